From an optimization exercise on the open Yosys and OpenROAD flow, aimed at small area and a short achievable clock period; shortcuts taken in it are not production practice.
At most, simulation tests tie the RTL to the original design; equivalence was not proved.
Order is by start time. A run may have started before the one above it ended, and the first run may already hold edits.
Some runs may be left out. An edit can pass the tests and still lose a function that they never use.
For runs 3, 20 to 22, 25, 27, 28, 33 to 35, 48 and 49, only the layout was checked, not whether the RTL still works.
Power is estimated from default activity; no workload was simulated.

<file path="flow/design.v">
`default_nettype none
`timescale 1ns/1ns
module pe #(
    parameter int A_W = 8,  
    parameter int B_W = 8,
    parameter int ACC_W = 18
) (
    input logic clk, 
    input logic rst,  
    input logic clr,  
    input logic signed [A_W-1:0] a_in,
    input logic signed [B_W-1:0] b_in,
    output logic signed [A_W-1:0] a_out,
    output logic signed [B_W-1:0] b_out,
    output logic signed [ACC_W-1:0] acc_out
);
    localparam int PROD_W = A_W + B_W;
    logic signed [PROD_W-1:0] prod;
    assign prod = a_in * b_in;
    always_ff @(posedge clk) begin
        if (rst) begin
            acc_out <= '0;
            a_out <= '0;
            b_out <= '0;
        end else if (clr) begin
            acc_out <= '0;
            a_out <= a_in;
            b_out <= b_in;
        end else begin
            a_out <= a_in;
            b_out <= b_in;
            acc_out <= acc_out + $signed(prod);
        end
    end
endmodule
`default_nettype none
`timescale 1ns/1ns
module sysarray #(
    parameter int A_W = 8,  
    parameter int B_W = 8,  
    parameter int ACC_W = 18
) (
    input logic clk,
    input logic rst,
    input logic clr,
    input logic [2:0][A_W-1:0] left,
    input logic [2:0][B_W-1:0] top,
    output logic [8:0][ACC_W-1:0] out
);
    logic [2:0][3:0][A_W-1:0] a_bus;  
    logic [3:0][2:0][B_W-1:0] b_bus;
    assign a_bus[0][0] = left[0];  
    assign a_bus[1][0] = left[1];
    assign a_bus[2][0] = left[2];
    assign b_bus[0][0] = top[0];
    assign b_bus[0][1] = top[1];
    assign b_bus[0][2] = top[2];
    pe #(.A_W(A_W),.B_W(B_W),.ACC_W(ACC_W)) pe1 (
        .clk(clk), 
        .rst(rst), 
        .clr(clr),
        .a_in(a_bus[0][0]), 
        .b_in(b_bus[0][0]),
        .a_out(a_bus[0][1]),
        .b_out(b_bus[1][0]),
        .acc_out(out[0])
    );
    pe #(.A_W(A_W),.B_W(B_W),.ACC_W(ACC_W)) pe2 (
        .clk(clk), 
        .rst(rst), 
        .clr(clr),
        .a_in(a_bus[0][1]), 
        .b_in(b_bus[0][1]),
        .a_out(a_bus[0][2]),
        .b_out(b_bus[1][1]),
        .acc_out(out[1])
    );
    pe #(.A_W(A_W),.B_W(B_W),.ACC_W(ACC_W)) pe3 (
        .clk(clk), 
        .rst(rst), 
        .clr(clr),
        .a_in(a_bus[0][2]), 
        .b_in(b_bus[0][2]),
        .a_out(a_bus[0][3]),
        .b_out(b_bus[1][2]),
        .acc_out(out[2])
    );
    pe #(.A_W(A_W),.B_W(B_W),.ACC_W(ACC_W)) pe4 (
        .clk(clk), 
        .rst(rst), 
        .clr(clr),
        .a_in(a_bus[1][0]), 
        .b_in(b_bus[1][0]),
        .a_out(a_bus[1][1]),
        .b_out(b_bus[2][0]),
        .acc_out(out[3])
    );
    pe #(.A_W(A_W),.B_W(B_W),.ACC_W(ACC_W)) pe5 (
        .clk(clk), 
        .rst(rst), 
        .clr(clr),
        .a_in(a_bus[1][1]), 
        .b_in(b_bus[1][1]),
        .a_out(a_bus[1][2]),
        .b_out(b_bus[2][1]),
        .acc_out(out[4])
    );
    pe #(.A_W(A_W),.B_W(B_W),.ACC_W(ACC_W)) pe6 (
        .clk(clk), 
        .rst(rst), 
        .clr(clr),
        .a_in(a_bus[1][2]), 
        .b_in(b_bus[1][2]),
        .a_out(a_bus[1][3]),
        .b_out(b_bus[2][2]),
        .acc_out(out[5])
    );
    pe #(.A_W(A_W),.B_W(B_W),.ACC_W(ACC_W)) pe7 (
        .clk(clk), 
        .rst(rst), 
        .clr(clr),
        .a_in(a_bus[2][0]), 
        .b_in(b_bus[2][0]),
        .a_out(a_bus[2][1]),
        .b_out(b_bus[3][0]),
        .acc_out(out[6])
    );
    pe #(.A_W(A_W),.B_W(B_W),.ACC_W(ACC_W)) pe8 (
        .clk(clk), 
        .rst(rst), 
        .clr(clr),
        .a_in(a_bus[2][1]), 
        .b_in(b_bus[2][1]),
        .a_out(a_bus[2][2]),
        .b_out(b_bus[3][1]),
        .acc_out(out[7])
    );
    pe #(.A_W(A_W),.B_W(B_W),.ACC_W(ACC_W)) pe9 (
        .clk(clk), 
        .rst(rst), 
        .clr(clr),
        .a_in(a_bus[2][2]), 
        .b_in(b_bus[2][2]),
        .a_out(a_bus[2][3]),
        .b_out(b_bus[3][2]),
        .acc_out(out[8])
    );
endmodule
`default_nettype none
`timescale 1ns/1ns
module sysarray_flat (
    input  wire         clk,
    input  wire         rst,
    input  wire         clr,
    input  wire [23:0]  a_left,
    input  wire [23:0]  b_top,
    output wire [161:0] acc_out
);
    sysarray #(.A_W(8), .B_W(8), .ACC_W(18)) u_arr (
        .clk(clk),
        .rst(rst),
        .clr(clr),
        .left(a_left),
        .top(b_top),
        .out(acc_out)
    );
endmodule
</file>
<file path="flow/run.sh">
#!/bin/bash
# synth_recipe.tcl (not shown) runs the flow's synth.tcl, then flattens the netlist and writes it again
# the make line also repeats each setting of config.mk as NAME=value (left out here)
make -C /OpenROAD-flow-scripts/flow DESIGN_CONFIG=/design/flow/config.mk WORK_HOME=/design/flow/orfs CLKGATE_MAP_FILE= SYNTH_SCRIPT=/design/flow/synth_recipe.tcl finish
</file>
<file path="flow/config.mk">
export PLATFORM = sky130hd
export DESIGN_NAME = sysarray_flat
export DESIGN_NICKNAME = sysarray_flat
export VERILOG_FILES = /design/flow/design.v
export SDC_FILE = /design/flow/constraint.sdc
export NUM_CORES = 4
export LEC_CHECK = 0
export CAP_MARGIN = 20
export CORE_MARGIN = 2
export CORE_UTILIZATION = 40
export SLEW_MARGIN = 20
</file>
<file path="flow/constraint.sdc">
create_clock -name core_clock -period 5.0 [get_ports {clk}]
set_input_delay 1.0000 -clock core_clock [delete_from_list [all_inputs] [get_ports {clk}]]
set_output_delay 1.0000 -clock core_clock [all_outputs]
set_load 0.01 [all_outputs]
</file>
==> summary.txt, run 1 <==
largest net degree at the start of global routing=68; Tightest Hold Check Type=reg -> reg; TritonCTS Buffers=39; ys flop type=dfxtp_1; most numerous cell in the Yosys netlist=inv_1; outcome=no timing/DRC/antenna violations; cell area after synthesis=35,900 sq um; Worst-Margin Slew=0.819 ns; # clock sinks=258; Final Hold Fails=0; Crit path arrival time=5.41 ns; Setup WS pre-CTS=-1.06 ns; Setup CP Type=in -> reg; CTS H-tree depth=2; CTS max path bufs=3; max_cap viols=0; Final Max Slew Viols=0; router iterations before antenna repair=5; post-synth top area share=40.1%; Clk pin slew, worst setup/hold paths=0.05 ns; Critical Path RT=5.51 ns; CTS tree=done; first-pass GRT wire length=146,000 um; cell taking the most area after synthesis=fa_1; gpl congestion=0.853; area grow syn2layout=22.2%; Max IR drop VDD=0.000726 V; Starting DRT DRC Count=805; die width=304 um; layout cell share with drive strength beyond 1=15.2%; global route overflow=0; drc violations=0; DIE AREA=92,200 sq um; worst skew pair latency=0.59 ns; most used cell, CP=fa_1; Finish-stage setup viols=0; crit-path cells=buf_2 > clkinv_2 > buf_4 > nor2_4 > fa_2 > fa_1 > fa_1 > fa_1 > ha_1 > ha_2 > or3_4 > o22a_4 > o311a_4 > buf_6 > o21a_1 > nor3_2; Rel. slew slack=45.4%; routed vias/inst=4.68; Period Utilization, post-route=98.0%; CP delay by family, top=adder cells; placed cell areas=42,200 sq um; GRT Total Usage=19.6%; cell row count=109; DRT antenna net count=0; WL/cell=15.9 um; startpoint types=input port; vias in the first global route=27,861; initial antenna violation count=2; DPL Wire Length=72,100 um; CP endpoint kind=flip-flop; Power Dens Cells=383 nW/um^2; Synth Area per Inst=9.97 sq um; Setup WS post-layout=0.0984 ns; final WL=85,000 um; fmax=204 MHz; Core Box Area=88,600 sq um; clock skew=0.0316 ns; cell area after layout=43,900 sq um; delay of the slowest critical-path stage=0.58 ns; asr flop ratio synth=0%; commonest cells in the netlist=inv_1, fa_1, ha_1; slowest library cell on the worst path=fa_1; Post-Syn Nets=4,751; Initial Util=40.5%; critical path peak fanout=8; Seq/Total Area, Yosys=14.4%; Crit path buffers/inverters=4; die height=304 um; clock root cell=clkbuf_16; minimum clock period=4.90 ns; Seq cells post-synth=258; Synth area leaders=fa_1, dfxtp_1, ha_1; Post-layout nets=5,306; Pleak=0.0227 uW; EDFF count, synth=0; post-synth cell types=59; via count=25,029; Antenna Cells=0; Yosys warnings=1; Post-Synthesis Cells=3,602; Buffers on Ports=212; # IOs=213
[cell type report]
class	count	area, sq um
clock buffers	47	1040
clock inverters	22	295
fillers	8263	44800
inverters	789	2970
multi-input cells	2504	28200
flip-flops and latches	258	5190
well taps	1165	1460
repair buffers	565	4730
[per-stage QoR]
| step | instances | hold slack (ns) | TNS [ns] | total power [uW] | utilization [%] |
|---|---|---|---|---|---|
| after global placement | 5270 | 0.567 | -34.10 | 13500 | 47.6 |
| after detailed placement | 5270 | 0.569 | -35.53 | 13600 | 47.6 |
| after CTS | 5347 | 0.589 | 0 | 17000 | 49.3 |
| after global routing | 5350 | 0.565 | -0.00725 | 18600 | 49.5 |
| final | 5350 | 0.540 | 0 | 16800 | 49.5 |
| after floorplan | 3602 | 0.500 | -2.08 | 9840 | - |
[final timing paths]
check	start	depth (start not counted)	endpoint	slack, ns
hold reg to reg	u_arr.pe3.b_out[2]	1	u_arr.pe6.b_out[2]	0.54
hold / removal	u_arr.pe3.b_out[2]	1	u_arr.pe6.b_out[2]	0.54
setup reg to reg	u_arr.pe2.b_out[2]	17	u_arr.pe5.acc_out[17]	0.21
setup / recovery	b_top[7]	16	u_arr.pe1.acc_out[14]	0.1
[repair_timing]
item / CTS / global route
buffers inserted: 8 / 4
gates resized for setup: 118 / 174
pin swaps: 49 / 83
hold buffers: 0 / 0
setup endpoints to repair: 36 / 47
[routing by layer]
layer | vias up | wire length [um] | track usage [%]
li1 | 12031 | - | -
met1 | 12591 | 37100 | 25.3
met2 | 307 | 42700 | 34.5
met3 | 96 | 3530 | 2.98
met4 | 4 | 1630 | 4.45
met5 | - | 24 | 0
[registers in the layout, indices dropped and copies added, names as in the netlist]
| register | count |
|---|---|
| u_arr.pe1.acc_out | 18 |
| u_arr.pe2.acc_out | 18 |
| u_arr.pe3.acc_out | 18 |
| u_arr.pe4.acc_out | 18 |
| u_arr.pe5.acc_out | 18 |
| u_arr.pe6.acc_out | 18 |
| u_arr.pe7.acc_out | 18 |
| u_arr.pe8.acc_out | 18 |
| u_arr.pe9.acc_out | 18 |
| u_arr.pe1.a_out | 8 |
| u_arr.pe1.b_out | 8 |
| u_arr.pe2.a_out | 8 |
| u_arr.pe2.b_out | 8 |
| u_arr.pe3.b_out | 8 |
| u_arr.pe4.a_out | 8 |
| u_arr.pe4.b_out | 8 |
| u_arr.pe5.a_out | 8 |
| u_arr.pe5.b_out | 8 |
| u_arr.pe6.b_out | 8 |
| u_arr.pe7.a_out | 8 |
| u_arr.pe8.a_out | 8 |
[power by group]
part	internal, uW	total (uW)	switching (uW)
combinational	5710	11200	5500
clock	1800	2950	1150
sequential	2340	2670	325
[logic make-up (layout without fill, tap and decap cells)]
| family | count (synthesis) | count (layout) | synth area share (%) |
|---|---|---|---|
| mux | 8 | 8 | 0.244 |
| fa+ha+maj | 1098 | 1098 | 53.3 |
| simple gates | 977 | 977 | 14.2 |
| flops | 258 | 258 | 14.4 |
| buf+inv | 840 | 1423 | 8.78 |
| compound gates | 272 | 272 | 5.43 |
| xor+xnor | 149 | 149 | 3.63 |
[cell usage in the layout (no fill, tap or decap), types with 13 or more instances in the layout]
master	n
nor3_1	22
nor2_1	144
clkdlybuf4s50_1	163
ha_1	354
a21oi_1	38
fa_2	18
ha_4	16
o21a_1	21
a21o_1	32
xnor2_1	96
inv_1	776
and2_1	335
o21ai_0	41
a211oi_1	32
dfxtp_1	236
clkbuf_2	26
xor2_1	53
nand2_1	244
nand2b_1	18
clkbuf_16	39
o211ai_1	13
and2_4	19
buf_4	334
fa_1	702
nor2b_1	128
buf_6	20
dfxtp_2	22
## Run 2: large edit since run 1, in outline
flow/design.v: 167 -> 410 lines; modules unchanged: 0
  pe: edited, 33 -> 326 lines, shown in part
  fa: new, 10 lines
  ha: new, 9 lines
  sysarray: edited, 111 -> 42 lines, not shown
  sysarray_flat: edited, 17 -> 17 lines
==> module pe, changes in run 2, first 20 of 356 lines <==
@@ -1,33 +1,326 @@
-module pe #(
-    parameter int A_W = 8,  
-    parameter int B_W = 8,
-    parameter int ACC_W = 18
-) (
-    input logic clk, 
-    input logic rst,  
-    input logic clr,  
-    input logic signed [A_W-1:0] a_in,
-    input logic signed [B_W-1:0] b_in,
-    output logic signed [A_W-1:0] a_out,
-    output logic signed [B_W-1:0] b_out,
-    output logic signed [ACC_W-1:0] acc_out
+module pe (
+    input  logic        clk,
+    input  logic        rst,
+    input  logic        clr,
+    input  logic [7:0]  a_in,
+    input  logic [7:0]  b_in,
==> module fa as of run 2 <==
module fa (
    input  logic x,
    input  logic y,
    input  logic z,
    output logic s,
    output logic c
);
    assign s = x ^ y ^ z;
    assign c = (x & y) | (x & z) | (y & z);
endmodule
==> module ha as of run 2 <==
module ha (
    input  logic x,
    input  logic y,
    output logic s,
    output logic c
);
    assign s = x ^ y;
    assign c = x & y;
endmodule
==> module sysarray_flat, changes in run 2 <==
@@ -6,7 +6,7 @@
     input  wire [23:0]  b_top,
     output wire [161:0] acc_out
 );
-    sysarray #(.A_W(8), .B_W(8), .ACC_W(18)) u_arr (
+    sysarray u_arr (
         .clk(clk),
         .rst(rst),
         .clr(clr),
--- a/flow/config.mk
+++ b/flow/config.mk
@@ -9,3 +9,5 @@
 export CORE_MARGIN = 2
 export CORE_UTILIZATION = 40
 export SLEW_MARGIN = 20
+export SYNTH_HIERARCHICAL = 1
+export SYNTH_MINIMUM_KEEP_SIZE = 0
==> run 2 against run 1 <==
Global-route usage is 1.9 points higher. Cell area is 23% lower. Utilization is 1.5 points lower. Wire length is 8.9% lower. Synthesized area is 21% lower. Largest power group unchanged. Critical path depth is 4 lower. Combinational power is 12% higher. Sequential cell count stayed put.
==> summary.txt, run 2 <==
DPL Wire Length=62,900 um (was 72,100 um); leading cell type in the layout, fill and taps excluded=and2_1 (was inv_1); Biggest register=u_arr.g_row.g_col.u_pe.acc_out; layout cell share with drive strength beyond 1=10.1% (was 15.2%); Synth area leaders=fa_1, dfxtp_1, and2_1 (was fa_1, dfxtp_1, ha_1); clock skew=0.0145 ns (was 0.0316 ns); Seq cells post-synth=258 (unchanged); DIE AREA=73,300 sq um (was 92,200 sq um); Initial Util=40.5% (about the same); global route overflow=0 (unchanged); via count=21,349 (was 25,029); RSZ-0062 raised after global routing=false; Worst Hold Depth=2 (was 1); CTS H-tree depth=2 (unchanged); drc violations=0 (unchanged); routed vias/inst=5.22 (was 4.68); hold_ws=0.574 ns (was 0.540 ns); clock root cell=clkbuf_16 (unchanged); Seq/Total Area, Yosys=18.2% (was 14.4%); Period Utilization, post-route=94.9% (was 98.0%); register-to-register setup slack=0.61 ns (was 0.21 ns); vias in the first global route=23,569 (was 27,861); sequential cell fraction of total power=15.5% (was 15.9%); sw frac=44.4% (was 41.4%); Post-Syn Nets=3,511 (was 4,751); area grow syn2layout=18.5% (was 22.2%); largest registers=u_arr.g_row.g_col.u_pe.acc_out x162, u_arr.g_row.g_col.g_hop.a_q x48, u_arr.g_row.g_col.g_hop.b_q x48; placed cell areas=32,500 sq um (was 42,200 sq um); cell taking the most area after synthesis=fa_1 (unchanged); # clock sinks=258 (unchanged); # IOs=213 (unchanged); die height=271 um (was 304 um); Yosys warnings=8 (was 1); post-synth top area share=31.0% (was 40.1%); Crit path arrival time=5.17 ns (was 5.41 ns); router iterations before antenna repair=7 (was 5); Final Hold Fails=0 (unchanged); Finish-stage setup viols=0 (unchanged); DRT antenna net count=0 (unchanged); cell row count=97 (was 109); Pleak=0.0147 uW (was 0.0227 uW); initial antenna violation count=2 (unchanged); Power, Total=18,100 uW (was 16,800 uW); WL/cell=18.9 um (was 15.9 um); GRT Total Usage=21.5% (was 19.6%); worst skew pair latency=0.55 ns (was 0.59 ns); gpl congestion=0.908 (was 0.853); Synth Area per Inst=10.2 sq um (was 9.97 sq um); EDFF count, synth=0 (unchanged); CTS tree=done (unchanged); clock power share=15.0% (was 17.5%); Post-CTS Hold Fix Bufs=0 (unchanged); Worst-Margin Slew=1.00 ns (was 0.819 ns); Post-layout nets=3,834 (was 5,306); Power Dens Cells=535 nW/um^2 (was 383 nW/um^2); post-synth cell types=49 (was 59); commonest cells in the netlist=and2_1, fa_1, dfxtp_1 (was inv_1, fa_1, ha_1); Rel. slew slack=33.2% (was 45.4%); max reg flops=162; CP endpoint kind=flip-flop (unchanged); Comb pwr share=69.5% (was 66.6%); Post-Synthesis Cells=2,794 (was 3,602); fmax=211 MHz (was 204 MHz); Starting DRT DRC Count=891 (was 805); Max IR drop VDD=0.000460 V (was 0.000726 V); TritonCTS Buffers=37 (was 39); Buffers on Ports=212 (unchanged); first-pass GRT wire length=127,000 um (was 146,000 um); ys flop type=dfxtp_1 (unchanged); Setup CP Type=in -> reg (unchanged); Int Pwr=10,000 uW (was 9850 uW); Final Max Slew Viols=0 (unchanged); Post-CTS Resized=0 (was 118); die width=271 um (was 304 um); largest net degree at the start of global routing=58 (was 68); critical path peak fanout=7 (was 8); Core Box Area=70,300 sq um (was 88,600 sq um); cell area after synthesis=28,500 sq um (was 35,900 sq um); cell area after layout=33,700 sq um (was 43,900 sq um); most numerous cell in the Yosys netlist=and2_1 (was inv_1); Reg2Reg Depth=11 (was 17); Tightest Hold Check Type=reg -> reg (unchanged); asr flop ratio synth=0% (unchanged); Switch Pwr=8020 uW (was 6970 uW); minimum clock period=4.74 ns (was 4.90 ns); postcts setup bufs=0 (was 8); CTS max path bufs=3 (unchanged); final WL=77,400 um (was 85,000 um); startpoint types=input port (unchanged); Clk pin slew, worst setup/hold paths=0.06 ns (was 0.05 ns); Critical Path RT=5.43 ns (was 5.51 ns); max_cap viols=0 (unchanged); commonest non-fill, non-tap cells in the layout=and2_1, fa_1, dfxtp_1 (was inv_1, fa_1, ha_1); outcome=no timing/DRC/antenna violations (unchanged)
==> run 2: final timing paths <==
check / from / end
hold / removal: u_arr.g_row[1].g_col[2].u_pe.acc_out[0] / u_arr.g_row[1].g_col[2].u_pe.acc_out[0]
setup / recovery: b_top[21] / u_arr.g_row[0].g_col[2].u_pe.acc_out[12]
hold reg to reg: u_arr.g_row[1].g_col[2].u_pe.acc_out[0] / u_arr.g_row[1].g_col[2].u_pe.acc_out[0]
setup reg to reg: u_arr.g_row[1].g_col[0].g_hop.a_q[4] / u_arr.g_row[1].g_col[1].u_pe.acc_out[16]
==> run 2: per-stage QoR <==
stage	setup slack (ns)	util [%]	std cells	TNS, ns
2_1_floorplan	0.402	-	2794	0
3_3_place_gp	-0.221	46.2	4018	-3.72
3_5_place_dp	-0.321	46.2	4018	-5.35
4_1_cts	0.283	48.0	4086	0
5_1_grt	0.0483	48.0	4087	0
6_report	0.255	48.0	4087	0
==> run 2: cells by family after synthesis <==
kind of cell	share of synthesized area [%]
AOI/OAI and AO/OA	12.2
DFF	18.2
and+or+nand+nor	22.1
adders and majority gates	40.9
buffers and inverters	3.12
xor gates and xnor gates	2.49
muxes	0.950
==> run 2: layout make-up <==
| class | count | area [sq um] |
|---|---|---|
| Sequential cell | 258 | 5160 |
| Antenna cell | 1 | 2.50 |
| Clock inverter | 12 | 97.6 |
| Tap cell | 940 | 1180 |
| Multi-Input combinational cell | 2346 | 22400 |
| Clock buffer | 56 | 1150 |
| Timing Repair Buffer | 375 | 3350 |
| Inverter | 99 | 372 |
| Fill cell | 6540 | 36600 |
==> run 2: power groups by stage <==
stage          sequential (uW)  clock, uW  combinational [uW]
3_5_place_dp              2840          0               12400
3_3_place_gp              2840          0               12400
2_1_floorplan             2750          0                8670
5_1_grt                   2840       2890               14000
6_report                  2800       2720               12500
4_1_cts                   2810       2820               12500
==> run 2: per-module statistics from Yosys, one instance, submodules excluded, a selection <==
module | flip-flops and latches | copies in the design | area (sq um) | cells inside
fa | 0 | 432 | 20.0 | 1
ha | 0 | 63 | 12.5 | 1
pe | 18 | 9 | 1820 | 233
sysarray | 96 | 1 | 2600 | 202
==> run 2: metal layers <==
layer / track usage (%) / routed length [um]
met3: 3.78 / 3170
met4: 6.51 / 2150
met1: 27.4 / 33600
met2: 37.1 / 38500
met5: 0 / 0
==> run 2: critical path: stages <==
cell and delay, ns:
clkdlybuf4s50_1 0.54, and2_1 0.23, fa_1 0.51, fa_1 0.47, fa_1 0.46, fa_1 0.50
ha_1 0.41, and2_1 0.24, o2111ai_1 0.13, a31oi_1 0.24, nor3_1 0.07, nor3_1 0.36
==> inputs of run 3 (changes only) <==
--- a/flow/design.v
+++ b/flow/design.v
@@ -191,6 +191,24 @@
     logic inv_c1;
     logic inv_s2;
     logic inv_c2;
+    logic cpc0;
+    logic cpc1;
+    logic cpc2;
+    logic cpc3;
+    logic cpc4;
+    logic cpc5;
+    logic cpc6;
+    logic cpc7;
+    logic cpc8;
+    logic cpc9;
+    logic cpc10;
+    logic cpc11;
+    logic cpc12;
+    logic cpc13;
+    logic cpc14;
+    logic cpc15;
+    logic cpc16;
+    logic cpc17;
     assign pp0_0 = a_in[0] & b_in[0];
     assign pp0_1 = a_in[0] & b_in[1];
     assign pp0_2 = a_in[0] & b_in[2];
@@ -320,7 +338,24 @@
     assign inv_c2 = acc_out[17];
     assign rx = {inv_c1, inv_c0, inv_s0, fa_s47, fa_s46, fa_c44, fa_c43, fa_c42, fa_c41, fa_c40, fa_c39, fa_c38, fa_c37, fa_c36, fa_c35, ha_c6, pp1_0, acc_out[0]};
     assign ry = {inv_s2, inv_s1, fa_c47, fa_c46, fa_c45, fa_s45, fa_s44, fa_s43, fa_s42, fa_s41, fa_s40, fa_s39, fa_s38, fa_s37, fa_s36, fa_s35, ha_s6, pp0_0};
-    assign sum = rx + ry;
+    ha u_cpa0 (.x(acc_out[0]), .y(pp0_0), .s(sum[0]), .c(cpc0));
+    fa u_cpa1 (.x(pp1_0), .y(ha_s6), .z(cpc0), .s(sum[1]), .c(cpc1));
+    fa u_cpa2 (.x(ha_c6), .y(fa_s35), .z(cpc1), .s(sum[2]), .c(cpc2));
+    fa u_cpa3 (.x(fa_c35), .y(fa_s36), .z(cpc2), .s(sum[3]), .c(cpc3));
+    fa u_cpa4 (.x(fa_c36), .y(fa_s37), .z(cpc3), .s(sum[4]), .c(cpc4));
+    fa u_cpa5 (.x(fa_c37), .y(fa_s38), .z(cpc4), .s(sum[5]), .c(cpc5));
+    fa u_cpa6 (.x(fa_c38), .y(fa_s39), .z(cpc5), .s(sum[6]), .c(cpc6));
+    fa u_cpa7 (.x(fa_c39), .y(fa_s40), .z(cpc6), .s(sum[7]), .c(cpc7));
+    fa u_cpa8 (.x(fa_c40), .y(fa_s41), .z(cpc7), .s(sum[8]), .c(cpc8));
+    fa u_cpa9 (.x(fa_c41), .y(fa_s42), .z(cpc8), .s(sum[9]), .c(cpc9));
+    fa u_cpa10 (.x(fa_c42), .y(fa_s43), .z(cpc9), .s(sum[10]), .c(cpc10));
+    fa u_cpa11 (.x(fa_c43), .y(fa_s44), .z(cpc10), .s(sum[11]), .c(cpc11));
+    fa u_cpa12 (.x(fa_c44), .y(fa_s45), .z(cpc11), .s(sum[12]), .c(cpc12));
+    fa u_cpa13 (.x(fa_s46), .y(fa_c45), .z(cpc12), .s(sum[13]), .c(cpc13));
+    fa u_cpa14 (.x(fa_s47), .y(fa_c46), .z(cpc13), .s(sum[14]), .c(cpc14));
+    fa u_cpa15 (.x(inv_s0), .y(fa_c47), .z(cpc14), .s(sum[15]), .c(cpc15));
+    fa u_cpa16 (.x(inv_c0), .y(inv_s1), .z(cpc15), .s(sum[16]), .c(cpc16));
+    fa u_cpa17 (.x(inv_c1), .y(inv_s2), .z(cpc16), .s(sum[17]), .c(cpc17));
     always_ff @(posedge clk) begin
         if (rst || clr) acc_out <= '0;
         else            acc_out <= sum;
==> run 3 against run 2 <==
Critical endpoint is now u_arr.g_row[0].g_col[0].u_pe.acc_out[17]. Wire length shrank 24%. Clock skew rose by 0.0045 ns. Now fails the layout checks on negative setup slack. Via count fell by 29%. Highest routed layer unchanged. First-iteration DRC count shrank 50%. Cell area is 7.7% lower.
==> summary.txt, run 3 <==
largest net degree at the start of global routing=104 (was 58); Int Pwr=7920 uW (was 10,000 uW); Comb pwr share=54.9% (was 69.5%); Clk pin slew, worst setup/hold paths=0.06 ns (about the same); placed cell areas=29,500 sq um (was 32,500 sq um); Final Hold Fails=0 (unchanged); Switch Pwr=4190 uW (was 8020 uW); routed vias/inst=4.77 (was 5.22); SO Faults=negative setup slack; initial antenna violation count=0 (was 2); RSZ-0062 raised after global routing=true (was false); Worst Hold Depth=2 (unchanged); Antenna Cells=0 (was 1); clock skew=0.0191 ns (was 0.0145 ns); cell area after layout=31,100 sq um (was 33,700 sq um); WL/cell=18.5 um (was 18.9 um); Post-layout nets=3,079 (was 3,834); vias in the first global route=18,312 (was 23,569); Post-Synthesis Cells=1,885 (was 2,794); post-synth top area share=47.9% (was 31.0%); die height=251 um (was 271 um); gpl congestion=0.939 (was 0.908); outcome=finished with violations (was no timing/DRC/antenna violations); commonest non-fill, non-tap cells in the layout=fa_1, and2_1, buf_4 (was and2_1, fa_1, dfxtp_1); Buffers on Ports=212 (unchanged); max_cap viols=0 (unchanged); Post-CTS Hold Fix Bufs=0 (unchanged); M1 GR Usage=25.1% (was 27.4%); post-synth cell types=13 (was 49); first-pass GRT wire length=97,900 um (was 127,000 um); startpoint types=input port (unchanged); most numerous cell in the Yosys netlist=fa_1 (was and2_1); Max IR drop VDD=0.000321 V (was 0.000460 V); worst skew pair latency=0.56 ns (was 0.55 ns); GRT Total Usage=19.7% (was 21.5%); grt met2 use=33.9% (was 37.1%); Yosys warnings=8 (unchanged); CTS H-tree depth=2 (unchanged); Period Utilization, post-route=151% (was 94.9%); Final Max Slew Viols=0 (unchanged); Post-Syn Nets=2,602 (was 3,511); Multi-input gate area=19,000 sq um (was 22,400 sq um); Tightest Hold Check Type=reg -> reg (unchanged); Seq cells post-synth=258 (unchanged); Seq/Total Area, Yosys=21.1% (was 18.2%); cell area after synthesis=24,400 sq um (was 28,500 sq um); Reg2Reg Depth=20 (was 11); DIE AREA=63,100 sq um (was 73,300 sq um); non-filler cells, final=3,173 (was 4,087); area grow syn2layout=27.4% (was 18.5%); sequential cell fraction of total power=21.9% (was 15.5%); met3 Use GR=3.40% (was 3.78%); final core utilization=51.6% (was 48.0%); CTS tree=done (unchanged); CP endpoint kind=flip-flop (unchanged); cell taking the most area after synthesis=fa_1 (unchanged); CTS max path bufs=3 (unchanged); Filler Cell Count=5,278 (was 6,540); global route overflow=0 (unchanged); Starting DRT DRC Count=449 (was 891); Synth area leaders=fa_1, dfxtp_1, and2_1 (unchanged); critical path peak fanout=5 (was 7); # clock sinks=258 (unchanged); ys flop type=dfxtp_1 (unchanged); EDFF count, synth=0 (unchanged); TritonCTS Buffers=37 (unchanged); Reg area=5200 sq um (was 5160 sq um); DPL Wire Length=48,300 um (was 62,900 um); Worst-Margin Slew=0.919 ns (was 1.00 ns); via count=15,149 (was 21,349); Rel. slew slack=38.8% (was 33.2%); leading cell type in the layout, fill and taps excluded=fa_1 (was and2_1); die width=251 um (was 271 um); asr flop ratio synth=0% (unchanged); Setup WS post-layout=-2.55 ns (was 0.255 ns); minimum clock period=7.55 ns (was 4.74 ns); Critical Path RT=5.40 ns (was 5.43 ns); largest registers=u_arr.g_row.g_col.u_pe.acc_out x162, u_arr.g_row.g_col.g_hop.a_q x48, u_arr.g_row.g_col.g_hop.b_q x48 (unchanged); Pleak=0.0132 uW (was 0.0147 uW); layout cell share with drive strength beyond 1=30.1% (was 10.1%); cell row count=90 (was 97); Biggest register=u_arr.g_row.g_col.u_pe.acc_out (unchanged); Core Box Area=60,400 sq um (was 70,300 sq um); Crit path arrival time=7.95 ns (was 5.17 ns); DRT antenna net count=0 (unchanged); commonest cells in the netlist=fa_1, and2_1, dfxtp_1 (was and2_1, fa_1, dfxtp_1); drc violations=0 (unchanged); GRT Max-Usage Layer=met2 (unchanged); clock power share=23.2% (was 15.0%); # IOs=213 (unchanged); max reg flops=162 (unchanged); fmax=132 MHz (was 211 MHz); Power Dens Cells=389 nW/um^2 (was 535 nW/um^2); Initial Util=40.5% (about the same); Placed Cells=3,098 (was 4,018); Finish-stage setup viols=64 (was 0); sw frac=34.6% (was 44.4%); router iterations before antenna repair=4 (was 7); clock root cell=clkbuf_16 (unchanged); Setup CP Type=in -> reg (unchanged); final WL=58,800 um (was 77,400 um); Synth Area per Inst=13.0 sq um (was 10.2 sq um)
run 3: cell types whose count changed after synthesis, moves of 63 or more:
cell,change
nand2_1,-81
ha_1,-144
a21oi_1,-117
nor3b_2,+90
nor3b_1,+63
nor2_1,-108
nor3_1,-81
fa_1,+144
run 3: critical path: stages:
cell	delay (ns)
buf_8	0.10
and2_4	0.16
ha_4	0.25
fa_1	0.43
fa_2	0.37
fa_2	0.40
fa_2	0.35
fa_2	0.35
fa_2	0.35
fa_2	0.36
fa_2	0.35
fa_2	0.34
fa_2	0.38
fa_2	0.35
fa_2	0.34
fa_2	0.35
fa_2	0.34
fa_2	0.35
fa_2	0.40
fa_1	0.46
nor3b_2	0.16
run 3: kinds of logic after synthesis:
logic type	after synthesis	synth area share [%]
DFF	258	21.1
adders and majority gates	666	52.1
buffers and inverters	127	3.96
and+or+nand+nor	834	22.8
run 3: worst paths after layout:
| check | from | end | slack [ns] |
|---|---|---|---|
| worst min-delay path | u_arr.g_row[0].g_col[0].g_hop.a_q[4] | u_arr.g_row[0].g_col[1].g_hop.a_q[4] | 0.60 |
| worst max-delay path | b_top[2] | u_arr.g_row[0].g_col[0].u_pe.acc_out[17] | -2.55 |
| worst min register to register | u_arr.g_row[0].g_col[0].g_hop.a_q[4] | u_arr.g_row[0].g_col[1].g_hop.a_q[4] | 0.60 |
| worst max register to register | u_arr.g_row[0].g_col[0].g_hop.b_q[2] | u_arr.g_row[1].g_col[0].u_pe.acc_out[17] | -2.35 |
run 3: final cells by class:
cell class,count,area share [%]
Clock buffer,50,3.49
Clock inverter,18,0.708
Inverter,54,0.651
Multi-Input combinational cell,1500,61.2
Sequential cell,258,16.7
Tap cell,782,3.14
Timing Repair Buffer,511,14.1
run 3: repair_timing:
action,in CTS,in global routing
resized for setup,171,45
buffers inserted,6,1
endpoints found under the setup margin,72,67
pin swaps,50,31
run 3: stage by stage:
stage	hold slack (ns)	total power (uW)	TNS [ns]	setup slack, ns
6_report	0.605	12100	-79.67	-2.55
3_3_place_gp	0.589	9180	-124.54	-3.51
4_1_cts	0.618	12400	-80.83	-2.61
3_5_place_dp	0.606	9400	-129.13	-3.61
5_1_grt	0.649	13300	-88.02	-2.70
2_1_floorplan	0.481	7240	-85.98	-2.71
run 3: power groups by stage:
stage          combinational (uW)  clock, uW  sequential [uW]
5_1_grt                      7620       2980             2690
6_report                     6660       2810             2650
4_1_cts                      6810       2920             2660
3_3_place_gp                 6490          0             2690
2_1_floorplan                4530          0             2710
3_5_place_dp                 6710          0             2700
run 3: routing by layer:
metal	wire length (um)	part of all wire, %
met1	24500	42
met2	30000	51
met3	2470	4.2
met4	1830	3.1
met5	0	0
==> inputs of run 4 (changes only) <==
--- a/flow/design.v
+++ b/flow/design.v
@@ -191,24 +191,6 @@
     logic inv_c1;
     logic inv_s2;
     logic inv_c2;
-    logic cpc0;
-    logic cpc1;
-    logic cpc2;
-    logic cpc3;
-    logic cpc4;
-    logic cpc5;
-    logic cpc6;
-    logic cpc7;
-    logic cpc8;
-    logic cpc9;
-    logic cpc10;
-    logic cpc11;
-    logic cpc12;
-    logic cpc13;
-    logic cpc14;
-    logic cpc15;
-    logic cpc16;
-    logic cpc17;
     assign pp0_0 = a_in[0] & b_in[0];
     assign pp0_1 = a_in[0] & b_in[1];
     assign pp0_2 = a_in[0] & b_in[2];
@@ -338,24 +320,7 @@
     assign inv_c2 = acc_out[17];
     assign rx = {inv_c1, inv_c0, inv_s0, fa_s47, fa_s46, fa_c44, fa_c43, fa_c42, fa_c41, fa_c40, fa_c39, fa_c38, fa_c37, fa_c36, fa_c35, ha_c6, pp1_0, acc_out[0]};
     assign ry = {inv_s2, inv_s1, fa_c47, fa_c46, fa_c45, fa_s45, fa_s44, fa_s43, fa_s42, fa_s41, fa_s40, fa_s39, fa_s38, fa_s37, fa_s36, fa_s35, ha_s6, pp0_0};
-    ha u_cpa0 (.x(acc_out[0]), .y(pp0_0), .s(sum[0]), .c(cpc0));
-    fa u_cpa1 (.x(pp1_0), .y(ha_s6), .z(cpc0), .s(sum[1]), .c(cpc1));
-    fa u_cpa2 (.x(ha_c6), .y(fa_s35), .z(cpc1), .s(sum[2]), .c(cpc2));
-    fa u_cpa3 (.x(fa_c35), .y(fa_s36), .z(cpc2), .s(sum[3]), .c(cpc3));
-    fa u_cpa4 (.x(fa_c36), .y(fa_s37), .z(cpc3), .s(sum[4]), .c(cpc4));
-    fa u_cpa5 (.x(fa_c37), .y(fa_s38), .z(cpc4), .s(sum[5]), .c(cpc5));
-    fa u_cpa6 (.x(fa_c38), .y(fa_s39), .z(cpc5), .s(sum[6]), .c(cpc6));
-    fa u_cpa7 (.x(fa_c39), .y(fa_s40), .z(cpc6), .s(sum[7]), .c(cpc7));
-    fa u_cpa8 (.x(fa_c40), .y(fa_s41), .z(cpc7), .s(sum[8]), .c(cpc8));
-    fa u_cpa9 (.x(fa_c41), .y(fa_s42), .z(cpc8), .s(sum[9]), .c(cpc9));
-    fa u_cpa10 (.x(fa_c42), .y(fa_s43), .z(cpc9), .s(sum[10]), .c(cpc10));
-    fa u_cpa11 (.x(fa_c43), .y(fa_s44), .z(cpc10), .s(sum[11]), .c(cpc11));
-    fa u_cpa12 (.x(fa_c44), .y(fa_s45), .z(cpc11), .s(sum[12]), .c(cpc12));
-    fa u_cpa13 (.x(fa_s46), .y(fa_c45), .z(cpc12), .s(sum[13]), .c(cpc13));
-    fa u_cpa14 (.x(fa_s47), .y(fa_c46), .z(cpc13), .s(sum[14]), .c(cpc14));
-    fa u_cpa15 (.x(inv_s0), .y(fa_c47), .z(cpc14), .s(sum[15]), .c(cpc15));
-    fa u_cpa16 (.x(inv_c0), .y(inv_s1), .z(cpc15), .s(sum[16]), .c(cpc16));
-    fa u_cpa17 (.x(inv_c1), .y(inv_s2), .z(cpc16), .s(sum[17]), .c(cpc17));
+    assign sum = rx + ry;
     always_ff @(posedge clk) begin
         if (rst || clr) acc_out <= '0;
         else            acc_out <= sum;
--- a/flow/config.mk
+++ b/flow/config.mk
@@ -8,6 +8,7 @@
 export CAP_MARGIN = 20
 export CORE_MARGIN = 2
 export CORE_UTILIZATION = 40
+export SETUP_SLACK_MARGIN = 1.0
 export SLEW_MARGIN = 20
 export SYNTH_HIERARCHICAL = 1
 export SYNTH_MINIMUM_KEEP_SIZE = 0
==> run 4 against run 3 <==
Now clean on timing, DRC and antenna. Synthesized area up 16%. Clock-buffer cell count up 3. Synthesized cell count up 48%. Clock power down 12%. Global-route usage up 1.7 points. Sequential power up 6%. Worst hold slack worse by 0.071 ns. Via count up 41%. Die area up 16%. Largest power group unchanged.
==> summary.txt, run 4 <==
Biggest register=u_arr.g_row.g_col.u_pe.acc_out (unchanged); placed cell areas=32,700 sq um (was 29,500 sq um); Final Hold Fails=0 (unchanged); die width=271 um (was 251 um); asr flop ratio synth=0% (unchanged); Buffers on Ports=212 (unchanged); Period Utilization, post-route=81.6% (was 151%); post-synth cell types=49 (was 13); Post-Synthesis Cells=2,794 (was 1,885); CTS max path bufs=3 (unchanged); worst r2r src=u_arr.g_row[0].g_col[0].g_hop.b_q[1] (was u_arr.g_row[0].g_col[0].g_hop.b_q[2]); area grow syn2layout=23.4% (was 27.4%); EDFF count, synth=0 (unchanged); DPL Wire Length=61,800 um (was 48,300 um); post-synth top area share=31.0% (was 47.9%); Max IR drop VDD=0.000334 V (was 0.000321 V); worst skew pair latency=0.55 ns (was 0.56 ns); cell area after synthesis=28,500 sq um (was 24,400 sq um); largest net degree at the start of global routing=56 (was 104); clock root cell=clkbuf_16 (unchanged); GRT Total Usage=21.5% (was 19.7%); routed vias/inst=5.29 (was 4.77); Post-CTS Hold Fix Bufs=0 (unchanged); router iterations before antenna repair=5 (was 4); CTS H-tree depth=2 (unchanged); Synth Area per Inst=10.2 sq um (was 13.0 sq um); Core Box Area=70,300 sq um (was 60,400 sq um); # IOs=213 (unchanged); drc violations=0 (unchanged); RSZ-0062 raised after global routing=true (unchanged); most numerous cell in the Yosys netlist=and2_1 (was fa_1); outcome=no timing/DRC/antenna violations (was finished with violations); Starting DRT DRC Count=1,042 (was 449); Crit path arrival time=4.50 ns (was 7.95 ns); DIE AREA=73,300 sq um (was 63,100 sq um); layout cell share with drive strength beyond 1=23.1% (was 30.1%); Synth area leaders=fa_1, dfxtp_1, and2_1 (unchanged); Final Max Slew Viols=0 (unchanged); Yosys warnings=8 (unchanged); WL/cell=19.5 um (was 18.5 um); max_cap viols=0 (unchanged); Finish-stage setup viols=0 (was 64); startpoint types=input port (unchanged); Tightest Hold Check Type=reg -> reg (unchanged); cell area after layout=35,100 sq um (was 31,100 sq um); fmax=245 MHz (was 132 MHz); DRT antenna net count=0 (unchanged); Rel. slew slack=26.0% (was 38.8%); Pleak=0.0146 uW (was 0.0132 uW); Antenna Cells=0 (unchanged); slowest library cell on the worst path=fa_2 (was fa_1); CP endpoint kind=flip-flop (unchanged); final WL=78,700 um (was 58,800 um); leading cell type in the layout, fill and taps excluded=and2_1 (was fa_1); minimum clock period=4.08 ns (was 7.55 ns); Post-layout nets=3,799 (was 3,079); Placed Cells=3,943 (was 3,098); cell row count=97 (was 90); Initial Util=40.5% (about the same); largest registers=u_arr.g_row.g_col.u_pe.acc_out x162, u_arr.g_row.g_col.g_hop.a_q x48, u_arr.g_row.g_col.g_hop.b_q x48 (unchanged); Worst-Margin Slew=1.11 ns (was 0.919 ns); Reg-to-Reg End=u_arr.g_row[1].g_col[0].u_pe.acc_out[13] (was u_arr.g_row[1].g_col[0].u_pe.acc_out[17]); worst hold start=u_arr.g_row[2].g_col[0].g_hop.a_q[3] (was u_arr.g_row[0].g_col[0].g_hop.a_q[4]); hold_ws=0.534 ns (was 0.605 ns); final core utilization=50.0% (was 51.6%); vias in the first global route=23,025 (was 18,312); Post-Syn Nets=3,511 (was 2,602); non-filler cells, final=4,044 (was 3,173); Filler Cell Count=6,370 (was 5,278); # clock sinks=258 (unchanged); crit-path cells=buf_2 > and2_4 > fa_1 > fa_2 > fa_2 > fa_2 > ha_4 > buf_6 > nand4_1 > nor2_2 > a211o_1 > xnor2_1 > nor2_1 (was buf_8 > and2_4 > ha_4 > fa_1 > fa_2 > fa_2 > fa_2 > fa_2 > fa_2 > fa_2 > fa_2 > fa_2 > fa_2 > fa_2 > fa_2 > fa_2 > fa_2 > fa_2 > fa_2 > fa_1 > nor3b_2); Hold Path Sink=u_arr.g_row[2].g_col[1].g_hop.a_q[3] (was u_arr.g_row[0].g_col[1].g_hop.a_q[4]); cell taking the most area after synthesis=fa_1 (unchanged); register-to-register setup slack=0.98 ns (was -2.35 ns); TritonCTS Buffers=36 (was 37); commonest non-fill, non-tap cells in the layout=and2_1, fa_1, nand2_1 (was fa_1, and2_1, buf_4); max reg flops=162 (unchanged); initial antenna violation count=7 (was 0); commonest cells in the netlist=and2_1, fa_1, dfxtp_1 (was fa_1, and2_1, dfxtp_1); via count=21,374 (was 15,149); sum of negative setup slack=0 ns (was -79.67 ns); CTS tree=done (unchanged); Seq/Total Area, Yosys=18.2% (was 21.1%); Worst Hold Depth=1 (was 2); Clk pin slew, worst setup/hold paths=0.05 ns (was 0.06 ns); Seq cells post-synth=258 (unchanged); critical path peak fanout=5 (unchanged); most used cell, CP=fa_2 (unchanged); first-pass GRT wire length=126,000 um (was 97,900 um); delay of the slowest critical-path stage=0.59 ns (was 0.46 ns); die height=271 um (was 251 um); Critical Path RT=5.41 ns (was 5.40 ns); clock skew=0.0181 ns (was 0.0191 ns); global route overflow=0 (unchanged); gpl congestion=0.876 (was 0.939); Reg2Reg Depth=12 (was 20); Power Dens Cells=564 nW/um^2 (was 389 nW/um^2); ys flop type=dfxtp_1 (unchanged); Setup CP Type=in -> reg (unchanged)
-- run 4: area by class of cell --
cell class                 count  area, sq um  share of cell area [%]
tap                          940         1180                    3.35
timing repair buffer         341         2980                    8.49
clock buffer                  53         1060                    3.01
sequential                   258         5330                    15.2
multi-input combinational   2346        24100                    68.7
inverter                      99          372                    1.06
clock inverter                 7         60.1                   0.171
-- run 4: how the worst max path moves through the flow --
stage | startpoint | to | slack [ns]
after global placement | a_left[6] | u_arr.g_row[0].g_col[0].u_pe.acc_out[12] | -0.02
final | a_left[14] | u_arr.g_row[1].g_col[0].u_pe.acc_out[13] | 0.92
after detailed placement | b_top[13] | u_arr.g_row[0].g_col[1].u_pe.acc_out[16] | -0.04
after CTS | u_arr.g_row[1].g_col[0].g_hop.b_q[6] | u_arr.g_row[1].g_col[1].u_pe.acc_out[14] | 1.00
after global routing | a_left[14] | u_arr.g_row[1].g_col[0].u_pe.acc_out[13] | 0.88
after floorplan | b_top[5] | u_arr.g_row[0].g_col[0].u_pe.acc_out[16] | 0.79
-- run 4: stage by stage --
stage	total power, uW	worst slack, ns
finish	19800	0.918
global route	21400	0.878
CTS	18900	1.00
detailed placement	15700	-0.0386
global placement	15600	-0.0241
floorplan	12800	0.785
-- run 4: kinds of logic (layout without fill, tap and decap cells) --
kind of cell	after synthesis	after routing	share of synthesized area [%]
AND/OR/NAND/NOR	1131	1131	22.1
multiplexers	27	27	0.950
buffers and inverters	190	500	3.12
flip-flops	258	258	18.2
XOR/XNOR	81	81	2.49
AO/OA/AOI/OAI	441	441	12.2
adder cells (fa/ha/maj)	666	666	40.9
-- run 4: critical path, delay by kind of cell --
family / cells / cell delay [ns]
buffers and inverters: 2 / 0.25
adder cells (fa/ha/maj): 5 / 2.28
AO/OA/AOI/OAI: 1 / 0.17
XOR/XNOR: 1 / 0.12
AND/OR/NAND/NOR: 4 / 0.67
-- run 4: modules after synthesis (local to each module, per instance), a selection --
module | cells | flip-flops and latches
sysarray | 202 | 96
pe | 233 | 18
fa | 1 | 0
ha | 1 | 0
-- run 4: repair_timing --
item,in CTS,in global routing
setup buffers,21,19
gates cloned,1,0
resized for setup,294,275
setup endpoints to repair,88,77
pin swaps,97,178
-- run 4: metal layers --
layer	vias to the layer above	share of wire, %	global-route usage, %
li1	10001	-	-
met1	10798	44	28.5
met2	461	49	36.5
met3	104	4.7	3.67
met4	10	2.2	4.97
met5	-	0.065	0
-- run 4: power breakdown --
group / internal [uW] / switching [uW] / leakage [uW]
logic: 7130 / 7380 / 0.0119
clock network: 1500 / 983 / 0.000555
registers: 2400 / 401 / 0.00215
==> inputs of run 5 (changes only) <==
--- a/flow/config.mk
+++ b/flow/config.mk
@@ -8,7 +8,7 @@
 export CAP_MARGIN = 20
 export CORE_MARGIN = 2
 export CORE_UTILIZATION = 40
-export SETUP_SLACK_MARGIN = 1.0
+export SETUP_SLACK_MARGIN = 0.5
 export SLEW_MARGIN = 20
 export SYNTH_HIERARCHICAL = 1
 export SYNTH_MINIMUM_KEEP_SIZE = 0
==> run 5 against run 4 <==
Still clean. Final cell count increased by 1.4%. First-iteration DRC count decreased by 16%. Total power decreased by 5.6%. Utilization decreased by 1.3 points. Clock-buffer cell count decreased by 2. Clock power increased by 8.9%. Synthesized area unchanged. Fmax decreased by 7.3%. Critical endpoint is now u_arr.g_row[1].g_col[0].u_pe.acc_out[16].
==> summary.txt, run 5 <==
largest registers=u_arr.g_row.g_col.u_pe.acc_out x162, u_arr.g_row.g_col.g_hop.a_q x48, u_arr.g_row.g_col.g_hop.b_q x48 (unchanged); Final Hold Fails=0 (unchanged); Synth area leaders=fa_1, dfxtp_1, and2_1 (unchanged); worst skew pair latency=0.56 ns (was 0.55 ns); commonest non-fill, non-tap cells in the layout=and2_1, fa_1, dfxtp_1 (was and2_1, fa_1, nand2_1); Power Dens Cells=547 nW/um^2 (was 564 nW/um^2); leading cell type in the layout, fill and taps excluded=and2_1 (unchanged); Yosys warnings=8 (unchanged); commonest cells in the netlist=and2_1, fa_1, dfxtp_1 (unchanged); most numerous cell in the Yosys netlist=and2_1 (unchanged); Power, Total=18,700 uW (was 19,800 uW); sum of negative setup slack=0 ns (unchanged); Post-Synthesis Cells=2,794 (unchanged); # clock sinks=258 (unchanged); asr flop ratio synth=0% (unchanged); Placed Cells=4,033 (was 3,943); cell row count=97 (unchanged); Setup crit start=a_left[8] (was a_left[14]); startpoint types=input port (unchanged); EDFF count, synth=0 (unchanged); vias in the first global route=23,724 (was 23,025); post-synth cell types=49 (unchanged); global route overflow=0 (unchanged); clock skew=0.0292 ns (was 0.0181 ns); DRT antenna net count=0 (unchanged); Starting DRT DRC Count=877 (was 1,042); largest net degree at the start of global routing=48 (was 56); cell area after synthesis=28,500 sq um (unchanged); CTS H-tree depth=2 (unchanged); slowest library cell on the worst path=fa_1 (was fa_2); Biggest register=u_arr.g_row.g_col.u_pe.acc_out (unchanged); Tightest Hold Check Type=reg -> reg (unchanged); via count=21,544 (was 21,374); crit-path cells=clkdlybuf4s50_1 > nand2_1 > fa_1 > fa_1 > fa_1 > fa_1 > ha_1 > buf_4 > o211ai_2 > a31oi_4 > a2111oi_4 > mux2i_1 (was buf_2 > and2_4 > fa_1 > fa_2 > fa_2 > fa_2 > ha_4 > buf_6 > nand4_1 > nor2_2 > a211o_1 > xnor2_1 > nor2_1); final core utilization=48.6% (was 50.0%); CTS max path bufs=3 (unchanged); most used cell, CP=fa_1 (was fa_2); Rel. slew slack=53.0% (was 26.0%); ys flop type=dfxtp_1 (unchanged); Seq cells post-synth=258 (unchanged); met1 wire length=33,800 um (was 34,500 um); Pleak=0.0150 uW (was 0.0146 uW); Crit path arrival time=4.88 ns (was 4.50 ns); Buffers on Ports=212 (unchanged); Period Utilization, post-route=88.1% (was 81.6%); RSZ-0062 raised after global routing=true (unchanged); Reg2Reg Depth=11 (was 12); Post-layout nets=3,853 (was 3,799); DIE AREA=73,300 sq um (unchanged); Finish-stage setup viols=0 (unchanged); Post-Syn Nets=3,511 (unchanged); Reg-to-Reg End=u_arr.g_row[1].g_col[1].u_pe.acc_out[16] (was u_arr.g_row[1].g_col[0].u_pe.acc_out[13]); critical path peak fanout=4 (was 5); minimum clock period=4.40 ns (was 4.08 ns); max_cap viols=0 (unchanged); drc violations=0 (unchanged); delay of the slowest critical-path stage=0.57 ns (was 0.59 ns); worst hold start=u_arr.g_row[2].g_col[0].g_hop.a_q[5] (was u_arr.g_row[2].g_col[0].g_hop.a_q[3]); non-filler cells, final=4,101 (was 4,044); die height=271 um (unchanged); cell taking the most area after synthesis=fa_1 (unchanged); routed vias/inst=5.25 (was 5.29); worst r2r src=u_arr.g_row[1].g_col[0].g_hop.b_q[3] (was u_arr.g_row[0].g_col[0].g_hop.b_q[1]); die width=271 um (unchanged); Worst-Margin Slew=0.705 ns (was 1.11 ns); first-pass GRT wire length=126,000 um (about the same); router iterations before antenna repair=5 (unchanged); Crit path buffers/inverters=2 (unchanged); area grow syn2layout=20.1% (was 23.4%); met3 wire length=3470 um (was 3730 um); final WL=77,600 um (was 78,700 um); DPL Wire Length=62,800 um (was 61,800 um); crit path capture=u_arr.g_row[1].g_col[0].u_pe.acc_out[16] (was u_arr.g_row[1].g_col[0].u_pe.acc_out[13]); WL/cell=18.9 um (was 19.5 um); max reg flops=162 (unchanged); clock root cell=clkbuf_16 (unchanged); register-to-register setup slack=0.73 ns (was 0.98 ns); # IOs=213 (unchanged); Max IR drop VDD=0.000488 V (was 0.000334 V); outcome=no timing/DRC/antenna violations (unchanged); post-synth top area share=31.0% (unchanged); cell area after layout=34,200 sq um (was 35,100 sq um); TritonCTS Buffers=38 (was 36); Top Layer Used=met4 (was met5); GRT Total Usage=21.3% (was 21.5%); placed cell areas=32,600 sq um (was 32,700 sq um); Initial Util=40.5% (unchanged); Setup WS post-layout=0.597 ns (was 0.918 ns); Critical Path RT=5.48 ns (was 5.41 ns); CP delay by family, top=adder cells (unchanged); Final Max Slew Viols=0 (unchanged); gpl congestion=0.895 (was 0.876); CP endpoint kind=flip-flop (unchanged); layout cell share with drive strength beyond 1=12.8% (was 23.1%); Setup WS pre-CTS=-0.288 ns (was -0.0386 ns); hold_ws=0.554 ns (was 0.534 ns); Seq/Total Area, Yosys=18.2% (unchanged); WP depth=12 (was 13); fmax=227 MHz (was 245 MHz); initial antenna violation count=1 (was 7); Setup CP Type=in -> reg (unchanged); Routed met2 length=37,800 um (was 38,800 um); Clk pin slew, worst setup/hold paths=0.06 ns (was 0.05 ns); Synth Area per Inst=10.2 sq um (unchanged); Filler Cell Count=6,483 (was 6,370); CTS tree=done (unchanged); Core Box Area=70,300 sq um (unchanged)
==> run 5: logic make-up after synthesis <==
| kind of cell | after synthesis | synth area share (%) |
|---|---|---|
| mux | 27 | 0.950 |
| flops | 258 | 18.2 |
| xor+xnor | 81 | 2.49 |
| buf+inv | 190 | 3.12 |
| compound gates | 441 | 12.2 |
| fa+ha+maj | 666 | 40.9 |
| simple gates | 1131 | 22.1 |
==> run 5: modules after synthesis (local to each module, per instance), excerpt <==
module | copies in the design | cells | area, sq um | flip-flops and latches
ha | 63 | 1 | 12.5 | 0
sysarray | 1 | 202 | 2600 | 96
fa | 432 | 1 | 20.0 | 0
pe | 9 | 233 | 1820 | 18
==> run 5: repair_timing <==
action                     4_1_cts  5_1_grt
pin swaps                       10       32
hold buffers                     0        0
gates resized for setup         34       82
setup endpoints to repair       34       47
setup buffers                    1        2
==> run 5: per-layer routing <==
layer  vias up  track usage (%)
li1      10108                -
met5         -                0
met1     10799             27.6
met4         0             6.79
met2       509             36.4
met3       128             3.49
==> run 5: worst reg2reg max path, stage by stage, from the launching register on <==
cell       delay [ns]
dfxtp_1          0.54
and2_1           0.21
fa_1             0.45
fa_1             0.44
fa_1             0.58
fa_1             0.43
ha_1             0.43
a21oi_2          0.29
o21ai_0          0.20
and3_1           0.24
a2111oi_4        0.20
mux2i_1          0.22
==> run 5: area by class of cell <==
cell class	instances	area, sq um	area share [%]
timing repair buffer	393	3490	10.2
clock inverter	13	134	0.392
sequential	258	5180	15.2
inverter	99	372	1.09
tap	940	1180	3.44
antenna	1	2.50	0.00732
multi-input combinational	2346	22700	66.5
clock buffer	51	1090	3.19
==> run 5: report_power, final <==
part / total, uW / leakage [uW] / internal (uW) / switching, uW
registers: 2800 / 0.00212 / 2410 / 388
clock network: 2700 / 0.000598 / 1630 / 1070
logic: 13200 / 0.0122 / 6380 / 6810
==> run 5: how the worst min path moves through the flow <==
| stage | end | slack [ns] | depth (start not counted) |
|---|---|---|---|
| floorplan | u_arr.g_row[0].g_col[1].g_hop.a_q[7] | 0.44 | 1 |
| global placement | u_arr.g_row[2].g_col[1].g_hop.b_q[5] | 0.54 | 1 |
| detailed placement | u_arr.g_row[2].g_col[1].g_hop.b_q[5] | 0.54 | 1 |
| CTS | u_arr.g_row[2].g_col[1].g_hop.b_q[5] | 0.56 | 1 |
| global route | u_arr.g_row[2].g_col[1].g_hop.a_q[5] | 0.56 | 1 |
| finish | u_arr.g_row[2].g_col[1].g_hop.a_q[5] | 0.55 | 1 |
==> inputs of run 6 (changes only) <==
--- a/flow/config.mk
+++ b/flow/config.mk
@@ -8,7 +8,7 @@
 export CAP_MARGIN = 20
 export CORE_MARGIN = 2
 export CORE_UTILIZATION = 40
-export SETUP_SLACK_MARGIN = 0.5
+export SETUP_SLACK_MARGIN = 2.0
 export SLEW_MARGIN = 20
 export SYNTH_HIERARCHICAL = 1
 export SYNTH_MINIMUM_KEEP_SIZE = 0
==> run 6 against run 5 <==
Via count up 2.8%. Clock-buffer cell count up 1. Critical path type unchanged. Fmax up 11%. Critical path depth unchanged. Total power up 24%. Highest routed layer unchanged. Global-route usage up 1.0 points.
==> summary.txt, run 6 <==
outcome=no timing/DRC/antenna violations (unchanged); critical path peak fanout=5 (was 4); DIE AREA=73,300 sq um (unchanged); Clk pin slew, worst setup/hold paths=0.06 ns (about the same); TritonCTS Buffers=37 (was 38); area grow syn2layout=37.9% (was 20.1%); layout cell share with drive strength beyond 1=39.2% (was 12.8%); Post-CTS Hold Fix Bufs=0 (unchanged); Yosys warnings=8 (unchanged); commonest non-fill, non-tap cells in the layout=and2_1, fa_1, buf_4 (was and2_1, fa_1, dfxtp_1); Pleak=0.0156 uW (was 0.0150 uW); minimum clock period=3.96 ns (was 4.40 ns); gpl congestion=0.885 (was 0.895); max_cap viols=0 (unchanged); Initial Util=40.5% (unchanged); Finish-stage setup viols=0 (unchanged); Power Dens Cells=589 nW/um^2 (was 547 nW/um^2); GRT Total Usage=22.3% (was 21.3%); Period Utilization, post-route=79.2% (was 88.1%); Setup WS pre-CTS=-0.0292 ns (was -0.288 ns); post-synth top area share=31.0% (unchanged); cell row count=97 (unchanged); Seq cells post-synth=258 (unchanged); largest registers=u_arr.g_row.g_col.u_pe.acc_out x162, u_arr.g_row.g_col.g_hop.a_q x48, u_arr.g_row.g_col.g_hop.b_q x48 (unchanged); mux contribution to synthesized area=0.950% (unchanged); CTS H-tree depth=2 (unchanged); Filler Cell Count=5,931 (was 6,483); Post-Synthesis Cells=2,794 (unchanged); Synth Area per Inst=10.2 sq um (unchanged); Biggest register=u_arr.g_row.g_col.u_pe.acc_out (unchanged); ys flop type=dfxtp_1 (unchanged); drc violations=0 (unchanged); cell area after synthesis=28,500 sq um (unchanged); Setup WS post-layout=1.04 ns (was 0.597 ns); Seq/Total Area, Yosys=18.2% (unchanged); combinational family with the most area after synthesis=adder cells (unchanged); die height=271 um (unchanged); cell taking the most area after synthesis=fa_1 (unchanged); clock root cell=clkbuf_16 (unchanged); Buffers on Ports=212 (unchanged); Final Hold Fails=0 (unchanged); CP endpoint kind=flip-flop (unchanged); Post-layout nets=3,925 (was 3,853); vias in the first global route=24,580 (was 23,724); clock skew=0.0218 ns (was 0.0292 ns); Core Box Area=70,300 sq um (unchanged); leading cell type in the layout, fill and taps excluded=and2_1 (unchanged); Worst-Margin Slew=1.10 ns (was 0.705 ns); # clock sinks=258 (unchanged); post-synth cell types=49 (unchanged); sum of negative setup slack=0 ns (unchanged); Post-Syn Nets=3,511 (unchanged); routed vias/inst=5.30 (was 5.25); initial antenna violation count=2 (was 1); die width=271 um (unchanged); Crit path arrival time=4.43 ns (was 4.88 ns); fmax=253 MHz (was 227 MHz); # IOs=213 (unchanged); most numerous cell in the Yosys netlist=and2_1 (unchanged); asr flop ratio synth=0% (unchanged); largest net degree at the start of global routing=84 (was 48); Synth area leaders=fa_1, dfxtp_1, and2_1 (unchanged); DRT antenna net count=0 (unchanged); Critical Path RT=5.47 ns (was 5.48 ns); slowest library cell on the worst path=fa_2 (was fa_1); Synth Area in Compound Gates=12.2% (unchanged); max reg flops=162 (unchanged); Starting DRT DRC Count=888 (was 877); adder-cell area share of the yosys netlist=40.9% (unchanged); CTS max path bufs=3 (unchanged); commonest cells in the netlist=and2_1, fa_1, dfxtp_1 (unchanged); WL/cell=19.9 um (was 18.9 um); worst skew pair latency=0.56 ns (about the same); Setup CP Type=in -> reg (unchanged); hold_ws=0.525 ns (was 0.554 ns); global route overflow=0 (unchanged); CP delay by family, top=adder cells (unchanged); crit-path cells=buf_8 > and2_4 > fa_1 > fa_2 > fa_2 > fa_1 > ha_4 > o21a_1 > o211ai_2 > a31oi_4 > a2111oi_4 > mux2i_1 (was clkdlybuf4s50_1 > nand2_1 > fa_1 > fa_1 > fa_1 > fa_1 > ha_1 > buf_4 > o211ai_2 > a31oi_4 > a2111oi_4 > mux2i_1); startpoint types=input port (unchanged); DPL Wire Length=63,100 um (was 62,800 um); Final Max Slew Viols=0 (unchanged); Tightest Hold Check Type=reg -> reg (unchanged); RSZ-0062 raised after global routing=true (unchanged); final WL=83,000 um (was 77,600 um); first-pass GRT wire length=132,000 um (was 126,000 um); Crit path buffers/inverters=1 (was 2); Rel. slew slack=26.7% (was 53.0%); via count=22,158 (was 21,544); Post-Synth XOR/XNOR Area=2.49% (unchanged); delay of the slowest critical-path stage=0.53 ns (was 0.57 ns); Max IR drop VDD=0.000479 V (was 0.000488 V); CTS tree=done (unchanged); EDFF count, synth=0 (unchanged); simple-gate share of the synthesized area=22.1% (unchanged); router iterations before antenna repair=5 (unchanged); Power, Total=23,100 uW (was 18,700 uW)
## run 6: cell counts after synthesis
No cell type changed its count.
## run 6: cells by family (layout without fill, tap and decap cells)
logic type | Yosys count | count (layout)
buffers and inverters | 190 | 633
adders and majority gates | 666 | 666
DFF | 258 | 258
other | 0 | 4
muxes | 27 | 27
xor gates and xnor gates | 81 | 81
and+or+nand+nor | 1131 | 1131
AOI/OAI and AO/OA | 441 | 441
## run 6: area by class of cell
cell class | instances | area (sq um) | area share [%]
Timing Repair Buffer | 466 | 4390 | 11.2
Tap cell | 940 | 1180 | 3.00
Clock buffer | 52 | 1090 | 2.79
Inverter | 99 | 372 | 0.947
Antenna cell | 4 | 10.0 | 0.0255
Clock inverter | 16 | 219 | 0.558
Sequential cell | 258 | 5410 | 13.8
Multi-Input combinational cell | 2346 | 26600 | 67.7
## run 6: worst paths after layout
check,from,endpoint,slack [ns],depth (start not counted)
setup / recovery,a_left[9],u_arr.g_row[1].g_col[0].u_pe.acc_out[16],1.04,12
hold / removal,u_arr.g_row[2].g_col[0].g_hop.a_q[3],u_arr.g_row[2].g_col[1].g_hop.a_q[3],0.53,1
setup reg to reg,u_arr.g_row[0].g_col[1].g_hop.a_q[3],u_arr.g_row[0].g_col[2].u_pe.acc_out[14],1.15,10
hold reg to reg,u_arr.g_row[2].g_col[0].g_hop.a_q[3],u_arr.g_row[2].g_col[1].g_hop.a_q[3],0.53,1
## run 6: what timing repair did
action | in CTS | in global routing
resized for setup | 652 | 283
hold endpoints to repair | 0 | 0
pin swaps | 350 | 280
gates cloned | 1 | 0
setup buffers | 123 | 58
endpoints found under the setup margin | 127 | 118
## run 6: power by group
group	switching [uW]	leakage [uW]	internal, uW	total, uW
clock network	1060	0.000637	1790	2850
logic	8660	0.0128	8800	17500
registers	406	0.00217	2400	2800
## run 6: metrics by stage
step | util [%] | cells | instance area (sq um)
floorplan | - | 2794 | 30500
global placement | 47.9 | 3927 | 33700
detailed placement | 47.9 | 3927 | 33700
CTS | 53.4 | 4119 | 37500
global route | 55.8 | 4177 | 39200
finish | 55.8 | 4181 | 39200
## run 6: layer usage
layer  GRT usage (%)  share of wire, %  vias up
li1                -                 -    10280
met5               0                 0        -
met1            28.6                43    11308
met2            39.0                51      442
met3            3.46               4.2      128
met4            6.32               2.5        0
## run 6: modules after synthesis (local to each module, per instance), a selection
module | flops+latches | copies in the design
sysarray | 96 | 1
pe | 18 | 9
fa | 0 | 432
ha | 0 | 63
==> inputs of run 7 (changes only) <==
--- a/flow/config.mk
+++ b/flow/config.mk
@@ -8,7 +8,7 @@
 export CAP_MARGIN = 20
 export CORE_MARGIN = 2
 export CORE_UTILIZATION = 40
-export SETUP_SLACK_MARGIN = 2.0
+export SETUP_SLACK_MARGIN = 1.5
 export SLEW_MARGIN = 20
 export SYNTH_HIERARCHICAL = 1
 export SYNTH_MINIMUM_KEEP_SIZE = 0
==> run 7 against run 6 <==
Clock skew shrank 0.0024 ns. Fmax grew 0.28%. Via count grew 0.38%. Global-route usage grew 0.13 points. Utilization shrank 1.1 points. Combinational power is essentially flat. Register-to-register slack is essentially flat. Sequential cell count is the same. Sequential power is essentially flat. Die area is the same. Clock power shrank 6%. Critical path depth grew 3. Largest cell class unchanged.
==> summary.txt, run 7 <==
clock skew=0.0194 ns (was 0.0218 ns); Yosys warnings=8 (unchanged); Initial Util=40.5% (unchanged); max reg flops=162 (unchanged); Power, Total=23,100 uW (about the same); ys flop type=dfxtp_1 (unchanged); Rel. slew slack=28.3% (was 26.7%); layout cell share with drive strength beyond 1=36.4% (was 39.2%); gpl congestion=0.925 (was 0.885); worst skew pair latency=0.56 ns (about the same); Worst Hold Depth=1 (unchanged); Post-Synthesis Cells=2,794 (unchanged); CTS H-tree depth=2 (unchanged); die height=271 um (unchanged); startpoint types=input port (unchanged); WL/cell=20.0 um (was 19.9 um); GRT Total Usage=22.5% (was 22.3%); sum of negative setup slack=0 ns (unchanged); Seq cells post-synth=258 (unchanged); CTS max path bufs=3 (unchanged); Seq/Total Area, Yosys=18.2% (unchanged); Reg-to-Reg End=u_arr.g_row[0].g_col[2].u_pe.acc_out[16] (was u_arr.g_row[0].g_col[2].u_pe.acc_out[14]); leading cell type in the layout, fill and taps excluded=and2_1 (unchanged); Hold Path Sink=u_arr.g_row[2].g_col[1].g_hop.a_q[0] (was u_arr.g_row[2].g_col[1].g_hop.a_q[3]); worst r2r src=u_arr.g_row[0].g_col[1].g_hop.a_q[5] (was u_arr.g_row[0].g_col[1].g_hop.a_q[3]); Starting DRT DRC Count=894 (was 888); global route overflow=0 (unchanged); Tightest Hold Check Type=reg -> reg (unchanged); RSZ-0062 raised after global routing=true (unchanged); clock root cell=clkbuf_16 (unchanged); initial antenna violation count=1 (was 2); final WL=83,500 um (was 83,000 um); Clk pin slew, worst setup/hold paths=0.06 ns (about the same); Buffers on Ports=212 (unchanged); asr flop ratio synth=0% (unchanged); largest registers=u_arr.g_row.g_col.u_pe.acc_out x162, u_arr.g_row.g_col.g_hop.a_q x48, u_arr.g_row.g_col.g_hop.b_q x48 (unchanged); Worst-Margin Slew=1.07 ns (was 1.10 ns); Pleak=0.0154 uW (was 0.0156 uW); most numerous cell in the Yosys netlist=and2_1 (unchanged); Critical Path RT=5.43 ns (was 5.47 ns); Antenna Cells=0 (was 4); Finish-stage setup viols=0 (unchanged); Post-layout nets=3,921 (was 3,925); Post-CTS Hold Fix Bufs=0 (unchanged); Biggest register=u_arr.g_row.g_col.u_pe.acc_out (unchanged); Core Box Area=70,300 sq um (unchanged); fmax=253 MHz (about the same); drc violations=0 (unchanged); Period Utilization, post-route=79.0% (was 79.2%); CP endpoint kind=flip-flop (unchanged); DIE AREA=73,300 sq um (unchanged); Reg2Reg Depth=10 (unchanged); cell row count=97 (unchanged); critical path peak fanout=4 (was 5); max_cap viols=0 (unchanged); CTS tree=done (unchanged); first-pass GRT wire length=133,000 um (was 132,000 um); vias in the first global route=24,535 (was 24,580); Synth Area per Inst=10.2 sq um (unchanged); commonest non-fill, non-tap cells in the layout=and2_1, fa_1, buf_4 (unchanged); TritonCTS Buffers=37 (unchanged); register-to-register setup slack=1.14 ns (was 1.15 ns); Post-Syn Nets=3,511 (unchanged); Final Hold Fails=0 (unchanged); commonest cells in the netlist=and2_1, fa_1, dfxtp_1 (unchanged); router iterations before antenna repair=7 (was 5); Power Dens Cells=599 nW/um^2 (was 589 nW/um^2); Final Max Slew Viols=0 (unchanged); Max IR drop VDD=0.000479 V (about the same); Setup CP Type=in -> reg (unchanged); worst hold start=u_arr.g_row[2].g_col[0].g_hop.a_q[0] (was u_arr.g_row[2].g_col[0].g_hop.a_q[3]); cell taking the most area after synthesis=fa_1 (unchanged); post-synth top area share=31.0% (unchanged); outcome=no timing/DRC/antenna violations (unchanged); cell area after synthesis=28,500 sq um (unchanged); DPL Wire Length=63,200 um (was 63,100 um); # IOs=213 (unchanged); Crit path arrival time=4.37 ns (was 4.43 ns); largest net degree at the start of global routing=53 (was 84); area grow syn2layout=35.3% (was 37.9%); # clock sinks=258 (unchanged); DRT antenna net count=0 (unchanged); post-synth cell types=49 (unchanged); Synth area leaders=fa_1, dfxtp_1, and2_1 (unchanged); routed vias/inst=5.33 (was 5.30); minimum clock period=3.95 ns (was 3.96 ns); EDFF count, synth=0 (unchanged); die width=271 um (unchanged); via count=22,243 (was 22,158)
-- run 7: worst max path at each step --
stage / from / endpoint / slack, ns / cells past startpoint
global placement: a_left[14] / u_arr.g_row[1].g_col[0].u_pe.acc_out[16] / -0.01 / 11
finish: a_left[9] / u_arr.g_row[1].g_col[0].u_pe.acc_out[15] / 1.05 / 15
detailed placement: a_left[14] / u_arr.g_row[1].g_col[0].u_pe.acc_out[12] / -0.07 / 12
CTS: a_left[0] / u_arr.g_row[0].g_col[0].u_pe.acc_out[16] / 1.07 / 12
floorplan: b_top[5] / u_arr.g_row[0].g_col[0].u_pe.acc_out[16] / 0.79 / 11
global route: a_left[9] / u_arr.g_row[1].g_col[0].u_pe.acc_out[15] / 0.99 / 15
-- run 7: area by class of cell --
class	count	area [sq um]
tap	940	1180
timing repair buffer	462	4260
clock buffer	49	1040
multi-input combinational	2346	26100
fill	6008	31800
inverter	99	372
sequential	258	5420
clock inverter	16	156
-- run 7: power by group --
part           total [uW]  switching, uW  internal, uW  leakage [uW]
sequential           2800            401          2400       0.00217
clock                2670           1100          1570      0.000587
combinational       17600           8780          8820        0.0127
-- run 7: critical path, cell delays in order --
cell and delay, ns:
buf_8 0.11, and2_4 0.13, fa_1 0.50, fa_2 0.36, fa_1 0.50, fa_1 0.46
ha_4 0.29, buf_6 0.12, o211ai_1 0.08, buf_4 0.18, nor2_4 0.06, buf_4 0.16
a31oi_4 0.14, nand3_1 0.10, nor3b_2 0.16
-- run 7: kinds of logic (layout without fill, tap and decap cells) --
family	after synthesis	in the layout	synth area share, %
compound gates	441	441	12.2
simple gates	1131	1131	22.1
flops	258	258	18.2
xor+xnor	81	81	2.49
mux	27	27	0.950
fa+ha+maj	666	666	40.9
buf+inv	190	626	3.12
-- run 7: repair_timing --
action / in CTS / in global routing
buffers inserted: 106 / 73
resized for setup: 599 / 280
pin swaps: 325 / 303
setup endpoints to repair: 103 / 96
-- run 7: per-layer routing --
layer  share of wire (%)  GRT usage, %  up-vias
li1                    -             -    10256
met1                  43          28.6    11325
met2                  51          39.6      502
met3                 3.4          2.62      160
met4                 3.1          7.21        0
met5                   0             0        -
-- run 7: through the flow --
step	cell area (sq um)	utilization, %	setup WS [ns]	hold WS (ns)	instances
finish	38500	54.8	1.05	0.527	4170
global route	38500	54.8	0.993	0.541	4170
CTS	36700	52.2	1.07	0.525	4097
detailed placement	33400	47.5	-0.0738	0.540	3926
global placement	33400	47.5	-0.0149	0.538	3926
floorplan	30200	-	0.786	0.436	2794
-- run 7: Yosys stat by module, one instance, submodules excluded, a selection --
module    cells  cell area, sq um  copies in the design  flops+latches
fa            1              20.0                   432              0
ha            1              12.5                    63              0
pe          233              1820                     9             18
sysarray    202              2600                     1             96
==> inputs of run 8 (changes only) <==
--- a/flow/design.v
+++ b/flow/design.v
@@ -191,6 +191,11 @@
     logic inv_c1;
     logic inv_s2;
     logic inv_c2;
+    logic cpc0;
+    logic cpc1;
+    logic cpc2;
+    logic cpc3;
+    logic [14:0] hi_sum;
     assign pp0_0 = a_in[0] & b_in[0];
     assign pp0_1 = a_in[0] & b_in[1];
     assign pp0_2 = a_in[0] & b_in[2];
@@ -320,7 +325,12 @@
     assign inv_c2 = acc_out[17];
     assign rx = {inv_c1, inv_c0, inv_s0, fa_s47, fa_s46, fa_c44, fa_c43, fa_c42, fa_c41, fa_c40, fa_c39, fa_c38, fa_c37, fa_c36, fa_c35, ha_c6, pp1_0, acc_out[0]};
     assign ry = {inv_s2, inv_s1, fa_c47, fa_c46, fa_c45, fa_s45, fa_s44, fa_s43, fa_s42, fa_s41, fa_s40, fa_s39, fa_s38, fa_s37, fa_s36, fa_s35, ha_s6, pp0_0};
-    assign sum = rx + ry;
+    ha u_cpa0 (.x(acc_out[0]), .y(pp0_0), .s(sum[0]), .c(cpc0));
+    fa u_cpa1 (.x(pp1_0), .y(ha_s6), .z(cpc0), .s(sum[1]), .c(cpc1));
+    fa u_cpa2 (.x(ha_c6), .y(fa_s35), .z(cpc1), .s(sum[2]), .c(cpc2));
+    fa u_cpa3 (.x(fa_c35), .y(fa_s36), .z(cpc2), .s(sum[3]), .c(cpc3));
+    assign hi_sum = {rx[17:4], cpc3} + {ry[17:4], cpc3};
+    assign sum[17:4] = hi_sum[14:1];
     always_ff @(posedge clk) begin
         if (rst || clr) acc_out <= '0;
         else            acc_out <= sum;
@@ -336,6 +346,26 @@
     assign s = x ^ y ^ z;
     assign c = (x & y) | (x & z) | (y & z);
 endmodule
+module bsel (
+    input  logic one,
+    input  logic two,
+    input  logic neg,
+    input  logic x,
+    input  logic y,
+    output logic p
+);
+    assign p = ((one & x) | (two & y)) ^ neg;
+endmodule
+module bseln (
+    input  logic one,
+    input  logic two,
+    input  logic neg,
+    input  logic x,
+    input  logic y,
+    output logic p
+);
+    assign p = ~(((one & x) | (two & y)) ^ neg);
+endmodule
 module ha (
     input  logic x,
     input  logic y,
--- a/flow/config.mk
+++ b/flow/config.mk
@@ -8,7 +8,7 @@
 export CAP_MARGIN = 20
 export CORE_MARGIN = 2
 export CORE_UTILIZATION = 40
-export SETUP_SLACK_MARGIN = 1.5
+export SETUP_SLACK_MARGIN = 1.0
 export SLEW_MARGIN = 20
 export SYNTH_HIERARCHICAL = 1
 export SYNTH_MINIMUM_KEEP_SIZE = 0
==> run 8 against run 7 <==
Final cell count is 8.1% lower. Wire length decreased by 13%. Via count is 11% lower. Non-clock buffer count decreased by 5. Highest routed layer unchanged.
==> summary.txt, run 8 <==
outcome=no timing/DRC/antenna violations (unchanged); Power Dens Cells=574 nW/um^2 (was 599 nW/um^2); non-filler cells, final=3,834 (was 4,170); CTS H-tree depth=2 (unchanged); ys flop type=dfxtp_1 (unchanged); Reg2Reg Depth=11 (was 10); Post-Syn Nets=3,241 (was 3,511); Initial Util=40.3% (was 40.5%); router iterations before antenna repair=5 (was 7); Buffers on Ports=212 (unchanged); NonClk Buf Share=11.8% (was 11.1%); Synth area leaders=fa_1, dfxtp_1, and2_1 (unchanged); inverters=63 (was 99); most numerous cell in the Yosys netlist=and2_1 (unchanged); Period Utilization, post-route=83.8% (was 79.0%); Crit path arrival time=4.61 ns (was 4.37 ns); Critical Path RT=5.42 ns (was 5.43 ns); # Taps=864 (was 940); largest class=multi-input combinational cells (unchanged); final WL=72,300 um (was 83,500 um); largest net degree at the start of global routing=74 (was 53); final core utilization=52.4% (was 54.8%); Max IR drop VDD=0.000652 V (was 0.000479 V); CP endpoint kind=flip-flop (unchanged); largest registers=u_arr.g_row.g_col.u_pe.acc_out x162, u_arr.g_row.g_col.g_hop.a_q x48, u_arr.g_row.g_col.g_hop.b_q x48 (unchanged); Setup CP Type=in -> reg (unchanged); Post-Synthesis Cells=2,524 (was 2,794); Final Max Slew Viols=0 (unchanged); layout cell share with drive strength beyond 1=27.4% (was 36.4%); DPL Wire Length=56,400 um (was 63,200 um); leading cell type in the layout, fill and taps excluded=and2_1 (unchanged); clock root cell=clkbuf_16 (unchanged); post-synth top area share=35.3% (was 31.0%); buffers outside the clock class=457 (was 462); Starting DRT DRC Count=764 (was 894); Rel. slew slack=58.1% (was 28.3%); clk_buf instances=49 (unchanged); worst r2r src=u_arr.g_row[0].g_col[0].g_hop.a_q[3] (was u_arr.g_row[0].g_col[1].g_hop.a_q[5]); CTS tree=done (unchanged); Hold Path Sink=u_arr.g_row[2].g_col[1].g_hop.a_q[3] (was u_arr.g_row[2].g_col[1].g_hop.a_q[0]); first-pass GRT wire length=116,000 um (was 133,000 um); GRT Total Usage=21.6% (was 22.5%); max reg flops=162 (unchanged); drc violations=0 (unchanged); WL/cell=18.9 um (was 20.0 um); delay of the slowest critical-path stage=0.60 ns (was 0.50 ns); comb_multi_in=2,130 (was 2,346); # clock sinks=258 (unchanged); Seq cells=258 (unchanged); register-to-register setup slack=0.93 ns (was 1.14 ns); max_cap viols=0 (unchanged); Worst Hold Depth=1 (unchanged); EDFF count, synth=0 (unchanged); Clk pin slew, worst setup/hold paths=0.05 ns (was 0.06 ns); cell taking the most area after synthesis=fa_1 (unchanged); asr flop ratio synth=0% (unchanged); cell area after synthesis=26,500 sq um (was 28,500 sq um); gpl congestion=0.868 (was 0.925); startpoint types=input port (unchanged); commonest non-fill, non-tap cells in the layout=and2_1, fa_1, buf_4 (unchanged); clock skew=0.0222 ns (was 0.0194 ns); die height=261 um (was 271 um); minimum clock period=4.19 ns (was 3.95 ns); TritonCTS Buffers=36 (was 37); Final Hold Fails=0 (unchanged); clock-cell share of area=3.32% (was 3.11%); commonest cells in the netlist=and2_1, fa_1, dfxtp_1 (unchanged); Seq cells post-synth=258 (unchanged); multi-input combinational area share=65.5% (was 67.7%); Filler Cell Count=5,841 (was 6,008); crit-path cells=buf_6 > buf_6 > buf_6 > buf_6 > and2_4 > fa_2 > fa_2 > fa_2 > fa_1 > ha_4 > buf_6 > nand4_1 > or3_4 > a21oi_2 > nor3b_2 (was buf_8 > and2_4 > fa_1 > fa_2 > fa_1 > fa_1 > ha_4 > buf_6 > o211ai_1 > buf_4 > nor2_4 > buf_4 > a31oi_4 > nand3_1 > nor3b_2); Reg-to-Reg End=u_arr.g_row[0].g_col[1].u_pe.acc_out[13] (was u_arr.g_row[0].g_col[2].u_pe.acc_out[16]); vias in the first global route=21,769 (was 24,535); Core Box Area=65,700 sq um (was 70,300 sq um); RSZ-0062 raised after global routing=true (unchanged); Worst-Margin Slew=0.628 ns (was 1.07 ns); worst skew pair latency=0.55 ns (was 0.56 ns); via count=19,854 (was 22,243); CTS max path bufs=3 (unchanged); Seq/Total Area, Yosys=19.5% (was 18.2%); # IOs=213 (unchanged); DIE AREA=68,400 sq um (was 73,300 sq um); area grow syn2layout=29.9% (was 35.3%); Tightest Hold Check Type=reg -> reg (unchanged); slowest library cell on the worst path=fa_2 (was fa_1); cell row count=94 (was 97); Antenna Cells=1 (was 0); die width=261 um (was 271 um); global route overflow=0 (unchanged); fmax=239 MHz (was 253 MHz); worst hold start=u_arr.g_row[2].g_col[0].g_hop.a_q[3] (was u_arr.g_row[2].g_col[0].g_hop.a_q[0]); Seq area share=15.5% (was 14.1%); post-synth cell types=37 (was 49); Post-layout nets=3,663 (was 3,921); Reg area=5350 sq um (was 5420 sq um); Multi-input gate area=22,600 sq um (was 26,100 sq um); Placed Cells=3,691 (was 3,926); initial antenna violation count=1 (unchanged); most used cell, CP=buf_6 (was fa_1); Synth Area per Inst=10.5 sq um (was 10.2 sq um); Yosys warnings=8 (unchanged); routed vias/inst=5.18 (was 5.33); Finish-stage setup viols=0 (unchanged); Pleak=0.0148 uW (was 0.0154 uW); critical path peak fanout=6 (was 4); DRT antenna net count=0 (unchanged); Biggest register=u_arr.g_row.g_col.u_pe.acc_out (unchanged)
==> run 8: per-stage QoR <==
stage	hold slack [ns]	setup WS, ns	power (uW)	area (sq um)	TNS, ns
final	0.533	0.808	19800	34400	0
after global routing	0.543	0.704	21400	34400	0
after CTS	0.540	0.678	18700	33200	0
after detailed placement	0.565	-0.179	15000	31100	-2.43
after global placement	0.553	-0.156	14900	31100	-1.49
after floorplan	0.436	0.697	11500	27100	0
==> run 8: worst max path at each step <==
stage,start,to,slack [ns],cells after the start
3_3_place_gp,b_top[18],u_arr.g_row[0].g_col[2].u_pe.acc_out[13],-0.16,12
4_1_cts,b_top[14],u_arr.g_row[0].g_col[1].u_pe.acc_out[17],0.68,14
5_1_grt,b_top[14],u_arr.g_row[0].g_col[1].u_pe.acc_out[14],0.70,15
3_5_place_dp,a_left[8],u_arr.g_row[1].g_col[0].u_pe.acc_out[13],-0.18,12
2_1_floorplan,a_left[1],u_arr.g_row[0].g_col[0].u_pe.acc_out[13],0.70,11
6_report,b_top[14],u_arr.g_row[0].g_col[1].u_pe.acc_out[14],0.81,15
==> run 8: metal layers <==
layer | wire length (um) | up-vias | track usage (%)
met5 | 0 | - | 0
met4 | 1850 | 0 | 6.16
met3 | 3120 | 95 | 2.94
met2 | 36400 | 438 | 37.6
met1 | 30900 | 10183 | 27.9
li1 | - | 9138 | -
==> run 8: cells by family (layout without fill, tap and decap cells) <==
| kind of cell | after synthesis | count (layout) | synth area share, % |
|---|---|---|---|
| adders and majority gates | 666 | 666 | 44.7 |
| and+or+nand+nor | 1095 | 1095 | 22.8 |
| buffers and inverters | 136 | 581 | 2.54 |
| DFF | 258 | 258 | 19.5 |
| xor gates and xnor gates | 99 | 99 | 3.27 |
| other | 0 | 1 | 0 |
| AOI/OAI and AO/OA | 270 | 270 | 7.22 |
==> run 8: power breakdown <==
group / switching [uW] / internal (uW)
Combinational: 7050 / 7400
Clock: 992 / 1540
Sequential: 363 / 2410
Total: 8410 / 11300
==> run 8: what timing repair did <==
item / 4_1_cts / 5_1_grt
hold buffers: 0 / 0
resized for setup: 388 / 270
endpoints found under the setup margin: 90 / 81
buffers inserted: 35 / 45
pin swaps: 154 / 223
gates cloned: 1 / 0
==> run 8: modules after synthesis, one instance, submodules excluded, excerpt <==
| module | flip-flops and latches | area (sq um) | cells inside |
|---|---|---|---|
| sysarray | 96 | 2600 | 202 |
| pe | 18 | 1540 | 199 |
| fa | 0 | 20.0 | 1 |
| ha | 0 | 12.5 | 1 |
==> run 8: worst max-delay path, delay by kind of cell <==
| family | cells | cell delay (ns) |
|---|---|---|
| fa+ha+maj | 5 | 2.21 |
| simple gates | 4 | 0.72 |
| buf+inv | 5 | 0.53 |
| compound gates | 1 | 0.14 |
==> inputs of run 9 (changes only) <==
==> flow/flow/run.sh (new file) <==
#!/bin/bash
# The standard layout, with every port buffered by the smallest buffer
# (sky130_fd_sc_hd__buf_1) rather than the cell buffer_ports picks by itself;
# repair_design and repair_timing resize them afterwards where needed.
set -euo pipefail
export BUFFER_PORTS_ARGS="-buffer_cell sky130_fd_sc_hd__buf_1"
bash standard.sh > standard.log 2>&1
==> flow/standard.sh (new file) <==
#!/bin/bash
# synth_recipe.tcl (not shown) runs the flow's synth.tcl, then flattens the netlist and writes it again
# the make line also repeats each setting of config.mk as NAME=value (left out here)
make -C /OpenROAD-flow-scripts/flow DESIGN_CONFIG=/design/flow/config.mk WORK_HOME=/design/flow/orfs CLKGATE_MAP_FILE= SYNTH_SCRIPT=/design/flow/synth_recipe.tcl "${@:-finish}"
removed: flow/run.sh
==> run 9 against run 8 <==
Utilization decreased by 3.0 points. Clock-buffer cell count is 1 lower. First-iteration DRC count increased by 10%. Sequential share of layout area is 0.98 points higher. Total power down 6.3%. Synthesized area is the same. Global-route usage decreased by 0.55 points. Critical endpoint is now u_arr.g_row[0].g_col[0].u_pe.acc_out[10].
==> summary.txt, run 9 <==
Power Dens Cells=571 nW/um^2 (was 574 nW/um^2); first-pass GRT wire length=113,000 um (was 116,000 um); Seq/Total Area, Yosys=19.5% (unchanged); Final Max Slew Viols=0 (unchanged); Power, Total=18,500 uW (was 19,800 uW); delay of the slowest critical-path stage=0.51 ns (was 0.60 ns); WL/cell=19.0 um (was 18.9 um); post-synth top area share=35.3% (unchanged); cell taking the most area after synthesis=fa_1 (unchanged); max_cap viols=0 (unchanged); Seq cells post-synth=258 (unchanged); Reg-to-Reg End=u_arr.g_row[1].g_col[0].u_pe.acc_out[13] (was u_arr.g_row[0].g_col[1].u_pe.acc_out[13]); area grow syn2layout=22.3% (was 29.9%); Antenna Cells=0 (was 1); minimum clock period=4.10 ns (was 4.19 ns); DRT antenna net count=0 (unchanged); Finish-stage setup viols=0 (unchanged); CTS tree=done (unchanged); Reg2Reg Depth=11 (unchanged); Biggest register=u_arr.g_row.g_col.u_pe.acc_out (unchanged); Rel. slew slack=35.7% (was 58.1%); slowest library cell on the worst path=fa_1 (was fa_2); post-synth cell types=37 (unchanged); # clock sinks=258 (unchanged); Final Hold Fails=0 (unchanged); ys flop type=dfxtp_1 (unchanged); largest net degree at the start of global routing=51 (was 74); cell area after layout=32,400 sq um (was 34,400 sq um); die width=261 um (unchanged); Starting DRT DRC Count=843 (was 764); commonest non-fill, non-tap cells in the layout=and2_1, fa_1, nand2_1 (was and2_1, fa_1, buf_4); Synth Area per Inst=10.5 sq um (unchanged); TritonCTS Buffers=36 (unchanged); worst skew pair latency=0.57 ns (was 0.55 ns); Post-CTS Hold Fix Bufs=0 (unchanged); placed cell areas=28,800 sq um (was 31,100 sq um); Core Box Area=65,700 sq um (unchanged); worst r2r src=u_arr.g_row[0].g_col[0].g_hop.b_q[2] (was u_arr.g_row[0].g_col[0].g_hop.a_q[3]); commonest cells in the netlist=and2_1, fa_1, dfxtp_1 (unchanged); EDFF count, synth=0 (unchanged); Clk pin slew, worst setup/hold paths=0.06 ns (was 0.05 ns); Crit path buffers/inverters=3 (was 5); CP endpoint kind=flip-flop (unchanged); Post-layout nets=3,539 (was 3,663); initial antenna violation count=3 (was 1); most numerous cell in the Yosys netlist=and2_1 (unchanged); Worst Hold Depth=1 (unchanged); via count=19,240 (was 19,854); Setup CP Type=in -> reg (unchanged); register-to-register setup slack=0.97 ns (was 0.93 ns); CP delay by family, top=adder cells (unchanged); crit-path cells=buf_2 > and2_4 > fa_2 > fa_2 > fa_1 > fa_1 > ha_4 > a21o_1 > buf_6 > a211oi_4 > buf_4 > o21ai_4 > xnor2_1 > nor2_1 (was buf_6 > buf_6 > buf_6 > buf_6 > and2_4 > fa_2 > fa_2 > fa_2 > fa_1 > ha_4 > buf_6 > nand4_1 > or3_4 > a21oi_2 > nor3b_2); fmax=244 MHz (was 239 MHz); final core utilization=49.3% (was 52.4%); gpl congestion=0.887 (was 0.868); clock root cell=clkbuf_16 (unchanged); drc violations=0 (unchanged); Worst-Margin Slew=0.965 ns (was 0.628 ns); global route overflow=0 (unchanged); routed vias/inst=5.18 (about the same); router iterations before antenna repair=5 (unchanged); hold_ws=0.523 ns (was 0.533 ns); CTS H-tree depth=2 (unchanged); clock skew=0.0309 ns (was 0.0222 ns); largest registers=u_arr.g_row.g_col.u_pe.acc_out x162, u_arr.g_row.g_col.g_hop.a_q x48, u_arr.g_row.g_col.g_hop.b_q x48 (unchanged); critical path peak fanout=6 (unchanged); startpoint types=input port (unchanged); cell row count=94 (unchanged); vias in the first global route=21,177 (was 21,769); asr flop ratio synth=0% (unchanged); worst hold start=u_arr.g_row[2].g_col[0].g_hop.b_q[5] (was u_arr.g_row[2].g_col[0].g_hop.a_q[3]); DPL Wire Length=54,500 um (was 56,400 um); RSZ-0062 raised after global routing=true (unchanged); DIE AREA=68,400 sq um (unchanged); layout cell share with drive strength beyond 1=23.6% (was 27.4%); # IOs=213 (unchanged); Yosys warnings=8 (unchanged); Buffers on Ports=212 (unchanged); Top Layer Used=met5 (was met4); Hold Path Sink=u_arr.g_row[2].g_col[1].g_hop.b_q[5] (was u_arr.g_row[2].g_col[1].g_hop.a_q[3]); Pleak=0.0138 uW (was 0.0148 uW); sum of negative setup slack=0 ns (unchanged); Initial Util=40.3% (unchanged); leading cell type in the layout, fill and taps excluded=and2_1 (unchanged); final WL=70,600 um (was 72,300 um); cell area after synthesis=26,500 sq um (unchanged); Crit path arrival time=4.54 ns (was 4.61 ns); Period Utilization, post-route=82.0% (was 83.8%); Post-Synthesis Cells=2,524 (unchanged); Routed met2 length=35,700 um (was 36,400 um); max reg flops=162 (unchanged); outcome=no timing/DRC/antenna violations (unchanged); Critical Path RT=5.44 ns (was 5.42 ns); Synth area leaders=fa_1, dfxtp_1, and2_1 (unchanged); Post-Syn Nets=3,241 (unchanged); GRT Total Usage=21.0% (was 21.6%); Max IR drop VDD=0.000465 V (was 0.000652 V); met1 wire length=29,500 um (was 30,900 um); die height=261 um (unchanged); Tightest Hold Check Type=reg -> reg (unchanged); met3 wire length=3230 um (was 3120 um); CTS max path bufs=3 (unchanged)
## run 9: through the flow
step / setup slack [ns] / instances
after detailed placement: 0.0559 / 3559
after global placement: 0.0509 / 3559
final: 0.899 / 3712
after global routing: 0.810 / 3712
after floorplan: 0.697 / 2524
after CTS: 0.939 / 3649
## run 9: modules after synthesis, one instance, submodules excluded, excerpt
module,cells inside,flops+latches,copies in the design,cell area [sq um]
sysarray,202,96,1,2600
pe,199,18,9,1540
ha,1,0,72,12.5
fa,1,0,459,20.0
## run 9: area by class of cell
cell class / count / area (sq um)
repair buffers: 333 / 2010
clock inverters: 16 / 248
fillers: 5939 / 33300
well taps: 864 / 1080
inverters: 63 / 236
clock buffers: 48 / 1040
multi-input cells: 2130 / 22500
flip-flops and latches: 258 / 5350
## run 9: timing repair
action,CTS,global route
setup buffers,26,62
cloned,0,1
setup endpoints to repair,74,69
resized for setup,220,250
pin swaps,54,171
## run 9: logic make-up after synthesis
| group | synth area share, % |
|---|---|
| and+or+nand+nor | 22.8 |
| adders and majority gates | 44.7 |
| AOI/OAI and AO/OA | 7.22 |
| DFF | 19.5 |
| buffers and inverters | 2.54 |
| xor gates and xnor gates | 3.27 |
## run 9: worst max-delay path by stage
stage | from | end | depth (start not counted)
2_1_floorplan | a_left[1] | u_arr.g_row[0].g_col[0].u_pe.acc_out[13] | 11
3_3_place_gp | a_left[12] | u_arr.g_row[1].g_col[0].u_pe.acc_out[13] | 12
3_5_place_dp | a_left[12] | u_arr.g_row[1].g_col[0].u_pe.acc_out[17] | 11
4_1_cts | u_arr.g_row[1].g_col[0].g_hop.b_q[7] | u_arr.g_row[1].g_col[1].u_pe.acc_out[17] | 11
5_1_grt | b_top[6] | u_arr.g_row[0].g_col[0].u_pe.acc_out[13] | 13
6_report | b_top[5] | u_arr.g_row[0].g_col[0].u_pe.acc_out[10] | 14
## run 9: layer usage
layer  track usage [%]  up-vias
met1              26.7     9810
met4              6.55        6
met5                 0        -
met3              3.46      108
met2              36.6      415
li1                  -     8901
## run 9: worst reg2reg max path: cells and delay by family, from the launching register on
| family | cells | cell delay (ns) |
|---|---|---|
| fa+ha+maj | 5 | 2.03 |
| compound gates | 3 | 0.93 |
| flops | 1 | 0.49 |
| simple gates | 2 | 0.27 |
| xor+xnor | 1 | 0.19 |
## run 9: report_power, final
group,total [uW],switching (uW),internal (uW)
logic,12900,6720,6210
clock network,2820,1050,1770
registers,2760,352,2410
total,18500,8120,10400
==> inputs of run 10 (changes only) <==
--- a/flow/config.mk
+++ b/flow/config.mk
@@ -8,7 +8,7 @@
 export CAP_MARGIN = 20
 export CORE_MARGIN = 2
 export CORE_UTILIZATION = 40
-export SETUP_SLACK_MARGIN = 1.0
+export SETUP_SLACK_MARGIN = 1.25
 export SLEW_MARGIN = 20
 export SYNTH_HIERARCHICAL = 1
 export SYNTH_MINIMUM_KEEP_SIZE = 0
==> run 10 against run 9 <==
Clock power shrank 4%. First-iteration DRC count grew 0.71%. Still clean on timing, DRC and antenna. Combinational power grew 16%. Critical endpoint is now u_arr.g_row[0].g_col[2].u_pe.acc_out[15]. Die area is the same.
==> summary.txt, run 10 <==
Rel. slew slack=35.8% (was 35.7%); max reg flops=162 (unchanged); Reg2Reg Depth=11 (unchanged); worst r2r src=u_arr.g_row[0].g_col[1].g_hop.a_q[1] (was u_arr.g_row[0].g_col[0].g_hop.b_q[2]); register-to-register setup slack=0.96 ns (was 0.97 ns); Setup CP Type=in -> reg (unchanged); TritonCTS Buffers=36 (unchanged); first-pass GRT wire length=117,000 um (was 113,000 um); RSZ-0062 raised after global routing=true (unchanged); Pleak=0.0145 uW (was 0.0138 uW); sum of negative setup slack=0 ns (unchanged); CTS H-tree depth=2 (unchanged); Starting DRT DRC Count=849 (was 843); initial antenna violation count=1 (was 3); layout cell share with drive strength beyond 1=31.3% (was 23.6%); final WL=73,400 um (was 70,600 um); EDFF count, synth=0 (unchanged); CP delay by family, top=adder cells (unchanged); Yosys warnings=8 (unchanged); vias in the first global route=22,004 (was 21,177); Core Box Area=65,700 sq um (unchanged); WP depth=13 (was 14); fmax=244 MHz (about the same); Crit path arrival time=4.53 ns (was 4.54 ns); Post-Syn Nets=3,241 (unchanged); Tightest Hold Check Type=reg -> reg (unchanged); routed vias/inst=5.21 (was 5.18); Biggest register=u_arr.g_row.g_col.u_pe.acc_out (unchanged); Max IR drop VDD=0.000796 V (was 0.000465 V); via count=19,871 (was 19,240); Initial Util=40.3% (unchanged); Worst-Margin Slew=0.963 ns (was 0.965 ns); Final Hold Fails=0 (unchanged); worst hold start=u_arr.g_row[2].g_col[0].g_hop.a_q[4] (was u_arr.g_row[2].g_col[0].g_hop.b_q[5]); largest registers=u_arr.g_row.g_col.u_pe.acc_out x162, u_arr.g_row.g_col.g_hop.a_q x48, u_arr.g_row.g_col.g_hop.b_q x48 (unchanged); Period Utilization, post-route=82.1% (was 82.0%); DIE AREA=68,400 sq um (unchanged); Power Dens Cells=594 nW/um^2 (was 571 nW/um^2); sequential cell fraction of total power=13.6% (was 14.9%); non-filler cells, final=3,813 (was 3,712); CTS max path bufs=3 (unchanged); WL/cell=19.3 um (was 19.0 um); Synth Area per Inst=10.5 sq um (unchanged); clock skew=0.0164 ns (was 0.0309 ns); most numerous cell in the Yosys netlist=and2_1 (unchanged); # IOs=213 (unchanged); global route overflow=0 (unchanged); leading cell type in the layout, fill and taps excluded=and2_1 (unchanged); Seq/Total Area, Yosys=19.5% (unchanged); Post-layout nets=3,640 (was 3,539); Crit path buffers/inverters=2 (was 3); Switch Pwr=8960 uW (was 8120 uW); Worst Hold Depth=1 (unchanged); clock root cell=clkbuf_16 (unchanged); Int Pwr=11,400 uW (was 10,400 uW); Seq cells post-synth=258 (unchanged); router iterations before antenna repair=5 (unchanged); DPL Wire Length=54,300 um (was 54,500 um); Placed Cells=3,553 (was 3,559); Post-CTS Hold Fix Bufs=0 (unchanged); cell taking the most area after synthesis=fa_1 (unchanged); die width=261 um (unchanged); Critical Path RT=5.43 ns (was 5.44 ns); asr flop ratio synth=0% (unchanged); Synth area leaders=fa_1, dfxtp_1, and2_1 (unchanged); gpl congestion=0.877 (was 0.887); commonest cells in the netlist=and2_1, fa_1, dfxtp_1 (unchanged); sw frac=44.1% (was 43.9%); # clock sinks=258 (unchanged); commonest non-fill, non-tap cells in the layout=and2_1, fa_1, nand2_1 (unchanged); slowest library cell on the worst path=fa_1 (unchanged); critical path peak fanout=5 (was 6); largest net degree at the start of global routing=61 (was 51); max_cap viols=0 (unchanged); DRT antenna net count=0 (unchanged); crit-path cells=buf_1 > buf_6 > and2_4 > fa_2 > fa_2 > fa_1 > fa_1 > ha_4 > a21o_4 > a221o_1 > a211oi_2 > xor2_1 > nor2_1 (was buf_2 > and2_4 > fa_2 > fa_2 > fa_1 > fa_1 > ha_4 > a21o_1 > buf_6 > a211oi_4 > buf_4 > o21ai_4 > xnor2_1 > nor2_1); drc violations=0 (unchanged); Comb pwr share=73.1% (was 69.9%); CTS tree=done (unchanged); cell row count=94 (unchanged); Post-Synthesis Cells=2,524 (unchanged); Finish-stage setup viols=0 (unchanged); area grow syn2layout=29.0% (was 22.3%); post-synth cell types=37 (unchanged); minimum clock period=4.11 ns (was 4.10 ns); Buffers on Ports=212 (unchanged); post-synth top area share=35.3% (unchanged); GRT Total Usage=21.6% (was 21.0%); clock power share=13.3% (was 15.2%); Antenna Cells=0 (unchanged); delay of the slowest critical-path stage=0.50 ns (was 0.51 ns); worst skew pair latency=0.56 ns (was 0.57 ns); ys flop type=dfxtp_1 (unchanged); die height=261 um (unchanged); outcome=no timing/DRC/antenna violations (unchanged); startpoint types=input port (unchanged); Clk pin slew, worst setup/hold paths=0.06 ns (about the same); cell area after synthesis=26,500 sq um (unchanged); Hold Path Sink=u_arr.g_row[2].g_col[1].g_hop.a_q[4] (was u_arr.g_row[2].g_col[1].g_hop.b_q[5]); CP endpoint kind=flip-flop (unchanged); Final Max Slew Viols=0 (unchanged); Reg-to-Reg End=u_arr.g_row[0].g_col[2].u_pe.acc_out[15] (was u_arr.g_row[1].g_col[0].u_pe.acc_out[13])
## run 10: cell counts after synthesis
No cell type changed its count.
## run 10: modules after synthesis, one instance, submodules excluded, excerpt
module	area [sq um]	flip-flops and latches	cells inside
sysarray	2600	96	202
ha	12.5	0	1
fa	20.0	0	1
pe	1540	18	199
## run 10: final cells by class
cell class | count | area, sq um
Timing Repair Buffer | 434 | 3030
Multi-Input combinational cell | 2130 | 23200
Sequential cell | 258 | 5390
Fill cell | 5821 | 31500
Tap cell | 864 | 1080
Inverter | 63 | 236
Clock buffer | 50 | 1070
Clock inverter | 14 | 159
## run 10: how the worst max path moves through the flow
stage                from                                       end  slack, ns
6_report        b_top[21]  u_arr.g_row[0].g_col[2].u_pe.acc_out[15]       0.89
5_1_grt         b_top[10]  u_arr.g_row[0].g_col[1].u_pe.acc_out[13]       0.83
4_1_cts        a_left[16]  u_arr.g_row[2].g_col[0].u_pe.acc_out[13]       0.89
3_5_place_dp    b_top[22]  u_arr.g_row[0].g_col[2].u_pe.acc_out[13]       0.13
3_3_place_gp    b_top[22]  u_arr.g_row[0].g_col[2].u_pe.acc_out[13]       0.17
2_1_floorplan   a_left[1]  u_arr.g_row[0].g_col[0].u_pe.acc_out[13]       0.70
## run 10: power groups by stage
stage               clock network [uW]  registers [uW]  logic (uW)
floorplan                            0            2760        8960
global placement                     0            2820       10800
detailed placement                   0            2830       10900
CTS                               2800            2770       13200
global route                      2870            2800       16300
finish                            2700            2760       14900
## run 10: per-layer routing
layer / GRT usage [%] / part of all wire, % / up-vias / wire length [um]
li1: - / - / 9112 / -
met1: 27.3 / 42 / 10235 / 30800
met2: 38.6 / 51 / 411 / 37700
met3: 3.36 / 4.2 / 113 / 3110
met4: 5.45 / 2.5 / 0 / 1830
met5: 0 / 0 / - / 0
## run 10: cells by family after synthesis
family	share of synthesized area (%)
compound gates	7.22
xor+xnor	3.27
fa+ha+maj	44.7
buf+inv	2.54
flops	19.5
simple gates	22.8
## run 10: per-stage QoR
stage	utilization [%]	instance area [sq um]	hold slack [ns]	power [uW]	worst slack, ns
finish	52.0	34200	0.511	20300	0.895
global route	52.0	34200	0.529	22000	0.825
CTS	49.9	32800	0.528	18800	0.890
detailed placement	44.1	29000	0.551	13700	0.126
global placement	44.1	29000	0.549	13600	0.169
floorplan	-	27400	0.436	11700	0.697
## run 10: what timing repair did
| item | 4_1_cts | 5_1_grt |
|---|---|---|
| setup endpoints to repair | 90 | 87 |
| pin swaps | 263 | 277 |
| gates resized for setup | 467 | 201 |
| cloned | 2 | 0 |
| setup buffers | 123 | 71 |
==> inputs of run 11 (changes only) <==
--- a/flow/config.mk
+++ b/flow/config.mk
@@ -8,7 +8,8 @@
 export CAP_MARGIN = 20
 export CORE_MARGIN = 2
 export CORE_UTILIZATION = 40
-export SETUP_SLACK_MARGIN = 1.25
+export CTS_BUF_LIST = sky130_fd_sc_hd__clkbuf_4 sky130_fd_sc_hd__clkbuf_8
+export SETUP_SLACK_MARGIN = 1.0
 export SLEW_MARGIN = 20
 export SYNTH_HIERARCHICAL = 1
 export SYNTH_MINIMUM_KEEP_SIZE = 0
==> run 11 against run 10 <==
Synthesized area unchanged. Die area unchanged. First-iteration DRC count up 1.5%. Final cell count down 2.5%. Sequential share of layout area up 1.1 points. Utilization down 3.6 points. Total power down 13%. Worst hold slack better by 0.021 ns. Critical path type unchanged.
==> summary.txt, run 11 <==
adder-cell area share of the yosys netlist=44.7% (unchanged); max reg flops=162 (unchanged); most used cell, CP=fa_1; combinational family with the most area after synthesis=adder cells (unchanged); router iterations before antenna repair=5 (unchanged); Initial Util=40.3% (unchanged); DIE AREA=68,400 sq um (unchanged); Worst Hold Depth=1 (unchanged); Synth Area in Compound Gates=7.22% (unchanged); Biggest register=u_arr.g_row.g_col.u_pe.acc_out (unchanged); slowest library cell on the worst path=fa_1 (unchanged); Yosys warnings=8 (unchanged); Int Pwr=9840 uW (was 11,400 uW); Post-Synth XOR/XNOR Area=3.27% (unchanged); Period Utilization, post-route=80.4% (was 82.1%); RSZ-0062 raised after global routing=true (unchanged); Finish-stage setup viols=0 (unchanged); Synth area leaders=fa_1, dfxtp_1, and2_1 (unchanged); Final Max Slew Viols=0 (unchanged); GRT Total Usage=20.9% (was 21.6%); sw frac=44.4% (was 44.1%); outcome=no timing/DRC/antenna violations (unchanged); die width=261 um (unchanged); Max IR drop VDD=0.000556 V (was 0.000796 V); fmax=249 MHz (was 244 MHz); ys flop type=dfxtp_1 (unchanged); Pleak=0.0136 uW (was 0.0145 uW); minimum clock period=4.02 ns (was 4.11 ns); initial antenna violation count=3 (was 1); vias in the first global route=21,240 (was 22,004); max_cap viols=0 (unchanged); mux contribution to synthesized area=0% (unchanged); post-synth cell types=37 (unchanged); via count=19,165 (was 19,871); Worst-Margin Slew=0.968 ns (was 0.963 ns); Reg2Reg Depth=11 (unchanged); drc violations=0 (unchanged); sequential cell fraction of total power=15.6% (was 13.6%); Tightest Hold Check Type=reg -> reg (unchanged); Synth Area per Inst=10.5 sq um (unchanged); first-pass GRT wire length=113,000 um (was 117,000 um); EDFF count, synth=0 (unchanged); Clock net power=2690 uW (was 2700 uW); Post-layout nets=3,526 (was 3,640); Top Consumer=combinational logic (unchanged); largest net degree at the start of global routing=51 (was 61); sequential group power=2760 uW (about the same); gpl congestion=0.887 (was 0.877); CP endpoint kind=flip-flop (unchanged); CTS H-tree depth=2 (unchanged); worst skew pair latency=0.68 ns (was 0.56 ns); cell taking the most area after synthesis=fa_1 (unchanged); Seq cells post-synth=258 (unchanged); Setup CP Type=in -> reg (unchanged); Switch Pwr=7850 uW (was 8960 uW); die height=261 um (unchanged); Seq/Total Area, Yosys=19.5% (unchanged); Final Hold Fails=0 (unchanged); routed vias/inst=5.15 (was 5.21); register-to-register setup slack=1.03 ns (was 0.96 ns); cell area after synthesis=26,500 sq um (unchanged); Post-Synthesis Cells=2,524 (unchanged); startpoint types=input port (unchanged); Comb pwr share=69.2% (was 73.1%); combinational power=12,200 uW (was 14,900 uW); Crit path arrival time=4.56 ns (was 4.53 ns); clock root cell=clkbuf_8 (was clkbuf_16); area grow syn2layout=20.1% (was 29.0%); sum of negative setup slack=0 ns (unchanged); Critical Path RT=5.54 ns (was 5.43 ns); largest registers=u_arr.g_row.g_col.u_pe.acc_out x162, u_arr.g_row.g_col.g_hop.a_q x48, u_arr.g_row.g_col.g_hop.b_q x48 (unchanged); WL/cell=18.8 um (was 19.3 um); simple-gate share of the synthesized area=22.8% (unchanged); most numerous cell in the Yosys netlist=and2_1 (unchanged); crit-path cells=buf_12 > and2_4 > fa_1 > fa_2 > fa_1 > fa_1 > ha_4 > a21o_4 > a221o_1 > a211oi_2 > xor2_1 > nor2_1 (was buf_1 > buf_6 > and2_4 > fa_2 > fa_2 > fa_1 > fa_1 > ha_4 > a21o_4 > a221o_1 > a211oi_2 > xor2_1 > nor2_1); Reg-to-Reg End=u_arr.g_row[2].g_col[0].u_pe.acc_out[15] (was u_arr.g_row[0].g_col[2].u_pe.acc_out[15]); Buffers on Ports=212 (unchanged); worst hold start=u_arr.g_row[2].g_col[0].g_hop.b_q[1] (was u_arr.g_row[2].g_col[0].g_hop.a_q[4]); Power Dens Cells=556 nW/um^2 (was 594 nW/um^2); final WL=70,100 um (was 73,400 um); DPL Wire Length=54,500 um (was 54,300 um); placed cell areas=28,800 sq um (was 29,000 sq um); worst r2r src=u_arr.g_row[0].g_col[1].g_hop.b_q[6] (was u_arr.g_row[0].g_col[1].g_hop.a_q[1]); Setup crit start=a_left[16] (was b_top[21]); Starting DRT DRC Count=862 (was 849); CTS tree=done (unchanged); Crit path buffers/inverters=1 (was 2); commonest non-fill, non-tap cells in the layout=and2_1, fa_1, nand2_1 (unchanged); asr flop ratio synth=0% (unchanged); Core Box Area=65,700 sq um (unchanged); commonest cells in the netlist=and2_1, fa_1, dfxtp_1 (unchanged); DRT antenna net count=0 (unchanged); post-synth top area share=35.3% (unchanged); CP delay by family, top=adder cells (unchanged); delay of the slowest critical-path stage=0.56 ns (was 0.50 ns); Rel. slew slack=35.4% (was 35.8%); clock power share=15.2% (was 13.3%); CTS max path bufs=3 (unchanged); # clock sinks=258 (unchanged); Clk pin slew, worst setup/hold paths=0.06 ns (about the same); layout cell share with drive strength beyond 1=22.8% (was 31.3%); clock skew=0.0496 ns (was 0.0164 ns)
## run 11: cell count changes in the layout (fill, tap and decap cells not counted), moves of 12 or more
cell | before | now
buf_4 | 171 | 96
buf_6 | 69 | 9
clkbuf_8 | 10 | 70
fa_1 | 334 | 375
fa_2 | 134 | 93
and2_1 | 425 | 465
and2_4 | 79 | 39
clkbuf_16 | 37 | 0
o21ai_2 | 20 | 0
dfxtp_2 | 29 | 47
ha_1 | 123 | 138
clkbuf_4 | 2 | 15
o21ai_0 | 8 | 20
## run 11: final cells by class
type                       count  area (sq um)
timing repair buffer         303          1650
clock buffer                  80          1040
sequential                   258          5370
inverter                      63           236
fill                        6050         33900
clock inverter                19           250
tap                          864          1080
multi-input combinational   2130         22200
antenna                        1          2.50
## run 11: per-layer routing
layer  global-route usage (%)  up-vias  routed length, um
met5                        0        -                 13
met4                     6.83        2               2150
met3                     3.35      130               3230
met2                     36.3      400              35200
met1                     26.6     9744              29500
li1                         -     8889                  -
## run 11: metrics by stage
step / instances / setup slack [ns] / hold slack [ns] / util [%]
final: 3718 / 0.978 / 0.532 / 48.4
after global routing: 3718 / 0.846 / 0.544 / 48.4
after CTS: 3667 / 0.955 / 0.533 / 46.4
after detailed placement: 3559 / 0.0559 / 0.563 / 43.7
after global placement: 3559 / 0.0509 / 0.556 / 43.7
after floorplan: 2524 / 0.697 / 0.436 / -
## run 11: Yosys stat by module (local to each module, per instance), a selection
module    flip-flops and latches  copies in the design  cells inside
sysarray                      96                     1           202
pe                            18                     9           199
fa                             0                   459             1
ha                             0                    72             1
## run 11: worst max-delay path by stage
stage / cells after the start / end
after floorplan: 11 / u_arr.g_row[0].g_col[0].u_pe.acc_out[13]
after global placement: 12 / u_arr.g_row[1].g_col[0].u_pe.acc_out[13]
after detailed placement: 11 / u_arr.g_row[1].g_col[0].u_pe.acc_out[17]
after CTS: 11 / u_arr.g_row[1].g_col[1].u_pe.acc_out[17]
after global routing: 12 / u_arr.g_row[2].g_col[0].u_pe.acc_out[15]
final: 12 / u_arr.g_row[2].g_col[0].u_pe.acc_out[15]
## run 11: repair_timing
action | 4_1_cts | 5_1_grt
pin swaps | 23 | 151
resized for setup | 148 | 266
buffers inserted | 9 | 49
hold buffers | 0 | 0
endpoints found under the hold margin | 0 | 0
gates cloned | 0 | 1
setup endpoints to repair | 61 | 64
## run 11: cell families (layout without fill, tap and decap cells)
kind of cell             Yosys count  after routing
XOR/XNOR                          99             99
AO/OA/AOI/OAI                    270            270
other                              0              1
AND/OR/NAND/NOR                 1095           1095
adder cells (fa/ha/maj)          666            666
flip-flops                       258            258
buffers and inverters            136            465
==> inputs of run 12 (changes only) <==
==> flow/config.mk (replaced) <==
export PLATFORM = sky130hd
export DESIGN_NAME = sysarray_flat
export DESIGN_NICKNAME = sysarray_flat
export VERILOG_FILES = /design/flow/design.v
export SDC_FILE = /design/flow/constraint.sdc
export NUM_CORES = 4
export LEC_CHECK = 0
export CAP_MARGIN = 0
export CORE_MARGIN = 2
export CORE_UTILIZATION = 40
export SETUP_SLACK_MARGIN = 1.0
export SLEW_MARGIN = 0
export SYNTH_HIERARCHICAL = 1
export SYNTH_MINIMUM_KEEP_SIZE = 0
==> run 12 against run 11 <==
Still clean. Global-route usage increased by 0.082 points. Synthesized cell count unchanged. Synthesized area unchanged. Combinational power increased by 6%. Register-to-register slack got worse by 0.06 ns. Final cell count decreased by 0.16%. Total power increased by 4.6%. Largest cell class unchanged. Largest power group unchanged.
==> summary.txt, run 12 <==
critical path peak fanout=6 (was 8); gpl congestion=0.887 (unchanged); Pleak=0.0138 uW (was 0.0136 uW); ys flop type=dfxtp_1 (unchanged); initial antenna violation count=3 (unchanged); startpoint types=input port (unchanged); Antenna Cells=0 (was 1); via count=19,240 (was 19,165); met3 Use GR=3.46% (was 3.35%); router iterations before antenna repair=5 (unchanged); layout cell share with drive strength beyond 1=23.6% (was 22.8%); sum of negative setup slack=0 ns (unchanged); Setup WS post-layout=0.899 ns (was 0.978 ns); Setup CP Type=in -> reg (unchanged); Seq cells post-synth=258 (unchanged); Crit path buffers/inverters=3 (was 1); Reg-to-Reg End=u_arr.g_row[1].g_col[0].u_pe.acc_out[13] (was u_arr.g_row[2].g_col[0].u_pe.acc_out[15]); CP endpoint kind=flip-flop (unchanged); Synth area leaders=fa_1, dfxtp_1, and2_1 (unchanged); slowest library cell on the worst path=fa_1 (unchanged); CTS H-tree depth=2 (unchanged); Clk pin slew, worst setup/hold paths=0.06 ns (about the same); largest net degree at the start of global routing=51 (unchanged); Post-Synthesis Cells=2,524 (unchanged); Final Max Slew Viols=0 (unchanged); largest registers=u_arr.g_row.g_col.u_pe.acc_out x162, u_arr.g_row.g_col.g_hop.a_q x48, u_arr.g_row.g_col.g_hop.b_q x48 (unchanged); Worst Hold Depth=1 (unchanged); leading cell type in the layout, fill and taps excluded=and2_1 (unchanged); Synth Area per Inst=10.5 sq um (unchanged); Crit path arrival time=4.54 ns (was 4.56 ns); minimum clock period=4.10 ns (was 4.02 ns); RSZ-0062 raised after global routing=true (unchanged); CTS max path bufs=3 (unchanged); Power Dens Cells=571 nW/um^2 (was 556 nW/um^2); Post-Syn Nets=3,241 (unchanged); final WL=70,600 um (was 70,100 um); EDFF count, synth=0 (unchanged); CTS tree=done (unchanged); WL/cell=19.0 um (was 18.8 um); die width=261 um (unchanged); register-to-register setup slack=0.97 ns (was 1.03 ns); Power, Total=18,500 uW (was 17,700 uW); clock root cell=clkbuf_16 (was clkbuf_8); Critical Path RT=5.44 ns (was 5.54 ns); grt met2 use=36.6% (was 36.3%); Max IR drop VDD=0.000465 V (was 0.000556 V); DRT antenna net count=0 (unchanged); global route overflow=0 (unchanged); fmax=244 MHz (was 249 MHz); Biggest register=u_arr.g_row.g_col.u_pe.acc_out (unchanged); # clock sinks=258 (unchanged); cell row count=94 (unchanged); commonest non-fill, non-tap cells in the layout=and2_1, fa_1, nand2_1 (unchanged); max reg flops=162 (unchanged); Setup WS pre-CTS=0.0559 ns (unchanged); Rel. slew slack=35.7% (was 35.4%); Hold Path Sink=u_arr.g_row[2].g_col[1].g_hop.b_q[5] (was u_arr.g_row[2].g_col[1].g_hop.b_q[1]); post-synth cell types=37 (unchanged); Yosys warnings=8 (unchanged); area grow syn2layout=22.3% (was 20.1%); Reg2Reg Depth=11 (unchanged); crit-path cells=buf_2 > and2_4 > fa_2 > fa_2 > fa_1 > fa_1 > ha_4 > a21o_1 > buf_6 > a211oi_4 > buf_4 > o21ai_4 > xnor2_1 > nor2_1 (was buf_12 > and2_4 > fa_1 > fa_2 > fa_1 > fa_1 > ha_4 > a21o_4 > a221o_1 > a211oi_2 > xor2_1 > nor2_1); cell taking the most area after synthesis=fa_1 (unchanged); clock skew=0.0309 ns (was 0.0496 ns); Finish-stage setup viols=0 (unchanged); # IOs=213 (unchanged); worst skew pair latency=0.57 ns (was 0.68 ns); routed vias/inst=5.18 (was 5.15); die height=261 um (unchanged); DIE AREA=68,400 sq um (unchanged); first-pass GRT wire length=113,000 um (about the same); TritonCTS Buffers=36 (was 53); Worst-Margin Slew=0.965 ns (was 0.968 ns); DPL Wire Length=54,500 um (unchanged); outcome=no timing/DRC/antenna violations (unchanged); GRT Max-Usage Layer=met2 (unchanged); Post-CTS Hold Fix Bufs=0 (unchanged); post-synth top area share=35.3% (unchanged); worst r2r src=u_arr.g_row[0].g_col[0].g_hop.b_q[2] (was u_arr.g_row[0].g_col[1].g_hop.b_q[6]); Buffers on Ports=212 (unchanged); most numerous cell in the Yosys netlist=and2_1 (unchanged); Tightest Hold Check Type=reg -> reg (unchanged); Initial Util=40.3% (unchanged); Final Hold Fails=0 (unchanged); asr flop ratio synth=0% (unchanged); delay of the slowest critical-path stage=0.51 ns (was 0.56 ns); cell area after synthesis=26,500 sq um (unchanged); Period Utilization, post-route=82.0% (was 80.4%); GRT Total Usage=21.0% (was 20.9%); drc violations=0 (unchanged); Seq/Total Area, Yosys=19.5% (unchanged); CP delay by family, top=adder cells (unchanged); commonest cells in the netlist=and2_1, fa_1, dfxtp_1 (unchanged); worst hold start=u_arr.g_row[2].g_col[0].g_hop.b_q[5] (was u_arr.g_row[2].g_col[0].g_hop.b_q[1]); Starting DRT DRC Count=843 (was 862); Core Box Area=65,700 sq um (unchanged); Post-layout nets=3,539 (was 3,526); max_cap viols=0 (unchanged); vias in the first global route=21,177 (was 21,240); M1 GR Usage=26.7% (was 26.6%)
[run 12: cell count changes in the layout (fill, tap and decap cells not counted), moves of 14 or more]
cell / change
fa_1: -14
clkbuf_8: -63
fa_2: +14
clkbuf_4: -14
dfxtp_1: +15
buf_4: +22
clkbuf_16: +38
dfxtp_2: -15
[run 12: logic make-up after synthesis]
| logic type | share of synthesized area, % |
|---|---|
| AO/OA/AOI/OAI | 7.22 |
| XOR/XNOR | 3.27 |
| flip-flops | 19.5 |
| adder cells (fa/ha/maj) | 44.7 |
| AND/OR/NAND/NOR | 22.8 |
| buffers and inverters | 2.54 |
[run 12: routing by layer]
layer / wire length (um) / vias up
met5: 41 / -
met4: 2070 / 6
met3: 3230 / 108
met2: 35700 / 415
met1: 29500 / 9810
li1: - / 8901
[run 12: report_power, final]
group	total, uW	internal, uW	switching, uW	leakage (uW)
clock	2820	1770	1050	0.000634
sequential	2760	2410	352	0.00216
combinational	12900	6210	6720	0.0110
[run 12: area by class of cell]
| type | instances | area, sq um |
|---|---|---|
| fill | 5939 | 33300 |
| multi-input combinational | 2130 | 22500 |
| sequential | 258 | 5350 |
| timing repair buffer | 333 | 2010 |
| tap | 864 | 1080 |
| clock buffer | 48 | 1040 |
| clock inverter | 16 | 248 |
| inverter | 63 | 236 |
[run 12: per-module statistics from Yosys (local to each module, per instance), a selection]
module | flip-flops and latches | cell area [sq um]
sysarray | 96 | 2600
pe | 18 | 1540
fa | 0 | 20.0
ha | 0 | 12.5
[run 12: worst max-delay path by stage]
stage	start	to	slack, ns	cells past startpoint
floorplan	a_left[1]	u_arr.g_row[0].g_col[0].u_pe.acc_out[13]	0.70	11
global placement	a_left[12]	u_arr.g_row[1].g_col[0].u_pe.acc_out[13]	0.05	12
detailed placement	a_left[12]	u_arr.g_row[1].g_col[0].u_pe.acc_out[17]	0.06	11
CTS	u_arr.g_row[1].g_col[0].g_hop.b_q[7]	u_arr.g_row[1].g_col[1].u_pe.acc_out[17]	0.94	11
global route	b_top[6]	u_arr.g_row[0].g_col[0].u_pe.acc_out[13]	0.81	13
finish	b_top[5]	u_arr.g_row[0].g_col[0].u_pe.acc_out[10]	0.90	14
[run 12: timing repair]
action | in CTS | in global routing
cloned | 0 | 1
pin swaps | 54 | 171
resized for setup | 220 | 250
setup buffers | 26 | 62
endpoints found under the setup margin | 74 | 69
[run 12: metrics by stage]
step	hold WS, ns	std cells	area (sq um)	utilization (%)
finish	0.523	3712	32400	49.3
global route	0.538	3712	32400	49.3
detailed placement	0.563	3559	28800	43.7
global placement	0.556	3559	28800	43.7
CTS	0.539	3649	30900	47.0
floorplan	0.436	2524	27100	-
==> inputs of run 13 (changes only) <==
==> flow/config.mk (replaced) <==
export PLATFORM = sky130hd
export DESIGN_NAME = sysarray_flat
export DESIGN_NICKNAME = sysarray_flat
export VERILOG_FILES = /design/flow/design.v
export SDC_FILE = /design/flow/constraint.sdc
export NUM_CORES = 4
export LEC_CHECK = 0
export CAP_MARGIN = 20
export CORE_MARGIN = 2
export CORE_UTILIZATION = 60
export CTS_BUF_LIST = sky130_fd_sc_hd__clkbuf_4 sky130_fd_sc_hd__clkbuf_8
export SETUP_SLACK_MARGIN = 1.0
export SLEW_MARGIN = 20
export SYNTH_HIERARCHICAL = 1
export SYNTH_MINIMUM_KEEP_SIZE = 0
==> run 13 against run 12 <==
Sequential power hardly changed. Cell area is 2.4% lower. Clock-buffer cell count is 27 higher. Non-clock buffer count is 6 higher.
==> summary.txt, run 13 <==
Synth Area per Inst=10.5 sq um (unchanged); worst r2r src=u_arr.g_row[1].g_col[0].g_hop.b_q[6] (was u_arr.g_row[0].g_col[0].g_hop.b_q[2]); leading cell type in the layout, fill and taps excluded=and2_1 (unchanged); post-synth cell types=37 (unchanged); Period Utilization, post-route=81.7% (was 82.0%); initial antenna violation count=3 (unchanged); commonest non-fill, non-tap cells in the layout=and2_1, fa_1, nand2_1 (unchanged); Seq cells post-synth=258 (unchanged); # clock sinks=258 (unchanged); Critical Path RT=5.59 ns (was 5.44 ns); Synth area leaders=fa_1, dfxtp_1, and2_1 (unchanged); delay of the slowest critical-path stage=0.58 ns (was 0.51 ns); worst skew pair latency=0.66 ns (was 0.57 ns); RSZ-0062 raised after global routing=true (unchanged); layout cell share with drive strength beyond 1=23.4% (was 23.6%); DIE AREA=45,900 sq um (was 68,400 sq um); Power Dens Cells=564 nW/um^2 (was 571 nW/um^2); post-synth top area share=35.3% (unchanged); clock skew=0.0370 ns (was 0.0309 ns); Core Box Area=43,900 sq um (was 65,700 sq um); die height=214 um (was 261 um); Crit path arrival time=4.67 ns (was 4.54 ns); Post-Synthesis Cells=2,524 (unchanged); commonest cells in the netlist=and2_1, fa_1, dfxtp_1 (unchanged); Initial Util=60.4% (was 40.3%); outcome=no timing/DRC/antenna violations (unchanged); minimum clock period=4.08 ns (was 4.10 ns); DPL Wire Length=52,700 um (was 54,500 um); simple-gate share of the synthesized area=22.8% (unchanged); fmax=245 MHz (was 244 MHz); Buffers on Ports=212 (unchanged); WL/cell=19.7 um (was 19.0 um); sum of negative setup slack=0 ns (unchanged); crit-path cells=buf_1 > buf_6 > and2_4 > fa_1 > fa_2 > fa_1 > fa_1 > ha_4 > buf_6 > and3_4 > a211oi_4 > or3_4 > a21oi_1 > nor3b_2 (was buf_2 > and2_4 > fa_2 > fa_2 > fa_1 > fa_1 > ha_4 > a21o_1 > buf_6 > a211oi_4 > buf_4 > o21ai_4 > xnor2_1 > nor2_1); most numerous cell in the Yosys netlist=and2_1 (unchanged); Post-Syn Nets=3,241 (unchanged); Worst Hold Depth=1 (unchanged); max reg flops=162 (unchanged); Rel. slew slack=44.9% (was 35.7%); Worst-Margin Slew=0.826 ns (was 0.965 ns); critical path peak fanout=8 (was 6); register-to-register setup slack=1.00 ns (was 0.97 ns); Clk pin slew, worst setup/hold paths=0.06 ns (about the same); drc violations=0 (unchanged); vias in the first global route=20,855 (was 21,177); Yosys warnings=8 (unchanged); routed vias/inst=5.62 (was 5.18); Post-CTS Resized=148 (was 220); router iterations before antenna repair=5 (unchanged); first-pass GRT wire length=110,000 um (was 113,000 um); max_cap viols=0 (unchanged); postcts setup bufs=17 (was 26); worst hold start=u_arr.g_row[2].g_col[0].g_hop.b_q[1] (was u_arr.g_row[2].g_col[0].g_hop.b_q[5]); clock root cell=clkbuf_8 (was clkbuf_16); non-filler cells, final=3,472 (was 3,712); cell row count=77 (was 94); # IOs=213 (unchanged); startpoint types=input port (unchanged); EDFF count, synth=0 (unchanged); die width=214 um (was 261 um); largest registers=u_arr.g_row.g_col.u_pe.acc_out x162, u_arr.g_row.g_col.g_hop.a_q x48, u_arr.g_row.g_col.g_hop.b_q x48 (unchanged); Seq/Total Area, Yosys=19.5% (unchanged); CP endpoint kind=flip-flop (unchanged); Hold Path Sink=u_arr.g_row[2].g_col[1].g_hop.b_q[1] (was u_arr.g_row[2].g_col[1].g_hop.b_q[5]); Finish-stage setup viols=0 (unchanged); Final Max Slew Viols=0 (unchanged); Post-layout nets=3,559 (was 3,539); TritonCTS Buffers=50 (was 36); Post-Synth XOR/XNOR Area=3.27% (unchanged); global route overflow=0 (unchanged); CTS max path bufs=3 (unchanged); Tightest Hold Check Type=reg -> reg (unchanged); most used cell, CP=fa_1; gpl congestion=0.882 (was 0.887); via count=19,504 (was 19,240); final WL=68,500 um (was 70,600 um); asr flop ratio synth=0% (unchanged); slowest library cell on the worst path=fa_1 (unchanged); ys flop type=dfxtp_1 (unchanged); Filler Cell Count=3,372 (was 5,939); placed cell areas=28,500 sq um (was 28,800 sq um); Biggest register=u_arr.g_row.g_col.u_pe.acc_out (unchanged); DRT antenna net count=0 (unchanged); adder-cell area share of the yosys netlist=44.7% (unchanged); Final Hold Fails=0 (unchanged); cell taking the most area after synthesis=fa_1 (unchanged); Setup CP Type=in -> reg (unchanged); Max IR drop VDD=0.000526 V (was 0.000465 V); combinational family with the most area after synthesis=adder cells (unchanged); Reg2Reg Depth=11 (unchanged); Synth Area in Compound Gates=7.22% (unchanged); CTS H-tree depth=2 (unchanged); Starting DRT DRC Count=1,149 (was 843); Reg-to-Reg End=u_arr.g_row[1].g_col[1].u_pe.acc_out[13] (was u_arr.g_row[1].g_col[0].u_pe.acc_out[13]); Pleak=0.0137 uW (was 0.0138 uW); area grow syn2layout=19.4% (was 22.3%); mux contribution to synthesized area=0% (unchanged); Post-CTS Hold Fix Bufs=0 (unchanged); GRT Total Usage=30.2% (was 21.0%); Placed Cells=3,300 (was 3,559); cell area after layout=31,700 sq um (was 32,400 sq um); cell area after synthesis=26,500 sq um (unchanged); largest net degree at the start of global routing=64 (was 51); CTS tree=done (unchanged)
-- run 13: cell counts after synthesis --
No cell type changed its count.
-- run 13: critical path, delay by kind of cell --
kind            cells  cell delay, ns
buf+inv             3            0.33
simple gates        4            0.72
compound gates      2            0.47
fa+ha+maj           5            2.14
-- run 13: worst max-delay path by stage --
| stage | from | to | slack, ns | depth (start not counted) |
|---|---|---|---|---|
| floorplan | a_left[1] | u_arr.g_row[0].g_col[0].u_pe.acc_out[13] | 0.70 | 11 |
| global placement | b_top[23] | u_arr.g_row[0].g_col[2].u_pe.acc_out[17] | 0.06 | 12 |
| detailed placement | b_top[23] | u_arr.g_row[0].g_col[2].u_pe.acc_out[17] | 0.03 | 12 |
| CTS | u_arr.g_row[1].g_col[0].g_hop.a_q[4] | u_arr.g_row[1].g_col[1].u_pe.acc_out[17] | 0.95 | 11 |
| global route | b_top[13] | u_arr.g_row[0].g_col[1].u_pe.acc_out[8] | 0.84 | 14 |
| finish | b_top[13] | u_arr.g_row[0].g_col[1].u_pe.acc_out[14] | 0.92 | 14 |
-- run 13: Yosys stat by module, one instance, submodules excluded, a selection --
module | flops+latches | times used | cell area, sq um | cells
sysarray | 96 | 1 | 2600 | 202
pe | 18 | 9 | 1540 | 199
ha | 0 | 72 | 12.5 | 1
fa | 0 | 459 | 20.0 | 1
-- run 13: through the flow --
stage                     total power (uW)  hold WS [ns]  util (%)  worst slack (ns)
final                                17800         0.521      72.1             0.916
after global routing                 19300         0.542      72.1             0.836
after CTS                            16400         0.529      68.6             0.945
after detailed placement             13500         0.560      64.9            0.0292
after global placement               13300         0.552      64.9            0.0604
after floorplan                      11500         0.436         -             0.697
-- run 13: cell families after synthesis --
family	Yosys count
flops	258
compound gates	270
fa+ha+maj	666
simple gates	1095
xor+xnor	99
buf+inv	136
-- run 13: per-layer routing --
metal | global-route usage, % | up-vias | wire, um
li1 | - | 8947 | -
met1 | 40.8 | 9851 | 29000
met2 | 49.8 | 550 | 33400
met3 | 5.01 | 152 | 3700
met4 | 9.86 | 4 | 2390
met5 | 0 | - | 31
-- run 13: layout make-up --
| class | instances | area [sq um] | area share (%) |
|---|---|---|---|
| multi-input combinational | 2130 | 22200 | 70.3 |
| sequential | 258 | 5350 | 16.9 |
| timing repair buffer | 339 | 1990 | 6.28 |
| clock buffer | 75 | 945 | 2.98 |
| tap | 592 | 741 | 2.34 |
| inverter | 63 | 236 | 0.747 |
| clock inverter | 14 | 150 | 0.474 |
| antenna | 1 | 2.50 | 0.00790 |
-- run 13: where the power goes --
part / switching [uW] / internal [uW] / leakage, uW
sequential: 370 / 2410 / 0.00216
combinational: 6650 / 6060 / 0.0110
clock: 1000 / 1360 / 0.000581
total: 8020 / 9830 / 0.0137
==> inputs of run 14 (changes only) <==
--- a/flow/config.mk
+++ b/flow/config.mk
@@ -7,8 +7,8 @@
 export LEC_CHECK = 0
 export CAP_MARGIN = 20
 export CORE_MARGIN = 2
-export CORE_UTILIZATION = 60
-export CTS_BUF_LIST = sky130_fd_sc_hd__clkbuf_4 sky130_fd_sc_hd__clkbuf_8
+export CORE_UTILIZATION = 40
+export CTS_BUF_LIST = sky130_fd_sc_hd__clkbuf_2 sky130_fd_sc_hd__clkbuf_4 sky130_fd_sc_hd__clkbuf_8
 export SETUP_SLACK_MARGIN = 1.0
 export SLEW_MARGIN = 20
 export SYNTH_HIERARCHICAL = 1
==> run 14 against run 13 <==
Still clean. Clock-buffer cell count increased by 5. Total power decreased by 0.85%. Clock power increased by 14%. Combinational power decreased by 4%. Clock skew increased by 0.013 ns. First-iteration DRC count decreased by 25%. Largest cell class unchanged.
==> summary.txt, run 14 <==
commonest cells in the netlist=and2_1, fa_1, dfxtp_1 (unchanged); Final Hold Fails=0 (unchanged); Clk pin slew, worst setup/hold paths=0.06 ns (about the same); outcome=no timing/DRC/antenna violations (unchanged); die width=261 um (was 214 um); leading cell type in the layout, fill and taps excluded=and2_1 (unchanged); fmax=249 MHz (was 245 MHz); Tightest Hold Check Type=reg -> reg (unchanged); Yosys warnings=8 (unchanged); clock root cell=clkbuf_8 (unchanged); non-filler cells, final=3,718 (was 3,472); Setup WS post-layout=0.978 ns (was 0.916 ns); Final Max Slew Viols=0 (unchanged); register-to-register setup slack=1.03 ns (was 1.00 ns); router iterations before antenna repair=5 (unchanged); DPL Wire Length=54,500 um (was 52,700 um); commonest non-fill, non-tap cells in the layout=and2_1, fa_1, nand2_1 (unchanged); asr flop ratio synth=0% (unchanged); Period Utilization, post-route=80.4% (was 81.7%); max reg flops=162 (unchanged); cell area after synthesis=26,500 sq um (unchanged); Setup CP Type=in -> reg (unchanged); area grow syn2layout=20.1% (was 19.4%); drc violations=0 (unchanged); final WL=70,100 um (was 68,500 um); CTS H-tree depth=2 (unchanged); largest registers=u_arr.g_row.g_col.u_pe.acc_out x162, u_arr.g_row.g_col.g_hop.a_q x48, u_arr.g_row.g_col.g_hop.b_q x48 (unchanged); DRT antenna net count=0 (unchanged); startpoint types=input port (unchanged); post-synth top area share=35.3% (unchanged); Rel. slew slack=35.4% (was 44.9%); via count=19,165 (was 19,504); clock skew=0.0496 ns (was 0.0370 ns); Biggest register=u_arr.g_row.g_col.u_pe.acc_out (unchanged); WL/cell=18.8 um (was 19.7 um); minimum clock period=4.02 ns (was 4.08 ns); Starting DRT DRC Count=862 (was 1,149); # IOs=213 (unchanged); vias in the first global route=21,240 (was 20,855); initial antenna violation count=3 (unchanged); global route overflow=0 (unchanged); Buffers on Ports=212 (unchanged); ys flop type=dfxtp_1 (unchanged); Power Dens Cells=556 nW/um^2 (was 564 nW/um^2); GRT Total Usage=20.9% (was 30.2%); critical path peak fanout=8 (unchanged); sum of negative setup slack=0 ns (unchanged); Power, Total=17,700 uW (was 17,800 uW); Finish-stage setup viols=0 (unchanged); Setup WS pre-CTS=0.0559 ns (was 0.0292 ns); Synth area leaders=fa_1, dfxtp_1, and2_1 (unchanged); # clock sinks=258 (unchanged); Pleak=0.0136 uW (was 0.0137 uW); CTS max path bufs=3 (unchanged); max_cap viols=0 (unchanged); die height=261 um (was 214 um); cell row count=94 (was 77); post-synth cell types=37 (unchanged); Placed Cells=3,559 (was 3,300); Critical Path RT=5.54 ns (was 5.59 ns); most numerous cell in the Yosys netlist=and2_1 (unchanged); Seq/Total Area, Yosys=19.5% (unchanged); final core utilization=48.4% (was 72.1%); RSZ-0062 raised after global routing=true (unchanged); Initial Util=40.3% (was 60.4%); Core Box Area=65,700 sq um (was 43,900 sq um); Worst-Margin Slew=0.968 ns (was 0.826 ns); EDFF count, synth=0 (unchanged); largest net degree at the start of global routing=51 (was 64); Post-Syn Nets=3,241 (unchanged); worst skew pair latency=0.68 ns (was 0.66 ns); Crit path arrival time=4.56 ns (was 4.67 ns); Max IR drop VDD=0.000556 V (was 0.000526 V); layout cell share with drive strength beyond 1=22.8% (was 23.4%); Synth Area per Inst=10.5 sq um (unchanged); CP endpoint kind=flip-flop (unchanged); Seq cells post-synth=258 (unchanged); CTS tree=done (unchanged); routed vias/inst=5.15 (was 5.62); DIE AREA=68,400 sq um (was 45,900 sq um); Post-Synthesis Cells=2,524 (unchanged); Post-layout nets=3,526 (was 3,559); TritonCTS Buffers=53 (was 50); cell area after layout=31,800 sq um (was 31,700 sq um); cell taking the most area after synthesis=fa_1 (unchanged); hold_ws=0.532 ns (was 0.521 ns); first-pass GRT wire length=113,000 um (was 110,000 um); placed cell areas=28,800 sq um (was 28,500 sq um); gpl congestion=0.887 (was 0.882)
## run 14: cell types whose count changed in the layout (fill, tap and decap cells not counted), moves of 4 or more
| cell | before | now |
|---|---|---|
| buf_6 | 16 | 9 |
| buf_1 | 170 | 166 |
| and2_1 | 460 | 465 |
| and3_1 | 14 | 10 |
| dfxtp_2 | 42 | 47 |
| buf_4 | 119 | 96 |
| and3_4 | 13 | 17 |
| dfxtp_4 | 35 | 39 |
| and2_4 | 44 | 39 |
| dfxtp_1 | 181 | 172 |
| clkbuf_8 | 61 | 70 |
## run 14: final timing paths
path	from	end	cells past startpoint
worst min register to register	u_arr.g_row[2].g_col[0].g_hop.b_q[1]	u_arr.g_row[2].g_col[1].g_hop.b_q[1]	1
worst max-delay path	a_left[16]	u_arr.g_row[2].g_col[0].u_pe.acc_out[15]	12
worst min-delay path	u_arr.g_row[2].g_col[0].g_hop.b_q[1]	u_arr.g_row[2].g_col[1].g_hop.b_q[1]	1
worst max register to register	u_arr.g_row[0].g_col[1].g_hop.b_q[6]	u_arr.g_row[2].g_col[0].u_pe.acc_out[15]	11
## run 14: repair_timing
item | CTS | global route
hold buffers | 0 | 0
endpoints found under the setup margin | 61 | 64
resized for setup | 148 | 266
gates cloned | 0 | 1
setup buffers | 9 | 49
pin swaps | 23 | 151
## run 14: worst max-delay path: stages
cell      delay [ns]
buf_12          0.11
and2_4          0.14
fa_1            0.50
fa_2            0.41
fa_1            0.51
fa_1            0.56
ha_4            0.23
a21o_4          0.23
a221o_1         0.39
a211oi_2        0.25
xor2_1          0.18
nor2_1          0.05
## run 14: layer usage
metal | global-route usage (%) | wire length (um) | vias up
met5 | 0 | 13 | -
met4 | 6.83 | 2150 | 2
met3 | 3.35 | 3230 | 130
met2 | 36.3 | 35200 | 400
met1 | 26.6 | 29500 | 9744
li1 | - | - | 8889
## run 14: area by class of cell
class                   instances  area (sq um)
clock inverters                19           250
repair buffers                303          1650
multi-input cells            2130         22200
inverters                      63           236
fillers                      6050         33900
diodes                          1          2.50
flip-flops and latches        258          5370
well taps                     864          1080
clock buffers                  80          1040
## run 14: power breakdown
part | switching [uW] | internal, uW | total (uW)
clock | 1050 | 1640 | 2690
combinational | 6450 | 5800 | 12200
sequential | 349 | 2410 | 2760
total | 7850 | 9840 | 17700
## run 14: cells by family after synthesis
kind of cell	share of synthesized area (%)
flip-flops	19.5
XOR/XNOR	3.27
AND/OR/NAND/NOR	22.8
AO/OA/AOI/OAI	7.22
adder cells (fa/ha/maj)	44.7
buffers and inverters	2.54
==> inputs of run 15 (changes only) <==
--- a/flow/config.mk
+++ b/flow/config.mk
@@ -5,10 +5,11 @@
 export SDC_FILE = /design/flow/constraint.sdc
 export NUM_CORES = 4
 export LEC_CHECK = 0
+export ABC_AREA = 1
 export CAP_MARGIN = 20
 export CORE_MARGIN = 2
 export CORE_UTILIZATION = 40
-export CTS_BUF_LIST = sky130_fd_sc_hd__clkbuf_2 sky130_fd_sc_hd__clkbuf_4 sky130_fd_sc_hd__clkbuf_8
+export CTS_BUF_LIST = sky130_fd_sc_hd__clkbuf_4 sky130_fd_sc_hd__clkbuf_8
 export SETUP_SLACK_MARGIN = 1.0
 export SLEW_MARGIN = 20
 export SYNTH_HIERARCHICAL = 1
==> run 15 against run 14 <==
Synthesized area is 11% higher. Critical endpoint is now u_arr.g_row[0].g_col[2].u_pe.acc_out[15]. Clock-buffer cell count increased by 2. Sequential share of layout area decreased by 0.77 points. Worst setup slack gained 0.19 ns. Register-to-register slack improved by 0.22 ns. Total power shrank 4.5%. Largest power group unchanged. Utilization is 3.8 points lower. Sequential power grew 3%.
==> summary.txt, run 15 <==
TritonCTS Buffers=55 (was 53); max reg flops=162 (unchanged); clock skew=0.0264 ns (was 0.0496 ns); Seq cells post-synth=258 (unchanged); Tightest Hold Check Type=reg -> reg (unchanged); Final Max Slew Viols=0 (unchanged); Switch Pwr=8380 uW (was 7850 uW); startpoint types=input port (unchanged); Setup crit start=b_top[19] (was a_left[16]); Yosys warnings=8 (unchanged); leading cell type in the layout, fill and taps excluded=nand2_1 (was and2_1); final core utilization=44.6% (was 48.4%); largest registers=u_arr.g_row.g_col.u_pe.acc_out x162, u_arr.g_row.g_col.g_hop.a_q x48, u_arr.g_row.g_col.g_hop.b_q x48 (unchanged); commonest cells in the netlist=nand2_1, inv_1, fa_1 (was and2_1, fa_1, dfxtp_1); worst r2r src=u_arr.g_row[1].g_col[1].g_hop.b_q[1] (was u_arr.g_row[0].g_col[1].g_hop.b_q[6]); CTS max path bufs=3 (unchanged); Post-CTS Hold Fix Bufs=0 (unchanged); clock root cell=clkbuf_8 (unchanged); initial antenna violation count=4 (was 3); CP endpoint kind=flip-flop (unchanged); Synth Area per Inst=7.43 sq um (was 10.5 sq um); CTS tree=done (unchanged); Crit path arrival time=4.43 ns (was 4.56 ns); Seq/Total Area, Yosys=17.6% (was 19.5%); Filler Cell Count=7,512 (was 6,050); clock power share=15.7% (was 15.2%); Int Pwr=8530 uW (was 9840 uW); Setup CP Type=in -> reg (unchanged); Biggest register=u_arr.g_row.g_col.u_pe.acc_out (unchanged); Finish-stage setup viols=0 (unchanged); asr flop ratio synth=0% (unchanged); delay of the slowest critical-path stage=0.58 ns (was 0.56 ns); critical path peak fanout=9 (was 8); Post-Synthesis Cells=3,953 (was 2,524); Setup WS post-layout=1.17 ns (was 0.978 ns); Clk pin slew, worst setup/hold paths=0.06 ns (about the same); # clock sinks=258 (unchanged); Starting DRT DRC Count=904 (was 862); Rel. slew slack=29.2% (was 35.4%); final WL=72,800 um (was 70,100 um); first-pass GRT wire length=120,000 um (was 113,000 um); Synth area leaders=fa_1, dfxtp_1, nand2_1 (was fa_1, dfxtp_1, and2_1); EDFF count, synth=0 (unchanged); Placed Cells=4,962 (was 3,559); drc violations=0 (unchanged); # IOs=213 (unchanged); die width=275 um (was 261 um); Max IR drop VDD=0.000329 V (was 0.000556 V); Worst-Margin Slew=1.06 ns (was 0.968 ns); via count=22,653 (was 19,165); GRT Total Usage=19.9% (was 20.9%); Setup WS pre-CTS=0.406 ns (was 0.0559 ns); most numerous cell in the Yosys netlist=nand2_1 (was and2_1); layout cell share with drive strength beyond 1=8.78% (was 22.8%); most used cell, CP=nand2_1 (was fa_1); die height=275 um (was 261 um); worst skew pair latency=0.66 ns (was 0.68 ns); Initial Util=40.3% (about the same); sum of negative setup slack=0 ns (unchanged); sw frac=49.5% (was 44.4%); Post-Syn Nets=4,670 (was 3,241); DPL Wire Length=59,800 um (was 54,500 um); routed vias/inst=4.47 (was 5.15); cell row count=99 (was 94); Period Utilization, post-route=76.6% (was 80.4%); vias in the first global route=23,247 (was 21,240); sequential cell fraction of total power=16.7% (was 15.6%); ys flop type=dfxtp_1 (unchanged); post-synth cell types=21 (was 37); Pleak=0.0191 uW (was 0.0136 uW); CP delay by family, top=adder cells (unchanged); DIE AREA=75,600 sq um (was 68,400 sq um); non-filler cells, final=5,064 (was 3,718); WL/cell=14.4 um (was 18.8 um); CTS H-tree depth=2 (unchanged); crit-path cells=buf_1 > nand2_1 > inv_1 > fa_1 > fa_2 > fa_2 > fa_1 > ha_4 > nand2_1 > nand2_1 > nand2_1 > nand2_1 > nand2_1 > nand3_1 > nand2_1 > nand2_1 > nor2_1 (was buf_12 > and2_4 > fa_1 > fa_2 > fa_1 > fa_1 > ha_4 > a21o_4 > a221o_1 > a211oi_2 > xor2_1 > nor2_1); Crit path buffers/inverters=2 (was 1); slowest library cell on the worst path=fa_2 (was fa_1); post-synth top area share=31.9% (was 35.3%); Comb pwr share=67.6% (was 69.2%); commonest non-fill, non-tap cells in the layout=nand2_1, inv_1, fa_1 (was and2_1, fa_1, nand2_1); Critical Path RT=5.60 ns (was 5.54 ns); DRT antenna net count=0 (unchanged); Final Hold Fails=0 (unchanged); router iterations before antenna repair=5 (unchanged); RSZ-0062 raised after global routing=false (was true); Power Dens Cells=520 nW/um^2 (was 556 nW/um^2); fmax=261 MHz (was 249 MHz); global route overflow=0 (unchanged); largest net degree at the start of global routing=43 (was 51); Post-layout nets=4,778 (was 3,526); minimum clock period=3.83 ns (was 4.02 ns); Core Box Area=72,800 sq um (was 65,700 sq um); max_cap viols=0 (unchanged); cell taking the most area after synthesis=fa_1 (unchanged); gpl congestion=0.866 (was 0.887); outcome=no timing/DRC/antenna violations (unchanged); area grow syn2layout=10.6% (was 20.1%); cell area after synthesis=29,400 sq um (was 26,500 sq um); Buffers on Ports=212 (unchanged); worst hold start=u_arr.g_row[2].g_col[0].g_hop.a_q[1] (was u_arr.g_row[2].g_col[0].g_hop.b_q[1])
## run 15: changes by cell type after synthesis, sizes merged, moves of 96 or more
cell and delta:
inv +879, nand2 +1008, nor2 +231, clkbuf +108, and2 -477, nor2b -96
## run 15: timing repair
item / CTS / global route
endpoints found under the setup margin: 0 / 32
buffers inserted: 0 / 0
resized for setup: 0 / 56
## run 15: layout make-up
| class | count | area, sq um | area share [%] |
|---|---|---|---|
| clock inverters | 16 | 211 | 0.651 |
| multi-input cells | 2562 | 20300 | 62.3 |
| well taps | 959 | 1200 | 3.69 |
| clock buffers | 82 | 1030 | 3.16 |
| flip-flops and latches | 258 | 5230 | 16.1 |
| repair buffers | 242 | 1030 | 3.16 |
| inverters | 942 | 3540 | 10.9 |
| diodes | 3 | 7.51 | 0.0231 |
## run 15: per-stage QoR
step	total power [uW]	hold slack [ns]	instance area [sq um]
floorplan	12000	0.400	30000
global placement	14300	0.569	31200
detailed placement	14400	0.580	31200
CTS	17200	0.592	32400
global route	18900	0.539	32500
finish	16900	0.518	32500
## run 15: logic make-up after synthesis
family,Yosys count,synth area share [%]
AOI/OAI and AO/OA,162,2.76
DFF,258,17.6
adders and majority gates,666,40.3
buffers and inverters,1133,15.3
and+or+nand+nor,1725,23.8
xor gates and xnor gates,9,0.268
## run 15: modules after synthesis (local to each module, per instance), excerpt
module | cell area (sq um) | cells inside | flops+latches
ha | 12.5 | 1 | 0
fa | 20.0 | 1 | 0
pe | 1830 | 347 | 18
sysarray | 2810 | 299 | 96
## run 15: metal layers
layer  routed length (um)  global-route usage (%)
met4                 2150                    5.95
met5                   13                       0
met3                 3490                    3.76
met2                35300                    34.3
met1                31900                    25.4
## run 15: worst min-delay path, delay by kind of cell, from the launching register on
| kind | cells | cell delay (ns) |
|---|---|---|
| simple gates | 1 | 0.03 |
| buf+inv | 1 | 0.07 |
| flops | 1 | 0.38 |
## run 15: path summary, 6_finish.rpt
kind	depth (start not counted)	slack, ns	endpoint
hold reg to reg	2	0.52	u_arr.g_row[2].g_col[1].g_hop.a_q[1]
hold / removal	2	0.52	u_arr.g_row[2].g_col[1].g_hop.a_q[1]
setup / recovery	17	1.17	u_arr.g_row[0].g_col[2].u_pe.acc_out[15]
setup reg to reg	12	1.25	u_arr.g_row[2].g_col[1].u_pe.acc_out[16]
## run 15: power by group through the flow
stage               clock network [uW]  logic [uW]  registers, uW
detailed placement                   0       11500           2870
finish                            2650       11400           2830
global placement                     0       11400           2870
floorplan                            0        9270           2750
CTS                               2770       11600           2830
global route                      2850       13200           2870
==> inputs of run 16 (changes only) <==
--- a/flow/design.v
+++ b/flow/design.v
@@ -195,7 +195,83 @@
     logic cpc1;
     logic cpc2;
     logic cpc3;
-    logic [14:0] hi_sum;
+    logic pp_p4;
+    logic pp_g4;
+    logic pp_p5;
+    logic pp_g5;
+    logic pp_p6;
+    logic pp_g6;
+    logic pp_p7;
+    logic pp_g7;
+    logic pp_p8;
+    logic pp_g8;
+    logic pp_p9;
+    logic pp_g9;
+    logic pp_p10;
+    logic pp_g10;
+    logic pp_p11;
+    logic pp_g11;
+    logic pp_p12;
+    logic pp_g12;
+    logic pp_p13;
+    logic pp_g13;
+    logic pp_p14;
+    logic pp_g14;
+    logic pp_p15;
+    logic pp_g15;
+    logic pp_p16;
+    logic pp_g16;
+    logic pp_p17;
+    logic pp_g17;
+    logic pg1;
+    logic pg2;
+    logic pq3;
+    logic pg4;
+    logic pq5;
+    logic pg6;
+    logic pq7;
+    logic pg8;
+    logic pq9;
+    logic pg10;
+    logic pq11;
+    logic pg12;
+    logic pq13;
+    logic pn14;
+    logic pg15;
+    logic pg16;
+    logic pn17;
+    logic pg18;
+    logic pn19;
+    logic pq20;
+    logic pg21;
+    logic pq22;
+    logic pn23;
+    logic pg24;
+    logic pn25;
+    logic pq26;
+    logic pg27;
+    logic pq28;
+    logic pg29;
+    logic pn30;
+    logic pg31;
+    logic pn32;
+    logic pg33;
+    logic pg34;
+    logic pg35;
+    logic pq36;
+    logic pn37;
+    logic pg38;
+    logic pn39;
+    logic pq40;
+    logic pn41;
+    logic pg42;
+    logic pg43;
+    logic pg44;
+    logic pn45;
+    logic pg46;
+    logic pg47;
+    logic pn48;
+    logic pg49;
     assign pp0_0 = a_in[0] & b_in[0];
     assign pp0_1 = a_in[0] & b_in[1];
     assign pp0_2 = a_in[0] & b_in[2];
@@ -329,8 +405,83 @@
     fa u_cpa1 (.x(pp1_0), .y(ha_s6), .z(cpc0), .s(sum[1]), .c(cpc1));
     fa u_cpa2 (.x(ha_c6), .y(fa_s35), .z(cpc1), .s(sum[2]), .c(cpc2));
     fa u_cpa3 (.x(fa_c35), .y(fa_s36), .z(cpc2), .s(sum[3]), .c(cpc3));
-    assign hi_sum = {rx[17:4], cpc3} + {ry[17:4], cpc3};
-    assign sum[17:4] = hi_sum[14:1];
+    ha u_hpg4 (.x(fa_c36), .y(fa_s37), .s(pp_p4), .c(pp_g4));
+    ha u_hpg5 (.x(fa_c37), .y(fa_s38), .s(pp_p5), .c(pp_g5));
+    ha u_hpg6 (.x(fa_c38), .y(fa_s39), .s(pp_p6), .c(pp_g6));
+    ha u_hpg7 (.x(fa_c39), .y(fa_s40), .s(pp_p7), .c(pp_g7));
+    ha u_hpg8 (.x(fa_c40), .y(fa_s41), .s(pp_p8), .c(pp_g8));
+    ha u_hpg9 (.x(fa_c41), .y(fa_s42), .s(pp_p9), .c(pp_g9));
+    ha u_hpg10 (.x(fa_c42), .y(fa_s43), .s(pp_p10), .c(pp_g10));
+    ha u_hpg11 (.x(fa_c43), .y(fa_s44), .s(pp_p11), .c(pp_g11));
+    ha u_hpg12 (.x(fa_c44), .y(fa_s45), .s(pp_p12), .c(pp_g12));
+    ha u_hpg13 (.x(fa_s46), .y(fa_c45), .s(pp_p13), .c(pp_g13));
+    ha u_hpg14 (.x(fa_s47), .y(fa_c46), .s(pp_p14), .c(pp_g14));
+    ha u_hpg15 (.x(inv_s0), .y(fa_c47), .s(pp_p15), .c(pp_g15));
+    ha u_hpg16 (.x(inv_c0), .y(inv_s1), .s(pp_p16), .c(pp_g16));
+    ha u_hpg17 (.x(inv_c1), .y(inv_s2), .s(pp_p17), .c(pp_g17));
+    paoi u_pg1 (.g1(pp_g4), .p1(pp_p4), .g0(cpc3), .y(pg1));
+    paoi u_pg2 (.g1(pp_g6), .p1(pp_p6), .g0(pp_g5), .y(pg2));
+    pnand u_pq3 (.a(pp_p6), .b(pp_p5), .y(pq3));
+    paoi u_pg4 (.g1(pp_g8), .p1(pp_p8), .g0(pp_g7), .y(pg4));
+    pnand u_pq5 (.a(pp_p8), .b(pp_p7), .y(pq5));
+    paoi u_pg6 (.g1(pp_g10), .p1(pp_p10), .g0(pp_g9), .y(pg6));
+    pnand u_pq7 (.a(pp_p10), .b(pp_p9), .y(pq7));
+    paoi u_pg8 (.g1(pp_g12), .p1(pp_p12), .g0(pp_g11), .y(pg8));
+    pnand u_pq9 (.a(pp_p12), .b(pp_p11), .y(pq9));
+    paoi u_pg10 (.g1(pp_g14), .p1(pp_p14), .g0(pp_g13), .y(pg10));
+    pnand u_pq11 (.a(pp_p14), .b(pp_p13), .y(pq11));
+    paoi u_pg12 (.g1(pp_g16), .p1(pp_p16), .g0(pp_g15), .y(pg12));
+    pnand u_pq13 (.a(pp_p16), .b(pp_p15), .y(pq13));
+    pinv u_pn14 (.a(pg1), .y(pn14));
+    paoi u_pg15 (.g1(pp_g5), .p1(pp_p5), .g0(pn14), .y(pg15));
+    poai u_pg16 (.g1(pg2), .p1(pq3), .g0(pg1), .y(pg16));
+    pinv u_pn17 (.a(pg4), .y(pn17));
+    paoi u_pg18 (.g1(pp_g9), .p1(pp_p9), .g0(pn17), .y(pg18));
+    pinv u_pn19 (.a(pq5), .y(pn19));
+    pnand u_pq20 (.a(pp_p9), .b(pn19), .y(pq20));
+    poai u_pg21 (.g1(pg6), .p1(pq7), .g0(pg4), .y(pg21));
+    pnor u_pq22 (.a(pq7), .b(pq5), .y(pq22));
+    pinv u_pn23 (.a(pg8), .y(pn23));
+    paoi u_pg24 (.g1(pp_g13), .p1(pp_p13), .g0(pn23), .y(pg24));
+    pinv u_pn25 (.a(pq9), .y(pn25));
+    pnand u_pq26 (.a(pp_p13), .b(pn25), .y(pq26));
+    poai u_pg27 (.g1(pg10), .p1(pq11), .g0(pg8), .y(pg27));
+    pnor u_pq28 (.a(pq11), .b(pq9), .y(pq28));
+    paoi u_pg29 (.g1(pp_g7), .p1(pp_p7), .g0(pg16), .y(pg29));
+    pinv u_pn30 (.a(pg16), .y(pn30));
+    poai u_pg31 (.g1(pg4), .p1(pq5), .g0(pn30), .y(pg31));
+    pinv u_pn32 (.a(pg16), .y(pn32));
+    poai u_pg33 (.g1(pg18), .p1(pq20), .g0(pn32), .y(pg33));
+    paoi u_pg34 (.g1(pg21), .p1(pq22), .g0(pg16), .y(pg34));
+    paoi u_pg35 (.g1(pp_g15), .p1(pp_p15), .g0(pg27), .y(pg35));
+    pnand u_pq36 (.a(pp_p15), .b(pq28), .y(pq36));
+    pinv u_pn37 (.a(pg27), .y(pn37));
+    poai u_pg38 (.g1(pg12), .p1(pq13), .g0(pn37), .y(pg38));
+    pinv u_pn39 (.a(pq28), .y(pn39));
+    pnor u_pq40 (.a(pq13), .b(pn39), .y(pq40));
+    pinv u_pn41 (.a(pg34), .y(pn41));
+    paoi u_pg42 (.g1(pp_g11), .p1(pp_p11), .g0(pn41), .y(pg42));
+    poai u_pg43 (.g1(pg8), .p1(pq9), .g0(pg34), .y(pg43));
+    poai u_pg44 (.g1(pg24), .p1(pq26), .g0(pg34), .y(pg44));
+    pinv u_pn45 (.a(pg34), .y(pn45));
+    paoi u_pg46 (.g1(pg27), .p1(pq28), .g0(pn45), .y(pg46));
+    poai u_pg47 (.g1(pg35), .p1(pq36), .g0(pg34), .y(pg47));
+    pinv u_pn48 (.a(pg34), .y(pn48));
+    paoi u_pg49 (.g1(pg38), .p1(pq40), .g0(pn48), .y(pg49));
+    assign sum[4] = pp_p4 ^ cpc3;
+    assign sum[5] = ~(pp_p5 ^ pg1);
+    assign sum[6] = ~(pp_p6 ^ pg15);
+    assign sum[7] = pp_p7 ^ pg16;
+    assign sum[8] = ~(pp_p8 ^ pg29);
+    assign sum[9] = pp_p9 ^ pg31;
+    assign sum[10] = pp_p10 ^ pg33;
+    assign sum[11] = ~(pp_p11 ^ pg34);
+    assign sum[12] = ~(pp_p12 ^ pg42);
+    assign sum[13] = pp_p13 ^ pg43;
+    assign sum[14] = pp_p14 ^ pg44;
+    assign sum[15] = ~(pp_p15 ^ pg46);
+    assign sum[16] = pp_p16 ^ pg47;
+    assign sum[17] = ~(pp_p17 ^ pg49);
     always_ff @(posedge clk) begin
         if (rst || clr) acc_out <= '0;
         else            acc_out <= sum;
@@ -366,6 +517,21 @@
 );
     assign p = ~(((one & x) | (two & y)) ^ neg);
 endmodule
+module paoi (input logic g1, input logic p1, input logic g0, output logic y);
+    assign y = ~(g1 | (p1 & g0));
+endmodule
+module poai (input logic g1, input logic p1, input logic g0, output logic y);
+    assign y = ~(g1 & (p1 | g0));
+endmodule
+module pnand (input logic a, input logic b, output logic y);
+    assign y = ~(a & b);
+endmodule
+module pnor (input logic a, input logic b, output logic y);
+    assign y = ~(a | b);
+endmodule
+module pinv (input logic a, output logic y);
+    assign y = ~a;
+endmodule
 module ha (
     input  logic x,
     input  logic y,
==> run 16 against run 15 <==
Register-to-register slack worse by 0.08 ns. Highest routed layer unchanged. Synthesized area down 3.4%. Sequential cell count unchanged. Utilization up 1.4 points.
==> summary.txt, run 16 <==
outcome=no timing/DRC/antenna violations (unchanged); # IOs=213 (unchanged); max reg flops=162 (unchanged); vias in the first global route=21,732 (was 23,247); Core Box Area=70,100 sq um (was 72,800 sq um); DIE AREA=73,100 sq um (was 75,600 sq um); Max IR drop VDD=0.000605 V (was 0.000329 V); Hold Path Sink=u_arr.g_row[1].g_col[1].g_hop.a_q[7] (was u_arr.g_row[2].g_col[1].g_hop.a_q[1]); most used cell, CP=nand2_1 (unchanged); EDFF count, synth=0 (unchanged); CTS max path bufs=3 (unchanged); clock skew=0.0366 ns (was 0.0264 ns); delay of the slowest critical-path stage=0.56 ns (was 0.58 ns); CTS tree=done (unchanged); startpoint types=input port (unchanged); mux contribution to synthesized area=0% (unchanged); Synth Area per Inst=8.08 sq um (was 7.43 sq um); router iterations before antenna repair=5 (unchanged); Setup WS post-layout=1.13 ns (was 1.17 ns); Seq cells post-synth=258 (unchanged); hold_ws=0.470 ns (was 0.518 ns); WP depth=16 (was 17); commonest non-fill, non-tap cells in the layout=inv_1, nand2_1, fa_1 (was nand2_1, inv_1, fa_1); asr flop ratio synth=0% (unchanged); post-synth cell types=18 (was 21); gpl congestion=0.850 (was 0.866); Reg-to-Reg End=u_arr.g_row[2].g_col[2].u_pe.acc_out[13] (was u_arr.g_row[2].g_col[1].u_pe.acc_out[16]); final WL=68,700 um (was 72,800 um); max_cap viols=0 (unchanged); sum of negative setup slack=0 ns (unchanged); Period Utilization, post-route=77.4% (was 76.6%); register-to-register setup slack=1.17 ns (was 1.25 ns); Power, Total=17,000 uW (was 16,900 uW); worst r2r src=u_arr.g_row[2].g_col[1].g_hop.b_q[5] (was u_arr.g_row[1].g_col[1].g_hop.b_q[1]); Post-Syn Nets=4,229 (was 4,670); Multi-input gate area=19,900 sq um (was 20,300 sq um); routed vias/inst=4.43 (was 4.47); Synth Area in Compound Gates=5.87% (was 2.76%); initial antenna violation count=4 (unchanged); largest net degree at the start of global routing=41 (was 43); first-pass GRT wire length=114,000 um (was 120,000 um); Initial Util=40.5% (was 40.3%); Int Pwr=8980 uW (was 8530 uW); minimum clock period=3.87 ns (was 3.83 ns); CP delay by family, top=adder cells (unchanged); post-synth top area share=32.4% (was 31.9%); clock root cell=clkbuf_8 (unchanged); worst skew pair latency=0.68 ns (was 0.66 ns); CP endpoint kind=flip-flop (unchanged); fmax=258 MHz (was 261 MHz); Tightest Hold Check Type=reg -> reg (unchanged); Critical Path RT=5.55 ns (was 5.60 ns); Comb pwr share=66.7% (was 67.6%); die width=270 um (was 275 um); Synth area leaders=fa_1, dfxtp_1, inv_1 (was fa_1, dfxtp_1, nand2_1); Crit path arrival time=4.42 ns (was 4.43 ns); slowest library cell on the worst path=fa_2 (unchanged); Setup WS pre-CTS=0.232 ns (was 0.406 ns); Power Dens Cells=527 nW/um^2 (was 520 nW/um^2); Final Max Slew Viols=0 (unchanged); area grow syn2layout=13.7% (was 10.6%); RSZ-0062 raised after global routing=false (unchanged); Crit path buffers/inverters=3 (was 2); TritonCTS Buffers=57 (was 55); sequential cell fraction of total power=16.5% (was 16.7%); WL/cell=14.8 um (was 14.4 um); Yosys warnings=8 (unchanged); simple-gate share of the synthesized area=19.7% (was 23.8%); leading cell type in the layout, fill and taps excluded=inv_1 (was nand2_1); via count=20,566 (was 22,653); Reg area=5390 sq um (was 5230 sq um)
[run 16: cell count changes after synthesis, sizes merged]
cell and change:
a21oi +27, and2 -27, fa -9, ha +9, inv -99, nand2 -288
nand3 -117, nor2 +36, o21ai +36, xor2 -9
[run 16: logic make-up (layout without fill, tap and decap cells)]
family / count (synthesis) / after routing
AOI/OAI and AO/OA: 225 / 225
DFF: 258 / 258
other: 0 / 3
and+or+nand+nor: 1329 / 1329
buffers and inverters: 1034 / 1217
adders and majority gates: 666 / 666
[run 16: repair_timing]
item	CTS	global route
resized for setup	48	151
pin swaps	0	8
endpoints found under the setup margin	31	62
setup buffers	6	14
[run 16: per-stage QoR]
step                      instances  util, %  cell area [sq um]
final                          4638     46.0              32300
after global routing           4638     46.0              32300
after CTS                      4621     45.2              31700
after detailed placement       4509     43.1              30200
after global placement         4509     43.1              30200
after floorplan                3512        -              29200
[run 16: Yosys stat by module (local to each module, per instance), excerpt]
module / copies in the design / cells / flops+latches
fa: 459 / 1 / 0
pinv: 108 / 1 / 0
poai: 81 / 1 / 0
sysarray: 1 / 299 / 96
pnand: 81 / 1 / 0
pe: 9 / 235 / 18
pnor: 27 / 1 / 0
[run 16: routing by layer]
metal | vias to the layer above | GRT usage (%) | part of all wire [%]
met5 | - | 0 | 0.017
met3 | 98 | 3.88 | 5.1
met1 | 9805 | 25.1 | 44
li1 | 10321 | - | -
met4 | 2 | 5.52 | 2.3
met2 | 340 | 33.5 | 49
[run 16: worst max-delay path by stage]
stage | endpoint | startpoint
floorplan | u_arr.g_row[2].g_col[0].u_pe.acc_out[12] | a_left[21]
global placement | u_arr.g_row[0].g_col[0].u_pe.acc_out[12] | b_top[3]
detailed placement | u_arr.g_row[1].g_col[0].u_pe.acc_out[12] | a_left[11]
CTS | u_arr.g_row[1].g_col[1].u_pe.acc_out[12] | u_arr.g_row[1].g_col[0].g_hop.b_q[7]
global route | u_arr.g_row[2].g_col[2].u_pe.acc_out[15] | u_arr.g_row[2].g_col[1].g_hop.b_q[6]
finish | u_arr.g_row[1].g_col[0].u_pe.acc_out[13] | a_left[9]
[run 16: final cells by class]
| type | instances | share of cell area [%] |
|---|---|---|
| diodes | 3 | 0.0233 |
| inverters | 843 | 9.80 |
| clock inverters | 22 | 0.915 |
| well taps | 940 | 3.64 |
| multi-input cells | 2220 | 61.6 |
| flip-flops and latches | 258 | 16.7 |
| clock buffers | 84 | 3.35 |
| repair buffers | 268 | 3.98 |
[run 16: power groups by stage]
stage | Sequential [uW] | Combinational, uW | Clock, uW
global route | 2860 | 13000 | 3060
global placement | 2880 | 10800 | 0
CTS | 2830 | 11100 | 2970
finish | 2810 | 11400 | 2860
detailed placement | 2870 | 10900 | 0
floorplan | 2750 | 9220 | 0
==> inputs of run 17 (changes only) <==
--- a/flow/config.mk
+++ b/flow/config.mk
@@ -5,7 +5,6 @@
 export SDC_FILE = /design/flow/constraint.sdc
 export NUM_CORES = 4
 export LEC_CHECK = 0
-export ABC_AREA = 1
 export CAP_MARGIN = 20
 export CORE_MARGIN = 2
 export CORE_UTILIZATION = 40
==> run 17 against run 16 <==
Largest cell class unchanged. Clock skew grew 0.017 ns. Highest routed layer unchanged. Global-route usage up 0.32 points. Sequential power decreased by 2%. Combinational power down 8%. Utilization grew 0.72 points. Register-to-register slack got worse by 0.04 ns. Largest power group unchanged. Non-clock buffer count decreased by 11. Critical path depth decreased by 2. Sequential share of layout area up 1.0 points. Still clean. Sequential cell count unchanged. Synthesized cell count shrank 30%.
==> summary.txt, run 17 <==
mux contribution to synthesized area=0% (unchanged); asr flop ratio synth=0% (unchanged); global route overflow=0 (unchanged); # IOs=213 (unchanged); Setup WS pre-CTS=0.150 ns (was 0.232 ns); Post-CTS Hold Fix Bufs=0 (unchanged); startpoint types=input port (unchanged); fmax=256 MHz (was 258 MHz); delay of the slowest critical-path stage=0.57 ns (was 0.56 ns); Post-Synthesis Cells=2,461 (was 3,512); RSZ-0062 raised after global routing=true (was false); Rel. slew slack=50.1% (was 34.7%); Worst-Margin Slew=0.749 ns (was 0.979 ns); Synth area leaders=fa_1, dfxtp_1, and2_1 (was fa_1, dfxtp_1, inv_1); Yosys warnings=8 (unchanged); CP delay by family, top=adder cells (unchanged); sw frac=44.6% (was 47.3%); first-pass GRT wire length=105,000 um (was 114,000 um); clock root cell=clkbuf_8 (unchanged); Int Pwr=8720 uW (was 8980 uW); slowest library cell on the worst path=fa_1 (was fa_2); area grow syn2layout=15.8% (was 13.7%); Switch Pwr=7010 uW (was 8050 uW); CTS max path bufs=3 (unchanged); adder-cell area share of the yosys netlist=45.4% (was 41.5%); Max IR drop VDD=0.000580 V (was 0.000605 V); Initial Util=40.4% (was 40.5%); Comb pwr share=67.0% (was 66.7%); Post-layout nets=3,426 (was 4,365); Crit path arrival time=4.41 ns (was 4.42 ns); routed vias/inst=4.85 (was 4.43); Setup CP Type=in -> reg (unchanged); critical path peak fanout=7 (was 6); outcome=no timing/DRC/antenna violations (unchanged); DPL Wire Length=51,000 um (was 56,000 um); largest net degree at the start of global routing=56 (was 41); Tightest Hold Check Type=reg -> reg (unchanged); most used cell, CP=fa_1 (was nand2_1); Final Hold Fails=0 (unchanged); minimum clock period=3.91 ns (was 3.87 ns); Top Layer Used=met5 (unchanged); Routed met2 length=32,600 um (was 33,500 um); DRT antenna net count=0 (unchanged); cell taking the most area after synthesis=fa_1 (unchanged); crit-path cells=clkbuf_2 > and2_4 > fa_1 > fa_2 > fa_1 > fa_1 > ha_4 > a21oi_4 > o21ai_2 > a21oi_4 > inv_2 > a21oi_2 > xor2_1 > nor2_1 (was buf_1 > nand2_1 > inv_1 > fa_1 > fa_2 > fa_2 > fa_1 > ha_4 > nand2_1 > nor2_1 > a21oi_4 > buf_4 > o21ai_1 > nand2_1 > nand2_2 > nor2_2); CTS tree=done (unchanged); Setup WS post-layout=1.09 ns (was 1.13 ns); final WL=64,700 um (was 68,700 um); drc violations=0 (unchanged); largest registers=u_arr.g_row.g_col.u_pe.acc_out x162, u_arr.g_row.g_col.g_hop.a_q x48, u_arr.g_row.g_col.g_hop.b_q x48 (unchanged); cell area after synthesis=26,000 sq um (was 28,400 sq um); combinational family with the most area after synthesis=adder cells (unchanged); worst skew pair latency=0.67 ns (was 0.68 ns); commonest cells in the netlist=and2_1, fa_1, dfxtp_1 (was inv_1, nand2_1, fa_1); post-synth cell types=18 (unchanged); leading cell type in the layout, fill and taps excluded=and2_1 (was inv_1); Period Utilization, post-route=78.1% (was 77.4%); Seq/Total Area, Yosys=19.9% (was 18.2%); Crit path buffers/inverters=2 (was 3); CTS H-tree depth=2 (unchanged); # clock sinks=258 (unchanged); Biggest register=u_arr.g_row.g_col.u_pe.acc_out (unchanged); via count=17,504 (was 20,566); ys flop type=dfxtp_1 (unchanged); simple-gate share of the synthesized area=19.7% (about the same); DIE AREA=67,000 sq um (was 73,100 sq um); max_cap viols=0 (unchanged); TritonCTS Buffers=53 (was 57); sum of negative setup slack=0 ns (unchanged); Critical Path RT=5.50 ns (was 5.55 ns); die width=259 um (was 270 um); clock power share=15.6% (was 16.8%); commonest non-fill, non-tap cells in the layout=and2_1, fa_1, nand2_1 (was inv_1, nand2_1, fa_1); Pleak=0.0130 uW (was 0.0181 uW); Starting DRT DRC Count=570 (was 829); Power Dens Cells=523 nW/um^2 (was 527 nW/um^2); Post-Synth XOR/XNOR Area=4.25% (was 0%); met1 wire length=26,500 um (was 30,100 um); die height=259 um (was 270 um); vias in the first global route=19,923 (was 21,732); post-synth top area share=35.4% (was 32.4%); Synth Area per Inst=10.6 sq um (was 8.08 sq um); Finish-stage setup viols=0 (unchanged); EDFF count, synth=0 (unchanged); met3 wire length=3290 um (was 3480 um); GRT Total Usage=19.9% (was 19.6%); layout cell share with drive strength beyond 1=20.7% (was 20.5%); Post-Syn Nets=3,178 (was 4,229); CP endpoint kind=flip-flop (unchanged); WL/cell=17.9 um (was 14.8 um); Clk pin slew, worst setup/hold paths=0.06 ns (about the same); initial antenna violation count=7 (was 4); gpl congestion=0.861 (was 0.850); Core Box Area=64,300 sq um (was 70,100 sq um); cell row count=93 (was 97); sequential cell fraction of total power=17.4% (was 16.5%); Seq cells post-synth=258 (unchanged); most numerous cell in the Yosys netlist=and2_1 (was inv_1); Synth Area in Compound Gates=6.42% (was 5.87%); Final Max Slew Viols=0 (unchanged); router iterations before antenna repair=5 (unchanged); Buffers on Ports=212 (unchanged); max reg flops=162 (unchanged); clock skew=0.0535 ns (was 0.0366 ns)
run 17: per-module statistics from Yosys (local to each module, per instance), excerpt:
module    times used  cells  flip-flops and latches  area [sq um]
sysarray           1    202                      96          2600
pe                 9    129                      18          1020
fa               459      1                       0          20.0
ha               198      1                       0          12.5
paoi             144      1                       0          8.76
poai              81      1                       0          5.00
pinv             108      1                       0          3.75
pnand             81      1                       0          3.75
pnor              27      1                       0          3.75
run 17: repair_timing:
item	CTS	global route
buffers inserted	7	16
gates cloned	0	0
pin swaps	3	54
endpoints found under the setup margin	52	58
gates resized for setup	81	158
run 17: per-layer routing:
metal | vias up | GRT usage (%)
li1 | 8172 | -
met1 | 8840 | 24.1
met2 | 354 | 34.6
met3 | 132 | 4.28
met4 | 6 | 7.55
met5 | - | 0
run 17: metrics by stage:
step	area [sq um]	util, %	hold slack, ns	instances	power [uW]
after detailed placement	28000	43.6	0.566	3486	12600
after floorplan	26600	-	0.436	2461	10900
after global routing	30100	46.7	0.553	3607	17200
final	30100	46.7	0.527	3607	15700
after CTS	29400	45.7	0.541	3587	15300
after global placement	28000	43.6	0.554	3486	12200
run 17: worst paths after layout:
check | startpoint | slack, ns | cells past startpoint | endpoint
max | a_left[18] | 1.09 | 14 | u_arr.g_row[2].g_col[0].u_pe.acc_out[15]
min | u_arr.g_row[2].g_col[0].g_hop.a_q[2] | 0.53 | 1 | u_arr.g_row[2].g_col[1].g_hop.a_q[2]
max reg2reg | u_arr.g_row[1].g_col[0].g_hop.b_q[5] | 1.13 | 13 | u_arr.g_row[1].g_col[1].u_pe.acc_out[15]
min reg2reg | u_arr.g_row[2].g_col[0].g_hop.a_q[2] | 0.53 | 1 | u_arr.g_row[2].g_col[1].g_hop.a_q[2]
run 17: kinds of logic (layout without fill, tap and decap cells):
kind of cell	count (synthesis)	in the layout
buffers and inverters	226	513
and+or+nand+nor	960	960
AOI/OAI and AO/OA	225	225
xor gates and xnor gates	126	126
other	0	4
DFF	258	258
adders and majority gates	666	666
run 17: power by group through the flow:
| stage | Combinational, uW | Clock (uW) | Sequential (uW) |
|---|---|---|---|
| floorplan | 8130 | 0 | 2720 |
| global placement | 9450 | 0 | 2790 |
| detailed placement | 9780 | 0 | 2790 |
| CTS | 9990 | 2550 | 2750 |
| global route | 11800 | 2630 | 2780 |
| finish | 10500 | 2450 | 2740 |
run 17: layout make-up:
cell class	instances	area, sq um
Clock buffer	83	1070
Clock inverter	11	95.1
Tap cell	855	1070
Sequential cell	258	5330
Fill cell	5901	34300
Inverter	162	608
Timing Repair Buffer	257	1200
Antenna cell	4	10.0
Multi-Input combinational cell	1977	20700
==> inputs of run 18 (changes only) <==
--- a/flow/config.mk
+++ b/flow/config.mk
@@ -9,7 +9,7 @@
 export CORE_MARGIN = 2
 export CORE_UTILIZATION = 40
 export CTS_BUF_LIST = sky130_fd_sc_hd__clkbuf_4 sky130_fd_sc_hd__clkbuf_8
-export SETUP_SLACK_MARGIN = 1.0
+export SETUP_SLACK_MARGIN = 1.3
 export SLEW_MARGIN = 20
 export SYNTH_HIERARCHICAL = 1
 export SYNTH_MINIMUM_KEEP_SIZE = 0
==> run 18 against run 17 <==
Largest cell class unchanged. Critical path depth grew 2. Final cell count grew 2.5%. Highest routed layer unchanged. Largest power group unchanged. Worst setup slack lost 0.020 ns. Sequential cell count is the same. First-iteration DRC count grew 10%. Combinational power grew 26%.
==> summary.txt, run 18 <==
# IOs=213 (unchanged); cell row count=93 (unchanged); # clock sinks=258 (unchanged); largest net degree at the start of global routing=60 (was 56); gpl congestion=0.850 (was 0.861); sw frac=44.0% (was 44.6%); DRT antenna net count=0 (unchanged); Max IR drop VDD=0.000802 V (was 0.000580 V); final WL=66,100 um (was 64,700 um); met1 wire length=27,500 um (was 26,500 um); global route overflow=0 (unchanged); via count=17,873 (was 17,504); Post-Synthesis Cells=2,461 (unchanged); Setup CP Type=in -> reg (unchanged); Power Dens Cells=571 nW/um^2 (was 523 nW/um^2); CTS H-tree depth=2 (unchanged); Buffers on Ports=212 (unchanged); Synth area leaders=fa_1, dfxtp_1, and2_1 (unchanged); Filler Cell Count=5,770 (was 5,901); Post-CTS Hold Fix Bufs=0 (unchanged); commonest cells in the netlist=and2_1, fa_1, dfxtp_1 (unchanged); final core utilization=50.3% (was 46.7%); CP delay by family, top=adder cells (unchanged); initial antenna violation count=2 (was 7); crit-path cells=buf_1 > buf_6 > and2_4 > fa_1 > fa_2 > fa_1 > fa_1 > ha_4 > nand2_4 > o21ai_4 > a21oi_4 > buf_12 > buf_4 > o21ai_4 > xnor2_1 > nor2_1 (was clkbuf_2 > and2_4 > fa_1 > fa_2 > fa_1 > fa_1 > ha_4 > a21oi_4 > o21ai_2 > a21oi_4 > inv_2 > a21oi_2 > xor2_1 > nor2_1); sequential cell fraction of total power=14.7% (was 17.4%); die height=259 um (unchanged); ys flop type=dfxtp_1 (unchanged); CP endpoint kind=flip-flop (unchanged); minimum clock period=3.93 ns (was 3.91 ns); Crit path arrival time=4.43 ns (was 4.41 ns); cell area after synthesis=26,000 sq um (unchanged); first-pass GRT wire length=107,000 um (was 105,000 um); leading cell type in the layout, fill and taps excluded=and2_1 (unchanged); mux contribution to synthesized area=0% (unchanged); WL/cell=17.9 um (about the same); post-synth top area share=35.4% (unchanged); die width=259 um (unchanged); Placed Cells=3,487 (was 3,486); Final Max Slew Viols=0 (unchanged); Post-Syn Nets=3,178 (unchanged); clock skew=0.0226 ns (was 0.0535 ns); DIE AREA=67,000 sq um (unchanged); slowest library cell on the worst path=fa_1 (unchanged); router iterations before antenna repair=4 (was 5); Period Utilization, post-route=78.5% (was 78.1%); Biggest register=u_arr.g_row.g_col.u_pe.acc_out (unchanged); drc violations=0 (unchanged); Antenna Cells=0 (was 4); Starting DRT DRC Count=627 (was 570); CTS tree=done (unchanged); Routed met2 length=33,500 um (was 32,600 um); Int Pwr=10,400 uW (was 8720 uW); area grow syn2layout=24.8% (was 15.8%); TritonCTS Buffers=54 (was 53); DPL Wire Length=50,700 um (was 51,000 um); RSZ-0062 raised after global routing=true (unchanged); Setup WS post-layout=1.07 ns (was 1.09 ns); non-filler cells, final=3,697 (was 3,607); Rel. slew slack=40.0% (was 50.1%); Initial Util=40.4% (unchanged); outcome=no timing/DRC/antenna violations (unchanged); GRT Total Usage=20.1% (was 19.9%); cell area after layout=32,400 sq um (was 30,100 sq um); adder-cell area share of the yosys netlist=45.4% (unchanged); routed vias/inst=4.83 (was 4.85); CTS max path bufs=3 (unchanged); startpoint types=input port (unchanged); fmax=255 MHz (was 256 MHz); delay of the slowest critical-path stage=0.51 ns (was 0.57 ns); Pleak=0.0138 uW (was 0.0130 uW); Post-Synth XOR/XNOR Area=4.25% (unchanged); Finish-stage setup viols=0 (unchanged); Worst-Margin Slew=0.900 ns (was 0.749 ns); most numerous cell in the Yosys netlist=and2_1 (unchanged); EDFF count, synth=0 (unchanged); Final Hold Fails=0 (unchanged); Switch Pwr=8150 uW (was 7010 uW); max reg flops=162 (unchanged); Post-layout nets=3,521 (was 3,426); combinational family with the most area after synthesis=adder cells (unchanged); Seq/Total Area, Yosys=19.9% (unchanged); Setup WS pre-CTS=0.0902 ns (was 0.150 ns); vias in the first global route=20,334 (was 19,923); Yosys warnings=8 (unchanged); Top Layer Used=met5 (unchanged); Power, Total=18,500 uW (was 15,700 uW); met3 wire length=3340 um (was 3290 um); placed cell areas=28,300 sq um (was 28,000 sq um); critical path peak fanout=7 (unchanged); Comb pwr share=71.5% (was 67.0%); layout cell share with drive strength beyond 1=31.8% (was 20.7%); clock power share=13.8% (was 15.6%); hold_ws=0.517 ns (was 0.527 ns); Seq cells post-synth=258 (unchanged); worst skew pair latency=0.65 ns (was 0.67 ns); Critical Path RT=5.51 ns (was 5.50 ns); commonest non-fill, non-tap cells in the layout=and2_1, fa_1, nand2_1 (unchanged); sum of negative setup slack=0 ns (unchanged); Synth Area in Compound Gates=6.42% (unchanged); Crit path buffers/inverters=4 (was 2); Synth Area per Inst=10.6 sq um (unchanged); most used cell, CP=fa_1 (unchanged); post-synth cell types=18 (unchanged); cell taking the most area after synthesis=fa_1 (unchanged); Tightest Hold Check Type=reg -> reg (unchanged); Clk pin slew, worst setup/hold paths=0.06 ns (about the same); clock root cell=clkbuf_8 (unchanged); max_cap viols=0 (unchanged); largest registers=u_arr.g_row.g_col.u_pe.acc_out x162, u_arr.g_row.g_col.g_hop.a_q x48, u_arr.g_row.g_col.g_hop.b_q x48 (unchanged); simple-gate share of the synthesized area=19.7% (unchanged); Core Box Area=64,300 sq um (unchanged); asr flop ratio synth=0% (unchanged)
==> run 18: changes by cell type in the layout (fill, tap and decap cells not counted), sizes merged <==
cell      previous run  this run
clkinv               7         8
clkinvlp             1         2
inv                164       162
clkbuf             105        87
diode                4         0
bufinv               1         5
buf                235       343
==> run 18: cell families after synthesis <==
family / after synthesis
adder cells (fa/ha/maj): 666
AO/OA/AOI/OAI: 225
AND/OR/NAND/NOR: 960
flip-flops: 258
buffers and inverters: 226
XOR/XNOR: 126
==> run 18: power by group through the flow <==
stage / combinational (uW) / clock (uW) / sequential [uW]
3_3_place_gp: 9690 / 0 / 2790
6_report: 13200 / 2560 / 2720
3_5_place_dp: 9980 / 0 / 2790
4_1_cts: 11400 / 2680 / 2740
2_1_floorplan: 8310 / 0 / 2730
5_1_grt: 14600 / 2770 / 2760
==> run 18: timing repair <==
| action | in CTS | in global routing |
|---|---|---|
| pin swaps | 154 | 211 |
| buffers inserted | 61 | 55 |
| hold endpoints to repair | 0 | 0 |
| endpoints found under the setup margin | 74 | 68 |
| resized for setup | 360 | 252 |
==> run 18: area by class of cell <==
class / count / area [sq um] / area share, %
clock buffers: 79 / 1010 / 3.10
clock inverters: 15 / 205 / 0.633
inverters: 162 / 613 / 1.89
multi-input cells: 1977 / 21800 / 67.4
flip-flops and latches: 258 / 5440 / 16.8
well taps: 855 / 1070 / 3.30
repair buffers: 351 / 2240 / 6.91
==> run 18: layer usage <==
metal	up-vias	track usage, %
li1	8360	-
met1	9097	25.1
met2	302	35.0
met3	112	4.58
met4	2	5.35
met5	-	0
==> run 18: worst paths after layout <==
| path | start | slack, ns | endpoint | cells after the start |
|---|---|---|---|---|
| worst max-delay path | b_top[6] | 1.07 | u_arr.g_row[0].g_col[0].u_pe.acc_out[16] | 16 |
| worst min-delay path | u_arr.g_row[2].g_col[0].g_hop.a_q[0] | 0.52 | u_arr.g_row[2].g_col[1].g_hop.a_q[0] | 1 |
| worst max register to register | u_arr.g_row[0].g_col[0].g_hop.b_q[2] | 1.19 | u_arr.g_row[1].g_col[0].u_pe.acc_out[14] | 13 |
| worst min register to register | u_arr.g_row[2].g_col[0].g_hop.a_q[0] | 0.52 | u_arr.g_row[2].g_col[1].g_hop.a_q[0] | 1 |
==> run 18: per-module statistics from Yosys (local to each module, per instance), a selection <==
| module | area (sq um) | times used | cells inside |
|---|---|---|---|
| ha | 12.5 | 198 | 1 |
| pnor | 3.75 | 27 | 1 |
| poai | 5.00 | 81 | 1 |
| pinv | 3.75 | 108 | 1 |
| sysarray | 2600 | 1 | 202 |
| paoi | 8.76 | 144 | 1 |
==> inputs of run 19 (changes only) <==
--- a/flow/config.mk
+++ b/flow/config.mk
@@ -9,7 +9,7 @@
 export CORE_MARGIN = 2
 export CORE_UTILIZATION = 40
 export CTS_BUF_LIST = sky130_fd_sc_hd__clkbuf_4 sky130_fd_sc_hd__clkbuf_8
-export SETUP_SLACK_MARGIN = 1.3
+export SETUP_SLACK_MARGIN = 0.7
 export SLEW_MARGIN = 20
 export SYNTH_HIERARCHICAL = 1
 export SYNTH_MINIMUM_KEEP_SIZE = 0
==> run 19 against run 18 <==
Global-route usage fell by 0.68 points. Still clean. Clock-buffer cell count rose by 2. Largest power group unchanged. Wire length fell by 4.7%. Utilization fell by 5.0 points. Clock skew rose by 0.011 ns. Synthesized area did not move. Fmax fell by 6.2%. Worst hold slack improved by 0.021 ns. Cell area fell by 10%. Sequential power barely moved. Worst setup slack got worse by 0.26 ns.
==> summary.txt, run 19 <==
outcome=no timing/DRC/antenna violations (unchanged); Synth area leaders=fa_1, dfxtp_1, and2_1 (unchanged); cell taking the most area after synthesis=fa_1 (unchanged); Tightest Hold Check Type=reg -> reg (unchanged); die width=259 um (unchanged); Yosys warnings=8 (unchanged); DIE AREA=67,000 sq um (unchanged); fmax=239 MHz (was 255 MHz); largest registers=u_arr.g_row.g_col.u_pe.acc_out x162, u_arr.g_row.g_col.g_hop.a_q x48, u_arr.g_row.g_col.g_hop.b_q x48 (unchanged); Finish-stage setup viols=0 (unchanged); Rel. slew slack=53.1% (was 40.0%); Multi-input gate area=19,900 sq um (was 21,800 sq um); CP endpoint kind=flip-flop (unchanged); Initial Util=40.4% (unchanged); Buffers on Ports=212 (unchanged); Starting DRT DRC Count=628 (was 627); Clk pin slew, worst setup/hold paths=0.06 ns (about the same); Seq/Total Area, Yosys=19.9% (unchanged); DRT antenna net count=0 (unchanged); commonest cells in the netlist=and2_1, fa_1, dfxtp_1 (unchanged); placed cell areas=27,800 sq um (was 28,300 sq um); via count=17,566 (was 17,873); sum of negative setup slack=0 ns (unchanged); largest net degree at the start of global routing=33 (was 60); gpl congestion=0.853 (was 0.850); CTS max path bufs=3 (unchanged); Synth Area per Inst=10.6 sq um (unchanged); most numerous cell in the Yosys netlist=and2_1 (unchanged); leading cell type in the layout, fill and taps excluded=and2_1 (unchanged); Period Utilization, post-route=83.7% (was 78.5%); Post-Synthesis Cells=2,461 (unchanged); routed vias/inst=4.87 (was 4.83); Placed Cells=3,511 (was 3,487); delay of the slowest critical-path stage=0.55 ns (was 0.51 ns); post-synth cell types=18 (unchanged); worst r2r src=u_arr.g_row[2].g_col[1].g_hop.a_q[3] (was u_arr.g_row[0].g_col[0].g_hop.b_q[2]); final core utilization=45.3% (was 50.3%); Crit path arrival time=4.69 ns (was 4.43 ns); minimum clock period=4.18 ns (was 3.93 ns); RSZ-0062 raised after global routing=true (unchanged); CTS H-tree depth=2 (unchanged); Reg area=5230 sq um (was 5440 sq um); final WL=63,000 um (was 66,100 um); Post-CTS Hold Fix Bufs=0 (unchanged); Seq cells post-synth=258 (unchanged); Core Box Area=64,300 sq um (unchanged); Max IR drop VDD=0.000392 V (was 0.000802 V); EDFF count, synth=0 (unchanged); Biggest register=u_arr.g_row.g_col.u_pe.acc_out (unchanged); die height=259 um (unchanged); area grow syn2layout=12.3% (was 24.8%); cell area after synthesis=26,000 sq um (unchanged); worst skew pair latency=0.65 ns (about the same); Post-layout nets=3,429 (was 3,521); postcts setup bufs=0 (was 61); layout cell share with drive strength beyond 1=13.2% (was 31.8%); WL/cell=17.5 um (was 17.9 um); CTS tree=done (unchanged); TritonCTS Buffers=54 (unchanged); ys flop type=dfxtp_1 (unchanged); clock skew=0.0332 ns (was 0.0226 ns); critical path peak fanout=5 (was 7); post-synth top area share=35.4% (unchanged); Filler Cell Count=6,076 (was 5,770); cell area after layout=29,200 sq um (was 32,400 sq um); Post-Syn Nets=3,178 (unchanged); crit-path cells=buf_1 > buf_4 > nand2_1 > fa_1 > fa_1 > fa_1 > fa_1 > ha_1 > nand2_1 > nor2_1 > inv_1 > nor2_1 > a21oi_2 > xor2_1 > nor2_1 (was buf_1 > buf_6 > and2_4 > fa_1 > fa_2 > fa_1 > fa_1 > ha_4 > nand2_4 > o21ai_4 > a21oi_4 > buf_12 > buf_4 > o21ai_4 > xnor2_1 > nor2_1); Power Dens Cells=507 nW/um^2 (was 571 nW/um^2); Pleak=0.0130 uW (was 0.0138 uW); Setup CP Type=in -> reg (unchanged); max reg flops=162 (unchanged); Final Max Slew Viols=0 (unchanged); cell row count=93 (unchanged); DPL Wire Length=50,400 um (was 50,700 um); drc violations=0 (unchanged); most used cell, CP=fa_1 (unchanged); asr flop ratio synth=0% (unchanged); Worst-Margin Slew=0.704 ns (was 0.900 ns); global route overflow=0 (unchanged); router iterations before antenna repair=5 (was 4); vias in the first global route=19,918 (was 20,334); Critical Path RT=5.50 ns (was 5.51 ns); worst hold start=u_arr.g_row[2].g_col[0].g_hop.a_q[2] (was u_arr.g_row[2].g_col[0].g_hop.a_q[0]); commonest non-fill, non-tap cells in the layout=and2_1, fa_1, dfxtp_1 (was and2_1, fa_1, nand2_1); Setup crit start=b_top[7] (was b_top[6]); slowest library cell on the worst path=fa_1 (unchanged); GRT Total Usage=19.5% (was 20.1%); first-pass GRT wire length=104,000 um (was 107,000 um); initial antenna violation count=3 (was 2); # IOs=213 (unchanged); clock root cell=clkbuf_8 (unchanged); non-filler cells, final=3,608 (was 3,697); max_cap viols=0 (unchanged); startpoint types=input port (unchanged); # clock sinks=258 (unchanged); Final Hold Fails=0 (unchanged)
## run 19: final timing paths
path	slack (ns)	end	depth (start not counted)
worst max-delay path	0.82	u_arr.g_row[0].g_col[0].u_pe.acc_out[17]	15
worst max register to register	0.90	u_arr.g_row[2].g_col[2].u_pe.acc_out[15]	13
worst min register to register	0.54	u_arr.g_row[2].g_col[1].g_hop.a_q[2]	1
worst min-delay path	0.54	u_arr.g_row[2].g_col[1].g_hop.a_q[2]	1
## run 19: metal layers
| layer | wire length, um | GRT usage (%) | vias to the layer above |
|---|---|---|---|
| li1 | - | - | 8172 |
| met1 | 26600 | 24.2 | 8963 |
| met2 | 31200 | 33.6 | 313 |
| met3 | 3500 | 4.62 | 114 |
| met4 | 1690 | 5.56 | 4 |
| met5 | 26 | 0 | - |
## run 19: kinds of logic after synthesis
logic type	synth area share (%)
xor gates and xnor gates	4.25
DFF	19.9
AOI/OAI and AO/OA	6.42
adders and majority gates	45.4
buffers and inverters	4.33
and+or+nand+nor	19.7
## run 19: what timing repair did
item                                    4_1_cts  5_1_grt
gates resized for setup                       6       62
endpoints found under the setup margin        6       52
pin swaps                                     0        1
hold endpoints to repair                      0        0
## run 19: final cells by class
class / count / share of cell area [%]
tap: 855 / 3.67
sequential: 258 / 17.9
inverter: 162 / 2.09
clock inverter: 15 / 0.446
timing repair buffer: 259 / 4.06
clock buffer: 81 / 3.52
antenna: 1 / 0.00858
multi-input combinational: 1977 / 68.3
## run 19: stage by stage
step,setup WS (ns),hold slack [ns],total power [uW]
2_1_floorplan,0.702,0.436,10500
3_3_place_gp,0.121,0.551,12000
3_5_place_dp,-0.0297,0.578,12300
4_1_cts,0.713,0.591,14900
5_1_grt,0.685,0.556,16300
6_report,0.816,0.538,14800
## run 19: critical path, delay by kind of cell
| kind | cells | cell delay [ns] |
|---|---|---|
| adders and majority gates | 5 | 2.32 |
| and+or+nand+nor | 5 | 0.66 |
| buffers and inverters | 3 | 0.47 |
| xor gates and xnor gates | 1 | 0.15 |
| AOI/OAI and AO/OA | 1 | 0.08 |
## run 19: power breakdown
group	total (uW)	internal [uW]	switching, uW
Clock	2450	1410	1050
Combinational	9610	4240	5370
Sequential	2720	2400	319
Total	14800	8050	6740
## run 19: modules after synthesis, one instance, submodules excluded, a selection
module    times used  flip-flops and latches
sysarray           1                      96
paoi             144                       0
pinv             108                       0
pnand             81                       0
ha               198                       0
pe                 9                      18
poai              81                       0
fa               459                       0
pnor              27                       0
==> run 20: too many edits to list; what changed since run 19 <==
flow/design.v: 606 -> 656 lines; modules unchanged: 11
  pe: edited, 487 -> 537 lines, shown in part
==> module pe, changes in run 20, first 62 of 369 lines <==
@@ -234,42 +234,67 @@
     logic pq11;
     logic pg12;
     logic pq13;
-    logic pn14;
-    logic pg15;
+    logic pg14;
+    logic pq15;
     logic pg16;
-    logic pn17;
+    logic pq17;
     logic pg18;
-    logic pn19;
-    logic pq20;
-    logic pg21;
-    logic pq22;
-    logic pn23;
+    logic pq19;
+    logic pg20;
+    logic pq21;
+    logic pg22;
+    logic pq23;
     logic pg24;
-    logic pn25;
-    logic pq26;
+    logic pq25;
+    logic pn26;
     logic pg27;
-    logic pq28;
+    logic pg28;
     logic pg29;
-    logic pn30;
+    logic pq30;
     logic pg31;
-    logic pn32;
+    logic pq32;
     logic pg33;
-    logic pg34;
+    logic pq34;
     logic pg35;
     logic pq36;
-    logic pn37;
-    logic pg38;
-    logic pn39;
+    logic pg37;
+    logic pq38;
+    logic pg39;
     logic pq40;
-    logic pn41;
-    logic pg42;
+    logic pg41;
+    logic pq42;
     logic pg43;
-    logic pg44;
-    logic pn45;
-    logic pg46;
+    logic pq44;
+    logic pg45;
+    logic pq46;
     logic pg47;
-    logic pn48;
+    logic pq48;
--- a/flow/config.mk
+++ b/flow/config.mk
@@ -9,7 +9,7 @@
 export CORE_MARGIN = 2
 export CORE_UTILIZATION = 40
 export CTS_BUF_LIST = sky130_fd_sc_hd__clkbuf_4 sky130_fd_sc_hd__clkbuf_8
-export SETUP_SLACK_MARGIN = 0.7
+export SETUP_SLACK_MARGIN = 1.0
 export SLEW_MARGIN = 20
 export SYNTH_HIERARCHICAL = 1
 export SYNTH_MINIMUM_KEEP_SIZE = 0
==> run 20 against run 19 <==
Critical path depth fell by 2. Final cell count grew 6.0%. Worst hold slack worse by 0.026 ns. Non-clock buffer count down 29. Clock skew rose by 0.0012 ns. Worst setup slack gained 0.30 ns. Combinational power rose by 33%. Total power grew 23%. Highest routed layer unchanged.
==> summary.txt, run 20 <==
gpl congestion=0.905 (was 0.853); Final Max Slew Viols=0 (unchanged); leading cell type in the layout, fill and taps excluded=and2_1 (unchanged); EDFF count, synth=0 (unchanged); WL/cell=18.6 um (was 17.5 um); # IOs=213 (unchanged); critical path peak fanout=9 (was 5); max_cap viols=0 (unchanged); area grow syn2layout=13.5% (was 12.3%); Period Utilization, post-route=77.7% (was 83.7%); Clk pin slew, worst setup/hold paths=0.07 ns (was 0.06 ns); ys flop type=dfxtp_1 (unchanged); GRT Total Usage=21.2% (was 19.5%); cell row count=95 (was 93); die width=265 um (was 259 um); most numerous cell in the Yosys netlist=and2_1 (unchanged); vias in the first global route=21,871 (was 19,918); final WL=71,300 um (was 63,000 um); CTS H-tree depth=2 (unchanged); Critical Path RT=5.52 ns (was 5.50 ns); Post-CTS Hold Fix Bufs=0 (unchanged); Post-layout nets=3,624 (was 3,429); RSZ-0062 raised after global routing=true (unchanged); Initial Util=40.5% (was 40.4%); drc violations=0 (unchanged); Max IR drop VDD=0.000472 V (was 0.000392 V); routed vias/inst=5.00 (was 4.87); post-synth top area share=33.7% (was 35.4%); CTS max path bufs=3 (unchanged); Tightest Hold Check Type=reg -> reg (unchanged); commonest cells in the netlist=and2_1, fa_1, nand2_1 (was and2_1, fa_1, dfxtp_1); cell area after layout=30,900 sq um (was 29,200 sq um); worst hold start=u_arr.g_row[1].g_col[0].g_hop.a_q[1] (was u_arr.g_row[2].g_col[0].g_hop.a_q[2]); commonest non-fill, non-tap cells in the layout=and2_1, fa_1, nand2_1 (was and2_1, fa_1, dfxtp_1); Crit path arrival time=4.41 ns (was 4.69 ns); post-synth cell types=18 (unchanged); clock root cell=clkbuf_8 (unchanged); Seq cells post-synth=258 (unchanged); postcts setup bufs=0 (unchanged); Synth Area per Inst=10.1 sq um (was 10.6 sq um); Buffers on Ports=212 (unchanged); Core Box Area=67,300 sq um (was 64,300 sq um); Hold Path Sink=u_arr.g_row[1].g_col[1].g_hop.a_q[1] (was u_arr.g_row[2].g_col[1].g_hop.a_q[2]); CP endpoint kind=flip-flop (unchanged); Yosys warnings=8 (unchanged); worst r2r src=u_arr.g_row[2].g_col[0].g_hop.b_q[5] (was u_arr.g_row[2].g_col[1].g_hop.a_q[3]); startpoint types=input port (unchanged); Worst-Margin Slew=0.925 ns (was 0.704 ns); Setup WS pre-CTS=0.317 ns (was -0.0297 ns); minimum clock period=3.88 ns (was 4.18 ns); cell area after synthesis=27,200 sq um (was 26,000 sq um); Starting DRT DRC Count=858 (was 628); Worst Hold Depth=1 (unchanged); hold_ws=0.512 ns (was 0.538 ns); Power Dens Cells=586 nW/um^2 (was 507 nW/um^2); layout cell share with drive strength beyond 1=19.1% (was 13.2%); TritonCTS Buffers=53 (was 54); DRT antenna net count=0 (unchanged); die height=265 um (was 259 um); Setup WS post-layout=1.12 ns (was 0.816 ns); Final Hold Fails=0 (unchanged); initial antenna violation count=4 (was 3); via count=19,127 (was 17,566); Reg-to-Reg End=u_arr.g_row[1].g_col[2].u_pe.acc_out[13] (was u_arr.g_row[2].g_col[2].u_pe.acc_out[15]); Setup CP Type=in -> reg (unchanged); sum of negative setup slack=0 ns (unchanged); outcome=no timing/DRC/antenna violations (unchanged); Setup crit start=b_top[11] (was b_top[7]); Seq/Total Area, Yosys=19.0% (was 19.9%); first-pass GRT wire length=118,000 um (was 104,000 um); DPL Wire Length=58,300 um (was 50,400 um); Rel. slew slack=38.4% (was 53.1%); Finish-stage setup viols=0 (unchanged); global route overflow=0 (unchanged); fmax=258 MHz (was 239 MHz); Pleak=0.0128 uW (was 0.0130 uW); Post-Synthesis Cells=2,686 (was 2,461); Power, Total=18,100 uW (was 14,800 uW); CTS tree=done (unchanged); largest registers=u_arr.g_row.g_col.u_pe.acc_out x162, u_arr.g_row.g_col.g_hop.a_q x48, u_arr.g_row.g_col.g_hop.b_q x48 (unchanged); Synth area leaders=fa_1, dfxtp_1, and2_1 (unchanged); Post-Syn Nets=3,403 (was 3,178); # clock sinks=258 (unchanged); max reg flops=162 (unchanged); router iterations before antenna repair=5 (unchanged); DIE AREA=70,200 sq um (was 67,000 sq um); placed cell areas=29,600 sq um (was 27,800 sq um); worst skew pair latency=0.67 ns (was 0.65 ns); Reg2Reg Depth=12 (was 13); largest net degree at the start of global routing=47 (was 33); asr flop ratio synth=0% (unchanged); register-to-register setup slack=1.16 ns (was 0.90 ns); Filler Cell Count=6,450 (was 6,076); Biggest register=u_arr.g_row.g_col.u_pe.acc_out (unchanged); cell taking the most area after synthesis=fa_1 (unchanged); clock skew=0.0343 ns (was 0.0332 ns)
==> run 20: layout make-up <==
| cell class | instances | area [sq um] | area share (%) |
|---|---|---|---|
| Sequential cell | 258 | 5250 | 17.0 |
| Clock buffer | 83 | 1030 | 3.33 |
| Timing Repair Buffer | 230 | 971 | 3.14 |
| Multi-Input combinational cell | 2265 | 22000 | 71.3 |
| Inverter | 99 | 372 | 1.20 |
| Tap cell | 873 | 1090 | 3.53 |
| Antenna cell | 1 | 2.50 | 0.00810 |
| Clock inverter | 14 | 161 | 0.522 |
==> run 20: critical path, stage by stage <==
cell and delay [ns]:
buf_1 0.33, and2_1 0.21, fa_1 0.43, fa_1 0.39, fa_1 0.51, fa_1 0.45
ha_4 0.29, a21oi_2 0.22, o21ai_2 0.11, a21oi_2 0.10, o21ai_1 0.10, xnor2_1 0.19
nor2_1 0.06
==> run 20: cells by family after synthesis <==
group / count (synthesis) / share of synthesized area, %
adder cells (fa/ha/maj): 666 / 43.3
XOR/XNOR: 126 / 4.05
flip-flops: 258 / 19.0
buffers and inverters: 163 / 3.26
AO/OA/AOI/OAI: 369 / 9.64
AND/OR/NAND/NOR: 1104 / 20.8
==> run 20: worst max path at each step <==
stage | slack [ns] | to | cells past startpoint
global route | 1.0 | u_arr.g_row[1].g_col[2].u_pe.acc_out[12] | 12
finish | 1.12 | u_arr.g_row[0].g_col[1].u_pe.acc_out[13] | 13
detailed placement | 0.32 | u_arr.g_row[0].g_col[2].u_pe.acc_out[13] | 13
CTS | 1.0 | u_arr.g_row[2].g_col[1].u_pe.acc_out[12] | 12
global placement | 0.32 | u_arr.g_row[0].g_col[2].u_pe.acc_out[13] | 13
floorplan | 0.98 | u_arr.g_row[1].g_col[0].u_pe.acc_out[14] | 12
==> run 20: repair_timing <==
item                                    4_1_cts  5_1_grt
pin swaps                                     0        0
endpoints found under the setup margin        4       66
hold endpoints to repair                      0        0
resized for setup                             4       92
==> run 20: where the power goes <==
part           internal, uW  switching (uW)
clock network          1460            1060
registers              2410             360
logic                  5410            7420
total                  9280            8840
==> run 20: through the flow <==
stage               utilization [%]  std cells
finish                         45.9       3823
global route                   45.9       3823
CTS                            45.7       3822
detailed placement             44.0       3725
global placement               44.0       3725
floorplan                         -       2686
==> run 20: routing by layer <==
layer | global-route usage [%] | vias to the layer above | share of wire [%]
li1 | - | 9015 | -
met1 | 27.3 | 9635 | 43
met2 | 36.6 | 374 | 50
met3 | 3.74 | 97 | 4.5
met4 | 5.62 | 6 | 2.3
met5 | 0 | - | 0.052
==> inputs of run 21 (changes only) <==
--- a/flow/design.v
+++ b/flow/design.v
@@ -236,67 +236,42 @@
     logic pq11;
     logic pg12;
     logic pq13;
-    logic pg14;
-    logic pq15;
+    logic pn14;
+    logic pg15;
     logic pg16;
-    logic pq17;
+    logic pn17;
     logic pg18;
-    logic pq19;
-    logic pg20;
-    logic pq21;
-    logic pg22;
-    logic pq23;
+    logic pn19;
+    logic pq20;
+    logic pg21;
+    logic pq22;
+    logic pn23;
     logic pg24;
-    logic pq25;
-    logic pn26;
+    logic pn25;
+    logic pq26;
     logic pg27;
-    logic pg28;
+    logic pq28;
     logic pg29;
-    logic pq30;
+    logic pn30;
     logic pg31;
-    logic pq32;
+    logic pn32;
     logic pg33;
-    logic pq34;
+    logic pg34;
     logic pg35;
     logic pq36;
-    logic pg37;
-    logic pq38;
-    logic pg39;
+    logic pn37;
+    logic pg38;
+    logic pn39;
     logic pq40;
-    logic pg41;
-    logic pq42;
+    logic pn41;
+    logic pg42;
     logic pg43;
-    logic pq44;
-    logic pg45;
-    logic pq46;
+    logic pg44;
+    logic pn45;
+    logic pg46;
     logic pg47;
-    logic pq48;
+    logic pn48;
     logic pg49;
-    logic pn50;
-    logic pg51;
-    logic pg52;
-    logic pg53;
-    logic pg54;
-    logic pq55;
-    logic pg56;
-    logic pq57;
-    logic pg58;
-    logic pq59;
-    logic pg60;
-    logic pq61;
-    logic pg62;
-    logic pq63;
-    logic pg64;
-    logic pq65;
-    logic pn66;
-    logic pg67;
-    logic pg68;
-    logic pn69;
-    logic pg70;
-    logic pn71;
-    logic pg72;
-    logic pg73;
-    logic pg74;
     assign pp0_0 = a_in[0] & b_in[0];
     assign pp0_1 = a_in[0] & b_in[1];
     assign pp0_2 = a_in[0] & b_in[2];
@@ -445,93 +420,68 @@
     ha u_hpg16 (.x(inv_c0), .y(inv_s1), .s(pp_p16), .c(pp_g16));
     ha u_hpg17 (.x(inv_c1), .y(inv_s2), .s(pp_p17), .c(pp_g17));
     paoi u_pg1 (.g1(pp_g4), .p1(pp_p4), .g0(cpc3), .y(pg1));
-    paoi u_pg2 (.g1(pp_g5), .p1(pp_p5), .g0(pp_g4), .y(pg2));
-    pnand u_pq3 (.a(pp_p5), .b(pp_p4), .y(pq3));
-    paoi u_pg4 (.g1(pp_g6), .p1(pp_p6), .g0(pp_g5), .y(pg4));
-    pnand u_pq5 (.a(pp_p6), .b(pp_p5), .y(pq5));
-    paoi u_pg6 (.g1(pp_g7), .p1(pp_p7), .g0(pp_g6), .y(pg6));
-    pnand u_pq7 (.a(pp_p7), .b(pp_p6), .y(pq7));
-    paoi u_pg8 (.g1(pp_g8), .p1(pp_p8), .g0(pp_g7), .y(pg8));
-    pnand u_pq9 (.a(pp_p8), .b(pp_p7), .y(pq9));
-    paoi u_pg10 (.g1(pp_g9), .p1(pp_p9), .g0(pp_g8), .y(pg10));
-    pnand u_pq11 (.a(pp_p9), .b(pp_p8), .y(pq11));
-    paoi u_pg12 (.g1(pp_g10), .p1(pp_p10), .g0(pp_g9), .y(pg12));
-    pnand u_pq13 (.a(pp_p10), .b(pp_p9), .y(pq13));
-    paoi u_pg14 (.g1(pp_g11), .p1(pp_p11), .g0(pp_g10), .y(pg14));
-    pnand u_pq15 (.a(pp_p11), .b(pp_p10), .y(pq15));
-    paoi u_pg16 (.g1(pp_g12), .p1(pp_p12), .g0(pp_g11), .y(pg16));
-    pnand u_pq17 (.a(pp_p12), .b(pp_p11), .y(pq17));
-    paoi u_pg18 (.g1(pp_g13), .p1(pp_p13), .g0(pp_g12), .y(pg18));
-    pnand u_pq19 (.a(pp_p13), .b(pp_p12), .y(pq19));
-    paoi u_pg20 (.g1(pp_g14), .p1(pp_p14), .g0(pp_g13), .y(pg20));
-    pnand u_pq21 (.a(pp_p14), .b(pp_p13), .y(pq21));
-    paoi u_pg22 (.g1(pp_g15), .p1(pp_p15), .g0(pp_g14), .y(pg22));
-    pnand u_pq23 (.a(pp_p15), .b(pp_p14), .y(pq23));
-    paoi u_pg24 (.g1(pp_g16), .p1(pp_p16), .g0(pp_g15), .y(pg24));
-    pnand u_pq25 (.a(pp_p16), .b(pp_p15), .y(pq25));
-    pinv u_pn26 (.a(cpc3), .y(pn26));
-    poai u_pg27 (.g1(pg2), .p1(pq3), .g0(pn26), .y(pg27));
-    poai u_pg28 (.g1(pg4), .p1(pq5), .g0(pg1), .y(pg28));
-    poai u_pg29 (.g1(pg6), .p1(pq7), .g0(pg2), .y(pg29));
-    pnor u_pq30 (.a(pq7), .b(pq3), .y(pq30));
-    poai u_pg31 (.g1(pg8), .p1(pq9), .g0(pg4), .y(pg31));
-    pnor u_pq32 (.a(pq9), .b(pq5), .y(pq32));
-    poai u_pg33 (.g1(pg10), .p1(pq11), .g0(pg6), .y(pg33));
-    pnor u_pq34 (.a(pq11), .b(pq7), .y(pq34));
-    poai u_pg35 (.g1(pg12), .p1(pq13), .g0(pg8), .y(pg35));
-    pnor u_pq36 (.a(pq13), .b(pq9), .y(pq36));
-    poai u_pg37 (.g1(pg14), .p1(pq15), .g0(pg10), .y(pg37));
-    pnor u_pq38 (.a(pq15), .b(pq11), .y(pq38));
-    poai u_pg39 (.g1(pg16), .p1(pq17), .g0(pg12), .y(pg39));
-    pnor u_pq40 (.a(pq17), .b(pq13), .y(pq40));
-    poai u_pg41 (.g1(pg18), .p1(pq19), .g0(pg14), .y(pg41));
-    pnor u_pq42 (.a(pq19), .b(pq15), .y(pq42));
-    poai u_pg43 (.g1(pg20), .p1(pq21), .g0(pg16), .y(pg43));
-    pnor u_pq44 (.a(pq21), .b(pq17), .y(pq44));
-    poai u_pg45 (.g1(pg22), .p1(pq23), .g0(pg18), .y(pg45));
-    pnor u_pq46 (.a(pq23), .b(pq19), .y(pq46));
-    poai u_pg47 (.g1(pg24), .p1(pq25), .g0(pg20), .y(pg47));
-    pnor u_pq48 (.a(pq25), .b(pq21), .y(pq48));
-    paoi u_pg49 (.g1(pg29), .p1(pq30), .g0(cpc3), .y(pg49));
-    pinv u_pn50 (.a(pg1), .y(pn50));
-    paoi u_pg51 (.g1(pg31), .p1(pq32), .g0(pn50), .y(pg51));
-    paoi u_pg52 (.g1(pg33), .p1(pq34), .g0(pg27), .y(pg52));
-    paoi u_pg53 (.g1(pg35), .p1(pq36), .g0(pg28), .y(pg53));
-    paoi u_pg54 (.g1(pg37), .p1(pq38), .g0(pg29), .y(pg54));
-    pnand u_pq55 (.a(pq38), .b(pq30), .y(pq55));
-    paoi u_pg56 (.g1(pg39), .p1(pq40), .g0(pg31), .y(pg56));
-    pnand u_pq57 (.a(pq40), .b(pq32), .y(pq57));
-    paoi u_pg58 (.g1(pg41), .p1(pq42), .g0(pg33), .y(pg58));
-    pnand u_pq59 (.a(pq42), .b(pq34), .y(pq59));
-    paoi u_pg60 (.g1(pg43), .p1(pq44), .g0(pg35), .y(pg60));
-    pnand u_pq61 (.a(pq44), .b(pq36), .y(pq61));
-    paoi u_pg62 (.g1(pg45), .p1(pq46), .g0(pg37), .y(pg62));
-    pnand u_pq63 (.a(pq46), .b(pq38), .y(pq63));
-    paoi u_pg64 (.g1(pg47), .p1(pq48), .g0(pg39), .y(pg64));
-    pnand u_pq65 (.a(pq48), .b(pq40), .y(pq65));
-    pinv u_pn66 (.a(cpc3), .y(pn66));
-    poai u_pg67 (.g1(pg54), .p1(pq55), .g0(pn66), .y(pg67));
-    poai u_pg68 (.g1(pg56), .p1(pq57), .g0(pg1), .y(pg68));
-    pinv u_pn69 (.a(pg27), .y(pn69));
-    poai u_pg70 (.g1(pg58), .p1(pq59), .g0(pn69), .y(pg70));
-    pinv u_pn71 (.a(pg28), .y(pn71));
-    poai u_pg72 (.g1(pg60), .p1(pq61), .g0(pn71), .y(pg72));
-    poai u_pg73 (.g1(pg62), .p1(pq63), .g0(pg49), .y(pg73));
-    poai u_pg74 (.g1(pg64), .p1(pq65), .g0(pg51), .y(pg74));
+    paoi u_pg2 (.g1(pp_g6), .p1(pp_p6), .g0(pp_g5), .y(pg2));
+    pnand u_pq3 (.a(pp_p6), .b(pp_p5), .y(pq3));
+    paoi u_pg4 (.g1(pp_g8), .p1(pp_p8), .g0(pp_g7), .y(pg4));
+    pnand u_pq5 (.a(pp_p8), .b(pp_p7), .y(pq5));
+    paoi u_pg6 (.g1(pp_g10), .p1(pp_p10), .g0(pp_g9), .y(pg6));
+    pnand u_pq7 (.a(pp_p10), .b(pp_p9), .y(pq7));
+    paoi u_pg8 (.g1(pp_g12), .p1(pp_p12), .g0(pp_g11), .y(pg8));
+    pnand u_pq9 (.a(pp_p12), .b(pp_p11), .y(pq9));
+    paoi u_pg10 (.g1(pp_g14), .p1(pp_p14), .g0(pp_g13), .y(pg10));
+    pnand u_pq11 (.a(pp_p14), .b(pp_p13), .y(pq11));
+    paoi u_pg12 (.g1(pp_g16), .p1(pp_p16), .g0(pp_g15), .y(pg12));
+    pnand u_pq13 (.a(pp_p16), .b(pp_p15), .y(pq13));
+    pinv u_pn14 (.a(pg1), .y(pn14));
+    paoi u_pg15 (.g1(pp_g5), .p1(pp_p5), .g0(pn14), .y(pg15));
+    poai u_pg16 (.g1(pg2), .p1(pq3), .g0(pg1), .y(pg16));
+    pinv u_pn17 (.a(pg4), .y(pn17));
+    paoi u_pg18 (.g1(pp_g9), .p1(pp_p9), .g0(pn17), .y(pg18));
+    pinv u_pn19 (.a(pq5), .y(pn19));
+    pnand u_pq20 (.a(pp_p9), .b(pn19), .y(pq20));
+    poai u_pg21 (.g1(pg6), .p1(pq7), .g0(pg4), .y(pg21));
+    pnor u_pq22 (.a(pq7), .b(pq5), .y(pq22));
+    pinv u_pn23 (.a(pg8), .y(pn23));
+    paoi u_pg24 (.g1(pp_g13), .p1(pp_p13), .g0(pn23), .y(pg24));
+    pinv u_pn25 (.a(pq9), .y(pn25));
+    pnand u_pq26 (.a(pp_p13), .b(pn25), .y(pq26));
+    poai u_pg27 (.g1(pg10), .p1(pq11), .g0(pg8), .y(pg27));
+    pnor u_pq28 (.a(pq11), .b(pq9), .y(pq28));
+    paoi u_pg29 (.g1(pp_g7), .p1(pp_p7), .g0(pg16), .y(pg29));
+    pinv u_pn30 (.a(pg16), .y(pn30));
+    poai u_pg31 (.g1(pg4), .p1(pq5), .g0(pn30), .y(pg31));
+    pinv u_pn32 (.a(pg16), .y(pn32));
+    poai u_pg33 (.g1(pg18), .p1(pq20), .g0(pn32), .y(pg33));
+    paoi u_pg34 (.g1(pg21), .p1(pq22), .g0(pg16), .y(pg34));
+    paoi u_pg35 (.g1(pp_g15), .p1(pp_p15), .g0(pg27), .y(pg35));
+    pnand u_pq36 (.a(pp_p15), .b(pq28), .y(pq36));
+    pinv u_pn37 (.a(pg27), .y(pn37));
+    poai u_pg38 (.g1(pg12), .p1(pq13), .g0(pn37), .y(pg38));
+    pinv u_pn39 (.a(pq28), .y(pn39));
+    pnor u_pq40 (.a(pq13), .b(pn39), .y(pq40));
+    pinv u_pn41 (.a(pg34), .y(pn41));
+    paoi u_pg42 (.g1(pp_g11), .p1(pp_p11), .g0(pn41), .y(pg42));
+    poai u_pg43 (.g1(pg8), .p1(pq9), .g0(pg34), .y(pg43));
+    poai u_pg44 (.g1(pg24), .p1(pq26), .g0(pg34), .y(pg44));
+    pinv u_pn45 (.a(pg34), .y(pn45));
+    paoi u_pg46 (.g1(pg27), .p1(pq28), .g0(pn45), .y(pg46));
+    poai u_pg47 (.g1(pg35), .p1(pq36), .g0(pg34), .y(pg47));
+    pinv u_pn48 (.a(pg34), .y(pn48));
+    paoi u_pg49 (.g1(pg38), .p1(pq40), .g0(pn48), .y(pg49));
     assign sum[4] = pp_p4 ^ cpc3;
     assign sum[5] = ~(pp_p5 ^ pg1);
-    assign sum[6] = pp_p6 ^ pg27;
-    assign sum[7] = pp_p7 ^ pg28;
-    assign sum[8] = ~(pp_p8 ^ pg49);
-    assign sum[9] = ~(pp_p9 ^ pg51);
-    assign sum[10] = ~(pp_p10 ^ pg52);
-    assign sum[11] = ~(pp_p11 ^ pg53);
-    assign sum[12] = pp_p12 ^ pg67;
-    assign sum[13] = pp_p13 ^ pg68;
-    assign sum[14] = pp_p14 ^ pg70;
-    assign sum[15] = pp_p15 ^ pg72;
-    assign sum[16] = pp_p16 ^ pg73;
-    assign sum[17] = pp_p17 ^ pg74;
+    assign sum[6] = ~(pp_p6 ^ pg15);
+    assign sum[7] = pp_p7 ^ pg16;
+    assign sum[8] = ~(pp_p8 ^ pg29);
+    assign sum[9] = pp_p9 ^ pg31;
+    assign sum[10] = pp_p10 ^ pg33;
+    assign sum[11] = ~(pp_p11 ^ pg34);
+    assign sum[12] = ~(pp_p12 ^ pg42);
+    assign sum[13] = pp_p13 ^ pg43;
+    assign sum[14] = pp_p14 ^ pg44;
+    assign sum[15] = ~(pp_p15 ^ pg46);
+    assign sum[16] = pp_p16 ^ pg47;
+    assign sum[17] = ~(pp_p17 ^ pg49);
     always_ff @(posedge clk) begin
         if (rst || clr) acc_out <= '0;
         else            acc_out <= sum;
==> run 21 against run 20 <==
Still clean on timing, DRC and antenna. Sequential cell count did not move. Sequential power hardly changed. First-iteration DRC count fell by 16%. Wire length decreased by 8.3%. Clock power up 3%. Cell area fell by 3.6%. Sequential share of layout area is 0.84 points higher. Clock skew decreased by 0.013 ns. Fmax decreased by 2.2%. Clock-buffer cell count is 9 higher. Synthesized cell count fell by 8.4%. Highest routed layer unchanged.
==> summary.txt, run 21 <==
worst skew pair latency=0.65 ns (was 0.67 ns); die height=259 um (was 265 um); global route overflow=0 (unchanged); met3 Use GR=4.12% (was 3.74%); DIE AREA=67,000 sq um (was 70,200 sq um); Yosys warnings=8 (unchanged); Power Dens Cells=525 nW/um^2 (was 586 nW/um^2); GRT Max-Usage Layer=met2 (unchanged); DPL Wire Length=51,400 um (was 58,300 um); DRT antenna net count=0 (unchanged); M1 GR Usage=24.9% (was 27.3%); asr flop ratio synth=0% (unchanged); Filler Cell Count=5,993 (was 6,450); clock root cell=clkbuf_8 (unchanged); vias in the first global route=19,894 (was 21,871); RSZ-0062 raised after global routing=true (unchanged); Starting DRT DRC Count=719 (was 858); outcome=no timing/DRC/antenna violations (unchanged); routed vias/inst=4.88 (was 5.00); Synth Area in Compound Gates=6.42% (was 9.64%); CTS tree=done (unchanged); drc violations=0 (unchanged); Post-Synth XOR/XNOR Area=4.25% (was 4.05%); Core Box Area=64,300 sq um (was 67,300 sq um); # clock sinks=258 (unchanged); router iterations before antenna repair=5 (unchanged); Critical Path RT=5.51 ns (was 5.52 ns); Final Hold Fails=0 (unchanged); largest net degree at the start of global routing=52 (was 47); ys flop type=dfxtp_1 (unchanged); critical path peak fanout=6 (was 9); CTS H-tree depth=2 (unchanged); post-synth top area share=35.4% (was 33.7%); final WL=65,400 um (was 71,300 um); Post-layout nets=3,423 (was 3,624); largest registers=u_arr.g_row.g_col.u_pe.acc_out x162, u_arr.g_row.g_col.g_hop.a_q x48, u_arr.g_row.g_col.g_hop.b_q x48 (unchanged); adder-cell area share of the yosys netlist=45.4% (was 43.3%); most used cell, CP=fa_1 (unchanged); Buffers on Ports=212 (unchanged); EDFF count, synth=0 (unchanged); hold_ws=0.526 ns (was 0.512 ns); Crit path buffers/inverters=2 (was 1); cell row count=93 (was 95); Period Utilization, post-route=79.4% (was 77.7%); slowest library cell on the worst path=fa_1 (unchanged); gpl congestion=0.862 (was 0.905); Seq/Total Area, Yosys=19.9% (was 19.0%); Post-Syn Nets=3,178 (was 3,403); minimum clock period=3.97 ns (was 3.88 ns); commonest cells in the netlist=and2_1, fa_1, dfxtp_1 (was and2_1, fa_1, nand2_1); TritonCTS Buffers=54 (was 53); initial antenna violation count=4 (unchanged); combinational family with the most area after synthesis=adder cells (unchanged); simple-gate share of the synthesized area=19.7% (was 20.8%); via count=17,599 (was 19,127); CTS max path bufs=3 (unchanged); Final Max Slew Viols=0 (unchanged); max_cap viols=0 (unchanged); CP endpoint kind=flip-flop (unchanged); Clk pin slew, worst setup/hold paths=0.07 ns (about the same); Tightest Hold Check Type=reg -> reg (unchanged); Setup CP Type=in -> reg (unchanged); fmax=252 MHz (was 258 MHz); crit-path cells=buf_6 > and2_4 > fa_1 > fa_2 > fa_1 > fa_1 > ha_4 > a21oi_4 > o21ai_2 > a21oi_4 > buf_4 > o21ai_1 > xnor2_1 > nor2_1 (was buf_1 > and2_1 > fa_1 > fa_1 > fa_1 > fa_1 > ha_4 > a21oi_2 > o21ai_2 > a21oi_2 > o21ai_1 > xnor2_1 > nor2_1); layout cell share with drive strength beyond 1=18.3% (was 19.1%); cell taking the most area after synthesis=fa_1 (unchanged); CP delay by family, top=adder cells (unchanged); Crit path arrival time=4.48 ns (was 4.41 ns); post-synth cell types=18 (unchanged); die width=259 um (was 265 um); commonest non-fill, non-tap cells in the layout=and2_1, fa_1, nand2_1 (unchanged); Synth Area per Inst=10.6 sq um (was 10.1 sq um); clock skew=0.0212 ns (was 0.0343 ns); mux contribution to synthesized area=0% (unchanged); Post-CTS Hold Fix Bufs=0 (unchanged); Post-Synthesis Cells=2,461 (was 2,686); WL/cell=18.1 um (was 18.6 um); max reg flops=162 (unchanged); area grow syn2layout=14.8% (was 13.5%); Pleak=0.0131 uW (was 0.0128 uW); Rel. slew slack=47.0% (was 38.4%); Seq cells post-synth=258 (unchanged); cell area after synthesis=26,000 sq um (was 27,200 sq um); first-pass GRT wire length=106,000 um (was 118,000 um); Finish-stage setup viols=0 (unchanged); grt met2 use=35.2% (was 36.6%); Max IR drop VDD=0.000574 V (was 0.000472 V); Initial Util=40.4% (was 40.5%); startpoint types=input port (unchanged); sum of negative setup slack=0 ns (unchanged); Synth area leaders=fa_1, dfxtp_1, and2_1 (unchanged); Worst-Margin Slew=0.795 ns (was 0.925 ns); leading cell type in the layout, fill and taps excluded=and2_1 (unchanged); most numerous cell in the Yosys netlist=and2_1 (unchanged); delay of the slowest critical-path stage=0.58 ns (was 0.51 ns); # IOs=213 (unchanged); GRT Total Usage=20.1% (was 21.2%); Biggest register=u_arr.g_row.g_col.u_pe.acc_out (unchanged)
==> run 21: cell type report <==
class                      instances  area [sq um]  share of cell area [%]
inverter                         162           608                    2.04
clock buffer                      92          1180                    3.95
tap                              855          1070                    3.59
timing repair buffer             253          1200                    4.04
multi-input combinational       1977         20400                    68.3
clock inverter                     5          75.1                   0.252
sequential                       258          5310                    17.8
antenna                            4          10.0                  0.0336
==> run 21: repair_timing <==
action	in CTS	in global routing
endpoints found under the setup margin	47	58
cloned	0	0
buffers inserted	4	8
resized for setup	67	159
pin swaps	1	19
==> run 21: final timing paths <==
check	slack [ns]	to	cells past startpoint	start
setup reg to reg	1.17	u_arr.g_row[2].g_col[2].u_pe.acc_out[16]	13	u_arr.g_row[2].g_col[1].g_hop.a_q[6]
hold / removal	0.53	u_arr.g_row[2].g_col[1].g_hop.a_q[1]	1	u_arr.g_row[2].g_col[0].g_hop.a_q[1]
setup / recovery	1.03	u_arr.g_row[0].g_col[0].u_pe.acc_out[13]	14	a_left[6]
hold reg to reg	0.53	u_arr.g_row[2].g_col[1].g_hop.a_q[1]	1	u_arr.g_row[2].g_col[0].g_hop.a_q[1]
==> run 21: through the flow <==
stage	power, uW	instances	worst slack, ns	area, sq um	utilization, %
global route	17200	3605	0.954	29800	46.3
detailed placement	12300	3493	0.117	27800	43.2
floorplan	10600	2461	0.841	26200	-
finish	15700	3606	1.03	29800	46.3
global placement	12000	3493	0.186	27800	43.2
CTS	15200	3594	0.998	29200	45.4
==> run 21: logic make-up after synthesis <==
family	count (synthesis)
xor+xnor	126
flops	258
buf+inv	226
fa+ha+maj	666
simple gates	960
compound gates	225
==> run 21: where the power goes <==
group	switching, uW	internal (uW)	total [uW]
sequential	360	2400	2760
clock	1030	1570	2600
combinational	5580	4710	10300
==> run 21: worst reg2reg max path, cell delays in order (launching register included) <==
cell,delay [ns]
dfxtp_1,0.46
and2_1,0.20
fa_1,0.44
fa_1,0.42
fa_1,0.53
fa_1,0.41
ha_1,0.39
nand2_1,0.09
nor2_1,0.14
a21oi_2,0.07
buf_4,0.18
o21ai_1,0.18
xnor2_1,0.14
nor2_1,0.05
==> run 21: routing by layer <==
layer / share of wire (%) / wire length (um)
met3: 4.9 / 3200
met5: 0.011 / 7
met1: 42 / 27400
met4: 2.6 / 1730
met2: 51 / 33100
==> inputs of run 22 (changes only) <==
--- a/flow/config.mk
+++ b/flow/config.mk
@@ -9,7 +9,7 @@
 export CORE_MARGIN = 2
 export CORE_UTILIZATION = 40
 export CTS_BUF_LIST = sky130_fd_sc_hd__clkbuf_4 sky130_fd_sc_hd__clkbuf_8
-export SETUP_SLACK_MARGIN = 1.0
+export SETUP_SLACK_MARGIN = 1.2
 export SLEW_MARGIN = 20
 export SYNTH_HIERARCHICAL = 1
 export SYNTH_MINIMUM_KEEP_SIZE = 0
==> run 22 against run 21 <==
Combinational power is 12% higher. Global-route usage hardly changed. Synthesized area stayed put. Cell area is 5.1% higher. First-iteration DRC count is 6.1% lower. Worst hold slack better by 0.0052 ns. Sequential cell count stayed put. Synthesized cell count stayed put. Sequential share of layout area is 0.60 points lower. Worst setup slack better by 0.032 ns. Utilization is 2.4 points higher. Non-clock buffer count is 61 higher. Critical path type unchanged.
==> summary.txt, run 22 <==
M1 GR Usage=25.2% (was 24.9%); Post-Syn Nets=3,178 (unchanged); placed cell areas=27,900 sq um (was 27,800 sq um); cell taking the most area after synthesis=fa_1 (unchanged); GRT Max-Usage Layer=met2 (unchanged); Clk pin slew, worst setup/hold paths=0.05 ns (was 0.07 ns); WL/cell=18.1 um (about the same); via count=17,691 (was 17,599); Post-layout nets=3,485 (was 3,423); area grow syn2layout=20.7% (was 14.8%); met3 wire length=3070 um (was 3200 um); critical path peak fanout=6 (unchanged); Biggest register=u_arr.g_row.g_col.u_pe.acc_out (unchanged); Final Hold Fails=0 (unchanged); slowest library cell on the worst path=fa_1 (unchanged); Post-Synthesis Cells=2,461 (unchanged); Reg-to-Reg End=u_arr.g_row[1].g_col[2].u_pe.acc_out[15] (was u_arr.g_row[2].g_col[2].u_pe.acc_out[16]); met3 Use GR=4.18% (was 4.12%); Setup CP Type=in -> reg (unchanged); router iterations before antenna repair=5 (unchanged); ys flop type=dfxtp_1 (unchanged); Critical Path RT=5.50 ns (was 5.51 ns); Top Layer Used=met4 (was met5); cell area after synthesis=26,000 sq um (unchanged); drc violations=0 (unchanged); commonest cells in the netlist=and2_1, fa_1, dfxtp_1 (unchanged); worst skew pair latency=0.65 ns (about the same); Synth Area per Inst=10.6 sq um (unchanged); crit-path cells=buf_2 > and2_1 > fa_2 > fa_1 > fa_1 > fa_1 > ha_4 > a21oi_2 > o21ai_2 > a21oi_4 > buf_4 > o21ai_1 > xnor2_1 > nor2_1 (was buf_6 > and2_4 > fa_1 > fa_2 > fa_1 > fa_1 > ha_4 > a21oi_4 > o21ai_2 > a21oi_4 > buf_4 > o21ai_1 > xnor2_1 > nor2_1); max reg flops=162 (unchanged); Multi-input gate area=21,200 sq um (was 20,400 sq um); Seq/Total Area, Yosys=19.9% (unchanged); most numerous cell in the Yosys netlist=and2_1 (unchanged); DIE AREA=67,000 sq um (unchanged); Period Utilization, post-route=78.8% (was 79.4%); post-synth top area share=35.4% (unchanged); sum of negative setup slack=0 ns (unchanged); Reg area=5400 sq um (was 5310 sq um); GRT Total Usage=20.1% (about the same); most used cell, CP=fa_1 (unchanged); worst hold start=u_arr.g_row[1].g_col[0].g_hop.a_q[5] (was u_arr.g_row[2].g_col[0].g_hop.a_q[1]); Yosys warnings=8 (unchanged); Finish-stage setup viols=0 (unchanged); Core Box Area=64,300 sq um (unchanged); WP depth=14 (unchanged); post-synth cell types=18 (unchanged); register-to-register setup slack=1.22 ns (was 1.17 ns); Worst-Margin Slew=0.675 ns (was 0.795 ns); CTS H-tree depth=2 (unchanged); asr flop ratio synth=0% (unchanged); TritonCTS Buffers=55 (was 54); gpl congestion=0.866 (was 0.862); largest net degree at the start of global routing=47 (was 52); CP endpoint kind=flip-flop (unchanged); cell row count=93 (unchanged); Post-CTS Hold Fix Bufs=0 (unchanged); # IOs=213 (unchanged); clock skew=0.0316 ns (was 0.0212 ns); max_cap viols=0 (unchanged); Setup crit start=b_top[6] (was a_left[6]); Rel. slew slack=55.0% (was 47.0%); Worst Hold Depth=1 (unchanged); die width=259 um (unchanged); Crit path arrival time=4.44 ns (was 4.48 ns); largest registers=u_arr.g_row.g_col.u_pe.acc_out x162, u_arr.g_row.g_col.g_hop.a_q x48, u_arr.g_row.g_col.g_hop.b_q x48 (unchanged); layout cell share with drive strength beyond 1=27.0% (was 18.3%); Setup WS post-layout=1.06 ns (was 1.03 ns); startpoint types=input port (unchanged); CP delay by family, top=adder cells (unchanged); Buffers on Ports=212 (unchanged); cell area after layout=31,300 sq um (was 29,800 sq um); crit path capture=u_arr.g_row[0].g_col[0].u_pe.acc_out[13] (unchanged); Filler Cell Count=5,797 (was 5,993); Hold Path Sink=u_arr.g_row[1].g_col[1].g_hop.a_q[5] (was u_arr.g_row[2].g_col[1].g_hop.a_q[1]); outcome=no timing/DRC/antenna violations (unchanged); minimum clock period=3.94 ns (was 3.97 ns); fmax=254 MHz (was 252 MHz); met1 wire length=28,000 um (was 27,400 um); Initial Util=40.4% (unchanged); Starting DRT DRC Count=675 (was 719); routed vias/inst=4.83 (was 4.88); die height=259 um (unchanged); final WL=66,200 um (was 65,400 um); Pleak=0.0135 uW (was 0.0131 uW); CTS tree=done (unchanged); Max IR drop VDD=0.000753 V (was 0.000574 V); DPL Wire Length=50,900 um (was 51,400 um); commonest non-fill, non-tap cells in the layout=and2_1, fa_1, nand2_1 (unchanged); initial antenna violation count=3 (was 4); clock root cell=clkbuf_8 (unchanged); EDFF count, synth=0 (unchanged); # clock sinks=258 (unchanged); leading cell type in the layout, fill and taps excluded=and2_1 (unchanged); Routed met2 length=33,600 um (was 33,100 um); delay of the slowest critical-path stage=0.57 ns (was 0.58 ns); Synth area leaders=fa_1, dfxtp_1, and2_1 (unchanged); Seq cells post-synth=258 (unchanged); first-pass GRT wire length=106,000 um (about the same); RSZ-0062 raised after global routing=true (unchanged); Tightest Hold Check Type=reg -> reg (unchanged); Crit path buffers/inverters=2 (unchanged); Final Max Slew Viols=0 (unchanged)
-- run 22: cell count changes in the layout (fill, tap and decap cells not counted), moves of 22 or more --
| cell | change |
|---|---|
| buf_4 | +63 |
| fa_1 | -58 |
| fa_2 | +58 |
| and2_1 | -33 |
| and2_4 | +33 |
| dfxtp_4 | +28 |
| inv_1 | -23 |
| inv_2 | +22 |
| o21ai_1 | -22 |
-- run 22: worst reg2reg max path, stage by stage (launching register included) --
cell and delay [ns]:
dfxtp_4 0.38, and2_1 0.18, fa_1 0.46, fa_1 0.52, fa_1 0.43, fa_1 0.55
ha_4 0.23, nand2_1 0.12, o21ai_2 0.09, a21oi_2 0.12, buf_6 0.17, inv_1 0.07
a21oi_2 0.14, xor2_1 0.16, nor2_1 0.05
-- run 22: kinds of logic (layout without fill, tap and decap cells) --
kind of cell,after synthesis,count (layout),synth area share (%)
flops,258,258,19.9
compound gates,225,225,6.42
other cells,0,3,0
xor+xnor,126,126,4.25
simple gates,960,960,19.7
fa+ha+maj,666,666,45.4
buf+inv,226,573,4.33
-- run 22: area by class of cell --
cell class                 count  area share, %
antenna                        3         0.0240
clock buffer                  85           3.51
clock inverter                12          0.451
inverter                     162           1.95
multi-input combinational   1977           67.5
sequential                   258           17.2
tap                          855           3.41
timing repair buffer         314           5.87
-- run 22: power by group --
group | switching (uW) | internal, uW
Combinational | 6120 | 5370
Clock | 1020 | 1540
Sequential | 352 | 2390
-- run 22: modules after synthesis, one instance, submodules excluded, excerpt --
| module | flip-flops and latches | copies in the design | cell area, sq um | cells inside |
|---|---|---|---|---|
| ha | 0 | 198 | 12.5 | 1 |
| sysarray | 96 | 1 | 2600 | 202 |
| pnor | 0 | 27 | 3.75 | 1 |
| poai | 0 | 81 | 5.00 | 1 |
| paoi | 0 | 144 | 8.76 | 1 |
| fa | 0 | 459 | 20.0 | 1 |
| pe | 18 | 9 | 1020 | 129 |
| pinv | 0 | 108 | 3.75 | 1 |
| pnand | 0 | 81 | 3.75 | 1 |
-- run 22: timing repair --
item	CTS	global route
resized for setup	220	293
buffers inserted	18	56
pin swaps	53	148
endpoints found under the setup margin	67	64
-- run 22: stage by stage --
| step | hold slack (ns) | cells | util (%) | power [uW] |
|---|---|---|---|---|
| floorplan | 0.436 | 2461 | - | 10600 |
| global placement | 0.549 | 3492 | 43.4 | 12000 |
| detailed placement | 0.569 | 3492 | 43.4 | 12300 |
| CTS | 0.539 | 3607 | 46.5 | 15700 |
| global route | 0.548 | 3666 | 48.7 | 18300 |
| finish | 0.531 | 3666 | 48.7 | 16800 |
==> inputs of run 23 (changes only) <==
==> flow/design.v: back to that of run 16 <==
--- a/flow/config.mk
+++ b/flow/config.mk
@@ -9,7 +9,9 @@
 export CORE_MARGIN = 2
 export CORE_UTILIZATION = 40
 export CTS_BUF_LIST = sky130_fd_sc_hd__clkbuf_4 sky130_fd_sc_hd__clkbuf_8
-export SETUP_SLACK_MARGIN = 1.2
+export CTS_CLUSTER_DIAMETER = 60
+export CTS_CLUSTER_SIZE = 16
+export SETUP_SLACK_MARGIN = 1.0
 export SLEW_MARGIN = 20
 export SYNTH_HIERARCHICAL = 1
 export SYNTH_MINIMUM_KEEP_SIZE = 0
==> run 23 against run 22 <==
Still clean on timing, DRC and antenna. Combinational power shrank 7%. Sequential power is essentially flat. Final cell count shrank 2.2%. Fmax about the same. Sequential share of layout area increased by 0.52 points. Register-to-register slack got worse by 0.10 ns. Clock-buffer cell count shrank 40. Clock power is 14% lower. Worst setup slack better by 0.0019 ns. Wire length shrank 2.7%. Critical endpoint is now u_arr.g_row[0].g_col[0].u_pe.acc_out[12].
==> summary.txt, run 23 <==
gpl congestion=0.861 (was 0.866); die width=259 um (unchanged); area grow syn2layout=15.4% (was 20.7%); Worst Hold Depth=1 (unchanged); Power, Total=15,600 uW (was 16,800 uW); fmax=254 MHz (about the same); GRT Total Usage=19.8% (was 20.1%); commonest cells in the netlist=and2_1, fa_1, dfxtp_1 (unchanged); Reg area=5320 sq um (was 5400 sq um); simple-gate share of the synthesized area=19.7% (unchanged); mux contribution to synthesized area=0% (unchanged); sum of negative setup slack=0 ns (unchanged); drc violations=0 (unchanged); initial antenna violation count=8 (was 3); layout cell share with drive strength beyond 1=20.6% (was 27.0%); post-synth top area share=35.4% (unchanged); cell taking the most area after synthesis=fa_1 (unchanged); Max IR drop VDD=0.000580 V (was 0.000753 V); register-to-register setup slack=1.12 ns (was 1.22 ns); Setup WS post-layout=1.06 ns (about the same); adder-cell area share of the yosys netlist=45.4% (unchanged); EDFF count, synth=0 (unchanged); global route overflow=0 (unchanged); leading cell type in the layout, fill and taps excluded=and2_1 (unchanged); largest registers=u_arr.g_row.g_col.u_pe.acc_out x162, u_arr.g_row.g_col.g_hop.a_q x48, u_arr.g_row.g_col.g_hop.b_q x48 (unchanged); vias in the first global route=19,764 (was 19,901); Pleak=0.0129 uW (was 0.0135 uW); CP endpoint kind=flip-flop (unchanged); critical path peak fanout=9 (was 6); Power Dens Cells=521 nW/um^2 (was 536 nW/um^2); final WL=64,500 um (was 66,200 um); clock skew=0.0375 ns (was 0.0316 ns); Tightest Hold Check Type=reg -> reg (unchanged); Biggest register=u_arr.g_row.g_col.u_pe.acc_out (unchanged); worst r2r src=u_arr.g_row[1].g_col[0].g_hop.b_q[5] (was u_arr.g_row[2].g_col[0].g_hop.b_q[6]); most numerous cell in the Yosys netlist=and2_1 (unchanged); Initial Util=40.4% (unchanged); via count=17,423 (was 17,691); Starting DRT DRC Count=589 (was 675); Setup WS pre-CTS=0.150 ns (was 0.123 ns); # clock sinks=258 (unchanged); hold_ws=0.546 ns (was 0.531 ns); Worst-Margin Slew=0.749 ns (was 0.675 ns); max_cap viols=0 (unchanged); largest net degree at the start of global routing=56 (was 47); Filler Cell Count=5,904 (was 5,797); Post-Syn Nets=3,178 (unchanged); max reg flops=162 (unchanged); DRT antenna net count=0 (unchanged); combinational family with the most area after synthesis=adder cells (unchanged); minimum clock period=3.94 ns (about the same); Post-Synthesis Cells=2,461 (unchanged); router iterations before antenna repair=5 (unchanged); Period Utilization, post-route=78.8% (about the same); die height=259 um (unchanged); worst hold start=u_arr.g_row[0].g_col[0].g_hop.a_q[4] (was u_arr.g_row[1].g_col[0].g_hop.a_q[5]); Final Max Slew Viols=0 (unchanged); Synth Area in Compound Gates=6.42% (unchanged); Buffers on Ports=212 (unchanged); outcome=no timing/DRC/antenna violations (unchanged); Post-layout nets=3,413 (was 3,485); Hold Path Sink=u_arr.g_row[0].g_col[1].g_hop.a_q[4] (was u_arr.g_row[1].g_col[1].g_hop.a_q[5]); Clk pin slew, worst setup/hold paths=0.10 ns (was 0.05 ns); Post-CTS Hold Fix Bufs=0 (unchanged); ys flop type=dfxtp_1 (unchanged); routed vias/inst=4.86 (was 4.83); clock root cell=clkbuf_8 (unchanged); asr flop ratio synth=0% (unchanged); worst skew pair latency=0.64 ns (was 0.65 ns); post-synth cell types=18 (unchanged); final core utilization=46.6% (was 48.7%); cell row count=93 (unchanged); Synth area leaders=fa_1, dfxtp_1, and2_1 (unchanged); RSZ-0062 raised after global routing=true (unchanged); Synth Area per Inst=10.6 sq um (unchanged); Post-Synth XOR/XNOR Area=4.25% (unchanged); TritonCTS Buffers=41 (was 55); Placed Cells=3,486 (was 3,492); Crit path arrival time=4.43 ns (was 4.44 ns); Multi-input gate area=20,800 sq um (was 21,200 sq um); Setup CP Type=in -> reg (unchanged); DPL Wire Length=51,000 um (was 50,900 um); startpoint types=input port (unchanged); # IOs=213 (unchanged); Seq cells post-synth=258 (unchanged); Reg2Reg Depth=13 (was 14); Reg-to-Reg End=u_arr.g_row[1].g_col[1].u_pe.acc_out[12] (was u_arr.g_row[1].g_col[2].u_pe.acc_out[15]); CTS tree=done (unchanged); WL/cell=18.0 um (was 18.1 um); Final Hold Fails=0 (unchanged); cell area after synthesis=26,000 sq um (unchanged); commonest non-fill, non-tap cells in the layout=and2_1, fa_1, nand2_1 (unchanged); first-pass GRT wire length=105,000 um (was 106,000 um); Finish-stage setup viols=0 (unchanged); CTS max path bufs=3 (unchanged); cell area after layout=30,000 sq um (was 31,300 sq um); Yosys warnings=8 (unchanged); Seq/Total Area, Yosys=19.9% (unchanged); non-filler cells, final=3,584 (was 3,666); placed cell areas=28,000 sq um (was 27,900 sq um); Rel. slew slack=50.1% (was 55.0%); DIE AREA=67,000 sq um (unchanged); Core Box Area=64,300 sq um (unchanged); CTS H-tree depth=2 (unchanged); Critical Path RT=5.49 ns (was 5.50 ns)
## run 23: worst max-delay path by stage
| stage | start | endpoint | slack (ns) | cells past startpoint |
|---|---|---|---|---|
| after detailed placement | b_top[7] | u_arr.g_row[0].g_col[0].u_pe.acc_out[15] | 0.15 | 14 |
| after global routing | b_top[4] | u_arr.g_row[0].g_col[0].u_pe.acc_out[12] | 0.95 | 14 |
| after global placement | b_top[7] | u_arr.g_row[0].g_col[0].u_pe.acc_out[15] | 0.22 | 14 |
| after CTS | u_arr.g_row[1].g_col[0].g_hop.b_q[6] | u_arr.g_row[1].g_col[1].u_pe.acc_out[12] | 1.00 | 13 |
| after floorplan | a_left[1] | u_arr.g_row[0].g_col[0].u_pe.acc_out[15] | 0.84 | 13 |
| final | b_top[4] | u_arr.g_row[0].g_col[0].u_pe.acc_out[12] | 1.06 | 14 |
## run 23: worst max-delay path: stages
cell     delay (ns)
buf_4          0.14
and2_4         0.14
fa_1           0.51
fa_2           0.36
fa_1           0.48
fa_1           0.58
ha_4           0.24
a21oi_4        0.17
o21ai_2        0.10
a21oi_4        0.27
inv_1          0.09
a21oi_2        0.14
xor2_1         0.15
nor2_1         0.06
## run 23: Yosys stat by module, one instance, submodules excluded, excerpt
module    area [sq um]  cells inside  flip-flops and latches
pnor              3.75             1                       0
paoi              8.76             1                       0
pinv              3.75             1                       0
sysarray          2600           202                      96
fa                20.0             1                       0
ha                12.5             1                       0
pnand             3.75             1                       0
pe                1020           129                      18
poai              5.00             1                       0
## run 23: final cells by class
class                           instances  share of cell area, %
Inverter                              162                   2.03
Tap cell                              855                   3.57
Antenna cell                            5                 0.0418
Clock buffer                           45                   2.00
Sequential cell                       258                   17.7
Timing Repair Buffer                  256                   4.06
Clock inverter                         26                   1.14
Multi-Input combinational cell       1977                   69.4
## run 23: cells by family (layout without fill, tap and decap cells)
family	after synthesis	count (layout)
AOI/OAI and AO/OA	225	225
and+or+nand+nor	960	960
xor gates and xnor gates	126	126
adders and majority gates	666	666
DFF	258	258
buffers and inverters	226	489
other	0	5
## run 23: repair_timing
| action | in CTS | in global routing |
|---|---|---|
| endpoints found under the setup margin | 55 | 59 |
| setup buffers | 9 | 13 |
| pin swaps | 4 | 67 |
| gates resized for setup | 84 | 181 |
## run 23: per-layer routing
metal  routed length, um  global-route usage (%)  vias to the layer above
met1               26600                    24.2                     8812
met2               32300                    34.5                      339
met5                  33                       0                        -
li1                    -                       -                     8138
met4                2350                    7.32                        6
met3                3140                    4.09                      128
## run 23: power by group
| group | internal [uW] | leakage (uW) | switching, uW |
|---|---|---|---|
| Clock | 1120 | 0.000481 | 1070 |
| Sequential | 2400 | 0.00215 | 335 |
| Combinational | 5000 | 0.0102 | 5690 |
## Run 24: large edit since run 23, in outline
flow/design.v: 606 -> 654 lines; modules unchanged: 11
  pe: edited, 487 -> 529 lines, shown in part
  xor2m: new, 3 lines
  maj3m: new, 3 lines
==> module pe, changes in run 24, first 42 of 273 lines <==
@@ -141,48 +141,62 @@
     logic fa_c26;
     logic fa_s27;
     logic fa_c27;
+    logic fx_s0;
+    logic fx_c0;
+    logic fx_s0_xy;
+    logic fx_s1;
+    logic fx_c1;
+    logic fx_s1_xy;
+    logic fx_s2;
+    logic fx_c2;
+    logic fx_s2_xy;
+    logic fx_s3;
+    logic fx_c3;
+    logic fx_s3_xy;
+    logic fx_s4;
+    logic fx_c4;
+    logic fx_s4_xy;
     logic fa_s28;
     logic fa_c28;
     logic fa_s29;
     logic fa_c29;
+    logic ha_s6;
+    logic ha_c6;
     logic fa_s30;
     logic fa_c30;
     logic fa_s31;
     logic fa_c31;
     logic fa_s32;
     logic fa_c32;
+    logic fx_s5;
+    logic fx_c5;
+    logic fx_s5_xy;
+    logic fx_s6;
+    logic fx_c6;
+    logic fx_s6_xy;
+    logic fx_s7;
+    logic fx_c7;
+    logic fx_s7_xy;
+    logic fx_s8;
+    logic fx_c8;
==> module xor2m as of run 24 <==
module xor2m (input logic a, input logic b, output logic y);
    assign y = a ^ b;
endmodule
==> module maj3m as of run 24 <==
module maj3m (input logic a, input logic b, input logic c, output logic y);
    assign y = (a & b) | (c & (a | b));
endmodule
--- a/flow/config.mk
+++ b/flow/config.mk
@@ -9,8 +9,6 @@
 export CORE_MARGIN = 2
 export CORE_UTILIZATION = 40
 export CTS_BUF_LIST = sky130_fd_sc_hd__clkbuf_4 sky130_fd_sc_hd__clkbuf_8
-export CTS_CLUSTER_DIAMETER = 60
-export CTS_CLUSTER_SIZE = 16
 export SETUP_SLACK_MARGIN = 1.0
 export SLEW_MARGIN = 20
 export SYNTH_HIERARCHICAL = 1
==> run 24 against run 23 <==
Critical endpoint is now u_arr.g_row[1].g_col[0].u_pe.acc_out[15]. Still clean. Utilization decreased by 1.7 points. Critical path type unchanged. Synthesized cell count grew 10%. Largest power group unchanged. Sequential power is essentially flat.
==> summary.txt, run 24 <==
DRT antenna net count=0 (unchanged); cell area after synthesis=27,100 sq um (was 26,000 sq um); slowest library cell on the worst path=fa_1 (unchanged); post-synth top area share=24.6% (was 35.4%); cell taking the most area after synthesis=fa_1 (unchanged); delay of the slowest critical-path stage=0.51 ns (was 0.58 ns); clock root cell=clkbuf_8 (unchanged); Reg2Reg Depth=14 (was 13); CTS tree=done (unchanged); global route overflow=0 (unchanged); Post-Syn Nets=3,304 (was 3,178); Period Utilization, post-route=77.1% (was 78.8%); largest net degree at the start of global routing=61 (was 56); cell row count=95 (was 93); via count=18,910 (was 17,423); drc violations=0 (unchanged); Worst Hold Depth=1 (unchanged); vias in the first global route=20,928 (was 19,764); DPL Wire Length=52,600 um (was 51,000 um); Yosys warnings=8 (unchanged); Power, Total=15,500 uW (was 15,600 uW); commonest non-fill, non-tap cells in the layout=and2_1, fa_1, xor2_1 (was and2_1, fa_1, nand2_1); Pleak=0.0137 uW (was 0.0129 uW); GRT Total Usage=19.3% (was 19.8%); Biggest register=u_arr.g_row.g_col.u_pe.acc_out (unchanged); Crit path arrival time=4.38 ns (was 4.43 ns); die width=264 um (was 259 um); fmax=259 MHz (was 254 MHz); leading cell type in the layout, fill and taps excluded=and2_1 (unchanged); startpoint types=input port (unchanged); EDFF count, synth=0 (unchanged); Setup WS post-layout=1.14 ns (was 1.06 ns); Buffers on Ports=212 (unchanged); Critical Path RT=5.52 ns (was 5.49 ns); worst skew pair latency=0.66 ns (was 0.64 ns); Setup crit start=a_left[10] (was b_top[4]); Final Max Slew Viols=0 (unchanged); worst hold start=u_arr.g_row[2].g_col[0].g_hop.b_q[6] (was u_arr.g_row[0].g_col[0].g_hop.a_q[4]); first-pass GRT wire length=109,000 um (was 105,000 um); die height=264 um (was 259 um); commonest cells in the netlist=and2_1, fa_1, xor2_1 (was and2_1, fa_1, dfxtp_1); asr flop ratio synth=0% (unchanged); Worst-Margin Slew=0.753 ns (was 0.749 ns); ys flop type=dfxtp_1 (unchanged); Setup WS pre-CTS=0.192 ns (was 0.150 ns); # IOs=213 (unchanged); worst r2r src=u_arr.g_row[1].g_col[0].g_hop.b_q[5] (unchanged); outcome=no timing/DRC/antenna violations (unchanged); Max IR drop VDD=0.000385 V (was 0.000580 V); Finish-stage setup viols=0 (unchanged); minimum clock period=3.86 ns (was 3.94 ns); largest registers=u_arr.g_row.g_col.u_pe.acc_out x162, u_arr.g_row.g_col.g_hop.a_q x48, u_arr.g_row.g_col.g_hop.b_q x48 (unchanged); routed vias/inst=4.91 (was 4.86); crit path capture=u_arr.g_row[1].g_col[0].u_pe.acc_out[15] (was u_arr.g_row[0].g_col[0].u_pe.acc_out[12]); Power Dens Cells=514 nW/um^2 (was 521 nW/um^2); max reg flops=162 (unchanged); Tightest Hold Check Type=reg -> reg (unchanged); CTS H-tree depth=2 (unchanged); CP endpoint kind=flip-flop (unchanged); Post-layout nets=3,525 (was 3,413); router iterations before antenna repair=5 (unchanged); Antenna Cells=0 (was 5); initial antenna violation count=0 (was 8); # clock sinks=258 (unchanged); post-synth cell types=19 (was 18); Synth area leaders=fa_1, dfxtp_1, and2_1 (unchanged); area grow syn2layout=11.2% (was 15.4%); crit-path cells=clkbuf_2 > and2_1 > fa_1 > fa_1 > maj3_2 > xor2_1 > xor2_1 > ha_1 > a21oi_2 > o21ai_1 > a21oi_4 > inv_1 > a21oi_2 > xor2_1 > nor2_1 (was buf_4 > and2_4 > fa_1 > fa_2 > fa_1 > fa_1 > ha_4 > a21oi_4 > o21ai_2 > a21oi_4 > inv_1 > a21oi_2 > xor2_1 > nor2_1); Filler Cell Count=6,478 (was 5,904); sum of negative setup slack=0 ns (unchanged); critical path peak fanout=9 (unchanged); Seq cells post-synth=258 (unchanged); CTS max path bufs=3 (unchanged); gpl congestion=0.857 (was 0.861); Seq/Total Area, Yosys=19.1% (was 19.9%); Clk pin slew, worst setup/hold paths=0.06 ns (was 0.10 ns); RSZ-0062 raised after global routing=true (unchanged); Initial Util=40.4% (about the same); most used cell, CP=xor2_1 (was fa_1); Core Box Area=67,000 sq um (was 64,300 sq um); Final Hold Fails=0 (unchanged); most numerous cell in the Yosys netlist=and2_1 (unchanged); layout cell share with drive strength beyond 1=14.5% (was 20.6%); final WL=66,200 um (was 64,500 um); DIE AREA=69,800 sq um (was 67,000 sq um); max_cap viols=0 (unchanged); Starting DRT DRC Count=597 (was 589); Reg-to-Reg End=u_arr.g_row[1].g_col[1].u_pe.acc_out[17] (was u_arr.g_row[1].g_col[1].u_pe.acc_out[12]); register-to-register setup slack=1.16 ns (was 1.12 ns); WL/cell=17.2 um (was 18.0 um); Rel. slew slack=49.8% (was 50.1%); Post-Synthesis Cells=2,713 (was 2,461); Synth Area per Inst=9.98 sq um (was 10.6 sq um); TritonCTS Buffers=53 (was 41); clock skew=0.0496 ns (was 0.0375 ns); Setup CP Type=in -> reg (unchanged)
run 24: timing repair:
item                                    in CTS  in global routing
hold buffers                                 0                  0
resized for setup                            5                 42
buffers inserted                             0                  2
pin swaps                                    0                  1
endpoints found under the setup margin      11                 50
run 24: worst max-delay path, delay by kind of cell:
kind	cells	cell delay (ns)
compound gates	4	0.64
simple gates	2	0.28
buf+inv	2	0.29
fa+ha+maj	4	1.67
xor+xnor	3	0.47
run 24: area by class of cell:
type	count	area, sq um	area share [%]
timing repair buffer	230	981	3.26
inverter	162	608	2.02
clock buffer	82	1080	3.60
sequential	258	5180	17.2
clock inverter	15	307	1.02
multi-input combinational	2229	20900	69.3
tap	873	1090	3.63
run 24: layer usage:
metal  GRT usage, %  vias to the layer above  wire length (um)
li1               -                     9021                 -
met1           24.0                     9421             28700
met2           34.1                      360             32700
met3           3.54                      108              3070
met4           5.76                        0              1820
met5              0                        -                 0
run 24: metrics by stage:
stage	utilization, %	instances	area (sq um)	hold slack [ns]
after floorplan	-	2713	27100	0.436
after global placement	42.6	3750	28600	0.551
after detailed placement	42.6	3750	28600	0.564
after CTS	44.7	3847	30000	0.579
after global routing	44.9	3849	30100	0.587
final	44.9	3849	30100	0.563
run 24: how the worst min path moves through the flow:
stage / to / slack [ns]
global placement: u_arr.g_row[0].g_col[2].u_pe.acc_out[0] / 0.55
CTS: u_arr.g_row[2].g_col[2].u_pe.acc_out[0] / 0.58
floorplan: u_arr.g_row[0].g_col[1].g_hop.a_q[7] / 0.44
global route: u_arr.g_row[2].g_col[1].g_hop.b_q[6] / 0.59
finish: u_arr.g_row[2].g_col[1].g_hop.b_q[6] / 0.56
detailed placement: u_arr.g_row[0].g_col[2].u_pe.acc_out[0] / 0.56
run 24: cell families after synthesis:
kind of cell	count (synthesis)	synth area share, %
adder cells (fa/ha/maj)	666	39.4
AND/OR/NAND/NOR	960	18.9
flip-flops	258	19.1
buffers and inverters	226	4.16
AO/OA/AOI/OAI	225	6.16
XOR/XNOR	378	12.2
run 24: where the power goes:
group | switching, uW | leakage [uW] | internal, uW | total, uW
Combinational | 5610 | 0.0109 | 4250 | 9850
Sequential | 342 | 0.00212 | 2400 | 2740
Clock | 1040 | 0.000719 | 1840 | 2890
Total | 6990 | 0.0137 | 8490 | 15500
run 24: modules after synthesis, one instance, submodules excluded, a selection:
module    cells  flops+latches  times used
fa            1              0         333
ha            1              0         198
maj3m         1              0         126
paoi          1              0         144
pe          129             18           9
pinv          1              0         108
pnand         1              0          81
pnor          1              0          27
poai          1              0          81
sysarray    202             96           1
xor2m         1              0         252
## Run 25: large edit since run 24, in outline
flow/design.v: 654 -> 756 lines; modules unchanged: 13
  pe: edited, 529 -> 631 lines, shown in part
==> module pe, changes in run 25, first 57 of 512 lines <==
@@ -73,101 +73,27 @@
     logic pp7_7;
     logic ha_s0;
     logic ha_c0;
-    logic fa_s0;
-    logic fa_c0;
-    logic ha_s1;
-    logic ha_c1;
-    logic fa_s1;
-    logic fa_c1;
-    logic fa_s2;
-    logic fa_c2;
-    logic ha_s2;
-    logic ha_c2;
-    logic fa1_s0;
-    logic fa1_c0;
-    logic fa_s3;
-    logic fa_c3;
-    logic fa_s4;
-    logic fa_c4;
-    logic fa_s5;
-    logic fa_c5;
-    logic fa_s6;
-    logic fa_c6;
-    logic fa_s7;
-    logic fa_c7;
-    logic ha_s3;
-    logic ha_c3;
-    logic fa_s8;
-    logic fa_c8;
-    logic ha_s4;
-    logic ha_c4;
-    logic fa_s9;
-    logic fa_c9;
-    logic fa_s10;
-    logic fa_c10;
-    logic fa_s11;
-    logic fa_c11;
-    logic fa_s12;
-    logic fa_c12;
-    logic fa_s13;
-    logic fa_c13;
-    logic fa_s14;
-    logic fa_c14;
-    logic fa_s15;
-    logic fa_c15;
-    logic fa_s16;
-    logic fa_c16;
-    logic fa_s17;
-    logic fa_c17;
-    logic fa_s18;
-    logic fa_c18;
-    logic fa_s19;
-    logic fa_c19;
-    logic fa_s20;
-    logic fa_c20;
-    logic fa_s21;
--- a/flow/config.mk
+++ b/flow/config.mk
@@ -9,7 +9,7 @@
 export CORE_MARGIN = 2
 export CORE_UTILIZATION = 40
 export CTS_BUF_LIST = sky130_fd_sc_hd__clkbuf_4 sky130_fd_sc_hd__clkbuf_8
-export SETUP_SLACK_MARGIN = 1.0
+export SETUP_SLACK_MARGIN = 1.3
 export SLEW_MARGIN = 20
 export SYNTH_HIERARCHICAL = 1
 export SYNTH_MINIMUM_KEEP_SIZE = 0
==> run 25 against run 24 <==
Via count up 16%. Largest cell class unchanged. Non-clock buffer count is 29 higher. Wire length rose by 6.8%.
==> summary.txt, run 25 <==
Starting DRT DRC Count=635 (was 597); placed cell areas=31,500 sq um (was 28,600 sq um); Clk pin slew, worst setup/hold paths=0.06 ns (about the same); Final Hold Fails=0 (unchanged); CTS max path bufs=3 (unchanged); layout cell share with drive strength beyond 1=24.4% (was 14.5%); global route overflow=0 (unchanged); vias in the first global route=21,924 (was 20,928); Crit path arrival time=4.11 ns (was 4.38 ns); cell taking the most area after synthesis=xor2_1 (was fa_1); DPL Wire Length=55,000 um (was 52,600 um); asr flop ratio synth=0% (unchanged); # clock sinks=258 (unchanged); post-synth top area share=27.3% (was 24.6%); largest net degree at the start of global routing=37 (was 61); drc violations=0 (unchanged); Core Box Area=73,300 sq um (was 67,000 sq um); router iterations before antenna repair=5 (unchanged); Placed Cells=4,446 (was 3,750); max reg flops=162 (unchanged); startpoint types=input port (unchanged); CTS tree=done (unchanged); commonest cells in the netlist=xor2_1, and2_1, maj3_2 (was and2_1, fa_1, xor2_1); Setup CP Type=in -> reg (unchanged); Tightest Hold Check Type=reg -> reg (unchanged); Post-CTS Hold Fix Bufs=0 (unchanged); worst skew pair latency=0.65 ns (was 0.66 ns); cell area after layout=33,300 sq um (was 30,100 sq um); sum of negative setup slack=0 ns (unchanged); CTS H-tree depth=2 (unchanged); most numerous cell in the Yosys netlist=xor2_1 (was and2_1); die width=277 um (was 264 um); final WL=70,700 um (was 66,200 um); commonest non-fill, non-tap cells in the layout=xor2_1, and2_1, maj3_2 (was and2_1, fa_1, xor2_1); Post-Syn Nets=3,610 (was 3,304); initial antenna violation count=1 (was 0); cell area after synthesis=29,700 sq um (was 27,100 sq um); Setup WS post-layout=1.41 ns (was 1.14 ns); Finish-stage setup viols=0 (unchanged); Setup WS pre-CTS=0.450 ns (was 0.192 ns); GRT Total Usage=18.2% (was 19.3%); Critical Path RT=5.52 ns (about the same); die height=277 um (was 264 um); cell row count=99 (was 95); Synth area leaders=xor2_1, dfxtp_1, maj3_2 (was fa_1, dfxtp_1, and2_1); Synth Area per Inst=8.95 sq um (was 9.98 sq um); gpl congestion=0.813 (was 0.857); Biggest register=u_arr.g_row.g_col.u_pe.acc_out (unchanged); Initial Util=40.6% (was 40.4%); critical path peak fanout=7 (was 9); hold_ws=0.534 ns (was 0.563 ns); Worst-Margin Slew=0.650 ns (was 0.753 ns); Final Max Slew Viols=0 (unchanged); clock skew=0.0225 ns (was 0.0496 ns); fmax=279 MHz (was 259 MHz); first-pass GRT wire length=114,000 um (was 109,000 um); Seq/Total Area, Yosys=17.4% (was 19.1%); Power Dens Cells=478 nW/um^2 (was 514 nW/um^2); Pleak=0.0160 uW (was 0.0137 uW); Rel. slew slack=56.4% (was 49.8%); Power, Total=15,900 uW (was 15,500 uW); max_cap viols=0 (unchanged); non-filler cells, final=4,579 (was 3,849); CP endpoint kind=flip-flop (unchanged); Post-Synthesis Cells=3,325 (was 2,713); Max IR drop VDD=0.000401 V (was 0.000385 V); Post-layout nets=3,861 (was 3,525); # IOs=213 (unchanged); largest registers=u_arr.g_row.g_col.u_pe.acc_out x162, u_arr.g_row.g_col.g_hop.a_q x48, u_arr.g_row.g_col.g_hop.b_q x48 (unchanged); via count=21,992 (was 18,910); area grow syn2layout=11.9% (was 11.2%); Yosys warnings=8 (unchanged); post-synth cell types=19 (unchanged); DRT antenna net count=0 (unchanged); Period Utilization, post-route=71.8% (was 77.1%); outcome=no timing/DRC/antenna violations (unchanged); Seq cells post-synth=258 (unchanged); final core utilization=45.4% (was 44.9%); clock root cell=clkbuf_8 (unchanged); EDFF count, synth=0 (unchanged); Buffers on Ports=212 (unchanged); WL/cell=15.4 um (was 17.2 um); minimum clock period=3.59 ns (was 3.86 ns); ys flop type=dfxtp_1 (unchanged); RSZ-0062 raised after global routing=true (unchanged); routed vias/inst=4.80 (was 4.91); leading cell type in the layout, fill and taps excluded=xor2_1 (was and2_1); TritonCTS Buffers=54 (was 53); DIE AREA=76,600 sq um (was 69,800 sq um)
==> run 25: cell count changes after synthesis <==
cell and delta:
fa_1 -306, xor2_1 +612, maj3_2 +306
==> run 25: power by group <==
part	total (uW)	switching (uW)	internal [uW]
clock	2550	1070	1470
sequential	2730	343	2390
combinational	10600	5940	4690
total	15900	7350	8550
==> run 25: per-layer routing <==
metal	routed length, um	global-route usage (%)
met5	0	0
met4	1420	4.67
met3	2830	3.03
met2	33700	31.7
met1	32800	23.2
==> run 25: cell type report <==
type / count / area [sq um]
inverters: 162 / 613
multi-input cells: 2841 / 23700
repair buffers: 259 / 1280
flip-flops and latches: 258 / 5270
fillers: 7318 / 40000
well taps: 959 / 1200
clock buffers: 81 / 1040
clock inverters: 15 / 150
diodes: 4 / 10.0
==> run 25: worst paths after layout <==
check,cells after the start,slack [ns],endpoint,start
setup / recovery,19,1.41,u_arr.g_row[0].g_col[2].u_pe.acc_out[12],b_top[23]
hold / removal,1,0.53,u_arr.g_row[0].g_col[1].g_hop.a_q[6],u_arr.g_row[0].g_col[0].g_hop.a_q[6]
setup reg to reg,15,1.48,u_arr.g_row[0].g_col[1].u_pe.acc_out[17],u_arr.g_row[0].g_col[0].g_hop.a_q[3]
hold reg to reg,1,0.53,u_arr.g_row[0].g_col[1].g_hop.a_q[6],u_arr.g_row[0].g_col[0].g_hop.a_q[6]
==> run 25: per-module statistics from Yosys, one instance, submodules excluded, excerpt <==
module | cells inside | flops+latches | area (sq um)
sysarray | 202 | 96 | 2600
pe | 129 | 18 | 1020
fa | 1 | 0 | 20.0
ha | 1 | 0 | 12.5
maj3m | 1 | 0 | 11.3
paoi | 1 | 0 | 8.76
xor2m | 1 | 0 | 8.76
poai | 1 | 0 | 5.00
pinv | 1 | 0 | 3.75
pnand | 1 | 0 | 3.75
pnor | 1 | 0 | 3.75
==> run 25: kinds of logic after synthesis <==
| group | synth area share, % |
|---|---|
| XOR/XNOR | 29.1 |
| flip-flops | 17.4 |
| adder cells (fa/ha/maj) | 26.9 |
| buffers and inverters | 3.78 |
| AO/OA/AOI/OAI | 5.60 |
| AND/OR/NAND/NOR | 17.2 |
==> run 25: timing repair <==
action	in CTS	in global routing
resized for setup	25	162
buffers inserted	1	32
setup endpoints to repair	35	65
pin swaps	1	83
gates cloned	0	0
==> run 25: worst max-delay path, cell delays in order <==
cell	delay, ns
buf_6	0.09
buf_6	0.11
and2_4	0.15
ha_4	0.26
inv_4	0.03
xor2_1	0.16
xor2_1	0.24
xor2_1	0.19
xor2_1	0.23
xor2_1	0.19
xor2_1	0.19
ha_1	0.29
a21oi_2	0.21
o21ai_2	0.09
a21oi_4	0.25
inv_1	0.09
a21oi_2	0.13
xor2_1	0.15
nor2_1	0.05
==> inputs of run 26 (changes only) <==
==> flow/design.v: back to that of run 24 <==
--- a/flow/config.mk
+++ b/flow/config.mk
@@ -9,7 +9,7 @@
 export CORE_MARGIN = 2
 export CORE_UTILIZATION = 40
 export CTS_BUF_LIST = sky130_fd_sc_hd__clkbuf_4 sky130_fd_sc_hd__clkbuf_8
-export SETUP_SLACK_MARGIN = 1.3
+export SETUP_SLACK_MARGIN = 0.9
 export SLEW_MARGIN = 20
 export SYNTH_HIERARCHICAL = 1
 export SYNTH_MINIMUM_KEEP_SIZE = 0
==> run 26 against run 25 <==
Cell area down 10%. Highest routed layer is now met5. Via count is 14% lower. Largest cell class unchanged. Synthesized area decreased by 9.0%. Combinational power shrank 7%. Die area down 8.9%. Clock skew up 0.0026 ns. Register-to-register slack worse by 0.38 ns. Global-route usage grew 1.4 points. Synthesized cell count down 18%.
==> summary.txt, run 26 <==
minimum clock period=3.97 ns (was 3.59 ns); cell row count=95 (was 99); Reg2Reg Depth=14 (was 15); clock root cell=clkbuf_8 (unchanged); Pleak=0.0136 uW (was 0.0160 uW); Clk pin slew, worst setup/hold paths=0.06 ns (about the same); ys flop type=dfxtp_1 (unchanged); worst r2r src=u_arr.g_row[0].g_col[0].g_hop.b_q[4] (was u_arr.g_row[0].g_col[0].g_hop.a_q[3]); Final Hold Fails=0 (unchanged); Tightest Hold Check Type=reg -> reg (unchanged); vias in the first global route=21,494 (was 21,924); TritonCTS Buffers=53 (was 54); max reg flops=162 (unchanged); Final Max Slew Viols=0 (unchanged); DRT antenna net count=0 (unchanged); router iterations before antenna repair=6 (was 5); RSZ-0062 raised after global routing=true (unchanged); Worst-Margin Slew=0.825 ns (was 0.650 ns); Post-Syn Nets=3,304 (was 3,610); CTS tree=done (unchanged); Setup CP Type=in -> reg (unchanged); WP depth=15 (was 19); Initial Util=40.4% (was 40.6%); die width=264 um (was 277 um); Synth Area in Compound Gates=6.16% (was 5.60%); initial antenna violation count=3 (was 1); Synth Area per Inst=9.98 sq um (was 8.95 sq um); Synth area leaders=fa_1, dfxtp_1, and2_1 (was xor2_1, dfxtp_1, maj3_2); first-pass GRT wire length=111,000 um (was 114,000 um); commonest cells in the netlist=and2_1, fa_1, xor2_1 (was xor2_1, and2_1, maj3_2); final WL=66,800 um (was 70,700 um); asr flop ratio synth=0% (unchanged); simple-gate share of the synthesized area=18.9% (was 17.2%); Post-Synthesis Cells=2,713 (was 3,325); max_cap viols=0 (unchanged); CP endpoint kind=flip-flop (unchanged); GRT Total Usage=19.7% (was 18.2%); Setup crit start=a_left[10] (was b_top[23]); Post-Synth XOR/XNOR Area=12.2% (was 29.1%); Post-layout nets=3,527 (was 3,861); area grow syn2layout=10.4% (was 11.9%); commonest non-fill, non-tap cells in the layout=and2_1, fa_1, xor2_1 (was xor2_1, and2_1, maj3_2); via count=18,990 (was 21,992); Power Dens Cells=506 nW/um^2 (was 478 nW/um^2); Buffers on Ports=212 (unchanged); post-synth top area share=24.6% (was 27.3%); CP delay by family, top=adder cells (was XOR/XNOR gates); non-filler cells, final=3,850 (was 4,579); DIE AREA=69,800 sq um (was 76,600 sq um); Period Utilization, post-route=79.5% (was 71.8%); largest net degree at the start of global routing=49 (was 37); Max IR drop VDD=0.000375 V (was 0.000401 V); register-to-register setup slack=1.10 ns (was 1.48 ns); CTS max path bufs=3 (unchanged); most used cell, CP=xor2_1 (unchanged); cell taking the most area after synthesis=fa_1 (was xor2_1); routed vias/inst=4.93 (was 4.80); EDFF count, synth=0 (unchanged); Yosys warnings=8 (unchanged); Crit path buffers/inverters=2 (was 4); Placed Cells=3,754 (was 4,446); global route overflow=0 (unchanged); gpl congestion=0.862 (was 0.813); Core Box Area=67,000 sq um (was 73,300 sq um); die height=264 um (was 277 um); CTS H-tree depth=2 (unchanged); Starting DRT DRC Count=620 (was 635); Rel. slew slack=45.0% (was 56.4%); fmax=252 MHz (was 279 MHz); leading cell type in the layout, fill and taps excluded=and2_1 (was xor2_1); Reg-to-Reg End=u_arr.g_row[1].g_col[0].u_pe.acc_out[15] (was u_arr.g_row[0].g_col[1].u_pe.acc_out[17]); Worst Hold Depth=1 (unchanged); Critical Path RT=5.52 ns (about the same); drc violations=0 (unchanged); Seq cells post-synth=258 (unchanged); # clock sinks=258 (unchanged); Biggest register=u_arr.g_row.g_col.u_pe.acc_out (unchanged); sum of negative setup slack=0 ns (unchanged); crit path capture=u_arr.g_row[1].g_col[0].u_pe.acc_out[15] (was u_arr.g_row[0].g_col[2].u_pe.acc_out[12]); combinational family with the most area after synthesis=adder cells (was XOR/XNOR gates); Post-CTS Resized=0 (was 25); adder-cell area share of the yosys netlist=39.4% (was 26.9%); outcome=no timing/DRC/antenna violations (unchanged); Post-CTS Hold Fix Bufs=0 (unchanged); DPL Wire Length=52,500 um (was 55,000 um); slowest library cell on the worst path=fa_1 (was ha_1); WL/cell=17.3 um (was 15.4 um); postcts setup bufs=0 (was 1); Crit path arrival time=4.49 ns (was 4.11 ns); Filler Cell Count=6,508 (was 7,318); largest registers=u_arr.g_row.g_col.u_pe.acc_out x162, u_arr.g_row.g_col.g_hop.a_q x48, u_arr.g_row.g_col.g_hop.b_q x48 (unchanged); worst skew pair latency=0.64 ns (was 0.65 ns); final core utilization=44.6% (was 45.4%); cell area after synthesis=27,100 sq um (was 29,700 sq um); most numerous cell in the Yosys netlist=and2_1 (was xor2_1); post-synth cell types=19 (unchanged); mux contribution to synthesized area=0% (unchanged); startpoint types=input port (unchanged); clock skew=0.0252 ns (was 0.0225 ns); Seq/Total Area, Yosys=19.1% (was 17.4%); # IOs=213 (unchanged); Finish-stage setup viols=0 (unchanged)
==> run 26: cell count changes after synthesis <==
cell / delta
fa_1: +306
maj3_2: -306
xor2_1: -612
==> run 26: per-module statistics from Yosys (local to each module, per instance), excerpt <==
module,area [sq um],flops+latches,cells inside,times used
fa,20.0,0,1,333
ha,12.5,0,1,198
maj3m,11.3,0,1,126
paoi,8.76,0,1,144
pe,1020,18,129,9
poai,5.00,0,1,81
sysarray,2600,96,202,1
==> run 26: area by class of cell <==
class / instances / area (sq um) / share of cell area (%)
clock buffers: 78 / 1020 / 3.40
well taps: 873 / 1090 / 3.65
diodes: 1 / 2.50 / 0.00837
clock inverters: 17 / 189 / 0.632
multi-input cells: 2229 / 20800 / 69.7
flip-flops and latches: 258 / 5170 / 17.3
inverters: 162 / 608 / 2.03
repair buffers: 232 / 995 / 3.33
==> run 26: per-layer routing <==
layer,up-vias,global-route usage (%),part of all wire (%)
met5,-,0,0.022
met4,2,5.37,2.3
met3,111,3.62,4.4
met2,351,34.5,49
met1,9507,24.7,44
li1,9019,-,-
==> run 26: worst min-delay path by stage <==
stage | from | end | slack, ns
floorplan | u_arr.g_row[0].g_col[0].g_hop.a_q[7] | u_arr.g_row[0].g_col[1].g_hop.a_q[7] | 0.44
global route | u_arr.g_row[1].g_col[0].g_hop.b_q[6] | u_arr.g_row[1].g_col[1].g_hop.b_q[6] | 0.57
CTS | u_arr.g_row[1].g_col[1].u_pe.acc_out[0] | u_arr.g_row[1].g_col[1].u_pe.acc_out[0] | 0.58
global placement | u_arr.g_row[2].g_col[0].u_pe.acc_out[0] | u_arr.g_row[2].g_col[0].u_pe.acc_out[0] | 0.56
finish | u_arr.g_row[0].g_col[0].g_hop.a_q[0] | u_arr.g_row[0].g_col[1].g_hop.a_q[0] | 0.56
detailed placement | u_arr.g_row[1].g_col[1].u_pe.acc_out[0] | u_arr.g_row[1].g_col[1].u_pe.acc_out[0] | 0.56
==> run 26: cell families after synthesis <==
group,Yosys count
compound gates,225
fa+ha+maj,666
xor+xnor,378
simple gates,960
flops,258
buf+inv,226
==> run 26: where the power goes <==
part           total [uW]  internal, uW  switching, uW
registers            2740          2400            342
logic                9850          4220           5630
clock network        2540          1510           1040
total               15100          8130           7010
==> run 26: metrics by stage <==
step | total power (uW) | worst slack [ns] | hold slack, ns | area [sq um]
2_1_floorplan | 10800 | 0.943 | 0.436 | 27100
3_3_place_gp | 12200 | 0.332 | 0.555 | 28600
3_5_place_dp | 12500 | 0.251 | 0.565 | 28600
4_1_cts | 15200 | 0.941 | 0.584 | 29800
5_1_grt | 16600 | 0.874 | 0.575 | 29900
6_report | 15100 | 1.03 | 0.565 | 29900
## Run 27: large edit since run 26, in outline
flow/design.v: 654 -> 1152 lines; modules unchanged: 13
  pe_small: new, 487 lines, shown in part
  sysarray: edited, 42 -> 53 lines, not shown
==> module pe_small as of run 27, first 55 of 487 lines <==
module pe_small (
    input  logic        clk,
    input  logic        rst,
    input  logic        clr,
    input  logic [7:0]  a_in,
    input  logic [7:0]  b_in,
    output logic [17:0] acc_out
);
    logic [17:0] rx, ry, sum;
    logic pp0_0;
    logic pp0_1;
    logic pp0_2;
    logic pp0_3;
    logic pp0_4;
    logic pp0_5;
    logic pp0_6;
    logic pp0_7;
    logic pp1_0;
    logic pp1_1;
    logic pp1_2;
    logic pp1_3;
    logic pp1_4;
    logic pp1_5;
    logic pp1_6;
    logic pp1_7;
    logic pp2_0;
    logic pp2_1;
    logic pp2_2;
    logic pp2_3;
    logic pp2_4;
    logic pp2_5;
    logic pp2_6;
    logic pp2_7;
    logic pp3_0;
    logic pp3_1;
    logic pp3_2;
    logic pp3_3;
    logic pp3_4;
    logic pp3_5;
    logic pp3_6;
    logic pp3_7;
    logic pp4_0;
    logic pp4_1;
    logic pp4_2;
    logic pp4_3;
    logic pp4_4;
    logic pp4_5;
    logic pp4_6;
    logic pp4_7;
    logic pp5_0;
    logic pp5_1;
    logic pp5_2;
    logic pp5_3;
    logic pp5_4;
    logic pp5_5;
--- a/flow/config.mk
+++ b/flow/config.mk
@@ -9,7 +9,7 @@
 export CORE_MARGIN = 2
 export CORE_UTILIZATION = 40
 export CTS_BUF_LIST = sky130_fd_sc_hd__clkbuf_4 sky130_fd_sc_hd__clkbuf_8
-export SETUP_SLACK_MARGIN = 0.9
+export SETUP_SLACK_MARGIN = 1.2
 export SLEW_MARGIN = 20
 export SYNTH_HIERARCHICAL = 1
 export SYNTH_MINIMUM_KEEP_SIZE = 0
==> run 27 against run 26 <==
Critical path type is now reg -> reg. Clock-buffer cell count shrank 1. Non-clock buffer count rose by 53. Clock skew is 0.034 ns higher. First-iteration DRC count is 15% higher. Cell area is 3.1% higher. Die area down 1.8%. Highest routed layer unchanged. Worst setup slack improved by 0.15 ns. Still clean on timing, DRC and antenna.
==> summary.txt, run 27 <==
Clk pin slew, worst setup/hold paths=0.06 ns (about the same); Post-Synthesis Cells=2,601 (was 2,713); Buffers on Ports=212 (unchanged); clock skew=0.0596 ns (was 0.0252 ns); outcome=no timing/DRC/antenna violations (unchanged); DIE AREA=68,500 sq um (was 69,800 sq um); Reg2Reg Depth=13 (was 14); Initial Util=40.4% (about the same); cell area after synthesis=26,600 sq um (was 27,100 sq um); minimum clock period=3.82 ns (was 3.97 ns); Reg-to-Reg End=u_arr.g_row[1].g_col[1].g_small.u_pe.acc_out[16] (was u_arr.g_row[1].g_col[0].u_pe.acc_out[15]); Synth Area per Inst=10.2 sq um (was 9.98 sq um); CTS max path bufs=3 (unchanged); Placed Cells=3,630 (was 3,754); Worst Hold Depth=1 (unchanged); non-filler cells, final=3,781 (was 3,850); largest registers=u_arr.g_row.g_col.g_fast.u_pe.acc_out x90, u_arr.g_row.g_col.g_small.u_pe.acc_out x72 (was u_arr.g_row.g_col.u_pe.acc_out x162, u_arr.g_row.g_col.g_hop.a_q x48, u_arr.g_row.g_col.g_hop.b_q x48); post-synth top area share=29.3% (was 24.6%); worst hold start=u_arr.g_row[1].g_col[0].g_hop.a_q[6] (was u_arr.g_row[0].g_col[0].g_hop.a_q[0]); Core Box Area=65,700 sq um (was 67,000 sq um); sum of negative setup slack=0 ns (unchanged); die height=262 um (was 264 um); Period Utilization, post-route=76.4% (was 79.5%); Setup CP Type=reg -> reg (was in -> reg); max reg flops=90 (was 162); Worst-Margin Slew=0.697 ns (was 0.825 ns); cell taking the most area after synthesis=fa_1 (unchanged); # clock sinks=258 (unchanged); register-to-register setup slack=1.18 ns (was 1.10 ns); max_cap viols=0 (unchanged); RSZ-0062 raised after global routing=true (unchanged); Power Dens Cells=523 nW/um^2 (was 506 nW/um^2); Max IR drop VDD=0.000578 V (was 0.000375 V); # IOs=213 (unchanged); clock root cell=clkbuf_8 (unchanged); Final Max Slew Viols=0 (unchanged); WL/cell=18.3 um (was 17.3 um); worst r2r src=u_arr.g_row[1].g_col[0].g_hop.b_q[6] (was u_arr.g_row[0].g_col[0].g_hop.b_q[4]); post-synth cell types=19 (unchanged); CP delay by family, top=adder cells (unchanged); layout cell share with drive strength beyond 1=23.3% (was 14.2%); EDFF count, synth=0 (unchanged); crit-path cells=and2_1 > fa_2 > fa_2 > fa_1 > fa_1 > ha_4 > nand2_2 > nor2_1 > a21oi_4 > buf_4 > o21ai_2 > xnor2_1 > nor2_1 (was clkbuf_2 > and2_1 > fa_1 > fa_1 > maj3_2 > xor2_1 > xor2_1 > ha_1 > a21oi_2 > o21ai_1 > a21oi_4 > inv_1 > a21oi_2 > xor2_1 > nor2_1); Finish-stage setup viols=0 (unchanged); worst skew pair latency=0.67 ns (was 0.64 ns); die width=262 um (was 264 um); final WL=69,100 um (was 66,800 um); Post-Syn Nets=3,248 (was 3,304); Post-CTS Hold Fix Bufs=0 (unchanged); met3 Use GR=4.30% (was 3.62%); via count=18,536 (was 18,990); GRT Total Usage=20.3% (was 19.7%); asr flop ratio synth=0% (unchanged); CTS H-tree depth=2 (unchanged); TritonCTS Buffers=52 (was 53); CTS tree=done (unchanged); GRT Max-Usage Layer=met2 (unchanged); drc violations=0 (unchanged); startpoint types=flip-flop (was input port); Filler Cell Count=6,090 (was 6,508); delay of the slowest critical-path stage=0.54 ns (was 0.52 ns); Biggest register=u_arr.g_row.g_col.g_fast.u_pe.acc_out (was u_arr.g_row.g_col.u_pe.acc_out); Yosys warnings=9 (was 8); grt met2 use=35.3% (was 34.5%); Final Hold Fails=0 (unchanged); Crit path arrival time=4.31 ns (was 4.49 ns); commonest non-fill, non-tap cells in the layout=and2_1, fa_1, xor2_1 (unchanged); fmax=262 MHz (was 252 MHz); Critical Path RT=5.49 ns (was 5.52 ns); Seq cells post-synth=258 (unchanged); global route overflow=0 (unchanged); area grow syn2layout=16.0% (was 10.4%); router iterations before antenna repair=5 (was 6); ys flop type=dfxtp_1 (unchanged); gpl congestion=0.860 (was 0.862); leading cell type in the layout, fill and taps excluded=and2_1 (unchanged); vias in the first global route=20,281 (was 21,494); cell row count=94 (was 95); Post-layout nets=3,523 (was 3,527); M1 GR Usage=24.9% (was 24.7%); critical path peak fanout=7 (was 9); Starting DRT DRC Count=710 (was 620); CP endpoint kind=flip-flop (unchanged); initial antenna violation count=2 (was 3); Tightest Hold Check Type=reg -> reg (unchanged); commonest cells in the netlist=and2_1, fa_1, dfxtp_1 (was and2_1, fa_1, xor2_1); DPL Wire Length=53,000 um (was 52,500 um); Hold Path Sink=u_arr.g_row[1].g_col[1].g_hop.a_q[6] (was u_arr.g_row[0].g_col[1].g_hop.a_q[0]); Seq/Total Area, Yosys=19.4% (was 19.1%); routed vias/inst=4.90 (was 4.93); Synth area leaders=fa_1, dfxtp_1, and2_1 (unchanged); largest net degree at the start of global routing=41 (was 49); Pleak=0.0136 uW (about the same); DRT antenna net count=0 (unchanged); Rel. slew slack=53.5% (was 45.0%); Crit path buffers/inverters=1 (was 2); slowest library cell on the worst path=fa_1 (unchanged); most numerous cell in the Yosys netlist=and2_1 (unchanged); first-pass GRT wire length=109,000 um (was 111,000 um)
[run 27: changes by cell type after synthesis, sizes merged]
cell	previous run	this run
xor2	315	203
fa	333	389
maj3	126	70
[run 27: layout make-up]
cell class	instances	area [sq um]	share of cell area [%]
well taps	864	1080	3.51
repair buffers	285	1440	4.66
clock inverters	17	171	0.556
clock buffers	77	978	3.17
flip-flops and latches	258	5370	17.4
inverters	162	608	1.97
multi-input cells	2117	21200	68.7
diodes	1	2.50	0.00812
[run 27: metrics by stage]
step	hold WS [ns]	worst slack [ns]	utilization, %	instance area, sq um	total power, uW
3_3_place_gp	0.547	0.311	43.0	28300	12200
2_1_floorplan	0.436	1.10	-	26800	10700
6_report	0.513	1.18	46.9	30800	16100
3_5_place_dp	0.566	0.235	43.0	28300	12500
4_1_cts	0.526	1.15	45.5	29900	15400
5_1_grt	0.519	1.05	46.9	30800	17600
[run 27: power by group]
| part | total [uW] | switching, uW | internal (uW) |
|---|---|---|---|
| registers | 2750 | 356 | 2390 |
| clock network | 2450 | 1040 | 1410 |
| logic | 10900 | 5960 | 4960 |
[run 27: worst max path at each step]
stage,startpoint,endpoint,slack (ns),cells past startpoint
2_1_floorplan,a_left[1],u_arr.g_row[0].g_col[0].g_fast.u_pe.acc_out[15],1.10,14
3_3_place_gp,b_top[21],u_arr.g_row[0].g_col[2].g_fast.u_pe.acc_out[15],0.31,15
3_5_place_dp,b_top[21],u_arr.g_row[0].g_col[2].g_fast.u_pe.acc_out[12],0.23,15
4_1_cts,u_arr.g_row[1].g_col[0].g_hop.b_q[6],u_arr.g_row[1].g_col[1].g_small.u_pe.acc_out[17],1.15,14
5_1_grt,u_arr.g_row[1].g_col[0].g_hop.b_q[6],u_arr.g_row[1].g_col[1].g_small.u_pe.acc_out[16],1.05,13
6_report,u_arr.g_row[1].g_col[0].g_hop.b_q[6],u_arr.g_row[1].g_col[1].g_small.u_pe.acc_out[16],1.18,13
[run 27: logic make-up after synthesis]
family	share of synthesized area, %
fa+ha+maj	42.0
compound gates	6.27
flops	19.4
simple gates	19.3
buf+inv	4.23
xor+xnor	8.77
[run 27: what timing repair did]
| item | 4_1_cts | 5_1_grt |
|---|---|---|
| gates resized for setup | 131 | 190 |
| setup endpoints to repair | 56 | 65 |
| pin swaps | 19 | 64 |
| setup buffers | 12 | 44 |
| gates cloned | 0 | 0 |
[run 27: per-layer routing]
layer / part of all wire, % / vias to the layer above / wire, um
met3: 5.0 / 126 / 3430
met5: 0.023 / - / 16
met1: 42 / 9348 / 29000
met2: 50 / 345 / 34600
li1: - / 8715 / -
met4: 3.0 / 2 / 2100
==> inputs of run 28 (changes only) <==
--- a/flow/config.mk
+++ b/flow/config.mk
@@ -9,7 +9,7 @@
 export CORE_MARGIN = 2
 export CORE_UTILIZATION = 40
 export CTS_BUF_LIST = sky130_fd_sc_hd__clkbuf_4 sky130_fd_sc_hd__clkbuf_8
-export SETUP_SLACK_MARGIN = 1.2
+export SETUP_SLACK_MARGIN = 1.1
 export SLEW_MARGIN = 20
 export SYNTH_HIERARCHICAL = 1
 export SYNTH_MINIMUM_KEEP_SIZE = 0
==> run 28 against run 27 <==
Still clean on timing, DRC and antenna. Critical path depth is 1 higher. Die area stayed put. Synthesized cell count stayed put. Worst setup slack better by 0.0062 ns. Critical endpoint is now u_arr.g_row[0].g_col[1].g_fast.u_pe.acc_out[17]. Sequential power hardly changed. Combinational power is 5% lower. Utilization is 0.79 points lower. Worst hold slack better by 0.014 ns. Via count is 0.83% lower.
==> summary.txt, run 28 <==
outcome=no timing/DRC/antenna violations (unchanged); Multi-input gate area=20,900 sq um (was 21,200 sq um); M1 GR Usage=24.8% (was 24.9%); Post-Syn Nets=3,248 (unchanged); CTS H-tree depth=2 (unchanged); Crit path arrival time=4.33 ns (was 4.31 ns); initial antenna violation count=10 (was 2); commonest cells in the netlist=and2_1, fa_1, dfxtp_1 (unchanged); max_cap viols=0 (unchanged); post-synth cell types=19 (unchanged); Power, Total=15,500 uW (was 16,100 uW); die width=262 um (unchanged); Crit path buffers/inverters=2 (was 1); largest net degree at the start of global routing=62 (was 41); GRT Total Usage=20.2% (was 20.3%); final core utilization=46.1% (was 46.9%); drc violations=0 (unchanged); gpl congestion=0.893 (was 0.860); Post-Synthesis Cells=2,601 (unchanged); EDFF count, synth=0 (unchanged); Seq cells post-synth=258 (unchanged); Worst-Margin Slew=1.01 ns (was 0.697 ns); crit-path cells=clkbuf_2 > and2_1 > fa_1 > fa_1 > maj3_2 > maj3_2 > ha_1 > a21oi_2 > o21ai_1 > inv_1 > o21ai_1 > a21oi_2 > xor2_1 > nor2_1 (was and2_1 > fa_2 > fa_2 > fa_1 > fa_1 > ha_4 > nand2_2 > nor2_1 > a21oi_4 > buf_4 > o21ai_2 > xnor2_1 > nor2_1); TritonCTS Buffers=55 (was 52); Clk pin slew, worst setup/hold paths=0.06 ns (about the same); # clock sinks=258 (unchanged); slowest library cell on the worst path=fa_1 (unchanged); Critical Path RT=5.52 ns (was 5.49 ns); vias in the first global route=20,427 (was 20,281); met3 Use GR=5.67% (was 4.30%); startpoint types=input port (was flip-flop); Power Dens Cells=511 nW/um^2 (was 523 nW/um^2); Filler Cell Count=6,225 (was 6,090); first-pass GRT wire length=109,000 um (about the same); Rel. slew slack=32.4% (was 53.5%); DPL Wire Length=53,700 um (was 53,000 um); DIE AREA=68,500 sq um (unchanged); Buffers on Ports=212 (unchanged); Biggest register=u_arr.g_row.g_col.g_fast.u_pe.acc_out (unchanged); minimum clock period=3.81 ns (was 3.82 ns); fmax=262 MHz (about the same); Finish-stage setup viols=0 (unchanged); die height=262 um (unchanged); most numerous cell in the Yosys netlist=and2_1 (unchanged); CTS max path bufs=3 (unchanged); Initial Util=40.4% (unchanged); Reg area=5330 sq um (was 5370 sq um); critical path peak fanout=9 (was 7); Period Utilization, post-route=76.3% (was 76.4%); layout cell share with drive strength beyond 1=20.5% (was 23.3%); Post-layout nets=3,507 (was 3,523); commonest non-fill, non-tap cells in the layout=and2_1, fa_1, xor2_1 (unchanged); RSZ-0062 raised after global routing=true (unchanged); clock root cell=clkbuf_8 (unchanged); delay of the slowest critical-path stage=0.50 ns (was 0.54 ns); cell area after layout=30,300 sq um (was 30,800 sq um); Yosys warnings=9 (unchanged); max reg flops=90 (unchanged); Max IR drop VDD=0.000392 V (was 0.000578 V); Starting DRT DRC Count=701 (was 710); hold_ws=0.527 ns (was 0.513 ns); worst skew pair latency=0.67 ns (about the same); post-synth top area share=29.3% (unchanged); router iterations before antenna repair=5 (unchanged); sum of negative setup slack=0 ns (unchanged); cell area after synthesis=26,600 sq um (unchanged); placed cell areas=28,300 sq um (about the same); Core Box Area=65,700 sq um (unchanged); CP delay by family, top=adder cells (unchanged); Seq/Total Area, Yosys=19.4% (unchanged); cell taking the most area after synthesis=fa_1 (unchanged); leading cell type in the layout, fill and taps excluded=and2_1 (unchanged); WL/cell=18.1 um (was 18.3 um); Tightest Hold Check Type=reg -> reg (unchanged); DRT antenna net count=0 (unchanged); grt met2 use=34.6% (was 35.3%); final WL=68,300 um (was 69,100 um); CP endpoint kind=flip-flop (unchanged); routed vias/inst=4.88 (was 4.90); cell row count=94 (unchanged); Synth area leaders=fa_1, dfxtp_1, and2_1 (unchanged); Final Hold Fails=0 (unchanged); via count=18,383 (was 18,536); asr flop ratio synth=0% (unchanged); non-filler cells, final=3,766 (was 3,781); clock skew=0.0415 ns (was 0.0596 ns); Setup WS pre-CTS=0.333 ns (was 0.235 ns); Setup CP Type=in -> reg (was reg -> reg); area grow syn2layout=14.0% (was 16.0%); Pleak=0.0135 uW (was 0.0136 uW); largest registers=u_arr.g_row.g_col.g_fast.u_pe.acc_out x90, u_arr.g_row.g_col.g_small.u_pe.acc_out x72 (unchanged); CTS tree=done (unchanged); global route overflow=0 (unchanged); GRT Max-Usage Layer=met2 (unchanged); Final Max Slew Viols=0 (unchanged); # IOs=213 (unchanged); Synth Area per Inst=10.2 sq um (unchanged); Placed Cells=3,631 (was 3,630); Setup WS post-layout=1.19 ns (was 1.18 ns); ys flop type=dfxtp_1 (unchanged)
## run 28: cell counts after synthesis
Identical to the previous run, type by type.
## run 28: per-module statistics from Yosys (local to each module, per instance), excerpt
module	area, sq um	cells inside	times used
pnand	3.75	1	81
pe_small	1020	129	4
paoi	8.76	1	144
pnor	3.75	1	27
fa	20.0	1	389
ha	12.5	1	198
xor2m	8.76	1	140
poai	5.00	1	81
pe	1020	129	5
sysarray	2600	202	1
pinv	3.75	1	108
maj3m	11.3	1	70
## run 28: final timing paths
kind / endpoint / cells after the start / slack, ns / start
max: u_arr.g_row[0].g_col[1].g_fast.u_pe.acc_out[17] / 14 / 1.19 / b_top[11]
min: u_arr.g_row[2].g_col[1].g_hop.b_q[5] / 1 / 0.53 / u_arr.g_row[2].g_col[0].g_hop.b_q[5]
max reg2reg: u_arr.g_row[1].g_col[2].g_small.u_pe.acc_out[12] / 13 / 1.20 / u_arr.g_row[1].g_col[1].g_hop.a_q[3]
min reg2reg: u_arr.g_row[2].g_col[1].g_hop.b_q[5] / 1 / 0.53 / u_arr.g_row[2].g_col[0].g_hop.b_q[5]
## run 28: cells by family (layout without fill, tap and decap cells)
kind of cell | count (synthesis) | after routing | share of synthesized area, %
adder cells (fa/ha/maj) | 666 | 666 | 42.0
buffers and inverters | 226 | 525 | 4.23
XOR/XNOR | 266 | 266 | 8.77
other | 0 | 2 | 0
AO/OA/AOI/OAI | 225 | 225 | 6.27
AND/OR/NAND/NOR | 960 | 960 | 19.3
flip-flops | 258 | 258 | 19.4
## run 28: what timing repair did
item / CTS / global route
endpoints found under the setup margin: 37 / 58
pin swaps: 3 / 51
gates resized for setup: 59 / 163
hold buffers: 0 / 0
buffers inserted: 7 / 29
## run 28: worst register-to-register path: cells and delay by family, from the launching register on
| family | cells | cell delay (ns) |
|---|---|---|
| DFF | 1 | 0.37 |
| adders and majority gates | 5 | 2.21 |
| AOI/OAI and AO/OA | 4 | 0.64 |
| buffers and inverters | 1 | 0.06 |
| xor gates and xnor gates | 1 | 0.15 |
| and+or+nand+nor | 2 | 0.21 |
## run 28: power breakdown
group	total [uW]	internal (uW)	leakage [uW]	switching, uW
logic	10400	4640	0.0107	5730
registers	2740	2400	0.00215	346
clock network	2370	1350	0.000603	1020
## run 28: routing by layer
layer | up-vias | part of all wire [%]
li1 | 8681 | -
met1 | 9204 | 42
met2 | 363 | 49
met3 | 123 | 6.4
met4 | 12 | 2.6
met5 | - | 0.10
## run 28: final cells by class
cell class                      instances  share of cell area (%)
Inverter                              162                    2.01
Antenna cell                            2                  0.0165
Timing Repair Buffer                  266                    4.15
Clock buffer                           86                    3.53
Sequential cell                       258                    17.6
Tap cell                              864                    3.57
Multi-Input combinational cell       2117                    68.9
Clock inverter                         11                   0.206
==> inputs of run 29 (changes only) <==
==> flow/design.v: back to that of run 24 <==
==> run 29 against run 28 <==
Global-route usage shrank 0.83 points. Synthesized area is 1.8% higher. Critical path depth grew 1. Total power about the same. Die area is 1.8% higher. Via count up 2.5%. Worst setup slack gained 0.026 ns.
==> summary.txt, run 29 <==
Post-CTS Hold Fix Bufs=0 (unchanged); critical path peak fanout=5 (was 9); CTS H-tree depth=2 (unchanged); via count=18,846 (was 18,383); gpl congestion=0.846 (was 0.893); post-synth cell types=19 (unchanged); Seq cells post-synth=258 (unchanged); Post-Synthesis Cells=2,713 (was 2,601); # clock sinks=258 (unchanged); cell taking the most area after synthesis=fa_1 (unchanged); minimum clock period=3.79 ns (was 3.81 ns); final WL=66,200 um (was 68,300 um); Finish-stage setup viols=0 (unchanged); CTS max path bufs=3 (unchanged); Final Hold Fails=0 (unchanged); Biggest register=u_arr.g_row.g_col.u_pe.acc_out (was u_arr.g_row.g_col.g_fast.u_pe.acc_out); Crit path arrival time=4.29 ns (was 4.33 ns); RSZ-0062 raised after global routing=false (was true); worst skew pair latency=0.65 ns (was 0.67 ns); Max IR drop VDD=0.000435 V (was 0.000392 V); worst r2r src=u_arr.g_row[2].g_col[1].g_hop.a_q[6] (was u_arr.g_row[1].g_col[1].g_hop.a_q[3]); global route overflow=0 (unchanged); area grow syn2layout=11.9% (was 14.0%); asr flop ratio synth=0% (unchanged); Core Box Area=67,000 sq um (was 65,700 sq um); first-pass GRT wire length=109,000 um (about the same); cell area after layout=30,300 sq um (about the same); Setup crit start=a_left[5] (was b_top[11]); clock root cell=clkbuf_8 (unchanged); CP delay by family, top=adder cells (unchanged); GRT Total Usage=19.4% (was 20.2%); Starting DRT DRC Count=607 (was 701); max reg flops=162 (was 90); DIE AREA=69,800 sq um (was 68,500 sq um); delay of the slowest critical-path stage=0.44 ns (was 0.50 ns); layout cell share with drive strength beyond 1=17.9% (was 20.5%); Pleak=0.0137 uW (was 0.0135 uW); Seq/Total Area, Yosys=19.1% (was 19.4%); max_cap viols=0 (unchanged); Period Utilization, post-route=75.7% (was 76.3%); Power Dens Cells=512 nW/um^2 (was 511 nW/um^2); Buffers on Ports=212 (unchanged); Worst Hold Depth=1 (unchanged); EDFF count, synth=0 (unchanged); die width=264 um (was 262 um); slowest library cell on the worst path=fa_1 (unchanged); cell row count=95 (was 94); Reg-to-Reg End=u_arr.g_row[2].g_col[2].u_pe.acc_out[17] (was u_arr.g_row[1].g_col[2].g_small.u_pe.acc_out[12]); Rel. slew slack=33.6% (was 32.4%); Setup CP Type=in -> reg (unchanged); Clk pin slew, worst setup/hold paths=0.07 ns (was 0.06 ns); largest registers=u_arr.g_row.g_col.u_pe.acc_out x162, u_arr.g_row.g_col.g_hop.a_q x48, u_arr.g_row.g_col.g_hop.b_q x48 (was u_arr.g_row.g_col.g_fast.u_pe.acc_out x90, u_arr.g_row.g_col.g_small.u_pe.acc_out x72); leading cell type in the layout, fill and taps excluded=and2_1 (unchanged); Critical Path RT=5.50 ns (was 5.52 ns); # IOs=213 (unchanged); crit-path cells=buf_1 > buf_4 > and2_1 > fa_1 > fa_1 > maj3_2 > maj3_2 > ha_1 > a21oi_2 > o21ai_2 > inv_1 > o21ai_1 > a21oi_2 > xor2_1 > nor2_1 (was clkbuf_2 > and2_1 > fa_1 > fa_1 > maj3_2 > maj3_2 > ha_1 > a21oi_2 > o21ai_1 > inv_1 > o21ai_1 > a21oi_2 > xor2_1 > nor2_1); Reg2Reg Depth=14 (was 13); Final Max Slew Viols=0 (unchanged); Post-layout nets=3,528 (was 3,507); Yosys warnings=8 (was 9); vias in the first global route=20,882 (was 20,427); fmax=264 MHz (was 262 MHz); Worst-Margin Slew=0.996 ns (was 1.01 ns); commonest cells in the netlist=and2_1, fa_1, xor2_1 (was and2_1, fa_1, dfxtp_1); routed vias/inst=4.89 (was 4.88); sum of negative setup slack=0 ns (unchanged); die height=264 um (was 262 um); WL/cell=17.2 um (was 18.1 um); Synth area leaders=fa_1, dfxtp_1, and2_1 (unchanged); Synth Area per Inst=9.98 sq um (was 10.2 sq um); commonest non-fill, non-tap cells in the layout=and2_1, xor2_1, fa_1 (was and2_1, fa_1, xor2_1); most numerous cell in the Yosys netlist=and2_1 (unchanged); cell area after synthesis=27,100 sq um (was 26,600 sq um); DRT antenna net count=0 (unchanged); clock skew=0.0195 ns (was 0.0415 ns); Hold Path Sink=u_arr.g_row[2].g_col[1].g_hop.a_q[1] (was u_arr.g_row[2].g_col[1].g_hop.b_q[5]); worst hold start=u_arr.g_row[2].g_col[0].g_hop.a_q[1] (was u_arr.g_row[2].g_col[0].g_hop.b_q[5]); post-synth top area share=24.6% (was 29.3%); DPL Wire Length=52,500 um (was 53,700 um); Initial Util=40.4% (about the same); Tightest Hold Check Type=reg -> reg (unchanged); register-to-register setup slack=1.31 ns (was 1.20 ns); CTS tree=done (unchanged); outcome=no timing/DRC/antenna violations (unchanged); router iterations before antenna repair=5 (unchanged); placed cell areas=28,700 sq um (was 28,300 sq um); Crit path buffers/inverters=3 (was 2); largest net degree at the start of global routing=51 (was 62); TritonCTS Buffers=53 (was 55); startpoint types=input port (unchanged); CP endpoint kind=flip-flop (unchanged); drc violations=0 (unchanged); initial antenna violation count=2 (was 10); Filler Cell Count=6,435 (was 6,225); ys flop type=dfxtp_1 (unchanged); Post-Syn Nets=3,304 (was 3,248)
-- run 29: cell count changes in the layout (fill, tap and decap cells not counted), moves of 16 or more --
cell,previous run,this run
maj3_2,70,126
fa_1,352,312
dfxtp_1,190,207
buf_4,51,21
xor2_1,203,314
dfxtp_4,31,9
ha_4,23,7
ha_1,182,200
fa_2,37,21
-- run 29: final cells by class --
cell class,count,area [sq um],area share [%]
diodes,2,5.00,0.0165
clock buffers,81,1060,3.52
clock inverters,17,219,0.723
inverters,162,608,2.01
multi-input cells,2229,21000,69.5
flip-flops and latches,258,5250,17.3
well taps,873,1090,3.61
repair buffers,233,1000,3.31
-- run 29: worst max-delay path by stage --
stage                                                     to  depth (start not counted)
floorplan           u_arr.g_row[0].g_col[0].u_pe.acc_out[15]                         14
global placement    u_arr.g_row[0].g_col[2].u_pe.acc_out[15]                         15
detailed placement  u_arr.g_row[0].g_col[0].u_pe.acc_out[15]                         14
CTS                 u_arr.g_row[0].g_col[2].u_pe.acc_out[15]                         15
global route        u_arr.g_row[0].g_col[0].u_pe.acc_out[15]                         15
finish              u_arr.g_row[0].g_col[0].u_pe.acc_out[17]                         15
-- run 29: cell families (layout without fill, tap and decap cells) --
group | after synthesis | count (layout) | share of synthesized area [%]
other | 0 | 2 | 0
buffers and inverters | 226 | 493 | 4.16
AO/OA/AOI/OAI | 225 | 225 | 6.16
XOR/XNOR | 378 | 378 | 12.2
adder cells (fa/ha/maj) | 666 | 666 | 39.4
flip-flops | 258 | 258 | 19.1
AND/OR/NAND/NOR | 960 | 960 | 18.9
-- run 29: report_power, final --
group | internal (uW) | switching, uW
combinational | 4460 | 5620
clock | 1620 | 1060
sequential | 2400 | 346
-- run 29: stage by stage --
step / worst slack [ns] / std cells / hold WS (ns) / util [%] / power [uW]
floorplan: 1.10 / 2713 / 0.436 / - / 11000
global placement: 0.392 / 3746 / 0.550 / 42.8 / 12300
detailed placement: 0.311 / 3746 / 0.572 / 42.8 / 12600
CTS: 1.09 / 3844 / 0.566 / 44.8 / 15500
global route: 1.09 / 3855 / 0.565 / 45.2 / 17000
finish: 1.21 / 3855 / 0.542 / 45.2 / 15500
-- run 29: routing by layer --
metal	part of all wire, %	vias up	wire length (um)	global-route usage, %
met2	50	334	33200	34.5
met1	42	9379	28000	23.5
li1	-	9016	-	-
met3	4.2	115	2770	3.59
met4	3.2	2	2140	6.65
met5	0.020	-	13	0
-- run 29: what timing repair did --
action | 4_1_cts | 5_1_grt
endpoints found under the setup margin | 14 | 59
pin swaps | 0 | 6
setup buffers | 0 | 9
resized for setup | 10 | 98
==> inputs of run 30 (changes only) <==
==> flow/flow/run.sh (replaced) <==
#!/bin/bash
set -euo pipefail
export BUFFER_PORTS_ARGS="-buffer_cell sky130_fd_sc_hd__buf_1"
export PRE_RESIZE_TCL="$PWD/flow/pre_resize.tcl"
bash standard.sh > standard.log 2>&1
==> flow/flow/pre_resize.tcl (new file) <==
# Input-port buffers (named input* by buffer_ports) to buf_4.
set n 0
foreach inst [get_cells input*] {
  if { [get_property $inst ref_name] == "sky130_fd_sc_hd__buf_1" } {
    replace_cell $inst sky130_fd_sc_hd__buf_4
    incr n
  }
}
puts "pre_resize: $n input buffers made sky130_fd_sc_hd__buf_4"
--- a/flow/config.mk
+++ b/flow/config.mk
@@ -9,7 +9,7 @@
 export CORE_MARGIN = 2
 export CORE_UTILIZATION = 40
 export CTS_BUF_LIST = sky130_fd_sc_hd__clkbuf_4 sky130_fd_sc_hd__clkbuf_8
-export SETUP_SLACK_MARGIN = 1.1
+export SETUP_SLACK_MARGIN = 1.25
 export SLEW_MARGIN = 20
 export SYNTH_HIERARCHICAL = 1
 export SYNTH_MINIMUM_KEEP_SIZE = 0
==> run 30 against run 29 <==
Critical path depth unchanged. First-iteration DRC count increased by 34%. Sequential cell count unchanged. Sequential share of layout area about the same. Clock power decreased by 8.2%. Fmax increased by 2.4%. Worst setup slack improved by 0.090 ns. Final cell count increased by 0.42%.
==> summary.txt, run 30 <==
outcome=no timing/DRC/antenna violations (unchanged); M1 GR Usage=24.2% (was 23.5%); critical path peak fanout=9 (was 5); grt met2 use=33.6% (was 34.5%); Crit path arrival time=4.21 ns (was 4.29 ns); DRT antenna net count=0 (unchanged); Setup CP Type=in -> reg (unchanged); Power, Total=15,700 uW (was 15,500 uW); worst skew pair latency=0.65 ns (about the same); global route overflow=0 (unchanged); DPL Wire Length=52,500 um (about the same); Finish-stage setup viols=0 (unchanged); post-synth top area share=24.6% (unchanged); Worst-Margin Slew=0.816 ns (was 0.996 ns); die width=264 um (unchanged); register-to-register setup slack=1.41 ns (was 1.31 ns); CTS H-tree depth=2 (unchanged); # IOs=213 (unchanged); router iterations before antenna repair=5 (unchanged); initial antenna violation count=4 (was 2); gpl congestion=0.879 (was 0.846); die height=264 um (unchanged); Post-layout nets=3,547 (was 3,528); leading cell type in the layout, fill and taps excluded=and2_1 (unchanged); placed cell areas=28,900 sq um (was 28,700 sq um); Critical Path RT=5.51 ns (was 5.50 ns); commonest cells in the netlist=and2_1, fa_1, xor2_1 (unchanged); Seq cells post-synth=258 (unchanged); clock root cell=clkbuf_8 (unchanged); layout cell share with drive strength beyond 1=21.1% (was 17.9%); Synth area leaders=fa_1, dfxtp_1, and2_1 (unchanged); Yosys warnings=8 (unchanged); delay of the slowest critical-path stage=0.46 ns (was 0.44 ns); cell area after synthesis=27,100 sq um (unchanged); post-synth cell types=19 (unchanged); clock skew=0.0189 ns (was 0.0195 ns); # clock sinks=258 (unchanged); crit-path cells=buf_4 > and2_4 > fa_1 > fa_2 > maj3_2 > xor2_1 > xor2_1 > ha_1 > a21oi_2 > o21ai_1 > a21oi_4 > inv_1 > a21oi_2 > xor2_1 > nor2_1 (was buf_1 > buf_4 > and2_1 > fa_1 > fa_1 > maj3_2 > maj3_2 > ha_1 > a21oi_2 > o21ai_2 > inv_1 > o21ai_1 > a21oi_2 > xor2_1 > nor2_1); Pleak=0.0138 uW (was 0.0137 uW); routed vias/inst=4.90 (was 4.89); Final Hold Fails=0 (unchanged); CP delay by family, top=adder cells (unchanged); area grow syn2layout=13.2% (was 11.9%); Post-CTS Hold Fix Bufs=0 (unchanged); EDFF count, synth=0 (unchanged); Post-Synthesis Cells=2,713 (unchanged); vias in the first global route=21,015 (was 20,882); largest net degree at the start of global routing=54 (was 51); worst hold start=u_arr.g_row[2].g_col[0].g_hop.a_q[6] (was u_arr.g_row[2].g_col[0].g_hop.a_q[1]); commonest non-fill, non-tap cells in the layout=and2_1, xor2_1, fa_1 (unchanged); Seq/Total Area, Yosys=19.1% (unchanged); Power Dens Cells=513 nW/um^2 (was 512 nW/um^2); CTS tree=done (unchanged); fmax=271 MHz (was 264 MHz); drc violations=0 (unchanged); Setup crit start=b_top[22] (was a_left[5]); via count=18,958 (was 18,846); sum of negative setup slack=0 ns (unchanged); Clk pin slew, worst setup/hold paths=0.06 ns (was 0.07 ns); RSZ-0062 raised after global routing=true (was false); Synth Area per Inst=9.98 sq um (unchanged); Initial Util=40.4% (unchanged); Max IR drop VDD=0.000554 V (was 0.000435 V); cell row count=95 (unchanged); most numerous cell in the Yosys netlist=and2_1 (unchanged); Starting DRT DRC Count=811 (was 607); worst r2r src=u_arr.g_row[0].g_col[0].g_hop.a_q[1] (was u_arr.g_row[2].g_col[1].g_hop.a_q[6]); most used cell, CP=xor2_1; slowest library cell on the worst path=fa_1 (unchanged); Crit path buffers/inverters=2 (was 3); Reg2Reg Depth=14 (unchanged); met3 Use GR=4.02% (was 3.59%); TritonCTS Buffers=57 (was 53); Core Box Area=67,000 sq um (unchanged); cell area after layout=30,700 sq um (was 30,300 sq um); GRT Total Usage=19.4% (about the same); Hold Path Sink=u_arr.g_row[2].g_col[1].g_hop.a_q[6] (was u_arr.g_row[2].g_col[1].g_hop.a_q[1]); GRT Max-Usage Layer=met2 (unchanged); Filler Cell Count=6,394 (was 6,435); CP endpoint kind=flip-flop (unchanged); max reg flops=162 (unchanged); max_cap viols=0 (unchanged); asr flop ratio synth=0% (unchanged); WL/cell=17.2 um (about the same); Final Max Slew Viols=0 (unchanged); Tightest Hold Check Type=reg -> reg (unchanged); Reg-to-Reg End=u_arr.g_row[0].g_col[1].u_pe.acc_out[17] (was u_arr.g_row[2].g_col[2].u_pe.acc_out[17]); Rel. slew slack=45.6% (was 33.6%); Period Utilization, post-route=73.9% (was 75.7%); first-pass GRT wire length=109,000 um (about the same); startpoint types=input port (unchanged); DIE AREA=69,800 sq um (unchanged); minimum clock period=3.70 ns (was 3.79 ns); Buffers on Ports=212 (unchanged); Post-Syn Nets=3,304 (unchanged); Worst Hold Depth=1 (unchanged); final WL=66,500 um (was 66,200 um); CTS max path bufs=3 (unchanged); cell taking the most area after synthesis=fa_1 (unchanged); ys flop type=dfxtp_1 (unchanged); largest registers=u_arr.g_row.g_col.u_pe.acc_out x162, u_arr.g_row.g_col.g_hop.a_q x48, u_arr.g_row.g_col.g_hop.b_q x48 (unchanged); Biggest register=u_arr.g_row.g_col.u_pe.acc_out (unchanged)
## run 30: what timing repair did
| item | CTS | global route |
|---|---|---|
| pin swaps | 1 | 49 |
| gates cloned | 0 | 0 |
| gates resized for setup | 27 | 112 |
| endpoints found under the setup margin | 28 | 61 |
| setup buffers | 6 | 19 |
## run 30: kinds of logic after synthesis
kind of cell | Yosys count | synth area share (%)
compound gates | 225 | 6.16
fa+ha+maj | 666 | 39.4
buf+inv | 226 | 4.16
flops | 258 | 19.1
simple gates | 960 | 18.9
xor+xnor | 378 | 12.2
## run 30: per-module statistics from Yosys, one instance, submodules excluded, excerpt
module	flops+latches	cells	copies in the design	cell area [sq um]
fa	0	1	333	20.0
ha	0	1	198	12.5
pe	18	129	9	1020
pinv	0	1	108	3.75
pnand	0	1	81	3.75
pnor	0	1	27	3.75
poai	0	1	81	5.00
xor2m	0	1	252	8.76
## run 30: routing by layer
| metal | wire, um | share of wire [%] |
|---|---|---|
| met4 | 1920 | 2.9 |
| met5 | 30 | 0.045 |
| met1 | 28500 | 43 |
| met3 | 3120 | 4.7 |
| met2 | 33000 | 50 |
## run 30: metrics by stage
stage	util, %	worst slack, ns	hold WS [ns]	std cells
floorplan	-	1.10	0.436	2713
global placement	42.9	0.430	0.558	3745
detailed placement	43.1	0.546	0.563	3745
CTS	45.0	1.24	0.559	3851
global route	45.7	1.15	0.538	3871
finish	45.7	1.30	0.516	3871
## run 30: worst max-delay path by stage
stage	slack, ns	to	cells after the start
floorplan	1.10	u_arr.g_row[0].g_col[0].u_pe.acc_out[15]	14
global placement	0.43	u_arr.g_row[1].g_col[0].u_pe.acc_out[12]	13
detailed placement	0.55	u_arr.g_row[1].g_col[0].u_pe.acc_out[12]	15
CTS	1.24	u_arr.g_row[1].g_col[1].u_pe.acc_out[15]	14
global route	1.15	u_arr.g_row[0].g_col[2].u_pe.acc_out[15]	15
finish	1.30	u_arr.g_row[0].g_col[2].u_pe.acc_out[15]	15
## run 30: layout make-up
| type | count | area [sq um] | area share [%] |
|---|---|---|---|
| clock buffer | 89 | 1120 | 3.65 |
| tap | 873 | 1090 | 3.56 |
| inverter | 162 | 608 | 1.98 |
| antenna | 1 | 2.50 | 0.00816 |
| multi-input combinational | 2229 | 21200 | 69.2 |
| timing repair buffer | 248 | 1250 | 4.09 |
| clock inverter | 11 | 55.1 | 0.180 |
| sequential | 258 | 5310 | 17.3 |
## run 30: power by group
group	internal (uW)	switching, uW
registers	2400	340
clock network	1400	1040
logic	4730	5800
total	8540	7180
==> inputs of run 31 (changes only) <==
--- a/flow/config.mk
+++ b/flow/config.mk
@@ -9,7 +9,7 @@
 export CORE_MARGIN = 2
 export CORE_UTILIZATION = 40
 export CTS_BUF_LIST = sky130_fd_sc_hd__clkbuf_4 sky130_fd_sc_hd__clkbuf_8
-export SETUP_SLACK_MARGIN = 1.25
+export SETUP_SLACK_MARGIN = 1.1
 export SLEW_MARGIN = 20
 export SYNTH_HIERARCHICAL = 1
 export SYNTH_MINIMUM_KEEP_SIZE = 0
==> run 31 against run 30 <==
Wire length fell by 0.65%. Die area did not move. Clock power fell by 2%. Worst hold slack improved by 0.015 ns. Still clean. Sequential share of layout area barely moved. Clock-buffer cell count fell by 4. Combinational power fell by 5%.
==> summary.txt, run 31 <==
Multi-input gate area=21,000 sq um (was 21,200 sq um); EDFF count, synth=0 (unchanged); die height=264 um (unchanged); cell row count=95 (unchanged); router iterations before antenna repair=5 (unchanged); Yosys warnings=8 (unchanged); Worst-Margin Slew=0.698 ns (was 0.816 ns); Synth area leaders=fa_1, dfxtp_1, and2_1 (unchanged); Final Max Slew Viols=0 (unchanged); Finish-stage setup viols=0 (unchanged); commonest cells in the netlist=and2_1, fa_1, xor2_1 (unchanged); die width=264 um (unchanged); commonest non-fill, non-tap cells in the layout=and2_1, xor2_1, fa_1 (unchanged); minimum clock period=3.75 ns (was 3.70 ns); gpl congestion=0.846 (was 0.879); GRT Total Usage=19.4% (about the same); most numerous cell in the Yosys netlist=and2_1 (unchanged); DPL Wire Length=52,600 um (was 52,500 um); post-synth cell types=19 (unchanged); CTS max path bufs=3 (unchanged); Setup CP Type=reg -> reg (was in -> reg); area grow syn2layout=11.7% (was 13.2%); # IOs=213 (unchanged); outcome=no timing/DRC/antenna violations (unchanged); Tightest Hold Check Type=reg -> reg (unchanged); clock root cell=clkbuf_8 (unchanged); via count=18,829 (was 18,958); DRT antenna net count=0 (unchanged); Synth Area per Inst=9.98 sq um (unchanged); largest net degree at the start of global routing=51 (was 54); clock skew=0.0228 ns (was 0.0189 ns); hold_ws=0.531 ns (was 0.516 ns); Reg area=5240 sq um (was 5310 sq um); max reg flops=162 (unchanged); clock power share=15.9% (was 15.6%); sum of negative setup slack=0 ns (unchanged); asr flop ratio synth=0% (unchanged); cell area after synthesis=27,100 sq um (unchanged); Post-CTS Hold Fix Bufs=0 (unchanged); Seq/Total Area, Yosys=19.1% (unchanged); Final Hold Fails=0 (unchanged); critical path peak fanout=8 (was 9); CP endpoint kind=flip-flop (unchanged); Crit path arrival time=4.26 ns (was 4.21 ns); Int Pwr=8200 uW (was 8540 uW); vias in the first global route=20,888 (was 21,015); Comb pwr share=66.0% (was 67.0%); Rel. slew slack=53.5% (was 45.6%); startpoint types=flip-flop (was input port); first-pass GRT wire length=109,000 um (about the same); Period Utilization, post-route=75.1% (was 73.9%); final core utilization=45.1% (was 45.7%); RSZ-0062 raised after global routing=true (unchanged); WL/cell=17.2 um (about the same); DIE AREA=69,800 sq um (unchanged); Post-Syn Nets=3,304 (unchanged); Starting DRT DRC Count=657 (was 811); Buffers on Ports=212 (unchanged); ys flop type=dfxtp_1 (unchanged); Core Box Area=67,000 sq um (unchanged); Post-Synthesis Cells=2,713 (unchanged); # clock sinks=258 (unchanged); final WL=66,100 um (was 66,500 um); Seq cells post-synth=258 (unchanged); Post-layout nets=3,523 (was 3,547); Setup WS pre-CTS=0.486 ns (was 0.546 ns); CTS H-tree depth=2 (unchanged); sw frac=46.0% (was 45.7%); worst skew pair latency=0.64 ns (was 0.65 ns); leading cell type in the layout, fill and taps excluded=and2_1 (unchanged); Critical Path RT=5.51 ns (about the same); Filler Cell Count=6,443 (was 6,394); drc violations=0 (unchanged); largest registers=u_arr.g_row.g_col.u_pe.acc_out x162, u_arr.g_row.g_col.g_hop.a_q x48, u_arr.g_row.g_col.g_hop.b_q x48 (unchanged); Biggest register=u_arr.g_row.g_col.u_pe.acc_out (unchanged); global route overflow=0 (unchanged); TritonCTS Buffers=54 (was 57); cell taking the most area after synthesis=fa_1 (unchanged); CTS tree=done (unchanged); post-synth top area share=24.6% (unchanged); Max IR drop VDD=0.000457 V (was 0.000554 V); layout cell share with drive strength beyond 1=18.0% (was 21.1%); Pleak=0.0137 uW (was 0.0138 uW); Switch Pwr=6980 uW (was 7180 uW); initial antenna violation count=1 (was 4); sequential cell fraction of total power=18.1% (was 17.4%); Clk pin slew, worst setup/hold paths=0.06 ns (about the same); Initial Util=40.4% (unchanged); Setup WS post-layout=1.25 ns (was 1.30 ns); routed vias/inst=4.89 (was 4.90); max_cap viols=0 (unchanged); Power Dens Cells=502 nW/um^2 (was 513 nW/um^2); fmax=266 MHz (was 271 MHz)
[run 31: worst max-delay path, cell delays in order (launching register included)]
cell	delay, ns
dfxtp_1	0.50
and2_1	0.20
fa_1	0.44
fa_1	0.43
maj3_2	0.35
xor2_1	0.17
xor2_1	0.15
ha_1	0.36
a21oi_2	0.20
o21ai_1	0.12
a21oi_4	0.25
inv_1	0.10
a21oi_2	0.15
xor2_1	0.15
nor2_1	0.06
[run 31: layout make-up]
type / instances / area share [%]
Tap cell: 873 / 3.61
Clock buffer: 85 / 3.52
Antenna cell: 3 / 0.0248
Clock inverter: 11 / 0.294
Inverter: 162 / 2.01
Timing Repair Buffer: 227 / 3.63
Multi-Input combinational cell: 2229 / 69.6
Sequential cell: 258 / 17.3
[run 31: what timing repair did]
action / 4_1_cts / 5_1_grt
resized for setup: 5 / 60
setup buffers: 0 / 3
setup endpoints to repair: 7 / 46
[run 31: power groups by stage]
stage                     Combinational, uW  Sequential [uW]  Clock (uW)
after floorplan                        8200             2750           0
after global placement                 9490             2800           0
after detailed placement               9840             2800           0
after CTS                              9930             2760        2540
after global routing                  11200             2810        2620
final                                 10000             2750        2410
[run 31: through the flow]
| step | instances | area [sq um] | power (uW) |
|---|---|---|---|
| finish | 3848 | 30200 | 15200 |
| global route | 3848 | 30200 | 16600 |
| CTS | 3842 | 30100 | 15200 |
| detailed placement | 3746 | 28900 | 12600 |
| global placement | 3746 | 28700 | 12300 |
| floorplan | 2713 | 27300 | 11000 |
[run 31: routing by layer]
layer	part of all wire [%]	vias up	GRT usage, %
met2	50	323	34.5
met5	0	-	0
met4	3.0	0	6.34
met1	43	9412	23.5
li1	-	8996	-
met3	3.9	98	3.38
[run 31: cells by family (layout without fill, tap and decap cells)]
group	after synthesis	count (layout)	share of synthesized area, %
and+or+nand+nor	960	960	18.9
xor gates and xnor gates	378	378	12.2
adders and majority gates	666	666	39.4
DFF	258	258	19.1
AOI/OAI and AO/OA	225	225	6.16
other	0	3	0
buffers and inverters	226	485	4.16
[run 31: path summary, 6_finish.rpt]
kind	slack, ns	endpoint	start	cells after the start
setup / recovery	1.25	u_arr.g_row[2].g_col[2].u_pe.acc_out[17]	u_arr.g_row[2].g_col[1].g_hop.b_q[6]	14
hold / removal	0.53	u_arr.g_row[2].g_col[1].g_hop.a_q[0]	u_arr.g_row[2].g_col[0].g_hop.a_q[0]	1
setup reg to reg	1.25	u_arr.g_row[2].g_col[2].u_pe.acc_out[17]	u_arr.g_row[2].g_col[1].g_hop.b_q[6]	14
hold reg to reg	0.53	u_arr.g_row[2].g_col[1].g_hop.a_q[0]	u_arr.g_row[2].g_col[0].g_hop.a_q[0]	1
==> inputs of run 32 (changes only) <==
==> flow/flow/run.sh (replaced) <==
#!/bin/bash
set -euo pipefail
export BUFFER_PORTS_ARGS="-buffer_cell sky130_fd_sc_hd__buf_1"
export PRE_RESIZE_TCL="$PWD/flow/pre_resize.tcl"
bash standard.sh ABC_LOAD_IN_FF=1 finish > standard.log 2>&1
==> run 32 against run 31 <==
Global-route usage increased by 0.65 points. Fmax decreased by 0.82%. Sequential share of layout area increased by 0.24 points. Clock-buffer cell count decreased by 9. Register-to-register slack improved by 0.02 ns. First-iteration DRC count increased by 6.4%. Critical path depth unchanged. Synthesized cell count unchanged. Non-clock buffer count increased by 11. Clock skew decreased by 0.0045 ns. Cell area decreased by 0.45%. Wire length increased by 1.0%. Still clean.
==> summary.txt, run 32 <==
global route overflow=0 (unchanged); WL/cell=17.3 um (was 17.2 um); Crit path buffers/inverters=2 (was 1); Seq cells post-synth=258 (unchanged); CTS tree=done (unchanged); Power Dens Cells=504 nW/um^2 (was 502 nW/um^2); worst r2r src=u_arr.g_row[1].g_col[0].g_hop.a_q[2] (was u_arr.g_row[2].g_col[1].g_hop.b_q[6]); largest net degree at the start of global routing=36 (was 51); post-synth cell types=19 (unchanged); cell area after synthesis=26,500 sq um (was 27,100 sq um); first-pass GRT wire length=109,000 um (about the same); TritonCTS Buffers=55 (was 54); layout cell share with drive strength beyond 1=15.6% (was 18.0%); Placed Cells=3,743 (was 3,746); clock skew=0.0183 ns (was 0.0228 ns); crit path capture=u_arr.g_row[0].g_col[2].u_pe.acc_out[15] (was u_arr.g_row[2].g_col[2].u_pe.acc_out[17]); Reg2Reg Depth=14 (unchanged); Worst-Margin Slew=0.676 ns (was 0.698 ns); most numerous cell in the Yosys netlist=and2_0 (was and2_1); ys flop type=dfxtp_1 (unchanged); slowest library cell on the worst path=fa_1 (was dfxtp_1); post-synth top area share=25.1% (was 24.6%); Yosys warnings=8 (unchanged); Clk pin slew, worst setup/hold paths=0.06 ns (about the same); critical path peak fanout=9 (was 8); Post-Syn Nets=3,304 (unchanged); EDFF count, synth=0 (unchanged); cell row count=94 (was 95); hold_ws=0.544 ns (was 0.531 ns); non-filler cells, final=3,854 (was 3,848); largest registers=u_arr.g_row.g_col.u_pe.acc_out x162, u_arr.g_row.g_col.g_hop.a_q x48, u_arr.g_row.g_col.g_hop.b_q x48 (unchanged); CP delay by family, top=adder cells (unchanged); Buffers on Ports=212 (unchanged); Initial Util=40.4% (about the same); gpl congestion=0.876 (was 0.846); routed vias/inst=4.91 (was 4.89); Final Max Slew Viols=0 (unchanged); max reg flops=162 (unchanged); Post-CTS Hold Fix Bufs=0 (unchanged); RSZ-0062 raised after global routing=true (unchanged); Setup WS pre-CTS=0.409 ns (was 0.486 ns); Setup WS post-layout=1.22 ns (was 1.25 ns); Pleak=0.0133 uW (was 0.0137 uW); WP depth=14 (unchanged); router iterations before antenna repair=5 (unchanged); via count=18,941 (was 18,829); commonest cells in the netlist=and2_0, fa_1, xor2_1 (was and2_1, fa_1, xor2_1); Starting DRT DRC Count=699 (was 657); Setup crit start=b_top[21] (was u_arr.g_row[2].g_col[1].g_hop.b_q[6]); placed cell areas=28,500 sq um (was 28,900 sq um); cell area after layout=30,100 sq um (was 30,200 sq um); DPL Wire Length=52,100 um (was 52,600 um); Synth Area per Inst=9.78 sq um (was 9.98 sq um); final core utilization=45.8% (was 45.1%); Biggest register=u_arr.g_row.g_col.u_pe.acc_out (unchanged); CTS H-tree depth=2 (unchanged); commonest non-fill, non-tap cells in the layout=and2_0, xor2_1, fa_1 (was and2_1, xor2_1, fa_1); fmax=264 MHz (was 266 MHz); DIE AREA=68,400 sq um (was 69,800 sq um); area grow syn2layout=13.4% (was 11.7%); # clock sinks=258 (unchanged); Power, Total=15,200 uW (about the same); sum of negative setup slack=0 ns (unchanged); max_cap viols=0 (unchanged); leading cell type in the layout, fill and taps excluded=and2_0 (was and2_1); register-to-register setup slack=1.27 ns (was 1.25 ns); minimum clock period=3.78 ns (was 3.75 ns); crit-path cells=buf_4 > and2_0 > ha_1 > fa_1 > fa_1 > xor2_1 > ha_1 > a21oi_1 > o21ai_1 > a21oi_4 > inv_1 > a21oi_2 > xor2_1 > nor2_1 (was and2_1 > fa_1 > fa_1 > maj3_2 > xor2_1 > xor2_1 > ha_1 > a21oi_2 > o21ai_1 > a21oi_4 > inv_1 > a21oi_2 > xor2_1 > nor2_1); clock root cell=clkbuf_8 (unchanged); outcome=no timing/DRC/antenna violations (unchanged); Post-Synthesis Cells=2,713 (unchanged)
-- run 32: cell count changes in the layout (fill, tap and decap cells not counted), moves of 16 or more --
cell,change
and2_1,-483
a21oi_2,-98
and2_0,+483
a21oi_1,+99
dfxtp_2,+16
dfxtp_1,-24
-- run 32: kinds of logic (layout without fill, tap and decap cells) --
| family | after synthesis | after routing | synth area share (%) |
|---|---|---|---|
| buf+inv | 226 | 502 | 4.38 |
| flops | 258 | 258 | 19.5 |
| simple gates | 960 | 960 | 19.2 |
| xor+xnor | 378 | 378 | 12.5 |
| fa+ha+maj | 666 | 666 | 40.2 |
| other cells | 0 | 1 | 0 |
| compound gates | 225 | 225 | 4.24 |
-- run 32: timing repair --
action | CTS | global route
setup endpoints to repair | 28 | 54
gates cloned | 0 | 0
setup buffers | 2 | 6
resized for setup | 14 | 94
pin swaps | 0 | 5
-- run 32: per-module statistics from Yosys, one instance, submodules excluded, a selection --
module | area, sq um | copies in the design | cells
paoi | 5.00 | 144 | 1
maj3m | 11.3 | 126 | 1
fa | 20.0 | 333 | 1
ha | 12.5 | 198 | 1
pe | 1030 | 9 | 129
pnor | 3.75 | 27 | 1
sysarray | 2600 | 1 | 202
-- run 32: report_power, final --
part	internal, uW	switching, uW	total, uW
clock network	1670	1080	2740
logic	4250	5410	9660
registers	2400	351	2760
-- run 32: layer usage --
layer	up-vias	routed length, um	track usage, %
met4	0	1490	5.59
met5	-	0	0
li1	9032	-	-
met1	9452	29400	25.2
met2	346	33100	35.0
met3	111	2770	3.58
-- run 32: final cells by class --
type,instances,area (sq um),share of cell area (%)
diodes,1,2.50,0.00831
clock buffers,76,1010,3.35
clock inverters,26,318,1.06
inverters,162,608,2.02
multi-input cells,2229,20600,68.5
flip-flops and latches,258,5290,17.6
well taps,864,1080,3.59
repair buffers,238,1180,3.92
-- run 32: worst min-delay path by stage --
stage,from,end,slack (ns),cells past startpoint
final,u_arr.g_row[2].g_col[0].g_hop.a_q[2],u_arr.g_row[2].g_col[1].g_hop.a_q[2],0.54,1
after detailed placement,u_arr.g_row[2].g_col[0].u_pe.acc_out[0],u_arr.g_row[2].g_col[0].u_pe.acc_out[0],0.57,2
after global placement,u_arr.g_row[1].g_col[1].u_pe.acc_out[0],u_arr.g_row[1].g_col[1].u_pe.acc_out[0],0.56,2
after floorplan,u_arr.g_row[0].g_col[0].g_hop.a_q[7],u_arr.g_row[0].g_col[1].g_hop.a_q[7],0.44,1
after global routing,u_arr.g_row[2].g_col[0].g_hop.a_q[0],u_arr.g_row[2].g_col[1].g_hop.a_q[0],0.56,1
after CTS,b_top[2],u_arr.g_row[0].g_col[0].g_hop.b_q[2],0.57,2
## Run 33: large edit since run 32, in outline
flow/design.v: 654 -> 633 lines; modules unchanged: 13
  pe: edited, 529 -> 508 lines, shown in part
==> module pe, changes in run 33, first 64 of 213 lines <==
@@ -141,6 +141,30 @@
     logic fa_c26;
     logic fa_s27;
     logic fa_c27;
+    logic fa_s28;
+    logic fa_c28;
+    logic fa_s29;
+    logic fa_c29;
+    logic fa_s30;
+    logic fa_c30;
+    logic fa_s31;
+    logic fa_c31;
+    logic fa_s32;
+    logic fa_c32;
+    logic fa_s33;
+    logic fa_c33;
+    logic fa_s34;
+    logic fa_c34;
+    logic ha_s6;
+    logic ha_c6;
+    logic fa_s35;
+    logic fa_c35;
+    logic fa_s36;
+    logic fa_c36;
+    logic fa_s37;
+    logic fa_c37;
+    logic fa_s38;
+    logic fa_c38;
     logic fx_s0;
     logic fx_c0;
     logic fx_s0_xy;
@@ -156,47 +180,16 @@
     logic fx_s4;
     logic fx_c4;
     logic fx_s4_xy;
-    logic fa_s28;
-    logic fa_c28;
-    logic fa_s29;
-    logic fa_c29;
-    logic ha_s6;
-    logic ha_c6;
-    logic fa_s30;
-    logic fa_c30;
-    logic fa_s31;
-    logic fa_c31;
-    logic fa_s32;
-    logic fa_c32;
     logic fx_s5;
     logic fx_c5;
     logic fx_s5_xy;
     logic fx_s6;
     logic fx_c6;
     logic fx_s6_xy;
-    logic fx_s7;
-    logic fx_c7;
-    logic fx_s7_xy;
-    logic fx_s8;
-    logic fx_c8;
-    logic fx_s8_xy;
-    logic fx_s9;
-    logic fx_c9;
-    logic fx_s9_xy;
-    logic fx_s10;
-    logic fx_c10;
==> flow/flow/run.sh (replaced) <==
#!/bin/bash
set -euo pipefail
export BUFFER_PORTS_ARGS="-buffer_cell sky130_fd_sc_hd__buf_1"
export PRE_RESIZE_TCL="$PWD/flow/pre_resize.tcl"
bash standard.sh > standard.log 2>&1
==> run 33 against run 32 <==
Critical path depth unchanged. Clock-buffer cell count is 1 higher. Die area is essentially flat. Synthesized cell count shrank 4.6%. Clock skew is 0.021 ns higher. Cell area up 0.26%. Final cell count decreased by 3.3%. Combinational power is 6% higher. First-iteration DRC count down 4.7%. Sequential power about the same. Synthesized area hardly changed. Critical path type unchanged. Largest cell class unchanged.
==> summary.txt, run 33 <==
Setup crit start=a_left[2] (was b_top[21]); Core Box Area=65,700 sq um (unchanged); Seq cells=258 (unchanged); # IOs=213 (unchanged); Crit path arrival time=4.36 ns (was 4.28 ns); routed vias/inst=4.89 (was 4.91); # clock sinks=258 (unchanged); Multi-input gate area=20,600 sq um (about the same); multi-input combinational area share=68.3% (was 68.5%); Final Hold Fails=0 (unchanged); first-pass GRT wire length=107,000 um (was 109,000 um); asr flop ratio synth=0% (unchanged); NonClk Buf Share=3.97% (was 3.92%); Starting DRT DRC Count=666 (was 699); via count=18,209 (was 18,941); commonest cells in the netlist=and2_1, fa_1, dfxtp_1 (was and2_0, fa_1, xor2_1); global route overflow=0 (unchanged); largest registers=u_arr.g_row.g_col.u_pe.acc_out x162, u_arr.g_row.g_col.g_hop.a_q x48, u_arr.g_row.g_col.g_hop.b_q x48 (unchanged); clock-cell share of area=4.64% (was 4.41%); Tightest Hold Check Type=reg -> reg (unchanged); cell area after layout=30,200 sq um (was 30,100 sq um); placed cell areas=28,500 sq um (about the same); CTS tree=done (unchanged); Reg2Reg Depth=14 (unchanged); DRT antenna net count=0 (unchanged); minimum clock period=3.85 ns (was 3.78 ns); Setup WS pre-CTS=0.485 ns (was 0.409 ns); clock root cell=clkbuf_8 (unchanged); register-to-register setup slack=1.26 ns (was 1.27 ns); max_cap viols=0 (unchanged); ys flop type=dfxtp_1 (unchanged); GRT Total Usage=19.8% (was 20.0%); Setup WS post-layout=1.15 ns (was 1.22 ns); RSZ-0062 raised after global routing=true (unchanged); WL/cell=17.5 um (was 17.3 um); vias in the first global route=20,560 (was 21,105); CTS max path bufs=3 (unchanged); max reg flops=162 (unchanged); inverters=162 (unchanged); EDFF count, synth=0 (unchanged); Post-layout nets=3,473 (was 3,535); cell row count=94 (unchanged); drc violations=0 (unchanged); die width=261 um (was 262 um); startpoint types=input port (unchanged); Max IR drop VDD=0.000355 V (was 0.000434 V); Worst-Margin Slew=0.722 ns (was 0.676 ns); initial antenna violation count=1 (was 2); Post-Syn Nets=3,241 (was 3,304); Reg area=5280 sq um (was 5290 sq um); router iterations before antenna repair=5 (unchanged); gpl congestion=0.873 (was 0.876); final WL=65,200 um (was 66,800 um); comb_multi_in=2,103 (was 2,229); most numerous cell in the Yosys netlist=and2_1 (was and2_0); post-synth cell types=19 (unchanged); Buffers on Ports=212 (unchanged); leading cell type in the layout, fill and taps excluded=and2_1 (was and2_0); Critical Path RT=5.50 ns (about the same); Final Max Slew Viols=0 (unchanged); Rel. slew slack=51.9% (was 54.6%); Seq area share=17.5% (was 17.6%); # Taps=864 (unchanged); critical path peak fanout=6 (was 9); commonest non-fill, non-tap cells in the layout=and2_1, fa_1, nand2_1 (was and2_0, xor2_1, fa_1); Yosys warnings=8 (unchanged); Finish-stage setup viols=0 (unchanged); worst r2r src=u_arr.g_row[2].g_col[0].g_hop.a_q[5] (was u_arr.g_row[1].g_col[0].g_hop.a_q[2]); Seq/Total Area, Yosys=19.5% (about the same); Setup CP Type=in -> reg (unchanged); Clk pin slew, worst setup/hold paths=0.06 ns (about the same); area grow syn2layout=13.8% (was 13.4%); fmax=259 MHz (was 264 MHz); outcome=no timing/DRC/antenna violations (unchanged); Synth area leaders=fa_1, dfxtp_1, and2_1 (was fa_1, dfxtp_1, and2_0); DPL Wire Length=52,100 um (about the same); TritonCTS Buffers=55 (unchanged); post-synth top area share=29.9% (was 25.1%); Worst Hold Depth=1 (unchanged); Filler Cell Count=6,247 (was 6,227); CTS H-tree depth=2 (unchanged); crit path capture=u_arr.g_row[0].g_col[0].u_pe.acc_out[9] (was u_arr.g_row[0].g_col[2].u_pe.acc_out[15]); Biggest register=u_arr.g_row.g_col.u_pe.acc_out (unchanged); clock skew=0.0389 ns (was 0.0183 ns); buffers outside the clock class=239 (was 238); CP endpoint kind=flip-flop (unchanged); largest net degree at the start of global routing=46 (was 36); Initial Util=40.3% (was 40.4%); cell area after synthesis=26,500 sq um (about the same); Antenna Cells=0 (was 1); worst skew pair latency=0.66 ns (was 0.65 ns); Pleak=0.0135 uW (was 0.0133 uW); Reg-to-Reg End=u_arr.g_row[2].g_col[1].u_pe.acc_out[12] (was u_arr.g_row[1].g_col[1].u_pe.acc_out[12]); sum of negative setup slack=0 ns (unchanged); cell taking the most area after synthesis=fa_1 (unchanged); DIE AREA=68,400 sq um (about the same); die height=261 um (was 262 um); Synth Area per Inst=10.3 sq um (was 9.78 sq um); Power Dens Cells=524 nW/um^2 (was 504 nW/um^2); Period Utilization, post-route=77.1% (was 75.7%); layout cell share with drive strength beyond 1=18.3% (was 15.6%); Seq cells post-synth=258 (unchanged); Post-Synthesis Cells=2,587 (was 2,713); largest class=multi-input combinational cells (unchanged); clk_buf instances=77 (was 76)
==> run 33: cell types whose count changed after synthesis, moves of 63 or more <==
cell | before | now
and2_0 | 495 | 0
and2_1 | 0 | 495
a21oi_1 | 144 | 0
a21oi_2 | 0 | 144
xor2_1 | 315 | 189
fa_1 | 333 | 396
maj3_2 | 126 | 63
==> run 33: critical path, cell delays in order <==
cell,delay [ns]
buf_4,0.13
buf_4,0.15
and2_1,0.17
fa_1,0.49
fa_1,0.52
fa_1,0.42
ha_1,0.37
nand2_1,0.07
o21ai_1,0.36
buf_4,0.22
inv_1,0.04
o21ai_1,0.16
xnor2_1,0.19
nor2_1,0.07
==> run 33: report_power, final <==
group / internal, uW / switching (uW)
sequential: 2410 / 350
clock: 1840 / 1070
combinational: 4530 / 5630
total: 8780 / 7040
==> run 33: cells by family (layout without fill, tap and decap cells) <==
kind of cell    after synthesis  in the layout  share of synthesized area (%)
simple gates                960            960                           19.3
fa+ha+maj                   666            666                           42.3
flops                       258            258                           19.5
xor+xnor                    252            252                           8.32
buf+inv                     226            502                           4.24
compound gates              225            225                           6.28
==> run 33: metrics by stage <==
step	util [%]	cells	hold slack [ns]	total power, uW
after floorplan	-	2587	0.436	11000
after global placement	43.1	3617	0.554	12500
after detailed placement	43.4	3617	0.563	12800
after CTS	45.6	3723	0.566	15900
after global routing	45.9	3727	0.548	17300
final	45.9	3727	0.537	15800
==> run 33: worst min path at each step <==
stage / from / to / slack [ns]
after CTS: a_left[19] / u_arr.g_row[2].g_col[0].g_hop.a_q[3] / 0.57
after detailed placement: u_arr.g_row[2].g_col[1].u_pe.acc_out[0] / u_arr.g_row[2].g_col[1].u_pe.acc_out[0] / 0.56
final: u_arr.g_row[2].g_col[0].g_hop.b_q[2] / u_arr.g_row[2].g_col[1].g_hop.b_q[2] / 0.54
after floorplan: u_arr.g_row[0].g_col[0].g_hop.a_q[7] / u_arr.g_row[0].g_col[1].g_hop.a_q[7] / 0.44
after global placement: u_arr.g_row[2].g_col[0].u_pe.acc_out[0] / u_arr.g_row[2].g_col[0].u_pe.acc_out[0] / 0.55
after global routing: u_arr.g_row[2].g_col[0].g_hop.b_q[2] / u_arr.g_row[2].g_col[1].g_hop.b_q[2] / 0.55
==> run 33: routing by layer <==
metal	global-route usage [%]	vias to the layer above	wire, um
li1	-	8584	-
met1	24.6	9202	27900
met2	34.4	327	32300
met3	4.69	96	3580
met4	4.97	0	1460
met5	0	-	0
==> run 33: what timing repair did <==
| action | CTS | global route |
|---|---|---|
| pin swaps | 0 | 3 |
| hold buffers | 0 | 0 |
| setup endpoints to repair | 19 | 54 |
| gates resized for setup | 11 | 81 |
| buffers inserted | 5 | 4 |
| gates cloned | 0 | 0 |
--- run 34: outline of the changes from run 33 ---
flow/design.v: 633 -> 704 lines; modules unchanged: 13
  pe: edited, 508 -> 579 lines, shown in part
==> module pe, changes in run 34, first 74 of 454 lines <==
@@ -141,30 +141,6 @@
     logic fa_c26;
     logic fa_s27;
     logic fa_c27;
-    logic fa_s28;
-    logic fa_c28;
-    logic fa_s29;
-    logic fa_c29;
-    logic fa_s30;
-    logic fa_c30;
-    logic fa_s31;
-    logic fa_c31;
-    logic fa_s32;
-    logic fa_c32;
-    logic fa_s33;
-    logic fa_c33;
-    logic fa_s34;
-    logic fa_c34;
-    logic ha_s6;
-    logic ha_c6;
-    logic fa_s35;
-    logic fa_c35;
-    logic fa_s36;
-    logic fa_c36;
-    logic fa_s37;
-    logic fa_c37;
-    logic fa_s38;
-    logic fa_c38;
     logic fx_s0;
     logic fx_c0;
     logic fx_s0_xy;
@@ -180,16 +156,47 @@
     logic fx_s4;
     logic fx_c4;
     logic fx_s4_xy;
+    logic fa_s28;
+    logic fa_c28;
+    logic fa_s29;
+    logic fa_c29;
+    logic ha_s6;
+    logic ha_c6;
+    logic fa_s30;
+    logic fa_c30;
+    logic fa_s31;
+    logic fa_c31;
+    logic fa_s32;
+    logic fa_c32;
     logic fx_s5;
     logic fx_c5;
     logic fx_s5_xy;
     logic fx_s6;
     logic fx_c6;
     logic fx_s6_xy;
-    logic fa_s39;
-    logic fa_c39;
-    logic fa_s40;
-    logic fa_c40;
+    logic fx_s7;
+    logic fx_c7;
+    logic fx_s7_xy;
+    logic fx_s8;
+    logic fx_c8;
+    logic fx_s8_xy;
+    logic fx_s9;
+    logic fx_c9;
+    logic fx_s9_xy;
+    logic fx_s10;
+    logic fx_c10;
+    logic fx_s10_xy;
+    logic fx_s11;
+    logic fx_c11;
+    logic fx_s11_xy;
+    logic fx_s12;
+    logic fx_c12;
==> run 34 against run 33 <==
Worst hold slack better by 0.0073 ns. Clock power is 14% lower. Final cell count increased by 11%. Cell area grew 3.7%. Largest cell class unchanged. Largest power group unchanged. Critical path type is now reg -> reg.
==> summary.txt, run 34 <==
cell taking the most area after synthesis=fa_1 (unchanged); Period Utilization, post-route=73.5% (was 77.1%); commonest non-fill, non-tap cells in the layout=and2_1, fa_1, xor2_1 (was and2_1, fa_1, nand2_1); critical path peak fanout=9 (was 6); hold_ws=0.544 ns (was 0.537 ns); CP endpoint kind=flip-flop (unchanged); largest registers=u_arr.g_row.g_col.u_pe.acc_out x162, u_arr.g_row.g_col.g_hop.a_q x48, u_arr.g_row.g_col.g_hop.b_q x48 (unchanged); Starting DRT DRC Count=768 (was 666); TritonCTS Buffers=54 (was 55); # clock sinks=258 (unchanged); die height=270 um (was 261 um); sw frac=48.7% (was 44.5%); most numerous cell in the Yosys netlist=and2_1 (unchanged); vias in the first global route=21,736 (was 20,560); met3 Use GR=3.98% (was 4.69%); drc violations=0 (unchanged); asr flop ratio synth=0% (unchanged); cell area after layout=31,300 sq um (was 30,200 sq um); Crit path arrival time=4.22 ns (was 4.36 ns); via count=20,456 (was 18,209); worst skew pair latency=0.67 ns (was 0.66 ns); Clk pin slew, worst setup/hold paths=0.06 ns (about the same); CTS tree=done (unchanged); Post-layout nets=3,749 (was 3,473); DIE AREA=73,000 sq um (was 68,400 sq um); met1 wire length=32,800 um (was 27,900 um); clock skew=0.0388 ns (was 0.0389 ns); startpoint types=flip-flop (was input port); final core utilization=44.7% (was 45.9%); Int Pwr=8630 uW (was 8780 uW); Critical Path RT=5.54 ns (was 5.50 ns); cell area after synthesis=28,300 sq um (was 26,500 sq um); area grow syn2layout=10.5% (was 13.8%); GRT Total Usage=20.2% (was 19.8%); sum of negative setup slack=0 ns (unchanged); grt met2 use=34.0% (was 34.4%); fmax=272 MHz (was 259 MHz); Final Max Slew Viols=0 (unchanged); outcome=no timing/DRC/antenna violations (unchanged); Filler Cell Count=7,064 (was 6,247); cell row count=97 (was 94); post-synth top area share=23.5% (was 29.9%); sequential cell fraction of total power=16.5% (was 17.4%); Reg2Reg Depth=13 (was 14); Post-CTS Resized=0 (was 11); max reg flops=162 (unchanged); Placed Cells=4,042 (was 3,617); DRT antenna net count=0 (unchanged); postcts setup bufs=0 (was 5); first-pass GRT wire length=118,000 um (was 107,000 um); Power Dens Cells=537 nW/um^2 (was 524 nW/um^2); Post-Syn Nets=3,529 (was 3,241); Finish-stage setup viols=0 (unchanged); Seq/Total Area, Yosys=18.2% (was 19.5%); worst r2r src=u_arr.g_row[2].g_col[0].g_hop.b_q[6] (was u_arr.g_row[2].g_col[0].g_hop.a_q[5]); Rel. slew slack=38.1% (was 51.9%); Pleak=0.0135 uW (about the same); Initial Util=40.5% (was 40.3%); Setup WS pre-CTS=0.653 ns (was 0.485 ns); gpl congestion=0.909 (was 0.873); routed vias/inst=4.94 (was 4.89); clock power share=15.0% (was 18.4%); initial antenna violation count=7 (was 1); Reg-to-Reg End=u_arr.g_row[1].g_col[2].u_pe.acc_out[16] (was u_arr.g_row[2].g_col[1].u_pe.acc_out[12]); Seq cells post-synth=258 (unchanged); die width=270 um (was 261 um); GRT Max-Usage Layer=met2 (unchanged); Routed met2 length=34,700 um (was 32,300 um); DPL Wire Length=58,500 um (was 52,100 um); ys flop type=dfxtp_1 (unchanged); Worst Hold Depth=1 (unchanged); largest net degree at the start of global routing=50 (was 46); Reg area=5190 sq um (was 5280 sq um); Buffers on Ports=212 (unchanged); RSZ-0062 raised after global routing=true (unchanged); leading cell type in the layout, fill and taps excluded=and2_1 (unchanged); M1 GR Usage=26.5% (was 24.6%); CTS H-tree depth=2 (unchanged); post-synth cell types=19 (unchanged); Yosys warnings=8 (unchanged); WL/cell=17.5 um (about the same); Core Box Area=70,000 sq um (was 65,700 sq um); register-to-register setup slack=1.32 ns (was 1.26 ns); Worst-Margin Slew=0.928 ns (was 0.722 ns); layout cell share with drive strength beyond 1=16.5% (was 18.3%); router iterations before antenna repair=5 (unchanged); Post-CTS Hold Fix Bufs=0 (unchanged); non-filler cells, final=4,140 (was 3,727); Max IR drop VDD=0.000406 V (was 0.000355 V); CTS max path bufs=3 (unchanged); Multi-input gate area=22,300 sq um (was 20,600 sq um); clock root cell=clkbuf_8 (unchanged); Synth Area per Inst=9.64 sq um (was 10.3 sq um); Tightest Hold Check Type=reg -> reg (unchanged); # IOs=213 (unchanged); Setup WS post-layout=1.32 ns (was 1.15 ns); worst hold start=u_arr.g_row[2].g_col[0].g_hop.b_q[5] (was u_arr.g_row[2].g_col[0].g_hop.b_q[2]); EDFF count, synth=0 (unchanged); Setup CP Type=reg -> reg (was in -> reg); Switch Pwr=8180 uW (was 7040 uW); Comb pwr share=68.5% (was 64.2%); Setup crit start=u_arr.g_row[2].g_col[0].g_hop.b_q[6] (was a_left[2])
## run 34: changes by cell type after synthesis, sizes merged
cell	before	now
a21oi	144	207
fa	396	333
inv	162	99
maj3	63	126
nand2	198	279
nor2	162	225
o21ai	81	162
xnor2	63	81
xor2	189	297
## run 34: per-module statistics from Yosys, one instance, submodules excluded, excerpt
module / cells inside / area, sq um / flip-flops and latches
paoi: 1 / 8.76 / 0
pnor: 1 / 3.75 / 0
pnand: 1 / 3.75 / 0
xor2m: 1 / 8.76 / 0
maj3m: 1 / 11.3 / 0
poai: 1 / 5.00 / 0
pe: 129 / 1020 / 18
fa: 1 / 20.0 / 0
sysarray: 202 / 2600 / 96
ha: 1 / 12.5 / 0
pinv: 1 / 3.75 / 0
## run 34: worst max path at each step
stage	end	slack, ns	depth (start not counted)
floorplan	u_arr.g_row[0].g_col[0].u_pe.acc_out[16]	1.15	12
global placement	u_arr.g_row[1].g_col[0].u_pe.acc_out[17]	0.48	14
detailed placement	u_arr.g_row[1].g_col[0].u_pe.acc_out[16]	0.65	14
CTS	u_arr.g_row[1].g_col[0].u_pe.acc_out[12]	1.24	13
global route	u_arr.g_row[1].g_col[1].u_pe.acc_out[12]	1.06	13
finish	u_arr.g_row[1].g_col[2].u_pe.acc_out[16]	1.32	13
## run 34: cell type report
| class | count | area share (%) |
|---|---|---|
| inverters | 99 | 1.19 |
| well taps | 940 | 3.76 |
| clock buffers | 76 | 3.10 |
| diodes | 4 | 0.0320 |
| repair buffers | 228 | 3.52 |
| multi-input cells | 2517 | 71.2 |
| flip-flops and latches | 258 | 16.6 |
| clock inverters | 18 | 0.616 |
## run 34: power by group through the flow
stage | Combinational (uW) | Clock (uW) | Sequential [uW]
5_1_grt | 12900 | 2720 | 2830
6_report | 11500 | 2510 | 2780
3_5_place_dp | 11500 | 0 | 2830
2_1_floorplan | 9470 | 0 | 2760
4_1_cts | 11600 | 2630 | 2790
3_3_place_gp | 11500 | 0 | 2830
## run 34: cells by family after synthesis
kind of cell / after synthesis / synth area share [%]
compound gates: 369 / 9.26
flops: 258 / 18.2
simple gates: 1104 / 20.0
buf+inv: 163 / 3.14
xor+xnor: 378 / 11.7
fa+ha+maj: 666 / 37.7
## run 34: worst max-delay path, stage by stage (launching register included)
cell     delay (ns)
dfxtp_1        0.54
and2_1         0.22
fa_1           0.42
fa_1           0.45
maj3_2         0.35
xor2_1         0.17
xor2_1         0.14
ha_1           0.38
nand2_1        0.13
nor2_1         0.23
nand2_1        0.09
o21ai_1        0.25
xnor2_1        0.17
nor2_2         0.04
==> run 35: too many edits to list; what changed since run 34 <==
flow/design.v: 704 -> 671 lines; modules unchanged: 13
  pe: edited, 579 -> 543 lines, shown in part
  and2m: new, 3 lines
==> module pe, changes in run 35, first 76 of 288 lines <==
@@ -248,67 +248,42 @@
     logic pq11;
     logic pg12;
     logic pq13;
-    logic pg14;
-    logic pq15;
+    logic pn14;
+    logic pg15;
     logic pg16;
-    logic pq17;
+    logic pn17;
     logic pg18;
-    logic pq19;
-    logic pg20;
-    logic pq21;
-    logic pg22;
-    logic pq23;
+    logic pn19;
+    logic pq20;
+    logic pg21;
+    logic pq22;
+    logic pn23;
     logic pg24;
-    logic pq25;
-    logic pn26;
+    logic pn25;
+    logic pq26;
     logic pg27;
-    logic pg28;
+    logic pq28;
     logic pg29;
-    logic pq30;
+    logic pn30;
     logic pg31;
-    logic pq32;
+    logic pn32;
     logic pg33;
-    logic pq34;
+    logic pg34;
     logic pg35;
     logic pq36;
-    logic pg37;
-    logic pq38;
-    logic pg39;
+    logic pn37;
+    logic pg38;
+    logic pn39;
     logic pq40;
-    logic pg41;
-    logic pq42;
+    logic pn41;
+    logic pg42;
     logic pg43;
-    logic pq44;
-    logic pg45;
-    logic pq46;
+    logic pg44;
+    logic pn45;
+    logic pg46;
     logic pg47;
-    logic pq48;
+    logic pn48;
     logic pg49;
-    logic pn50;
-    logic pg51;
-    logic pg52;
-    logic pg53;
-    logic pg54;
-    logic pq55;
-    logic pg56;
-    logic pq57;
-    logic pg58;
-    logic pq59;
-    logic pg60;
-    logic pq61;
-    logic pg62;
==> module and2m as of run 35 <==
module and2m (input logic a, input logic b, output logic y);
    assign y = a & b;
endmodule
==> run 35 against run 34 <==
Critical path type is now in -> reg. Fmax decreased by 2.6%. Largest power group unchanged. Sequential power about the same. Sequential share of layout area increased by 0.45 points. Synthesized cell count decreased by 3.7%. Global-route usage decreased by 1.2 points. Die area decreased by 3.5%. Clock power increased by 6%.
==> summary.txt, run 35 <==
outcome=no timing/DRC/antenna violations (unchanged); Clk pin slew, worst setup/hold paths=0.06 ns (about the same); gpl congestion=0.841 (was 0.909); Biggest register=u_arr.g_row.g_col.u_pe.acc_out (unchanged); Buffers on Ports=212 (unchanged); largest registers=u_arr.g_row.g_col.u_pe.acc_out x162, u_arr.g_row.g_col.g_hop.a_q x48, u_arr.g_row.g_col.g_hop.b_q x48 (unchanged); post-synth cell types=19 (unchanged); area grow syn2layout=12.1% (was 10.5%); Worst-Margin Slew=0.833 ns (was 0.928 ns); Tightest Hold Check Type=reg -> reg (unchanged); critical path peak fanout=7 (was 9); initial antenna violation count=1 (was 7); met3 wire length=3750 um (was 3510 um); met1 wire length=29,800 um (was 32,800 um); via count=18,850 (was 20,456); met3 Use GR=4.68% (was 3.98%); hold_ws=0.549 ns (was 0.544 ns); placed cell areas=29,100 sq um (was 30,100 sq um); Final Max Slew Viols=0 (unchanged); DRT antenna net count=0 (unchanged); CTS max path bufs=3 (unchanged); most numerous cell in the Yosys netlist=and2_1 (unchanged); Reg2Reg Depth=13 (unchanged); leading cell type in the layout, fill and taps excluded=and2_1 (unchanged); router iterations before antenna repair=5 (unchanged); DIE AREA=70,400 sq um (was 73,000 sq um); worst hold start=u_arr.g_row[1].g_col[0].g_hop.a_q[5] (was u_arr.g_row[2].g_col[0].g_hop.b_q[5]); Power Dens Cells=502 nW/um^2 (was 537 nW/um^2); # clock sinks=258 (unchanged); RSZ-0062 raised after global routing=false (was true); # IOs=213 (unchanged); routed vias/inst=4.74 (was 4.94); final core utilization=45.4% (was 44.7%); Routed met2 length=30,900 um (was 34,700 um); Crit path arrival time=4.29 ns (was 4.22 ns); Rel. slew slack=44.5% (was 38.1%); die width=265 um (was 270 um); post-synth top area share=24.4% (was 23.5%); Finish-stage setup viols=0 (unchanged); EDFF count, synth=0 (unchanged); global route overflow=0 (unchanged); layout cell share with drive strength beyond 1=16.7% (was 16.5%); Post-Syn Nets=3,295 (was 3,529); worst skew pair latency=0.64 ns (was 0.67 ns); Synth area leaders=fa_1, dfxtp_1, xor2_1 (was fa_1, dfxtp_1, and2_1); worst r2r src=u_arr.g_row[1].g_col[0].g_hop.b_q[6] (was u_arr.g_row[2].g_col[0].g_hop.b_q[6]); TritonCTS Buffers=53 (was 54); Setup WS pre-CTS=0.540 ns (was 0.653 ns); Yosys warnings=8 (unchanged); CP endpoint kind=flip-flop (unchanged); Final Hold Fails=0 (unchanged); asr flop ratio synth=0% (unchanged); final WL=65,500 um (was 72,600 um); Seq cells post-synth=258 (unchanged); max reg flops=162 (unchanged); clock skew=0.0246 ns (was 0.0388 ns); Initial Util=40.5% (about the same); Period Utilization, post-route=75.5% (was 73.5%); Setup CP Type=in -> reg (was reg -> reg); CTS tree=done (unchanged); die height=265 um (was 270 um); first-pass GRT wire length=107,000 um (was 118,000 um); Setup WS post-layout=1.23 ns (was 1.32 ns); GRT Total Usage=19.0% (was 20.2%); cell area after layout=30,600 sq um (was 31,300 sq um); ys flop type=dfxtp_1 (unchanged); Max IR drop VDD=0.000309 V (was 0.000406 V); Seq/Total Area, Yosys=18.9% (was 18.2%); max_cap viols=0 (unchanged); Pleak=0.0137 uW (was 0.0135 uW); Power, Total=15,400 uW (was 16,800 uW); register-to-register setup slack=1.29 ns (was 1.32 ns); Critical Path RT=5.52 ns (was 5.54 ns); Post-layout nets=3,520 (was 3,749); Core Box Area=67,400 sq um (was 70,000 sq um); minimum clock period=3.77 ns (was 3.68 ns); Reg-to-Reg End=u_arr.g_row[1].g_col[1].u_pe.acc_out[14] (was u_arr.g_row[1].g_col[2].u_pe.acc_out[16]); commonest non-fill, non-tap cells in the layout=and2_1, xor2_1, fa_1 (was and2_1, fa_1, xor2_1); Post-CTS Hold Fix Bufs=0 (unchanged); DPL Wire Length=50,500 um (was 58,500 um); Setup crit start=b_top[22] (was u_arr.g_row[2].g_col[0].g_hop.b_q[6]); fmax=265 MHz (was 272 MHz); startpoint types=input port (was flip-flop); GRT Max-Usage Layer=met2 (unchanged); cell area after synthesis=27,300 sq um (was 28,300 sq um); commonest cells in the netlist=and2_1, xor2_1, fa_1 (was and2_1, fa_1, xor2_1); sum of negative setup slack=0 ns (unchanged); Placed Cells=3,871 (was 4,042); Filler Cell Count=6,534 (was 7,064); vias in the first global route=19,972 (was 21,736); non-filler cells, final=3,974 (was 4,140); CTS H-tree depth=2 (unchanged); largest net degree at the start of global routing=51 (was 50); M1 GR Usage=25.3% (was 26.5%); crit path capture=u_arr.g_row[0].g_col[2].u_pe.acc_out[13] (was u_arr.g_row[1].g_col[2].u_pe.acc_out[16]); grt met2 use=31.3% (was 34.0%); Synth Area per Inst=9.66 sq um (was 9.64 sq um); cell row count=95 (was 97); clock root cell=clkbuf_8 (unchanged); cell taking the most area after synthesis=fa_1 (unchanged); Starting DRT DRC Count=640 (was 768); drc violations=0 (unchanged); WL/cell=16.5 um (was 17.5 um); Top Layer Used=met4 (was met5); Post-Synthesis Cells=2,830 (was 2,938)
run 35: cell types whose count changed in the layout (fill, tap and decap cells not counted), moves of 59 or more:
cell	previous run	this run
inv_1	99	162
nor2_1	212	153
ha_1	207	81
a21oi_2	207	136
nand2_1	279	198
o21ai_1	162	76
xor2_1	297	419
and2_1	495	612
run 35: where the power goes:
part / switching [uW] / total, uW / internal, uW / leakage (uW)
logic: 5760 / 9930 / 4180 / 0.0109
registers: 354 / 2760 / 2410 / 0.00213
clock network: 1070 / 2670 / 1610 / 0.000673
total: 7180 / 15400 / 8190 / 0.0137
run 35: Yosys stat by module (local to each module, per instance), a selection:
| module | cells inside | cell area [sq um] | flip-flops and latches | times used |
|---|---|---|---|---|
| fa | 1 | 20.0 | 0 | 333 |
| poai | 1 | 5.00 | 0 | 81 |
| paoi | 1 | 8.76 | 0 | 144 |
| sysarray | 202 | 2600 | 96 | 1 |
| maj3m | 1 | 11.3 | 0 | 126 |
| ha | 1 | 12.5 | 0 | 72 |
| pe | 129 | 1020 | 18 | 9 |
run 35: what timing repair did:
action                     in CTS  in global routing
resized for setup               1                 71
setup endpoints to repair       6                 55
setup buffers                   0                  2
pin swaps                       0                  7
run 35: how the worst min path moves through the flow:
stage                                         endpoint  slack, ns  cells after the start
6_report          u_arr.g_row[1].g_col[1].g_hop.a_q[5]       0.55                      1
5_1_grt           u_arr.g_row[0].g_col[1].g_hop.a_q[0]       0.57                      1
4_1_cts           u_arr.g_row[2].g_col[0].g_hop.b_q[6]       0.58                      2
3_5_place_dp   u_arr.g_row[1].g_col[1].u_pe.acc_out[0]       0.57                      2
3_3_place_gp   u_arr.g_row[2].g_col[0].u_pe.acc_out[0]       0.55                      2
2_1_floorplan     u_arr.g_row[0].g_col[1].g_hop.a_q[7]       0.44                      1
run 35: layout make-up:
type	instances	area, sq um	area share (%)
multi-input combinational	2346	21300	69.5
sequential	258	5220	17.0
timing repair buffer	234	1150	3.74
tap	873	1090	3.57
clock buffer	81	1060	3.46
inverter	162	608	1.99
clock inverter	18	220	0.719
antenna	2	5.00	0.0163
run 35: cell families after synthesis:
family / Yosys count / synth area share, %
AND/OR/NAND/NOR: 1077 / 21.4
adder cells (fa/ha/maj): 540 / 33.3
XOR/XNOR: 504 / 16.2
flip-flops: 258 / 18.9
buffers and inverters: 226 / 4.12
AO/OA/AOI/OAI: 225 / 6.10
run 35: critical path, stage by stage:
cell and delay, ns:
buf_4 0.14, buf_4 0.15, and2_1 0.15, fa_1 0.49
fa_1 0.46, maj3_2 0.35, xor2_1 0.19, xor2_1 0.26
xor2_2 0.25, nand2_1 0.10, o21ai_1 0.22, a21oi_4 0.09
o21ai_1 0.22, xnor2_1 0.16, nor2_1 0.05
==> inputs of run 36 (changes only) <==
==> flow/design.v: back to that of run 24 <==
--- a/flow/flow/pre_resize.tcl
+++ b/flow/flow/pre_resize.tcl
@@ -7,3 +7,12 @@
   }
 }
 puts "pre_resize: $n input buffers made sky130_fd_sc_hd__buf_4"
+set n 0
+foreach inst [get_cells *] {
+  if { [string match "*g_hop*" [get_name $inst]] &&
+       [get_property $inst ref_name] == "sky130_fd_sc_hd__dfxtp_1" } {
+    replace_cell $inst sky130_fd_sc_hd__dfxtp_2
+    incr n
+  }
+}
+puts "pre_resize: $n operand registers made sky130_fd_sc_hd__dfxtp_2"
==> run 36 against run 35 <==
Sequential share of layout area rose by 0.38 points. Cell area fell by 0.86%. Wire length rose by 0.27%. Synthesized area fell by 0.95%. Sequential cell count did not move. Total power barely moved. First-iteration DRC count fell by 3.8%. Critical endpoint is now u_arr.g_row[0].g_col[1].u_pe.acc_out[16]. Final cell count fell by 3.2%. Clock skew rose by 0.0012 ns. Register-to-register slack improved by 0.02 ns. Combinational power barely moved.
==> summary.txt, run 36 <==
outcome=no timing/DRC/antenna violations (unchanged); die height=264 um (was 265 um); Max IR drop VDD=0.000432 V (was 0.000309 V); cell taking the most area after synthesis=fa_1 (unchanged); Power Dens Cells=506 nW/um^2 (was 502 nW/um^2); max_cap viols=0 (unchanged); asr flop ratio synth=0% (unchanged); CP endpoint kind=flip-flop (unchanged); post-synth top area share=24.6% (was 24.4%); commonest non-fill, non-tap cells in the layout=and2_1, xor2_1, fa_1 (unchanged); global route overflow=0 (unchanged); Post-CTS Hold Fix Bufs=0 (unchanged); # IOs=213 (unchanged); DIE AREA=69,800 sq um (was 70,400 sq um); Post-layout nets=3,527 (was 3,520); sum of negative setup slack=0 ns (unchanged); adder-cell area share of the yosys netlist=39.4% (was 33.3%); simple-gate share of the synthesized area=18.9% (was 21.4%); leading cell type in the layout, fill and taps excluded=and2_1 (unchanged); Final Hold Fails=0 (unchanged); Period Utilization, post-route=75.1% (was 75.5%); largest registers=u_arr.g_row.g_col.u_pe.acc_out x162, u_arr.g_row.g_col.g_hop.a_q x48, u_arr.g_row.g_col.g_hop.b_q x48 (unchanged); startpoint types=input port (unchanged); minimum clock period=3.75 ns (was 3.77 ns); CP delay by family, top=adder cells (unchanged); Power, Total=15,400 uW (about the same); GRT Total Usage=19.4% (was 19.0%); Synth Area in Compound Gates=6.16% (was 6.10%); Core Box Area=67,000 sq um (was 67,400 sq um); delay of the slowest critical-path stage=0.49 ns (about the same); area grow syn2layout=12.2% (was 12.1%); fmax=266 MHz (was 265 MHz); worst skew pair latency=0.64 ns (about the same); Critical Path RT=5.50 ns (was 5.52 ns); most used cell, CP=buf_4; grt met2 use=34.6% (was 31.3%); final WL=65,700 um (was 65,500 um); Rel. slew slack=53.2% (was 44.5%); Initial Util=40.4% (was 40.5%); clock root cell=clkbuf_8 (unchanged); layout cell share with drive strength beyond 1=19.5% (was 16.7%); Multi-input gate area=21,000 sq um (was 21,300 sq um); post-synth cell types=19 (unchanged); non-filler cells, final=3,848 (was 3,974); vias in the first global route=20,996 (was 19,972); Yosys warnings=8 (unchanged); Worst-Margin Slew=0.703 ns (was 0.833 ns); RSZ-0062 raised after global routing=true (was false); Seq cells post-synth=258 (unchanged); Placed Cells=3,746 (was 3,871); die width=264 um (was 265 um); largest net degree at the start of global routing=51 (unchanged); Biggest register=u_arr.g_row.g_col.u_pe.acc_out (unchanged); mux contribution to synthesized area=0% (unchanged); router iterations before antenna repair=5 (unchanged); clock skew=0.0258 ns (was 0.0246 ns); routed vias/inst=4.89 (was 4.74); WL/cell=17.1 um (was 16.5 um); commonest cells in the netlist=and2_1, fa_1, xor2_1 (was and2_1, xor2_1, fa_1); ys flop type=dfxtp_1 (unchanged); initial antenna violation count=1 (unchanged); Crit path arrival time=4.25 ns (was 4.29 ns); cell row count=95 (unchanged); EDFF count, synth=0 (unchanged); # clock sinks=258 (unchanged); Starting DRT DRC Count=616 (was 640); Setup CP Type=in -> reg (unchanged); max reg flops=162 (unchanged); Buffers on Ports=212 (unchanged); CTS H-tree depth=2 (unchanged); Tightest Hold Check Type=reg -> reg (unchanged); Clk pin slew, worst setup/hold paths=0.06 ns (about the same); CTS max path bufs=3 (unchanged); combinational family with the most area after synthesis=adder cells (unchanged); critical path peak fanout=9 (was 7); via count=18,823 (was 18,850); most numerous cell in the Yosys netlist=and2_1 (unchanged); Seq/Total Area, Yosys=19.1% (was 18.9%); drc violations=0 (unchanged); crit-path cells=buf_4 > and2_1 > fa_1 > fa_2 > xor2_1 > xor2_1 > buf_4 > maj3_2 > ha_4 > nand2_1 > o21ai_1 > a21oi_4 > buf_4 > o21ai_1 > xnor2_1 > nor2_1 (was buf_4 > buf_4 > and2_1 > fa_1 > fa_1 > maj3_2 > xor2_1 > xor2_1 > xor2_2 > nand2_1 > o21ai_1 > a21oi_4 > o21ai_1 > xnor2_1 > nor2_1); met3 Use GR=3.79% (was 4.68%); Synth Area per Inst=9.98 sq um (was 9.66 sq um); register-to-register setup slack=1.31 ns (was 1.29 ns); Post-Syn Nets=3,304 (was 3,295); Post-Synthesis Cells=2,713 (was 2,830); Reg area=5290 sq um (was 5220 sq um); GRT Max-Usage Layer=met2 (unchanged); slowest library cell on the worst path=fa_1 (unchanged); DRT antenna net count=0 (unchanged); Final Max Slew Viols=0 (unchanged); gpl congestion=0.846 (was 0.841); Crit path buffers/inverters=3 (was 2); Finish-stage setup viols=0 (unchanged); Pleak=0.0137 uW (about the same); TritonCTS Buffers=56 (was 53); first-pass GRT wire length=109,000 um (was 107,000 um); hold_ws=0.523 ns (was 0.549 ns); cell area after synthesis=27,100 sq um (was 27,300 sq um); M1 GR Usage=23.4% (was 25.3%); Post-Synth XOR/XNOR Area=12.2% (was 16.2%); Filler Cell Count=6,416 (was 6,534); DPL Wire Length=52,600 um (was 50,500 um); Synth area leaders=fa_1, dfxtp_1, and2_1 (was fa_1, dfxtp_1, xor2_1); CTS tree=done (unchanged)
## run 36: report_power, final
| group | internal (uW) | switching (uW) | leakage (uW) |
|---|---|---|---|
| Sequential | 2410 | 344 | 0.00215 |
| Clock | 1590 | 1000 | 0.000652 |
| Combinational | 4420 | 5590 | 0.0109 |
## run 36: per-stage QoR
stage | util (%) | area, sq um | setup WS [ns]
floorplan | - | 27300 | 1.10
global placement | 42.8 | 28700 | 0.392
detailed placement | 43.3 | 29000 | 0.490
CTS | 45.1 | 30300 | 1.18
global route | 45.3 | 30400 | 1.02
finish | 45.3 | 30400 | 1.25
## run 36: repair_timing
item / 4_1_cts / 5_1_grt
buffers inserted: 0 / 5
gates resized for setup: 0 / 9
endpoints found under the setup margin: 0 / 26
## run 36: final cells by class
| type | count | share of cell area [%] |
|---|---|---|
| diodes | 2 | 0.0165 |
| clock buffers | 86 | 3.51 |
| clock inverters | 9 | 0.569 |
| inverters | 162 | 2.00 |
| multi-input cells | 2229 | 69.2 |
| flip-flops and latches | 258 | 17.4 |
| well taps | 873 | 3.60 |
| repair buffers | 229 | 3.66 |
## run 36: cell families (layout without fill, tap and decap cells)
family	count (synthesis)	after routing
buffers and inverters	226	486
other	0	2
AO/OA/AOI/OAI	225	225
adder cells (fa/ha/maj)	666	666
XOR/XNOR	378	378
AND/OR/NAND/NOR	960	960
flip-flops	258	258
## run 36: final timing paths
check	from	cells past startpoint	endpoint
worst max register to register	u_arr.g_row[1].g_col[0].g_hop.b_q[6]	14	u_arr.g_row[1].g_col[1].u_pe.acc_out[12]
worst max-delay path	b_top[13]	16	u_arr.g_row[0].g_col[1].u_pe.acc_out[16]
worst min-delay path	u_arr.g_row[2].g_col[0].g_hop.a_q[0]	1	u_arr.g_row[2].g_col[1].g_hop.a_q[0]
worst min register to register	u_arr.g_row[2].g_col[0].g_hop.a_q[0]	1	u_arr.g_row[2].g_col[1].g_hop.a_q[0]
## run 36: modules after synthesis, one instance, submodules excluded, a selection
module | copies in the design | cells inside | flip-flops and latches | cell area (sq um)
fa | 333 | 1 | 0 | 20.0
ha | 198 | 1 | 0 | 12.5
maj3m | 126 | 1 | 0 | 11.3
paoi | 144 | 1 | 0 | 8.76
pe | 9 | 129 | 18 | 1020
pinv | 108 | 1 | 0 | 3.75
pnand | 81 | 1 | 0 | 3.75
pnor | 27 | 1 | 0 | 3.75
poai | 81 | 1 | 0 | 5.00
sysarray | 1 | 202 | 96 | 2600
xor2m | 252 | 1 | 0 | 8.76
## run 36: per-layer routing
metal	vias up	wire [um]
li1	9008	-
met3	94	2860
met5	-	0
met2	316	33400
met1	9405	27800
met4	0	1680
==> inputs of run 37 (changes only) <==
==> flow/flow/pre_resize.tcl (replaced) <==
# Input-port buffers (named input* by buffer_ports) to buf_4.
set n 0
foreach inst [get_cells input*] {
  if { [get_property $inst ref_name] == "sky130_fd_sc_hd__buf_1" } {
    replace_cell $inst sky130_fd_sc_hd__buf_4
    incr n
  }
}
puts "pre_resize: $n input buffers made sky130_fd_sc_hd__buf_4"
--- a/flow/config.mk
+++ b/flow/config.mk
@@ -9,6 +9,8 @@
 export CORE_MARGIN = 2
 export CORE_UTILIZATION = 40
 export CTS_BUF_LIST = sky130_fd_sc_hd__clkbuf_4 sky130_fd_sc_hd__clkbuf_8
+export CTS_CLUSTER_DIAMETER = 60
+export CTS_CLUSTER_SIZE = 16
 export SETUP_SLACK_MARGIN = 1.1
 export SLEW_MARGIN = 20
 export SYNTH_HIERARCHICAL = 1
==> run 37 against run 36 <==
Still clean on timing, DRC and antenna. Critical path depth down 1. Synthesized cell count unchanged. Sequential power about the same. Cell area down 1.2%. Global-route usage down 0.15 points. Synthesized area unchanged. Total power down 2.9%. Worst hold slack better by 0.017 ns. Non-clock buffer count up 1. Sequential cell count unchanged. Clock skew up 0.0036 ns. Register-to-register slack worse by 0.06 ns. Critical path type unchanged. Largest cell class unchanged. Largest power group unchanged. Highest routed layer unchanged.
==> summary.txt, run 37 <==
outcome=no timing/DRC/antenna violations (unchanged); Post-layout nets=3,510 (was 3,527); # IOs=213 (unchanged); max reg flops=162 (unchanged); final WL=65,600 um (was 65,700 um); CTS H-tree depth=2 (unchanged); first-pass GRT wire length=108,000 um (was 109,000 um); max_cap viols=0 (unchanged); Post-Synthesis Cells=2,713 (unchanged); Biggest register=u_arr.g_row.g_col.u_pe.acc_out (unchanged); cell row count=95 (unchanged); gpl congestion=0.846 (unchanged); via count=18,716 (was 18,823); GRT Total Usage=19.2% (was 19.4%); Final Max Slew Viols=0 (unchanged); sum of negative setup slack=0 ns (unchanged); cell area after layout=30,000 sq um (was 30,400 sq um); Seq/Total Area, Yosys=19.1% (unchanged); fmax=266 MHz (about the same); Synth area leaders=fa_1, dfxtp_1, and2_1 (unchanged); vias in the first global route=20,700 (was 20,996); Buffers on Ports=212 (unchanged); TritonCTS Buffers=38 (was 56); minimum clock period=3.76 ns (was 3.75 ns); Synth Area per Inst=9.98 sq um (unchanged); commonest non-fill, non-tap cells in the layout=and2_1, xor2_1, fa_1 (unchanged); Power Dens Cells=497 nW/um^2 (was 506 nW/um^2); routed vias/inst=4.90 (was 4.89); leading cell type in the layout, fill and taps excluded=and2_1 (unchanged); startpoint types=input port (unchanged); EDFF count, synth=0 (unchanged); Yosys warnings=8 (unchanged); CTS max path bufs=3 (unchanged); placed cell areas=28,900 sq um (was 29,000 sq um); largest registers=u_arr.g_row.g_col.u_pe.acc_out x162, u_arr.g_row.g_col.g_hop.a_q x48, u_arr.g_row.g_col.g_hop.b_q x48 (unchanged); post-synth top area share=24.6% (unchanged); non-filler cells, final=3,822 (was 3,848); Seq cells post-synth=258 (unchanged); initial antenna violation count=1 (unchanged); asr flop ratio synth=0% (unchanged); drc violations=0 (unchanged); Initial Util=40.4% (unchanged); post-synth cell types=19 (unchanged); area grow syn2layout=10.9% (was 12.2%); Filler Cell Count=6,443 (was 6,416); Power, Total=14,900 uW (was 15,400 uW); largest net degree at the start of global routing=51 (unchanged); CTS tree=done (unchanged); layout cell share with drive strength beyond 1=17.4% (was 19.5%); Setup CP Type=in -> reg (unchanged); die height=264 um (unchanged); Starting DRT DRC Count=707 (was 616); router iterations before antenna repair=4 (was 5); commonest cells in the netlist=and2_1, fa_1, xor2_1 (unchanged); RSZ-0062 raised after global routing=true (unchanged); Clk pin slew, worst setup/hold paths=0.07 ns (was 0.06 ns); Final Hold Fails=0 (unchanged); die width=264 um (unchanged); DRT antenna net count=0 (unchanged); Core Box Area=67,000 sq um (unchanged); Rel. slew slack=53.9% (was 53.2%); Setup WS pre-CTS=0.486 ns (was 0.490 ns); clock skew=0.0295 ns (was 0.0258 ns); Finish-stage setup viols=0 (unchanged); Placed Cells=3,746 (unchanged); DPL Wire Length=52,600 um (about the same); most numerous cell in the Yosys netlist=and2_1 (unchanged); DIE AREA=69,800 sq um (unchanged); Period Utilization, post-route=75.2% (was 75.1%); Crit path arrival time=4.22 ns (was 4.25 ns); Critical Path RT=5.46 ns (was 5.50 ns); Pleak=0.0135 uW (was 0.0137 uW); Post-CTS Hold Fix Bufs=0 (unchanged); ys flop type=dfxtp_1 (unchanged); global route overflow=0 (unchanged); cell taking the most area after synthesis=fa_1 (unchanged); Post-Syn Nets=3,304 (unchanged); CP endpoint kind=flip-flop (unchanged); cell area after synthesis=27,100 sq um (unchanged); Max IR drop VDD=0.000458 V (was 0.000432 V); WL/cell=17.2 um (was 17.1 um); Setup WS post-layout=1.24 ns (was 1.25 ns); clock root cell=clkbuf_8 (unchanged); critical path peak fanout=9 (unchanged); # clock sinks=258 (unchanged); Tightest Hold Check Type=reg -> reg (unchanged); worst skew pair latency=0.61 ns (was 0.64 ns); Worst-Margin Slew=0.692 ns (was 0.703 ns)
## run 37: cell counts after synthesis
No cell type changed its count.
## run 37: cells by family (layout without fill, tap and decap cells)
kind of cell,after synthesis,after routing,synth area share [%]
and+or+nand+nor,960,960,18.9
adders and majority gates,666,666,39.4
xor gates and xnor gates,378,378,12.2
DFF,258,258,19.1
buffers and inverters,226,461,4.16
AOI/OAI and AO/OA,225,225,6.16
other,0,1,0
## run 37: path summary, 6_finish.rpt
| check | start | endpoint | slack (ns) | cells after the start |
|---|---|---|---|---|
| worst max register to register | u_arr.g_row[2].g_col[1].g_hop.a_q[4] | u_arr.g_row[2].g_col[2].u_pe.acc_out[17] | 1.25 | 14 |
| worst max-delay path | a_left[1] | u_arr.g_row[0].g_col[0].u_pe.acc_out[15] | 1.24 | 15 |
| worst min register to register | u_arr.g_row[1].g_col[0].g_hop.b_q[2] | u_arr.g_row[1].g_col[1].g_hop.b_q[2] | 0.54 | 1 |
| worst min-delay path | u_arr.g_row[1].g_col[0].g_hop.b_q[2] | u_arr.g_row[1].g_col[1].g_hop.b_q[2] | 0.54 | 1 |
## run 37: worst max-delay path, cell delays in order
cell	delay (ns)
buf_4	0.15
and2_4	0.16
fa_1	0.48
fa_2	0.39
maj3_2	0.34
xor2_1	0.17
xor2_1	0.20
ha_1	0.30
a21oi_2	0.18
o21ai_1	0.11
a21oi_4	0.26
inv_1	0.10
a21oi_2	0.15
xor2_1	0.17
nor2_1	0.06
## run 37: cell type report
class | count | area (sq um) | share of cell area, %
antenna | 1 | 2.50 | 0.00834
clock buffer | 50 | 669 | 2.23
clock inverter | 19 | 243 | 0.809
inverter | 162 | 608 | 2.03
multi-input combinational | 2229 | 21000 | 70.1
sequential | 258 | 5240 | 17.5
tap | 873 | 1090 | 3.64
timing repair buffer | 230 | 1120 | 3.73
## run 37: stage by stage
step           hold slack [ns]  util [%]
6_report                 0.539      44.8
5_1_grt                  0.556      44.8
4_1_cts                  0.553      44.5
3_5_place_dp             0.567      43.1
3_3_place_gp             0.550      42.8
2_1_floorplan            0.436         -
## run 37: where the power goes
| part | total (uW) | switching, uW | internal, uW |
|---|---|---|---|
| combinational | 10100 | 5620 | 4440 |
| sequential | 2750 | 347 | 2400 |
| clock | 2090 | 979 | 1110 |
## run 37: timing repair
action / in CTS / in global routing
buffers inserted: 0 / 6
pin swaps: 0 / 1
endpoints found under the setup margin: 8 / 49
resized for setup: 5 / 61
## run 37: routing by layer
metal  part of all wire, %  track usage [%]  wire [um]
met4                   2.8             5.91       1830
met1                    43             23.6      27900
met5                     0                0          0
met2                    51             34.5      33300
met3                   3.9             3.03       2570
==> inputs of run 38 (changes only) <==
--- a/flow/design.v
+++ b/flow/design.v
@@ -8,7 +8,7 @@
     input  logic [7:0]  b_in,
     output logic [17:0] acc_out
 );
-    logic [17:0] rx, ry, sum;
+    logic [17:0] sum;
     logic pp0_0;
     logic pp0_1;
     logic pp0_2;
@@ -115,6 +115,7 @@
     logic fa_c13;
     logic fa_s14;
     logic fa_c14;
+    logic iv_s0;
     logic fa_s15;
     logic fa_c15;
     logic fa_s16;
@@ -199,16 +200,14 @@
     logic fx_s13_xy;
     logic fa_s33;
     logic fa_c33;
-    logic inv_s0;
-    logic inv_c0;
-    logic inv_s1;
-    logic inv_c1;
-    logic inv_s2;
-    logic inv_c2;
-    logic cpc0;
-    logic cpc1;
-    logic cpc2;
-    logic cpc3;
+    logic ha_s7;
+    logic ha_c7;
+    logic rc_s0;
+    logic rc_c0;
+    logic rc_s1;
+    logic rc_c1;
+    logic rc_s2;
+    logic rc_c2;
     logic pp_p4;
     logic pp_g4;
     logic pp_p5;
@@ -233,10 +232,13 @@
     logic pp_g14;
     logic pp_p15;
     logic pp_g15;
+    logic iv_s1;
     logic pp_p16;
     logic pp_g16;
+    logic iv_s2;
     logic pp_p17;
     logic pp_g17;
+    logic iv_s3;
     logic pg1;
     logic pg2;
     logic pq3;
@@ -356,7 +358,7 @@
     fa u_fa_s1 (.x(pp1_6), .y(acc_out[7]), .z(pp0_7), .s(fa_s1), .c(fa_c1));
     fa u_fa_s2 (.x(pp4_3), .y(pp2_5), .z(pp3_4), .s(fa_s2), .c(fa_c2));
     ha u_ha_s2 (.x(pp5_2), .y(pp6_1), .s(ha_s2), .c(ha_c2));
-    assign fa1_s0 = ~(acc_out[8] ^ pp1_7);
+    assign fa1_s0 = acc_out[8] ^ pp1_7;
     assign fa1_c0 = acc_out[8] | pp1_7;
     fa u_fa_s3 (.x(pp4_4), .y(pp2_6), .z(pp3_5), .s(fa_s3), .c(fa_c3));
     fa u_fa_s4 (.x(pp7_1), .y(pp5_3), .z(pp6_2), .s(fa_s4), .c(fa_c4));
@@ -372,7 +374,8 @@
     fa u_fa_s12 (.x(fa_s0), .y(ha_c0), .z(ha_s1), .s(fa_s12), .c(fa_c12));
     fa u_fa_s13 (.x(ha_s2), .y(pp7_0), .z(ha_c1), .s(fa_s13), .c(fa_c13));
     fa u_fa_s14 (.x(fa_s2), .y(fa_c0), .z(fa_s1), .s(fa_s14), .c(fa_c14));
-    fa u_fa_s15 (.x(fa_c1), .y(ha_c2), .z(fa1_s0), .s(fa_s15), .c(fa_c15));
+    pinv u_iv_s0 (.a(fa1_s0), .y(iv_s0));
+    fa u_fa_s15 (.x(fa_c1), .y(ha_c2), .z(iv_s0), .s(fa_s15), .c(fa_c15));
     fa u_fa_s16 (.x(fa_s4), .y(fa_c2), .z(fa_s3), .s(fa_s16), .c(fa_c16));
     fa u_fa_s17 (.x(fa_c3), .y(pp7_2), .z(fa1_c0), .s(fa_s17), .c(fa_c17));
     fa u_fa_s18 (.x(fa_s6), .y(fa_c4), .z(fa_s5), .s(fa_s18), .c(fa_c18));
@@ -435,18 +438,17 @@
     xor2m u_fx_s13 (.a(fx_s13_xy), .b(fa_c28), .y(fx_s13));
     maj3m u_fx_c13 (.a(fa_c23), .b(fa_s29), .c(fa_c28), .y(fx_c13));
     fa u_fa_s33 (.x(fa_c29), .y(acc_out[14]), .z(pp7_7), .s(fa_s33), .c(fa_c33));
-    assign inv_s0 = ~acc_out[15];
-    assign inv_c0 = acc_out[15];
-    assign inv_s1 = ~acc_out[16];
-    assign inv_c1 = acc_out[16];
-    assign inv_s2 = ~acc_out[17];
-    assign inv_c2 = acc_out[17];
-    assign rx = {inv_c1, inv_c0, inv_s0, fa_s33, fx_s13, fx_s12, fx_s11, fx_c9, fx_c8, fx_c7, fx_c6, fx_c5, fa_c32, fa_c31, fa_c30, ha_c6, pp1_0, acc_out[0]};
-    assign ry = {inv_s2, inv_s1, fa_c33, fx_c13, fx_c12, fx_c11, fx_c10, fx_s10, fx_s9, fx_s8, fx_s7, fx_s6, fx_s5, fa_s32, fa_s31, fa_s30, ha_s6, pp0_0};
-    ha u_cpa0 (.x(acc_out[0]), .y(pp0_0), .s(sum[0]), .c(cpc0));
-    fa u_cpa1 (.x(cpc0), .y(pp1_0), .z(ha_s6), .s(sum[1]), .c(cpc1));
-    fa u_cpa2 (.x(cpc1), .y(ha_c6), .z(fa_s30), .s(sum[2]), .c(cpc2));
-    fa u_cpa3 (.x(cpc2), .y(fa_c30), .z(fa_s31), .s(sum[3]), .c(cpc3));
+    ha u_ha_s7 (.x(acc_out[0]), .y(pp0_0), .s(ha_s7), .c(ha_c7));
+    fa u_rc_s0 (.x(ha_c7), .y(pp1_0), .z(ha_s6), .s(rc_s0), .c(rc_c0));
+    fa u_rc_s1 (.x(rc_c0), .y(ha_c6), .z(fa_s30), .s(rc_s1), .c(rc_c1));
+    fa u_rc_s2 (.x(rc_c1), .y(fa_c30), .z(fa_s31), .s(rc_s2), .c(rc_c2));
+    pinv u_iv_s1 (.a(acc_out[15]), .y(iv_s1));
+    pinv u_iv_s2 (.a(acc_out[16]), .y(iv_s2));
+    pinv u_iv_s3 (.a(acc_out[17]), .y(iv_s3));
+    assign sum[0] = ha_s7;
+    assign sum[1] = rc_s0;
+    assign sum[2] = rc_s1;
+    assign sum[3] = rc_s2;
     ha u_hpg4 (.x(fa_c31), .y(fa_s32), .s(pp_p4), .c(pp_g4));
     ha u_hpg5 (.x(fa_c32), .y(fx_s5), .s(pp_p5), .c(pp_g5));
     ha u_hpg6 (.x(fx_c5), .y(fx_s6), .s(pp_p6), .c(pp_g6));
@@ -454,14 +456,14 @@
     ha u_hpg8 (.x(fx_c7), .y(fx_s8), .s(pp_p8), .c(pp_g8));
     ha u_hpg9 (.x(fx_c8), .y(fx_s9), .s(pp_p9), .c(pp_g9));
     ha u_hpg10 (.x(fx_c9), .y(fx_s10), .s(pp_p10), .c(pp_g10));
-    ha u_hpg11 (.x(fx_s11), .y(fx_c10), .s(pp_p11), .c(pp_g11));
-    ha u_hpg12 (.x(fx_s12), .y(fx_c11), .s(pp_p12), .c(pp_g12));
-    ha u_hpg13 (.x(fx_s13), .y(fx_c12), .s(pp_p13), .c(pp_g13));
-    ha u_hpg14 (.x(fa_s33), .y(fx_c13), .s(pp_p14), .c(pp_g14));
-    ha u_hpg15 (.x(inv_s0), .y(fa_c33), .s(pp_p15), .c(pp_g15));
-    ha u_hpg16 (.x(inv_c0), .y(inv_s1), .s(pp_p16), .c(pp_g16));
-    ha u_hpg17 (.x(inv_c1), .y(inv_s2), .s(pp_p17), .c(pp_g17));
-    paoi u_pg1 (.g1(pp_g4), .p1(pp_p4), .g0(cpc3), .y(pg1));
+    ha u_hpg11 (.x(fx_c10), .y(fx_s11), .s(pp_p11), .c(pp_g11));
+    ha u_hpg12 (.x(fx_c11), .y(fx_s12), .s(pp_p12), .c(pp_g12));
+    ha u_hpg13 (.x(fx_c12), .y(fx_s13), .s(pp_p13), .c(pp_g13));
+    ha u_hpg14 (.x(fx_c13), .y(fa_s33), .s(pp_p14), .c(pp_g14));
+    ha u_hpg15 (.x(fa_c33), .y(iv_s1), .s(pp_p15), .c(pp_g15));
+    ha u_hpg16 (.x(acc_out[15]), .y(iv_s2), .s(pp_p16), .c(pp_g16));
+    ha u_hpg17 (.x(acc_out[16]), .y(iv_s3), .s(pp_p17), .c(pp_g17));
+    paoi u_pg1 (.g1(pp_g4), .p1(pp_p4), .g0(rc_c2), .y(pg1));
     paoi u_pg2 (.g1(pp_g6), .p1(pp_p6), .g0(pp_g5), .y(pg2));
     pnand u_pq3 (.a(pp_p6), .b(pp_p5), .y(pq3));
     paoi u_pg4 (.g1(pp_g8), .p1(pp_p8), .g0(pp_g7), .y(pg4));
@@ -510,7 +512,7 @@
     poai u_pg47 (.g1(pg35), .p1(pq36), .g0(pg34), .y(pg47));
     pinv u_pn48 (.a(pg34), .y(pn48));
     paoi u_pg49 (.g1(pg38), .p1(pq40), .g0(pn48), .y(pg49));
-    assign sum[4] = pp_p4 ^ cpc3;
+    assign sum[4] = pp_p4 ^ rc_c2;
     assign sum[5] = ~(pp_p5 ^ pg1);
     assign sum[6] = ~(pp_p6 ^ pg15);
     assign sum[7] = pp_p7 ^ pg16;
@@ -539,25 +541,14 @@
     assign s = x ^ y ^ z;
     assign c = (x & y) | (x & z) | (y & z);
 endmodule
-module bsel (
-    input  logic one,
-    input  logic two,
-    input  logic neg,
-    input  logic x,
-    input  logic y,
-    output logic p
-);
-    assign p = ((one & x) | (two & y)) ^ neg;
-endmodule
-module bseln (
-    input  logic one,
-    input  logic two,
-    input  logic neg,
+module ha (
     input  logic x,
     input  logic y,
-    output logic p
+    output logic s,
+    output logic c
 );
-    assign p = ~(((one & x) | (two & y)) ^ neg);
+    assign s = x ^ y;
+    assign c = x & y;
 endmodule
 module xor2m (input logic a, input logic b, output logic y);
     assign y = a ^ b;
@@ -580,15 +571,6 @@
 module pinv (input logic a, output logic y);
     assign y = ~a;
 endmodule
-module ha (
-    input  logic x,
-    input  logic y,
-    output logic s,
-    output logic c
-);
-    assign s = x ^ y;
-    assign c = x & y;
-endmodule
 `default_nettype none
 `timescale 1ns/1ns
 module sysarray (
--- a/flow/config.mk
+++ b/flow/config.mk
@@ -9,8 +9,6 @@
 export CORE_MARGIN = 2
 export CORE_UTILIZATION = 40
 export CTS_BUF_LIST = sky130_fd_sc_hd__clkbuf_4 sky130_fd_sc_hd__clkbuf_8
-export CTS_CLUSTER_DIAMETER = 60
-export CTS_CLUSTER_SIZE = 16
 export SETUP_SLACK_MARGIN = 1.1
 export SLEW_MARGIN = 20
 export SYNTH_HIERARCHICAL = 1
==> run 38 against run 37 <==
Fmax grew 1.3%. Largest cell class unchanged. Sequential cell count unchanged. Global-route usage rose by 0.53 points. Cell area is 0.72% higher. Still clean on timing, DRC and antenna. Critical endpoint is now u_arr.g_row[0].g_col[0].u_pe.acc_out[17]. Die area down 0.74%. Clock power grew about 20%.
==> summary.txt, run 38 <==
ys flop type=dfxtp_1 (unchanged); asr flop ratio synth=0% (unchanged); non-filler cells, final=3,841 (was 3,822); area grow syn2layout=12.5% (was 10.9%); commonest non-fill, non-tap cells in the layout=and2_1, xor2_1, fa_1 (unchanged); commonest cells in the netlist=and2_1, fa_1, xor2_1 (unchanged); die width=263 um (was 264 um); Post-Syn Nets=3,277 (was 3,304); max reg flops=162 (unchanged); DRT antenna net count=0 (unchanged); largest net degree at the start of global routing=47 (was 51); largest registers=u_arr.g_row.g_col.u_pe.acc_out x162, u_arr.g_row.g_col.g_hop.a_q x48, u_arr.g_row.g_col.g_hop.b_q x48 (unchanged); sum of negative setup slack=0 ns (unchanged); Placed Cells=3,741 (was 3,746); post-synth top area share=24.8% (was 24.6%); placed cell areas=28,900 sq um (about the same); drc violations=0 (unchanged); max_cap viols=0 (unchanged); router iterations before antenna repair=5 (was 4); leading cell type in the layout, fill and taps excluded=and2_1 (unchanged); sequential cell fraction of total power=18.1% (was 18.4%); DIE AREA=69,300 sq um (was 69,800 sq um); crit-path cells=buf_4 > and2_1 > ha_1 > fa_1 > fa_1 > fa_1 > a21oi_2 > o21ai_1 > a21oi_2 > inv_1 > a21oi_2 > xor2_1 > nor2_1 (was buf_4 > and2_4 > fa_1 > fa_2 > maj3_2 > xor2_1 > xor2_1 > ha_1 > a21oi_2 > o21ai_1 > a21oi_4 > inv_1 > a21oi_2 > xor2_1 > nor2_1); first-pass GRT wire length=110,000 um (was 108,000 um); TritonCTS Buffers=54 (was 38); final WL=67,000 um (was 65,600 um); sw frac=45.6% (was 46.6%); Setup CP Type=in -> reg (unchanged); CTS max path bufs=3 (unchanged); # clock sinks=258 (unchanged); worst skew pair latency=0.65 ns (was 0.61 ns); Seq/Total Area, Yosys=19.2% (was 19.1%); Switch Pwr=6940 uW (was 6950 uW); Post-Synthesis Cells=2,686 (was 2,713); RSZ-0062 raised after global routing=false (was true); CP endpoint kind=flip-flop (unchanged); Buffers on Ports=212 (unchanged); CTS H-tree depth=2 (unchanged); Final Max Slew Viols=0 (unchanged); final core utilization=45.3% (was 44.8%); Starting DRT DRC Count=664 (was 707); Pleak=0.0137 uW (was 0.0135 uW); Critical Path RT=5.52 ns (was 5.46 ns); Post-layout nets=3,518 (was 3,510); Power Dens Cells=503 nW/um^2 (was 497 nW/um^2); Yosys warnings=8 (unchanged); Filler Cell Count=6,392 (was 6,443); Crit path buffers/inverters=2 (unchanged); Int Pwr=8270 uW (was 7960 uW); CP delay by family, top=adder cells (unchanged); delay of the slowest critical-path stage=0.46 ns (was 0.48 ns); Clk pin slew, worst setup/hold paths=0.06 ns (was 0.07 ns); post-synth cell types=19 (unchanged); Synth area leaders=fa_1, dfxtp_1, and2_1 (unchanged); Biggest register=u_arr.g_row.g_col.u_pe.acc_out (unchanged); Crit path arrival time=4.23 ns (was 4.22 ns); Max IR drop VDD=0.000571 V (was 0.000458 V); cell taking the most area after synthesis=fa_1 (unchanged); Finish-stage setup viols=0 (unchanged); Final Hold Fails=0 (unchanged); Seq cells post-synth=258 (unchanged); # IOs=213 (unchanged); global route overflow=0 (unchanged); gpl congestion=0.833 (was 0.846); Reg area=5250 sq um (was 5240 sq um); die height=263 um (was 264 um); Initial Util=40.2% (was 40.4%); hold_ws=0.556 ns (was 0.539 ns); clock skew=0.0213 ns (was 0.0295 ns); cell area after synthesis=26,900 sq um (was 27,100 sq um); routed vias/inst=4.89 (was 4.90); Rel. slew slack=55.5% (was 53.9%); Tightest Hold Check Type=reg -> reg (unchanged); clock root cell=clkbuf_8 (unchanged); outcome=no timing/DRC/antenna violations (unchanged); Core Box Area=66,800 sq um (was 67,000 sq um); vias in the first global route=20,778 (was 20,700); Comb pwr share=65.4% (was 67.5%); Period Utilization, post-route=74.3% (was 75.2%); fmax=269 MHz (was 266 MHz); layout cell share with drive strength beyond 1=17.9% (was 17.4%); clock power share=16.5% (was 14.0%); EDFF count, synth=0 (unchanged); Multi-input gate area=21,000 sq um (about the same); most numerous cell in the Yosys netlist=and2_1 (unchanged); via count=18,765 (was 18,716); minimum clock period=3.71 ns (was 3.76 ns); Worst-Margin Slew=0.663 ns (was 0.692 ns); WL/cell=17.4 um (was 17.2 um); DPL Wire Length=53,000 um (was 52,600 um); initial antenna violation count=5 (was 1); cell row count=95 (unchanged); critical path peak fanout=9 (unchanged); cell area after layout=30,200 sq um (was 30,000 sq um); CTS tree=done (unchanged); Synth Area per Inst=10.0 sq um (was 9.98 sq um); GRT Total Usage=19.8% (was 19.2%); Post-CTS Hold Fix Bufs=0 (unchanged); startpoint types=input port (unchanged); slowest library cell on the worst path=fa_1 (unchanged)
==> run 38: path summary, 6_finish.rpt <==
path / start / end / slack, ns / depth (start not counted)
max: b_top[2] / u_arr.g_row[0].g_col[0].u_pe.acc_out[17] / 1.29 / 13
min: u_arr.g_row[1].g_col[0].g_hop.a_q[1] / u_arr.g_row[1].g_col[1].g_hop.a_q[1] / 0.56 / 1
max reg2reg: u_arr.g_row[1].g_col[0].g_hop.b_q[1] / u_arr.g_row[1].g_col[1].u_pe.acc_out[15] / 1.30 / 12
min reg2reg: u_arr.g_row[1].g_col[0].g_hop.a_q[1] / u_arr.g_row[1].g_col[1].g_hop.a_q[1] / 0.56 / 1
==> run 38: worst reg2reg max path, stage by stage, from the launching register on <==
cell and delay (ns):
dfxtp_1 0.54, and2_1 0.19, ha_1 0.25, fa_1 0.42
fa_1 0.40, fa_1 0.45, a21oi_2 0.25, o21ai_1 0.29
a21oi_4 0.33, inv_1 0.09, a21oi_2 0.14, xor2_1 0.16
nor2_1 0.05
==> run 38: timing repair <==
action | 4_1_cts | 5_1_grt
gates resized for setup | 9 | 57
setup endpoints to repair | 15 | 46
setup buffers | 0 | 3
==> run 38: modules after synthesis, one instance, submodules excluded, excerpt <==
module,cells inside,copies in the design,cell area (sq um)
sysarray,202,1,2600
pinv,1,144,3.75
pnor,1,27,3.75
pnand,1,81,3.75
xor2m,1,252,8.76
pe,122,9,987
ha,1,198,12.5
maj3m,1,126,11.3
poai,1,81,5.00
==> run 38: layer usage <==
layer  vias to the layer above  GRT usage, %  share of wire [%]
met5                         -             0              0.045
met1                      9357          24.3                 43
met4                         4          6.07                2.5
met2                       306          34.9                 50
li1                       9000             -                  -
met3                        98          3.90                4.6
==> run 38: power by group through the flow <==
stage	combinational, uW	clock, uW	sequential [uW]
floorplan	8030	0	2800
global placement	9480	0	2800
detailed placement	9820	0	2810
CTS	9910	2620	2770
global route	11200	2690	2810
finish	9940	2510	2760
==> run 38: layout make-up <==
cell class	instances	area share, %
Multi-Input combinational cell	2229	69.5
Tap cell	873	3.61
Inverter	162	2.01
Clock buffer	82	3.46
Antenna cell	2	0.0166
Sequential cell	258	17.4
Timing Repair Buffer	222	3.50
Clock inverter	13	0.497
==> run 38: metrics by stage <==
stage,setup WS (ns),total power [uW]
6_report,1.29,15200
5_1_grt,1.09,16700
4_1_cts,1.12,15300
3_5_place_dp,0.537,12600
3_3_place_gp,0.280,12300
2_1_floorplan,1.10,10800
==> run 38: cells by family after synthesis <==
family	after synthesis	share of synthesized area [%]
adder cells (fa/ha/maj)	666	39.7
AND/OR/NAND/NOR	960	19.1
flip-flops	258	19.2
buffers and inverters	199	3.43
AO/OA/AOI/OAI	225	6.20
XOR/XNOR	378	12.3
==> inputs of run 39 (changes only) <==
--- a/flow/config.mk
+++ b/flow/config.mk
@@ -9,6 +9,8 @@
 export CORE_MARGIN = 2
 export CORE_UTILIZATION = 40
 export CTS_BUF_LIST = sky130_fd_sc_hd__clkbuf_4 sky130_fd_sc_hd__clkbuf_8
+export CTS_CLUSTER_DIAMETER = 60
+export CTS_CLUSTER_SIZE = 16
 export SETUP_SLACK_MARGIN = 1.1
 export SLEW_MARGIN = 20
 export SYNTH_HIERARCHICAL = 1
==> run 39 against run 38 <==
Highest routed layer unchanged. Critical path depth unchanged. Register-to-register slack about the same. Combinational power barely moved. Wire length decreased by 0.25%. Sequential cell count unchanged.
==> summary.txt, run 39 <==
clock skew=0.0259 ns (was 0.0213 ns); Setup WS post-layout=1.27 ns (was 1.29 ns); clock root cell=clkbuf_8 (unchanged); via count=18,687 (was 18,765); largest registers=u_arr.g_row.g_col.u_pe.acc_out x162, u_arr.g_row.g_col.g_hop.a_q x48, u_arr.g_row.g_col.g_hop.b_q x48 (unchanged); slowest library cell on the worst path=fa_1 (unchanged); TritonCTS Buffers=41 (was 54); Post-Syn Nets=3,277 (unchanged); outcome=no timing/DRC/antenna violations (unchanged); Core Box Area=66,800 sq um (unchanged); most numerous cell in the Yosys netlist=and2_1 (unchanged); # IOs=213 (unchanged); Pleak=0.0135 uW (was 0.0137 uW); cell row count=95 (unchanged); Period Utilization, post-route=74.6% (was 74.3%); DIE AREA=69,300 sq um (unchanged); commonest cells in the netlist=and2_1, fa_1, xor2_1 (unchanged); Post-Synthesis Cells=2,686 (unchanged); CTS max path bufs=3 (unchanged); initial antenna violation count=5 (unchanged); Synth Area in Compound Gates=6.20% (unchanged); adder-cell area share of the yosys netlist=39.7% (unchanged); routed vias/inst=4.89 (about the same); Max IR drop VDD=0.000553 V (was 0.000571 V); commonest non-fill, non-tap cells in the layout=and2_1, xor2_1, fa_1 (unchanged); Final Max Slew Viols=0 (unchanged); Post-layout nets=3,507 (was 3,518); sum of negative setup slack=0 ns (unchanged); Synth area leaders=fa_1, dfxtp_1, and2_1 (unchanged); Synth Area per Inst=10.0 sq um (unchanged); delay of the slowest critical-path stage=0.46 ns (about the same); Post-Synth XOR/XNOR Area=12.3% (unchanged); Biggest register=u_arr.g_row.g_col.u_pe.acc_out (unchanged); final core utilization=44.9% (was 45.3%); drc violations=0 (unchanged); final WL=66,800 um (was 67,000 um); RSZ-0062 raised after global routing=true (was false); DRT antenna net count=0 (unchanged); Tightest Hold Check Type=reg -> reg (unchanged); post-synth cell types=19 (unchanged); Crit path arrival time=4.23 ns (about the same); Critical Path RT=5.49 ns (was 5.52 ns); Seq/Total Area, Yosys=19.2% (unchanged); Starting DRT DRC Count=631 (was 664); fmax=268 MHz (was 269 MHz); Finish-stage setup viols=0 (unchanged); worst skew pair latency=0.63 ns (was 0.65 ns); Initial Util=40.2% (unchanged); Seq cells post-synth=258 (unchanged); # clock sinks=258 (unchanged); ys flop type=dfxtp_1 (unchanged); simple-gate share of the synthesized area=19.1% (unchanged); Final Hold Fails=0 (unchanged); layout cell share with drive strength beyond 1=17.4% (was 17.9%); GRT Total Usage=19.7% (was 19.8%); DPL Wire Length=53,000 um (unchanged); Power Dens Cells=496 nW/um^2 (was 503 nW/um^2); combinational family with the most area after synthesis=adder cells (unchanged); post-synth top area share=24.8% (unchanged); Clk pin slew, worst setup/hold paths=0.08 ns (was 0.06 ns); Power, Total=14,900 uW (was 15,200 uW); max reg flops=162 (unchanged); CP delay by family, top=adder cells (unchanged); gpl congestion=0.833 (unchanged); Yosys warnings=8 (unchanged); startpoint types=input port (unchanged); area grow syn2layout=11.7% (was 12.5%); crit-path cells=buf_4 > and2_1 > ha_1 > fa_1 > fa_1 > fa_1 > a21oi_2 > o21ai_1 > a21oi_2 > inv_1 > a21oi_2 > xor2_1 > nor2_1 (unchanged); CP endpoint kind=flip-flop (unchanged); EDFF count, synth=0 (unchanged); Setup CP Type=in -> reg (unchanged); Crit path buffers/inverters=2 (unchanged); asr flop ratio synth=0% (unchanged); critical path peak fanout=9 (unchanged); CTS tree=done (unchanged); CTS H-tree depth=2 (unchanged); Buffers on Ports=212 (unchanged); die width=263 um (unchanged); Rel. slew slack=56.3% (was 55.5%); leading cell type in the layout, fill and taps excluded=and2_1 (unchanged); mux contribution to synthesized area=0% (unchanged); minimum clock period=3.73 ns (was 3.71 ns); max_cap viols=0 (unchanged); Worst-Margin Slew=0.651 ns (was 0.663 ns); vias in the first global route=20,665 (was 20,778); global route overflow=0 (unchanged); first-pass GRT wire length=110,000 um (about the same); Filler Cell Count=6,423 (was 6,392); router iterations before antenna repair=4 (was 5); cell taking the most area after synthesis=fa_1 (unchanged); cell area after synthesis=26,900 sq um (unchanged); largest net degree at the start of global routing=47 (unchanged); WL/cell=17.5 um (was 17.4 um); die height=263 um (unchanged); Setup WS pre-CTS=0.537 ns (unchanged)
==> run 39: per-stage QoR <==
step	cells	hold slack (ns)	area, sq um
final	3823	0.548	30000
after global routing	3823	0.559	30000
after global placement	3741	0.557	28700
after floorplan	2686	0.436	27100
after CTS	3817	0.584	29800
after detailed placement	3741	0.566	28900
==> run 39: final cells by class <==
cell class	instances	area [sq um]	area share [%]
multi-input cells	2229	21000	70.1
flip-flops and latches	258	5240	17.5
well taps	873	1090	3.64
repair buffers	224	1070	3.58
clock buffers	45	619	2.06
inverters	162	608	2.03
clock inverters	31	347	1.15
diodes	1	2.50	0.00834
==> run 39: timing repair <==
action | 4_1_cts | 5_1_grt
resized for setup | 10 | 55
setup buffers | 0 | 5
setup endpoints to repair | 15 | 46
hold buffers | 0 | 0
pin swaps | 0 | 0
==> run 39: cell families after synthesis <==
group                    count (synthesis)
adder cells (fa/ha/maj)                666
buffers and inverters                  199
flip-flops                             258
XOR/XNOR                               378
AND/OR/NAND/NOR                        960
AO/OA/AOI/OAI                          225
==> run 39: path summary, 6_finish.rpt <==
check                                        from                                  endpoint  slack (ns)  depth (start not counted)
max                                      b_top[2]  u_arr.g_row[0].g_col[0].u_pe.acc_out[17]        1.27                         13
min          u_arr.g_row[2].g_col[0].g_hop.a_q[2]      u_arr.g_row[2].g_col[1].g_hop.a_q[2]        0.55                          1
max reg2reg  u_arr.g_row[1].g_col[0].g_hop.b_q[1]  u_arr.g_row[1].g_col[1].u_pe.acc_out[17]        1.29                         12
min reg2reg  u_arr.g_row[2].g_col[0].g_hop.a_q[2]      u_arr.g_row[2].g_col[1].g_hop.a_q[2]        0.55                          1
==> run 39: power breakdown <==
group          switching (uW)  leakage, uW  internal, uW
Clock                    1080     0.000479          1100
Combinational            5550       0.0109          4400
Sequential                352      0.00214          2400
Total                    6980       0.0135          7900
==> run 39: routing by layer <==
layer  part of all wire (%)  track usage (%)
met1                     43             24.4
met2                     50             34.9
met3                    4.2             3.65
met4                    2.7             5.88
met5                  0.045                0
==> run 39: Yosys stat by module, one instance, submodules excluded, a selection <==
module | copies in the design | cells
sysarray | 1 | 202
pe | 9 | 122
fa | 333 | 1
ha | 198 | 1
maj3m | 126 | 1
paoi | 144 | 1
xor2m | 252 | 1
poai | 81 | 1
pinv | 144 | 1
pnand | 81 | 1
pnor | 27 | 1
==> inputs of run 40 (changes only) <==
--- a/flow/config.mk
+++ b/flow/config.mk
@@ -11,6 +11,7 @@
 export CTS_BUF_LIST = sky130_fd_sc_hd__clkbuf_4 sky130_fd_sc_hd__clkbuf_8
 export CTS_CLUSTER_DIAMETER = 60
 export CTS_CLUSTER_SIZE = 16
+export PLACE_DENSITY = 0.75
 export SETUP_SLACK_MARGIN = 1.1
 export SLEW_MARGIN = 20
 export SYNTH_HIERARCHICAL = 1
==> run 40 against run 39 <==
Clock skew grew 0.019 ns. Synthesized area is the same. Worst hold slack gained 0.0093 ns. Critical path depth shrank 1. Die area is the same. Synthesized cell count is the same.
==> summary.txt, run 40 <==
DPL Wire Length=51,400 um (was 53,000 um); Starting DRT DRC Count=843 (was 631); Tightest Hold Check Type=reg -> reg (unchanged); Max IR drop VDD=0.000604 V (was 0.000553 V); asr flop ratio synth=0% (unchanged); EDFF count, synth=0 (unchanged); delay of the slowest critical-path stage=0.57 ns (was 0.46 ns); # clock sinks=258 (unchanged); CTS tree=done (unchanged); die height=263 um (unchanged); worst r2r src=u_arr.g_row[1].g_col[0].g_hop.b_q[6] (was u_arr.g_row[1].g_col[0].g_hop.b_q[1]); worst skew pair latency=0.65 ns (was 0.63 ns); vias in the first global route=20,064 (was 20,665); layout cell share with drive strength beyond 1=16.9% (was 17.4%); Setup CP Type=in -> reg (unchanged); RSZ-0062 raised after global routing=true (unchanged); initial antenna violation count=3 (was 5); Seq cells post-synth=258 (unchanged); Post-Synthesis Cells=2,686 (unchanged); clock skew=0.0451 ns (was 0.0259 ns); Worst-Margin Slew=0.793 ns (was 0.651 ns); Post-CTS Hold Fix Bufs=0 (unchanged); Seq/Total Area, Yosys=19.2% (unchanged); hold_ws=0.557 ns (was 0.548 ns); leading cell type in the layout, fill and taps excluded=and2_1 (unchanged); clock root cell=clkbuf_8 (unchanged); Final Hold Fails=0 (unchanged); CP delay by family, top=adder cells (unchanged); fmax=265 MHz (was 268 MHz); cell row count=95 (unchanged); Synth area leaders=fa_1, dfxtp_1, and2_1 (unchanged); post-synth top area share=24.8% (unchanged); routed vias/inst=4.91 (was 4.89); CTS H-tree depth=2 (unchanged); Power, Total=14,800 uW (was 14,900 uW); ys flop type=dfxtp_1 (unchanged); Clk pin slew, worst setup/hold paths=0.09 ns (was 0.08 ns); startpoint types=input port (unchanged); CTS max path bufs=3 (unchanged); post-synth cell types=19 (unchanged); Reg2Reg Depth=14 (was 12); slowest library cell on the worst path=fa_1 (unchanged); placed cell areas=28,900 sq um (about the same); gpl congestion=0.867 (was 0.833); first-pass GRT wire length=106,000 um (was 110,000 um); cell area after layout=30,000 sq um (about the same); critical path peak fanout=9 (unchanged); sum of negative setup slack=0 ns (unchanged); Biggest register=u_arr.g_row.g_col.u_pe.acc_out (unchanged); most numerous cell in the Yosys netlist=and2_1 (unchanged); die width=263 um (unchanged); GRT Total Usage=19.1% (was 19.7%); largest net degree at the start of global routing=42 (was 47); commonest non-fill, non-tap cells in the layout=and2_1, xor2_1, fa_1 (unchanged); Yosys warnings=8 (unchanged); via count=18,754 (was 18,687); Crit path buffers/inverters=1 (was 2); Synth Area per Inst=10.0 sq um (unchanged); WP depth=12 (was 13); max reg flops=162 (unchanged); Post-Syn Nets=3,277 (unchanged); outcome=no timing/DRC/antenna violations (unchanged); router iterations before antenna repair=5 (was 4); Core Box Area=66,800 sq um (unchanged); WL/cell=17.0 um (was 17.5 um); register-to-register setup slack=1.26 ns (was 1.29 ns); crit-path cells=buf_4 > and2_1 > fa_1 > fa_1 > maj3_2 > ha_1 > nand2_1 > o21ai_1 > a21oi_4 > o21ai_1 > xnor2_1 > nor2_2 (was buf_4 > and2_1 > ha_1 > fa_1 > fa_1 > fa_1 > a21oi_2 > o21ai_1 > a21oi_2 > inv_1 > a21oi_2 > xor2_1 > nor2_1); commonest cells in the netlist=and2_1, fa_1, xor2_1 (unchanged); max_cap viols=0 (unchanged); DIE AREA=69,300 sq um (unchanged); Buffers on Ports=212 (unchanged); area grow syn2layout=11.6% (was 11.7%); DRT antenna net count=0 (unchanged); Post-layout nets=3,508 (was 3,507); Pleak=0.0135 uW (about the same); worst hold start=u_arr.g_row[0].g_col[0].g_hop.b_q[3] (was u_arr.g_row[2].g_col[0].g_hop.a_q[2]); final WL=65,100 um (was 66,800 um); global route overflow=0 (unchanged); Rel. slew slack=47.2% (was 56.3%); Period Utilization, post-route=75.4% (was 74.6%); Power Dens Cells=492 nW/um^2 (was 496 nW/um^2); largest registers=u_arr.g_row.g_col.u_pe.acc_out x162, u_arr.g_row.g_col.g_hop.a_q x48, u_arr.g_row.g_col.g_hop.b_q x48 (unchanged); Crit path arrival time=4.24 ns (was 4.23 ns); Final Max Slew Viols=0 (unchanged); Antenna Cells=0 (was 1); Critical Path RT=5.47 ns (was 5.49 ns); TritonCTS Buffers=39 (was 41); cell taking the most area after synthesis=fa_1 (unchanged); Worst Hold Depth=1 (unchanged); Finish-stage setup viols=0 (unchanged); minimum clock period=3.77 ns (was 3.73 ns); drc violations=0 (unchanged); CP endpoint kind=flip-flop (unchanged); cell area after synthesis=26,900 sq um (unchanged); Hold Path Sink=u_arr.g_row[0].g_col[1].g_hop.b_q[3] (was u_arr.g_row[2].g_col[1].g_hop.a_q[2]); Initial Util=40.2% (unchanged); # IOs=213 (unchanged); Reg-to-Reg End=u_arr.g_row[1].g_col[1].u_pe.acc_out[12] (was u_arr.g_row[1].g_col[1].u_pe.acc_out[17])
[run 40: cell types whose count changed in the layout (fill, tap and decap cells not counted), sizes merged]
cell and delta:
inv +1, clkbuf -4, clkinvlp -1, clkinv +1, buf +2, diode -1
[run 40: modules after synthesis, one instance, submodules excluded, a selection]
module    area [sq um]  flip-flops and latches  times used
pnor              3.75                       0          27
ha                12.5                       0         198
pe                 987                      18           9
paoi              8.76                       0         144
poai              5.00                       0          81
maj3m             11.3                       0         126
pnand             3.75                       0          81
sysarray          2600                      96           1
fa                20.0                       0         333
pinv              3.75                       0         144
xor2m             8.76                       0         252
[run 40: repair_timing]
| item | CTS | global route |
|---|---|---|
| endpoints found under the setup margin | 15 | 40 |
| setup buffers | 0 | 1 |
| pin swaps | 0 | 1 |
| resized for setup | 7 | 36 |
[run 40: per-layer routing]
metal	global-route usage [%]	vias up	routed length (um)
li1	-	8991	-
met2	33.4	399	32100
met1	24.5	9270	28700
met3	2.91	92	2760
met4	5.51	2	1610
met5	0	-	16
[run 40: layout make-up]
type | instances | area [sq um]
fill | 6302 | 36800
multi-input combinational | 2229 | 21000
sequential | 258 | 5210
timing repair buffer | 227 | 1090
tap | 873 | 1090
inverter | 162 | 608
clock buffer | 40 | 544
clock inverter | 32 | 404
[run 40: cells by family (layout without fill, tap and decap cells)]
group           after synthesis  count (layout)  share of synthesized area (%)
buf+inv                     199             461                           3.43
simple gates                960             960                           19.1
xor+xnor                    378             378                           12.3
flops                       258             258                           19.2
compound gates              225             225                           6.20
fa+ha+maj                   666             666                           39.7
[run 40: power by group]
group	total [uW]	internal, uW	switching [uW]	leakage, uW
clock network	2170	1040	1130	0.000464
logic	9840	4370	5480	0.0109
registers	2750	2400	347	0.00213
total	14800	7810	6950	0.0135
[run 40: worst max path at each step]
stage | start | to | slack (ns)
after detailed placement | a_left[9] | u_arr.g_row[1].g_col[0].u_pe.acc_out[15] | 0.57
after global routing | u_arr.g_row[1].g_col[1].g_hop.a_q[0] | u_arr.g_row[1].g_col[2].u_pe.acc_out[17] | 1.08
after global placement | b_top[22] | u_arr.g_row[0].g_col[2].u_pe.acc_out[15] | 0.39
final | a_left[9] | u_arr.g_row[1].g_col[0].u_pe.acc_out[16] | 1.23
after floorplan | a_left[1] | u_arr.g_row[0].g_col[0].u_pe.acc_out[15] | 1.10
after CTS | u_arr.g_row[0].g_col[0].g_hop.b_q[2] | u_arr.g_row[1].g_col[0].u_pe.acc_out[15] | 1.11
[run 40: stage by stage]
stage               utilization [%]  setup slack, ns  instances
floorplan                         -             1.10       2686
global placement               43.0            0.394       3748
detailed placement             43.3            0.574       3748
CTS                            44.7             1.11       3820
global route                   44.9             1.08       3821
finish                         44.9             1.23       3821
==> inputs of run 41 (changes only) <==
--- a/flow/config.mk
+++ b/flow/config.mk
@@ -11,8 +11,8 @@
 export CTS_BUF_LIST = sky130_fd_sc_hd__clkbuf_4 sky130_fd_sc_hd__clkbuf_8
 export CTS_CLUSTER_DIAMETER = 60
 export CTS_CLUSTER_SIZE = 16
-export PLACE_DENSITY = 0.75
 export SETUP_SLACK_MARGIN = 1.1
 export SLEW_MARGIN = 20
 export SYNTH_HIERARCHICAL = 1
 export SYNTH_MINIMUM_KEEP_SIZE = 0
+export TNS_END_PERCENT = 0
==> run 41 against run 40 <==
Clock skew is 0.011 ns lower. Worst hold slack better by 0.0068 ns. Sequential cell count stayed put. Clock power is 7% lower. Combinational power is 1% higher. First-iteration DRC count is 19% lower. Largest power group unchanged.
==> summary.txt, run 41 <==
outcome=no timing/DRC/antenna violations (unchanged); Post-Synthesis Cells=2,686 (unchanged); Setup WS post-layout=1.21 ns (was 1.23 ns); sequential cell fraction of total power=18.7% (was 18.6%); Reg-to-Reg End=u_arr.g_row[1].g_col[2].u_pe.acc_out[12] (was u_arr.g_row[1].g_col[1].u_pe.acc_out[12]); Post-Syn Nets=3,277 (unchanged); crit-path cells=buf_4 > buf_4 > and2_1 > fa_1 > fa_1 > maj3_2 > maj3_2 > ha_1 > a21oi_2 > o21ai_1 > inv_1 > o21ai_1 > a21oi_2 > xor2_1 > nor2_1 (was buf_4 > and2_1 > fa_1 > fa_1 > maj3_2 > ha_1 > nand2_1 > o21ai_1 > a21oi_4 > o21ai_1 > xnor2_1 > nor2_2); Multi-input gate area=21,000 sq um (about the same); combinational power=9950 uW (was 9840 uW); Power Dens Cells=493 nW/um^2 (was 492 nW/um^2); vias in the first global route=20,627 (was 20,064); Int Pwr=7690 uW (was 7810 uW); # IOs=213 (unchanged); Yosys warnings=8 (unchanged); clock power share=13.7% (was 14.7%); max_cap viols=0 (unchanged); layout cell share with drive strength beyond 1=16.2% (was 16.9%); CP delay by family, top=adder cells (unchanged); clock root cell=clkbuf_8 (unchanged); Clk pin slew, worst setup/hold paths=0.09 ns (about the same); sequential group power=2750 uW (about the same); routed vias/inst=4.90 (was 4.91); EDFF count, synth=0 (unchanged); worst hold start=u_arr.g_row[2].g_col[0].g_hop.b_q[5] (was u_arr.g_row[0].g_col[0].g_hop.b_q[3]); gpl congestion=0.836 (was 0.867); Max IR drop VDD=0.000316 V (was 0.000604 V); max reg flops=162 (unchanged); sum of negative setup slack=0 ns (unchanged); DIE AREA=69,300 sq um (unchanged); commonest non-fill, non-tap cells in the layout=and2_1, xor2_1, fa_1 (unchanged); cell taking the most area after synthesis=fa_1 (unchanged); Period Utilization, post-route=75.8% (was 75.4%); minimum clock period=3.79 ns (was 3.77 ns); placed cell areas=28,900 sq um (about the same); Reg2Reg Depth=14 (unchanged); Setup CP Type=in -> reg (unchanged); Crit path arrival time=4.26 ns (was 4.24 ns); Top Consumer=combinational logic (unchanged); area grow syn2layout=11.1% (was 11.6%); cell row count=95 (unchanged); commonest cells in the netlist=and2_1, fa_1, xor2_1 (unchanged); DRT antenna net count=0 (unchanged); largest registers=u_arr.g_row.g_col.u_pe.acc_out x162, u_arr.g_row.g_col.g_hop.a_q x48, u_arr.g_row.g_col.g_hop.b_q x48 (unchanged); via count=18,707 (was 18,754); router iterations before antenna repair=5 (unchanged); Placed Cells=3,744 (was 3,748); post-synth top area share=24.8% (unchanged); Crit path buffers/inverters=3 (was 1); # clock sinks=258 (unchanged); Rel. slew slack=49.6% (was 47.2%); CTS H-tree depth=2 (unchanged); clock skew=0.0339 ns (was 0.0451 ns); critical path peak fanout=5 (was 9); first-pass GRT wire length=109,000 um (was 106,000 um); Seq/Total Area, Yosys=19.2% (unchanged); leading cell type in the layout, fill and taps excluded=and2_1 (unchanged); Comb pwr share=67.6% (was 66.7%); sw frac=47.7% (was 47.1%); Synth Area per Inst=10.0 sq um (unchanged); Biggest register=u_arr.g_row.g_col.u_pe.acc_out (unchanged); TritonCTS Buffers=40 (was 39); global route overflow=0 (unchanged); Buffers on Ports=212 (unchanged); Switch Pwr=7020 uW (was 6950 uW); Post-CTS Hold Fix Bufs=0 (unchanged); Power, Total=14,700 uW (was 14,800 uW); DPL Wire Length=53,700 um (was 51,400 um); Starting DRT DRC Count=683 (was 843); Setup WS pre-CTS=0.544 ns (was 0.574 ns); Reg area=5200 sq um (was 5210 sq um); Initial Util=40.2% (unchanged); Tightest Hold Check Type=reg -> reg (unchanged); slowest library cell on the worst path=fa_1 (unchanged); startpoint types=input port (unchanged); GRT Total Usage=19.7% (was 19.1%); Seq cells post-synth=258 (unchanged); final WL=66,700 um (was 65,100 um); CTS tree=done (unchanged); largest net degree at the start of global routing=51 (was 42); Final Hold Fails=0 (unchanged); Finish-stage setup viols=0 (unchanged); asr flop ratio synth=0% (unchanged); WL/cell=17.5 um (was 17.0 um); CTS max path bufs=3 (unchanged); Hold Path Sink=u_arr.g_row[2].g_col[1].g_hop.b_q[5] (was u_arr.g_row[0].g_col[1].g_hop.b_q[3]); WP depth=15 (was 12); fmax=264 MHz (was 265 MHz); post-synth cell types=19 (unchanged); worst skew pair latency=0.63 ns (was 0.65 ns); drc violations=0 (unchanged); die height=263 um (unchanged); register-to-register setup slack=1.24 ns (was 1.26 ns); die width=263 um (unchanged); Critical Path RT=5.48 ns (was 5.47 ns); ys flop type=dfxtp_1 (unchanged); worst r2r src=u_arr.g_row[1].g_col[1].g_hop.a_q[4] (was u_arr.g_row[1].g_col[0].g_hop.b_q[6]); cell area after synthesis=26,900 sq um (unchanged); Filler Cell Count=6,389 (was 6,302); Core Box Area=66,800 sq um (unchanged); Worst Hold Depth=1 (unchanged); hold_ws=0.564 ns (was 0.557 ns); RSZ-0062 raised after global routing=true (unchanged)
[run 41: cell count changes in the layout (fill, tap and decap cells not counted), sizes merged]
| cell | delta |
|---|---|
| buf | -4 |
| clkbuf | +5 |
| inv | -2 |
| bufinv | -3 |
| clkinv | -4 |
| clkinvlp | +3 |
| diode | +1 |
[run 41: per-layer routing]
| metal | track usage, % | wire length, um | up-vias |
|---|---|---|---|
| li1 | - | - | 8969 |
| met1 | 24.5 | 28400 | 9328 |
| met2 | 34.8 | 33500 | 316 |
| met3 | 3.61 | 3070 | 90 |
| met4 | 5.78 | 1720 | 4 |
| met5 | 0 | 22 | - |
[run 41: logic make-up (layout without fill, tap and decap cells)]
| logic type | count (synthesis) | in the layout | synth area share, % |
|---|---|---|---|
| AO/OA/AOI/OAI | 225 | 225 | 6.20 |
| XOR/XNOR | 378 | 378 | 12.3 |
| adder cells (fa/ha/maj) | 666 | 666 | 39.7 |
| buffers and inverters | 199 | 456 | 3.43 |
| flip-flops | 258 | 258 | 19.2 |
| other | 0 | 1 | 0 |
| AND/OR/NAND/NOR | 960 | 960 | 19.1 |
[run 41: worst max path at each step]
stage                                    startpoint                                       end
2_1_floorplan                            a_left[23]  u_arr.g_row[2].g_col[0].u_pe.acc_out[17]
3_5_place_dp                              b_top[10]  u_arr.g_row[0].g_col[1].u_pe.acc_out[12]
6_report                                 a_left[22]  u_arr.g_row[2].g_col[0].u_pe.acc_out[17]
3_3_place_gp                              b_top[13]  u_arr.g_row[0].g_col[1].u_pe.acc_out[12]
4_1_cts        u_arr.g_row[2].g_col[0].g_hop.a_q[0]  u_arr.g_row[2].g_col[1].u_pe.acc_out[12]
5_1_grt        u_arr.g_row[2].g_col[0].g_hop.b_q[4]  u_arr.g_row[1].g_col[2].u_pe.acc_out[17]
[run 41: area by class of cell]
type | instances | area share, %
Clock inverter | 26 | 0.951
Sequential cell | 258 | 17.4
Tap cell | 873 | 3.66
Inverter | 162 | 2.04
Antenna cell | 1 | 0.00838
Multi-Input combinational cell | 2229 | 70.3
Clock buffer | 45 | 2.01
Timing Repair Buffer | 223 | 3.56
[run 41: per-module statistics from Yosys (local to each module, per instance), a selection]
module,times used,area [sq um],flip-flops and latches,cells
pnand,81,3.75,0,1
pe,9,987,18,122
pinv,144,3.75,0,1
pnor,27,3.75,0,1
ha,198,12.5,0,1
maj3m,126,11.3,0,1
poai,81,5.00,0,1
fa,333,20.0,0,1
xor2m,252,8.76,0,1
sysarray,1,2600,96,202
paoi,144,8.76,0,1
[run 41: timing repair]
item / 4_1_cts / 5_1_grt
endpoints found under the setup margin: 7 / 53
gates resized for setup: 2 / 38
cloned: 0 / 0
pin swaps: 0 / 1
buffers inserted: 0 / 1
==> inputs of run 42 (changes only) <==
--- a/flow/config.mk
+++ b/flow/config.mk
@@ -15,4 +15,4 @@
 export SLEW_MARGIN = 20
 export SYNTH_HIERARCHICAL = 1
 export SYNTH_MINIMUM_KEEP_SIZE = 0
-export TNS_END_PERCENT = 0
+export TNS_END_PERCENT = 30
==> run 42 against run 41 <==
Cell area stayed put. Register-to-register slack worse by 0.08 ns. Clock power hardly changed. Critical endpoint is now u_arr.g_row[1].g_col[2].u_pe.acc_out[12]. Largest power group unchanged.
==> summary.txt, run 42 <==
Final Hold Fails=0 (unchanged); crit path capture=u_arr.g_row[1].g_col[2].u_pe.acc_out[12] (was u_arr.g_row[2].g_col[0].u_pe.acc_out[17]); first-pass GRT wire length=108,000 um (was 109,000 um); worst hold start=u_arr.g_row[1].g_col[0].g_hop.a_q[3] (was u_arr.g_row[2].g_col[0].g_hop.b_q[5]); Reg2Reg Depth=14 (unchanged); final core utilization=44.7% (unchanged); delay of the slowest critical-path stage=0.52 ns (was 0.46 ns); Clk pin slew, worst setup/hold paths=0.10 ns (was 0.09 ns); commonest non-fill, non-tap cells in the layout=and2_1, xor2_1, fa_1 (unchanged); register-to-register setup slack=1.16 ns (was 1.24 ns); commonest cells in the netlist=and2_1, fa_1, xor2_1 (unchanged); Biggest register=u_arr.g_row.g_col.u_pe.acc_out (unchanged); max reg flops=162 (unchanged); Synth Area per Inst=10.0 sq um (unchanged); RSZ-0062 raised after global routing=true (unchanged); crit-path cells=and2_1 > fa_1 > fa_1 > maj3_2 > xor2_1 > xor2_1 > ha_1 > a21oi_2 > o21ai_1 > a21oi_2 > inv_1 > a21oi_2 > xor2_1 > nor2_1 (was buf_4 > buf_4 > and2_1 > fa_1 > fa_1 > maj3_2 > maj3_2 > ha_1 > a21oi_2 > o21ai_1 > inv_1 > o21ai_1 > a21oi_2 > xor2_1 > nor2_1); routed vias/inst=4.89 (was 4.90); leading cell type in the layout, fill and taps excluded=and2_1 (unchanged); cell area after synthesis=26,900 sq um (unchanged); Seq cells post-synth=258 (unchanged); Reg-to-Reg End=u_arr.g_row[1].g_col[2].u_pe.acc_out[12] (unchanged); sum of negative setup slack=0 ns (unchanged); Core Box Area=66,800 sq um (unchanged); most numerous cell in the Yosys netlist=and2_1 (unchanged); layout cell share with drive strength beyond 1=16.3% (was 16.2%); gpl congestion=0.844 (was 0.836); Synth area leaders=fa_1, dfxtp_1, and2_1 (unchanged); drc violations=0 (unchanged); Worst-Margin Slew=0.673 ns (was 0.755 ns); Setup crit start=u_arr.g_row[2].g_col[0].g_hop.b_q[6] (was a_left[22]); Yosys warnings=8 (unchanged); Rel. slew slack=55.1% (was 49.6%); EDFF count, synth=0 (unchanged); Pleak=0.0135 uW (was 0.0134 uW); CTS tree=done (unchanged); post-synth cell types=19 (unchanged); area grow syn2layout=11.1% (unchanged); TritonCTS Buffers=38 (was 40); cell taking the most area after synthesis=fa_1 (unchanged); DRT antenna net count=0 (unchanged); non-filler cells, final=3,815 (was 3,817); CTS H-tree depth=2 (unchanged); Multi-input gate area=21,000 sq um (about the same); final WL=66,500 um (was 66,700 um); Period Utilization, post-route=76.8% (was 75.8%); Starting DRT DRC Count=640 (was 683); startpoint types=flip-flop (was input port); cell row count=95 (unchanged); Seq/Total Area, Yosys=19.2% (unchanged); CTS max path bufs=3 (unchanged); via count=18,668 (was 18,707); asr flop ratio synth=0% (unchanged); max_cap viols=0 (unchanged); worst r2r src=u_arr.g_row[2].g_col[0].g_hop.b_q[6] (was u_arr.g_row[1].g_col[1].g_hop.a_q[4]); Finish-stage setup viols=0 (unchanged); Post-layout nets=3,503 (was 3,505); Initial Util=40.2% (unchanged); largest registers=u_arr.g_row.g_col.u_pe.acc_out x162, u_arr.g_row.g_col.g_hop.a_q x48, u_arr.g_row.g_col.g_hop.b_q x48 (unchanged); vias in the first global route=20,415 (was 20,627); router iterations before antenna repair=5 (unchanged); Crit path arrival time=4.32 ns (was 4.26 ns); global route overflow=0 (unchanged); clock root cell=clkbuf_8 (unchanged); largest net degree at the start of global routing=44 (was 51); Post-CTS Hold Fix Bufs=0 (unchanged); Post-Synthesis Cells=2,686 (unchanged); die width=263 um (unchanged); GRT Total Usage=19.5% (was 19.7%); outcome=no timing/DRC/antenna violations (unchanged); critical path peak fanout=9 (was 5); Critical Path RT=5.48 ns (about the same); clock skew=0.0438 ns (was 0.0339 ns); Buffers on Ports=212 (unchanged); DIE AREA=69,300 sq um (unchanged); Filler Cell Count=6,384 (was 6,389); Hold Path Sink=u_arr.g_row[1].g_col[1].g_hop.a_q[3] (was u_arr.g_row[2].g_col[1].g_hop.b_q[5]); CP endpoint kind=flip-flop (unchanged); minimum clock period=3.84 ns (was 3.79 ns); slowest library cell on the worst path=dfxtp_1 (was fa_1); ys flop type=dfxtp_1 (unchanged); Max IR drop VDD=0.000422 V (was 0.000316 V); Reg area=5220 sq um (was 5200 sq um); initial antenna violation count=2 (was 3); worst skew pair latency=0.63 ns (about the same); Placed Cells=3,745 (was 3,744); fmax=260 MHz (was 264 MHz); post-synth top area share=24.8% (unchanged); # IOs=213 (unchanged); DPL Wire Length=53,600 um (was 53,700 um); Power Dens Cells=492 nW/um^2 (was 493 nW/um^2); WL/cell=17.4 um (was 17.5 um); Worst Hold Depth=1 (unchanged); Post-Syn Nets=3,277 (unchanged); die height=263 um (unchanged); Final Max Slew Viols=0 (unchanged); # clock sinks=258 (unchanged); Setup CP Type=reg -> reg (was in -> reg); Tightest Hold Check Type=reg -> reg (unchanged)
-- run 42: per-stage QoR --
stage	total power [uW]	hold WS (ns)	worst slack, ns	area [sq um]
6_report	14700	0.548	1.16	29900
5_1_grt	16200	0.571	0.991	29900
4_1_cts	14800	0.547	1.10	29800
3_5_place_dp	12700	0.575	0.523	28900
3_3_place_gp	12300	0.551	0.386	28700
2_1_floorplan	10800	0.436	1.10	27000
-- run 42: Yosys stat by module (local to each module, per instance), excerpt --
module / flip-flops and latches / times used / cells inside / cell area [sq um]
pinv: 0 / 144 / 1 / 3.75
maj3m: 0 / 126 / 1 / 11.3
fa: 0 / 333 / 1 / 20.0
paoi: 0 / 144 / 1 / 8.76
sysarray: 96 / 1 / 202 / 2600
pe: 18 / 9 / 122 / 987
pnand: 0 / 81 / 1 / 3.75
pnor: 0 / 27 / 1 / 3.75
xor2m: 0 / 252 / 1 / 8.76
poai: 0 / 81 / 1 / 5.00
ha: 0 / 198 / 1 / 12.5
-- run 42: per-layer routing --
| metal | up-vias | track usage (%) | part of all wire [%] |
|---|---|---|---|
| met5 | - | 0 | 0.015 |
| li1 | 8973 | - | - |
| met1 | 9272 | 24.2 | 43 |
| met3 | 86 | 3.36 | 4.2 |
| met2 | 335 | 34.6 | 51 |
| met4 | 2 | 5.36 | 2.3 |
-- run 42: critical path: cells and delay by family, from the launching register on --
family,cells,cell delay (ns)
buffers and inverters,1,0.10
AND/OR/NAND/NOR,2,0.28
flip-flops,1,0.52
adder cells (fa/ha/maj),4,1.56
XOR/XNOR,3,0.50
AO/OA/AOI/OAI,4,0.74
-- run 42: cell families (layout without fill, tap and decap cells) --
group / after synthesis / count (layout) / share of synthesized area [%]
buffers and inverters: 199 / 454 / 3.43
other: 0 / 1 / 0
adder cells (fa/ha/maj): 666 / 666 / 39.7
AND/OR/NAND/NOR: 960 / 960 / 19.1
XOR/XNOR: 378 / 378 / 12.3
AO/OA/AOI/OAI: 225 / 225 / 6.20
flip-flops: 258 / 258 / 19.2
-- run 42: layout make-up --
type | instances | area share (%)
antenna | 1 | 0.00838
clock buffer | 44 | 2.01
clock inverter | 25 | 0.935
inverter | 162 | 2.04
multi-input combinational | 2229 | 70.3
sequential | 258 | 17.5
tap | 873 | 3.66
timing repair buffer | 223 | 3.56
-- run 42: where the power goes --
group          switching [uW]  internal [uW]  total, uW
Combinational            5570           4350       9910
Sequential                352           2400       2750
Clock                    1010           1010       2020
Total                    6930           7760      14700
-- run 42: timing repair --
action	in CTS	in global routing
gates resized for setup	7	37
setup buffers	0	0
endpoints found under the setup margin	12	48
pin swaps	0	1
==> inputs of run 43 (changes only) <==
--- a/flow/config.mk
+++ b/flow/config.mk
@@ -11,8 +11,7 @@
 export CTS_BUF_LIST = sky130_fd_sc_hd__clkbuf_4 sky130_fd_sc_hd__clkbuf_8
 export CTS_CLUSTER_DIAMETER = 60
 export CTS_CLUSTER_SIZE = 16
-export SETUP_SLACK_MARGIN = 1.1
+export SETUP_SLACK_MARGIN = 1.0
 export SLEW_MARGIN = 20
 export SYNTH_HIERARCHICAL = 1
 export SYNTH_MINIMUM_KEEP_SIZE = 0
-export TNS_END_PERCENT = 30
==> run 43 against run 42 <==
Clock-buffer cell count fell by 2. Cell area fell by 0.75%. Clock power down 6%. Total power fell by 1.7%. Synthesized area stayed put. Still clean. Largest power group unchanged. Global-route usage shrank 0.64 points. Synthesized cell count stayed put. Fmax fell by 0.46%. Critical path type is now in -> reg.
==> summary.txt, run 43 <==
Post-CTS Hold Fix Bufs=0 (unchanged); combinational family with the most area after synthesis=adder cells (unchanged); post-synth cell types=19 (unchanged); via count=18,605 (was 18,668); die width=263 um (unchanged); placed cell areas=28,700 sq um (was 28,900 sq um); CTS tree=done (unchanged); Critical Path RT=5.48 ns (about the same); vias in the first global route=20,562 (was 20,415); Int Pwr=7550 uW (was 7760 uW); commonest cells in the netlist=and2_1, fa_1, xor2_1 (unchanged); Post-layout nets=3,504 (was 3,503); max_cap viols=0 (unchanged); met1 wire length=27,700 um (was 28,500 um); adder-cell area share of the yosys netlist=39.7% (unchanged); clock power share=13.2% (was 13.8%); # clock sinks=258 (unchanged); # IOs=213 (unchanged); routed vias/inst=4.88 (was 4.89); Starting DRT DRC Count=638 (was 640); Synth area leaders=fa_1, dfxtp_1, and2_1 (unchanged); sum of negative setup slack=0 ns (unchanged); DIE AREA=69,300 sq um (unchanged); sw frac=47.7% (was 47.2%); Biggest register=u_arr.g_row.g_col.u_pe.acc_out (unchanged); M1 GR Usage=23.8% (was 24.2%); Crit path arrival time=4.33 ns (was 4.32 ns); drc violations=0 (unchanged); Seq/Total Area, Yosys=19.2% (unchanged); Synth Area per Inst=10.0 sq um (unchanged); most numerous cell in the Yosys netlist=and2_1 (unchanged); post-synth top area share=24.8% (unchanged); Top Layer Used=met4 (was met5); layout cell share with drive strength beyond 1=15.0% (was 16.3%); worst r2r src=u_arr.g_row[0].g_col[1].g_hop.b_q[3] (was u_arr.g_row[2].g_col[0].g_hop.b_q[6]); outcome=no timing/DRC/antenna violations (unchanged); mux contribution to synthesized area=0% (unchanged); Setup CP Type=in -> reg (was reg -> reg); CTS max path bufs=3 (unchanged); register-to-register setup slack=1.25 ns (was 1.16 ns); commonest non-fill, non-tap cells in the layout=and2_1, fa_1, xor2_1 (was and2_1, xor2_1, fa_1); Period Utilization, post-route=77.1% (was 76.8%); Max IR drop VDD=0.000487 V (was 0.000422 V); Seq cells post-synth=258 (unchanged); largest net degree at the start of global routing=45 (was 44); Clk pin slew, worst setup/hold paths=0.09 ns (was 0.10 ns); GRT Max-Usage Layer=met2 (unchanged); Switch Pwr=6890 uW (was 6930 uW); DRT antenna net count=0 (unchanged); Finish-stage setup viols=0 (unchanged); cell row count=95 (unchanged); GRT Total Usage=18.8% (was 19.5%); die height=263 um (unchanged); minimum clock period=3.86 ns (was 3.84 ns); Core Box Area=66,800 sq um (unchanged); leading cell type in the layout, fill and taps excluded=and2_1 (unchanged); met3 Use GR=3.18% (was 3.36%); asr flop ratio synth=0% (unchanged); Comb pwr share=67.8% (was 67.5%); largest registers=u_arr.g_row.g_col.u_pe.acc_out x162, u_arr.g_row.g_col.g_hop.a_q x48, u_arr.g_row.g_col.g_hop.b_q x48 (unchanged); area grow syn2layout=10.3% (was 11.1%); worst skew pair latency=0.62 ns (was 0.63 ns); Post-Syn Nets=3,277 (unchanged); ys flop type=dfxtp_1 (unchanged); EDFF count, synth=0 (unchanged); Setup WS post-layout=1.14 ns (was 1.16 ns); global route overflow=0 (unchanged); sequential cell fraction of total power=19.0% (was 18.7%); cell area after synthesis=26,900 sq um (unchanged); first-pass GRT wire length=106,000 um (was 108,000 um); Pleak=0.0135 uW (about the same); Placed Cells=3,741 (was 3,745); critical path peak fanout=9 (unchanged); clock skew=0.0248 ns (was 0.0438 ns); DPL Wire Length=51,600 um (was 53,600 um); cell taking the most area after synthesis=fa_1 (unchanged); fmax=259 MHz (was 260 MHz); CP endpoint kind=flip-flop (unchanged); cell area after layout=29,600 sq um (was 29,900 sq um); gpl congestion=0.851 (was 0.844); Synth Area in Compound Gates=6.20% (unchanged); Post-Synthesis Cells=2,686 (unchanged); clock root cell=clkbuf_8 (unchanged); Tightest Hold Check Type=reg -> reg (unchanged); startpoint types=input port (was flip-flop); Setup WS pre-CTS=0.499 ns (was 0.523 ns); RSZ-0062 raised after global routing=false (was true); non-filler cells, final=3,815 (unchanged); simple-gate share of the synthesized area=19.1% (unchanged); Final Max Slew Viols=0 (unchanged); Worst Hold Depth=1 (unchanged); initial antenna violation count=1 (was 2); grt met2 use=32.7% (was 34.6%); slowest library cell on the worst path=fa_1 (was dfxtp_1); TritonCTS Buffers=38 (unchanged); CTS H-tree depth=2 (unchanged); crit-path cells=buf_4 > and2_1 > fa_1 > fa_1 > maj3_2 > ha_1 > nand2_1 > o21ai_1 > a21oi_4 > buf_4 > o21ai_1 > xnor2_1 > nor2_1 (was and2_1 > fa_1 > fa_1 > maj3_2 > xor2_1 > xor2_1 > ha_1 > a21oi_2 > o21ai_1 > a21oi_2 > inv_1 > a21oi_2 > xor2_1 > nor2_1); Hold Path Sink=u_arr.g_row[2].g_col[1].g_hop.a_q[1] (was u_arr.g_row[1].g_col[1].g_hop.a_q[3]); WL/cell=16.7 um (was 17.4 um); Initial Util=40.2% (unchanged); router iterations before antenna repair=5 (unchanged); hold_ws=0.528 ns (was 0.548 ns)
-- run 43: layout make-up --
class,count,area (sq um),area share [%]
Multi-Input combinational cell,2229,20800,70.3
Sequential cell,258,5200,17.6
Tap cell,873,1090,3.69
Timing Repair Buffer,224,1070,3.62
Inverter,162,608,2.05
Clock buffer,42,572,1.93
Clock inverter,26,243,0.819
Antenna cell,1,2.50,0.00845
-- run 43: how the worst max path moves through the flow --
stage | depth (start not counted) | slack (ns) | from | end
floorplan | 14 | 1.00 | a_left[2] | u_arr.g_row[0].g_col[0].u_pe.acc_out[15]
global placement | 15 | 0.39 | b_top[22] | u_arr.g_row[0].g_col[2].u_pe.acc_out[17]
detailed placement | 15 | 0.50 | b_top[22] | u_arr.g_row[0].g_col[2].u_pe.acc_out[15]
CTS | 14 | 1.07 | u_arr.g_row[1].g_col[0].g_hop.b_q[6] | u_arr.g_row[1].g_col[1].u_pe.acc_out[12]
global route | 13 | 1.00 | a_left[17] | u_arr.g_row[2].g_col[0].u_pe.acc_out[13]
finish | 13 | 1.14 | a_left[17] | u_arr.g_row[2].g_col[0].u_pe.acc_out[14]
-- run 43: power groups by stage --
stage | Combinational (uW) | Clock (uW) | Sequential [uW]
floorplan | 7860 | 0 | 2800
global placement | 9250 | 0 | 2790
CTS | 9700 | 2000 | 2750
global route | 11000 | 2080 | 2800
finish | 9790 | 1900 | 2740
detailed placement | 9620 | 0 | 2800
-- run 43: logic make-up (layout without fill, tap and decap cells) --
group	count (synthesis)	after routing
DFF	258	258
and+or+nand+nor	960	960
AOI/OAI and AO/OA	225	225
buffers and inverters	199	454
other	0	1
adders and majority gates	666	666
xor gates and xnor gates	378	378
-- run 43: worst max-delay path: cells and delay by family --
kind	cells	cell delay [ns]
adders and majority gates	4	1.71
AOI/OAI and AO/OA	3	0.84
buffers and inverters	2	0.34
and+or+nand+nor	3	0.30
xor gates and xnor gates	1	0.14
-- run 43: per-module statistics from Yosys (local to each module, per instance), a selection --
module / flops+latches / times used / cells
ha: 0 / 198 / 1
xor2m: 0 / 252 / 1
pnand: 0 / 81 / 1
maj3m: 0 / 126 / 1
pe: 18 / 9 / 122
sysarray: 96 / 1 / 202
paoi: 0 / 144 / 1
pinv: 0 / 144 / 1
pnor: 0 / 27 / 1
poai: 0 / 81 / 1
fa: 0 / 333 / 1
-- run 43: repair_timing --
| action | 4_1_cts | 5_1_grt |
|---|---|---|
| endpoints found under the hold margin | 0 | 0 |
| buffers inserted | 0 | 5 |
| resized for setup | 0 | 39 |
| endpoints found under the setup margin | 0 | 39 |
==> inputs of run 44 (changes only) <==
--- a/flow/config.mk
+++ b/flow/config.mk
@@ -11,7 +11,7 @@
 export CTS_BUF_LIST = sky130_fd_sc_hd__clkbuf_4 sky130_fd_sc_hd__clkbuf_8
 export CTS_CLUSTER_DIAMETER = 60
 export CTS_CLUSTER_SIZE = 16
-export SETUP_SLACK_MARGIN = 1.0
+export SETUP_SLACK_MARGIN = 1.2
 export SLEW_MARGIN = 20
 export SYNTH_HIERARCHICAL = 1
 export SYNTH_MINIMUM_KEEP_SIZE = 0
==> run 44 against run 43 <==
Worst hold slack gained 0.0090 ns. Utilization up 1.0 points. Via count is 1.0% higher. Critical path depth grew 1. Clock skew rose by 0.017 ns. Total power increased by 4.8%. Largest cell class unchanged.
==> summary.txt, run 44 <==
Rel. slew slack=43.8% (was 52.1%); Buffers on Ports=212 (unchanged); Routed met2 length=32,600 um (was 31,400 um); clock skew=0.0422 ns (was 0.0248 ns); Synth Area in Compound Gates=6.20% (unchanged); critical path peak fanout=9 (unchanged); post-synth top area share=24.8% (unchanged); # IOs=213 (unchanged); met3 wire length=3160 um (was 2670 um); Period Utilization, post-route=74.4% (was 77.1%); routed vias/inst=4.90 (was 4.88); vias in the first global route=20,707 (was 20,562); layout cell share with drive strength beyond 1=19.4% (was 15.0%); Initial Util=40.2% (unchanged); CP endpoint kind=flip-flop (unchanged); first-pass GRT wire length=110,000 um (was 106,000 um); cell taking the most area after synthesis=fa_1 (unchanged); DPL Wire Length=53,300 um (was 51,600 um); Setup crit start=a_left[20] (was a_left[17]); TritonCTS Buffers=40 (was 38); Tightest Hold Check Type=reg -> reg (unchanged); Post-Synthesis Cells=2,686 (unchanged); combinational family with the most area after synthesis=adder cells (unchanged); router iterations before antenna repair=5 (unchanged); startpoint types=input port (unchanged); Core Box Area=66,800 sq um (unchanged); Pleak=0.0136 uW (was 0.0135 uW); GRT Total Usage=19.7% (was 18.8%); Final Max Slew Viols=0 (unchanged); Biggest register=u_arr.g_row.g_col.u_pe.acc_out (unchanged); met1 wire length=29,300 um (was 27,700 um); Placed Cells=3,744 (was 3,741); CTS tree=done (unchanged); cell row count=95 (unchanged); Crit path arrival time=4.20 ns (was 4.33 ns); Post-Syn Nets=3,277 (unchanged); Final Hold Fails=0 (unchanged); Yosys warnings=8 (unchanged); via count=18,793 (was 18,605); CTS H-tree depth=2 (unchanged); WL/cell=17.5 um (was 16.7 um); sum of negative setup slack=0 ns (unchanged); largest net degree at the start of global routing=59 (was 45); leading cell type in the layout, fill and taps excluded=and2_1 (unchanged); DIE AREA=69,300 sq um (unchanged); asr flop ratio synth=0% (unchanged); # clock sinks=258 (unchanged); worst skew pair latency=0.63 ns (was 0.62 ns); gpl congestion=0.844 (was 0.851); EDFF count, synth=0 (unchanged); final WL=67,100 um (was 63,600 um); fmax=269 MHz (was 259 MHz); postcts setup bufs=0 (unchanged); non-filler cells, final=3,836 (was 3,815); mux contribution to synthesized area=0% (unchanged); Post-Synth XOR/XNOR Area=12.3% (unchanged); Post-layout nets=3,521 (was 3,504); clock root cell=clkbuf_8 (unchanged); commonest cells in the netlist=and2_1, fa_1, xor2_1 (unchanged); global route overflow=0 (unchanged); CTS max path bufs=3 (unchanged); commonest non-fill, non-tap cells in the layout=and2_1, xor2_1, fa_1 (was and2_1, fa_1, xor2_1); die height=263 um (unchanged); area grow syn2layout=12.8% (was 10.3%); max reg flops=162 (unchanged); Synth area leaders=fa_1, dfxtp_1, and2_1 (unchanged); max_cap viols=0 (unchanged); worst hold start=u_arr.g_row[2].g_col[0].g_hop.a_q[5] (was u_arr.g_row[2].g_col[0].g_hop.a_q[1]); Top Layer Used=met5 (was met4); Clk pin slew, worst setup/hold paths=0.08 ns (was 0.09 ns); RSZ-0062 raised after global routing=true (was false); simple-gate share of the synthesized area=19.1% (unchanged); ys flop type=dfxtp_1 (unchanged); Seq/Total Area, Yosys=19.2% (unchanged); Power Dens Cells=499 nW/um^2 (was 487 nW/um^2); initial antenna violation count=7 (was 1); adder-cell area share of the yosys netlist=39.7% (unchanged); Finish-stage setup viols=0 (unchanged); Power, Total=15,100 uW (was 14,400 uW); most numerous cell in the Yosys netlist=and2_1 (unchanged); Max IR drop VDD=0.000426 V (was 0.000487 V); drc violations=0 (unchanged); cell area after synthesis=26,900 sq um (unchanged); Setup CP Type=in -> reg (unchanged); Critical Path RT=5.47 ns (was 5.48 ns); worst r2r src=u_arr.g_row[2].g_col[0].g_hop.b_q[6] (was u_arr.g_row[0].g_col[1].g_hop.b_q[3]); Seq cells post-synth=258 (unchanged); Post-CTS Resized=24 (was 0); die width=263 um (unchanged); largest registers=u_arr.g_row.g_col.u_pe.acc_out x162, u_arr.g_row.g_col.g_hop.a_q x48, u_arr.g_row.g_col.g_hop.b_q x48 (unchanged); outcome=no timing/DRC/antenna violations (unchanged); Worst-Margin Slew=0.843 ns (was 0.719 ns); Post-CTS Hold Fix Bufs=0 (unchanged); DRT antenna net count=0 (unchanged); post-synth cell types=19 (unchanged); Starting DRT DRC Count=567 (was 638); Synth Area per Inst=10.0 sq um (unchanged); minimum clock period=3.72 ns (was 3.86 ns)
run 44: routing by layer:
| metal | global-route usage [%] | up-vias |
|---|---|---|
| met5 | 0 | - |
| met4 | 6.58 | 6 |
| met3 | 3.92 | 110 |
| met2 | 33.9 | 336 |
| met1 | 24.6 | 9340 |
| li1 | - | 9001 |
run 44: cell type report:
cell class                      count  area (sq um)
Clock inverter                     26           349
Sequential cell                   258          5310
Multi-Input combinational cell   2229         21100
Clock buffer                       46           627
Antenna cell                        3          7.51
Timing Repair Buffer              239          1190
Tap cell                          873          1090
Fill cell                        6337         36500
Inverter                          162           608
run 44: kinds of logic (layout without fill, tap and decap cells):
group | Yosys count | in the layout
AND/OR/NAND/NOR | 960 | 960
adder cells (fa/ha/maj) | 666 | 666
XOR/XNOR | 378 | 378
flip-flops | 258 | 258
AO/OA/AOI/OAI | 225 | 225
buffers and inverters | 199 | 473
other | 0 | 3
run 44: final timing paths:
kind | to | slack, ns | depth (start not counted)
worst max register to register | u_arr.g_row[1].g_col[2].u_pe.acc_out[12] | 1.37 | 14
worst min-delay path | u_arr.g_row[2].g_col[1].g_hop.a_q[5] | 0.54 | 1
worst max-delay path | u_arr.g_row[2].g_col[0].u_pe.acc_out[17] | 1.28 | 14
worst min register to register | u_arr.g_row[2].g_col[1].g_hop.a_q[5] | 0.54 | 1
run 44: critical path: stages:
cell	delay (ns)
buf_4	0.15
and2_1	0.18
fa_1	0.47
fa_1	0.47
maj3_2	0.36
maj3_2	0.33
ha_2	0.38
nand2_1	0.12
nor2_2	0.20
inv_1	0.07
nor2_1	0.16
a21oi_2	0.08
xor2_1	0.16
nor2_1	0.05
run 44: stage by stage:
stage	hold slack, ns	instance area (sq um)	utilization (%)	setup slack, ns
after floorplan	0.436	27100	-	1.10
after global placement	0.560	28700	43.0	0.342
after detailed placement	0.558	28900	43.3	0.540
after CTS	0.568	29900	44.8	1.21
after global routing	0.545	30300	45.4	1.17
final	0.537	30300	45.4	1.28
run 44: per-module statistics from Yosys, one instance, submodules excluded, excerpt:
module	flip-flops and latches	times used	cell area (sq um)	cells inside
pnand	0	81	3.75	1
sysarray	96	1	2600	202
pe	18	9	987	122
fa	0	333	20.0	1
poai	0	81	5.00	1
pinv	0	144	3.75	1
xor2m	0	252	8.76	1
paoi	0	144	8.76	1
pnor	0	27	3.75	1
ha	0	198	12.5	1
maj3m	0	126	11.3	1
run 44: where the power goes:
part | total (uW) | leakage (uW) | switching [uW] | internal (uW)
clock | 2220 | 0.000491 | 1030 | 1190
sequential | 2750 | 0.00215 | 350 | 2400
combinational | 10200 | 0.0110 | 5650 | 4520
total | 15100 | 0.0136 | 7030 | 8110
==> inputs of run 45 (changes only) <==
--- a/flow/design.v
+++ b/flow/design.v
@@ -253,41 +253,44 @@
     logic pg12;
     logic pq13;
     logic pn14;
-    logic pg15;
+    logic pn15;
     logic pg16;
-    logic pn17;
-    logic pg18;
+    logic pg17;
+    logic pn18;
     logic pn19;
-    logic pq20;
-    logic pg21;
-    logic pq22;
-    logic pn23;
-    logic pg24;
+    logic pg20;
+    logic pq21;
+    logic pg22;
+    logic pq23;
+    logic pn24;
     logic pn25;
-    logic pq26;
-    logic pg27;
-    logic pq28;
-    logic pg29;
-    logic pn30;
-    logic pg31;
-    logic pn32;
+    logic pg26;
+    logic pq27;
+    logic pg28;
+    logic pq29;
+    logic pg30;
+    logic pn31;
+    logic pg32;
     logic pg33;
     logic pg34;
     logic pg35;
     logic pq36;
     logic pn37;
-    logic pg38;
-    logic pn39;
+    logic pn38;
+    logic pg39;
     logic pq40;
     logic pn41;
-    logic pg42;
+    logic pn42;
     logic pg43;
     logic pg44;
     logic pn45;
-    logic pg46;
+    logic pn46;
     logic pg47;
     logic pn48;
-    logic pg49;
+    logic pn49;
+    logic pg50;
+    logic pg51;
+    logic pg52;
     assign pp0_0 = a_in[0] & b_in[0];
     assign pp0_1 = a_in[0] & b_in[1];
     assign pp0_2 = a_in[0] & b_in[2];
@@ -476,56 +479,59 @@
     pnand u_pq11 (.a(pp_p14), .b(pp_p13), .y(pq11));
     paoi u_pg12 (.g1(pp_g16), .p1(pp_p16), .g0(pp_g15), .y(pg12));
     pnand u_pq13 (.a(pp_p16), .b(pp_p15), .y(pq13));
-    pinv u_pn14 (.a(pg1), .y(pn14));
-    paoi u_pg15 (.g1(pp_g5), .p1(pp_p5), .g0(pn14), .y(pg15));
-    poai u_pg16 (.g1(pg2), .p1(pq3), .g0(pg1), .y(pg16));
-    pinv u_pn17 (.a(pg4), .y(pn17));
-    paoi u_pg18 (.g1(pp_g9), .p1(pp_p9), .g0(pn17), .y(pg18));
-    pinv u_pn19 (.a(pq5), .y(pn19));
-    pnand u_pq20 (.a(pp_p9), .b(pn19), .y(pq20));
-    poai u_pg21 (.g1(pg6), .p1(pq7), .g0(pg4), .y(pg21));
-    pnor u_pq22 (.a(pq7), .b(pq5), .y(pq22));
-    pinv u_pn23 (.a(pg8), .y(pn23));
-    paoi u_pg24 (.g1(pp_g13), .p1(pp_p13), .g0(pn23), .y(pg24));
-    pinv u_pn25 (.a(pq9), .y(pn25));
-    pnand u_pq26 (.a(pp_p13), .b(pn25), .y(pq26));
-    poai u_pg27 (.g1(pg10), .p1(pq11), .g0(pg8), .y(pg27));
-    pnor u_pq28 (.a(pq11), .b(pq9), .y(pq28));
-    paoi u_pg29 (.g1(pp_g7), .p1(pp_p7), .g0(pg16), .y(pg29));
-    pinv u_pn30 (.a(pg16), .y(pn30));
-    poai u_pg31 (.g1(pg4), .p1(pq5), .g0(pn30), .y(pg31));
-    pinv u_pn32 (.a(pg16), .y(pn32));
-    poai u_pg33 (.g1(pg18), .p1(pq20), .g0(pn32), .y(pg33));
-    paoi u_pg34 (.g1(pg21), .p1(pq22), .g0(pg16), .y(pg34));
-    paoi u_pg35 (.g1(pp_g15), .p1(pp_p15), .g0(pg27), .y(pg35));
-    pnand u_pq36 (.a(pp_p15), .b(pq28), .y(pq36));
-    pinv u_pn37 (.a(pg27), .y(pn37));
-    poai u_pg38 (.g1(pg12), .p1(pq13), .g0(pn37), .y(pg38));
-    pinv u_pn39 (.a(pq28), .y(pn39));
-    pnor u_pq40 (.a(pq13), .b(pn39), .y(pq40));
-    pinv u_pn41 (.a(pg34), .y(pn41));
-    paoi u_pg42 (.g1(pp_g11), .p1(pp_p11), .g0(pn41), .y(pg42));
-    poai u_pg43 (.g1(pg8), .p1(pq9), .g0(pg34), .y(pg43));
-    poai u_pg44 (.g1(pg24), .p1(pq26), .g0(pg34), .y(pg44));
-    pinv u_pn45 (.a(pg34), .y(pn45));
-    paoi u_pg46 (.g1(pg27), .p1(pq28), .g0(pn45), .y(pg46));
-    poai u_pg47 (.g1(pg35), .p1(pq36), .g0(pg34), .y(pg47));
-    pinv u_pn48 (.a(pg34), .y(pn48));
-    paoi u_pg49 (.g1(pg38), .p1(pq40), .g0(pn48), .y(pg49));
+    pinv u_pn14 (.a(pp_g5), .y(pn14));
+    pinv u_pn15 (.a(pp_p5), .y(pn15));
+    poai u_pg16 (.g1(pn14), .p1(pn15), .g0(pg1), .y(pg16));
+    poai u_pg17 (.g1(pg2), .p1(pq3), .g0(pg1), .y(pg17));
+    pinv u_pn18 (.a(pp_g9), .y(pn18));
+    pinv u_pn19 (.a(pp_p9), .y(pn19));
+    poai u_pg20 (.g1(pn18), .p1(pn19), .g0(pg4), .y(pg20));
+    pnor u_pq21 (.a(pn19), .b(pq5), .y(pq21));
+    poai u_pg22 (.g1(pg6), .p1(pq7), .g0(pg4), .y(pg22));
+    pnor u_pq23 (.a(pq7), .b(pq5), .y(pq23));
+    pinv u_pn24 (.a(pp_g13), .y(pn24));
+    pinv u_pn25 (.a(pp_p13), .y(pn25));
+    poai u_pg26 (.g1(pn24), .p1(pn25), .g0(pg8), .y(pg26));
+    pnor u_pq27 (.a(pn25), .b(pq9), .y(pq27));
+    poai u_pg28 (.g1(pg10), .p1(pq11), .g0(pg8), .y(pg28));
+    pnor u_pq29 (.a(pq11), .b(pq9), .y(pq29));
+    paoi u_pg30 (.g1(pp_g7), .p1(pp_p7), .g0(pg17), .y(pg30));
+    pinv u_pn31 (.a(pg17), .y(pn31));
+    poai u_pg32 (.g1(pg4), .p1(pq5), .g0(pn31), .y(pg32));
+    paoi u_pg33 (.g1(pg20), .p1(pq21), .g0(pg17), .y(pg33));
+    paoi u_pg34 (.g1(pg22), .p1(pq23), .g0(pg17), .y(pg34));
+    paoi u_pg35 (.g1(pp_g15), .p1(pp_p15), .g0(pg28), .y(pg35));
+    pnand u_pq36 (.a(pp_p15), .b(pq29), .y(pq36));
+    pinv u_pn37 (.a(pg12), .y(pn37));
+    pinv u_pn38 (.a(pq13), .y(pn38));
+    paoi u_pg39 (.g1(pn37), .p1(pn38), .g0(pg28), .y(pg39));
+    pnand u_pq40 (.a(pn38), .b(pq29), .y(pq40));
+    pinv u_pn41 (.a(pp_g11), .y(pn41));
+    pinv u_pn42 (.a(pp_p11), .y(pn42));
+    poai u_pg43 (.g1(pn41), .p1(pn42), .g0(pg34), .y(pg43));
+    poai u_pg44 (.g1(pg8), .p1(pq9), .g0(pg34), .y(pg44));
+    pinv u_pn45 (.a(pg26), .y(pn45));
+    pinv u_pn46 (.a(pq27), .y(pn46));
+    poai u_pg47 (.g1(pn45), .p1(pn46), .g0(pg34), .y(pg47));
+    pinv u_pn48 (.a(pg28), .y(pn48));
+    pinv u_pn49 (.a(pq29), .y(pn49));
+    poai u_pg50 (.g1(pn48), .p1(pn49), .g0(pg34), .y(pg50));
+    poai u_pg51 (.g1(pg35), .p1(pq36), .g0(pg34), .y(pg51));
+    poai u_pg52 (.g1(pg39), .p1(pq40), .g0(pg34), .y(pg52));
     assign sum[4] = pp_p4 ^ rc_c2;
     assign sum[5] = ~(pp_p5 ^ pg1);
-    assign sum[6] = ~(pp_p6 ^ pg15);
-    assign sum[7] = pp_p7 ^ pg16;
-    assign sum[8] = ~(pp_p8 ^ pg29);
-    assign sum[9] = pp_p9 ^ pg31;
-    assign sum[10] = pp_p10 ^ pg33;
+    assign sum[6] = pp_p6 ^ pg16;
+    assign sum[7] = pp_p7 ^ pg17;
+    assign sum[8] = ~(pp_p8 ^ pg30);
+    assign sum[9] = pp_p9 ^ pg32;
+    assign sum[10] = ~(pp_p10 ^ pg33);
     assign sum[11] = ~(pp_p11 ^ pg34);
-    assign sum[12] = ~(pp_p12 ^ pg42);
-    assign sum[13] = pp_p13 ^ pg43;
-    assign sum[14] = pp_p14 ^ pg44;
-    assign sum[15] = ~(pp_p15 ^ pg46);
-    assign sum[16] = pp_p16 ^ pg47;
-    assign sum[17] = ~(pp_p17 ^ pg49);
+    assign sum[12] = pp_p12 ^ pg43;
+    assign sum[13] = pp_p13 ^ pg44;
+    assign sum[14] = pp_p14 ^ pg47;
+    assign sum[15] = pp_p15 ^ pg50;
+    assign sum[16] = pp_p16 ^ pg51;
+    assign sum[17] = pp_p17 ^ pg52;
     always_ff @(posedge clk) begin
         if (rst || clr) acc_out <= '0;
         else            acc_out <= sum;
--- a/flow/config.mk
+++ b/flow/config.mk
@@ -11,7 +11,7 @@
 export CTS_BUF_LIST = sky130_fd_sc_hd__clkbuf_4 sky130_fd_sc_hd__clkbuf_8
 export CTS_CLUSTER_DIAMETER = 60
 export CTS_CLUSTER_SIZE = 16
-export SETUP_SLACK_MARGIN = 1.2
+export SETUP_SLACK_MARGIN = 1.1
 export SLEW_MARGIN = 20
 export SYNTH_HIERARCHICAL = 1
 export SYNTH_MINIMUM_KEEP_SIZE = 0
==> run 45 against run 44 <==
Still clean on timing, DRC and antenna. Worst setup slack worse by 0.044 ns. Total power decreased by 4.4%. Sequential cell count unchanged. Highest routed layer unchanged.
==> summary.txt, run 45 <==
outcome=no timing/DRC/antenna violations (unchanged); Power, Total=14,500 uW (was 15,100 uW); Rel. slew slack=53.5% (was 43.8%); Setup crit start=b_top[13] (was a_left[20]); cell area after layout=29,700 sq um (was 30,300 sq um); TritonCTS Buffers=41 (was 40); # clock sinks=258 (unchanged); Tightest Hold Check Type=reg -> reg (unchanged); adder-cell area share of the yosys netlist=39.8% (was 39.7%); routed vias/inst=4.89 (was 4.90); Setup WS post-layout=1.24 ns (was 1.28 ns); CP delay by family, top=adder cells (unchanged); final WL=65,000 um (was 67,100 um); Filler Cell Count=6,395 (was 6,337); Setup WS pre-CTS=0.630 ns (was 0.540 ns); startpoint types=input port (unchanged); # IOs=213 (unchanged); CP endpoint kind=flip-flop (unchanged); DPL Wire Length=52,400 um (was 53,300 um); Synth Area per Inst=9.89 sq um (was 10.0 sq um); GRT Max-Usage Layer=met2 (unchanged); register-to-register setup slack=1.26 ns (was 1.37 ns); combinational family with the most area after synthesis=adder cells (unchanged); Final Max Slew Viols=0 (unchanged); Critical Path RT=5.47 ns (about the same); Post-CTS Hold Fix Bufs=0 (unchanged); Finish-stage setup viols=0 (unchanged); layout cell share with drive strength beyond 1=14.4% (was 19.4%); Initial Util=40.6% (was 40.2%); die width=263 um (about the same); Biggest register=u_arr.g_row.g_col.u_pe.acc_out (unchanged); Core Box Area=66,100 sq um (was 66,800 sq um); Reg2Reg Depth=12 (was 14); ys flop type=dfxtp_1 (unchanged); critical path peak fanout=9 (unchanged); Clk pin slew, worst setup/hold paths=0.07 ns (was 0.08 ns); cell row count=94 (was 95); simple-gate share of the synthesized area=19.1% (about the same); gpl congestion=0.872 (was 0.844); Buffers on Ports=212 (unchanged); Placed Cells=3,766 (was 3,744); Yosys warnings=8 (unchanged); Worst-Margin Slew=0.692 ns (was 0.843 ns); router iterations before antenna repair=4 (was 5); GRT Total Usage=19.1% (was 19.7%); commonest cells in the netlist=and2_1, fa_1, xor2_1 (unchanged); Post-Synthesis Cells=2,713 (was 2,686); commonest non-fill, non-tap cells in the layout=and2_1, fa_1, xor2_1 (was and2_1, xor2_1, fa_1); drc violations=0 (unchanged); WL/cell=16.9 um (was 17.5 um); CTS tree=done (unchanged); CTS max path bufs=3 (unchanged); mux contribution to synthesized area=0% (unchanged); WP depth=13 (was 14); first-pass GRT wire length=107,000 um (was 110,000 um); grt met2 use=33.8% (was 33.9%); asr flop ratio synth=0% (unchanged); Seq cells post-synth=258 (unchanged); Starting DRT DRC Count=636 (was 567); max_cap viols=0 (unchanged); fmax=266 MHz (was 269 MHz); crit path capture=u_arr.g_row[0].g_col[1].u_pe.acc_out[13] (was u_arr.g_row[2].g_col[0].u_pe.acc_out[17]); non-filler cells, final=3,843 (was 3,836); post-synth cell types=19 (unchanged); worst skew pair latency=0.66 ns (was 0.63 ns); Post-Synth XOR/XNOR Area=12.3% (about the same); crit-path cells=buf_4 > and2_1 > ha_1 > fa_1 > fa_1 > xor2_1 > ha_1 > nand2_1 > o21ai_1 > a21oi_4 > o21ai_1 > xnor2_1 > nor2_1 (was buf_4 > and2_1 > fa_1 > fa_1 > maj3_2 > maj3_2 > ha_2 > nand2_1 > nor2_2 > inv_1 > nor2_1 > a21oi_2 > xor2_1 > nor2_1); max reg flops=162 (unchanged); cell area after synthesis=26,800 sq um (was 26,900 sq um); largest net degree at the start of global routing=58 (was 59); Seq/Total Area, Yosys=19.2% (about the same); CTS H-tree depth=2 (unchanged); largest registers=u_arr.g_row.g_col.u_pe.acc_out x162, u_arr.g_row.g_col.g_hop.a_q x48, u_arr.g_row.g_col.g_hop.b_q x48 (unchanged); Power Dens Cells=487 nW/um^2 (was 499 nW/um^2); global route overflow=0 (unchanged); Post-layout nets=3,536 (was 3,521); die height=263 um (about the same); Reg-to-Reg End=u_arr.g_row[1].g_col[1].u_pe.acc_out[14] (was u_arr.g_row[1].g_col[2].u_pe.acc_out[12]); clock skew=0.0621 ns (was 0.0422 ns); RSZ-0062 raised after global routing=true (unchanged); initial antenna violation count=3 (was 7); vias in the first global route=20,795 (was 20,707); Synth area leaders=fa_1, dfxtp_1, and2_1 (unchanged); hold_ws=0.544 ns (was 0.537 ns); area grow syn2layout=10.8% (was 12.8%); slowest library cell on the worst path=o21ai_1 (was fa_1); leading cell type in the layout, fill and taps excluded=and2_1 (unchanged); M1 GR Usage=23.5% (was 24.6%); met3 Use GR=4.00% (was 3.92%); clock root cell=clkbuf_8 (unchanged); most numerous cell in the Yosys netlist=and2_1 (unchanged); minimum clock period=3.76 ns (was 3.72 ns); Setup CP Type=in -> reg (unchanged); Period Utilization, post-route=75.3% (was 74.4%); DIE AREA=69,200 sq um (was 69,300 sq um); Post-Syn Nets=3,304 (was 3,277); Crit path buffers/inverters=1 (was 2); cell taking the most area after synthesis=fa_1 (unchanged); delay of the slowest critical-path stage=0.53 ns (was 0.47 ns); via count=18,804 (was 18,793); placed cell areas=28,700 sq um (was 28,900 sq um); DRT antenna net count=0 (unchanged)
-- run 45: changes by cell type after synthesis --
| cell | delta |
|---|---|
| nand2_1 | -9 |
| inv_1 | +27 |
| nor2_1 | +9 |
| xor2_1 | -27 |
| o21ai_1 | +36 |
| xnor2_1 | +27 |
| a21oi_2 | -36 |
-- run 45: repair_timing --
| item | 4_1_cts | 5_1_grt |
|---|---|---|
| endpoints found under the setup margin | 6 | 49 |
| setup buffers | 0 | 0 |
| resized for setup | 3 | 43 |
-- run 45: metal layers --
metal  up-vias  part of all wire, %
met5         -                0.025
met4         2                  2.5
met3        93                  4.7
met2       295                   50
met1      9386                   43
li1       9028                    -
-- run 45: cell type report --
type / instances / area (sq um) / share of cell area [%]
Multi-Input combinational cell: 2229 / 20700 / 69.7
Sequential cell: 258 / 5220 / 17.5
Timing Repair Buffer: 226 / 1100 / 3.69
Tap cell: 864 / 1080 / 3.64
Inverter: 189 / 709 / 2.39
Clock buffer: 45 / 613 / 2.06
Clock inverter: 30 / 287 / 0.964
Antenna cell: 2 / 5.00 / 0.0168
-- run 45: worst min-delay path by stage --
stage                                       startpoint                                 endpoint  depth (start not counted)
2_1_floorplan     u_arr.g_row[0].g_col[0].g_hop.a_q[7]     u_arr.g_row[0].g_col[1].g_hop.a_q[7]                          1
3_3_place_gp   u_arr.g_row[2].g_col[0].u_pe.acc_out[0]  u_arr.g_row[2].g_col[0].u_pe.acc_out[0]                          2
3_5_place_dp   u_arr.g_row[2].g_col[1].u_pe.acc_out[0]  u_arr.g_row[2].g_col[1].u_pe.acc_out[0]                          2
4_1_cts                                       b_top[8]     u_arr.g_row[1].g_col[0].g_hop.b_q[0]                          2
5_1_grt           u_arr.g_row[2].g_col[0].g_hop.b_q[6]     u_arr.g_row[2].g_col[1].g_hop.b_q[6]                          1
6_report          u_arr.g_row[2].g_col[0].g_hop.a_q[0]     u_arr.g_row[2].g_col[1].g_hop.a_q[0]                          1
-- run 45: where the power goes --
| part | internal (uW) | total (uW) | leakage [uW] | switching (uW) |
|---|---|---|---|---|
| Combinational | 4230 | 9680 | 0.0107 | 5450 |
| Clock | 952 | 2060 | 0.000452 | 1100 |
| Sequential | 2400 | 2740 | 0.00213 | 336 |
| Total | 7580 | 14500 | 0.0133 | 6890 |
-- run 45: Yosys stat by module, one instance, submodules excluded, a selection --
module	area (sq um)	times used	cells inside
ha	12.5	198	1
sysarray	2600	1	202
pnor	3.75	36	1
paoi	8.76	108	1
pe	987	9	122
xor2m	8.76	252	1
fa	20.0	333	1
maj3m	11.3	126	1
pinv	3.75	171	1
pnand	3.75	72	1
poai	5.00	117	1
==> inputs of run 46 (changes only) <==
--- a/flow/config.mk
+++ b/flow/config.mk
@@ -9,8 +9,6 @@
 export CORE_MARGIN = 2
 export CORE_UTILIZATION = 40
 export CTS_BUF_LIST = sky130_fd_sc_hd__clkbuf_4 sky130_fd_sc_hd__clkbuf_8
-export CTS_CLUSTER_DIAMETER = 60
-export CTS_CLUSTER_SIZE = 16
 export SETUP_SLACK_MARGIN = 1.1
 export SLEW_MARGIN = 20
 export SYNTH_HIERARCHICAL = 1
==> run 46 against run 45 <==
Still clean on timing, DRC and antenna. Register-to-register slack improved by 0.05 ns. Sequential share of layout area decreased by 0.22 points. Final cell count increased by 0.65%. Utilization increased by 0.49 points. Sequential power about the same. Worst setup slack improved by 0.057 ns. Worst hold slack got worse by 0.015 ns. Combinational power about the same. Non-clock buffer count increased by 1. Largest cell class unchanged. Largest power group unchanged.
==> summary.txt, run 46 <==
outcome=no timing/DRC/antenna violations (unchanged); CP delay by family, top=adder cells (unchanged); CTS tree=done (unchanged); Post-layout nets=3,550 (was 3,536); Crit path arrival time=4.22 ns (was 4.23 ns); Crit path buffers/inverters=1 (unchanged); Post-Syn Nets=3,304 (unchanged); WL/cell=16.9 um (about the same); Period Utilization, post-route=74.2% (was 75.3%); TritonCTS Buffers=54 (was 41); largest net degree at the start of global routing=58 (unchanged); Synth area leaders=fa_1, dfxtp_1, and2_1 (unchanged); asr flop ratio synth=0% (unchanged); worst skew pair latency=0.66 ns (about the same); Hold Path Sink=u_arr.g_row[2].g_col[1].g_hop.a_q[3] (was u_arr.g_row[2].g_col[1].g_hop.a_q[0]); die width=263 um (unchanged); critical path peak fanout=9 (unchanged); first-pass GRT wire length=108,000 um (was 107,000 um); slowest library cell on the worst path=o21ai_1 (unchanged); clock root cell=clkbuf_8 (unchanged); worst hold start=u_arr.g_row[2].g_col[0].g_hop.a_q[3] (was u_arr.g_row[2].g_col[0].g_hop.a_q[0]); Power Dens Cells=500 nW/um^2 (was 487 nW/um^2); Starting DRT DRC Count=547 (was 636); # IOs=213 (unchanged); RSZ-0062 raised after global routing=true (unchanged); Final Max Slew Viols=0 (unchanged); met3 Use GR=4.22% (was 4.00%); DPL Wire Length=52,400 um (unchanged); register-to-register setup slack=1.31 ns (was 1.26 ns); DRT antenna net count=0 (unchanged); Setup CP Type=in -> reg (unchanged); minimum clock period=3.71 ns (was 3.76 ns); Final Hold Fails=0 (unchanged); fmax=270 MHz (was 266 MHz); Post-CTS Hold Fix Bufs=0 (unchanged); M1 GR Usage=23.6% (was 23.5%); Setup WS pre-CTS=0.630 ns (unchanged); crit-path cells=buf_4 > and2_1 > ha_1 > fa_1 > fa_1 > xor2_1 > ha_1 > nand2_1 > o21ai_1 > a21oi_4 > o21ai_1 > xnor2_1 > nor2_1 (unchanged); worst r2r src=u_arr.g_row[0].g_col[0].g_hop.a_q[2] (was u_arr.g_row[1].g_col[0].g_hop.b_q[5]); GRT Max-Usage Layer=met2 (unchanged); Reg-to-Reg End=u_arr.g_row[0].g_col[1].u_pe.acc_out[12] (was u_arr.g_row[1].g_col[1].u_pe.acc_out[14]); gpl congestion=0.872 (unchanged); startpoint types=input port (unchanged); Buffers on Ports=212 (unchanged); final WL=65,500 um (was 65,000 um); cell taking the most area after synthesis=fa_1 (unchanged); Seq/Total Area, Yosys=19.2% (unchanged); Biggest register=u_arr.g_row.g_col.u_pe.acc_out (unchanged); Rel. slew slack=54.4% (was 53.5%); vias in the first global route=20,964 (was 20,795); sum of negative setup slack=0 ns (unchanged); Worst Hold Depth=1 (unchanged); delay of the slowest critical-path stage=0.52 ns (was 0.53 ns); layout cell share with drive strength beyond 1=15.0% (was 14.4%); EDFF count, synth=0 (unchanged); Finish-stage setup viols=0 (unchanged); leading cell type in the layout, fill and taps excluded=and2_1 (unchanged); Initial Util=40.6% (unchanged); Post-Synthesis Cells=2,713 (unchanged); Reg2Reg Depth=11 (was 12); Setup WS post-layout=1.29 ns (was 1.24 ns); Tightest Hold Check Type=reg -> reg (unchanged); router iterations before antenna repair=4 (unchanged); # clock sinks=258 (unchanged); Synth Area per Inst=9.89 sq um (unchanged); largest registers=u_arr.g_row.g_col.u_pe.acc_out x162, u_arr.g_row.g_col.g_hop.a_q x48, u_arr.g_row.g_col.g_hop.b_q x48 (unchanged); max reg flops=162 (unchanged); DIE AREA=69,200 sq um (unchanged); Clk pin slew, worst setup/hold paths=0.06 ns (was 0.07 ns); Yosys warnings=8 (unchanged); commonest non-fill, non-tap cells in the layout=and2_1, fa_1, xor2_1 (unchanged); die height=263 um (unchanged); CP endpoint kind=flip-flop (unchanged); clock skew=0.0395 ns (was 0.0621 ns); Max IR drop VDD=0.000424 V (was 0.000391 V); post-synth cell types=19 (unchanged); commonest cells in the netlist=and2_1, fa_1, xor2_1 (unchanged); CTS max path bufs=3 (unchanged); ys flop type=dfxtp_1 (unchanged); CTS H-tree depth=2 (unchanged); grt met2 use=33.6% (was 33.8%); Worst-Margin Slew=0.679 ns (was 0.692 ns); area grow syn2layout=12.0% (was 10.8%); initial antenna violation count=3 (unchanged); via count=18,852 (was 18,804); global route overflow=0 (unchanged); Core Box Area=66,100 sq um (unchanged); GRT Total Usage=19.2% (was 19.1%); cell area after synthesis=26,800 sq um (unchanged); cell row count=94 (unchanged); most numerous cell in the Yosys netlist=and2_1 (unchanged); post-synth top area share=24.8% (unchanged); Seq cells post-synth=258 (unchanged); Critical Path RT=5.51 ns (was 5.47 ns); max_cap viols=0 (unchanged); Pleak=0.0135 uW (was 0.0133 uW); drc violations=0 (unchanged); routed vias/inst=4.87 (was 4.89)
run 46: routing by layer:
metal	share of wire, %	up-vias
met5	0.024	-
met4	3.0	2
met3	5.0	113
met2	49	313
met1	43	9357
li1	-	9067
run 46: worst max path at each step:
stage | cells past startpoint | start | to | slack [ns]
after global routing | 13 | u_arr.g_row[1].g_col[1].g_hop.b_q[7] | u_arr.g_row[2].g_col[1].u_pe.acc_out[12] | 1.08
after global placement | 13 | b_top[23] | u_arr.g_row[0].g_col[2].u_pe.acc_out[17] | 0.44
after floorplan | 13 | a_left[2] | u_arr.g_row[0].g_col[0].u_pe.acc_out[17] | 1.11
after CTS | 13 | u_arr.g_row[2].g_col[0].g_hop.a_q[0] | u_arr.g_row[2].g_col[1].u_pe.acc_out[12] | 1.13
final | 13 | b_top[13] | u_arr.g_row[0].g_col[1].u_pe.acc_out[12] | 1.29
after detailed placement | 12 | b_top[10] | u_arr.g_row[0].g_col[1].u_pe.acc_out[12] | 0.63
run 46: worst reg2reg max path, cell delays in order (launching register included):
cell	delay, ns
dfxtp_1	0.55
and2_1	0.21
fa_1	0.43
fa_1	0.49
maj3_2	0.33
ha_1	0.34
nand2_1	0.08
o21ai_1	0.52
a21oi_4	0.18
o21ai_1	0.22
xnor2_1	0.14
nor2_1	0.06
run 46: report_power, final:
group	switching, uW	internal [uW]
logic	5460	4240
clock network	1080	1490
registers	334	2400
run 46: timing repair:
item	4_1_cts	5_1_grt
buffers inserted	0	1
pin swaps	0	0
setup endpoints to repair	6	46
gates resized for setup	2	39
run 46: cell type report:
cell class	instances	area [sq um]
fill	6372	36000
multi-input combinational	2229	20700
sequential	258	5210
timing repair buffer	227	1110
tap	864	1080
clock buffer	78	998
inverter	189	709
clock inverter	22	221
antenna	1	2.50
run 46: Yosys stat by module (local to each module, per instance), excerpt:
module | area [sq um] | copies in the design
maj3m | 11.3 | 126
pinv | 3.75 | 171
fa | 20.0 | 333
poai | 5.00 | 117
pnand | 3.75 | 72
pe | 987 | 9
sysarray | 2600 | 1
paoi | 8.76 | 108
xor2m | 8.76 | 252
ha | 12.5 | 198
pnor | 3.75 | 36
run 46: per-stage QoR:
step                      power (uW)  cell area (sq um)  hold slack (ns)  util (%)  cells
final                          15000              30100            0.529      45.5   3868
after detailed placement       12400              28700            0.569      43.5   3766
after floorplan                10500              26900            0.436         -   2713
after global routing           16500              30100            0.554      45.5   3868
after global placement         12000              28500            0.553      43.2   3766
after CTS                      15100              29900            0.539      45.3   3866
run 46: logic make-up after synthesis:
logic type,after synthesis,synth area share [%]
adders and majority gates,666,39.8
AOI/OAI and AO/OA,225,5.71
and+or+nand+nor,960,19.1
buffers and inverters,226,3.81
DFF,258,19.2
xor gates and xnor gates,378,12.3
==> inputs of run 47 (changes only) <==
--- a/flow/config.mk
+++ b/flow/config.mk
@@ -9,7 +9,7 @@
 export CORE_MARGIN = 2
 export CORE_UTILIZATION = 40
 export CTS_BUF_LIST = sky130_fd_sc_hd__clkbuf_4 sky130_fd_sc_hd__clkbuf_8
-export SETUP_SLACK_MARGIN = 1.1
+export SETUP_SLACK_MARGIN = 1.2
 export SLEW_MARGIN = 20
 export SYNTH_HIERARCHICAL = 1
 export SYNTH_MINIMUM_KEEP_SIZE = 0
==> run 47 against run 46 <==
Clock-buffer cell count is 4 lower. Fmax is 1.2% higher. Global-route usage down 0.26 points. Utilization grew 0.45 points. Clock skew down 0.020 ns. Clock power is 9.7% higher. Critical path depth up 1. Register-to-register slack improved by 0.08 ns. Combinational power increased by 0.6%. Synthesized cell count stayed put. Sequential power is essentially flat. Total power rose by 2.1%.
==> summary.txt, run 47 <==
outcome=no timing/DRC/antenna violations (unchanged); ys flop type=dfxtp_1 (unchanged); post-synth cell types=19 (unchanged); gpl congestion=0.850 (was 0.872); Reg2Reg Depth=13 (was 11); WL/cell=16.5 um (was 16.9 um); delay of the slowest critical-path stage=0.51 ns (was 0.52 ns); DRT antenna net count=0 (unchanged); Period Utilization, post-route=73.3% (was 74.2%); routed vias/inst=4.85 (was 4.87); Seq/Total Area, Yosys=19.2% (unchanged); largest registers=u_arr.g_row.g_col.u_pe.acc_out x162, u_arr.g_row.g_col.g_hop.a_q x48, u_arr.g_row.g_col.g_hop.b_q x48 (unchanged); worst r2r src=u_arr.g_row[0].g_col[1].g_hop.b_q[5] (was u_arr.g_row[0].g_col[0].g_hop.a_q[2]); max reg flops=162 (unchanged); crit-path cells=buf_4 > and2_4 > fa_2 > fa_1 > maj3_2 > xor2_1 > xor2_1 > ha_4 > a21oi_2 > o21ai_1 > a21oi_2 > o21ai_1 > xnor2_1 > nor2_1 (was buf_4 > and2_1 > ha_1 > fa_1 > fa_1 > xor2_1 > ha_1 > nand2_1 > o21ai_1 > a21oi_4 > o21ai_1 > xnor2_1 > nor2_1); global route overflow=0 (unchanged); area grow syn2layout=13.1% (was 12.0%); clock skew=0.0194 ns (was 0.0395 ns); Post-CTS Hold Fix Bufs=0 (unchanged); CTS max path bufs=3 (unchanged); postcts setup bufs=0 (unchanged); Post-Synthesis Cells=2,713 (unchanged); worst hold start=u_arr.g_row[2].g_col[0].g_hop.a_q[0] (was u_arr.g_row[2].g_col[0].g_hop.a_q[3]); cell taking the most area after synthesis=fa_1 (unchanged); Max IR drop VDD=0.000434 V (was 0.000424 V); final WL=63,800 um (was 65,500 um); clock root cell=clkbuf_8 (unchanged); EDFF count, synth=0 (unchanged); Synth area leaders=fa_1, dfxtp_1, and2_1 (unchanged); max_cap viols=0 (unchanged); register-to-register setup slack=1.39 ns (was 1.31 ns); Starting DRT DRC Count=696 (was 547); Tightest Hold Check Type=reg -> reg (unchanged); Initial Util=40.6% (unchanged); Post-layout nets=3,546 (was 3,550); Seq cells post-synth=258 (unchanged); Power, Total=15,300 uW (was 15,000 uW); Rel. slew slack=56.7% (was 54.4%); die height=263 um (unchanged); CP endpoint kind=flip-flop (unchanged); CTS tree=done (unchanged); initial antenna violation count=1 (was 3); Int Pwr=8530 uW (was 8140 uW); die width=263 um (unchanged); Critical Path RT=5.50 ns (was 5.51 ns); Post-CTS Resized=5 (was 2); worst skew pair latency=0.64 ns (was 0.66 ns); hold_ws=0.532 ns (was 0.529 ns); sw frac=44.4% (was 45.8%); CP delay by family, top=adder cells (unchanged); clock power share=18.4% (was 17.1%); cell area after synthesis=26,800 sq um (unchanged); # clock sinks=258 (unchanged); GRT Total Usage=19.0% (was 19.2%); asr flop ratio synth=0% (unchanged); RSZ-0062 raised after global routing=true (unchanged); Hold Path Sink=u_arr.g_row[2].g_col[1].g_hop.a_q[0] (was u_arr.g_row[2].g_col[1].g_hop.a_q[3]); critical path peak fanout=9 (unchanged); fmax=273 MHz (was 270 MHz); first-pass GRT wire length=107,000 um (was 108,000 um); Crit path arrival time=4.17 ns (was 4.22 ns); Reg-to-Reg End=u_arr.g_row[2].g_col[0].u_pe.acc_out[16] (was u_arr.g_row[0].g_col[1].u_pe.acc_out[12]); Power Dens Cells=505 nW/um^2 (was 500 nW/um^2); largest net degree at the start of global routing=37 (was 58); Final Max Slew Viols=0 (unchanged); Post-Syn Nets=3,304 (unchanged); drc violations=0 (unchanged); slowest library cell on the worst path=fa_1 (was o21ai_1); via count=18,736 (was 18,852); Comb pwr share=63.7% (was 64.6%); commonest cells in the netlist=and2_1, fa_1, xor2_1 (unchanged); Pleak=0.0136 uW (was 0.0135 uW); sequential cell fraction of total power=17.9% (was 18.2%); Worst-Margin Slew=0.646 ns (was 0.679 ns); Yosys warnings=8 (unchanged); Final Hold Fails=0 (unchanged); cell row count=94 (unchanged); startpoint types=input port (unchanged); sum of negative setup slack=0 ns (unchanged); Crit path buffers/inverters=1 (unchanged); commonest non-fill, non-tap cells in the layout=and2_1, fa_1, xor2_1 (unchanged); Clk pin slew, worst setup/hold paths=0.06 ns (about the same); post-synth top area share=24.8% (unchanged); Switch Pwr=6810 uW (was 6880 uW); Biggest register=u_arr.g_row.g_col.u_pe.acc_out (unchanged); layout cell share with drive strength beyond 1=16.8% (was 15.0%); DIE AREA=69,200 sq um (unchanged); vias in the first global route=20,612 (was 20,964); Worst Hold Depth=1 (unchanged); Core Box Area=66,100 sq um (unchanged); router iterations before antenna repair=5 (was 4); minimum clock period=3.66 ns (was 3.71 ns); Finish-stage setup viols=0 (unchanged); most numerous cell in the Yosys netlist=and2_1 (unchanged); DPL Wire Length=51,900 um (was 52,400 um); # IOs=213 (unchanged); leading cell type in the layout, fill and taps excluded=and2_1 (unchanged); TritonCTS Buffers=52 (was 54); Buffers on Ports=212 (unchanged); CTS H-tree depth=2 (unchanged); Synth Area per Inst=9.89 sq um (unchanged); Setup CP Type=in -> reg (unchanged)
run 47: Yosys stat by module, one instance, submodules excluded, a selection:
module    times used  cell area, sq um  cells inside
pnand             72              3.75             1
pnor              36              3.75             1
pe                 9               987           122
poai             117              5.00             1
ha               198              12.5             1
sysarray           1              2600           202
pinv             171              3.75             1
paoi             108              8.76             1
xor2m            252              8.76             1
maj3m            126              11.3             1
fa               333              20.0             1
run 47: worst max-delay path by stage:
stage,from,endpoint,slack [ns],cells past startpoint
after floorplan,a_left[1],u_arr.g_row[0].g_col[0].u_pe.acc_out[17],1.19,13
after global placement,b_top[13],u_arr.g_row[0].g_col[1].u_pe.acc_out[17],0.52,14
after detailed placement,b_top[14],u_arr.g_row[0].g_col[1].u_pe.acc_out[12],0.67,14
after CTS,u_arr.g_row[1].g_col[0].g_hop.a_q[0],u_arr.g_row[1].g_col[1].u_pe.acc_out[17],1.25,13
after global routing,u_arr.g_row[0].g_col[1].g_hop.b_q[6],u_arr.g_row[2].g_col[0].u_pe.acc_out[16],1.17,13
final,a_left[4],u_arr.g_row[0].g_col[0].u_pe.acc_out[16],1.34,14
run 47: power by group through the flow:
stage	combinational (uW)	sequential [uW]	clock [uW]
after detailed placement	9630	2800	0
after global placement	9290	2790	0
final	9770	2740	2820
after global routing	11000	2800	3020
after CTS	9750	2760	2940
after floorplan	7850	2800	0
run 47: stage by stage:
step	std cells	utilization, %	cell area, sq um	setup slack, ns
floorplan	2713	-	27000	1.19
global placement	3761	43.3	28600	0.522
detailed placement	3761	43.6	28800	0.673
CTS	3856	45.7	30200	1.25
global route	3865	45.9	30400	1.17
finish	3865	45.9	30400	1.34
run 47: final cells by class:
class	instances	area, sq um
fill	6283	35700
multi-input combinational	2229	20900
sequential	258	5250
timing repair buffer	225	1080
tap	864	1080
clock buffer	74	981
inverter	189	709
clock inverter	21	363
antenna	5	12.5
run 47: routing by layer:
| metal | GRT usage [%] | wire length (um) | part of all wire (%) |
|---|---|---|---|
| met1 | 23.9 | 27800 | 44 |
| met2 | 33.1 | 31600 | 50 |
| met5 | 0 | 0 | 0 |
| met3 | 3.39 | 2680 | 4.2 |
| met4 | 5.62 | 1700 | 2.7 |
run 47: logic make-up (layout without fill, tap and decap cells):
group	after synthesis	after routing	synth area share, %
flip-flops	258	258	19.2
adder cells (fa/ha/maj)	666	666	39.8
AND/OR/NAND/NOR	960	960	19.1
other	0	5	0
XOR/XNOR	378	378	12.3
buffers and inverters	226	509	3.81
AO/OA/AOI/OAI	225	225	5.71
--- run 48: outline of the changes from run 47 ---
flow/design.v: 642 -> 1134 lines; modules unchanged: 11
  pe_small: new, 481 lines, shown in part
  sysarray: edited, 42 -> 53 lines, not shown
==> module pe_small as of run 48, first 56 of 481 lines <==
module pe_small (
    input  logic        clk,
    input  logic        rst,
    input  logic        clr,
    input  logic [7:0]  a_in,
    input  logic [7:0]  b_in,
    output logic [17:0] acc_out
);
    logic [17:0] sum;
    logic pp0_0;
    logic pp0_1;
    logic pp0_2;
    logic pp0_3;
    logic pp0_4;
    logic pp0_5;
    logic pp0_6;
    logic pp0_7;
    logic pp1_0;
    logic pp1_1;
    logic pp1_2;
    logic pp1_3;
    logic pp1_4;
    logic pp1_5;
    logic pp1_6;
    logic pp1_7;
    logic pp2_0;
    logic pp2_1;
    logic pp2_2;
    logic pp2_3;
    logic pp2_4;
    logic pp2_5;
    logic pp2_6;
    logic pp2_7;
    logic pp3_0;
    logic pp3_1;
    logic pp3_2;
    logic pp3_3;
    logic pp3_4;
    logic pp3_5;
    logic pp3_6;
    logic pp3_7;
    logic pp4_0;
    logic pp4_1;
    logic pp4_2;
    logic pp4_3;
    logic pp4_4;
    logic pp4_5;
    logic pp4_6;
    logic pp4_7;
    logic pp5_0;
    logic pp5_1;
    logic pp5_2;
    logic pp5_3;
    logic pp5_4;
    logic pp5_5;
    logic pp5_6;
--- a/flow/config.mk
+++ b/flow/config.mk
@@ -9,7 +9,7 @@
 export CORE_MARGIN = 2
 export CORE_UTILIZATION = 40
 export CTS_BUF_LIST = sky130_fd_sc_hd__clkbuf_4 sky130_fd_sc_hd__clkbuf_8
-export SETUP_SLACK_MARGIN = 1.2
+export SETUP_SLACK_MARGIN = 1.1
 export SLEW_MARGIN = 20
 export SYNTH_HIERARCHICAL = 1
 export SYNTH_MINIMUM_KEEP_SIZE = 0
==> run 48 against run 47 <==
Worst hold slack improved by 0.0042 ns. Largest cell class unchanged. Via count fell by 2.8%. First-iteration DRC count rose by 2.2%. Clock skew rose by 0.00080 ns. Combinational power fell by 0.6%. Sequential cell count did not move. Register-to-register slack got worse by 0.16 ns.
==> summary.txt, run 48 <==
crit-path cells=and2_1 > fa_1 > fa_1 > fa_1 > fa_1 > ha_4 > a21oi_2 > o21ai_1 > buf_4 > a21oi_4 > o21ai_1 > xnor2_1 > nor2_1 (was buf_4 > and2_4 > fa_2 > fa_1 > maj3_2 > xor2_1 > xor2_1 > ha_4 > a21oi_2 > o21ai_1 > a21oi_2 > o21ai_1 > xnor2_1 > nor2_1); worst hold start=u_arr.g_row[2].g_col[0].g_hop.a_q[5] (was u_arr.g_row[2].g_col[0].g_hop.a_q[0]); Period Utilization, post-route=75.5% (was 73.3%); initial antenna violation count=3 (was 1); Reg-to-Reg End=u_arr.g_row[2].g_col[2].g_small.u_pe.acc_out[14] (was u_arr.g_row[2].g_col[0].u_pe.acc_out[16]); cell taking the most area after synthesis=fa_1 (unchanged); Synth Area per Inst=10.2 sq um (was 9.89 sq um); drc violations=0 (unchanged); Antenna Cells=0 (was 5); layout cell share with drive strength beyond 1=16.0% (was 16.8%); cell area after synthesis=26,200 sq um (was 26,800 sq um); CTS tree=done (unchanged); largest net degree at the start of global routing=45 (was 37); # IOs=213 (unchanged); Switch Pwr=6750 uW (was 6810 uW); CTS H-tree depth=2 (unchanged); clock root cell=clkbuf_8 (unchanged); Power Dens Cells=499 nW/um^2 (was 505 nW/um^2); M1 GR Usage=24.5% (was 23.9%); most used cell, CP=fa_1; Buffers on Ports=212 (unchanged); largest registers=u_arr.g_row.g_col.g_fast.u_pe.acc_out x90, u_arr.g_row.g_col.g_small.u_pe.acc_out x72 (was u_arr.g_row.g_col.u_pe.acc_out x162, u_arr.g_row.g_col.g_hop.a_q x48, u_arr.g_row.g_col.g_hop.b_q x48); CP delay by family, top=adder cells (unchanged); placed cell areas=28,200 sq um (was 28,800 sq um); non-filler cells, final=3,715 (was 3,865); first-pass GRT wire length=107,000 um (about the same); WL/cell=17.7 um (was 16.5 um); fmax=265 MHz (was 273 MHz); final core utilization=46.0% (was 45.9%); Finish-stage setup viols=0 (unchanged); Post-Synthesis Cells=2,565 (was 2,713); worst r2r src=u_arr.g_row[2].g_col[1].g_hop.b_q[6] (was u_arr.g_row[0].g_col[1].g_hop.b_q[5]); via count=18,213 (was 18,736); DIE AREA=67,500 sq um (was 69,200 sq um); area grow syn2layout=13.5% (was 13.1%); Final Max Slew Viols=0 (unchanged); clock power share=15.9% (was 18.4%); Critical Path RT=5.52 ns (was 5.50 ns); met3 Use GR=4.64% (was 3.39%); grt met2 use=34.5% (was 33.1%); final WL=65,900 um (was 63,800 um); Worst Hold Depth=1 (unchanged); Post-Syn Nets=3,212 (was 3,304); worst skew pair latency=0.64 ns (about the same); die width=260 um (was 263 um); router iterations before antenna repair=5 (unchanged); ys flop type=dfxtp_1 (unchanged); Final Hold Fails=0 (unchanged); Multi-input gate area=20,400 sq um (was 20,900 sq um); hold_ws=0.536 ns (was 0.532 ns); asr flop ratio synth=0% (unchanged); Biggest register=u_arr.g_row.g_col.g_fast.u_pe.acc_out (was u_arr.g_row.g_col.u_pe.acc_out); commonest non-fill, non-tap cells in the layout=and2_1, fa_1, ha_1 (was and2_1, fa_1, xor2_1); Placed Cells=3,621 (was 3,761); Crit path buffers/inverters=1 (unchanged); Initial Util=40.5% (was 40.6%); post-synth cell types=20 (was 19); Comb pwr share=65.5% (was 63.7%); Max IR drop VDD=0.000300 V (was 0.000434 V); DPL Wire Length=52,700 um (was 51,900 um); Crit path arrival time=4.29 ns (was 4.17 ns); gpl congestion=0.872 (was 0.850); DRT antenna net count=0 (unchanged); Pleak=0.0132 uW (was 0.0136 uW); delay of the slowest critical-path stage=0.53 ns (was 0.51 ns); Reg2Reg Depth=13 (unchanged); routed vias/inst=4.90 (was 4.85); sum of negative setup slack=0 ns (unchanged); die height=260 um (was 263 um); # clock sinks=258 (unchanged); outcome=no timing/DRC/antenna violations (unchanged)
-- run 48: layout make-up --
type	count	share of cell area [%]
inverter	181	2.29
multi-input combinational	2093	68.5
clock inverter	11	0.375
clock buffer	74	3.30
sequential	258	17.8
timing repair buffer	243	4.12
tap	855	3.60
-- run 48: what timing repair did --
action                                  CTS  global route
buffers inserted                          1             8
endpoints found under the setup margin   23            48
gates resized for setup                  28            92
pin swaps                                 0            17
-- run 48: through the flow --
step / power [uW] / setup slack [ns]
after floorplan: 10300 / 1.11
after global placement: 11800 / 0.445
after detailed placement: 12100 / 0.599
after CTS: 14600 / 1.10
after global routing: 16300 / 1.08
final: 14800 / 1.23
-- run 48: how the worst max path moves through the flow --
stage | start | endpoint | slack, ns
floorplan | a_left[2] | u_arr.g_row[0].g_col[0].g_fast.u_pe.acc_out[17] | 1.11
global placement | a_left[16] | u_arr.g_row[2].g_col[0].g_fast.u_pe.acc_out[13] | 0.45
detailed placement | a_left[17] | u_arr.g_row[2].g_col[0].g_fast.u_pe.acc_out[14] | 0.60
CTS | u_arr.g_row[1].g_col[0].g_hop.a_q[6] | u_arr.g_row[1].g_col[1].g_small.u_pe.acc_out[14] | 1.10
global route | u_arr.g_row[2].g_col[0].g_hop.a_q[1] | u_arr.g_row[2].g_col[1].g_small.u_pe.acc_out[17] | 1.08
finish | u_arr.g_row[2].g_col[1].g_hop.b_q[6] | u_arr.g_row[2].g_col[2].g_small.u_pe.acc_out[14] | 1.23
-- run 48: modules after synthesis, one instance, submodules excluded, a selection --
module | flip-flops and latches | area [sq um] | times used
pe | 18 | 987 | 5
paoi | 0 | 8.76 | 108
sysarray | 96 | 2600 | 1
fa | 0 | 20.0 | 393
xor2m | 0 | 8.76 | 140
poai | 0 | 5.00 | 105
maj3m | 0 | 11.3 | 70
ha | 0 | 12.5 | 194
pnor | 0 | 3.75 | 36
pnand | 0 | 3.75 | 64
pe_small | 18 | 970 | 4
pinv | 0 | 3.75 | 163
-- run 48: logic make-up after synthesis --
| logic type | synth area share [%] |
|---|---|
| XOR/XNOR | 8.76 |
| AND/OR/NAND/NOR | 19.5 |
| adder cells (fa/ha/maj) | 42.8 |
| AO/OA/AOI/OAI | 5.62 |
| buffers and inverters | 3.62 |
| flip-flops | 19.7 |
-- run 48: power by group through the flow --
stage                     clock (uW)  combinational [uW]  sequential (uW)
after CTS                       2440                9390             2780
final                           2350                9710             2760
after global placement             0                8950             2810
after global routing            2540               10900             2810
after floorplan                    0                7450             2810
after detailed placement           0                9270             2810
-- run 48: metal layers --
layer,vias up,share of wire (%)
li1,8583,-
met1,9156,42
met2,348,49
met3,122,5.3
met4,4,3.4
met5,-,0.050
--- run 49: outline of the changes from run 48 ---
flow/design.v: 1134 -> 1172 lines; modules unchanged: 12
  pe_small: edited, 481 -> 519 lines, shown in part
==> module pe_small, changes in run 49, first 76 of 342 lines <==
@@ -164,26 +164,34 @@
     logic fa_c36;
     logic fa_s37;
     logic fa_c37;
+    logic fx_s0;
+    logic fx_c0;
+    logic fx_s0_xy;
+    logic fx_s1;
+    logic fx_c1;
+    logic fx_s1_xy;
+    logic fx_s2;
+    logic fx_c2;
+    logic fx_s2_xy;
+    logic fx_s3;
+    logic fx_c3;
+    logic fx_s3_xy;
+    logic fx_s4;
+    logic fx_c4;
+    logic fx_s4_xy;
+    logic fx_s5;
+    logic fx_c5;
+    logic fx_s5_xy;
+    logic fx_s6;
+    logic fx_c6;
+    logic fx_s6_xy;
+    logic fx_s7;
+    logic fx_c7;
+    logic fx_s7_xy;
     logic fa_s38;
     logic fa_c38;
     logic fa_s39;
     logic fa_c39;
-    logic fa_s40;
-    logic fa_c40;
-    logic fa_s41;
-    logic fa_c41;
-    logic fa_s42;
-    logic fa_c42;
-    logic fa_s43;
-    logic fa_c43;
-    logic fa_s44;
-    logic fa_c44;
-    logic fa_s45;
-    logic fa_c45;
-    logic fa_s46;
-    logic fa_c46;
-    logic fa_s47;
-    logic fa_c47;
     logic ha_s7;
     logic ha_c7;
     logic rc_s0;
@@ -192,8 +200,8 @@
     logic rc_c1;
     logic rc_s2;
     logic rc_c2;
-    logic rc_s3;
-    logic rc_c3;
+    logic pp_p4;
+    logic pp_g4;
     logic pp_p5;
     logic pp_g5;
     logic pp_p6;
@@ -234,40 +242,47 @@
     logic pq9;
     logic pg10;
     logic pq11;
-    logic pn12;
-    logic pg13;
-    logic pg14;
+    logic pg12;
+    logic pq13;
+    logic pn14;
     logic pn15;
-    logic pn16;
+    logic pg16;
     logic pg17;
==> run 49 against run 48 <==
Global-route usage down 0.58 points. Sequential share of layout area down 0.30 points. Non-clock buffer count down 16. Utilization down 0.51 points. Sequential power about the same. Worst setup slack better by 0.0080 ns. Wire length down 2.3%. Critical path depth up 2. Critical path type is now in -> reg.
==> summary.txt, run 49 <==
outcome=no timing/DRC/antenna violations (unchanged); startpoint types=input port (was flip-flop); Tightest Hold Check Type=reg -> reg (unchanged); cell row count=94 (was 93); GRT Total Usage=19.4% (was 20.0%); die height=262 um (was 260 um); max_cap viols=0 (unchanged); commonest cells in the netlist=and2_1, fa_1, dfxtp_1 (unchanged); Core Box Area=65,900 sq um (was 64,600 sq um); first-pass GRT wire length=107,000 um (about the same); largest net degree at the start of global routing=38 (was 45); Final Max Slew Viols=0 (unchanged); Post-CTS Resized=2 (was 28); hold_ws=0.529 ns (was 0.536 ns); Filler Cell Count=6,322 (was 6,126); Reg2Reg Depth=12 (was 13); WL/cell=16.9 um (was 17.7 um); worst skew pair latency=0.66 ns (was 0.64 ns); TritonCTS Buffers=55 (was 53); leading cell type in the layout, fill and taps excluded=and2_1 (unchanged); Setup CP Type=in -> reg (was reg -> reg); Finish-stage setup viols=0 (unchanged); Critical Path RT=5.49 ns (was 5.52 ns); Post-Synth XOR/XNOR Area=10.9% (was 8.76%); critical path peak fanout=9 (was 8); Post-Syn Nets=3,280 (was 3,212); Synth area leaders=fa_1, dfxtp_1, and2_1 (unchanged); die width=262 um (was 260 um); postcts setup bufs=0 (was 1); Pleak=0.0134 uW (was 0.0132 uW); Seq/Total Area, Yosys=19.4% (was 19.7%); Crit path arrival time=4.26 ns (was 4.29 ns); Final Hold Fails=0 (unchanged); max reg flops=90 (unchanged); DPL Wire Length=51,600 um (was 52,700 um); # IOs=213 (unchanged); Starting DRT DRC Count=595 (was 711); Synth Area in Compound Gates=5.75% (was 5.62%); Post-layout nets=3,527 (was 3,477); CTS tree=done (unchanged); adder-cell area share of the yosys netlist=40.9% (was 42.8%); Rel. slew slack=52.1% (was 56.2%); Worst-Margin Slew=0.718 ns (was 0.657 ns); via count=18,585 (was 18,213); initial antenna violation count=1 (was 3); routed vias/inst=4.87 (was 4.90); commonest non-fill, non-tap cells in the layout=and2_1, fa_1, xor2_1 (was and2_1, fa_1, ha_1); post-synth cell types=19 (was 20); Power Dens Cells=503 nW/um^2 (was 499 nW/um^2); # clock sinks=258 (unchanged); register-to-register setup slack=1.28 ns (was 1.23 ns); fmax=266 MHz (was 265 MHz); router iterations before antenna repair=5 (unchanged); Clk pin slew, worst setup/hold paths=0.06 ns (was 0.05 ns); most numerous cell in the Yosys netlist=and2_1 (unchanged); Biggest register=u_arr.g_row.g_col.g_fast.u_pe.acc_out (unchanged); gpl congestion=0.864 (was 0.872); CTS H-tree depth=2 (unchanged); clock skew=0.0251 ns (was 0.0202 ns); Initial Util=40.4% (was 40.5%); vias in the first global route=20,717 (was 20,179); Hold Path Sink=u_arr.g_row[1].g_col[1].g_hop.a_q[1] (was u_arr.g_row[2].g_col[1].g_hop.a_q[5]); mux contribution to synthesized area=0% (unchanged); CP delay by family, top=adder cells (unchanged); CP endpoint kind=flip-flop (unchanged); Worst Hold Depth=1 (unchanged); Period Utilization, post-route=75.3% (was 75.5%); Post-Synthesis Cells=2,665 (was 2,565); delay of the slowest critical-path stage=0.51 ns (was 0.53 ns); CTS max path bufs=3 (unchanged); asr flop ratio synth=0% (unchanged); clock root cell=clkbuf_8 (unchanged); Buffers on Ports=212 (unchanged); worst r2r src=u_arr.g_row[1].g_col[1].g_hop.a_q[3] (was u_arr.g_row[2].g_col[1].g_hop.b_q[6]); Antenna Cells=0 (unchanged); final WL=64,400 um (was 65,900 um); Reg-to-Reg End=u_arr.g_row[1].g_col[2].g_small.u_pe.acc_out[12] (was u_arr.g_row[2].g_col[2].g_small.u_pe.acc_out[14]); layout cell share with drive strength beyond 1=15.3% (was 16.0%); Yosys warnings=9 (unchanged); combinational family with the most area after synthesis=adder cells (unchanged); slowest library cell on the worst path=fa_1 (unchanged); cell area after synthesis=26,600 sq um (was 26,200 sq um); DRT antenna net count=0 (unchanged); worst hold start=u_arr.g_row[1].g_col[0].g_hop.a_q[1] (was u_arr.g_row[2].g_col[0].g_hop.a_q[5]); crit-path cells=buf_4 > and2_1 > fa_1 > fa_1 > xor2_1 > xor2_1 > buf_4 > maj3_2 > ha_1 > nand2_1 > o21ai_1 > a21oi_4 > o21ai_1 > xnor2_1 > nor2_1 (was and2_1 > fa_1 > fa_1 > fa_1 > fa_1 > ha_4 > a21oi_2 > o21ai_1 > buf_4 > a21oi_4 > o21ai_1 > xnor2_1 > nor2_1); ys flop type=dfxtp_1 (unchanged); cell taking the most area after synthesis=fa_1 (unchanged); minimum clock period=3.77 ns (about the same); global route overflow=0 (unchanged); post-synth top area share=26.8% (was 30.0%); sum of negative setup slack=0 ns (unchanged); drc violations=0 (unchanged); simple-gate share of the synthesized area=19.3% (was 19.5%); Seq cells post-synth=258 (unchanged); DIE AREA=68,600 sq um (was 67,500 sq um); area grow syn2layout=12.5% (was 13.5%); largest registers=u_arr.g_row.g_col.g_fast.u_pe.acc_out x90, u_arr.g_row.g_col.g_small.u_pe.acc_out x72 (unchanged); Max IR drop VDD=0.000570 V (was 0.000300 V); EDFF count, synth=0 (unchanged); Synth Area per Inst=9.99 sq um (was 10.2 sq um); Post-CTS Hold Fix Bufs=0 (unchanged); Crit path buffers/inverters=2 (was 1)
[run 49: how the worst max path moves through the flow]
stage	startpoint	cells past startpoint	to	slack (ns)
after global routing	u_arr.g_row[1].g_col[0].g_hop.b_q[4]	12	u_arr.g_row[1].g_col[1].g_small.u_pe.acc_out[17]	1.10
after CTS	u_arr.g_row[2].g_col[0].g_hop.b_q[6]	12	u_arr.g_row[1].g_col[2].g_small.u_pe.acc_out[17]	1.10
after floorplan	a_left[2]	13	u_arr.g_row[0].g_col[0].g_fast.u_pe.acc_out[17]	1.11
after global placement	b_top[14]	14	u_arr.g_row[0].g_col[1].g_fast.u_pe.acc_out[13]	0.42
final	a_left[18]	15	u_arr.g_row[2].g_col[0].g_fast.u_pe.acc_out[15]	1.23
after detailed placement	a_left[18]	14	u_arr.g_row[2].g_col[0].g_fast.u_pe.acc_out[15]	0.58
[run 49: modules after synthesis (local to each module, per instance), excerpt]
module / area (sq um) / times used / flops+latches
pinv: 3.75 / 171 / 0
sysarray: 2600 / 1 / 96
maj3m: 11.3 / 102 / 0
fa: 20.0 / 357 / 0
pnor: 3.75 / 36 / 0
pe_small: 987 / 4 / 18
paoi: 8.76 / 108 / 0
pe: 987 / 5 / 18
poai: 5.00 / 117 / 0
ha: 12.5 / 198 / 0
[run 49: layout make-up]
cell class                      count  area (sq um)  share of cell area, %
Tap cell                          864          1080                   3.61
Timing Repair Buffer              227          1090                   3.65
Clock inverter                     21           262                  0.873
Sequential cell                   258          5240                   17.5
Multi-Input combinational cell   2181         20500                   68.5
Clock buffer                       80          1060                   3.53
Inverter                          189           709                   2.37
[run 49: per-layer routing]
layer,share of wire [%],global-route usage [%],wire [um]
met3,4.6,3.78,2990
met4,2.2,4.96,1430
met1,43,24.3,27700
met2,50,34.4,32300
met5,0.020,0,13
[run 49: through the flow]
step | power, uW | setup WS (ns) | instances | util (%) | cell area, sq um
global placement | 11900 | 0.424 | 3718 | 43.0 | 28300
finish | 15100 | 1.23 | 3820 | 45.5 | 30000
detailed placement | 12300 | 0.579 | 3718 | 43.3 | 28500
CTS | 15200 | 1.10 | 3819 | 45.3 | 29800
floorplan | 10500 | 1.11 | 2665 | - | 26700
global route | 16600 | 1.10 | 3820 | 45.5 | 30000
[run 49: worst register-to-register path, stage by stage, from the launching register on]
cell and delay [ns]:
dfxtp_1 0.47, and2_1 0.20, fa_1 0.44, fa_1 0.45, fa_1 0.52, maj3_2 0.32
ha_1 0.33, a21oi_2 0.15, o21ai_1 0.11, a21oi_4 0.23, o21ai_1 0.12, xnor2_1 0.19
nor2_1 0.06
[run 49: report_power, final]
part	internal (uW)	switching, uW
logic	4220	5370
clock network	1670	1070
registers	2410	338
total	8290	6780

separate check: timing with driven ports:
The results above use ideal ports. As a check the final layouts listed here were re-extracted and re-timed, cells and wires unchanged. Step 1, drivers: a clkbuf_16 drives clk and a buf_2 each remaining input, both assumed. Step 2 also shifts input and output timing later by t, the mid clock arrival at the registers, as if the neighbouring blocks saw the same clock. a / b / c = ideal ports / drivers / drivers and shift; a / b = the first two.
run | shift t [ns] | setup slack, ns | worst slew at a driven data input, ns | cell pins on the clock port's net
run 1 | 0.635 | 0.098 / 0.129 / -0.507 | 0.07 | 1
run 2 | 0.617 | 0.255 / 0.304 / -0.314 | 0.10 | 1
run 3 | 0.609 | -2.551 / -2.531 / -3.140 | 0.05 | 1
run 4 | 0.602 | 0.918 / 0.964 / 0.362 | 0.10 | 1
run 5 | 0.611 | 0.597 / 0.641 / 0.029 | 0.12 | 1
run 6 | 0.607 | 1.040 / 1.035 / 0.428 | 0.16 | 1
run 7 | 0.620 | 1.052 / 1.078 / 0.458 | 0.11 | 1
run 8 | 0.601 | 0.808 / 0.842 / 0.241 | 0.14 | 1
run 9 | 0.617 | 0.899 / 0.905 / 0.288 | 0.13 | 1
run 10 | 0.609 | 0.895 / 0.939 / 0.329 | 0.13 | 1
run 11 | 0.709 | 0.978 / 0.983 / 0.274 | 0.10 | 1
run 12 | 0.617 | 0.899 / 0.905 / 0.288 | 0.13 | 1
run 13 | 0.696 | 0.916 / 0.918 / 0.222 | 0.12 | 1
run 14 | 0.709 | 0.978 / 0.983 / 0.274 | 0.10 | 1
run 15 | 0.716 | 1.171 / 1.173 / 0.457 | 0.10 | 1
run 16 | 0.730 | 1.129 / 1.103 / 0.373 | 0.12 | 1
run 17 | 0.707 | 1.094 / 1.114 / 0.407 | 0.08 | 1
run 18 | 0.697 | 1.074 / 1.110 / 0.413 | 0.07 | 1
run 19 | 0.684 | 0.816 / 0.847 / 0.163 | 0.07 | 1
run 20 | 0.715 | 1.117 / 1.156 / 0.441 | 0.11 | 1
run 21 | 0.703 | 1.029 / 1.057 / 0.354 | 0.07 | 1
run 22 | 0.696 | 1.061 / 1.088 / 0.392 | 0.09 | 1
run 23 | 0.680 | 1.062 / 1.076 / 0.396 | 0.09 | 1
run 24 | 0.691 | 1.143 / 1.158 / 0.473 | 0.06 | 1
run 25 | 0.708 | 1.410 / 1.432 / 0.724 | 0.07 | 1
run 26 | 0.685 | 1.027 / 1.058 / 0.373 | 0.09 | 1
run 27 | 0.705 | 1.181 / 1.181 / 0.589 | 0.08 | 1
run 28 | 0.705 | 1.187 / 1.200 / 0.516 | 0.10 | 1
run 29 | 0.693 | 1.213 / 1.232 / 0.539 | 0.07 | 1
run 30 | 0.700 | 1.303 / 1.343 / 0.643 | 0.08 | 1
run 31 | 0.694 | 1.247 / 1.247 / 0.599 | 0.07 | 1
run 32 | 0.698 | 1.216 / 1.251 / 0.554 | 0.06 | 1
run 33 | 0.696 | 1.146 / 1.178 / 0.482 | 0.08 | 1
run 34 | 0.714 | 1.324 / 1.324 / 0.641 | 0.10 | 1
run 35 | 0.690 | 1.226 / 1.260 / 0.571 | 0.07 | 1
run 36 | 0.682 | 1.247 / 1.284 / 0.602 | 0.06 | 1
run 37 | 0.657 | 1.238 / 1.250 / 0.617 | 0.06 | 1
run 38 | 0.695 | 1.287 / 1.303 / 0.625 | 0.07 | 1
run 39 | 0.674 | 1.268 / 1.295 / 0.629 | 0.07 | 1
run 40 | 0.679 | 1.232 / 1.258 / 0.589 | 0.07 | 1
run 41 | 0.672 | 1.212 / 1.238 / 0.567 | 0.11 | 1
run 42 | 0.663 | 1.160 / 1.160 / 0.543 | 0.08 | 1
run 43 | 0.656 | 1.143 / 1.159 / 0.503 | 0.07 | 1
run 44 | 0.672 | 1.279 / 1.317 / 0.644 | 0.09 | 1
run 45 | 0.684 | 1.236 / 1.262 / 0.586 | 0.08 | 1
run 46 | 0.703 | 1.292 / 1.314 / 0.624 | 0.08 | 1
run 47 | 0.695 | 1.336 / 1.372 / 0.678 | 0.08 | 1
run 48 | 0.682 | 1.227 / 1.227 / 0.615 | 0.10 | 1
run 49 | 0.698 | 1.235 / 1.260 / 0.563 | 0.08 | 1
With both steps, setup timing fails in run 1 and run 2, where it was met with ideal ports. For run 16, which loses most, drivers alone change the setup slack by -0.026 ns; drivers and shift together by -0.756 ns.
